From an optimization exercise on the open Yosys and OpenROAD flow, aimed at small area, a short achievable clock period and few clock cycles per item; shortcuts taken in it are not production practice.
RTL that was checked went through simulation tests only; none was proved equivalent to the original.
The runs stand in the order in which they began. Some may have run side by side, so a run need not build on the results above it, and the first need not be the original design.
Not every run is shown, and edits may drop behaviour that the tests do not exercise.
Only the layout flow was run in runs 14, 23 and 25; the RTL was not checked for function there.
No activity file was given, so power comes from the tool's default toggle rates.

===== flow/constraint.sdc =====
create_clock -name core_clock -period 8.0 [get_ports {clk}]
set_input_delay 1.6000 -clock core_clock [delete_from_list [all_inputs] [get_ports {clk}]]
set_output_delay 1.6000 -clock core_clock [all_outputs]
set_load 0.01 [all_outputs]

===== flow/config.mk =====
export PLATFORM = sky130hd
export DESIGN_NAME = lms_core
export DESIGN_NICKNAME = lms_core
export VERILOG_FILES = /design/flow/design.v
export SDC_FILE = /design/flow/constraint.sdc
export NUM_CORES = 4
export LEC_CHECK = 0
export CAP_MARGIN = 20
export CORE_MARGIN = 2
export CORE_UTILIZATION = 40
export SLEW_MARGIN = 20

===== flow/run.sh =====
#!/bin/bash
# synth_recipe.tcl (not shown) runs the flow's synth.tcl, then flattens the netlist and writes it again
# the make line also repeats each setting of config.mk as NAME=value (left out here)
make -C /OpenROAD-flow-scripts/flow DESIGN_CONFIG=/design/flow/config.mk WORK_HOME=/design/flow/orfs CLKGATE_MAP_FILE= SYNTH_SCRIPT=/design/flow/synth_recipe.tcl finish

===== flow/design.v =====
`timescale 1ns / 1ps
module lms_core #(
    parameter WIDTH = 16,
    parameter FRAC  = 8
)(
    input wire clk,
    input wire rst,
    input wire start,
    input wire signed [WIDTH-1:0] x_in,
    input wire signed [WIDTH-1:0] d_in,
    output reg signed [WIDTH-1:0] y_out,
    output reg signed [WIDTH-1:0] e_out,
    output reg done
);
    localparam signed [WIDTH-1:0] MU_FIXED = 16'd2; 
    reg signed [WIDTH-1:0] w0, w1, w2, w3, w4, w5, w6, w7;
    reg signed [WIDTH-1:0] x0, x1, x2, x3, x4, x5, x6, x7;
    reg [4:0] bit_idx;       
    reg signed [31:0] acc;       
    reg signed [WIDTH-1:0] w_sum;  
    reg signed [WIDTH-1:0] slice_reg; 
    reg signed [31:0] slice_shifted;
    reg signed [WIDTH-1:0] term0, term1, term2, term3, term4, term5, term6, term7;
    reg [2:0] state;
    localparam IDLE = 0, CALC_OFFSET = 1, CALC_SLICE = 2, CALC_ACC = 3, CALC_E = 4, UPDATE_W = 5;
    function signed [WIDTH-1:0] fixed_mul;
        input signed [WIDTH-1:0] a, b;
        reg signed [2*WIDTH-1:0] res;
        begin
            res = a * b;
            fixed_mul = res >>> FRAC;
        end
    endfunction
    always @(posedge clk) begin
        if (rst) begin
            w0<=0; w1<=0; w2<=0; w3<=0; w4<=0; w5<=0; w6<=0; w7<=0;
            x0<=0; x1<=0; x2<=0; x3<=0; x4<=0; x5<=0; x6<=0; x7<=0;
            y_out <= 0; e_out <= 0; done <= 0;
            state <= IDLE;
        end else begin
            case (state)
                IDLE: begin
                    done <= 0;
                    if (start) begin
                        x7<=x6; x6<=x5; x5<=x4; x4<=x3; x3<=x2; x2<=x1; x1<=x0;
                        x0 <= x_in;
                        state <= CALC_OFFSET;
                    end
                end
                CALC_OFFSET: begin
                    w_sum = w0 + w1 + w2 + w3 + w4 + w5 + w6 + w7;
                    acc <= -w_sum; 
                    bit_idx <= 0; 
                    state <= CALC_SLICE;
                end
                CALC_SLICE: begin
                    if (bit_idx == WIDTH-1) begin
                         slice_reg <= (x0[bit_idx] ? -w0 : w0) + 
                                      (x1[bit_idx] ? -w1 : w1) + 
                                      (x2[bit_idx] ? -w2 : w2) + 
                                      (x3[bit_idx] ? -w3 : w3) + 
                                      (x4[bit_idx] ? -w4 : w4) + 
                                      (x5[bit_idx] ? -w5 : w5) + 
                                      (x6[bit_idx] ? -w6 : w6) + 
                                      (x7[bit_idx] ? -w7 : w7);
                    end else begin
                         slice_reg <= (x0[bit_idx] ? w0 : -w0) + 
                                      (x1[bit_idx] ? w1 : -w1) + 
                                      (x2[bit_idx] ? w2 : -w2) + 
                                      (x3[bit_idx] ? w3 : -w3) + 
                                      (x4[bit_idx] ? w4 : -w4) + 
                                      (x5[bit_idx] ? w5 : -w5) + 
                                      (x6[bit_idx] ? w6 : -w6) + 
                                      (x7[bit_idx] ? w7 : -w7);
                    end
                    state <= CALC_ACC;
                end
                CALC_ACC: begin
                    slice_shifted = {{16{slice_reg[15]}}, slice_reg};
                    acc <= acc + (slice_shifted <<< bit_idx);
                    if (bit_idx == WIDTH-1)
                        state <= CALC_E;
                    else begin
                        bit_idx <= bit_idx + 1;
                        state <= CALC_SLICE;
                    end
                end
                CALC_E: begin
                    y_out <= acc >>> 9;
                    e_out <= d_in - (acc >>> 9);
                    state <= UPDATE_W;
                end
                UPDATE_W: begin
                    term0 = fixed_mul(MU_FIXED, x0);
                    term1 = fixed_mul(MU_FIXED, x1);
                    term2 = fixed_mul(MU_FIXED, x2);
                    term3 = fixed_mul(MU_FIXED, x3);
                    term4 = fixed_mul(MU_FIXED, x4);
                    term5 = fixed_mul(MU_FIXED, x5);
                    term6 = fixed_mul(MU_FIXED, x6);
                    term7 = fixed_mul(MU_FIXED, x7);
                    if (e_out > 0) begin
                        w0 <= w0 + term0; w1 <= w1 + term1; w2 <= w2 + term2; w3 <= w3 + term3;
                        w4 <= w4 + term4; w5 <= w5 + term5; w6 <= w6 + term6; w7 <= w7 + term7;
                    end else if (e_out < 0) begin
                        w0 <= w0 - term0; w1 <= w1 - term1; w2 <= w2 - term2; w3 <= w3 - term3;
                        w4 <= w4 - term4; w5 <= w5 - term5; w6 <= w6 - term6; w7 <= w7 - term7;
                    end
                    done <= 1;
                    state <= IDLE;
                end
            endcase
        end
    end
endmodule

==> results of run 1 <==
==> per-stage QoR <==
step	total power, mW	hold WS, ps
5_1_grt	4.42	471
3_5_place_dp	2.34	446
2_1_floorplan	2.20	433
4_1_cts	4.30	454
3_3_place_gp	2.33	441
6_report	4.26	452
==> area by class of cell <==
| class | instances | area (um^2) |
|---|---|---|
| tap | 1155 | 1450 |
| sequential | 338 | 7230 |
| fill | 8808 | 48500 |
| inverter | 477 | 1790 |
| clock buffer | 63 | 1200 |
| timing repair buffer | 118 | 1070 |
| multi-input combinational | 3352 | 25300 |
| antenna | 1 | 2.50 |
| clock inverter | 11 | 186 |
==> cells in the final DEF (no fill, tap or decap), drive strengths merged, types with 23 or more instances in the layout <==
cell type      synthesis  layout
xor2                 105     105
edfxtp                46      46
nor2                 321     321
mux2i                 55      55
nor4                  25      25
o21ai                113     113
a211oi                27      27
a21oi                476     476
buf                   24      52
inv                  476     478
nor3                 103     103
nand2                701     701
nor2b                 57      57
a31oi                 23      23
dfxtp                292     292
mux4                  42      42
a21o                  50      50
nand2b                32      32
nand3                 54      54
clkbuf               174      63
or3                   41      41
fa                   267     267
ha                   220     220
clkdlybuf4s50          0      66
xnor2                361     361
o31ai                 32      32
==> layer usage <==
layer / GRT usage / share of wire / up-vias
met3: 0.0220 / 0.047 / 153
met2: 0.385 / 0.46 / 726
met1: 0.318 / 0.45 / 14400
li1: - / - / 14400
met4: 0.0836 / 0.038 / 0
met5: 0 / 0 / -
==> power by group through the flow <==
stage          registers, mW  clock network [mW]  logic [mW]
4_1_cts                 1.77                2.00       0.528
3_5_place_dp            1.81                   0       0.525
2_1_floorplan           1.79                   0       0.403
6_report                1.77                1.96       0.527
5_1_grt                 1.78                2.06       0.583
3_3_place_gp            1.81                   0       0.523
==> worst reg2reg max path, delay by kind of cell, from the launching register on <==
kind	cells	cell delay [ps]
DFF	1	390
buffers and inverters	4	440
xor gates and xnor gates	2	360
adders and majority gates	6	2540
AOI/OAI and AO/OA	7	1440
and+or+nand+nor	2	330
muxes	3	1480
==> synthesized netlist by cell type, types with 14 or more instances <==
| master | n | area [um^2] |
|---|---|---|
| o31ai_1 | 32 | 240 |
| nand2_1 | 701 | 2630 |
| edfxtp_1 | 46 | 1380 |
| a21o_1 | 50 | 375 |
| ha_1 | 220 | 2750 |
| mux2i_1 | 55 | 551 |
| xnor2_1 | 361 | 3160 |
| mux4_2 | 39 | 878 |
| dfxtp_1 | 292 | 5850 |
| nor4_1 | 22 | 138 |
| a211oi_1 | 27 | 203 |
| fa_1 | 267 | 5350 |
| a21oi_1 | 475 | 2380 |
| o21a_1 | 21 | 158 |
| nand4_1 | 14 | 87.6 |
| or3_1 | 41 | 257 |
| nor2b_1 | 57 | 357 |
| nor3_1 | 103 | 515 |
| o21ai_0 | 111 | 556 |
| nand3_1 | 54 | 270 |
| clkbuf_1 | 174 | 653 |
| xor2_1 | 104 | 911 |
| or2_2 | 14 | 87.6 |
| nor2_1 | 321 | 1200 |
| buf_1 | 16 | 60.1 |
| and3_1 | 17 | 106 |
| nand2b_1 | 32 | 200 |
| a31oi_1 | 23 | 144 |
| o22ai_1 | 16 | 100 |
| inv_1 | 475 | 1780 |
==> logic make-up (layout without fill, tap and decap cells) <==
group / after synthesis / after routing
AO/OA/AOI/OAI: 861 / 861
XOR/XNOR: 467 / 467
adder cells (fa/ha/maj): 487 / 487
buffers and inverters: 675 / 669
flip-flops: 338 / 338
multiplexers: 109 / 109
other: 0 / 1
AND/OR/NAND/NOR: 1428 / 1428
==> final timing paths <==
check,from,to,cells after the start
worst max register to register,bit_idx[0],slice_reg[14],24
worst max-delay path,bit_idx[0],slice_reg[14],24
worst min register to register,x7[6],x7[6],2
worst min-delay path,x7[6],x7[6],2
==> impl_metrics.env, run 1 <==
export IMPL_clockRootBuffer="clkbuf_16"
export IMPL_layout_setup_ws_ps=746
export IMPL_cts_resized=0
export IMPL_cap_violations=0
export IMPL_place_gp_congestion=0.982
export IMPL_synth_top_family_by_area="adder cells"
export IMPL_ys_types=76
export IMPL_die_area_um2=90000
export IMPL_synth_edf_count=46
export IMPL_antenna_found_initial=0
export IMPL_ys_ff_latch=338
export IMPL_post_route_period_util=0.907
export IMPL_dr_pass1_iters=5
export IMPL_synth_cells=4365
export IMPL_hold_path_class="register to register"
export IMPL_cp_required_ps=8310
export IMPL_grt_pass1_wl_mm=165
export IMPL_skew_ps=24.0
export IMPL_rsz0062_at_grt="no"
export IMPL_synthXorXnorAreaFrac=0.117
export IMPL_cts_buffers=42
export IMPL_clk_latency_ps=590
export IMPL_pre_cts_slack_ps=747
export IMPL_p_sw_frac=0.276
export IMPL_utilization=0.441
export IMPL_via_per_inst=5.39
export IMPL_ir_drop_uv=140
export IMPL_largest_register_ffs=25
export IMPL_area_delta_synth_final_pct=9.16
export IMPL_synth_compound_area_frac=0.146
export IMPL_setup_viol=0
export IMPL_start_kind="register"
export IMPL_place_area_um2=36800
export IMPL_r2r_slack_ps=750
export IMPL_critPathBufInv=4
export IMPL_vias=29700
export IMPL_synth_area_um2=35000
export IMPL_htree_levels=2
export IMPL_wl_per_cell_um=19.3
export IMPL_grt_pass1_vias=28700
export IMPL_endpoint_kind="register"
export IMPL_pin_count=68
export IMPL_synth_mux_area_frac=0.0469
export IMPL_status="finished clean"
export IMPL_cts_hold_buf=0
export IMPL_drc=0
export IMPL_dp_hpwl_mm=84.9
export IMPL_portBuffers=67
export IMPL_cts_tree="built"
export IMPL_core_um2=86800
export IMPL_synth_fa_ha_area_frac=0.231
export IMPL_slew_headroom=0.251
export IMPL_slew_violations=0
export IMPL_fmax_mhz=138
export IMPL_max_stage_delay_ps=800
export IMPL_drtAntennaViolNets=0
export IMPL_top_register="acc"
export IMPL_nets=4851
export IMPL_num_rows=108
export IMPL_p_comb_frac=0.124
export IMPL_crit_family="adder cells"
export IMPL_placedCellCount=5440
export IMPL_cp_common_cell="fa_1"
export IMPL_ys_flop_type="dfxtp_1"
export IMPL_fin_tns_setup_ps=0
export IMPL_die_h_um=300
export IMPL_intPower_mw=3.09
export IMPL_yosysWarnings=1
export IMPL_p_clk_frac=0.460
export IMPL_clock_sinks=338
export IMPL_clk_path_buf_depth=3
export IMPL_start_util=0.404
export IMPL_grt_overflow_total=0
export IMPL_drive_gt1_frac=0.0463
export IMPL_die_width_um=300
export IMPL_grt_max_degree=105
export IMPL_path_cells="buf_12 > mux4_2 > mux4_2 > nor2b_1 > xnor2_1 > fa_1 > fa_1 > fa_1 > inv_1 > fa_1 > inv_1 > ha_1 > inv_1 > fa_1 > nor2b_1 > o21ai_0 > a21oi_1 > o21ai_0 > a21oi_1 > o21ai_0 > a21oi_1 > o41ai_1 > xor2_1 > mux2i_1"
export IMPL_fin_cells=5515
export IMPL_yosys_area_share_simple=0.179
export IMPL_powerDensity_nw_per_um2=112
export IMPL_cts_clk_slew_worst_paths_ps=60
export IMPL_postCtsSetupRepairBufs=0
export IMPL_crit_type="register to register"
export IMPL_syn_avg_cell_area_um2=8.02
export IMPL_fin_crit_ps=7250
export IMPL_ys_async_sr_fraction=0
export IMPL_critPathArrivalTime_ps=7570
export IMPL_grt_usage=0.233
export IMPL_critPathSlowestCell="mux4_2"
export IMPL_finalInstanceArea_um2=38200
export IMPL_pwr_share_seq=0.416
export IMPL_worst_slew_pin_slew_ps=1110
export IMPL_hold_viol=0
export IMPL_ys_seq_area_frac=0.206
export IMPL_p_sw_mw=1.18
export IMPL_routed_wl_mm=106
export IMPL_path_max_fanout=33
export IMPL_leakage_nw=15.5
export IMPL_drt_iter0_drc=2332
Testbench counts, summed over its fixed seeds: cycles 73,728, items 2,048.
==> run 2: too many edits to list; what changed since run 1 <==
flow/design.v: 115 -> 2359 lines; modules unchanged: 0
  lms_core: edited, 114 -> 2358 lines, shown in part
==> module lms_core, changes in run 2, first 45 of 2450 lines <==
@@ -7,108 +7,2352 @@
     input wire start,
     input wire signed [WIDTH-1:0] x_in,
     input wire signed [WIDTH-1:0] d_in,
-    output reg signed [WIDTH-1:0] y_out,
-    output reg signed [WIDTH-1:0] e_out,
+    output wire signed [WIDTH-1:0] y_out,
+    output wire signed [WIDTH-1:0] e_out,
     output reg done
 );
-    localparam signed [WIDTH-1:0] MU_FIXED = 16'd2; 
-    reg signed [WIDTH-1:0] w0, w1, w2, w3, w4, w5, w6, w7;
-    reg signed [WIDTH-1:0] x0, x1, x2, x3, x4, x5, x6, x7;
-    reg [4:0] bit_idx;       
-    reg signed [31:0] acc;       
-    reg signed [WIDTH-1:0] w_sum;  
-    reg signed [WIDTH-1:0] slice_reg; 
-    reg signed [31:0] slice_shifted;
-    reg signed [WIDTH-1:0] term0, term1, term2, term3, term4, term5, term6, term7;
-    reg [2:0] state;
-    localparam IDLE = 0, CALC_OFFSET = 1, CALC_SLICE = 2, CALC_ACC = 3, CALC_E = 4, UPDATE_W = 5;
-    function signed [WIDTH-1:0] fixed_mul;
-        input signed [WIDTH-1:0] a, b;
-        reg signed [2*WIDTH-1:0] res;
-        begin
-            res = a * b;
-            fixed_mul = res >>> FRAC;
-        end
-    endfunction
+    reg [15:0] x0, x1, x2, x3, x4, x5, x6, x7;    
+    reg [15:0] u0, u1, u2, u3, v0, v1, v2, v3;    
+    reg [15:0] d_r;
+    reg ph1, ph2;                                 
+    reg [24:0] acc_a, acc_b;                      
+    wire xb1_0 = ph2 ? x0[8] : x0[0];
+    wire xb1_1 = ph2 ? x1[8] : x1[0];
+    wire xb1_2 = ph2 ? x2[8] : x2[0];
+    wire xb1_3 = ph2 ? x3[8] : x3[0];
+    wire xb1_4 = ph2 ? x4[8] : x4[0];
+    wire xb1_5 = ph2 ? x5[8] : x5[0];
+    wire xb1_6 = ph2 ? x6[8] : x6[0];
+    wire xb1_7 = ph2 ? x7[8] : x7[0];
+    wire xb2_0 = ph2 ? x0[9] : x0[1];
+    wire xb2_1 = ph2 ? x1[9] : x1[1];
+    wire xb2_2 = ph2 ? x2[9] : x2[1];
==> run 2 against run 1 <==
- worst hold slack gained 11 ps
- final cell count grew 42%
- worst setup slack lost 500 ps
- critical path depth grew 1
- clock skew grew 16 ps
- global-route usage grew 7.6 points
- clock-buffer cell count shrank 7
- sequential share of layout area shrank 7.6 points
- synthesized area grew 52%
- critical path type unchanged
- non-clock buffer count grew 162
- first-iteration DRC count grew 80%
==> impl_metrics.env, run 2 <==
export IMPL_critPathArrivalTime_ps=8290
export IMPL_via_per_inst=5.54
export IMPL_grt_max_degree=101
export IMPL_grt_usage=0.309
export IMPL_fmax_mhz=129
export IMPL_setup_viol=0
export IMPL_drtAntennaViolNets=0
export IMPL_final_common_cell="inv_1"
export IMPL_core_um2=132000
export IMPL_synth_area_leaders="fa_1, mux2i_1, dfxtp_1"
export IMPL_wl_per_cell_um=27.2
export IMPL_slew_violations=0
export IMPL_cap_violations=0
export IMPL_vias=43300
export IMPL_nets=7135
export IMPL_skew_ps=40.1
export IMPL_ys_ff_latch=325
export IMPL_htree_levels=2
export IMPL_drt_iter0_drc=4191
export IMPL_top_regs="acc_a x25, acc_b x25"
export IMPL_drive_gt1_frac=0.0710
export IMPL_utilization=0.446
export IMPL_grt_pass1_vias=43300
export IMPL_grt_overflow_total=0
export IMPL_die_area_um2=136000
export IMPL_dp_hpwl_mm=175
export IMPL_fin_cells=7812
export IMPL_grt_pass1_wl_mm=303
export IMPL_clk_latency_ps=670
export IMPL_cts_hold_buf=0
export IMPL_place_gp_congestion=1.05
export IMPL_synth_area_um2=53300
export IMPL_routed_wl_mm=212
export IMPL_ys_async_sr_fraction=0
export IMPL_rsz0062_at_grt="no"
export IMPL_antenna_found_initial=7
export IMPL_placedCellCount=7723
export IMPL_die_h_um=369
export IMPL_synth_cells=6004
export IMPL_syn_avg_cell_area_um2=8.88
export IMPL_cts_clk_slew_worst_paths_ps=60
export IMPL_start_util=0.404
export IMPL_slew_headroom=0.109
export IMPL_synth_edf_count=16
export IMPL_ys_seq_area_frac=0.125
export IMPL_crit_type="register to register"
export IMPL_portBuffers=67
export IMPL_synth_top_area_share=0.222
export IMPL_post_route_period_util=0.969
export IMPL_hold_path_class="register to register"
export IMPL_cp_required_ps=8540
export IMPL_endpoint_kind="register"
export IMPL_status="finished clean"
export IMPL_hold_viol=0
export IMPL_clk_path_buf_depth=3
export IMPL_num_rows=133
export IMPL_cts_buffers=46
export IMPL_ys_flop_type="dfxtp_1"
export IMPL_synth_top_cell_by_area="fa_1"
export IMPL_fin_tns_setup_ps=0
export IMPL_ys_types=84
export IMPL_synthTopCellsByCount="inv_1, mux2i_1, xnor2_1, fa_1, ha_1"
export IMPL_path_max_fanout=16
export IMPL_clock_sinks=325
export IMPL_worst_slew_pin_slew_ps=1340
export IMPL_pin_count=68
export IMPL_yosysMostFrequentCell="inv_1"
export IMPL_cts_tree="built"
export IMPL_yosysWarnings=1
export IMPL_die_width_um=369
export IMPL_clockRootBuffer="clkbuf_16"
export IMPL_drc=0
export IMPL_start_kind="register"
export IMPL_postCtsSetupRepairBufs=0
export IMPL_fin_crit_ps=7750
export IMPL_mostFrequentLayoutCells="inv_1, mux2i_1, xnor2_1, fa_1, ha_1"
export IMPL_area_delta_synth_final_pct=10.3
export IMPL_dr_pass1_iters=6
==> run 2: changes by cell type in the layout (fill, tap and decap cells not counted), moves of 30 or more <==
| cell | previous run | this run |
|---|---|---|
| nor2_1 | 321 | 460 |
| mux4_2 | 39 | 0 |
| ha_1 | 220 | 494 |
| edfxtp_1 | 46 | 16 |
| mux2i_1 | 55 | 627 |
| a21oi_1 | 475 | 191 |
| or3_1 | 41 | 4 |
| buf_4 | 50 | 210 |
| nand2_1 | 700 | 179 |
| fa_1 | 267 | 590 |
| inv_1 | 475 | 1026 |
| o21a_1 | 21 | 72 |
| a21o_1 | 50 | 126 |
| xnor2_1 | 361 | 613 |
==> run 2: what timing repair did <==
action / in CTS / in global routing
resized for setup: 0 / 1
setup endpoints to repair: 0 / 8
endpoints found under the hold margin: 0 / 0
==> run 2: path summary, 6_finish.rpt <==
| path | endpoint | depth (start not counted) | from | slack, ps |
|---|---|---|---|---|
| max | acc_b[20] | 25 | ph2 | 250 |
| min | ph2 | 1 | ph1 | 460 |
| max reg2reg | acc_b[20] | 25 | ph2 | 250 |
| min reg2reg | ph2 | 1 | ph1 | 460 |
==> run 2: worst max-delay path: stages (launching register included) <==
cell	delay, ps
dfxtp_4	620
mux2i_1	630
xnor2_2	200
mux2i_1	240
xor2_1	120
fa_1	470
fa_1	540
inv_1	50
fa_1	560
ha_1	230
a21o_1	160
a21o_1	190
a21o_1	180
a21o_1	180
a21o_1	190
a211oi_1	340
o21ai_0	260
o211ai_1	190
a31oi_1	130
o31ai_1	340
fa_1	250
inv_1	60
fa_1	500
inv_1	50
fa_1	460
fa_1	470
==> run 2: cell families after synthesis <==
logic type	after synthesis	share of synthesized area
compound gates	781	0.0975
flops	325	0.125
fa+ha+maj	1084	0.338
mux	693	0.131
simple gates	1013	0.0887
xor+xnor	753	0.124
buf+inv	1355	0.0963
==> run 2: cell type report <==
class	instances	area, um^2
multi-input combinational	4324	42100
fill	12900	73000
tap	1755	2200
sequential	325	6670
clock buffer	56	1250
antenna	3	7.51
timing repair buffer	280	2320
inverter	1039	3900
clock inverter	30	372
==> run 2: stage by stage <==
step / hold slack, ps / instance area (um^2) / worst slack, ps
2_1_floorplan: 414 / 53300 / 359
4_1_cts: 458 / 58800 / 340
5_1_grt: 475 / 58800 / 29.8
3_5_place_dp: 448 / 57100 / 330
3_3_place_gp: 449 / 57100 / 401
6_report: 463 / 58800 / 249
==> run 2: layer usage <==
metal | share of wire | track usage | routed length [um] | vias up
li1 | - | - | - | 19400
met1 | 0.41 | 0.405 | 88100 | 21400
met2 | 0.43 | 0.478 | 91300 | 1959
met3 | 0.095 | 0.0669 | 20200 | 470
met4 | 0.060 | 0.155 | 12700 | 10
met5 | 0.00032 | 0 | 68 | -
Testbench counts for the RTL of run 2, summed over its fixed seeds: cycles 6,144, items 2,048.
Power of run 2 is left out: the tool's default activity adds up to more than one toggle a clock period on the data nets, which glitch-free logic cannot reach.
--- run 3: outline of the changes from run 2 ---
flow/design.v: 2359 -> 4439 lines; modules unchanged: 0
  lms_core: edited, 2358 -> 4409 lines, shown in part
  lms_gp: new, 11 lines
  lms_g: new, 8 lines
  lms_fa: new, 10 lines
==> module lms_core as of run 3, first 91 of 4409 lines <==
module lms_core #(
    parameter WIDTH = 16,
    parameter FRAC  = 8
)(
    input wire clk,
    input wire rst,
    input wire start,
    input wire signed [WIDTH-1:0] x_in,
    input wire signed [WIDTH-1:0] d_in,
    output wire signed [WIDTH-1:0] y_out,
    output wire signed [WIDTH-1:0] e_out,
    output reg done
);
    reg [15:0] x0, x1, x2, x3, x4, x5, x6, x7;    
    reg [15:0] u0, u1, u2, u3, v0, v1, v2, v3;    
    reg [15:0] d_r;
    reg ph1, ph2;                                 
    reg [24:0] acc_a, acc_b;                      
    reg eq1_0;
    reg ng1_0;
    reg eq1_1;
    reg ng1_1;
    reg eq1_2;
    reg ng1_2;
    reg eq1_3;
    reg ng1_3;
    reg eq2_0;
    reg ng2_0;
    reg eq2_1;
    reg ng2_1;
    reg eq2_2;
    reg ng2_2;
    reg eq2_3;
    reg ng2_3;
    reg eq3_0;
    reg ng3_0;
    reg eq3_1;
    reg ng3_1;
    reg eq3_2;
    reg ng3_2;
    reg eq3_3;
    reg ng3_3;
    reg eq4_0;
    reg ng4_0;
    reg eq4_1;
    reg ng4_1;
    reg eq4_2;
    reg ng4_2;
    reg eq4_3;
    reg ng4_3;
    reg eq5_0;
    reg ng5_0;
    reg eq5_1;
    reg ng5_1;
    reg eq5_2;
    reg ng5_2;
    reg eq5_3;
    reg ng5_3;
    reg eq6_0;
    reg ng6_0;
    reg eq6_1;
    reg ng6_1;
    reg eq6_2;
    reg ng6_2;
    reg eq6_3;
    reg ng6_3;
    reg eq7_0;
    reg ng7_0;
    reg eq7_1;
    reg ng7_1;
    reg eq7_2;
    reg ng7_2;
    reg eq7_3;
    reg ng7_3;
    reg eq8_0;
    reg ng8_0;
    reg eq8_1;
    reg ng8_1;
    reg eq8_2;
    reg ng8_2;
    reg eq8_3;
    reg ng8_3;
    wire eqA1_0 = ~(x_in[0] ^ x0[0]);
    wire ngA1_0 = ~x_in[0];
    wire eqB1_0 = ~(x0[8] ^ x1[8]);
    wire ngB1_0 = ~x0[8];
    wire eqA1_1 = ~(x1[0] ^ x2[0]);
    wire ngA1_1 = ~x1[0];
    wire eqB1_1 = ~(x2[8] ^ x3[8]);
    wire ngB1_1 = ~x2[8];
    wire eqA1_2 = ~(x3[0] ^ x4[0]);
==> module lms_gp as of run 3 <==
module lms_gp (
    input wire g1,
    input wire p1,
    input wire g0,
    input wire p0,
    output wire g,
    output wire p
);
    assign g = g1 | (p1 & g0);
    assign p = p1 & p0;
endmodule
==> module lms_g as of run 3 <==
module lms_g (
    input wire g1,
    input wire p1,
    input wire g0,
    output wire g
);
    assign g = g1 | (p1 & g0);
endmodule
==> module lms_fa as of run 3 <==
module lms_fa (
    input wire a,
    input wire b,
    input wire c,
    output wire s,
    output wire co
);
    assign s = a ^ b ^ c;
    assign co = (a & b) | (a & c) | (b & c);
endmodule
--- a/flow/config.mk
+++ b/flow/config.mk
@@ -8,4 +8,7 @@
 export CAP_MARGIN = 20
 export CORE_MARGIN = 2
 export CORE_UTILIZATION = 40
+export SETUP_SLACK_MARGIN = 3.0
 export SLEW_MARGIN = 20
+export SYNTH_HIERARCHICAL = 1
+export SYNTH_MINIMUM_KEEP_SIZE = 0
==> run 3 against run 2 <==
- clock skew is 6.3 ps lower
- cell area is 1.5% higher
- critical path depth is 2 lower
==> impl_metrics.env, run 3 <==
export IMPL_start_kind="register"
export IMPL_grt_overflow_total=0
export IMPL_path_cells="inv_1 > ha_4 > fa_1 > ha_4 > and2_4 > a21o_4 > a21o_4 > a21o_1 > xor2_1 > or4_1 > or4_4 > o211ai_4 > buf_12 > buf_16 > mux2i_2 > ha_1 > and2_1 > a21o_1 > a21o_1 > a21o_1 > xor2_1 > nor4b_1 > or4_1"
export IMPL_synth_area_um2=50800
export IMPL_ys_async_sr_fraction=0
export IMPL_status="finished clean"
export IMPL_grt_max_degree=119
export IMPL_routed_wl_mm=180
export IMPL_endpoint_kind="register"
export IMPL_mostFrequentLayoutCells="mux2i_1, xnor2_1, fa_1, a21o_1, and2_1"
export IMPL_pin_count=68
export IMPL_cts_tree="built"
export IMPL_slew_headroom=0.292
export IMPL_fin_tns_setup_ps=0
export IMPL_drtAntennaViolNets=0
export IMPL_die_area_um2=130000
export IMPL_clk_latency_ps=640
export IMPL_area_delta_synth_final_pct=17.4
export IMPL_synth_top_cell_by_area="fa_1"
export IMPL_critPathSlowestCell="or4_4"
export IMPL_start_util=0.404
export IMPL_ys_types=50
export IMPL_via_per_inst=5.59
export IMPL_num_rows=130
export IMPL_busiest_layer="met2"
export IMPL_htree_levels=2
export IMPL_synth_area_leaders="fa_1, dfxtp_1, mux2i_1"
export IMPL_ys_seq_area_frac=0.154
export IMPL_wl_per_cell_um=26.2
export IMPL_cp_required_ps=8510
export IMPL_drt_iter0_drc=3006
export IMPL_drive_gt1_frac=0.208
export IMPL_cts_clk_slew_worst_paths_ps=60
export IMPL_dr_pass1_iters=6
export IMPL_vias=38400
export IMPL_clock_sinks=382
export IMPL_clk_path_buf_depth=3
export IMPL_fin_crit_ps=6200
export IMPL_drc=0
export IMPL_antenna_found_initial=3
export IMPL_cts_hold_buf=0
export IMPL_hold_viol=0
export IMPL_diodes=0
export IMPL_cts_buffers=48
export IMPL_skew_ps=33.8
export IMPL_worst_slew_pin_slew_ps=1040
export IMPL_nets=6202
export IMPL_place_gp_congestion=0.948
export IMPL_dp_hpwl_mm=136
export IMPL_globalRouteMet1Util=0.361
export IMPL_cap_violations=0
export IMPL_cp_common_cell="a21o_1"
export IMPL_use_met2=0.420
export IMPL_synth_edf_count=16
export IMPL_yosysMostFrequentCell="xnor2_1"
export IMPL_crit_type="register to register"
export IMPL_clockRootBuffer="clkbuf_16"
export IMPL_max_stage_delay_ps=540
export IMPL_syn_avg_cell_area_um2=10.0
export IMPL_grt_usage=0.270
export IMPL_core_um2=126000
export IMPL_hold_path_class="register to register"
export IMPL_fmax_mhz=161
export IMPL_die_h_um=361
export IMPL_die_width_um=361
export IMPL_setup_viol=0
export IMPL_synthTopCellsByCount="xnor2_1, mux2i_1, fa_1, a21o_1, and2_1"
export IMPL_grt_use_met3=0.0608
export IMPL_grt_pass1_vias=39400
export IMPL_yosysWarnings=7
export IMPL_ys_ff_latch=382
export IMPL_grt_pass1_wl_mm=262
export IMPL_path_max_fanout=7
export IMPL_portBuffers=67
export IMPL_post_route_period_util=0.775
export IMPL_critPathArrivalTime_ps=6710
export IMPL_synth_top_area_share=0.238
export IMPL_synth_cells=5082
export IMPL_ys_flop_type="dfxtp_1"
export IMPL_rsz0062_at_grt="yes"
export IMPL_final_common_cell="mux2i_1"
export IMPL_top_regs="acc_a x25, acc_b x25"
export IMPL_slew_violations=0
==> run 3: worst paths after layout <==
kind                                to  depth (start not counted)  slack, ps      from
worst max register to register  u0[15]                         23       1800  acc_b[2]
worst min register to register   ng5_3                          1        490     x5[4]
worst min-delay path             ng5_3                          1        490     x5[4]
worst max-delay path            u0[15]                         23       1800  acc_b[2]
==> run 3: logic make-up after synthesis <==
group / share of synthesized area
DFF: 0.154
muxes: 0.137
buffers and inverters: 0.0397
and+or+nand+nor: 0.115
adders and majority gates: 0.330
xor gates and xnor gates: 0.138
AOI/OAI and AO/OA: 0.0873
==> run 3: final cells by class <==
type / instances / area, um^2
Clock buffer: 68 / 1380
Clock inverter: 15 / 214
Fill cell: 11700 / 66200
Inverter: 108 / 407
Multi-Input combinational cell: 4198 / 43000
Sequential cell: 382 / 8090
Tap cell: 1650 / 2060
Timing Repair Buffer: 450 / 4530
==> run 3: critical path: cells and delay by family, from the launching register on <==
kind	cells	cell delay [ps]
simple gates	6	1990
compound gates	7	1440
fa+ha+maj	4	1370
buf+inv	3	450
xor+xnor	2	340
flops	1	320
mux	1	150
==> run 3: per-layer routing <==
layer,part of all wire,up-vias,wire length (um)
li1,-,17000,-
met1,0.43,19400,76700
met2,0.43,1584,77900
met3,0.088,483,15900
met4,0.052,2,9430
met5,0.000072,-,13
==> run 3: what timing repair did <==
| item | CTS | global route |
|---|---|---|
| setup endpoints to repair | 171 | 165 |
| pin swaps | 150 | 121 |
| resized for setup | 498 | 223 |
| buffers inserted | 192 | 99 |
| cloned | 5 | 1 |
| hold endpoints to repair | 0 | 0 |
==> run 3: per-module statistics from Yosys, one instance, submodules excluded <==
module	cells inside	flip-flops and latches
lms_gp	2	0
lms_g	1	0
lms_core	3781	382
lms_fa	1	0
==> run 3: through the flow <==
stage	hold WS (ps)	instance area, um^2	setup slack (ps)	cells	util
3_3_place_gp	481	52900	1120	6491	0.420
6_report	495	59700	1800	6871	0.474
3_5_place_dp	483	52900	1080	6491	0.420
2_1_floorplan	459	51400	2020	5082	-
4_1_cts	499	58000	1720	6771	0.461
5_1_grt	538	59700	1610	6871	0.474
Testbench counts for the RTL of run 3, summed over its fixed seeds: cycles 6,144, items 2,048.
Power of run 3 is left out for the same reason.
==> run 4: too many edits to list; what changed since run 3 <==
flow/design.v: 4439 -> 4688 lines; modules unchanged: 3
  lms_core: edited, 4409 -> 4658 lines, shown in part
==> module lms_core, changes in run 4, first 42 of 8386 lines <==
@@ -16,6 +16,11 @@
     reg [15:0] d_r;
     reg ph1, ph2;                                 
     reg [24:0] acc_a, acc_b;                      
+    reg [15:0] w_r;                               
+    reg [16:0] h_r;                               
+    reg [16:0] q_r;                               
+    wire [15:0] w_sum;
+    wire [16:0] h_sum, q_sum;
     reg eq1_0;
     reg ng1_0;
     reg eq1_1;
@@ -208,3164 +213,3405 @@
     wire ngA8_3 = ~x5[7];
     wire eqB8_3 = ~(x6[15] ^ x7[15]);
     wire ngB8_3 = x6[15];
-    wire s0_s1 = u0[0] ^ u1[0];
-    wire s0_c1 = u0[0] & u1[0];
-    wire s0_s2, s0_c2;
-    lms_fa fa2 (.a(u0[1]), .b(u1[1]), .c(u2[1]), .s(s0_s2), .co(s0_c2));
-    wire s0_s3, s0_c3;
-    lms_fa fa3 (.a(u0[2]), .b(u1[2]), .c(u2[2]), .s(s0_s3), .co(s0_c3));
-    wire s0_s4, s0_c4;
-    lms_fa fa4 (.a(u0[3]), .b(u1[3]), .c(u2[3]), .s(s0_s4), .co(s0_c4));
-    wire s0_s5, s0_c5;
-    lms_fa fa5 (.a(u0[4]), .b(u1[4]), .c(u2[4]), .s(s0_s5), .co(s0_c5));
-    wire s0_s6, s0_c6;
-    lms_fa fa6 (.a(u0[5]), .b(u1[5]), .c(u2[5]), .s(s0_s6), .co(s0_c6));
-    wire s0_s7, s0_c7;
-    lms_fa fa7 (.a(u0[6]), .b(u1[6]), .c(u2[6]), .s(s0_s7), .co(s0_c7));
-    wire s0_s8, s0_c8;
-    lms_fa fa8 (.a(u0[7]), .b(u1[7]), .c(u2[7]), .s(s0_s8), .co(s0_c8));
-    wire s0_s9, s0_c9;
-    lms_fa fa9 (.a(u0[8]), .b(u1[8]), .c(u2[8]), .s(s0_s9), .co(s0_c9));
-    wire s0_s10, s0_c10;
-    lms_fa fa10 (.a(u0[9]), .b(u1[9]), .c(u2[9]), .s(s0_s10), .co(s0_c10));
-    wire s0_s11, s0_c11;
-    lms_fa fa11 (.a(u0[10]), .b(u1[10]), .c(u2[10]), .s(s0_s11), .co(s0_c11));
-    wire s0_s12, s0_c12;
-    lms_fa fa12 (.a(u0[11]), .b(u1[11]), .c(u2[11]), .s(s0_s12), .co(s0_c12));
-    wire s0_s13, s0_c13;
-    lms_fa fa13 (.a(u0[12]), .b(u1[12]), .c(u2[12]), .s(s0_s13), .co(s0_c13));
==> run 4 against run 3 <==
- still clean
- die area increased by 4.9%
- register-to-register slack better by 820 ps
- flip-flop and latch count is 49 higher
- critical path type unchanged
- critical endpoint is now acc_b[18]
==> impl_metrics.env, run 4 <==
export IMPL_status="finished clean"
export IMPL_pin_count=68
export IMPL_synth_top_area_share=0.213
export IMPL_place_area_um2=55300
export IMPL_dp_hpwl_mm=138
export IMPL_worst_slew_pin_slew_ps=1050
export IMPL_synth_mux_area_frac=0.127
export IMPL_drtAntennaViolNets=0
export IMPL_synth_area_um2=53400
export IMPL_crit_type="register to register"
export IMPL_diodes=0
export IMPL_yosys_area_share_simple=0.103
export IMPL_yosysWarnings=7
export IMPL_die_h_um=369
export IMPL_synth_fa_ha_area_frac=0.322
export IMPL_wl_per_cell_um=25.3
export IMPL_skew_ps=33.5
export IMPL_synthTopCellsByCount="xnor2_1, mux2i_1, fa_1, a21o_1, ha_1"
export IMPL_clockRootBuffer="clkbuf_16"
export IMPL_cts_buffers=51
export IMPL_ys_types=59
export IMPL_portBuffers=67
export IMPL_clk_path_buf_depth=3
export IMPL_post_route_period_util=0.673
export IMPL_ys_flop_type="dfxtp_1"
export IMPL_grt_pass1_wl_mm=262
export IMPL_worstHoldPathCells=1
export IMPL_fin_tns_setup_ps=0
export IMPL_fill_cells=12400
export IMPL_synth_edf_count=16
export IMPL_die_area_um2=136000
export IMPL_slew_headroom=0.301
export IMPL_place_gp_congestion=0.930
export IMPL_yosysMostFrequentCell="xnor2_1"
export IMPL_synth_cells=5332
export IMPL_core_um2=133000
export IMPL_fin_crit_ps=5380
export IMPL_start_util=0.401
export IMPL_r2r_end="acc_b[18]"
export IMPL_syn_avg_cell_area_um2=10.0
export IMPL_r2r_slack_ps=2620
export IMPL_grt_max_degree=142
export IMPL_cap_violations=0
export IMPL_final_common_cell="xnor2_1"
export IMPL_synth_top_family_by_area="adder cells"
export IMPL_clk_latency_ps=680
export IMPL_synthXorXnorAreaFrac=0.149
export IMPL_num_rows=134
export IMPL_hold_path_end="done"
export IMPL_start_kind="register"
export IMPL_ys_async_sr_fraction=0
export IMPL_largest_register_ffs=25
export IMPL_routed_wl_mm=181
export IMPL_antenna_found_initial=6
export IMPL_r2r_cells=14
export IMPL_mostFrequentLayoutCells="xnor2_1, mux2i_1, a21o_1, fa_1, and2_1"
export IMPL_slew_violations=0
export IMPL_top_regs="acc_a x25, acc_b x24"
export IMPL_top_register="acc_a"
export IMPL_hold_path_class="register to register"
export IMPL_grt_usage=0.260
export IMPL_r2r_start="ng2_0"
export IMPL_cts_clk_slew_worst_paths_ps=60
export IMPL_critPathArrivalTime_ps=5930
export IMPL_hold_viol=0
export IMPL_nets=6425
export IMPL_grt_overflow_total=0
export IMPL_endpoint_kind="register"
export IMPL_path_max_fanout=3
export IMPL_cts_hold_buf=0
export IMPL_fmax_mhz=186
export IMPL_ys_ff_latch=431
export IMPL_via_per_inst=5.44
export IMPL_synth_compound_area_frac=0.0923
export IMPL_ys_seq_area_frac=0.165
export IMPL_synth_area_leaders="fa_1, dfxtp_1, xnor2_1"
export IMPL_vias=39000
export IMPL_finalInstanceArea_um2=61600
export IMPL_synth_top_cell_by_area="fa_1"
export IMPL_drc=0
export IMPL_setup_viol=0
export IMPL_die_width_um=369
export IMPL_cts_tree="built"
export IMPL_clock_sinks=431
export IMPL_drt_iter0_drc=3161
export IMPL_rsz0062_at_grt="yes"
export IMPL_holdCritStartpoint="ph2"
export IMPL_htree_levels=2
export IMPL_drive_gt1_frac=0.171
export IMPL_area_delta_synth_final_pct=15.5
export IMPL_dr_pass1_iters=5
export IMPL_cp_required_ps=8540
export IMPL_grt_pass1_vias=39400
==> run 4: cell types whose count changed after synthesis, moves of 18 or more <==
cell | before | now
xor2_1 | 95 | 134
clkbuf_1 | 204 | 185
inv_1 | 107 | 172
xnor2_1 | 707 | 770
a21o_1 | 448 | 546
mux2i_1 | 694 | 668
dfxtp_1 | 366 | 415
or2_2 | 129 | 109
o21ai_0 | 72 | 51
ha_1 | 375 | 464
fa_1 | 604 | 568
nor2_1 | 339 | 311
nand2_1 | 102 | 120
==> run 4: worst max-delay path by stage <==
| stage | startpoint | end | slack, ps | depth (start not counted) |
|---|---|---|---|---|
| 3_5_place_dp | acc_a[3] | u3[15] | 1680 | 22 |
| 5_1_grt | ng1_2 | acc_b[17] | 2510 | 17 |
| 6_report | ng2_0 | acc_b[18] | 2620 | 14 |
| 4_1_cts | ng2_2 | acc_b[18] | 2600 | 15 |
| 2_1_floorplan | eq2_0 | acc_b[18] | 2980 | 17 |
| 3_3_place_gp | acc_a[3] | u3[15] | 1760 | 22 |
==> run 4: cell families after synthesis <==
| logic type | Yosys count |
|---|---|
| adders and majority gates | 1032 |
| AOI/OAI and AO/OA | 681 |
| and+or+nand+nor | 1050 |
| xor gates and xnor gates | 906 |
| buffers and inverters | 555 |
| DFF | 431 |
| other | 2 |
| muxes | 675 |
==> run 4: layout make-up <==
type,instances,area (um^2),area share
Tap cell,1768,2210,0.0359
Sequential cell,431,9070,0.147
Timing Repair Buffer,350,3600,0.0584
Clock buffer,72,1520,0.0246
Multi-Input combinational cell,4349,44100,0.716
Timing Repair inverter,1,11.3,0.000183
Clock inverter,24,408,0.00662
Inverter,174,696,0.0113
==> run 4: worst max-delay path: stages, from the launching register on <==
cell and delay (ps):
dfxtp_4 410, fa_1 530, fa_2 370, fa_1 480
fa_2 530, or2_4 240, a21o_1 170, a21o_1 200
a21o_4 250, a21o_1 170, nand2_2 90, fa_1 470
fa_2 360, fa_2 540, fa_1 420
==> run 4: layer usage <==
layer | vias up | global-route usage | part of all wire
li1 | 17600 | - | -
met1 | 19300 | 0.351 | 0.43
met2 | 1641 | 0.401 | 0.43
met3 | 412 | 0.0555 | 0.090
met4 | 8 | 0.107 | 0.050
met5 | - | 0 | 0.00023
==> run 4: repair_timing <==
action,4_1_cts,5_1_grt
endpoints found under the setup margin,165,85
pin swaps,69,105
gates resized for setup,365,206
cloned,5,7
setup buffers,114,99
==> run 4: Yosys stat by module, one instance, submodules excluded <==
module	cells	flops+latches
lms_gp	2	0
lms_g	1	0
lms_core	3924	431
lms_fa	1	0
==> run 4: metrics by stage <==
| step | util | hold WS [ps] | cells | worst slack (ps) |
|---|---|---|---|---|
| 2_1_floorplan | - | 414 | 5334 | 2980 |
| 3_3_place_gp | 0.416 | 419 | 6848 | 1760 |
| 3_5_place_dp | 0.416 | 429 | 6848 | 1680 |
| 4_1_cts | 0.449 | 441 | 7063 | 2600 |
| 5_1_grt | 0.464 | 460 | 7169 | 2510 |
| 6_report | 0.464 | 439 | 7169 | 2620 |
Testbench counts for the RTL of run 4, summed over its fixed seeds: cycles 6,144, items 2,048.
Power of run 4 is left out for the same reason.
==> run 5: too many edits to list; what changed since run 4 <==
flow/design.v: 4688 -> 4343 lines; modules unchanged: 3
  lms_core: edited, 4658 -> 4313 lines, shown in part
==> module lms_core as of run 5, first 89 of 4313 lines <==
module lms_core #(
    parameter WIDTH = 16,
    parameter FRAC  = 8
)(
    input wire clk,
    input wire rst,
    input wire start,
    input wire signed [WIDTH-1:0] x_in,
    input wire signed [WIDTH-1:0] d_in,
    output wire signed [WIDTH-1:0] y_out,
    output wire signed [WIDTH-1:0] e_out,
    output reg done
);
    reg [15:0] x0, x1, x2, x3, x4, x5, x6, x7;    
    reg [15:0] u0, u1, u2, u3, v0, v1, v2, v3;    
    reg ph1, ph2;                                 
    reg [24:0] acc_a, acc_b;                      
    reg [15:0] w_r;                               
    reg [16:0] h_r;                               
    reg [16:0] q_r;                               
    wire [15:0] w_sum;
    wire [16:0] h_sum, q_sum;
    reg eq1_0;
    reg ng1_0;
    reg eq1_1;
    reg ng1_1;
    reg eq1_2;
    reg ng1_2;
    reg eq1_3;
    reg ng1_3;
    reg eq2_0;
    reg ng2_0;
    reg eq2_1;
    reg ng2_1;
    reg eq2_2;
    reg ng2_2;
    reg eq2_3;
    reg ng2_3;
    reg eq3_0;
    reg ng3_0;
    reg eq3_1;
    reg ng3_1;
    reg eq3_2;
    reg ng3_2;
    reg eq3_3;
    reg ng3_3;
    reg eq4_0;
    reg ng4_0;
    reg eq4_1;
    reg ng4_1;
    reg eq4_2;
    reg ng4_2;
    reg eq4_3;
    reg ng4_3;
    reg eq5_0;
    reg ng5_0;
    reg eq5_1;
    reg ng5_1;
    reg eq5_2;
    reg ng5_2;
    reg eq5_3;
    reg ng5_3;
    reg eq6_0;
    reg ng6_0;
    reg eq6_1;
    reg ng6_1;
    reg eq6_2;
    reg ng6_2;
    reg eq6_3;
    reg ng6_3;
    reg eq7_0;
    reg ng7_0;
    reg eq7_1;
    reg ng7_1;
    reg eq7_2;
    reg ng7_2;
    reg eq7_3;
    reg ng7_3;
    reg eq8_0;
    reg ng8_0;
    reg eq8_1;
    reg ng8_1;
    reg eq8_2;
    reg ng8_2;
    reg eq8_3;
    reg ng8_3;
    wire eqA1_0 = ~(x_in[0] ^ x0[0]);
    wire ngA1_0 = ~x_in[0];
    wire eqB1_0 = ~(x0[8] ^ x1[8]);
==> run 5 against run 4 <==
- still clean on timing, DRC and antenna
- clock skew rose by 20 ps
- fmax fell by 1.1%
- worst hold slack improved by 4.3 ps
==> impl_metrics.env, run 5 <==
export IMPL_status="finished clean"
export IMPL_clk_latency_ps=690
export IMPL_slew_violations=0
export IMPL_mostFrequentLayoutCells="xnor2_1, mux2i_1, a21o_1, fa_1, ha_1"
export IMPL_ys_async_sr_fraction=0
export IMPL_path_max_fanout=2
export IMPL_start_util=0.404
export IMPL_ys_flop_type="dfxtp_1"
export IMPL_fin_tns_setup_ps=0
export IMPL_grt_usage=0.270
export IMPL_htree_levels=2
export IMPL_slew_headroom=0.262
export IMPL_syn_avg_cell_area_um2=9.90
export IMPL_die_width_um=369
export IMPL_via_per_inst=5.55
export IMPL_num_rows=133
export IMPL_place_gp_congestion=0.964
export IMPL_rsz0062_at_grt="yes"
export IMPL_cts_clk_slew_worst_paths_ps=60
export IMPL_fill_cells=12400
export IMPL_worst_slew_pin_slew_ps=1080
export IMPL_synth_cells=5382
export IMPL_fin_cells=7207
export IMPL_yosysMostFrequentCell="xnor2_1"
export IMPL_grt_pass1_vias=40700
export IMPL_top_regs="acc_a x25, acc_b x24"
export IMPL_crit_family="adder cells"
export IMPL_cp_common_cell="fa_2"
export IMPL_start_kind="register"
export IMPL_routed_wl_mm=188
export IMPL_die_h_um=369
export IMPL_wl_per_cell_um=26.0
export IMPL_path_cells="fa_1 > fa_2 > fa_1 > fa_2 > buf_6 > and2_4 > a21o_1 > a21o_1 > a21o_1 > a21o_1 > nand2_2 > fa_1 > fa_2 > fa_2 > fa_2"
export IMPL_dp_hpwl_mm=141
export IMPL_worstHoldPathCells=1
export IMPL_fin_crit_ps=5440
export IMPL_pin_count=68
export IMPL_r2r_start="ng2_2"
export IMPL_diodes=0
export IMPL_hold_viol=0
export IMPL_crit_type="register to register"
export IMPL_ys_ff_latch=415
export IMPL_r2r_slack_ps=2560
export IMPL_met2_length_mm=81.4
export IMPL_synth_area_um2=53300
export IMPL_skew_ps=53.7
export IMPL_largest_register_ffs=25
export IMPL_dr_pass1_iters=5
export IMPL_critPathArrivalTime_ps=5960
export IMPL_critPathSlowestCell="fa_1"
export IMPL_top_register="acc_a"
export IMPL_clockRootBuffer="clkbuf_16"
export IMPL_fmax_mhz=184
export IMPL_area_delta_synth_final_pct=15.3
export IMPL_critPathBufInv=1
export IMPL_yosysWarnings=7
export IMPL_vias=40000
export IMPL_ys_seq_area_frac=0.156
export IMPL_grt_pass1_wl_mm=272
export IMPL_synth_edf_count=0
export IMPL_clk_path_buf_depth=3
export IMPL_synth_top_area_share=0.214
export IMPL_cap_violations=0
export IMPL_drive_gt1_frac=0.164
export IMPL_grt_max_degree=142
export IMPL_synth_area_leaders="fa_1, dfxtp_1, mux2i_1"
export IMPL_placedCellCount=6889
export IMPL_layout_setup_ws_ps=2560
export IMPL_die_area_um2=136000
export IMPL_nets=6480
export IMPL_synth_top_cell_by_area="fa_1"
export IMPL_post_route_period_util=0.680
export IMPL_synthTopCellsByCount="xnor2_1, mux2i_1, fa_1, a21o_1, ha_1"
export IMPL_hold_path_class="register to register"
export IMPL_drt_iter0_drc=3306
export IMPL_drtAntennaViolNets=0
export IMPL_endpoint_kind="register"
export IMPL_pre_cts_slack_ps=1520
export IMPL_cts_tree="built"
export IMPL_r2r_end="acc_b[18]"
export IMPL_hold_path_end="done"
export IMPL_clock_sinks=415
export IMPL_antenna_found_initial=2
export IMPL_cts_buffers=51
export IMPL_r2r_cells=15
export IMPL_max_stage_delay_ps=580
export IMPL_setup_viol=0
export IMPL_cp_required_ps=8520
export IMPL_wl_met1_mm=80.1
export IMPL_final_common_cell="xnor2_1"
export IMPL_utilization=0.466
export IMPL_highest_layer="met4"
export IMPL_met3WireLength_mm=15.8
export IMPL_core_um2=132000
export IMPL_drc=0
export IMPL_holdCritStartpoint="ph2"
export IMPL_ys_types=51
export IMPL_portBuffers=67
export IMPL_grt_overflow_total=0
-- run 5: cell types whose count changed in the layout (fill, tap and decap cells not counted), sizes merged, moves of 16 or more --
| cell | change |
|---|---|
| a21o | -25 |
| xnor2 | -25 |
| edfxtp | -16 |
| nand2 | -55 |
| nor3 | +36 |
| nand3 | +30 |
-- run 5: worst max-delay path by stage --
stage               cells past startpoint  startpoint  slack [ps]   endpoint
floorplan                              21    acc_a[1]        2960     v0[15]
global placement                       21    acc_a[1]        1600     u1[15]
detailed placement                     21    acc_a[1]        1520     u0[15]
CTS                                    16       ng2_1        2580  acc_b[18]
global route                           14       eq3_0        2490  acc_b[16]
finish                                 15       ng2_2        2560  acc_b[18]
-- run 5: final cells by class --
class	count	area (um^2)	area share
multi-input combinational	4402	44500	0.724
clock inverter	23	210	0.00342
timing repair buffer	359	3840	0.0624
tap	1755	2200	0.0357
inverter	181	699	0.0114
clock buffer	70	1420	0.0231
timing repair inverter	2	25.0	0.000407
sequential	415	8560	0.139
-- run 5: kinds of logic (layout without fill, tap and decap cells) --
kind of cell	Yosys count	count (layout)	synth area share
AO/OA/AOI/OAI	749	750	0.102
multiplexers	674	674	0.127
other	2	4	0.000141
flip-flops	415	415	0.156
buffers and inverters	569	635	0.0428
XOR/XNOR	887	887	0.146
AND/OR/NAND/NOR	1053	1054	0.104
adder cells (fa/ha/maj)	1033	1033	0.323
-- run 5: layer usage --
metal  global-route usage  up-vias
met4                0.127        0
met5                    0        -
met3               0.0566      474
met2                0.415     1685
li1                     -    17900
met1                0.360    19900
-- run 5: stage by stage --
step,cell area [um^2],hold WS (ps)
3_3_place_gp,55200,418
4_1_cts,59800,448
3_5_place_dp,55200,427
6_report,61500,444
2_1_floorplan,53500,414
5_1_grt,61500,470
-- run 5: Yosys stat by module (local to each module, per instance) --
module	flip-flops and latches	copies in the design	cell area, um^2	cells inside
lms_fa	0	560	20.0	1
lms_gp	0	295	13.8	2
lms_core	415	1	36400	4016
lms_g	0	216	7.51	1
-- run 5: worst reg2reg max path: stages, from the launching register on --
cell	delay, ps
dfxtp_1	480
fa_1	510
fa_2	360
fa_1	580
fa_2	450
buf_6	130
and2_4	140
a21o_1	150
a21o_1	170
a21o_1	240
a21o_1	200
nand2_2	100
fa_1	440
fa_2	360
fa_2	540
fa_2	430
-- run 5: timing repair --
action,in CTS,in global routing
hold buffers,0,0
pin swaps,97,102
gates cloned,7,6
buffers inserted,142,70
endpoints found under the hold margin,0,0
gates resized for setup,415,162
setup endpoints to repair,184,93
Testbench counts for the RTL of run 5, summed over its fixed seeds: cycles 6,144, items 2,048.
Power of run 5 is left out for the same reason.
==> run 6, diff against run 5 <==
--- a/flow/config.mk
+++ b/flow/config.mk
@@ -8,7 +8,7 @@
 export CAP_MARGIN = 20
 export CORE_MARGIN = 2
 export CORE_UTILIZATION = 40
-export SETUP_SLACK_MARGIN = 3.0
+export SETUP_SLACK_MARGIN = 4.0
 export SLEW_MARGIN = 20
 export SYNTH_HIERARCHICAL = 1
 export SYNTH_MINIMUM_KEEP_SIZE = 0
==> run 6 against run 5 <==
- synthesized cell count is the same
- clock-buffer cell count shrank 4
- worst hold slack lost 6.7 ps
- wire length grew 2.0%
- critical path depth shrank 1
- non-clock buffer count grew 72
- cell area grew 3.8%
- clock skew shrank 1.8 ps
- fmax grew 1.7%
- largest cell class unchanged
==> impl_metrics.env, run 6 <==
export IMPL_ys_flop_type="dfxtp_1"
export IMPL_place_gp_congestion=0.965
export IMPL_endpoint_kind="register"
export IMPL_hold_path_class="register to register"
export IMPL_critPathArrivalTime_ps=5890
export IMPL_die_width_um=369
export IMPL_yosysMostFrequentCell="xnor2_1"
export IMPL_grt_overflow_total=0
export IMPL_grt_max_degree=121
export IMPL_die_h_um=369
export IMPL_slew_violations=0
export IMPL_synth_top_area_share=0.214
export IMPL_max_stage_delay_ps=860
export IMPL_holdCritStartpoint="ph2"
export IMPL_top_regs="acc_a x25, acc_b x24"
export IMPL_fmax_mhz=187
export IMPL_r2r_start="v0[1]"
export IMPL_status="finished clean"
export IMPL_cts_clk_slew_worst_paths_ps=60
export IMPL_setup_viol=0
export IMPL_skew_ps=51.9
export IMPL_ys_async_sr_fraction=0
export IMPL_grt_pass1_wl_mm=276
export IMPL_cts_buffers=50
export IMPL_post_route_period_util=0.669
export IMPL_cap_violations=0
export IMPL_portBuffers=67
export IMPL_nets=6558
export IMPL_drtAntennaViolNets=0
export IMPL_mostFrequentLayoutCells="xnor2_1, mux2i_1, a21o_1, fa_1, and2_1"
export IMPL_fin_tns_setup_ps=0
export IMPL_synth_edf_count=0
export IMPL_cp_required_ps=8540
export IMPL_r2r_cells=14
export IMPL_critPathSlowestCell="dfxtp_1"
export IMPL_synth_top_cell_by_area="fa_1"
export IMPL_routed_wl_mm=191
export IMPL_vias=40800
export IMPL_crit_family="adder cells"
export IMPL_crit_type="register to register"
export IMPL_dr_pass1_iters=6
export IMPL_clk_latency_ps=680
export IMPL_clockRootBuffer="clkbuf_16"
export IMPL_slew_headroom=0.344
export IMPL_worst_slew_pin_slew_ps=978
export IMPL_pin_count=68
export IMPL_fin_crit_ps=5350
export IMPL_path_cells="mux2i_1 > xnor2_1 > fa_1 > fa_2 > or2_4 > a21o_1 > a21o_1 > a21o_1 > a21o_1 > nand2_1 > fa_1 > fa_2 > fa_2 > fa_2"
export IMPL_drc=0
export IMPL_ys_types=51
export IMPL_wl_per_cell_um=26.3
export IMPL_cts_tree="built"
export IMPL_die_area_um2=136000
export IMPL_synthTopCellsByCount="xnor2_1, mux2i_1, fa_1, a21o_1, ha_1"
export IMPL_antenna_found_initial=0
export IMPL_via_per_inst=5.60
export IMPL_rsz0062_at_grt="yes"
export IMPL_start_util=0.404
export IMPL_final_common_cell="xnor2_1"
export IMPL_start_kind="register"
export IMPL_grt_pass1_vias=40900
export IMPL_top_register="acc_a"
export IMPL_yosysWarnings=7
export IMPL_ys_ff_latch=415
export IMPL_drive_gt1_frac=0.215
export IMPL_largest_register_ffs=25
export IMPL_critPathBufInv=0
export IMPL_syn_avg_cell_area_um2=9.90
export IMPL_clock_sinks=415
export IMPL_path_max_fanout=9
export IMPL_cp_startpoint="v0[1]"
export IMPL_htree_levels=2
export IMPL_synth_area_um2=53300
export IMPL_num_rows=133
export IMPL_worstHoldPathCells=1
export IMPL_clk_path_buf_depth=3
export IMPL_synth_cells=5382
export IMPL_area_delta_synth_final_pct=19.7
export IMPL_cp_depth=14
export IMPL_dp_hpwl_mm=141
export IMPL_ys_seq_area_frac=0.156
export IMPL_core_um2=132000
export IMPL_grt_usage=0.275
export IMPL_drt_iter0_drc=4073
export IMPL_hold_viol=0
export IMPL_synth_area_leaders="fa_1, dfxtp_1, mux2i_1"
==> run 6: cell counts after synthesis <==
Identical to the previous run, type by type.
==> run 6: through the flow <==
step / cell area [um^2] / utilization / hold slack, ps / cells / worst slack [ps]
after floorplan: 54300 / - / 414 / 5384 / 3120
after global placement: 55400 / 0.421 / 417 / 6866 / 1730
after detailed placement: 55500 / 0.421 / 426 / 6868 / 1650
after CTS: 61600 / 0.468 / 440 / 7174 / 2630
after global routing: 63800 / 0.484 / 450 / 7282 / 2540
final: 63800 / 0.484 / 437 / 7285 / 2650
==> run 6: per-module statistics from Yosys, one instance, submodules excluded <==
module | cells | times used
lms_g | 1 | 216
lms_gp | 2 | 295
lms_core | 4016 | 1
lms_fa | 1 | 560
==> run 6: per-layer routing <==
layer  wire length (um)  vias to the layer above  GRT usage  part of all wire
met4              11200                        2      0.122             0.058
met2              80700                     2004      0.416              0.42
met3              19200                      530     0.0646              0.10
met5                 46                        -          0           0.00024
li1                   -                    18100          -                 -
met1              80200                    20200      0.370              0.42
==> run 6: area by class of cell <==
type / count / area, um^2
timing repair buffer: 431 / 4620
inverter: 181 / 699
multi-input combinational: 4408 / 45900
timing repair inverter: 3 / 31.3
tap: 1755 / 2200
fill: 12000 / 68000
sequential: 415 / 8600
clock buffer: 66 / 1390
clock inverter: 23 / 374
antenna: 3 / 7.51
==> run 6: logic make-up after synthesis <==
group                    synth area share
multiplexers                        0.127
flip-flops                          0.156
other                            0.000141
buffers and inverters              0.0428
adder cells (fa/ha/maj)             0.323
XOR/XNOR                            0.146
AND/OR/NAND/NOR                     0.104
AO/OA/AOI/OAI                       0.102
==> run 6: worst paths after layout <==
path	to	slack, ps
worst max register to register	acc_b[19]	2650
worst min register to register	done	440
worst max-delay path	acc_b[19]	2650
worst min-delay path	done	440
==> run 6: worst register-to-register path: cells and delay by family (launching register included) <==
family / cells / cell delay (ps)
compound gates: 4 / 810
xor+xnor: 1 / 200
fa+ha+maj: 6 / 2810
flops: 1 / 860
mux: 1 / 230
simple gates: 2 / 320
==> run 6: what timing repair did <==
action	in CTS	in global routing
gates cloned	16	5
resized for setup	661	218
endpoints found under the setup margin	221	210
buffers inserted	201	103
hold buffers	0	0
pin swaps	162	160
Power of run 6 is left out for the same reason.
## Run 7: large edit since run 6, in outline
flow/design.v: 4343 -> 4401 lines; modules unchanged: 3
  lms_core: edited, 4313 -> 4371 lines, shown in part
==> module lms_core, changes in run 7, first 91 of 7223 lines <==
@@ -15,6 +15,8 @@
     reg [15:0] u0, u1, u2, u3, v0, v1, v2, v3;    
     reg ph1, ph2;                                 
     reg [24:0] acc_a, acc_b;                      
+    reg [7:1] sc_r;                               
+    wire [7:1] sc_w;
     reg [15:0] w_r;                               
     reg [16:0] h_r;                               
     reg [16:0] q_r;                               
@@ -28,6 +30,9 @@
     reg ng1_2;
     reg eq1_3;
     reg ng1_3;
+    reg k1_0;
+    reg k1_1;
+    reg k1_2;
     reg eq2_0;
     reg ng2_0;
     reg eq2_1;
@@ -36,6 +41,9 @@
     reg ng2_2;
     reg eq2_3;
     reg ng2_3;
+    reg k2_0;
+    reg k2_1;
+    reg k2_2;
     reg eq3_0;
     reg ng3_0;
     reg eq3_1;
@@ -44,6 +52,9 @@
     reg ng3_2;
     reg eq3_3;
     reg ng3_3;
+    reg k3_0;
+    reg k3_1;
+    reg k3_2;
     reg eq4_0;
     reg ng4_0;
     reg eq4_1;
@@ -52,6 +63,9 @@
     reg ng4_2;
     reg eq4_3;
     reg ng4_3;
+    reg k4_0;
+    reg k4_1;
+    reg k4_2;
     reg eq5_0;
     reg ng5_0;
     reg eq5_1;
@@ -60,6 +74,9 @@
     reg ng5_2;
     reg eq5_3;
     reg ng5_3;
+    reg k5_0;
+    reg k5_1;
+    reg k5_2;
     reg eq6_0;
     reg ng6_0;
     reg eq6_1;
@@ -68,6 +85,9 @@
     reg ng6_2;
     reg eq6_3;
     reg ng6_3;
+    reg k6_0;
+    reg k6_1;
+    reg k6_2;
     reg eq7_0;
     reg ng7_0;
     reg eq7_1;
@@ -76,6 +96,9 @@
     reg ng7_2;
     reg eq7_3;
     reg ng7_3;
+    reg k7_0;
+    reg k7_1;
+    reg k7_2;
     reg eq8_0;
     reg ng8_0;
     reg eq8_1;
@@ -84,6 +107,9 @@
     reg ng8_2;
     reg eq8_3;
     reg ng8_3;
+    reg k8_0;
+    reg k8_1;
+    reg k8_2;
     wire eqA1_0 = ~(x_in[0] ^ x0[0]);
     wire ngA1_0 = ~x_in[0];
     wire eqB1_0 = ~(x0[8] ^ x1[8]);
@@ -100,6 +126,8 @@
     wire ngA1_3 = ~x5[0];
--- a/flow/config.mk
+++ b/flow/config.mk
@@ -8,7 +8,7 @@
 export CAP_MARGIN = 20
 export CORE_MARGIN = 2
 export CORE_UTILIZATION = 40
-export SETUP_SLACK_MARGIN = 4.0
+export SETUP_SLACK_MARGIN = 3.0
 export SLEW_MARGIN = 20
 export SYNTH_HIERARCHICAL = 1
 export SYNTH_MINIMUM_KEEP_SIZE = 0
==> run 7 against run 6 <==
- global-route usage is 1.3 points lower
- flip-flop and latch count is 31 higher
- utilization is 2.4 points lower
- fmax is 1.1% lower
- synthesized cell count is 1.8% higher
- highest routed layer is now met4
==> impl_metrics.env, run 7 <==
export IMPL_status="finished clean"
export IMPL_fin_crit_ps=5410
export IMPL_largest_register_ffs=25
export IMPL_synthTopCellsByCount="xnor2_1, mux2i_1, fa_1, a21o_1, ha_1"
export IMPL_die_area_um2=139000
export IMPL_synth_top_area_share=0.212
export IMPL_setup_viol=0
export IMPL_rsz0062_at_grt="yes"
export IMPL_multi_input_area_um2=44900
export IMPL_path_cells="buf_12 > buf_12 > buf_12 > mux2i_2 > xnor2_1 > ha_2 > fa_1 > fa_2 > fa_2 > fa_2 > fa_1 > fa_2 > fa_2 > fa_2"
export IMPL_cp_common_cell="fa_2"
export IMPL_fin_tns_setup_ps=0
export IMPL_via_per_inst=5.45
export IMPL_drt_iter0_drc=3656
export IMPL_cts_tree="built"
export IMPL_area_delta_synth_final_pct=14.2
export IMPL_ys_types=59
export IMPL_critPathBufInv=3
export IMPL_drc=0
export IMPL_drtAntennaViolNets=0
export IMPL_slew_headroom=0.325
export IMPL_place_gp_congestion=0.948
export IMPL_dp_hpwl_mm=144
export IMPL_slew_violations=0
export IMPL_core_um2=135000
export IMPL_seq_area_um2=9120
export IMPL_grt_pass1_wl_mm=270
export IMPL_wl_per_cell_um=25.5
export IMPL_fin_hold_ws_ps=440
export IMPL_mostFrequentLayoutCells="xnor2_1, mux2i_1, a21o_1, fa_1, ha_1"
export IMPL_clockRootBuffer="clkbuf_16"
export IMPL_ys_ff_latch=446
export IMPL_synth_area_um2=54500
export IMPL_hold_path_class="register to register"
export IMPL_ys_async_sr_fraction=0
export IMPL_top_register="acc_a"
export IMPL_vias=39800
export IMPL_max_stage_delay_ps=670
export IMPL_hold_viol=0
export IMPL_portBuffers=67
export IMPL_grt_usage=0.261
export IMPL_crit_family="adder cells"
export IMPL_fill_cells=12600
export IMPL_diodes=0
export IMPL_num_rows=135
export IMPL_syn_avg_cell_area_um2=9.95
export IMPL_synth_cells=5480
export IMPL_cap_violations=0
export IMPL_r2r_slack_ps=2590
export IMPL_drive_gt1_frac=0.157
export IMPL_path_max_fanout=8
export IMPL_top_regs="acc_a x25, acc_b x24"
export IMPL_dr_pass1_iters=6
export IMPL_antenna_found_initial=9
export IMPL_start_util=0.403
export IMPL_die_h_um=373
export IMPL_utilization=0.460
export IMPL_cp_required_ps=8520
export IMPL_grt_overflow_total=0
export IMPL_yosysWarnings=7
export IMPL_worst_slew_pin_slew_ps=1010
export IMPL_routed_wl_mm=186
export IMPL_synth_area_leaders="fa_1, dfxtp_1, xnor2_1"
export IMPL_cts_hold_buf=0
export IMPL_clock_sinks=446
export IMPL_ys_flop_type="dfxtp_1"
export IMPL_endpoint_kind="register"
export IMPL_placedCellCount=7017
export IMPL_crit_type="register to register"
export IMPL_cts_clk_slew_worst_paths_ps=60
export IMPL_fin_cells=7306
export IMPL_synth_edf_count=0
export IMPL_fmax_mhz=185
export IMPL_critPathArrivalTime_ps=5930
export IMPL_final_common_cell="xnor2_1"
export IMPL_pin_count=68
export IMPL_clk_latency_ps=710
export IMPL_ys_seq_area_frac=0.164
export IMPL_synth_top_cell_by_area="fa_1"
export IMPL_htree_levels=2
export IMPL_grt_max_degree=152
export IMPL_skew_ps=74.2
export IMPL_post_route_period_util=0.676
export IMPL_cts_buffers=55
export IMPL_grt_pass1_vias=40200
export IMPL_nets=6591
export IMPL_yosysMostFrequentCell="xnor2_1"
export IMPL_critPathSlowestCell="fa_2"
export IMPL_start_kind="register"
export IMPL_die_width_um=373
export IMPL_clk_path_buf_depth=3
-- run 7: cell types whose count changed after synthesis, sizes merged, moves of 32 or more --
| cell | previous run | this run |
|---|---|---|
| nor2 | 313 | 365 |
| ha | 464 | 498 |
| inv | 181 | 230 |
| buf | 222 | 190 |
| nand3 | 40 | 1 |
| mux2 | 0 | 32 |
-- run 7: area by class of cell --
type / instances / share of cell area
inverter: 231 / 0.0144
timing repair buffer: 318 / 0.0501
tap: 1781 / 0.0358
multi-input combinational: 4429 / 0.722
clock inverter: 30 / 0.00716
sequential: 446 / 0.146
clock buffer: 71 / 0.0245
-- run 7: path summary, 6_finish.rpt --
check	from	to	cells past startpoint
setup / recovery	eq1_0	acc_b[15]	14
hold / removal	ph2	done	1
setup reg to reg	eq1_0	acc_b[15]	14
hold reg to reg	ph2	done	1
-- run 7: timing repair --
item	4_1_cts	5_1_grt
pin swaps	55	105
setup buffers	90	84
endpoints found under the setup margin	160	82
resized for setup	328	209
hold endpoints to repair	0	0
cloned	13	1
-- run 7: kinds of logic (layout without fill, tap and decap cells) --
| group | after synthesis | in the layout | synth area share |
|---|---|---|---|
| adders and majority gates | 1075 | 1075 | 0.326 |
| and+or+nand+nor | 1062 | 1068 | 0.101 |
| xor gates and xnor gates | 905 | 905 | 0.145 |
| muxes | 699 | 699 | 0.129 |
| AOI/OAI and AO/OA | 677 | 679 | 0.0892 |
| buffers and inverters | 614 | 650 | 0.0450 |
| DFF | 446 | 446 | 0.164 |
| other | 2 | 3 | 0.000138 |
-- run 7: stage by stage --
step                worst slack [ps]  area, um^2
floorplan                       3000       54700
global placement                1850       56400
detailed placement              1730       56400
CTS                             2660       60600
global route                    2530       62200
finish                          2590       62200
-- run 7: Yosys stat by module, one instance, submodules excluded --
module    times used  cell area, um^2  flip-flops and latches  cells
lms_core           1            37800                     446   4122
lms_fa           552             20.0                       0      1
lms_g            216             7.51                       0      1
lms_gp           295             13.8                       0      2
-- run 7: routing by layer --
layer | track usage | up-vias | wire (um)
li1 | - | 18000 | -
met1 | 0.359 | 19800 | 81100
met2 | 0.402 | 1697 | 80000
met3 | 0.0586 | 369 | 17700
met4 | 0.0897 | 0 | 7160
met5 | 0 | - | 0
Testbench counts for the RTL of run 7, summed over its fixed seeds: cycles 6,144, items 2,048.
Power of run 7 is left out for the same reason.
==> run 8, diff against run 7 <==
--- a/flow/config.mk
+++ b/flow/config.mk
@@ -7,7 +7,8 @@
 export LEC_CHECK = 0
 export CAP_MARGIN = 20
 export CORE_MARGIN = 2
-export CORE_UTILIZATION = 40
+export CORE_UTILIZATION = 55
+export CTS_BUF_LIST = sky130_fd_sc_hd__clkbuf_4 sky130_fd_sc_hd__clkbuf_8
 export SETUP_SLACK_MARGIN = 3.0
 export SLEW_MARGIN = 20
 export SYNTH_HIERARCHICAL = 1
==> run 8 against run 7 <==
- critical endpoint is now acc_b[9]
- global-route usage rose by 9.9 points
- utilization grew 17 points
- critical path depth fell by 1
- cell area is 0.35% lower
- first-iteration DRC count is 8.1% lower
- clock-buffer cell count up 55
- still clean
- highest routed layer unchanged
- final cell count decreased by 5.8%
- via count is 0.82% higher
- synthesized area stayed put
- worst hold slack got worse by 4.8 ps
==> impl_metrics.env, run 8 <==
export IMPL_core_um2=98300
export IMPL_pin_count=68
export IMPL_synth_cells=5480
export IMPL_grt_usage=0.360
export IMPL_ys_flop_type="dfxtp_1"
export IMPL_seq_area_um2=9200
export IMPL_via_per_inst=5.83
export IMPL_worstHoldPathCells=1
export IMPL_r2r_slack_ps=2690
export IMPL_slew_violations=0
export IMPL_clock_sinks=446
export IMPL_setup_viol=0
export IMPL_path_cells="buf_12 > buf_12 > mux2i_2 > xnor2_1 > ha_2 > fa_1 > fa_2 > fa_1 > fa_2 > fa_1 > fa_2 > fa_2 > fa_2"
export IMPL_ys_types=59
export IMPL_wl_met1_mm=79.6
export IMPL_synth_area_um2=54500
export IMPL_portBuffers=67
export IMPL_critPathSlowestCell="fa_2"
export IMPL_r2r_end="acc_b[9]"
export IMPL_yosysMostFrequentCell="xnor2_1"
export IMPL_hold_path_end="done"
export IMPL_grt_pass1_wl_mm=268
export IMPL_start_util=0.555
export IMPL_highest_layer="met4"
export IMPL_nets=6631
export IMPL_drt_iter0_drc=3360
export IMPL_die_area_um2=102000
export IMPL_cp_common_cell="fa_2"
export IMPL_grt_max_degree=157
export IMPL_synth_edf_count=0
export IMPL_skew_ps=75.6
export IMPL_yosys_area_share_simple=0.101
export IMPL_cp_required_ps=8630
export IMPL_final_common_cell="xnor2_1"
export IMPL_synth_compound_area_frac=0.0892
export IMPL_max_stage_delay_ps=620
export IMPL_cap_violations=0
export IMPL_r2r_start="eq1_0"
export IMPL_clk_latency_ps=780
export IMPL_largest_register_ffs=25
export IMPL_grt_pass1_vias=40200
export IMPL_routed_wl_mm=187
export IMPL_crit_family="adder cells"
export IMPL_synth_top_area_share=0.212
export IMPL_hold_path_class="register to register"
export IMPL_met2_length_mm=84.2
export IMPL_top_register="acc_a"
export IMPL_grt_overflow_total=0
export IMPL_start_kind="register"
export IMPL_die_h_um=319
export IMPL_cp_startpoint="eq1_0"
export IMPL_mostFrequentLayoutCells="xnor2_1, mux2i_1, a21o_1, fa_1, ha_1"
export IMPL_num_rows=115
export IMPL_fill_cells=8256
export IMPL_synth_area_leaders="fa_1, dfxtp_1, xnor2_1"
export IMPL_clockRootBuffer="clkbuf_8"
export IMPL_syn_avg_cell_area_um2=9.95
export IMPL_ys_seq_area_frac=0.164
export IMPL_drc=0
export IMPL_multi_input_area_um2=45000
export IMPL_die_width_um=319
export IMPL_wl_per_cell_um=27.2
export IMPL_rsz0062_at_grt="yes"
export IMPL_vias=40100
export IMPL_top_regs="acc_a x25, acc_b x24"
export IMPL_cts_buffers=84
export IMPL_endpoint_kind="register"
export IMPL_crit_type="register to register"
export IMPL_antenna_found_initial=4
export IMPL_drive_gt1_frac=0.180
export IMPL_synthTopCellsByCount="xnor2_1, mux2i_1, fa_1, a21o_1, ha_1"
export IMPL_cts_clk_slew_worst_paths_ps=60
export IMPL_synth_fa_ha_area_frac=0.326
export IMPL_area_delta_synth_final_pct=13.8
export IMPL_met3WireLength_mm=15.1
export IMPL_post_route_period_util=0.664
export IMPL_fmax_mhz=188
export IMPL_status="finished clean"
export IMPL_ys_ff_latch=446
export IMPL_path_max_fanout=8
export IMPL_cts_tree="built"
export IMPL_clk_path_buf_depth=3
export IMPL_hold_viol=0
export IMPL_critPathArrivalTime_ps=5940
export IMPL_r2r_cells=13
export IMPL_synth_mux_area_frac=0.129
export IMPL_ys_async_sr_fraction=0
export IMPL_slew_headroom=0.218
export IMPL_fin_tns_setup_ps=0
export IMPL_dp_hpwl_mm=145
export IMPL_synth_top_cell_by_area="fa_1"
export IMPL_holdCritStartpoint="ph2"
export IMPL_synthXorXnorAreaFrac=0.145
export IMPL_synth_top_family_by_area="adder cells"
export IMPL_drtAntennaViolNets=0
export IMPL_worst_slew_pin_slew_ps=1170
export IMPL_fin_crit_ps=5310
export IMPL_place_gp_congestion=0.953
export IMPL_dr_pass1_iters=5
export IMPL_yosysWarnings=7
export IMPL_htree_levels=3
export IMPL_critPathBufInv=2
-- run 8: changes by cell type in the layout (fill, tap and decap cells not counted), sizes merged --
cell	change
buf	+19
bufbuf	-1
bufinv	-5
clkbuf	+57
clkdlybuf4s50	-1
clkinv	+1
diode	+5
dlygate4sd2	-5
dlymetal6s2s	+2
inv	+2
nand2	-5
-- run 8: stage by stage --
step                utilization  hold slack, ps  setup slack (ps)  instances  cell area [um^2]
floorplan                     -             414              3000       5481             54700
global placement          0.566             423              1710       6500             55600
detailed placement        0.566             427              1790       6500             55700
CTS                       0.609             440              2750       6753             59900
global route              0.631             477              2620       6881             62000
finish                    0.631             435              2690       6881             62000
-- run 8: routing by layer --
metal  GRT usage  vias up
met3      0.0686      421
met4       0.134        0
met2       0.575     1607
met1       0.484    20000
met5           0        -
li1            -    18000
-- run 8: timing repair --
action | 4_1_cts | 5_1_grt
buffers inserted | 94 | 115
hold buffers | 0 | 0
pin swaps | 57 | 121
endpoints found under the setup margin | 161 | 90
cloned | 5 | 8
resized for setup | 404 | 223
hold endpoints to repair | 0 | 0
-- run 8: cells by family after synthesis --
kind of cell / count (synthesis)
buf+inv: 614
xor+xnor: 905
mux: 699
flops: 446
simple gates: 1062
other cells: 2
compound gates: 677
fa+ha+maj: 1075
-- run 8: worst reg2reg max path: stages (launching register included) --
cell	delay (ps)
dfxtp_4	390
buf_12	140
buf_12	150
mux2i_2	230
xnor2_1	150
ha_2	200
fa_1	420
fa_2	590
fa_1	470
fa_2	620
fa_1	470
fa_2	380
fa_2	540
fa_2	420
-- run 8: area by class of cell --
| type | count | share of cell area |
|---|---|---|
| clock inverter | 28 | 0.00452 |
| tap | 1287 | 0.0260 |
| multi-input combinational | 4424 | 0.726 |
| inverter | 231 | 0.0144 |
| timing repair buffer | 334 | 0.0547 |
| clock buffer | 126 | 0.0261 |
| antenna | 5 | 0.000202 |
| sequential | 446 | 0.148 |
-- run 8: how the worst max path moves through the flow --
stage	cells after the start	slack (ps)	endpoint
final	13	2690	acc_b[9]
after global routing	13	2620	acc_b[15]
after CTS	13	2750	acc_b[15]
after detailed placement	22	1790	u1[15]
after global placement	20	1710	u3[15]
after floorplan	23	3000	u2[15]
-- run 8: per-module statistics from Yosys, one instance, submodules excluded --
module | area (um^2) | cells inside | flops+latches | times used
lms_g | 7.51 | 1 | 0 | 216
lms_gp | 13.8 | 2 | 0 | 295
lms_core | 37800 | 4122 | 446 | 1
lms_fa | 20.0 | 1 | 0 | 552
Power of run 8 is left out for the same reason.
==> run 9, diff against run 8 <==
--- a/flow/design.v
+++ b/flow/design.v
@@ -25,89 +25,153 @@
     wire [16:0] h_sum, q_sum;
     reg eq1_0;
     reg ng1_0;
+    reg eqn1_0;
+    reg ngn1_0;
     reg eq1_1;
     reg ng1_1;
+    reg eqn1_1;
+    reg ngn1_1;
     reg eq1_2;
     reg ng1_2;
+    reg eqn1_2;
+    reg ngn1_2;
     reg eq1_3;
     reg ng1_3;
+    reg eqn1_3;
+    reg ngn1_3;
     reg k1_0;
     reg k1_1;
     reg k1_2;
     reg eq2_0;
     reg ng2_0;
+    reg eqn2_0;
+    reg ngn2_0;
     reg eq2_1;
     reg ng2_1;
+    reg eqn2_1;
+    reg ngn2_1;
     reg eq2_2;
     reg ng2_2;
+    reg eqn2_2;
+    reg ngn2_2;
     reg eq2_3;
     reg ng2_3;
+    reg eqn2_3;
+    reg ngn2_3;
     reg k2_0;
     reg k2_1;
     reg k2_2;
     reg eq3_0;
     reg ng3_0;
+    reg eqn3_0;
+    reg ngn3_0;
     reg eq3_1;
     reg ng3_1;
+    reg eqn3_1;
+    reg ngn3_1;
     reg eq3_2;
     reg ng3_2;
+    reg eqn3_2;
+    reg ngn3_2;
     reg eq3_3;
     reg ng3_3;
+    reg eqn3_3;
+    reg ngn3_3;
     reg k3_0;
     reg k3_1;
     reg k3_2;
     reg eq4_0;
     reg ng4_0;
+    reg eqn4_0;
+    reg ngn4_0;
     reg eq4_1;
     reg ng4_1;
+    reg eqn4_1;
+    reg ngn4_1;
     reg eq4_2;
     reg ng4_2;
+    reg eqn4_2;
+    reg ngn4_2;
     reg eq4_3;
     reg ng4_3;
+    reg eqn4_3;
+    reg ngn4_3;
     reg k4_0;
     reg k4_1;
     reg k4_2;
     reg eq5_0;
     reg ng5_0;
+    reg eqn5_0;
+    reg ngn5_0;
     reg eq5_1;
     reg ng5_1;
+    reg eqn5_1;
+    reg ngn5_1;
     reg eq5_2;
     reg ng5_2;
+    reg eqn5_2;
+    reg ngn5_2;
     reg eq5_3;
     reg ng5_3;
+    reg eqn5_3;
+    reg ngn5_3;
     reg k5_0;
     reg k5_1;
     reg k5_2;
     reg eq6_0;
     reg ng6_0;
+    reg eqn6_0;
+    reg ngn6_0;
     reg eq6_1;
     reg ng6_1;
+    reg eqn6_1;
+    reg ngn6_1;
     reg eq6_2;
     reg ng6_2;
+    reg eqn6_2;
+    reg ngn6_2;
     reg eq6_3;
     reg ng6_3;
+    reg eqn6_3;
+    reg ngn6_3;
     reg k6_0;
     reg k6_1;
     reg k6_2;
     reg eq7_0;
     reg ng7_0;
+    reg eqn7_0;
+    reg ngn7_0;
     reg eq7_1;
     reg ng7_1;
+    reg eqn7_1;
+    reg ngn7_1;
     reg eq7_2;
     reg ng7_2;
+    reg eqn7_2;
+    reg ngn7_2;
     reg eq7_3;
     reg ng7_3;
+    reg eqn7_3;
+    reg ngn7_3;
     reg k7_0;
     reg k7_1;
     reg k7_2;
     reg eq8_0;
     reg ng8_0;
+    reg eqn8_0;
+    reg ngn8_0;
     reg eq8_1;
     reg ng8_1;
+    reg eqn8_1;
+    reg ngn8_1;
     reg eq8_2;
     reg ng8_2;
+    reg eqn8_2;
+    reg ngn8_2;
     reg eq8_3;
     reg ng8_3;
+    reg eqn8_3;
+    reg ngn8_3;
     reg k8_0;
     reg k8_1;
     reg k8_2;
@@ -263,14 +327,14 @@
     wire t1_0_6 = (eq1_0 ? u0[5] : v0[5]) ^ ng1_0;
     wire t1_0_7 = (eq1_0 ? u0[6] : v0[6]) ^ ng1_0;
     wire t1_0_8 = (eq1_0 ? u0[7] : v0[7]) ^ ng1_0;
-    wire t1_0_9 = (eq1_0 ? u0[8] : v0[8]) ^ ng1_0;
-    wire t1_0_10 = (eq1_0 ? u0[9] : v0[9]) ^ ng1_0;
-    wire t1_0_11 = (eq1_0 ? u0[10] : v0[10]) ^ ng1_0;
-    wire t1_0_12 = (eq1_0 ? u0[11] : v0[11]) ^ ng1_0;
-    wire t1_0_13 = (eq1_0 ? u0[12] : v0[12]) ^ ng1_0;
-    wire t1_0_14 = (eq1_0 ? u0[13] : v0[13]) ^ ng1_0;
-    wire t1_0_15 = (eq1_0 ? u0[14] : v0[14]) ^ ng1_0;
-    wire t1_0_16 = (eq1_0 ? u0[15] : v0[15]) ^ ng1_0;
+    wire t1_0_9 = ~((eqn1_0 ? v0[8] : u0[8]) ^ ngn1_0);
+    wire t1_0_10 = ~((eqn1_0 ? v0[9] : u0[9]) ^ ngn1_0);
+    wire t1_0_11 = ~((eqn1_0 ? v0[10] : u0[10]) ^ ngn1_0);
+    wire t1_0_12 = ~((eqn1_0 ? v0[11] : u0[11]) ^ ngn1_0);
+    wire t1_0_13 = ~((eqn1_0 ? v0[12] : u0[12]) ^ ngn1_0);
+    wire t1_0_14 = ~((eqn1_0 ? v0[13] : u0[13]) ^ ngn1_0);
+    wire t1_0_15 = ~((eqn1_0 ? v0[14] : u0[14]) ^ ngn1_0);
+    wire t1_0_16 = ~((eqn1_0 ? v0[15] : u0[15]) ^ ngn1_0);
     wire t1_1_17 = (eq1_1 ? u1[0] : v1[0]) ^ ng1_1;
     wire t1_1_18 = (eq1_1 ? u1[1] : v1[1]) ^ ng1_1;
     wire t1_1_19 = (eq1_1 ? u1[2] : v1[2]) ^ ng1_1;
@@ -279,14 +343,14 @@
     wire t1_1_22 = (eq1_1 ? u1[5] : v1[5]) ^ ng1_1;
     wire t1_1_23 = (eq1_1 ? u1[6] : v1[6]) ^ ng1_1;
     wire t1_1_24 = (eq1_1 ? u1[7] : v1[7]) ^ ng1_1;
-    wire t1_1_25 = (eq1_1 ? u1[8] : v1[8]) ^ ng1_1;
-    wire t1_1_26 = (eq1_1 ? u1[9] : v1[9]) ^ ng1_1;
-    wire t1_1_27 = (eq1_1 ? u1[10] : v1[10]) ^ ng1_1;
-    wire t1_1_28 = (eq1_1 ? u1[11] : v1[11]) ^ ng1_1;
-    wire t1_1_29 = (eq1_1 ? u1[12] : v1[12]) ^ ng1_1;
-    wire t1_1_30 = (eq1_1 ? u1[13] : v1[13]) ^ ng1_1;
-    wire t1_1_31 = (eq1_1 ? u1[14] : v1[14]) ^ ng1_1;
-    wire t1_1_32 = (eq1_1 ? u1[15] : v1[15]) ^ ng1_1;
+    wire t1_1_25 = ~((eqn1_1 ? v1[8] : u1[8]) ^ ngn1_1);
+    wire t1_1_26 = ~((eqn1_1 ? v1[9] : u1[9]) ^ ngn1_1);
+    wire t1_1_27 = ~((eqn1_1 ? v1[10] : u1[10]) ^ ngn1_1);
+    wire t1_1_28 = ~((eqn1_1 ? v1[11] : u1[11]) ^ ngn1_1);
+    wire t1_1_29 = ~((eqn1_1 ? v1[12] : u1[12]) ^ ngn1_1);
+    wire t1_1_30 = ~((eqn1_1 ? v1[13] : u1[13]) ^ ngn1_1);
+    wire t1_1_31 = ~((eqn1_1 ? v1[14] : u1[14]) ^ ngn1_1);
+    wire t1_1_32 = ~((eqn1_1 ? v1[15] : u1[15]) ^ ngn1_1);
     wire t1_2_33 = (eq1_2 ? u2[0] : v2[0]) ^ ng1_2;
     wire t1_2_34 = (eq1_2 ? u2[1] : v2[1]) ^ ng1_2;
     wire t1_2_35 = (eq1_2 ? u2[2] : v2[2]) ^ ng1_2;
@@ -295,14 +359,14 @@
     wire t1_2_38 = (eq1_2 ? u2[5] : v2[5]) ^ ng1_2;
     wire t1_2_39 = (eq1_2 ? u2[6] : v2[6]) ^ ng1_2;
     wire t1_2_40 = (eq1_2 ? u2[7] : v2[7]) ^ ng1_2;
-    wire t1_2_41 = (eq1_2 ? u2[8] : v2[8]) ^ ng1_2;
-    wire t1_2_42 = (eq1_2 ? u2[9] : v2[9]) ^ ng1_2;
-    wire t1_2_43 = (eq1_2 ? u2[10] : v2[10]) ^ ng1_2;
-    wire t1_2_44 = (eq1_2 ? u2[11] : v2[11]) ^ ng1_2;
-    wire t1_2_45 = (eq1_2 ? u2[12] : v2[12]) ^ ng1_2;
-    wire t1_2_46 = (eq1_2 ? u2[13] : v2[13]) ^ ng1_2;
-    wire t1_2_47 = (eq1_2 ? u2[14] : v2[14]) ^ ng1_2;
-    wire t1_2_48 = (eq1_2 ? u2[15] : v2[15]) ^ ng1_2;
+    wire t1_2_41 = ~((eqn1_2 ? v2[8] : u2[8]) ^ ngn1_2);
+    wire t1_2_42 = ~((eqn1_2 ? v2[9] : u2[9]) ^ ngn1_2);
+    wire t1_2_43 = ~((eqn1_2 ? v2[10] : u2[10]) ^ ngn1_2);
+    wire t1_2_44 = ~((eqn1_2 ? v2[11] : u2[11]) ^ ngn1_2);
+    wire t1_2_45 = ~((eqn1_2 ? v2[12] : u2[12]) ^ ngn1_2);
+    wire t1_2_46 = ~((eqn1_2 ? v2[13] : u2[13]) ^ ngn1_2);
+    wire t1_2_47 = ~((eqn1_2 ? v2[14] : u2[14]) ^ ngn1_2);
+    wire t1_2_48 = ~((eqn1_2 ? v2[15] : u2[15]) ^ ngn1_2);
     wire t1_3_49 = (eq1_3 ? u3[0] : v3[0]) ^ ng1_3;
     wire t1_3_50 = (eq1_3 ? u3[1] : v3[1]) ^ ng1_3;
     wire t1_3_51 = (eq1_3 ? u3[2] : v3[2]) ^ ng1_3;
@@ -311,14 +375,14 @@
     wire t1_3_54 = (eq1_3 ? u3[5] : v3[5]) ^ ng1_3;
     wire t1_3_55 = (eq1_3 ? u3[6] : v3[6]) ^ ng1_3;
     wire t1_3_56 = (eq1_3 ? u3[7] : v3[7]) ^ ng1_3;
-    wire t1_3_57 = (eq1_3 ? u3[8] : v3[8]) ^ ng1_3;
-    wire t1_3_58 = (eq1_3 ? u3[9] : v3[9]) ^ ng1_3;
-    wire t1_3_59 = (eq1_3 ? u3[10] : v3[10]) ^ ng1_3;
-    wire t1_3_60 = (eq1_3 ? u3[11] : v3[11]) ^ ng1_3;
-    wire t1_3_61 = (eq1_3 ? u3[12] : v3[12]) ^ ng1_3;
-    wire t1_3_62 = (eq1_3 ? u3[13] : v3[13]) ^ ng1_3;
-    wire t1_3_63 = (eq1_3 ? u3[14] : v3[14]) ^ ng1_3;
-    wire t1_3_64 = (eq1_3 ? u3[15] : v3[15]) ^ ng1_3;
+    wire t1_3_57 = ~((eqn1_3 ? v3[8] : u3[8]) ^ ngn1_3);
+    wire t1_3_58 = ~((eqn1_3 ? v3[9] : u3[9]) ^ ngn1_3);
+    wire t1_3_59 = ~((eqn1_3 ? v3[10] : u3[10]) ^ ngn1_3);
+    wire t1_3_60 = ~((eqn1_3 ? v3[11] : u3[11]) ^ ngn1_3);
+    wire t1_3_61 = ~((eqn1_3 ? v3[12] : u3[12]) ^ ngn1_3);
+    wire t1_3_62 = ~((eqn1_3 ? v3[13] : u3[13]) ^ ngn1_3);
+    wire t1_3_63 = ~((eqn1_3 ? v3[14] : u3[14]) ^ ngn1_3);
+    wire t1_3_64 = ~((eqn1_3 ? v3[15] : u3[15]) ^ ngn1_3);
     wire s1_s65 = k1_0 ^ t1_0_1;
     wire s1_c65 = k1_0 & t1_0_1;
     wire s1_s66, s1_c66;
@@ -485,14 +549,14 @@
     wire t2_0_164 = (eq2_0 ? u0[5] : v0[5]) ^ ng2_0;
     wire t2_0_165 = (eq2_0 ? u0[6] : v0[6]) ^ ng2_0;
     wire t2_0_166 = (eq2_0 ? u0[7] : v0[7]) ^ ng2_0;
-    wire t2_0_167 = (eq2_0 ? u0[8] : v0[8]) ^ ng2_0;
-    wire t2_0_168 = (eq2_0 ? u0[9] : v0[9]) ^ ng2_0;
-    wire t2_0_169 = (eq2_0 ? u0[10] : v0[10]) ^ ng2_0;
-    wire t2_0_170 = (eq2_0 ? u0[11] : v0[11]) ^ ng2_0;
-    wire t2_0_171 = (eq2_0 ? u0[12] : v0[12]) ^ ng2_0;
-    wire t2_0_172 = (eq2_0 ? u0[13] : v0[13]) ^ ng2_0;
-    wire t2_0_173 = (eq2_0 ? u0[14] : v0[14]) ^ ng2_0;
-    wire t2_0_174 = (eq2_0 ? u0[15] : v0[15]) ^ ng2_0;
+    wire t2_0_167 = ~((eqn2_0 ? v0[8] : u0[8]) ^ ngn2_0);
+    wire t2_0_168 = ~((eqn2_0 ? v0[9] : u0[9]) ^ ngn2_0);
+    wire t2_0_169 = ~((eqn2_0 ? v0[10] : u0[10]) ^ ngn2_0);
+    wire t2_0_170 = ~((eqn2_0 ? v0[11] : u0[11]) ^ ngn2_0);
+    wire t2_0_171 = ~((eqn2_0 ? v0[12] : u0[12]) ^ ngn2_0);
+    wire t2_0_172 = ~((eqn2_0 ? v0[13] : u0[13]) ^ ngn2_0);
+    wire t2_0_173 = ~((eqn2_0 ? v0[14] : u0[14]) ^ ngn2_0);
+    wire t2_0_174 = ~((eqn2_0 ? v0[15] : u0[15]) ^ ngn2_0);
     wire t2_1_175 = (eq2_1 ? u1[0] : v1[0]) ^ ng2_1;
     wire t2_1_176 = (eq2_1 ? u1[1] : v1[1]) ^ ng2_1;
     wire t2_1_177 = (eq2_1 ? u1[2] : v1[2]) ^ ng2_1;
@@ -501,14 +565,14 @@
     wire t2_1_180 = (eq2_1 ? u1[5] : v1[5]) ^ ng2_1;
     wire t2_1_181 = (eq2_1 ? u1[6] : v1[6]) ^ ng2_1;
     wire t2_1_182 = (eq2_1 ? u1[7] : v1[7]) ^ ng2_1;
-    wire t2_1_183 = (eq2_1 ? u1[8] : v1[8]) ^ ng2_1;
-    wire t2_1_184 = (eq2_1 ? u1[9] : v1[9]) ^ ng2_1;
-    wire t2_1_185 = (eq2_1 ? u1[10] : v1[10]) ^ ng2_1;
-    wire t2_1_186 = (eq2_1 ? u1[11] : v1[11]) ^ ng2_1;
-    wire t2_1_187 = (eq2_1 ? u1[12] : v1[12]) ^ ng2_1;
-    wire t2_1_188 = (eq2_1 ? u1[13] : v1[13]) ^ ng2_1;
-    wire t2_1_189 = (eq2_1 ? u1[14] : v1[14]) ^ ng2_1;
-    wire t2_1_190 = (eq2_1 ? u1[15] : v1[15]) ^ ng2_1;
+    wire t2_1_183 = ~((eqn2_1 ? v1[8] : u1[8]) ^ ngn2_1);
+    wire t2_1_184 = ~((eqn2_1 ? v1[9] : u1[9]) ^ ngn2_1);
+    wire t2_1_185 = ~((eqn2_1 ? v1[10] : u1[10]) ^ ngn2_1);
+    wire t2_1_186 = ~((eqn2_1 ? v1[11] : u1[11]) ^ ngn2_1);
+    wire t2_1_187 = ~((eqn2_1 ? v1[12] : u1[12]) ^ ngn2_1);
+    wire t2_1_188 = ~((eqn2_1 ? v1[13] : u1[13]) ^ ngn2_1);
+    wire t2_1_189 = ~((eqn2_1 ? v1[14] : u1[14]) ^ ngn2_1);
+    wire t2_1_190 = ~((eqn2_1 ? v1[15] : u1[15]) ^ ngn2_1);
     wire t2_2_191 = (eq2_2 ? u2[0] : v2[0]) ^ ng2_2;
     wire t2_2_192 = (eq2_2 ? u2[1] : v2[1]) ^ ng2_2;
     wire t2_2_193 = (eq2_2 ? u2[2] : v2[2]) ^ ng2_2;
@@ -517,14 +581,14 @@
     wire t2_2_196 = (eq2_2 ? u2[5] : v2[5]) ^ ng2_2;
     wire t2_2_197 = (eq2_2 ? u2[6] : v2[6]) ^ ng2_2;
     wire t2_2_198 = (eq2_2 ? u2[7] : v2[7]) ^ ng2_2;
-    wire t2_2_199 = (eq2_2 ? u2[8] : v2[8]) ^ ng2_2;
-    wire t2_2_200 = (eq2_2 ? u2[9] : v2[9]) ^ ng2_2;
-    wire t2_2_201 = (eq2_2 ? u2[10] : v2[10]) ^ ng2_2;
-    wire t2_2_202 = (eq2_2 ? u2[11] : v2[11]) ^ ng2_2;
-    wire t2_2_203 = (eq2_2 ? u2[12] : v2[12]) ^ ng2_2;
-    wire t2_2_204 = (eq2_2 ? u2[13] : v2[13]) ^ ng2_2;
-    wire t2_2_205 = (eq2_2 ? u2[14] : v2[14]) ^ ng2_2;
-    wire t2_2_206 = (eq2_2 ? u2[15] : v2[15]) ^ ng2_2;
+    wire t2_2_199 = ~((eqn2_2 ? v2[8] : u2[8]) ^ ngn2_2);
+    wire t2_2_200 = ~((eqn2_2 ? v2[9] : u2[9]) ^ ngn2_2);
+    wire t2_2_201 = ~((eqn2_2 ? v2[10] : u2[10]) ^ ngn2_2);
+    wire t2_2_202 = ~((eqn2_2 ? v2[11] : u2[11]) ^ ngn2_2);
+    wire t2_2_203 = ~((eqn2_2 ? v2[12] : u2[12]) ^ ngn2_2);
+    wire t2_2_204 = ~((eqn2_2 ? v2[13] : u2[13]) ^ ngn2_2);
+    wire t2_2_205 = ~((eqn2_2 ? v2[14] : u2[14]) ^ ngn2_2);
+    wire t2_2_206 = ~((eqn2_2 ? v2[15] : u2[15]) ^ ngn2_2);
     wire t2_3_207 = (eq2_3 ? u3[0] : v3[0]) ^ ng2_3;
     wire t2_3_208 = (eq2_3 ? u3[1] : v3[1]) ^ ng2_3;
     wire t2_3_209 = (eq2_3 ? u3[2] : v3[2]) ^ ng2_3;
@@ -533,14 +597,14 @@
     wire t2_3_212 = (eq2_3 ? u3[5] : v3[5]) ^ ng2_3;
     wire t2_3_213 = (eq2_3 ? u3[6] : v3[6]) ^ ng2_3;
     wire t2_3_214 = (eq2_3 ? u3[7] : v3[7]) ^ ng2_3;
-    wire t2_3_215 = (eq2_3 ? u3[8] : v3[8]) ^ ng2_3;
-    wire t2_3_216 = (eq2_3 ? u3[9] : v3[9]) ^ ng2_3;
-    wire t2_3_217 = (eq2_3 ? u3[10] : v3[10]) ^ ng2_3;
-    wire t2_3_218 = (eq2_3 ? u3[11] : v3[11]) ^ ng2_3;
-    wire t2_3_219 = (eq2_3 ? u3[12] : v3[12]) ^ ng2_3;
-    wire t2_3_220 = (eq2_3 ? u3[13] : v3[13]) ^ ng2_3;
-    wire t2_3_221 = (eq2_3 ? u3[14] : v3[14]) ^ ng2_3;
-    wire t2_3_222 = (eq2_3 ? u3[15] : v3[15]) ^ ng2_3;
+    wire t2_3_215 = ~((eqn2_3 ? v3[8] : u3[8]) ^ ngn2_3);
+    wire t2_3_216 = ~((eqn2_3 ? v3[9] : u3[9]) ^ ngn2_3);
+    wire t2_3_217 = ~((eqn2_3 ? v3[10] : u3[10]) ^ ngn2_3);
+    wire t2_3_218 = ~((eqn2_3 ? v3[11] : u3[11]) ^ ngn2_3);
+    wire t2_3_219 = ~((eqn2_3 ? v3[12] : u3[12]) ^ ngn2_3);
+    wire t2_3_220 = ~((eqn2_3 ? v3[13] : u3[13]) ^ ngn2_3);
+    wire t2_3_221 = ~((eqn2_3 ? v3[14] : u3[14]) ^ ngn2_3);
+    wire t2_3_222 = ~((eqn2_3 ? v3[15] : u3[15]) ^ ngn2_3);
     wire s2_s223 = k2_0 ^ t2_0_159;
     wire s2_c223 = k2_0 & t2_0_159;
     wire s2_s224, s2_c224;
@@ -708,14 +772,14 @@
     wire t3_0_322 = (eq3_0 ? u0[5] : v0[5]) ^ ng3_0;
     wire t3_0_323 = (eq3_0 ? u0[6] : v0[6]) ^ ng3_0;
     wire t3_0_324 = (eq3_0 ? u0[7] : v0[7]) ^ ng3_0;
-    wire t3_0_325 = (eq3_0 ? u0[8] : v0[8]) ^ ng3_0;
-    wire t3_0_326 = (eq3_0 ? u0[9] : v0[9]) ^ ng3_0;
-    wire t3_0_327 = (eq3_0 ? u0[10] : v0[10]) ^ ng3_0;
-    wire t3_0_328 = (eq3_0 ? u0[11] : v0[11]) ^ ng3_0;
-    wire t3_0_329 = (eq3_0 ? u0[12] : v0[12]) ^ ng3_0;
-    wire t3_0_330 = (eq3_0 ? u0[13] : v0[13]) ^ ng3_0;
-    wire t3_0_331 = (eq3_0 ? u0[14] : v0[14]) ^ ng3_0;
-    wire t3_0_332 = (eq3_0 ? u0[15] : v0[15]) ^ ng3_0;
+    wire t3_0_325 = ~((eqn3_0 ? v0[8] : u0[8]) ^ ngn3_0);
+    wire t3_0_326 = ~((eqn3_0 ? v0[9] : u0[9]) ^ ngn3_0);
+    wire t3_0_327 = ~((eqn3_0 ? v0[10] : u0[10]) ^ ngn3_0);
+    wire t3_0_328 = ~((eqn3_0 ? v0[11] : u0[11]) ^ ngn3_0);
+    wire t3_0_329 = ~((eqn3_0 ? v0[12] : u0[12]) ^ ngn3_0);
+    wire t3_0_330 = ~((eqn3_0 ? v0[13] : u0[13]) ^ ngn3_0);
+    wire t3_0_331 = ~((eqn3_0 ? v0[14] : u0[14]) ^ ngn3_0);
+    wire t3_0_332 = ~((eqn3_0 ? v0[15] : u0[15]) ^ ngn3_0);
     wire t3_1_333 = (eq3_1 ? u1[0] : v1[0]) ^ ng3_1;
     wire t3_1_334 = (eq3_1 ? u1[1] : v1[1]) ^ ng3_1;
     wire t3_1_335 = (eq3_1 ? u1[2] : v1[2]) ^ ng3_1;
@@ -724,14 +788,14 @@
     wire t3_1_338 = (eq3_1 ? u1[5] : v1[5]) ^ ng3_1;
     wire t3_1_339 = (eq3_1 ? u1[6] : v1[6]) ^ ng3_1;
     wire t3_1_340 = (eq3_1 ? u1[7] : v1[7]) ^ ng3_1;
-    wire t3_1_341 = (eq3_1 ? u1[8] : v1[8]) ^ ng3_1;
-    wire t3_1_342 = (eq3_1 ? u1[9] : v1[9]) ^ ng3_1;
-    wire t3_1_343 = (eq3_1 ? u1[10] : v1[10]) ^ ng3_1;
-    wire t3_1_344 = (eq3_1 ? u1[11] : v1[11]) ^ ng3_1;
-    wire t3_1_345 = (eq3_1 ? u1[12] : v1[12]) ^ ng3_1;
-    wire t3_1_346 = (eq3_1 ? u1[13] : v1[13]) ^ ng3_1;
-    wire t3_1_347 = (eq3_1 ? u1[14] : v1[14]) ^ ng3_1;
-    wire t3_1_348 = (eq3_1 ? u1[15] : v1[15]) ^ ng3_1;
+    wire t3_1_341 = ~((eqn3_1 ? v1[8] : u1[8]) ^ ngn3_1);
+    wire t3_1_342 = ~((eqn3_1 ? v1[9] : u1[9]) ^ ngn3_1);
+    wire t3_1_343 = ~((eqn3_1 ? v1[10] : u1[10]) ^ ngn3_1);
+    wire t3_1_344 = ~((eqn3_1 ? v1[11] : u1[11]) ^ ngn3_1);
+    wire t3_1_345 = ~((eqn3_1 ? v1[12] : u1[12]) ^ ngn3_1);
+    wire t3_1_346 = ~((eqn3_1 ? v1[13] : u1[13]) ^ ngn3_1);
+    wire t3_1_347 = ~((eqn3_1 ? v1[14] : u1[14]) ^ ngn3_1);
+    wire t3_1_348 = ~((eqn3_1 ? v1[15] : u1[15]) ^ ngn3_1);
     wire t3_2_349 = (eq3_2 ? u2[0] : v2[0]) ^ ng3_2;
     wire t3_2_350 = (eq3_2 ? u2[1] : v2[1]) ^ ng3_2;
     wire t3_2_351 = (eq3_2 ? u2[2] : v2[2]) ^ ng3_2;
@@ -740,14 +804,14 @@
     wire t3_2_354 = (eq3_2 ? u2[5] : v2[5]) ^ ng3_2;
     wire t3_2_355 = (eq3_2 ? u2[6] : v2[6]) ^ ng3_2;
     wire t3_2_356 = (eq3_2 ? u2[7] : v2[7]) ^ ng3_2;
-    wire t3_2_357 = (eq3_2 ? u2[8] : v2[8]) ^ ng3_2;
-    wire t3_2_358 = (eq3_2 ? u2[9] : v2[9]) ^ ng3_2;
-    wire t3_2_359 = (eq3_2 ? u2[10] : v2[10]) ^ ng3_2;
-    wire t3_2_360 = (eq3_2 ? u2[11] : v2[11]) ^ ng3_2;
-    wire t3_2_361 = (eq3_2 ? u2[12] : v2[12]) ^ ng3_2;
-    wire t3_2_362 = (eq3_2 ? u2[13] : v2[13]) ^ ng3_2;
-    wire t3_2_363 = (eq3_2 ? u2[14] : v2[14]) ^ ng3_2;
-    wire t3_2_364 = (eq3_2 ? u2[15] : v2[15]) ^ ng3_2;
+    wire t3_2_357 = ~((eqn3_2 ? v2[8] : u2[8]) ^ ngn3_2);
+    wire t3_2_358 = ~((eqn3_2 ? v2[9] : u2[9]) ^ ngn3_2);
+    wire t3_2_359 = ~((eqn3_2 ? v2[10] : u2[10]) ^ ngn3_2);
+    wire t3_2_360 = ~((eqn3_2 ? v2[11] : u2[11]) ^ ngn3_2);
+    wire t3_2_361 = ~((eqn3_2 ? v2[12] : u2[12]) ^ ngn3_2);
+    wire t3_2_362 = ~((eqn3_2 ? v2[13] : u2[13]) ^ ngn3_2);
+    wire t3_2_363 = ~((eqn3_2 ? v2[14] : u2[14]) ^ ngn3_2);
+    wire t3_2_364 = ~((eqn3_2 ? v2[15] : u2[15]) ^ ngn3_2);
     wire t3_3_365 = (eq3_3 ? u3[0] : v3[0]) ^ ng3_3;
     wire t3_3_366 = (eq3_3 ? u3[1] : v3[1]) ^ ng3_3;
     wire t3_3_367 = (eq3_3 ? u3[2] : v3[2]) ^ ng3_3;
@@ -756,14 +820,14 @@
     wire t3_3_370 = (eq3_3 ? u3[5] : v3[5]) ^ ng3_3;
     wire t3_3_371 = (eq3_3 ? u3[6] : v3[6]) ^ ng3_3;
     wire t3_3_372 = (eq3_3 ? u3[7] : v3[7]) ^ ng3_3;
-    wire t3_3_373 = (eq3_3 ? u3[8] : v3[8]) ^ ng3_3;
-    wire t3_3_374 = (eq3_3 ? u3[9] : v3[9]) ^ ng3_3;
-    wire t3_3_375 = (eq3_3 ? u3[10] : v3[10]) ^ ng3_3;
-    wire t3_3_376 = (eq3_3 ? u3[11] : v3[11]) ^ ng3_3;
-    wire t3_3_377 = (eq3_3 ? u3[12] : v3[12]) ^ ng3_3;
-    wire t3_3_378 = (eq3_3 ? u3[13] : v3[13]) ^ ng3_3;
-    wire t3_3_379 = (eq3_3 ? u3[14] : v3[14]) ^ ng3_3;
-    wire t3_3_380 = (eq3_3 ? u3[15] : v3[15]) ^ ng3_3;
+    wire t3_3_373 = ~((eqn3_3 ? v3[8] : u3[8]) ^ ngn3_3);
+    wire t3_3_374 = ~((eqn3_3 ? v3[9] : u3[9]) ^ ngn3_3);
+    wire t3_3_375 = ~((eqn3_3 ? v3[10] : u3[10]) ^ ngn3_3);
+    wire t3_3_376 = ~((eqn3_3 ? v3[11] : u3[11]) ^ ngn3_3);
+    wire t3_3_377 = ~((eqn3_3 ? v3[12] : u3[12]) ^ ngn3_3);
+    wire t3_3_378 = ~((eqn3_3 ? v3[13] : u3[13]) ^ ngn3_3);
+    wire t3_3_379 = ~((eqn3_3 ? v3[14] : u3[14]) ^ ngn3_3);
+    wire t3_3_380 = ~((eqn3_3 ? v3[15] : u3[15]) ^ ngn3_3);
     wire s3_s381 = k3_0 ^ t3_0_317;
     wire s3_c381 = k3_0 & t3_0_317;
     wire s3_s382, s3_c382;
@@ -931,14 +995,14 @@
     wire t4_0_480 = (eq4_0 ? u0[5] : v0[5]) ^ ng4_0;
     wire t4_0_481 = (eq4_0 ? u0[6] : v0[6]) ^ ng4_0;
     wire t4_0_482 = (eq4_0 ? u0[7] : v0[7]) ^ ng4_0;
-    wire t4_0_483 = (eq4_0 ? u0[8] : v0[8]) ^ ng4_0;
-    wire t4_0_484 = (eq4_0 ? u0[9] : v0[9]) ^ ng4_0;
-    wire t4_0_485 = (eq4_0 ? u0[10] : v0[10]) ^ ng4_0;
-    wire t4_0_486 = (eq4_0 ? u0[11] : v0[11]) ^ ng4_0;
-    wire t4_0_487 = (eq4_0 ? u0[12] : v0[12]) ^ ng4_0;
-    wire t4_0_488 = (eq4_0 ? u0[13] : v0[13]) ^ ng4_0;
-    wire t4_0_489 = (eq4_0 ? u0[14] : v0[14]) ^ ng4_0;
-    wire t4_0_490 = (eq4_0 ? u0[15] : v0[15]) ^ ng4_0;
+    wire t4_0_483 = ~((eqn4_0 ? v0[8] : u0[8]) ^ ngn4_0);
+    wire t4_0_484 = ~((eqn4_0 ? v0[9] : u0[9]) ^ ngn4_0);
+    wire t4_0_485 = ~((eqn4_0 ? v0[10] : u0[10]) ^ ngn4_0);
+    wire t4_0_486 = ~((eqn4_0 ? v0[11] : u0[11]) ^ ngn4_0);
+    wire t4_0_487 = ~((eqn4_0 ? v0[12] : u0[12]) ^ ngn4_0);
+    wire t4_0_488 = ~((eqn4_0 ? v0[13] : u0[13]) ^ ngn4_0);
+    wire t4_0_489 = ~((eqn4_0 ? v0[14] : u0[14]) ^ ngn4_0);
+    wire t4_0_490 = ~((eqn4_0 ? v0[15] : u0[15]) ^ ngn4_0);
     wire t4_1_491 = (eq4_1 ? u1[0] : v1[0]) ^ ng4_1;
     wire t4_1_492 = (eq4_1 ? u1[1] : v1[1]) ^ ng4_1;
     wire t4_1_493 = (eq4_1 ? u1[2] : v1[2]) ^ ng4_1;
@@ -947,14 +1011,14 @@
     wire t4_1_496 = (eq4_1 ? u1[5] : v1[5]) ^ ng4_1;
     wire t4_1_497 = (eq4_1 ? u1[6] : v1[6]) ^ ng4_1;
     wire t4_1_498 = (eq4_1 ? u1[7] : v1[7]) ^ ng4_1;
-    wire t4_1_499 = (eq4_1 ? u1[8] : v1[8]) ^ ng4_1;
-    wire t4_1_500 = (eq4_1 ? u1[9] : v1[9]) ^ ng4_1;
-    wire t4_1_501 = (eq4_1 ? u1[10] : v1[10]) ^ ng4_1;
-    wire t4_1_502 = (eq4_1 ? u1[11] : v1[11]) ^ ng4_1;
-    wire t4_1_503 = (eq4_1 ? u1[12] : v1[12]) ^ ng4_1;
-    wire t4_1_504 = (eq4_1 ? u1[13] : v1[13]) ^ ng4_1;
-    wire t4_1_505 = (eq4_1 ? u1[14] : v1[14]) ^ ng4_1;
-    wire t4_1_506 = (eq4_1 ? u1[15] : v1[15]) ^ ng4_1;
+    wire t4_1_499 = ~((eqn4_1 ? v1[8] : u1[8]) ^ ngn4_1);
+    wire t4_1_500 = ~((eqn4_1 ? v1[9] : u1[9]) ^ ngn4_1);
+    wire t4_1_501 = ~((eqn4_1 ? v1[10] : u1[10]) ^ ngn4_1);
+    wire t4_1_502 = ~((eqn4_1 ? v1[11] : u1[11]) ^ ngn4_1);
+    wire t4_1_503 = ~((eqn4_1 ? v1[12] : u1[12]) ^ ngn4_1);
+    wire t4_1_504 = ~((eqn4_1 ? v1[13] : u1[13]) ^ ngn4_1);
+    wire t4_1_505 = ~((eqn4_1 ? v1[14] : u1[14]) ^ ngn4_1);
+    wire t4_1_506 = ~((eqn4_1 ? v1[15] : u1[15]) ^ ngn4_1);
     wire t4_2_507 = (eq4_2 ? u2[0] : v2[0]) ^ ng4_2;
     wire t4_2_508 = (eq4_2 ? u2[1] : v2[1]) ^ ng4_2;
     wire t4_2_509 = (eq4_2 ? u2[2] : v2[2]) ^ ng4_2;
@@ -963,14 +1027,14 @@
     wire t4_2_512 = (eq4_2 ? u2[5] : v2[5]) ^ ng4_2;
     wire t4_2_513 = (eq4_2 ? u2[6] : v2[6]) ^ ng4_2;
     wire t4_2_514 = (eq4_2 ? u2[7] : v2[7]) ^ ng4_2;
-    wire t4_2_515 = (eq4_2 ? u2[8] : v2[8]) ^ ng4_2;
-    wire t4_2_516 = (eq4_2 ? u2[9] : v2[9]) ^ ng4_2;
-    wire t4_2_517 = (eq4_2 ? u2[10] : v2[10]) ^ ng4_2;
-    wire t4_2_518 = (eq4_2 ? u2[11] : v2[11]) ^ ng4_2;
-    wire t4_2_519 = (eq4_2 ? u2[12] : v2[12]) ^ ng4_2;
-    wire t4_2_520 = (eq4_2 ? u2[13] : v2[13]) ^ ng4_2;
-    wire t4_2_521 = (eq4_2 ? u2[14] : v2[14]) ^ ng4_2;
-    wire t4_2_522 = (eq4_2 ? u2[15] : v2[15]) ^ ng4_2;
+    wire t4_2_515 = ~((eqn4_2 ? v2[8] : u2[8]) ^ ngn4_2);
+    wire t4_2_516 = ~((eqn4_2 ? v2[9] : u2[9]) ^ ngn4_2);
+    wire t4_2_517 = ~((eqn4_2 ? v2[10] : u2[10]) ^ ngn4_2);
+    wire t4_2_518 = ~((eqn4_2 ? v2[11] : u2[11]) ^ ngn4_2);
+    wire t4_2_519 = ~((eqn4_2 ? v2[12] : u2[12]) ^ ngn4_2);
+    wire t4_2_520 = ~((eqn4_2 ? v2[13] : u2[13]) ^ ngn4_2);
+    wire t4_2_521 = ~((eqn4_2 ? v2[14] : u2[14]) ^ ngn4_2);
+    wire t4_2_522 = ~((eqn4_2 ? v2[15] : u2[15]) ^ ngn4_2);
     wire t4_3_523 = (eq4_3 ? u3[0] : v3[0]) ^ ng4_3;
     wire t4_3_524 = (eq4_3 ? u3[1] : v3[1]) ^ ng4_3;
     wire t4_3_525 = (eq4_3 ? u3[2] : v3[2]) ^ ng4_3;
@@ -979,14 +1043,14 @@
     wire t4_3_528 = (eq4_3 ? u3[5] : v3[5]) ^ ng4_3;
     wire t4_3_529 = (eq4_3 ? u3[6] : v3[6]) ^ ng4_3;
     wire t4_3_530 = (eq4_3 ? u3[7] : v3[7]) ^ ng4_3;
-    wire t4_3_531 = (eq4_3 ? u3[8] : v3[8]) ^ ng4_3;
-    wire t4_3_532 = (eq4_3 ? u3[9] : v3[9]) ^ ng4_3;
-    wire t4_3_533 = (eq4_3 ? u3[10] : v3[10]) ^ ng4_3;
-    wire t4_3_534 = (eq4_3 ? u3[11] : v3[11]) ^ ng4_3;
-    wire t4_3_535 = (eq4_3 ? u3[12] : v3[12]) ^ ng4_3;
-    wire t4_3_536 = (eq4_3 ? u3[13] : v3[13]) ^ ng4_3;
-    wire t4_3_537 = (eq4_3 ? u3[14] : v3[14]) ^ ng4_3;
-    wire t4_3_538 = (eq4_3 ? u3[15] : v3[15]) ^ ng4_3;
+    wire t4_3_531 = ~((eqn4_3 ? v3[8] : u3[8]) ^ ngn4_3);
+    wire t4_3_532 = ~((eqn4_3 ? v3[9] : u3[9]) ^ ngn4_3);
+    wire t4_3_533 = ~((eqn4_3 ? v3[10] : u3[10]) ^ ngn4_3);
+    wire t4_3_534 = ~((eqn4_3 ? v3[11] : u3[11]) ^ ngn4_3);
+    wire t4_3_535 = ~((eqn4_3 ? v3[12] : u3[12]) ^ ngn4_3);
+    wire t4_3_536 = ~((eqn4_3 ? v3[13] : u3[13]) ^ ngn4_3);
+    wire t4_3_537 = ~((eqn4_3 ? v3[14] : u3[14]) ^ ngn4_3);
+    wire t4_3_538 = ~((eqn4_3 ? v3[15] : u3[15]) ^ ngn4_3);
     wire s4_s539 = k4_0 ^ t4_0_475;
     wire s4_c539 = k4_0 & t4_0_475;
     wire s4_s540, s4_c540;
@@ -1154,14 +1218,14 @@
     wire t5_0_638 = (eq5_0 ? u0[5] : v0[5]) ^ ng5_0;
     wire t5_0_639 = (eq5_0 ? u0[6] : v0[6]) ^ ng5_0;
     wire t5_0_640 = (eq5_0 ? u0[7] : v0[7]) ^ ng5_0;
-    wire t5_0_641 = (eq5_0 ? u0[8] : v0[8]) ^ ng5_0;
-    wire t5_0_642 = (eq5_0 ? u0[9] : v0[9]) ^ ng5_0;
-    wire t5_0_643 = (eq5_0 ? u0[10] : v0[10]) ^ ng5_0;
-    wire t5_0_644 = (eq5_0 ? u0[11] : v0[11]) ^ ng5_0;
-    wire t5_0_645 = (eq5_0 ? u0[12] : v0[12]) ^ ng5_0;
-    wire t5_0_646 = (eq5_0 ? u0[13] : v0[13]) ^ ng5_0;
-    wire t5_0_647 = (eq5_0 ? u0[14] : v0[14]) ^ ng5_0;
-    wire t5_0_648 = (eq5_0 ? u0[15] : v0[15]) ^ ng5_0;
+    wire t5_0_641 = ~((eqn5_0 ? v0[8] : u0[8]) ^ ngn5_0);
+    wire t5_0_642 = ~((eqn5_0 ? v0[9] : u0[9]) ^ ngn5_0);
+    wire t5_0_643 = ~((eqn5_0 ? v0[10] : u0[10]) ^ ngn5_0);
+    wire t5_0_644 = ~((eqn5_0 ? v0[11] : u0[11]) ^ ngn5_0);
+    wire t5_0_645 = ~((eqn5_0 ? v0[12] : u0[12]) ^ ngn5_0);
+    wire t5_0_646 = ~((eqn5_0 ? v0[13] : u0[13]) ^ ngn5_0);
+    wire t5_0_647 = ~((eqn5_0 ? v0[14] : u0[14]) ^ ngn5_0);
+    wire t5_0_648 = ~((eqn5_0 ? v0[15] : u0[15]) ^ ngn5_0);
     wire t5_1_649 = (eq5_1 ? u1[0] : v1[0]) ^ ng5_1;
     wire t5_1_650 = (eq5_1 ? u1[1] : v1[1]) ^ ng5_1;
     wire t5_1_651 = (eq5_1 ? u1[2] : v1[2]) ^ ng5_1;
@@ -1170,14 +1234,14 @@
     wire t5_1_654 = (eq5_1 ? u1[5] : v1[5]) ^ ng5_1;
     wire t5_1_655 = (eq5_1 ? u1[6] : v1[6]) ^ ng5_1;
     wire t5_1_656 = (eq5_1 ? u1[7] : v1[7]) ^ ng5_1;
-    wire t5_1_657 = (eq5_1 ? u1[8] : v1[8]) ^ ng5_1;
-    wire t5_1_658 = (eq5_1 ? u1[9] : v1[9]) ^ ng5_1;
-    wire t5_1_659 = (eq5_1 ? u1[10] : v1[10]) ^ ng5_1;
-    wire t5_1_660 = (eq5_1 ? u1[11] : v1[11]) ^ ng5_1;
-    wire t5_1_661 = (eq5_1 ? u1[12] : v1[12]) ^ ng5_1;
-    wire t5_1_662 = (eq5_1 ? u1[13] : v1[13]) ^ ng5_1;
-    wire t5_1_663 = (eq5_1 ? u1[14] : v1[14]) ^ ng5_1;
-    wire t5_1_664 = (eq5_1 ? u1[15] : v1[15]) ^ ng5_1;
+    wire t5_1_657 = ~((eqn5_1 ? v1[8] : u1[8]) ^ ngn5_1);
+    wire t5_1_658 = ~((eqn5_1 ? v1[9] : u1[9]) ^ ngn5_1);
+    wire t5_1_659 = ~((eqn5_1 ? v1[10] : u1[10]) ^ ngn5_1);
+    wire t5_1_660 = ~((eqn5_1 ? v1[11] : u1[11]) ^ ngn5_1);
+    wire t5_1_661 = ~((eqn5_1 ? v1[12] : u1[12]) ^ ngn5_1);
+    wire t5_1_662 = ~((eqn5_1 ? v1[13] : u1[13]) ^ ngn5_1);
+    wire t5_1_663 = ~((eqn5_1 ? v1[14] : u1[14]) ^ ngn5_1);
+    wire t5_1_664 = ~((eqn5_1 ? v1[15] : u1[15]) ^ ngn5_1);
     wire t5_2_665 = (eq5_2 ? u2[0] : v2[0]) ^ ng5_2;
     wire t5_2_666 = (eq5_2 ? u2[1] : v2[1]) ^ ng5_2;
     wire t5_2_667 = (eq5_2 ? u2[2] : v2[2]) ^ ng5_2;
@@ -1186,14 +1250,14 @@
     wire t5_2_670 = (eq5_2 ? u2[5] : v2[5]) ^ ng5_2;
     wire t5_2_671 = (eq5_2 ? u2[6] : v2[6]) ^ ng5_2;
     wire t5_2_672 = (eq5_2 ? u2[7] : v2[7]) ^ ng5_2;
-    wire t5_2_673 = (eq5_2 ? u2[8] : v2[8]) ^ ng5_2;
-    wire t5_2_674 = (eq5_2 ? u2[9] : v2[9]) ^ ng5_2;
-    wire t5_2_675 = (eq5_2 ? u2[10] : v2[10]) ^ ng5_2;
-    wire t5_2_676 = (eq5_2 ? u2[11] : v2[11]) ^ ng5_2;
-    wire t5_2_677 = (eq5_2 ? u2[12] : v2[12]) ^ ng5_2;
-    wire t5_2_678 = (eq5_2 ? u2[13] : v2[13]) ^ ng5_2;
-    wire t5_2_679 = (eq5_2 ? u2[14] : v2[14]) ^ ng5_2;
-    wire t5_2_680 = (eq5_2 ? u2[15] : v2[15]) ^ ng5_2;
+    wire t5_2_673 = ~((eqn5_2 ? v2[8] : u2[8]) ^ ngn5_2);
+    wire t5_2_674 = ~((eqn5_2 ? v2[9] : u2[9]) ^ ngn5_2);
+    wire t5_2_675 = ~((eqn5_2 ? v2[10] : u2[10]) ^ ngn5_2);
+    wire t5_2_676 = ~((eqn5_2 ? v2[11] : u2[11]) ^ ngn5_2);
+    wire t5_2_677 = ~((eqn5_2 ? v2[12] : u2[12]) ^ ngn5_2);
+    wire t5_2_678 = ~((eqn5_2 ? v2[13] : u2[13]) ^ ngn5_2);
+    wire t5_2_679 = ~((eqn5_2 ? v2[14] : u2[14]) ^ ngn5_2);
+    wire t5_2_680 = ~((eqn5_2 ? v2[15] : u2[15]) ^ ngn5_2);
     wire t5_3_681 = (eq5_3 ? u3[0] : v3[0]) ^ ng5_3;
     wire t5_3_682 = (eq5_3 ? u3[1] : v3[1]) ^ ng5_3;
     wire t5_3_683 = (eq5_3 ? u3[2] : v3[2]) ^ ng5_3;
@@ -1202,14 +1266,14 @@
     wire t5_3_686 = (eq5_3 ? u3[5] : v3[5]) ^ ng5_3;
     wire t5_3_687 = (eq5_3 ? u3[6] : v3[6]) ^ ng5_3;
     wire t5_3_688 = (eq5_3 ? u3[7] : v3[7]) ^ ng5_3;
-    wire t5_3_689 = (eq5_3 ? u3[8] : v3[8]) ^ ng5_3;
-    wire t5_3_690 = (eq5_3 ? u3[9] : v3[9]) ^ ng5_3;
-    wire t5_3_691 = (eq5_3 ? u3[10] : v3[10]) ^ ng5_3;
-    wire t5_3_692 = (eq5_3 ? u3[11] : v3[11]) ^ ng5_3;
-    wire t5_3_693 = (eq5_3 ? u3[12] : v3[12]) ^ ng5_3;
-    wire t5_3_694 = (eq5_3 ? u3[13] : v3[13]) ^ ng5_3;
-    wire t5_3_695 = (eq5_3 ? u3[14] : v3[14]) ^ ng5_3;
-    wire t5_3_696 = (eq5_3 ? u3[15] : v3[15]) ^ ng5_3;
+    wire t5_3_689 = ~((eqn5_3 ? v3[8] : u3[8]) ^ ngn5_3);
+    wire t5_3_690 = ~((eqn5_3 ? v3[9] : u3[9]) ^ ngn5_3);
+    wire t5_3_691 = ~((eqn5_3 ? v3[10] : u3[10]) ^ ngn5_3);
+    wire t5_3_692 = ~((eqn5_3 ? v3[11] : u3[11]) ^ ngn5_3);
+    wire t5_3_693 = ~((eqn5_3 ? v3[12] : u3[12]) ^ ngn5_3);
+    wire t5_3_694 = ~((eqn5_3 ? v3[13] : u3[13]) ^ ngn5_3);
+    wire t5_3_695 = ~((eqn5_3 ? v3[14] : u3[14]) ^ ngn5_3);
+    wire t5_3_696 = ~((eqn5_3 ? v3[15] : u3[15]) ^ ngn5_3);
     wire s5_s697 = k5_0 ^ t5_0_633;
     wire s5_c697 = k5_0 & t5_0_633;
     wire s5_s698, s5_c698;
@@ -1377,14 +1441,14 @@
     wire t6_0_796 = (eq6_0 ? u0[5] : v0[5]) ^ ng6_0;
     wire t6_0_797 = (eq6_0 ? u0[6] : v0[6]) ^ ng6_0;
     wire t6_0_798 = (eq6_0 ? u0[7] : v0[7]) ^ ng6_0;
-    wire t6_0_799 = (eq6_0 ? u0[8] : v0[8]) ^ ng6_0;
-    wire t6_0_800 = (eq6_0 ? u0[9] : v0[9]) ^ ng6_0;
-    wire t6_0_801 = (eq6_0 ? u0[10] : v0[10]) ^ ng6_0;
-    wire t6_0_802 = (eq6_0 ? u0[11] : v0[11]) ^ ng6_0;
-    wire t6_0_803 = (eq6_0 ? u0[12] : v0[12]) ^ ng6_0;
-    wire t6_0_804 = (eq6_0 ? u0[13] : v0[13]) ^ ng6_0;
-    wire t6_0_805 = (eq6_0 ? u0[14] : v0[14]) ^ ng6_0;
-    wire t6_0_806 = (eq6_0 ? u0[15] : v0[15]) ^ ng6_0;
+    wire t6_0_799 = ~((eqn6_0 ? v0[8] : u0[8]) ^ ngn6_0);
+    wire t6_0_800 = ~((eqn6_0 ? v0[9] : u0[9]) ^ ngn6_0);
+    wire t6_0_801 = ~((eqn6_0 ? v0[10] : u0[10]) ^ ngn6_0);
+    wire t6_0_802 = ~((eqn6_0 ? v0[11] : u0[11]) ^ ngn6_0);
+    wire t6_0_803 = ~((eqn6_0 ? v0[12] : u0[12]) ^ ngn6_0);
+    wire t6_0_804 = ~((eqn6_0 ? v0[13] : u0[13]) ^ ngn6_0);
+    wire t6_0_805 = ~((eqn6_0 ? v0[14] : u0[14]) ^ ngn6_0);
+    wire t6_0_806 = ~((eqn6_0 ? v0[15] : u0[15]) ^ ngn6_0);
     wire t6_1_807 = (eq6_1 ? u1[0] : v1[0]) ^ ng6_1;
     wire t6_1_808 = (eq6_1 ? u1[1] : v1[1]) ^ ng6_1;
     wire t6_1_809 = (eq6_1 ? u1[2] : v1[2]) ^ ng6_1;
@@ -1393,14 +1457,14 @@
     wire t6_1_812 = (eq6_1 ? u1[5] : v1[5]) ^ ng6_1;
     wire t6_1_813 = (eq6_1 ? u1[6] : v1[6]) ^ ng6_1;
     wire t6_1_814 = (eq6_1 ? u1[7] : v1[7]) ^ ng6_1;
-    wire t6_1_815 = (eq6_1 ? u1[8] : v1[8]) ^ ng6_1;
-    wire t6_1_816 = (eq6_1 ? u1[9] : v1[9]) ^ ng6_1;
-    wire t6_1_817 = (eq6_1 ? u1[10] : v1[10]) ^ ng6_1;
-    wire t6_1_818 = (eq6_1 ? u1[11] : v1[11]) ^ ng6_1;
-    wire t6_1_819 = (eq6_1 ? u1[12] : v1[12]) ^ ng6_1;
-    wire t6_1_820 = (eq6_1 ? u1[13] : v1[13]) ^ ng6_1;
-    wire t6_1_821 = (eq6_1 ? u1[14] : v1[14]) ^ ng6_1;
-    wire t6_1_822 = (eq6_1 ? u1[15] : v1[15]) ^ ng6_1;
+    wire t6_1_815 = ~((eqn6_1 ? v1[8] : u1[8]) ^ ngn6_1);
+    wire t6_1_816 = ~((eqn6_1 ? v1[9] : u1[9]) ^ ngn6_1);
+    wire t6_1_817 = ~((eqn6_1 ? v1[10] : u1[10]) ^ ngn6_1);
+    wire t6_1_818 = ~((eqn6_1 ? v1[11] : u1[11]) ^ ngn6_1);
+    wire t6_1_819 = ~((eqn6_1 ? v1[12] : u1[12]) ^ ngn6_1);
+    wire t6_1_820 = ~((eqn6_1 ? v1[13] : u1[13]) ^ ngn6_1);
+    wire t6_1_821 = ~((eqn6_1 ? v1[14] : u1[14]) ^ ngn6_1);
+    wire t6_1_822 = ~((eqn6_1 ? v1[15] : u1[15]) ^ ngn6_1);
     wire t6_2_823 = (eq6_2 ? u2[0] : v2[0]) ^ ng6_2;
     wire t6_2_824 = (eq6_2 ? u2[1] : v2[1]) ^ ng6_2;
     wire t6_2_825 = (eq6_2 ? u2[2] : v2[2]) ^ ng6_2;
@@ -1409,14 +1473,14 @@
     wire t6_2_828 = (eq6_2 ? u2[5] : v2[5]) ^ ng6_2;
     wire t6_2_829 = (eq6_2 ? u2[6] : v2[6]) ^ ng6_2;
     wire t6_2_830 = (eq6_2 ? u2[7] : v2[7]) ^ ng6_2;
-    wire t6_2_831 = (eq6_2 ? u2[8] : v2[8]) ^ ng6_2;
-    wire t6_2_832 = (eq6_2 ? u2[9] : v2[9]) ^ ng6_2;
-    wire t6_2_833 = (eq6_2 ? u2[10] : v2[10]) ^ ng6_2;
-    wire t6_2_834 = (eq6_2 ? u2[11] : v2[11]) ^ ng6_2;
-    wire t6_2_835 = (eq6_2 ? u2[12] : v2[12]) ^ ng6_2;
-    wire t6_2_836 = (eq6_2 ? u2[13] : v2[13]) ^ ng6_2;
-    wire t6_2_837 = (eq6_2 ? u2[14] : v2[14]) ^ ng6_2;
-    wire t6_2_838 = (eq6_2 ? u2[15] : v2[15]) ^ ng6_2;
+    wire t6_2_831 = ~((eqn6_2 ? v2[8] : u2[8]) ^ ngn6_2);
+    wire t6_2_832 = ~((eqn6_2 ? v2[9] : u2[9]) ^ ngn6_2);
+    wire t6_2_833 = ~((eqn6_2 ? v2[10] : u2[10]) ^ ngn6_2);
+    wire t6_2_834 = ~((eqn6_2 ? v2[11] : u2[11]) ^ ngn6_2);
+    wire t6_2_835 = ~((eqn6_2 ? v2[12] : u2[12]) ^ ngn6_2);
+    wire t6_2_836 = ~((eqn6_2 ? v2[13] : u2[13]) ^ ngn6_2);
+    wire t6_2_837 = ~((eqn6_2 ? v2[14] : u2[14]) ^ ngn6_2);
+    wire t6_2_838 = ~((eqn6_2 ? v2[15] : u2[15]) ^ ngn6_2);
     wire t6_3_839 = (eq6_3 ? u3[0] : v3[0]) ^ ng6_3;
     wire t6_3_840 = (eq6_3 ? u3[1] : v3[1]) ^ ng6_3;
     wire t6_3_841 = (eq6_3 ? u3[2] : v3[2]) ^ ng6_3;
@@ -1425,14 +1489,14 @@
     wire t6_3_844 = (eq6_3 ? u3[5] : v3[5]) ^ ng6_3;
     wire t6_3_845 = (eq6_3 ? u3[6] : v3[6]) ^ ng6_3;
     wire t6_3_846 = (eq6_3 ? u3[7] : v3[7]) ^ ng6_3;
-    wire t6_3_847 = (eq6_3 ? u3[8] : v3[8]) ^ ng6_3;
-    wire t6_3_848 = (eq6_3 ? u3[9] : v3[9]) ^ ng6_3;
-    wire t6_3_849 = (eq6_3 ? u3[10] : v3[10]) ^ ng6_3;
-    wire t6_3_850 = (eq6_3 ? u3[11] : v3[11]) ^ ng6_3;
-    wire t6_3_851 = (eq6_3 ? u3[12] : v3[12]) ^ ng6_3;
-    wire t6_3_852 = (eq6_3 ? u3[13] : v3[13]) ^ ng6_3;
-    wire t6_3_853 = (eq6_3 ? u3[14] : v3[14]) ^ ng6_3;
-    wire t6_3_854 = (eq6_3 ? u3[15] : v3[15]) ^ ng6_3;
+    wire t6_3_847 = ~((eqn6_3 ? v3[8] : u3[8]) ^ ngn6_3);
+    wire t6_3_848 = ~((eqn6_3 ? v3[9] : u3[9]) ^ ngn6_3);
+    wire t6_3_849 = ~((eqn6_3 ? v3[10] : u3[10]) ^ ngn6_3);
+    wire t6_3_850 = ~((eqn6_3 ? v3[11] : u3[11]) ^ ngn6_3);
+    wire t6_3_851 = ~((eqn6_3 ? v3[12] : u3[12]) ^ ngn6_3);
+    wire t6_3_852 = ~((eqn6_3 ? v3[13] : u3[13]) ^ ngn6_3);
+    wire t6_3_853 = ~((eqn6_3 ? v3[14] : u3[14]) ^ ngn6_3);
+    wire t6_3_854 = ~((eqn6_3 ? v3[15] : u3[15]) ^ ngn6_3);
     wire s6_s855 = k6_0 ^ t6_0_791;
     wire s6_c855 = k6_0 & t6_0_791;
     wire s6_s856, s6_c856;
@@ -1600,14 +1664,14 @@
     wire t7_0_954 = (eq7_0 ? u0[5] : v0[5]) ^ ng7_0;
     wire t7_0_955 = (eq7_0 ? u0[6] : v0[6]) ^ ng7_0;
     wire t7_0_956 = (eq7_0 ? u0[7] : v0[7]) ^ ng7_0;
-    wire t7_0_957 = (eq7_0 ? u0[8] : v0[8]) ^ ng7_0;
-    wire t7_0_958 = (eq7_0 ? u0[9] : v0[9]) ^ ng7_0;
-    wire t7_0_959 = (eq7_0 ? u0[10] : v0[10]) ^ ng7_0;
-    wire t7_0_960 = (eq7_0 ? u0[11] : v0[11]) ^ ng7_0;
-    wire t7_0_961 = (eq7_0 ? u0[12] : v0[12]) ^ ng7_0;
-    wire t7_0_962 = (eq7_0 ? u0[13] : v0[13]) ^ ng7_0;
-    wire t7_0_963 = (eq7_0 ? u0[14] : v0[14]) ^ ng7_0;
-    wire t7_0_964 = (eq7_0 ? u0[15] : v0[15]) ^ ng7_0;
+    wire t7_0_957 = ~((eqn7_0 ? v0[8] : u0[8]) ^ ngn7_0);
+    wire t7_0_958 = ~((eqn7_0 ? v0[9] : u0[9]) ^ ngn7_0);
+    wire t7_0_959 = ~((eqn7_0 ? v0[10] : u0[10]) ^ ngn7_0);
+    wire t7_0_960 = ~((eqn7_0 ? v0[11] : u0[11]) ^ ngn7_0);
+    wire t7_0_961 = ~((eqn7_0 ? v0[12] : u0[12]) ^ ngn7_0);
+    wire t7_0_962 = ~((eqn7_0 ? v0[13] : u0[13]) ^ ngn7_0);
+    wire t7_0_963 = ~((eqn7_0 ? v0[14] : u0[14]) ^ ngn7_0);
+    wire t7_0_964 = ~((eqn7_0 ? v0[15] : u0[15]) ^ ngn7_0);
     wire t7_1_965 = (eq7_1 ? u1[0] : v1[0]) ^ ng7_1;
     wire t7_1_966 = (eq7_1 ? u1[1] : v1[1]) ^ ng7_1;
     wire t7_1_967 = (eq7_1 ? u1[2] : v1[2]) ^ ng7_1;
@@ -1616,14 +1680,14 @@
     wire t7_1_970 = (eq7_1 ? u1[5] : v1[5]) ^ ng7_1;
     wire t7_1_971 = (eq7_1 ? u1[6] : v1[6]) ^ ng7_1;
     wire t7_1_972 = (eq7_1 ? u1[7] : v1[7]) ^ ng7_1;
-    wire t7_1_973 = (eq7_1 ? u1[8] : v1[8]) ^ ng7_1;
-    wire t7_1_974 = (eq7_1 ? u1[9] : v1[9]) ^ ng7_1;
-    wire t7_1_975 = (eq7_1 ? u1[10] : v1[10]) ^ ng7_1;
-    wire t7_1_976 = (eq7_1 ? u1[11] : v1[11]) ^ ng7_1;
-    wire t7_1_977 = (eq7_1 ? u1[12] : v1[12]) ^ ng7_1;
-    wire t7_1_978 = (eq7_1 ? u1[13] : v1[13]) ^ ng7_1;
-    wire t7_1_979 = (eq7_1 ? u1[14] : v1[14]) ^ ng7_1;
-    wire t7_1_980 = (eq7_1 ? u1[15] : v1[15]) ^ ng7_1;
+    wire t7_1_973 = ~((eqn7_1 ? v1[8] : u1[8]) ^ ngn7_1);
+    wire t7_1_974 = ~((eqn7_1 ? v1[9] : u1[9]) ^ ngn7_1);
+    wire t7_1_975 = ~((eqn7_1 ? v1[10] : u1[10]) ^ ngn7_1);
+    wire t7_1_976 = ~((eqn7_1 ? v1[11] : u1[11]) ^ ngn7_1);
+    wire t7_1_977 = ~((eqn7_1 ? v1[12] : u1[12]) ^ ngn7_1);
+    wire t7_1_978 = ~((eqn7_1 ? v1[13] : u1[13]) ^ ngn7_1);
+    wire t7_1_979 = ~((eqn7_1 ? v1[14] : u1[14]) ^ ngn7_1);
+    wire t7_1_980 = ~((eqn7_1 ? v1[15] : u1[15]) ^ ngn7_1);
     wire t7_2_981 = (eq7_2 ? u2[0] : v2[0]) ^ ng7_2;
     wire t7_2_982 = (eq7_2 ? u2[1] : v2[1]) ^ ng7_2;
     wire t7_2_983 = (eq7_2 ? u2[2] : v2[2]) ^ ng7_2;
@@ -1632,14 +1696,14 @@
     wire t7_2_986 = (eq7_2 ? u2[5] : v2[5]) ^ ng7_2;
     wire t7_2_987 = (eq7_2 ? u2[6] : v2[6]) ^ ng7_2;
     wire t7_2_988 = (eq7_2 ? u2[7] : v2[7]) ^ ng7_2;
-    wire t7_2_989 = (eq7_2 ? u2[8] : v2[8]) ^ ng7_2;
-    wire t7_2_990 = (eq7_2 ? u2[9] : v2[9]) ^ ng7_2;
-    wire t7_2_991 = (eq7_2 ? u2[10] : v2[10]) ^ ng7_2;
-    wire t7_2_992 = (eq7_2 ? u2[11] : v2[11]) ^ ng7_2;
-    wire t7_2_993 = (eq7_2 ? u2[12] : v2[12]) ^ ng7_2;
-    wire t7_2_994 = (eq7_2 ? u2[13] : v2[13]) ^ ng7_2;
-    wire t7_2_995 = (eq7_2 ? u2[14] : v2[14]) ^ ng7_2;
-    wire t7_2_996 = (eq7_2 ? u2[15] : v2[15]) ^ ng7_2;
+    wire t7_2_989 = ~((eqn7_2 ? v2[8] : u2[8]) ^ ngn7_2);
+    wire t7_2_990 = ~((eqn7_2 ? v2[9] : u2[9]) ^ ngn7_2);
+    wire t7_2_991 = ~((eqn7_2 ? v2[10] : u2[10]) ^ ngn7_2);
+    wire t7_2_992 = ~((eqn7_2 ? v2[11] : u2[11]) ^ ngn7_2);
+    wire t7_2_993 = ~((eqn7_2 ? v2[12] : u2[12]) ^ ngn7_2);
+    wire t7_2_994 = ~((eqn7_2 ? v2[13] : u2[13]) ^ ngn7_2);
+    wire t7_2_995 = ~((eqn7_2 ? v2[14] : u2[14]) ^ ngn7_2);
+    wire t7_2_996 = ~((eqn7_2 ? v2[15] : u2[15]) ^ ngn7_2);
     wire t7_3_997 = (eq7_3 ? u3[0] : v3[0]) ^ ng7_3;
     wire t7_3_998 = (eq7_3 ? u3[1] : v3[1]) ^ ng7_3;
     wire t7_3_999 = (eq7_3 ? u3[2] : v3[2]) ^ ng7_3;
@@ -1648,14 +1712,14 @@
     wire t7_3_1002 = (eq7_3 ? u3[5] : v3[5]) ^ ng7_3;
     wire t7_3_1003 = (eq7_3 ? u3[6] : v3[6]) ^ ng7_3;
     wire t7_3_1004 = (eq7_3 ? u3[7] : v3[7]) ^ ng7_3;
-    wire t7_3_1005 = (eq7_3 ? u3[8] : v3[8]) ^ ng7_3;
-    wire t7_3_1006 = (eq7_3 ? u3[9] : v3[9]) ^ ng7_3;
-    wire t7_3_1007 = (eq7_3 ? u3[10] : v3[10]) ^ ng7_3;
-    wire t7_3_1008 = (eq7_3 ? u3[11] : v3[11]) ^ ng7_3;
-    wire t7_3_1009 = (eq7_3 ? u3[12] : v3[12]) ^ ng7_3;
-    wire t7_3_1010 = (eq7_3 ? u3[13] : v3[13]) ^ ng7_3;
-    wire t7_3_1011 = (eq7_3 ? u3[14] : v3[14]) ^ ng7_3;
-    wire t7_3_1012 = (eq7_3 ? u3[15] : v3[15]) ^ ng7_3;
+    wire t7_3_1005 = ~((eqn7_3 ? v3[8] : u3[8]) ^ ngn7_3);
+    wire t7_3_1006 = ~((eqn7_3 ? v3[9] : u3[9]) ^ ngn7_3);
+    wire t7_3_1007 = ~((eqn7_3 ? v3[10] : u3[10]) ^ ngn7_3);
+    wire t7_3_1008 = ~((eqn7_3 ? v3[11] : u3[11]) ^ ngn7_3);
+    wire t7_3_1009 = ~((eqn7_3 ? v3[12] : u3[12]) ^ ngn7_3);
+    wire t7_3_1010 = ~((eqn7_3 ? v3[13] : u3[13]) ^ ngn7_3);
+    wire t7_3_1011 = ~((eqn7_3 ? v3[14] : u3[14]) ^ ngn7_3);
+    wire t7_3_1012 = ~((eqn7_3 ? v3[15] : u3[15]) ^ ngn7_3);
     wire s7_s1013 = k7_0 ^ t7_0_949;
     wire s7_c1013 = k7_0 & t7_0_949;
     wire s7_s1014, s7_c1014;
@@ -1823,14 +1887,14 @@
     wire t8_0_1112 = (eq8_0 ? u0[5] : v0[5]) ^ ng8_0;
     wire t8_0_1113 = (eq8_0 ? u0[6] : v0[6]) ^ ng8_0;
     wire t8_0_1114 = (eq8_0 ? u0[7] : v0[7]) ^ ng8_0;
-    wire t8_0_1115 = (eq8_0 ? u0[8] : v0[8]) ^ ng8_0;
-    wire t8_0_1116 = (eq8_0 ? u0[9] : v0[9]) ^ ng8_0;
-    wire t8_0_1117 = (eq8_0 ? u0[10] : v0[10]) ^ ng8_0;
-    wire t8_0_1118 = (eq8_0 ? u0[11] : v0[11]) ^ ng8_0;
-    wire t8_0_1119 = (eq8_0 ? u0[12] : v0[12]) ^ ng8_0;
-    wire t8_0_1120 = (eq8_0 ? u0[13] : v0[13]) ^ ng8_0;
-    wire t8_0_1121 = (eq8_0 ? u0[14] : v0[14]) ^ ng8_0;
-    wire t8_0_1122 = (eq8_0 ? u0[15] : v0[15]) ^ ng8_0;
+    wire t8_0_1115 = ~((eqn8_0 ? v0[8] : u0[8]) ^ ngn8_0);
+    wire t8_0_1116 = ~((eqn8_0 ? v0[9] : u0[9]) ^ ngn8_0);
+    wire t8_0_1117 = ~((eqn8_0 ? v0[10] : u0[10]) ^ ngn8_0);
+    wire t8_0_1118 = ~((eqn8_0 ? v0[11] : u0[11]) ^ ngn8_0);
+    wire t8_0_1119 = ~((eqn8_0 ? v0[12] : u0[12]) ^ ngn8_0);
+    wire t8_0_1120 = ~((eqn8_0 ? v0[13] : u0[13]) ^ ngn8_0);
+    wire t8_0_1121 = ~((eqn8_0 ? v0[14] : u0[14]) ^ ngn8_0);
+    wire t8_0_1122 = ~((eqn8_0 ? v0[15] : u0[15]) ^ ngn8_0);
     wire t8_1_1123 = (eq8_1 ? u1[0] : v1[0]) ^ ng8_1;
     wire t8_1_1124 = (eq8_1 ? u1[1] : v1[1]) ^ ng8_1;
     wire t8_1_1125 = (eq8_1 ? u1[2] : v1[2]) ^ ng8_1;
@@ -1839,14 +1903,14 @@
     wire t8_1_1128 = (eq8_1 ? u1[5] : v1[5]) ^ ng8_1;
     wire t8_1_1129 = (eq8_1 ? u1[6] : v1[6]) ^ ng8_1;
     wire t8_1_1130 = (eq8_1 ? u1[7] : v1[7]) ^ ng8_1;
-    wire t8_1_1131 = (eq8_1 ? u1[8] : v1[8]) ^ ng8_1;
-    wire t8_1_1132 = (eq8_1 ? u1[9] : v1[9]) ^ ng8_1;
-    wire t8_1_1133 = (eq8_1 ? u1[10] : v1[10]) ^ ng8_1;
-    wire t8_1_1134 = (eq8_1 ? u1[11] : v1[11]) ^ ng8_1;
-    wire t8_1_1135 = (eq8_1 ? u1[12] : v1[12]) ^ ng8_1;
-    wire t8_1_1136 = (eq8_1 ? u1[13] : v1[13]) ^ ng8_1;
-    wire t8_1_1137 = (eq8_1 ? u1[14] : v1[14]) ^ ng8_1;
-    wire t8_1_1138 = (eq8_1 ? u1[15] : v1[15]) ^ ng8_1;
+    wire t8_1_1131 = ~((eqn8_1 ? v1[8] : u1[8]) ^ ngn8_1);
+    wire t8_1_1132 = ~((eqn8_1 ? v1[9] : u1[9]) ^ ngn8_1);
+    wire t8_1_1133 = ~((eqn8_1 ? v1[10] : u1[10]) ^ ngn8_1);
+    wire t8_1_1134 = ~((eqn8_1 ? v1[11] : u1[11]) ^ ngn8_1);
+    wire t8_1_1135 = ~((eqn8_1 ? v1[12] : u1[12]) ^ ngn8_1);
+    wire t8_1_1136 = ~((eqn8_1 ? v1[13] : u1[13]) ^ ngn8_1);
+    wire t8_1_1137 = ~((eqn8_1 ? v1[14] : u1[14]) ^ ngn8_1);
+    wire t8_1_1138 = ~((eqn8_1 ? v1[15] : u1[15]) ^ ngn8_1);
     wire t8_2_1139 = (eq8_2 ? u2[0] : v2[0]) ^ ng8_2;
     wire t8_2_1140 = (eq8_2 ? u2[1] : v2[1]) ^ ng8_2;
     wire t8_2_1141 = (eq8_2 ? u2[2] : v2[2]) ^ ng8_2;
@@ -1855,14 +1919,14 @@
     wire t8_2_1144 = (eq8_2 ? u2[5] : v2[5]) ^ ng8_2;
     wire t8_2_1145 = (eq8_2 ? u2[6] : v2[6]) ^ ng8_2;
     wire t8_2_1146 = (eq8_2 ? u2[7] : v2[7]) ^ ng8_2;
-    wire t8_2_1147 = (eq8_2 ? u2[8] : v2[8]) ^ ng8_2;
-    wire t8_2_1148 = (eq8_2 ? u2[9] : v2[9]) ^ ng8_2;
-    wire t8_2_1149 = (eq8_2 ? u2[10] : v2[10]) ^ ng8_2;
-    wire t8_2_1150 = (eq8_2 ? u2[11] : v2[11]) ^ ng8_2;
-    wire t8_2_1151 = (eq8_2 ? u2[12] : v2[12]) ^ ng8_2;
-    wire t8_2_1152 = (eq8_2 ? u2[13] : v2[13]) ^ ng8_2;
-    wire t8_2_1153 = (eq8_2 ? u2[14] : v2[14]) ^ ng8_2;
-    wire t8_2_1154 = (eq8_2 ? u2[15] : v2[15]) ^ ng8_2;
+    wire t8_2_1147 = ~((eqn8_2 ? v2[8] : u2[8]) ^ ngn8_2);
+    wire t8_2_1148 = ~((eqn8_2 ? v2[9] : u2[9]) ^ ngn8_2);
+    wire t8_2_1149 = ~((eqn8_2 ? v2[10] : u2[10]) ^ ngn8_2);
+    wire t8_2_1150 = ~((eqn8_2 ? v2[11] : u2[11]) ^ ngn8_2);
+    wire t8_2_1151 = ~((eqn8_2 ? v2[12] : u2[12]) ^ ngn8_2);
+    wire t8_2_1152 = ~((eqn8_2 ? v2[13] : u2[13]) ^ ngn8_2);
+    wire t8_2_1153 = ~((eqn8_2 ? v2[14] : u2[14]) ^ ngn8_2);
+    wire t8_2_1154 = ~((eqn8_2 ? v2[15] : u2[15]) ^ ngn8_2);
     wire t8_3_1155 = (eq8_3 ? u3[0] : v3[0]) ^ ng8_3;
     wire t8_3_1156 = (eq8_3 ? u3[1] : v3[1]) ^ ng8_3;
     wire t8_3_1157 = (eq8_3 ? u3[2] : v3[2]) ^ ng8_3;
@@ -1871,14 +1935,14 @@
     wire t8_3_1160 = (eq8_3 ? u3[5] : v3[5]) ^ ng8_3;
     wire t8_3_1161 = (eq8_3 ? u3[6] : v3[6]) ^ ng8_3;
     wire t8_3_1162 = (eq8_3 ? u3[7] : v3[7]) ^ ng8_3;
-    wire t8_3_1163 = (eq8_3 ? u3[8] : v3[8]) ^ ng8_3;
-    wire t8_3_1164 = (eq8_3 ? u3[9] : v3[9]) ^ ng8_3;
-    wire t8_3_1165 = (eq8_3 ? u3[10] : v3[10]) ^ ng8_3;
-    wire t8_3_1166 = (eq8_3 ? u3[11] : v3[11]) ^ ng8_3;
-    wire t8_3_1167 = (eq8_3 ? u3[12] : v3[12]) ^ ng8_3;
-    wire t8_3_1168 = (eq8_3 ? u3[13] : v3[13]) ^ ng8_3;
-    wire t8_3_1169 = (eq8_3 ? u3[14] : v3[14]) ^ ng8_3;
-    wire t8_3_1170 = (eq8_3 ? u3[15] : v3[15]) ^ ng8_3;
+    wire t8_3_1163 = ~((eqn8_3 ? v3[8] : u3[8]) ^ ngn8_3);
+    wire t8_3_1164 = ~((eqn8_3 ? v3[9] : u3[9]) ^ ngn8_3);
+    wire t8_3_1165 = ~((eqn8_3 ? v3[10] : u3[10]) ^ ngn8_3);
+    wire t8_3_1166 = ~((eqn8_3 ? v3[11] : u3[11]) ^ ngn8_3);
+    wire t8_3_1167 = ~((eqn8_3 ? v3[12] : u3[12]) ^ ngn8_3);
+    wire t8_3_1168 = ~((eqn8_3 ? v3[13] : u3[13]) ^ ngn8_3);
+    wire t8_3_1169 = ~((eqn8_3 ? v3[14] : u3[14]) ^ ngn8_3);
+    wire t8_3_1170 = ~((eqn8_3 ? v3[15] : u3[15]) ^ ngn8_3);
     wire s8_s1171 = k8_0 ^ t8_0_1107;
     wire s8_c1171 = k8_0 & t8_0_1107;
     wire s8_s1172, s8_c1172;
@@ -4282,89 +4346,153 @@
         q_r <= q_sum;
         eq1_0 <= ph1 ? eqB1_0 : eqA1_0;
         ng1_0 <= ph1 ? ngB1_0 : ngA1_0;
+        eqn1_0 <= ph1 ? ~eqB1_0 : ~eqA1_0;
+        ngn1_0 <= ph1 ? ~ngB1_0 : ~ngA1_0;
         eq1_1 <= ph1 ? eqB1_1 : eqA1_1;
         ng1_1 <= ph1 ? ngB1_1 : ngA1_1;
+        eqn1_1 <= ph1 ? ~eqB1_1 : ~eqA1_1;
+        ngn1_1 <= ph1 ? ~ngB1_1 : ~ngA1_1;
         eq1_2 <= ph1 ? eqB1_2 : eqA1_2;
         ng1_2 <= ph1 ? ngB1_2 : ngA1_2;
+        eqn1_2 <= ph1 ? ~eqB1_2 : ~eqA1_2;
+        ngn1_2 <= ph1 ? ~ngB1_2 : ~ngA1_2;
         eq1_3 <= ph1 ? eqB1_3 : eqA1_3;
         ng1_3 <= ph1 ? ngB1_3 : ngA1_3;
+        eqn1_3 <= ph1 ? ~eqB1_3 : ~eqA1_3;
+        ngn1_3 <= ph1 ? ~ngB1_3 : ~ngA1_3;
         k1_0 <= ph1 ? kB1[0] : kA1[0];
         k1_1 <= ph1 ? kB1[1] : kA1[1];
         k1_2 <= ph1 ? kB1[2] : kA1[2];
         eq2_0 <= ph1 ? eqB2_0 : eqA2_0;
         ng2_0 <= ph1 ? ngB2_0 : ngA2_0;
+        eqn2_0 <= ph1 ? ~eqB2_0 : ~eqA2_0;
+        ngn2_0 <= ph1 ? ~ngB2_0 : ~ngA2_0;
         eq2_1 <= ph1 ? eqB2_1 : eqA2_1;
         ng2_1 <= ph1 ? ngB2_1 : ngA2_1;
+        eqn2_1 <= ph1 ? ~eqB2_1 : ~eqA2_1;
+        ngn2_1 <= ph1 ? ~ngB2_1 : ~ngA2_1;
         eq2_2 <= ph1 ? eqB2_2 : eqA2_2;
         ng2_2 <= ph1 ? ngB2_2 : ngA2_2;
+        eqn2_2 <= ph1 ? ~eqB2_2 : ~eqA2_2;
+        ngn2_2 <= ph1 ? ~ngB2_2 : ~ngA2_2;
         eq2_3 <= ph1 ? eqB2_3 : eqA2_3;
         ng2_3 <= ph1 ? ngB2_3 : ngA2_3;
+        eqn2_3 <= ph1 ? ~eqB2_3 : ~eqA2_3;
+        ngn2_3 <= ph1 ? ~ngB2_3 : ~ngA2_3;
         k2_0 <= ph1 ? kB2[0] : kA2[0];
         k2_1 <= ph1 ? kB2[1] : kA2[1];
         k2_2 <= ph1 ? kB2[2] : kA2[2];
         eq3_0 <= ph1 ? eqB3_0 : eqA3_0;
         ng3_0 <= ph1 ? ngB3_0 : ngA3_0;
+        eqn3_0 <= ph1 ? ~eqB3_0 : ~eqA3_0;
+        ngn3_0 <= ph1 ? ~ngB3_0 : ~ngA3_0;
         eq3_1 <= ph1 ? eqB3_1 : eqA3_1;
         ng3_1 <= ph1 ? ngB3_1 : ngA3_1;
+        eqn3_1 <= ph1 ? ~eqB3_1 : ~eqA3_1;
+        ngn3_1 <= ph1 ? ~ngB3_1 : ~ngA3_1;
         eq3_2 <= ph1 ? eqB3_2 : eqA3_2;
         ng3_2 <= ph1 ? ngB3_2 : ngA3_2;
+        eqn3_2 <= ph1 ? ~eqB3_2 : ~eqA3_2;
+        ngn3_2 <= ph1 ? ~ngB3_2 : ~ngA3_2;
         eq3_3 <= ph1 ? eqB3_3 : eqA3_3;
         ng3_3 <= ph1 ? ngB3_3 : ngA3_3;
+        eqn3_3 <= ph1 ? ~eqB3_3 : ~eqA3_3;
+        ngn3_3 <= ph1 ? ~ngB3_3 : ~ngA3_3;
         k3_0 <= ph1 ? kB3[0] : kA3[0];
         k3_1 <= ph1 ? kB3[1] : kA3[1];
         k3_2 <= ph1 ? kB3[2] : kA3[2];
         eq4_0 <= ph1 ? eqB4_0 : eqA4_0;
         ng4_0 <= ph1 ? ngB4_0 : ngA4_0;
+        eqn4_0 <= ph1 ? ~eqB4_0 : ~eqA4_0;
+        ngn4_0 <= ph1 ? ~ngB4_0 : ~ngA4_0;
         eq4_1 <= ph1 ? eqB4_1 : eqA4_1;
         ng4_1 <= ph1 ? ngB4_1 : ngA4_1;
+        eqn4_1 <= ph1 ? ~eqB4_1 : ~eqA4_1;
+        ngn4_1 <= ph1 ? ~ngB4_1 : ~ngA4_1;
         eq4_2 <= ph1 ? eqB4_2 : eqA4_2;
         ng4_2 <= ph1 ? ngB4_2 : ngA4_2;
+        eqn4_2 <= ph1 ? ~eqB4_2 : ~eqA4_2;
+        ngn4_2 <= ph1 ? ~ngB4_2 : ~ngA4_2;
         eq4_3 <= ph1 ? eqB4_3 : eqA4_3;
         ng4_3 <= ph1 ? ngB4_3 : ngA4_3;
+        eqn4_3 <= ph1 ? ~eqB4_3 : ~eqA4_3;
+        ngn4_3 <= ph1 ? ~ngB4_3 : ~ngA4_3;
         k4_0 <= ph1 ? kB4[0] : kA4[0];
         k4_1 <= ph1 ? kB4[1] : kA4[1];
         k4_2 <= ph1 ? kB4[2] : kA4[2];
         eq5_0 <= ph1 ? eqB5_0 : eqA5_0;
         ng5_0 <= ph1 ? ngB5_0 : ngA5_0;
+        eqn5_0 <= ph1 ? ~eqB5_0 : ~eqA5_0;
+        ngn5_0 <= ph1 ? ~ngB5_0 : ~ngA5_0;
         eq5_1 <= ph1 ? eqB5_1 : eqA5_1;
         ng5_1 <= ph1 ? ngB5_1 : ngA5_1;
+        eqn5_1 <= ph1 ? ~eqB5_1 : ~eqA5_1;
+        ngn5_1 <= ph1 ? ~ngB5_1 : ~ngA5_1;
         eq5_2 <= ph1 ? eqB5_2 : eqA5_2;
         ng5_2 <= ph1 ? ngB5_2 : ngA5_2;
+        eqn5_2 <= ph1 ? ~eqB5_2 : ~eqA5_2;
+        ngn5_2 <= ph1 ? ~ngB5_2 : ~ngA5_2;
         eq5_3 <= ph1 ? eqB5_3 : eqA5_3;
         ng5_3 <= ph1 ? ngB5_3 : ngA5_3;
+        eqn5_3 <= ph1 ? ~eqB5_3 : ~eqA5_3;
+        ngn5_3 <= ph1 ? ~ngB5_3 : ~ngA5_3;
         k5_0 <= ph1 ? kB5[0] : kA5[0];
         k5_1 <= ph1 ? kB5[1] : kA5[1];
         k5_2 <= ph1 ? kB5[2] : kA5[2];
         eq6_0 <= ph1 ? eqB6_0 : eqA6_0;
         ng6_0 <= ph1 ? ngB6_0 : ngA6_0;
+        eqn6_0 <= ph1 ? ~eqB6_0 : ~eqA6_0;
+        ngn6_0 <= ph1 ? ~ngB6_0 : ~ngA6_0;
         eq6_1 <= ph1 ? eqB6_1 : eqA6_1;
         ng6_1 <= ph1 ? ngB6_1 : ngA6_1;
+        eqn6_1 <= ph1 ? ~eqB6_1 : ~eqA6_1;
+        ngn6_1 <= ph1 ? ~ngB6_1 : ~ngA6_1;
         eq6_2 <= ph1 ? eqB6_2 : eqA6_2;
         ng6_2 <= ph1 ? ngB6_2 : ngA6_2;
+        eqn6_2 <= ph1 ? ~eqB6_2 : ~eqA6_2;
+        ngn6_2 <= ph1 ? ~ngB6_2 : ~ngA6_2;
         eq6_3 <= ph1 ? eqB6_3 : eqA6_3;
         ng6_3 <= ph1 ? ngB6_3 : ngA6_3;
+        eqn6_3 <= ph1 ? ~eqB6_3 : ~eqA6_3;
+        ngn6_3 <= ph1 ? ~ngB6_3 : ~ngA6_3;
         k6_0 <= ph1 ? kB6[0] : kA6[0];
         k6_1 <= ph1 ? kB6[1] : kA6[1];
         k6_2 <= ph1 ? kB6[2] : kA6[2];
         eq7_0 <= ph1 ? eqB7_0 : eqA7_0;
         ng7_0 <= ph1 ? ngB7_0 : ngA7_0;
+        eqn7_0 <= ph1 ? ~eqB7_0 : ~eqA7_0;
+        ngn7_0 <= ph1 ? ~ngB7_0 : ~ngA7_0;
         eq7_1 <= ph1 ? eqB7_1 : eqA7_1;
         ng7_1 <= ph1 ? ngB7_1 : ngA7_1;
+        eqn7_1 <= ph1 ? ~eqB7_1 : ~eqA7_1;
+        ngn7_1 <= ph1 ? ~ngB7_1 : ~ngA7_1;
         eq7_2 <= ph1 ? eqB7_2 : eqA7_2;
         ng7_2 <= ph1 ? ngB7_2 : ngA7_2;
+        eqn7_2 <= ph1 ? ~eqB7_2 : ~eqA7_2;
+        ngn7_2 <= ph1 ? ~ngB7_2 : ~ngA7_2;
         eq7_3 <= ph1 ? eqB7_3 : eqA7_3;
         ng7_3 <= ph1 ? ngB7_3 : ngA7_3;
+        eqn7_3 <= ph1 ? ~eqB7_3 : ~eqA7_3;
+        ngn7_3 <= ph1 ? ~ngB7_3 : ~ngA7_3;
         k7_0 <= ph1 ? kB7[0] : kA7[0];
         k7_1 <= ph1 ? kB7[1] : kA7[1];
         k7_2 <= ph1 ? kB7[2] : kA7[2];
         eq8_0 <= ph1 ? eqB8_0 : eqA8_0;
         ng8_0 <= ph1 ? ngB8_0 : ngA8_0;
+        eqn8_0 <= ph1 ? ~eqB8_0 : ~eqA8_0;
+        ngn8_0 <= ph1 ? ~ngB8_0 : ~ngA8_0;
         eq8_1 <= ph1 ? eqB8_1 : eqA8_1;
         ng8_1 <= ph1 ? ngB8_1 : ngA8_1;
+        eqn8_1 <= ph1 ? ~eqB8_1 : ~eqA8_1;
+        ngn8_1 <= ph1 ? ~ngB8_1 : ~ngA8_1;
         eq8_2 <= ph1 ? eqB8_2 : eqA8_2;
         ng8_2 <= ph1 ? ngB8_2 : ngA8_2;
+        eqn8_2 <= ph1 ? ~eqB8_2 : ~eqA8_2;
+        ngn8_2 <= ph1 ? ~ngB8_2 : ~ngA8_2;
         eq8_3 <= ph1 ? eqB8_3 : eqA8_3;
         ng8_3 <= ph1 ? ngB8_3 : ngA8_3;
+        eqn8_3 <= ph1 ? ~eqB8_3 : ~eqA8_3;
+        ngn8_3 <= ph1 ? ~ngB8_3 : ~ngA8_3;
         k8_0 <= ph1 ? kB8[0] : kA8[0];
         k8_1 <= ph1 ? kB8[1] : kA8[1];
         k8_2 <= ph1 ? kB8[2] : kA8[2];
==> run 9 against run 8 <==
- worst setup slack better by 52 ps
- highest routed layer is now met5
- still clean
- critical path type unchanged
- fmax is 0.98% higher
- wire length is 5.2% higher
- non-clock buffer count is 48 lower
- first-iteration DRC count is 13% higher
- worst hold slack better by 4.8 ps
- critical path depth is 3 higher
==> impl_metrics.env, run 9 <==
export IMPL_status="finished clean"
export IMPL_r2r_start="eq1_1"
export IMPL_cp_common_cell="fa_2"
export IMPL_path_cells="buf_6 > mux2i_1 > xnor2_1 > fa_2 > fa_1 > fa_2 > or2_4 > and2_4 > a21o_1 > a21o_4 > a21o_1 > nand2_2 > fa_2 > fa_2 > fa_2 > fa_2"
export IMPL_vias=40600
export IMPL_via_per_inst=5.76
export IMPL_cap_violations=0
export IMPL_max_stage_delay_ps=540
export IMPL_clockRootBuffer="clkbuf_8"
export IMPL_holdCritStartpoint="ph2"
export IMPL_mostFrequentLayoutCells="mux2i_1, xnor2_1, fa_1, a21o_1, ha_1"
export IMPL_critPathSlowestCell="fa_1"
export IMPL_synth_top_cell_by_area="fa_1"
export IMPL_hold_path_end="done"
export IMPL_clock_sinks=510
export IMPL_grt_usage=0.374
export IMPL_slew_headroom=0.128
export IMPL_r2r_cells=16
export IMPL_fmax_mhz=190
export IMPL_critPathBufInv=1
export IMPL_rsz0062_at_grt="yes"
export IMPL_clk_path_buf_depth=3
export IMPL_drtAntennaViolNets=0
export IMPL_die_width_um=323
export IMPL_synth_cells=5606
export IMPL_ys_async_sr_fraction=0
export IMPL_top_regs="acc_a x25, acc_b x24"
export IMPL_endpoint_kind="register"
export IMPL_fin_crit_ps=5260
export IMPL_ys_seq_area_frac=0.182
export IMPL_r2r_end="acc_b[17]"
export IMPL_worst_slew_pin_slew_ps=1310
export IMPL_setup_viol=0
export IMPL_area_delta_synth_final_pct=12.4
export IMPL_worstHoldPathCells=1
export IMPL_grt_max_degree=203
export IMPL_syn_avg_cell_area_um2=10.0
export IMPL_place_gp_congestion=0.990
export IMPL_antenna_found_initial=8
export IMPL_die_area_um2=105000
export IMPL_start_kind="register"
export IMPL_drc=0
export IMPL_yosysMostFrequentCell="mux2i_1"
export IMPL_grt_overflow_total=0
export IMPL_synth_area_um2=56100
export IMPL_dr_pass1_iters=5
export IMPL_synth_area_leaders="fa_1, dfxtp_1, mux2i_1"
export IMPL_routed_wl_mm=197
export IMPL_largest_register_ffs=25
export IMPL_r2r_slack_ps=2740
export IMPL_ys_ff_latch=510
export IMPL_die_h_um=323
export IMPL_skew_ps=74.4
export IMPL_portBuffers=67
export IMPL_yosysWarnings=7
export IMPL_top_register="acc_a"
export IMPL_fin_tns_setup_ps=0
export IMPL_ys_types=60
export IMPL_cts_clk_slew_worst_paths_ps=60
export IMPL_cp_required_ps=8620
export IMPL_hold_viol=0
export IMPL_pre_cts_slack_ps=1460
export IMPL_num_rows=117
export IMPL_utilization=0.622
export IMPL_drt_iter0_drc=3807
export IMPL_htree_levels=3
export IMPL_layout_setup_ws_ps=2740
export IMPL_grt_pass1_wl_mm=279
export IMPL_slew_violations=0
export IMPL_synth_edf_count=0
export IMPL_drive_gt1_frac=0.178
export IMPL_cts_buffers=91
export IMPL_nets=6720
export IMPL_synth_top_area_share=0.206
export IMPL_hold_path_class="register to register"
export IMPL_final_common_cell="mux2i_1"
export IMPL_synthTopCellsByCount="mux2i_1, fa_1, xnor2_1, a21o_1, dfxtp_1"
export IMPL_pin_count=68
export IMPL_crit_type="register to register"
export IMPL_ys_flop_type="dfxtp_1"
export IMPL_grt_pass1_vias=40500
export IMPL_critPathArrivalTime_ps=5880
export IMPL_post_route_period_util=0.658
export IMPL_start_util=0.553
export IMPL_clk_latency_ps=810
export IMPL_path_max_fanout=4
export IMPL_cts_tree="built"
export IMPL_crit_family="adder cells"
export IMPL_dp_hpwl_mm=153
export IMPL_wl_per_cell_um=27.9
export IMPL_core_um2=101000
==> run 9: metal layers <==
metal,part of all wire,GRT usage,vias to the layer above,wire length (um)
met4,0.066,0.193,8,12900
met1,0.42,0.500,20100,83400
met2,0.43,0.566,1689,84200
li1,-,-,18300,-
met5,0.00028,0,-,55
met3,0.083,0.0853,505,16400
==> run 9: Yosys stat by module, one instance, submodules excluded <==
module    flip-flops and latches  cells inside  times used
lms_core                     510          4248           1
lms_fa                         0             1         552
lms_g                          0             1         216
lms_gp                         0             2         295
==> run 9: stage by stage <==
stage               cells  hold WS [ps]  instance area [um^2]
global placement     6699           430                 57200
global route         7047           471                 63000
finish               7050           440                 63100
floorplan            5607           414                 56100
CTS                  6938           451                 61100
detailed placement   6699           434                 57200
==> run 9: how the worst max path moves through the flow <==
stage	to	startpoint	slack, ps	cells past startpoint
after global routing	acc_b[17]	eq1_1	2620	17
after floorplan	v3[15]	acc_a[1]	2940	22
after global placement	v3[15]	acc_a[1]	1550	21
after CTS	acc_b[9]	eq1_0	2730	12
after detailed placement	v3[15]	acc_a[1]	1460	21
final	acc_b[17]	eq1_1	2740	16
==> run 9: area by class of cell <==
class	instances	area, um^2
flip-flops and latches	510	10600
repair buffers	286	2670
inverters	305	1180
multi-input cells	4415	44900
diodes	8	20.0
repair inverters	1	8.76
clock buffers	136	1700
well taps	1368	1710
fillers	8698	38400
clock inverters	21	251
==> run 9: logic make-up after synthesis <==
family                   count (synthesis)  share of synthesized area
buffers and inverters                  685                     0.0489
XOR/XNOR                               904                      0.142
flip-flops                             510                      0.182
AO/OA/AOI/OAI                          686                     0.0882
adder cells (fa/ha/maj)               1075                      0.317
AND/OR/NAND/NOR                       1052                     0.0974
other                                    2                   0.000134
multiplexers                           692                      0.125
==> run 9: timing repair <==
item                       in CTS  in global routing
gates cloned                    5                  2
pin swaps                      55                 90
setup buffers                  77                102
hold buffers                    0                  0
setup endpoints to repair     149                 52
gates resized for setup       436                225
Testbench counts for the RTL of run 9, summed over its fixed seeds: cycles 6,144, items 2,048.
Power of run 9 is left out for the same reason.
==> run 10, diff against run 9 <==
--- a/flow/design.v
+++ b/flow/design.v
@@ -3366,7 +3366,7 @@
     wire ez2007 = (era[16] ^ erb[16]) ~^ (era[15] | erb[15]);
     wire e_zero = ez1992 & ez1993 & ez1994 & ez1995 & ez1996 & ez1997 & ez1998 & ez1999 & ez2000 & ez2001 & ez2002 & ez2003 & ez2004 & ez2005 & ez2006 & ez2007;
     assign e_out = {eas1991, eas1990, eas1989, eas1988, eas1987, eas1986, eas1985, eas1984, eas1983, eas1982, eas1981, eas1980, eas1979, eas1978, eas1977, eas1976};
-    wire upd_n = done & e_out[15];
+    wire e_neg = e_out[15];
     wire upd = done & ~e_zero;
     wire [15:0] t0 = {{7{x0[15]}}, x0[15:7]};
     wire [15:0] t1 = {{7{x1[15]}}, x1[15:7]};
@@ -3388,9 +3388,8 @@
     wire [9:0] du3s = {t6[8], t6[8:0]} + {t7[8], t7[8:0]};
     wire [9:0] dv3s = {t6[8], t6[8:0]} - {t7[8], t7[8:0]};
     wire [15:0] du3 = {{6{du3s[9]}}, du3s}, dv3 = {{6{dv3s[9]}}, dv3s};
-    wire [15:0] m16 = {16{upd_n}};
-    wire [15:0] g16 = {16{upd}};
-    wire [15:0] du0g = (du0 & g16) ^ m16;
+    wire [15:0] m16 = {16{e_neg}};
+    wire [15:0] du0g = du0 ^ m16;
     wire u0ax2009 = u0[0] ^ du0g[0];
     wire u0ax2010 = u0[1] ^ du0g[1];
     wire u0ax2011 = u0[2] ^ du0g[2];
@@ -3424,7 +3423,7 @@
     wire u0ag2039 = u0[14] & du0g[14];
     wire u0ag2040 = u0[15] & du0g[15];
     wire u0ag2041;
-    lms_g gq2041 (.g1(u0ag2025), .p1(u0ax2009), .g0(upd_n), .g(u0ag2041));
+    lms_g gq2041 (.g1(u0ag2025), .p1(u0ax2009), .g0(e_neg), .g(u0ag2041));
     wire u0ag2042, u0ap2042;
     lms_gp gp2042 (.g1(u0ag2027), .p1(u0ax2011), .g0(u0ag2026), .p0(u0ax2010), .g(u0ag2042), .p(u0ap2042));
     wire u0ag2043, u0ap2043;
@@ -3489,7 +3488,7 @@
     lms_g gq2072 (.g1(u0ag2064), .p1(u0ap2064), .g0(u0ag2060), .g(u0ag2072));
     wire u0ag2073;
     lms_g gq2073 (.g1(u0ag2040), .p1(u0ax2024), .g0(u0ag2072), .g(u0ag2073));
-    wire u0as2074 = u0ax2009 ^ upd_n;
+    wire u0as2074 = u0ax2009 ^ e_neg;
     wire u0as2075 = u0ax2010 ^ u0ag2041;
     wire u0as2076 = u0ax2011 ^ u0ag2049;
     wire u0as2077 = u0ax2012 ^ u0ag2050;
@@ -3505,8 +3504,9 @@
     wire u0as2087 = u0ax2022 ^ u0ag2070;
     wire u0as2088 = u0ax2023 ^ u0ag2071;
     wire u0as2089 = u0ax2024 ^ u0ag2072;
-    wire [15:0] u0n = {u0as2089, u0as2088, u0as2087, u0as2086, u0as2085, u0as2084, u0as2083, u0as2082, u0as2081, u0as2080, u0as2079, u0as2078, u0as2077, u0as2076, u0as2075, u0as2074};
-    wire [15:0] du1g = (du1 & g16) ^ m16;
+    wire [15:0] u0s = {u0as2089, u0as2088, u0as2087, u0as2086, u0as2085, u0as2084, u0as2083, u0as2082, u0as2081, u0as2080, u0as2079, u0as2078, u0as2077, u0as2076, u0as2075, u0as2074};
+    wire [15:0] u0n = upd ? u0s : u0;
+    wire [15:0] du1g = du1 ^ m16;
     wire u1ax2090 = u1[0] ^ du1g[0];
     wire u1ax2091 = u1[1] ^ du1g[1];
     wire u1ax2092 = u1[2] ^ du1g[2];
@@ -3540,7 +3540,7 @@
     wire u1ag2120 = u1[14] & du1g[14];
     wire u1ag2121 = u1[15] & du1g[15];
     wire u1ag2122;
-    lms_g gq2122 (.g1(u1ag2106), .p1(u1ax2090), .g0(upd_n), .g(u1ag2122));
+    lms_g gq2122 (.g1(u1ag2106), .p1(u1ax2090), .g0(e_neg), .g(u1ag2122));
     wire u1ag2123, u1ap2123;
     lms_gp gp2123 (.g1(u1ag2108), .p1(u1ax2092), .g0(u1ag2107), .p0(u1ax2091), .g(u1ag2123), .p(u1ap2123));
     wire u1ag2124, u1ap2124;
@@ -3605,7 +3605,7 @@
     lms_g gq2153 (.g1(u1ag2145), .p1(u1ap2145), .g0(u1ag2141), .g(u1ag2153));
     wire u1ag2154;
     lms_g gq2154 (.g1(u1ag2121), .p1(u1ax2105), .g0(u1ag2153), .g(u1ag2154));
-    wire u1as2155 = u1ax2090 ^ upd_n;
+    wire u1as2155 = u1ax2090 ^ e_neg;
     wire u1as2156 = u1ax2091 ^ u1ag2122;
     wire u1as2157 = u1ax2092 ^ u1ag2130;
     wire u1as2158 = u1ax2093 ^ u1ag2131;
@@ -3621,8 +3621,9 @@
     wire u1as2168 = u1ax2103 ^ u1ag2151;
     wire u1as2169 = u1ax2104 ^ u1ag2152;
     wire u1as2170 = u1ax2105 ^ u1ag2153;
-    wire [15:0] u1n = {u1as2170, u1as2169, u1as2168, u1as2167, u1as2166, u1as2165, u1as2164, u1as2163, u1as2162, u1as2161, u1as2160, u1as2159, u1as2158, u1as2157, u1as2156, u1as2155};
-    wire [15:0] du2g = (du2 & g16) ^ m16;
+    wire [15:0] u1s = {u1as2170, u1as2169, u1as2168, u1as2167, u1as2166, u1as2165, u1as2164, u1as2163, u1as2162, u1as2161, u1as2160, u1as2159, u1as2158, u1as2157, u1as2156, u1as2155};
+    wire [15:0] u1n = upd ? u1s : u1;
+    wire [15:0] du2g = du2 ^ m16;
     wire u2ax2171 = u2[0] ^ du2g[0];
     wire u2ax2172 = u2[1] ^ du2g[1];
     wire u2ax2173 = u2[2] ^ du2g[2];
@@ -3656,7 +3657,7 @@
     wire u2ag2201 = u2[14] & du2g[14];
     wire u2ag2202 = u2[15] & du2g[15];
     wire u2ag2203;
-    lms_g gq2203 (.g1(u2ag2187), .p1(u2ax2171), .g0(upd_n), .g(u2ag2203));
+    lms_g gq2203 (.g1(u2ag2187), .p1(u2ax2171), .g0(e_neg), .g(u2ag2203));
     wire u2ag2204, u2ap2204;
     lms_gp gp2204 (.g1(u2ag2189), .p1(u2ax2173), .g0(u2ag2188), .p0(u2ax2172), .g(u2ag2204), .p(u2ap2204));
     wire u2ag2205, u2ap2205;
@@ -3721,7 +3722,7 @@
     lms_g gq2234 (.g1(u2ag2226), .p1(u2ap2226), .g0(u2ag2222), .g(u2ag2234));
     wire u2ag2235;
     lms_g gq2235 (.g1(u2ag2202), .p1(u2ax2186), .g0(u2ag2234), .g(u2ag2235));
-    wire u2as2236 = u2ax2171 ^ upd_n;
+    wire u2as2236 = u2ax2171 ^ e_neg;
     wire u2as2237 = u2ax2172 ^ u2ag2203;
     wire u2as2238 = u2ax2173 ^ u2ag2211;
     wire u2as2239 = u2ax2174 ^ u2ag2212;
@@ -3737,8 +3738,9 @@
     wire u2as2249 = u2ax2184 ^ u2ag2232;
     wire u2as2250 = u2ax2185 ^ u2ag2233;
     wire u2as2251 = u2ax2186 ^ u2ag2234;
-    wire [15:0] u2n = {u2as2251, u2as2250, u2as2249, u2as2248, u2as2247, u2as2246, u2as2245, u2as2244, u2as2243, u2as2242, u2as2241, u2as2240, u2as2239, u2as2238, u2as2237, u2as2236};
-    wire [15:0] du3g = (du3 & g16) ^ m16;
+    wire [15:0] u2s = {u2as2251, u2as2250, u2as2249, u2as2248, u2as2247, u2as2246, u2as2245, u2as2244, u2as2243, u2as2242, u2as2241, u2as2240, u2as2239, u2as2238, u2as2237, u2as2236};
+    wire [15:0] u2n = upd ? u2s : u2;
+    wire [15:0] du3g = du3 ^ m16;
     wire u3ax2252 = u3[0] ^ du3g[0];
     wire u3ax2253 = u3[1] ^ du3g[1];
     wire u3ax2254 = u3[2] ^ du3g[2];
@@ -3772,7 +3774,7 @@
     wire u3ag2282 = u3[14] & du3g[14];
     wire u3ag2283 = u3[15] & du3g[15];
     wire u3ag2284;
-    lms_g gq2284 (.g1(u3ag2268), .p1(u3ax2252), .g0(upd_n), .g(u3ag2284));
+    lms_g gq2284 (.g1(u3ag2268), .p1(u3ax2252), .g0(e_neg), .g(u3ag2284));
     wire u3ag2285, u3ap2285;
     lms_gp gp2285 (.g1(u3ag2270), .p1(u3ax2254), .g0(u3ag2269), .p0(u3ax2253), .g(u3ag2285), .p(u3ap2285));
     wire u3ag2286, u3ap2286;
@@ -3837,7 +3839,7 @@
     lms_g gq2315 (.g1(u3ag2307), .p1(u3ap2307), .g0(u3ag2303), .g(u3ag2315));
     wire u3ag2316;
     lms_g gq2316 (.g1(u3ag2283), .p1(u3ax2267), .g0(u3ag2315), .g(u3ag2316));
-    wire u3as2317 = u3ax2252 ^ upd_n;
+    wire u3as2317 = u3ax2252 ^ e_neg;
     wire u3as2318 = u3ax2253 ^ u3ag2284;
     wire u3as2319 = u3ax2254 ^ u3ag2292;
     wire u3as2320 = u3ax2255 ^ u3ag2293;
@@ -3853,8 +3855,9 @@
     wire u3as2330 = u3ax2265 ^ u3ag2313;
     wire u3as2331 = u3ax2266 ^ u3ag2314;
     wire u3as2332 = u3ax2267 ^ u3ag2315;
-    wire [15:0] u3n = {u3as2332, u3as2331, u3as2330, u3as2329, u3as2328, u3as2327, u3as2326, u3as2325, u3as2324, u3as2323, u3as2322, u3as2321, u3as2320, u3as2319, u3as2318, u3as2317};
-    wire [15:0] dv0g = (dv0 & g16) ^ m16;
+    wire [15:0] u3s = {u3as2332, u3as2331, u3as2330, u3as2329, u3as2328, u3as2327, u3as2326, u3as2325, u3as2324, u3as2323, u3as2322, u3as2321, u3as2320, u3as2319, u3as2318, u3as2317};
+    wire [15:0] u3n = upd ? u3s : u3;
+    wire [15:0] dv0g = dv0 ^ m16;
     wire v0ax2333 = v0[0] ^ dv0g[0];
     wire v0ax2334 = v0[1] ^ dv0g[1];
     wire v0ax2335 = v0[2] ^ dv0g[2];
@@ -3888,7 +3891,7 @@
     wire v0ag2363 = v0[14] & dv0g[14];
     wire v0ag2364 = v0[15] & dv0g[15];
     wire v0ag2365;
-    lms_g gq2365 (.g1(v0ag2349), .p1(v0ax2333), .g0(upd_n), .g(v0ag2365));
+    lms_g gq2365 (.g1(v0ag2349), .p1(v0ax2333), .g0(e_neg), .g(v0ag2365));
     wire v0ag2366, v0ap2366;
     lms_gp gp2366 (.g1(v0ag2351), .p1(v0ax2335), .g0(v0ag2350), .p0(v0ax2334), .g(v0ag2366), .p(v0ap2366));
     wire v0ag2367, v0ap2367;
@@ -3953,7 +3956,7 @@
     lms_g gq2396 (.g1(v0ag2388), .p1(v0ap2388), .g0(v0ag2384), .g(v0ag2396));
     wire v0ag2397;
     lms_g gq2397 (.g1(v0ag2364), .p1(v0ax2348), .g0(v0ag2396), .g(v0ag2397));
-    wire v0as2398 = v0ax2333 ^ upd_n;
+    wire v0as2398 = v0ax2333 ^ e_neg;
     wire v0as2399 = v0ax2334 ^ v0ag2365;
     wire v0as2400 = v0ax2335 ^ v0ag2373;
     wire v0as2401 = v0ax2336 ^ v0ag2374;
@@ -3969,8 +3972,9 @@
     wire v0as2411 = v0ax2346 ^ v0ag2394;
     wire v0as2412 = v0ax2347 ^ v0ag2395;
     wire v0as2413 = v0ax2348 ^ v0ag2396;
-    wire [15:0] v0n = {v0as2413, v0as2412, v0as2411, v0as2410, v0as2409, v0as2408, v0as2407, v0as2406, v0as2405, v0as2404, v0as2403, v0as2402, v0as2401, v0as2400, v0as2399, v0as2398};
-    wire [15:0] dv1g = (dv1 & g16) ^ m16;
+    wire [15:0] v0s = {v0as2413, v0as2412, v0as2411, v0as2410, v0as2409, v0as2408, v0as2407, v0as2406, v0as2405, v0as2404, v0as2403, v0as2402, v0as2401, v0as2400, v0as2399, v0as2398};
+    wire [15:0] v0n = upd ? v0s : v0;
+    wire [15:0] dv1g = dv1 ^ m16;
     wire v1ax2414 = v1[0] ^ dv1g[0];
     wire v1ax2415 = v1[1] ^ dv1g[1];
     wire v1ax2416 = v1[2] ^ dv1g[2];
@@ -4004,7 +4008,7 @@
     wire v1ag2444 = v1[14] & dv1g[14];
     wire v1ag2445 = v1[15] & dv1g[15];
     wire v1ag2446;
-    lms_g gq2446 (.g1(v1ag2430), .p1(v1ax2414), .g0(upd_n), .g(v1ag2446));
+    lms_g gq2446 (.g1(v1ag2430), .p1(v1ax2414), .g0(e_neg), .g(v1ag2446));
     wire v1ag2447, v1ap2447;
     lms_gp gp2447 (.g1(v1ag2432), .p1(v1ax2416), .g0(v1ag2431), .p0(v1ax2415), .g(v1ag2447), .p(v1ap2447));
     wire v1ag2448, v1ap2448;
@@ -4069,7 +4073,7 @@
     lms_g gq2477 (.g1(v1ag2469), .p1(v1ap2469), .g0(v1ag2465), .g(v1ag2477));
     wire v1ag2478;
     lms_g gq2478 (.g1(v1ag2445), .p1(v1ax2429), .g0(v1ag2477), .g(v1ag2478));
-    wire v1as2479 = v1ax2414 ^ upd_n;
+    wire v1as2479 = v1ax2414 ^ e_neg;
     wire v1as2480 = v1ax2415 ^ v1ag2446;
     wire v1as2481 = v1ax2416 ^ v1ag2454;
     wire v1as2482 = v1ax2417 ^ v1ag2455;
@@ -4085,8 +4089,9 @@
     wire v1as2492 = v1ax2427 ^ v1ag2475;
     wire v1as2493 = v1ax2428 ^ v1ag2476;
     wire v1as2494 = v1ax2429 ^ v1ag2477;
-    wire [15:0] v1n = {v1as2494, v1as2493, v1as2492, v1as2491, v1as2490, v1as2489, v1as2488, v1as2487, v1as2486, v1as2485, v1as2484, v1as2483, v1as2482, v1as2481, v1as2480, v1as2479};
-    wire [15:0] dv2g = (dv2 & g16) ^ m16;
+    wire [15:0] v1s = {v1as2494, v1as2493, v1as2492, v1as2491, v1as2490, v1as2489, v1as2488, v1as2487, v1as2486, v1as2485, v1as2484, v1as2483, v1as2482, v1as2481, v1as2480, v1as2479};
+    wire [15:0] v1n = upd ? v1s : v1;
+    wire [15:0] dv2g = dv2 ^ m16;
     wire v2ax2495 = v2[0] ^ dv2g[0];
     wire v2ax2496 = v2[1] ^ dv2g[1];
     wire v2ax2497 = v2[2] ^ dv2g[2];
@@ -4120,7 +4125,7 @@
     wire v2ag2525 = v2[14] & dv2g[14];
     wire v2ag2526 = v2[15] & dv2g[15];
     wire v2ag2527;
-    lms_g gq2527 (.g1(v2ag2511), .p1(v2ax2495), .g0(upd_n), .g(v2ag2527));
+    lms_g gq2527 (.g1(v2ag2511), .p1(v2ax2495), .g0(e_neg), .g(v2ag2527));
     wire v2ag2528, v2ap2528;
     lms_gp gp2528 (.g1(v2ag2513), .p1(v2ax2497), .g0(v2ag2512), .p0(v2ax2496), .g(v2ag2528), .p(v2ap2528));
     wire v2ag2529, v2ap2529;
@@ -4185,7 +4190,7 @@
     lms_g gq2558 (.g1(v2ag2550), .p1(v2ap2550), .g0(v2ag2546), .g(v2ag2558));
     wire v2ag2559;
     lms_g gq2559 (.g1(v2ag2526), .p1(v2ax2510), .g0(v2ag2558), .g(v2ag2559));
-    wire v2as2560 = v2ax2495 ^ upd_n;
+    wire v2as2560 = v2ax2495 ^ e_neg;
     wire v2as2561 = v2ax2496 ^ v2ag2527;
     wire v2as2562 = v2ax2497 ^ v2ag2535;
     wire v2as2563 = v2ax2498 ^ v2ag2536;
@@ -4201,8 +4206,9 @@
     wire v2as2573 = v2ax2508 ^ v2ag2556;
     wire v2as2574 = v2ax2509 ^ v2ag2557;
     wire v2as2575 = v2ax2510 ^ v2ag2558;
-    wire [15:0] v2n = {v2as2575, v2as2574, v2as2573, v2as2572, v2as2571, v2as2570, v2as2569, v2as2568, v2as2567, v2as2566, v2as2565, v2as2564, v2as2563, v2as2562, v2as2561, v2as2560};
-    wire [15:0] dv3g = (dv3 & g16) ^ m16;
+    wire [15:0] v2s = {v2as2575, v2as2574, v2as2573, v2as2572, v2as2571, v2as2570, v2as2569, v2as2568, v2as2567, v2as2566, v2as2565, v2as2564, v2as2563, v2as2562, v2as2561, v2as2560};
+    wire [15:0] v2n = upd ? v2s : v2;
+    wire [15:0] dv3g = dv3 ^ m16;
     wire v3ax2576 = v3[0] ^ dv3g[0];
     wire v3ax2577 = v3[1] ^ dv3g[1];
     wire v3ax2578 = v3[2] ^ dv3g[2];
@@ -4236,7 +4242,7 @@
     wire v3ag2606 = v3[14] & dv3g[14];
     wire v3ag2607 = v3[15] & dv3g[15];
     wire v3ag2608;
-    lms_g gq2608 (.g1(v3ag2592), .p1(v3ax2576), .g0(upd_n), .g(v3ag2608));
+    lms_g gq2608 (.g1(v3ag2592), .p1(v3ax2576), .g0(e_neg), .g(v3ag2608));
     wire v3ag2609, v3ap2609;
     lms_gp gp2609 (.g1(v3ag2594), .p1(v3ax2578), .g0(v3ag2593), .p0(v3ax2577), .g(v3ag2609), .p(v3ap2609));
     wire v3ag2610, v3ap2610;
@@ -4301,7 +4307,7 @@
     lms_g gq2639 (.g1(v3ag2631), .p1(v3ap2631), .g0(v3ag2627), .g(v3ag2639));
     wire v3ag2640;
     lms_g gq2640 (.g1(v3ag2607), .p1(v3ax2591), .g0(v3ag2639), .g(v3ag2640));
-    wire v3as2641 = v3ax2576 ^ upd_n;
+    wire v3as2641 = v3ax2576 ^ e_neg;
     wire v3as2642 = v3ax2577 ^ v3ag2608;
     wire v3as2643 = v3ax2578 ^ v3ag2616;
     wire v3as2644 = v3ax2579 ^ v3ag2617;
@@ -4317,7 +4323,8 @@
     wire v3as2654 = v3ax2589 ^ v3ag2637;
     wire v3as2655 = v3ax2590 ^ v3ag2638;
     wire v3as2656 = v3ax2591 ^ v3ag2639;
-    wire [15:0] v3n = {v3as2656, v3as2655, v3as2654, v3as2653, v3as2652, v3as2651, v3as2650, v3as2649, v3as2648, v3as2647, v3as2646, v3as2645, v3as2644, v3as2643, v3as2642, v3as2641};
+    wire [15:0] v3s = {v3as2656, v3as2655, v3as2654, v3as2653, v3as2652, v3as2651, v3as2650, v3as2649, v3as2648, v3as2647, v3as2646, v3as2645, v3as2644, v3as2643, v3as2642, v3as2641};
+    wire [15:0] v3n = upd ? v3s : v3;
     always @(posedge clk) begin
         if (rst) begin
             x0 <= 16'd0; x1 <= 16'd0; x2 <= 16'd0; x3 <= 16'd0;
==> run 10 against run 9 <==
- largest cell class unchanged
- non-clock buffer count grew 33
- clock-buffer cell count grew 9
- via count grew 1.3%
- first-iteration DRC count shrank 0.97%
- worst hold slack gained 70 ps
- cell area grew 1.6%
- still clean
- critical endpoint unchanged
==> impl_metrics.env, run 10 <==
export IMPL_grt_max_degree=185
export IMPL_dp_hpwl_mm=153
export IMPL_ys_types=52
export IMPL_core_um2=102000
export IMPL_grt_pass1_wl_mm=284
export IMPL_yosysWarnings=7
export IMPL_post_route_period_util=0.649
export IMPL_synth_area_leaders="fa_1, dfxtp_1, mux2i_1"
export IMPL_clock_sinks=510
export IMPL_die_h_um=325
export IMPL_start_kind="register"
export IMPL_yosysMostFrequentCell="mux2i_1"
export IMPL_rsz0062_at_grt="yes"
export IMPL_cp_common_cell="fa_2"
export IMPL_synth_edf_count=0
export IMPL_portBuffers=67
export IMPL_critPathSlowestCell="fa_1"
export IMPL_hold_path_class="register to register"
export IMPL_status="finished clean"
export IMPL_ys_async_sr_fraction=0
export IMPL_die_area_um2=105000
export IMPL_routed_wl_mm=199
export IMPL_drt_iter0_drc=3770
export IMPL_clockRootBuffer="clkbuf_8"
export IMPL_place_gp_congestion=0.984
export IMPL_synth_top_cell_by_area="fa_1"
export IMPL_largest_register_ffs=25
export IMPL_ys_ff_latch=510
export IMPL_nets=6750
export IMPL_cp_required_ps=8580
export IMPL_setup_viol=0
export IMPL_synthTopCellsByCount="mux2i_1, fa_1, a21o_1, xnor2_1, dfxtp_1"
export IMPL_synth_area_um2=56600
export IMPL_top_register="acc_a"
export IMPL_clk_latency_ps=750
export IMPL_ys_flop_type="dfxtp_1"
export IMPL_max_stage_delay_ps=590
export IMPL_finalInstanceArea_um2=64000
export IMPL_slew_violations=0
export IMPL_ys_seq_area_frac=0.180
export IMPL_fin_crit_ps=5200
export IMPL_fin_hold_ws_ps=510
export IMPL_synth_top_area_share=0.204
export IMPL_clk_path_buf_depth=3
export IMPL_worst_slew_pin_slew_ps=1230
export IMPL_cap_violations=0
export IMPL_path_cells="mux2i_2 > xnor2_1 > fa_1 > fa_1 > inv_1 > ha_2 > inv_1 > a21o_1 > a21o_1 > a21o_4 > a21o_1 > nand2_2 > fa_2 > fa_2 > fa_2 > fa_2"
export IMPL_critPathArrivalTime_ps=5770
export IMPL_cts_tree="built"
export IMPL_fill_cells=8542
export IMPL_cts_clk_slew_worst_paths_ps=50
export IMPL_fin_tns_setup_ps=0
export IMPL_synth_cells=5621
export IMPL_endpoint_kind="register"
export IMPL_area_delta_synth_final_pct=13.2
export IMPL_die_width_um=325
export IMPL_skew_ps=50.2
export IMPL_antenna_found_initial=16
export IMPL_grt_pass1_vias=41600
export IMPL_syn_avg_cell_area_um2=10.1
export IMPL_dr_pass1_iters=6
export IMPL_crit_type="register to register"
export IMPL_drc=0
export IMPL_path_max_fanout=8
export IMPL_grt_usage=0.372
export IMPL_top_regs="acc_a x25, acc_b x24"
export IMPL_mostFrequentLayoutCells="mux2i_1, a21o_1, fa_1, xnor2_1, ha_1"
export IMPL_wl_per_cell_um=28.1
export IMPL_num_rows=117
export IMPL_slew_headroom=0.179
export IMPL_drtAntennaViolNets=0
export IMPL_htree_levels=3
export IMPL_start_util=0.555
export IMPL_cts_buffers=94
export IMPL_pin_count=68
export IMPL_final_common_cell="mux2i_1"
export IMPL_grt_overflow_total=0
export IMPL_drive_gt1_frac=0.196
export IMPL_fmax_mhz=192
export IMPL_vias=41100
export IMPL_place_area_um2=58000
export IMPL_hold_viol=0
export IMPL_via_per_inst=5.80
## run 10: final cells by class
cell class	instances	area, um^2	area share
repair buffers	319	2990	0.0467
well taps	1368	1710	0.0267
clock inverters	22	250	0.00391
inverters	311	1200	0.0187
clock buffers	145	1790	0.0279
diodes	6	15.0	0.000234
flip-flops and latches	510	10700	0.167
multi-input cells	4404	45400	0.709
## run 10: cells by family after synthesis
family / after synthesis / synth area share
adder cells (fa/ha/maj): 1075 / 0.314
AND/OR/NAND/NOR: 922 / 0.0867
XOR/XNOR: 896 / 0.140
AO/OA/AOI/OAI: 824 / 0.105
buffers and inverters: 708 / 0.0519
multiplexers: 684 / 0.122
flip-flops: 510 / 0.180
other: 2 / 0.000133
## run 10: final timing paths
check,start,end,slack [ps],depth (start not counted)
max,eq1_2,acc_b[17],2800,16
min,u1[4],u1[4],510,2
max reg2reg,eq1_2,acc_b[17],2800,16
min reg2reg,u1[4],u1[4],510,2
## run 10: critical path: cells and delay by family (launching register included)
| kind | cells | cell delay, ps |
|---|---|---|
| flops | 1 | 500 |
| fa+ha+maj | 7 | 2980 |
| compound gates | 4 | 770 |
| simple gates | 1 | 80 |
| buf+inv | 2 | 120 |
| xor+xnor | 1 | 180 |
| mux | 1 | 400 |
## run 10: metrics by stage
step,instances,setup slack [ps],utilization
after floorplan,5622,2980,-
after global placement,6718,2200,0.569
after detailed placement,6718,2100,0.569
after CTS,6984,2760,0.609
after global routing,7082,2730,0.628
final,7085,2800,0.628
## run 10: routing by layer
metal  up-vias  part of all wire  track usage
met2      1728              0.43        0.566
met3       410             0.094       0.0925
met1     20300              0.42        0.495
met5         -           0.00052            0
li1      18600                 -            -
met4        14             0.055        0.182
## run 10: repair_timing
item,4_1_cts,5_1_grt
setup endpoints to repair,147,108
buffers inserted,96,93
cloned,3,1
hold buffers,0,0
resized for setup,459,295
pin swaps,76,172
## run 10: Yosys stat by module (local to each module, per instance)
module	cell area (um^2)	flops+latches
lms_core	39900	510
lms_fa	20.0	0
lms_g	7.51	0
lms_gp	13.8	0
Testbench counts for the RTL of run 10, summed over its fixed seeds: cycles 6,144, items 2,048.
Power of run 10 is left out for the same reason.
==> run 11, diff against run 10 <==
==> flow/design.v: back to that of run 4 <==
==> flow/config.mk (replaced) <==
export PLATFORM = sky130hd
export DESIGN_NAME = lms_core
export DESIGN_NICKNAME = lms_core
export VERILOG_FILES = /design/flow/design.v
export SDC_FILE = /design/flow/constraint.sdc
export NUM_CORES = 4
export LEC_CHECK = 0
export CAP_MARGIN = 20
export CORE_MARGIN = 2
export CORE_UTILIZATION = 40
export SETUP_SLACK_MARGIN = 2.0
export SLEW_MARGIN = 20
export SYNTH_HIERARCHICAL = 1
export SYNTH_MINIMUM_KEEP_SIZE = 0
==> run 11 against run 10 <==
- global-route usage decreased by 12 points
- non-clock buffer count down 192
- clock-buffer cell count down 67
- critical path type unchanged
- first-iteration DRC count fell by 17%
==> impl_metrics.env, run 11 <==
export IMPL_portBuffers=67
export IMPL_seq_area_um2=8850
export IMPL_die_area_um2=136000
export IMPL_antenna_found_initial=4
export IMPL_dr_pass1_iters=5
export IMPL_critPathBufInv=2
export IMPL_crit_type="register to register"
export IMPL_top_register="acc_a"
export IMPL_syn_avg_cell_area_um2=10.0
export IMPL_drtAntennaViolNets=0
export IMPL_top_regs="acc_a x25, acc_b x24"
export IMPL_grt_overflow_total=0
export IMPL_pin_count=68
export IMPL_largest_register_ffs=25
export IMPL_cts_hold_buf=0
export IMPL_crit_family="adder cells"
export IMPL_start_util=0.401
export IMPL_r2r_slack_ps=2060
export IMPL_wl_met1_mm=77.9
export IMPL_setup_viol=0
export IMPL_nets=6203
export IMPL_hold_viol=0
export IMPL_synth_area_um2=53400
export IMPL_slew_headroom=0.254
export IMPL_num_rows=134
export IMPL_hold_path_end="done"
export IMPL_synth_area_leaders="fa_1, dfxtp_1, xnor2_1"
export IMPL_drc=0
export IMPL_skew_ps=24.1
export IMPL_synth_mux_area_frac=0.127
export IMPL_r2r_cells=16
export IMPL_hold_path_class="register to register"
export IMPL_slew_violations=0
export IMPL_endpoint_kind="register"
export IMPL_max_stage_delay_ps=720
export IMPL_grt_usage=0.257
export IMPL_area_delta_synth_final_pct=7.28
export IMPL_critPathArrivalTime_ps=6470
export IMPL_die_width_um=369
export IMPL_vias=37600
export IMPL_holdCritStartpoint="ph2"
export IMPL_cts_clk_slew_worst_paths_ps=60
export IMPL_yosysMostFrequentCell="xnor2_1"
export IMPL_clk_latency_ps=670
export IMPL_ys_ff_latch=431
export IMPL_fill_cells=12800
export IMPL_core_um2=133000
export IMPL_worstHoldPathCells=1
export IMPL_clk_path_buf_depth=3
export IMPL_synth_compound_area_frac=0.0923
export IMPL_fmax_mhz=168
export IMPL_status="finished clean"
export IMPL_path_max_fanout=17
export IMPL_synth_top_cell_by_area="fa_1"
export IMPL_met2_length_mm=75.4
export IMPL_cp_required_ps=8540
export IMPL_r2r_end="acc_b[17]"
export IMPL_wl_per_cell_um=25.3
export IMPL_ys_seq_area_frac=0.165
export IMPL_post_route_period_util=0.742
export IMPL_ys_flop_type="dfxtp_1"
export IMPL_path_cells="fa_1 > fa_1 > fa_1 > fa_1 > inv_1 > ha_1 > inv_1 > a21o_1 > a21o_1 > a21o_1 > a21o_1 > nand2_1 > fa_1 > fa_1 > fa_1 > fa_1"
export IMPL_synthTopCellsByCount="xnor2_1, mux2i_1, fa_1, a21o_1, ha_1"
export IMPL_cp_common_cell="fa_1"
export IMPL_worst_slew_pin_slew_ps=1120
export IMPL_final_common_cell="xnor2_1"
export IMPL_routed_wl_mm=175
export IMPL_grt_pass1_wl_mm=259
export IMPL_multi_input_area_um2=42500
export IMPL_yosys_area_share_simple=0.103
export IMPL_grt_max_degree=111
export IMPL_synth_cells=5332
export IMPL_cts_buffers=53
export IMPL_die_h_um=369
export IMPL_place_gp_congestion=0.961
export IMPL_clock_sinks=431
export IMPL_dp_hpwl_mm=138
export IMPL_highest_layer="met5"
export IMPL_cts_tree="built"
export IMPL_htree_levels=2
export IMPL_synth_edf_count=16
export IMPL_drt_iter0_drc=3133
export IMPL_met3WireLength_mm=14.6
export IMPL_synth_top_family_by_area="adder cells"
export IMPL_drive_gt1_frac=0.0629
export IMPL_grt_pass1_vias=38600
export IMPL_fin_crit_ps=5940
export IMPL_yosysWarnings=7
export IMPL_ys_types=59
export IMPL_mostFrequentLayoutCells="xnor2_1, mux2i_1, fa_1, a21o_1, ha_1"
export IMPL_start_kind="register"
export IMPL_critPathSlowestCell="dfxtp_4"
export IMPL_synth_fa_ha_area_frac=0.322
export IMPL_rsz0062_at_grt="yes"
export IMPL_clockRootBuffer="clkbuf_16"
export IMPL_r2r_start="ng1_1"
export IMPL_via_per_inst=5.42
export IMPL_fin_tns_setup_ps=0
export IMPL_synth_top_area_share=0.213
export IMPL_cap_violations=0
export IMPL_ys_async_sr_fraction=0
export IMPL_synthXorXnorAreaFrac=0.149
run 11: cell type report:
| type | count | area share |
|---|---|---|
| Multi-Input combinational cell | 4348 | 0.742 |
| Sequential cell | 431 | 0.155 |
| Tap cell | 1768 | 0.0386 |
| Clock buffer | 78 | 0.0271 |
| Timing Repair Buffer | 127 | 0.0207 |
| Inverter | 174 | 0.0115 |
| Clock inverter | 20 | 0.00544 |
| Timing Repair inverter | 1 | 0.0000874 |
| Antenna cell | 1 | 0.0000437 |
run 11: timing repair:
| action | in CTS | in global routing |
|---|---|---|
| setup buffers | 0 | 1 |
| setup endpoints to repair | 64 | 22 |
| gates resized for setup | 14 | 19 |
| cloned | 0 | 2 |
| pin swaps | 1 | 2 |
run 11: modules after synthesis (local to each module, per instance):
module / cells inside / cell area, um^2 / flip-flops and latches / times used
lms_core: 3924 / 36200 / 431 / 1
lms_fa: 1 / 20.0 / 0 / 560
lms_gp: 2 / 13.8 / 0 / 309
lms_g: 1 / 7.51 / 0 / 230
run 11: how the worst max path moves through the flow:
stage,start,cells past startpoint,to
after global routing,acc_a[2],12,e_out[15]
after detailed placement,acc_a[1],23,v2[15]
final,ng1_1,16,acc_b[17]
after CTS,acc_a[1],20,v2[15]
after global placement,acc_a[1],22,v3[15]
after floorplan,eq2_0,17,acc_b[18]
run 11: cell families after synthesis:
| logic type | Yosys count |
|---|---|
| compound gates | 681 |
| flops | 431 |
| other cells | 2 |
| buf+inv | 555 |
| simple gates | 1050 |
| mux | 675 |
| fa+ha+maj | 1032 |
| xor+xnor | 906 |
run 11: layer usage:
metal | track usage | up-vias
met5 | 0 | -
met4 | 0.0944 | 4
met3 | 0.0478 | 362
met2 | 0.397 | 1457
met1 | 0.355 | 18700
li1 | - | 17100
run 11: metrics by stage:
step	hold slack, ps	std cells	instance area, um^2	setup slack, ps	utilization
2_1_floorplan	414	5334	53400	2510	-
5_1_grt	462	6947	57300	1940	0.431
4_1_cts	436	6944	57100	1960	0.430
3_3_place_gp	419	6845	55200	1510	0.415
6_report	431	6948	57300	2060	0.431
3_5_place_dp	430	6846	55200	1430	0.415
Testbench counts for the RTL of run 11, summed over its fixed seeds: cycles 6,144, items 2,048.
Power of run 11 is left out for the same reason.
==> run 12, diff against run 11 <==
--- a/flow/config.mk
+++ b/flow/config.mk
@@ -8,7 +8,7 @@
 export CAP_MARGIN = 20
 export CORE_MARGIN = 2
 export CORE_UTILIZATION = 40
-export SETUP_SLACK_MARGIN = 2.0
+export SETUP_SLACK_MARGIN = 2.5
 export SLEW_MARGIN = 20
 export SYNTH_HIERARCHICAL = 1
 export SYNTH_MINIMUM_KEEP_SIZE = 0
==> run 12 against run 11 <==
- clock skew fell by 1.5 ps
- critical endpoint unchanged
- synthesized area is the same
- first-iteration DRC count up 9.7%
- final cell count grew 1.4%
- wire length up 1.8%
- worst hold slack barely moved
- non-clock buffer count rose by 95
- synthesized cell count stayed put
- die area unchanged
- register-to-register slack better by 440 ps
==> impl_metrics.env, run 12 <==
export IMPL_status="finished clean"
export IMPL_cts_tree="built"
export IMPL_cap_violations=0
export IMPL_clock_sinks=431
export IMPL_num_rows=134
export IMPL_top_register="acc_a"
export IMPL_synth_area_leaders="fa_1, dfxtp_1, xnor2_1"
export IMPL_start_util=0.401
export IMPL_fill_cells=12700
export IMPL_area_delta_synth_final_pct=9.76
export IMPL_worstHoldPathCells=1
export IMPL_ys_ff_latch=431
export IMPL_top_regs="acc_a x25, acc_b x24"
export IMPL_pre_cts_slack_ps=1430
export IMPL_grt_usage=0.259
export IMPL_cts_buffers=53
export IMPL_cts_hold_buf=0
export IMPL_grt_max_degree=111
export IMPL_core_um2=133000
export IMPL_fin_crit_ps=5490
export IMPL_htree_levels=2
export IMPL_r2r_cells=14
export IMPL_die_width_um=369
export IMPL_endpoint_kind="register"
export IMPL_ys_seq_area_frac=0.165
export IMPL_post_route_period_util=0.686
export IMPL_synthTopCellsByCount="xnor2_1, mux2i_1, fa_1, a21o_1, ha_1"
export IMPL_syn_avg_cell_area_um2=10.0
export IMPL_cp_required_ps=8540
export IMPL_vias=38300
export IMPL_cts_clk_slew_worst_paths_ps=60
export IMPL_drtAntennaViolNets=0
export IMPL_fmax_mhz=182
export IMPL_antenna_found_initial=5
export IMPL_path_max_fanout=9
export IMPL_mostFrequentLayoutCells="xnor2_1, mux2i_1, fa_1, a21o_1, ha_1"
export IMPL_die_h_um=369
export IMPL_synth_top_cell_by_area="fa_1"
export IMPL_place_gp_congestion=0.961
export IMPL_r2r_start="v0[1]"
export IMPL_via_per_inst=5.43
export IMPL_place_area_um2=55200
export IMPL_drt_iter0_drc=3436
export IMPL_r2r_end="acc_b[17]"
export IMPL_dp_hpwl_mm=138
export IMPL_ys_types=59
export IMPL_skew_ps=22.6
export IMPL_setup_viol=0
export IMPL_grt_pass1_vias=38900
export IMPL_grt_pass1_wl_mm=262
export IMPL_r2r_slack_ps=2510
export IMPL_hold_viol=0
export IMPL_grt_overflow_total=0
export IMPL_drc=0
export IMPL_ys_async_sr_fraction=0
export IMPL_synth_area_um2=53400
export IMPL_ys_flop_type="dfxtp_1"
export IMPL_slew_violations=0
export IMPL_holdCritStartpoint="ph2"
export IMPL_finalInstanceArea_um2=58600
export IMPL_clk_latency_ps=670
export IMPL_crit_type="register to register"
export IMPL_slew_headroom=0.278
export IMPL_synth_cells=5332
export IMPL_clockRootBuffer="clkbuf_16"
export IMPL_hold_path_class="register to register"
export IMPL_routed_wl_mm=179
export IMPL_worst_slew_pin_slew_ps=1080
export IMPL_start_kind="register"
export IMPL_final_common_cell="xnor2_1"
export IMPL_portBuffers=67
export IMPL_synth_top_area_share=0.213
export IMPL_rsz0062_at_grt="yes"
export IMPL_nets=6299
export IMPL_dr_pass1_iters=5
export IMPL_wl_per_cell_um=25.4
export IMPL_yosysMostFrequentCell="xnor2_1"
export IMPL_critPathArrivalTime_ps=6030
export IMPL_pin_count=68
export IMPL_yosysWarnings=7
export IMPL_die_area_um2=136000
export IMPL_fin_tns_setup_ps=0
export IMPL_layout_setup_ws_ps=2510
export IMPL_synth_edf_count=16
export IMPL_largest_register_ffs=25
export IMPL_clk_path_buf_depth=3
export IMPL_hold_path_end="done"
export IMPL_drive_gt1_frac=0.0955
run 12: modules after synthesis, one instance, submodules excluded:
module	flip-flops and latches	times used
lms_gp	0	309
lms_g	0	230
lms_fa	0	560
lms_core	431	1
run 12: kinds of logic (layout without fill, tap and decap cells):
kind of cell	after synthesis	in the layout	synth area share
AND/OR/NAND/NOR	1050	1051	0.103
other	2	6	0.000141
buffers and inverters	555	495	0.0417
multiplexers	675	675	0.127
AO/OA/AOI/OAI	681	681	0.0923
XOR/XNOR	906	906	0.149
flip-flops	431	431	0.165
adder cells (fa/ha/maj)	1032	1032	0.322
run 12: timing repair:
action,4_1_cts,5_1_grt
setup endpoints to repair,135,39
resized for setup,97,94
buffers inserted,32,62
gates cloned,3,2
pin swaps,14,20
run 12: per-layer routing:
metal / up-vias / share of wire / global-route usage
met3: 367 / 0.090 / 0.0495
li1: 17300 / - / -
met4: 2 / 0.043 / 0.0977
met2: 1583 / 0.43 / 0.401
met5: - / 0.000045 / 0
met1: 19000 / 0.44 / 0.358
run 12: metrics by stage:
step	instances	util	hold WS, ps
finish	7045	0.441	432
global route	7044	0.441	462
CTS	6979	0.435	436
detailed placement	6846	0.415	430
global placement	6845	0.415	419
floorplan	5334	-	414
run 12: critical path, cell delays in order, from the launching register on:
cell and delay (ps):
dfxtp_1 830, mux2i_1 230, xnor2_1 250, fa_1 490, fa_1 510, ha_1 260, a21o_1 160, a21o_1 190
a21o_1 240, a21o_1 260, nand2_1 130, fa_2 460, fa_2 380, fa_1 530, fa_1 420
run 12: cell type report:
cell class	count	area, um^2	share of cell area
Clock inverter	20	312	0.00532
Antenna cell	2	5.00	0.0000854
Clock buffer	78	1550	0.0265
Inverter	174	684	0.0117
Tap cell	1768	2210	0.0378
Timing Repair inverter	1	5.00	0.0000854
Sequential cell	431	8970	0.153
Timing Repair Buffer	222	2210	0.0378
Multi-Input combinational cell	4349	42600	0.728
run 12: how the worst max path moves through the flow:
| stage | start | to | slack (ps) | depth (start not counted) |
|---|---|---|---|---|
| 6_report | v0[1] | acc_b[17] | 2510 | 14 |
| 3_3_place_gp | acc_a[1] | v3[15] | 1510 | 22 |
| 5_1_grt | ng4_1 | acc_b[20] | 2450 | 15 |
| 3_5_place_dp | acc_a[1] | v2[15] | 1430 | 23 |
| 2_1_floorplan | eq2_0 | acc_b[18] | 2510 | 17 |
| 4_1_cts | ng3_1 | acc_b[19] | 2460 | 15 |
Power of run 12 is left out for the same reason.
==> run 13, diff against run 12 <==
--- a/flow/config.mk
+++ b/flow/config.mk
@@ -8,7 +8,7 @@
 export CAP_MARGIN = 20
 export CORE_MARGIN = 2
 export CORE_UTILIZATION = 40
-export SETUP_SLACK_MARGIN = 2.5
+export SETUP_SLACK_MARGIN = 2.75
 export SLEW_MARGIN = 20
 export SYNTH_HIERARCHICAL = 1
 export SYNTH_MINIMUM_KEEP_SIZE = 0
==> run 13 against run 12 <==
- still clean
- critical path type unchanged
- fmax rose by 2.3%
- first-iteration DRC count fell by 11%
- non-clock buffer count rose by 20
- highest routed layer unchanged
==> impl_metrics.env, run 13 <==
export IMPL_r2r_end="acc_b[17]"
export IMPL_antenna_found_initial=5
export IMPL_synth_cells=5332
export IMPL_pre_cts_slack_ps=1720
export IMPL_hold_path_class="register to register"
export IMPL_fin_crit_ps=5370
export IMPL_fin_cells=7059
export IMPL_path_max_fanout=9
export IMPL_skew_ps=42.9
export IMPL_grt_pass1_wl_mm=259
export IMPL_pin_count=68
export IMPL_wl_per_cell_um=25.0
export IMPL_hold_path_end="done"
export IMPL_drtAntennaViolNets=0
export IMPL_cts_clk_slew_worst_paths_ps=60
export IMPL_synth_area_um2=53400
export IMPL_slew_headroom=0.272
export IMPL_rsz0062_at_grt="yes"
export IMPL_synth_top_cell_by_area="fa_1"
export IMPL_core_um2=133000
export IMPL_clock_sinks=431
export IMPL_cts_tree="built"
export IMPL_grt_usage=0.256
export IMPL_clockRootBuffer="clkbuf_16"
export IMPL_ys_ff_latch=431
export IMPL_hold_viol=0
export IMPL_setup_viol=0
export IMPL_post_route_period_util=0.671
export IMPL_dr_pass1_iters=5
export IMPL_drc=0
export IMPL_htree_levels=2
export IMPL_placedCellCount=6844
export IMPL_grt_pass1_vias=39200
export IMPL_routed_wl_mm=177
export IMPL_clk_latency_ps=690
export IMPL_ys_flop_type="dfxtp_1"
export IMPL_top_register="acc_a"
export IMPL_largest_register_ffs=25
export IMPL_synth_area_leaders="fa_1, dfxtp_1, xnor2_1"
export IMPL_cp_required_ps=8540
export IMPL_start_util=0.401
export IMPL_layout_setup_ws_ps=2630
export IMPL_drive_gt1_frac=0.120
export IMPL_via_per_inst=5.41
export IMPL_synth_edf_count=16
export IMPL_mostFrequentLayoutCells="xnor2_1, mux2i_1, a21o_1, fa_1, ha_1"
export IMPL_clk_path_buf_depth=3
export IMPL_yosysWarnings=7
export IMPL_area_delta_synth_final_pct=11.0
export IMPL_ys_async_sr_fraction=0
export IMPL_cap_violations=0
export IMPL_nets=6316
export IMPL_grt_overflow_total=0
export IMPL_place_gp_congestion=0.971
export IMPL_num_rows=134
export IMPL_endpoint_kind="register"
export IMPL_status="finished clean"
export IMPL_top_regs="acc_a x25, acc_b x24"
export IMPL_fmax_mhz=186
export IMPL_r2r_start="eq1_0"
export IMPL_vias=38200
export IMPL_syn_avg_cell_area_um2=10.0
export IMPL_grt_max_degree=144
export IMPL_drt_iter0_drc=3074
export IMPL_dp_hpwl_mm=137
export IMPL_r2r_slack_ps=2630
export IMPL_synthTopCellsByCount="xnor2_1, mux2i_1, fa_1, a21o_1, ha_1"
export IMPL_synth_top_area_share=0.213
export IMPL_worst_slew_pin_slew_ps=1090
export IMPL_holdCritStartpoint="ph2"
export IMPL_ys_types=59
export IMPL_die_area_um2=136000
export IMPL_fin_tns_setup_ps=0
export IMPL_portBuffers=67
export IMPL_r2r_cells=16
export IMPL_cts_buffers=51
export IMPL_critPathArrivalTime_ps=5910
export IMPL_crit_type="register to register"
export IMPL_yosysMostFrequentCell="xnor2_1"
export IMPL_die_width_um=369
export IMPL_final_common_cell="xnor2_1"
export IMPL_start_kind="register"
export IMPL_worstHoldPathCells=1
export IMPL_slew_violations=0
export IMPL_die_h_um=369
export IMPL_ys_seq_area_frac=0.165
export IMPL_fill_cells=12600
-- run 13: cell count changes in the layout (fill, tap and decap cells not counted), sizes merged, moves of 3 or more --
cell	change
buf	+19
inv	-3
clkinvlp	+6
dlygate4sd2	+3
clkbuf	-12
clkinv	+7
clkdlybuf4s50	-4
-- run 13: modules after synthesis (local to each module, per instance) --
module,cells inside,times used,flops+latches,area [um^2]
lms_core,3924,1,431,36200
lms_fa,1,560,0,20.0
lms_gp,2,309,0,13.8
lms_g,1,230,0,7.51
-- run 13: final cells by class --
| class | instances | area (um^2) | share of cell area |
|---|---|---|---|
| clock buffer | 64 | 1410 | 0.0237 |
| timing repair inverter | 1 | 5.00 | 0.0000845 |
| sequential | 431 | 9050 | 0.153 |
| clock inverter | 29 | 342 | 0.00576 |
| antenna | 2 | 5.00 | 0.0000845 |
| multi-input combinational | 4348 | 43100 | 0.727 |
| tap | 1768 | 2210 | 0.0373 |
| timing repair buffer | 242 | 2450 | 0.0414 |
| inverter | 174 | 674 | 0.0114 |
-- run 13: cells by family (layout without fill, tap and decap cells) --
kind of cell | count (synthesis) | after routing | synth area share
AND/OR/NAND/NOR | 1050 | 1050 | 0.103
adder cells (fa/ha/maj) | 1032 | 1032 | 0.322
XOR/XNOR | 906 | 906 | 0.149
AO/OA/AOI/OAI | 681 | 681 | 0.0923
multiplexers | 675 | 675 | 0.127
buffers and inverters | 555 | 510 | 0.0417
flip-flops | 431 | 431 | 0.165
other | 2 | 6 | 0.000141
-- run 13: repair_timing --
action                     in CTS  in global routing
gates cloned                    4                  2
hold buffers                    0                  0
pin swaps                      25                 25
gates resized for setup       185                131
buffers inserted               57                 57
setup endpoints to repair     144                 46
-- run 13: metal layers --
metal	wire, um	global-route usage
met1	77000	0.348
met2	77100	0.400
met3	14700	0.0514
met4	7820	0.100
met5	32	0
-- run 13: how the worst max path moves through the flow --
| stage | start | to |
|---|---|---|
| final | eq1_0 | acc_b[17] |
| after global routing | eq1_0 | acc_b[17] |
| after CTS | ng2_0 | acc_b[18] |
| after detailed placement | acc_a[1] | v3[15] |
| after global placement | acc_a[1] | u3[15] |
| after floorplan | ng2_1 | acc_b[18] |
-- run 13: metrics by stage --
step | hold WS (ps) | area, um^2 | util
2_1_floorplan | 414 | 53400 | -
3_3_place_gp | 418 | 55200 | 0.415
3_5_place_dp | 425 | 55200 | 0.415
4_1_cts | 438 | 58200 | 0.437
5_1_grt | 469 | 59200 | 0.446
6_report | 433 | 59300 | 0.446
-- run 13: worst max-delay path, stage by stage, from the launching register on --
cell	delay (ps)
dfxtp_4	350
buf_12	160
mux2i_1	270
xnor2_1	140
ha_1	260
fa_2	580
fa_1	480
or2_2	310
and2_1	130
a21o_1	210
a21o_1	260
a21o_1	240
nand2_2	90
fa_1	430
fa_2	350
fa_1	510
fa_2	420
Power of run 13 is left out for the same reason.
--- run 14: outline of the changes from run 13 ---
flow/design.v: 4688 -> 4408 lines; modules unchanged: 3
  lms_core: edited, 4658 -> 4378 lines, shown in part
==> module lms_core, changes in run 14, first 91 of 8290 lines <==
@@ -13,9 +13,10 @@
 );
     reg [15:0] x0, x1, x2, x3, x4, x5, x6, x7;    
     reg [15:0] u0, u1, u2, u3, v0, v1, v2, v3;    
-    reg [15:0] d_r;
     reg ph1, ph2;                                 
     reg [24:0] acc_a, acc_b;                      
+    reg [7:1] sc_r;                               
+    wire [7:1] sc_w;
     reg [15:0] w_r;                               
     reg [16:0] h_r;                               
     reg [16:0] q_r;                               
@@ -29,6 +30,9 @@
     reg ng1_2;
     reg eq1_3;
     reg ng1_3;
+    reg k1_0;
+    reg k1_1;
+    reg k1_2;
     reg eq2_0;
     reg ng2_0;
     reg eq2_1;
@@ -37,6 +41,9 @@
     reg ng2_2;
     reg eq2_3;
     reg ng2_3;
+    reg k2_0;
+    reg k2_1;
+    reg k2_2;
     reg eq3_0;
     reg ng3_0;
     reg eq3_1;
@@ -45,6 +52,9 @@
     reg ng3_2;
     reg eq3_3;
     reg ng3_3;
+    reg k3_0;
+    reg k3_1;
+    reg k3_2;
     reg eq4_0;
     reg ng4_0;
     reg eq4_1;
@@ -53,6 +63,9 @@
     reg ng4_2;
     reg eq4_3;
     reg ng4_3;
+    reg k4_0;
+    reg k4_1;
+    reg k4_2;
     reg eq5_0;
     reg ng5_0;
     reg eq5_1;
@@ -61,6 +74,9 @@
     reg ng5_2;
     reg eq5_3;
     reg ng5_3;
+    reg k5_0;
+    reg k5_1;
+    reg k5_2;
     reg eq6_0;
     reg ng6_0;
     reg eq6_1;
@@ -69,6 +85,9 @@
     reg ng6_2;
     reg eq6_3;
     reg ng6_3;
+    reg k6_0;
+    reg k6_1;
+    reg k6_2;
     reg eq7_0;
     reg ng7_0;
     reg eq7_1;
@@ -77,6 +96,9 @@
     reg ng7_2;
     reg eq7_3;
     reg ng7_3;
+    reg k7_0;
+    reg k7_1;
+    reg k7_2;
     reg eq8_0;
     reg ng8_0;
     reg eq8_1;
@@ -85,6 +107,9 @@
     reg ng8_2;
     reg eq8_3;
     reg ng8_3;
+    reg k8_0;
+    reg k8_1;
+    reg k8_2;
     wire eqA1_0 = ~(x_in[0] ^ x0[0]);
     wire ngA1_0 = ~x_in[0];
==> run 14 against run 13 <==
- non-clock buffer count grew 21
- highest routed layer is now met4
- first-iteration DRC count grew 9.6%
- worst hold slack gained 69 ps
- sequential share of layout area shrank 0.31 points
- flip-flop and latch count grew 15
- clock-buffer cell count shrank 2
- critical path depth shrank 2
- synthesized area grew 2.7%
- critical path type unchanged
==> impl_metrics.env, run 14 <==
export IMPL_synth_top_area_share=0.211
export IMPL_r2r_start="v2[4]"
export IMPL_synth_area_leaders="fa_1, dfxtp_1, mux2i_1"
export IMPL_start_util=0.404
export IMPL_path_max_fanout=10
export IMPL_placedCellCount=7019
export IMPL_synth_cells=5463
export IMPL_yosysWarnings=7
export IMPL_cts_buffers=54
export IMPL_endpoint="acc_b[17]"
export IMPL_via_per_inst=5.57
export IMPL_antenna_found_initial=3
export IMPL_synth_edf_count=0
export IMPL_ys_flop_type="dfxtp_1"
export IMPL_drtAntennaViolNets=0
export IMPL_synthTopCellsByCount="xnor2_1, mux2i_1, fa_1, a21o_1, ha_1"
export IMPL_synth_compound_area_frac=0.109
export IMPL_cts_tree="built"
export IMPL_portBuffers=67
export IMPL_synth_top_cell_by_area="fa_1"
export IMPL_grt_usage=0.264
export IMPL_die_area_um2=140000
export IMPL_clk_path_buf_depth=3
export IMPL_top_register="acc_a"
export IMPL_final_common_cell="xnor2_1"
export IMPL_rsz0062_at_grt="yes"
export IMPL_synth_area_um2=54800
export IMPL_top_regs="acc_a x25, acc_b x24"
export IMPL_status="finished clean"
export IMPL_mostFrequentLayoutCells="xnor2_1, mux2i_1, fa_1, a21o_1, ha_1"
export IMPL_slew_headroom=0.287
export IMPL_vias=40200
export IMPL_synth_fa_ha_area_frac=0.324
export IMPL_endpoint_kind="register"
export IMPL_critPathArrivalTime_ps=5910
export IMPL_fmax_mhz=186
export IMPL_wl_per_cell_um=26.1
export IMPL_htree_levels=2
export IMPL_ys_ff_latch=446
export IMPL_num_rows=135
export IMPL_slew_violations=0
export IMPL_area_delta_synth_final_pct=11.5
export IMPL_ys_seq_area_frac=0.163
export IMPL_drt_iter0_drc=3368
export IMPL_clockRootBuffer="clkbuf_16"
export IMPL_r2r_slack_ps=2620
export IMPL_grt_pass1_wl_mm=274
export IMPL_synthXorXnorAreaFrac=0.144
export IMPL_setup_viol=0
export IMPL_largest_register_ffs=25
export IMPL_hold_path_class="register to register"
export IMPL_post_route_period_util=0.672
export IMPL_clk_latency_ps=700
export IMPL_synth_mux_area_frac=0.126
export IMPL_synth_top_family_by_area="adder cells"
export IMPL_fin_cells=7229
export IMPL_fin_tns_setup_ps=0
export IMPL_cts_hold_buf=0
export IMPL_grt_overflow_total=0
export IMPL_cp_startpoint="v2[4]"
export IMPL_die_h_um=374
export IMPL_r2r_end="acc_b[17]"
export IMPL_r2r_cells=14
export IMPL_fin_crit_ps=5380
export IMPL_syn_avg_cell_area_um2=10.0
export IMPL_routed_wl_mm=188
export IMPL_dr_pass1_iters=6
export IMPL_cap_violations=0
export IMPL_worst_slew_pin_slew_ps=1070
export IMPL_ys_types=57
export IMPL_pre_cts_slack_ps=2280
export IMPL_yosysMostFrequentCell="xnor2_1"
export IMPL_cp_required_ps=8530
export IMPL_grt_max_degree=220
export IMPL_clock_sinks=446
export IMPL_drc=0
export IMPL_pin_count=68
export IMPL_dp_hpwl_mm=145
export IMPL_core_um2=136000
export IMPL_cts_clk_slew_worst_paths_ps=60
export IMPL_start_kind="register"
export IMPL_grt_pass1_vias=40700
export IMPL_layout_setup_ws_ps=2620
export IMPL_die_width_um=374
export IMPL_ys_async_sr_fraction=0
export IMPL_nets=6512
export IMPL_yosys_area_share_simple=0.0877
export IMPL_skew_ps=49.8
export IMPL_crit_type="register to register"
export IMPL_place_gp_congestion=0.942
export IMPL_drive_gt1_frac=0.128
export IMPL_hold_viol=0
run 14: changes by cell type after synthesis, moves of 43 or more:
cell,delta
inv_1,+80
a211oi_1,+121
xnor2_1,-43
nor2_1,-54
clkbuf_1,+96
nand2_1,-66
buf_1,-97
run 14: how the worst min path moves through the flow:
stage	from	cells after the start	to
global route	u0[8]	2	u0[8]
detailed placement	v0[9]	2	v0[9]
finish	v0[9]	2	v0[9]
global placement	u0[8]	2	u0[8]
floorplan	ph2	1	done
CTS	v0[9]	2	v0[9]
run 14: critical path, stage by stage (launching register included):
cell	delay, ps
dfxtp_1	810
mux2i_1	220
xnor2_1	200
fa_1	490
fa_1	580
or2_2	340
a21o_1	160
a21o_1	170
a21o_1	220
a21o_1	230
nand2_2	90
fa_1	440
fa_2	360
fa_2	530
fa_1	400
run 14: per-module statistics from Yosys, one instance, submodules excluded:
module | cells inside | cell area, um^2
lms_core | 4105 | 38100
lms_fa | 1 | 20.0
lms_g | 1 | 7.51
lms_gp | 2 | 13.8
run 14: cell families after synthesis:
family                     Yosys count
buffers and inverters              636
xor gates and xnor gates           897
other                                2
AOI/OAI and AO/OA                  829
adders and majority gates         1075
and+or+nand+nor                    893
muxes                              685
DFF                                446
run 14: routing by layer:
| metal | vias to the layer above | wire [um] | track usage |
|---|---|---|---|
| met1 | 20100 | 82100 | 0.363 |
| li1 | 18000 | - | - |
| met4 | 0 | 8220 | 0.0937 |
| met5 | - | 0 | 0 |
| met3 | 425 | 16500 | 0.0522 |
| met2 | 1659 | 81500 | 0.412 |
run 14: cell type report:
class                   count  area, um^2
diodes                      4        10.0
clock buffers              62        1430
clock inverters            36         455
fillers                 12800       74700
inverters                 255         968
multi-input cells        4382       44300
flip-flops and latches    446        9150
well taps                1781        2230
repair buffers            263        2590
run 14: through the flow:
stage	utilization	hold WS [ps]	instance area, um^2
floorplan	-	414	54900
global placement	0.419	489	56900
detailed placement	0.419	495	56900
CTS	0.441	503	59900
global route	0.450	516	61100
finish	0.450	502	61100
run 14: repair_timing:
item,4_1_cts,5_1_grt
cloned,6,1
endpoints found under the hold margin,0,0
setup endpoints to repair,93,40
resized for setup,167,162
pin swaps,18,54
buffers inserted,44,57
Power of run 14 is left out for the same reason.
==> run 15, diff against run 14 <==
==> flow/design.v: back to that of run 4 <==
--- a/flow/config.mk
+++ b/flow/config.mk
@@ -7,7 +7,8 @@
 export LEC_CHECK = 0
 export CAP_MARGIN = 20
 export CORE_MARGIN = 2
-export CORE_UTILIZATION = 40
+export CORE_UTILIZATION = 55
+export CTS_BUF_LIST = sky130_fd_sc_hd__clkbuf_4 sky130_fd_sc_hd__clkbuf_8
 export SETUP_SLACK_MARGIN = 2.75
 export SLEW_MARGIN = 20
 export SYNTH_HIERARCHICAL = 1
==> run 15 against run 14 <==
- first-iteration DRC count is essentially flat
- synthesized area shrank 2.7%
- register-to-register slack gained 40 ps
- worst hold slack lost 53 ps
==> impl_metrics.env, run 15 <==
export IMPL_vias=38400
export IMPL_status="finished clean"
export IMPL_cts_tree="built"
export IMPL_core_um2=96400
export IMPL_skew_ps=63.6
export IMPL_wl_per_cell_um=26.6
export IMPL_hold_viol=0
export IMPL_dr_pass1_iters=5
export IMPL_critPathArrivalTime_ps=5980
export IMPL_cts_buffers=84
export IMPL_top_register="acc_a"
export IMPL_synth_edf_count=16
export IMPL_synth_top_cell_by_area="fa_1"
export IMPL_top_regs="acc_a x25, acc_b x24"
export IMPL_clk_latency_ps=790
export IMPL_routed_wl_mm=177
export IMPL_place_gp_congestion=0.956
export IMPL_fin_hold_ws_ps=449
export IMPL_fin_cells=6642
export IMPL_largest_register_ffs=25
export IMPL_drt_iter0_drc=3367
export IMPL_syn_avg_cell_area_um2=10.0
export IMPL_fin_tns_setup_ps=0
export IMPL_cts_clk_slew_worst_paths_ps=60
export IMPL_synth_top_area_share=0.213
export IMPL_htree_levels=3
export IMPL_rsz0062_at_grt="yes"
export IMPL_die_area_um2=99600
export IMPL_num_rows=114
export IMPL_endpoint_kind="register"
export IMPL_final_common_cell="xnor2_1"
export IMPL_wl_met1_mm=74.9
export IMPL_synthTopCellsByCount="xnor2_1, mux2i_1, fa_1, a21o_1, ha_1"
export IMPL_antenna_found_initial=3
export IMPL_grt_pass1_vias=39200
export IMPL_drc=0
export IMPL_cp_required_ps=8640
export IMPL_mostFrequentLayoutCells="xnor2_1, mux2i_1, a21o_1, fa_1, ha_1"
export IMPL_dp_hpwl_mm=139
export IMPL_drtAntennaViolNets=0
export IMPL_drive_gt1_frac=0.132
export IMPL_cts_hold_buf=0
export IMPL_placedCellCount=6351
export IMPL_clock_sinks=431
export IMPL_clockRootBuffer="clkbuf_8"
export IMPL_r2r_slack_ps=2670
export IMPL_grt_overflow_total=0
export IMPL_clk_path_buf_depth=3
export IMPL_ys_async_sr_fraction=0
export IMPL_ys_ff_latch=431
export IMPL_synth_area_um2=53400
export IMPL_die_h_um=316
export IMPL_cap_violations=0
export IMPL_post_route_period_util=0.667
export IMPL_synth_cells=5332
export IMPL_met3WireLength_mm=15.0
export IMPL_fin_crit_ps=5330
export IMPL_ys_seq_area_frac=0.165
export IMPL_slew_headroom=0.343
export IMPL_start_util=0.554
export IMPL_worst_slew_pin_slew_ps=986
export IMPL_grt_max_degree=132
export IMPL_ys_types=59
export IMPL_slew_violations=0
export IMPL_hold_path_class="register to register"
export IMPL_pin_count=68
export IMPL_finalInstanceArea_um2=59000
export IMPL_grt_usage=0.355
export IMPL_portBuffers=67
export IMPL_path_max_fanout=13
export IMPL_area_delta_synth_final_pct=10.5
export IMPL_yosysMostFrequentCell="xnor2_1"
export IMPL_die_width_um=316
export IMPL_synth_area_leaders="fa_1, dfxtp_1, xnor2_1"
export IMPL_fmax_mhz=187
export IMPL_start_kind="register"
export IMPL_via_per_inst=5.79
export IMPL_highest_layer="met4"
export IMPL_ys_flop_type="dfxtp_1"
export IMPL_place_area_um2=54600
export IMPL_met2_length_mm=78.0
export IMPL_crit_type="register to register"
export IMPL_nets=6360
export IMPL_yosysWarnings=7
export IMPL_setup_viol=0
export IMPL_grt_pass1_wl_mm=257
run 15: modules after synthesis (local to each module, per instance):
module | cells inside | copies in the design
lms_core | 3924 | 1
lms_g | 1 | 230
lms_fa | 1 | 560
lms_gp | 2 | 309
run 15: cell type report:
class | count | area (um^2)
Timing Repair inverter | 1 | 8.76
Fill cell | 8377 | 37500
Sequential cell | 431 | 9000
Antenna cell | 2 | 5.00
Clock inverter | 37 | 428
Clock buffer | 120 | 1500
Multi-Input combinational cell | 4349 | 43200
Tap cell | 1276 | 1600
Timing Repair Buffer | 252 | 2580
Inverter | 174 | 677
run 15: path summary, 6_finish.rpt:
path / depth (start not counted) / from / endpoint
setup / recovery: 13 / eq1_0 / acc_b[15]
hold / removal: 1 / ph2 / done
setup reg to reg: 13 / eq1_0 / acc_b[15]
hold reg to reg: 1 / ph2 / done
run 15: cell families (layout without fill, tap and decap cells):
family          after synthesis  count (layout)  share of synthesized area
buf+inv                     555             584                     0.0417
xor+xnor                    906             906                      0.149
compound gates              681             681                     0.0923
mux                         675             675                      0.127
other cells                   2               6                   0.000141
fa+ha+maj                  1032            1032                      0.322
flops                       431             431                      0.165
simple gates               1050            1051                      0.103
run 15: what timing repair did:
item | CTS | global route
pin swaps | 35 | 34
resized for setup | 187 | 137
setup buffers | 75 | 51
setup endpoints to repair | 150 | 45
gates cloned | 4 | 2
run 15: worst max-delay path: stages, from the launching register on:
cell	delay [ps]
dfxtp_4	350
buf_12	180
buf_4	150
mux2i_2	230
xnor2_1	150
ha_1	190
fa_1	430
fa_2	690
fa_1	500
fa_2	560
fa_1	420
fa_1	390
fa_1	500
fa_1	410
run 15: metrics by stage:
stage               utilization  setup WS, ps
global placement          0.566          1830
CTS                       0.601          2570
finish                    0.612          2670
global route              0.612          2570
floorplan                     -          2710
detailed placement        0.566          1690
run 15: layer usage:
metal | GRT usage | vias up
li1 | - | 17500
met1 | 0.469 | 19000
met2 | 0.560 | 1518
met3 | 0.0831 | 454
met4 | 0.149 | 0
met5 | 0 | -
Testbench counts for the RTL of run 15, summed over its fixed seeds: cycles 6,144, items 2,048.
Power of run 15 is left out for the same reason.
==> run 16, diff against run 15 <==
==> flow/design.v: back to that of run 5 <==
==> run 16 against run 15 <==
- still clean on timing, DRC and antenna
- clock skew decreased by 17 ps
- non-clock buffer count increased by 34
- synthesized cell count increased by 0.94%
- wire length rose by 3.1%
- fmax fell by 2.8%
- first-iteration DRC count shrank 3.1%
- sequential share of layout area decreased by 0.89 points
==> impl_metrics.env, run 16 <==
export IMPL_status="finished clean"
export IMPL_synth_area_leaders="fa_1, dfxtp_1, mux2i_1"
export IMPL_ys_async_sr_fraction=0
export IMPL_critPathArrivalTime_ps=6100
export IMPL_endpoint="acc_b[20]"
export IMPL_use_met2=0.581
export IMPL_crit_type="register to register"
export IMPL_syn_avg_cell_area_um2=9.90
export IMPL_routed_wl_mm=182
export IMPL_dp_hpwl_mm=139
export IMPL_slew_headroom=0.289
export IMPL_r2r_end="acc_b[20]"
export IMPL_drtAntennaViolNets=0
export IMPL_hold_path_class="register to register"
export IMPL_synth_area_um2=53300
export IMPL_yosysMostFrequentCell="xnor2_1"
export IMPL_post_route_period_util=0.686
export IMPL_path_cells="buf_6 > fa_1 > fa_2 > fa_1 > fa_1 > and2_1 > a21o_1 > a21o_1 > a21o_1 > a21o_1 > nand2_1 > fa_2 > fa_1 > fa_2 > fa_2"
export IMPL_ys_flop_type="dfxtp_1"
export IMPL_start_util=0.553
export IMPL_core_um2=96400
export IMPL_clock_sinks=415
export IMPL_place_gp_congestion=0.936
export IMPL_drc=0
export IMPL_yosysWarnings=7
export IMPL_cap_violations=0
export IMPL_die_width_um=315
export IMPL_wl_per_cell_um=27.2
export IMPL_seq_area_um2=8540
export IMPL_ys_ff_latch=415
export IMPL_utilization=0.616
export IMPL_r2r_cells=15
export IMPL_busiest_layer="met2"
export IMPL_slew_violations=0
export IMPL_start_kind="register"
export IMPL_multi_input_area_um2=43800
export IMPL_grt_pass1_wl_mm=264
export IMPL_synth_top_cell_by_area="fa_1"
export IMPL_rsz0062_at_grt="yes"
export IMPL_die_h_um=315
export IMPL_htree_levels=3
export IMPL_final_common_cell="xnor2_1"
export IMPL_grt_overflow_total=0
export IMPL_grt_usage=0.364
export IMPL_fin_crit_ps=5490
export IMPL_synth_top_area_share=0.214
export IMPL_nets=6436
export IMPL_r2r_slack_ps=2510
export IMPL_endpoint_kind="register"
export IMPL_globalRouteMet1Util=0.472
export IMPL_vias=39600
export IMPL_fin_hold_ws_ps=433
export IMPL_critPathSlowestCell="fa_2"
export IMPL_pin_count=68
export IMPL_fmax_mhz=182
export IMPL_top_register="acc_a"
export IMPL_drive_gt1_frac=0.145
export IMPL_largest_register_ffs=25
export IMPL_cts_hold_buf=0
export IMPL_cp_required_ps=8610
export IMPL_dr_pass1_iters=5
export IMPL_fin_tns_setup_ps=0
export IMPL_cp_startpoint="ng4_0"
export IMPL_grt_use_met3=0.0839
export IMPL_antenna_found_initial=2
export IMPL_mostFrequentLayoutCells="xnor2_1, mux2i_1, a21o_1, fa_1, ha_1"
export IMPL_worst_slew_pin_slew_ps=1070
export IMPL_synth_cells=5382
export IMPL_r2r_start="ng4_0"
export IMPL_via_per_inst=5.90
export IMPL_clockRootBuffer="clkbuf_8"
export IMPL_ys_seq_area_frac=0.156
export IMPL_setup_viol=0
export IMPL_synth_edf_count=0
export IMPL_cts_tree="built"
export IMPL_die_area_um2=99400
export IMPL_cts_buffers=80
export IMPL_drt_iter0_drc=3262
export IMPL_cts_clk_slew_worst_paths_ps=70
export IMPL_path_max_fanout=3
export IMPL_portBuffers=67
export IMPL_area_delta_synth_final_pct=11.5
export IMPL_num_rows=114
export IMPL_hold_viol=0
export IMPL_ys_types=51
export IMPL_max_stage_delay_ps=550
export IMPL_clk_latency_ps=760
export IMPL_fill_cells=8267
export IMPL_skew_ps=46.6
export IMPL_grt_max_degree=166
export IMPL_grt_pass1_vias=39700
export IMPL_synthTopCellsByCount="xnor2_1, mux2i_1, fa_1, a21o_1, ha_1"
export IMPL_top_regs="acc_a x25, acc_b x24"
export IMPL_clk_path_buf_depth=3
[run 16: changes by cell type in the layout (fill, tap and decap cells not counted), moves of 18 or more]
cell	change
nand3_1	+30
nor3_1	+37
buf_4	+31
dfxtp_2	+25
dfxtp_1	-23
xnor2_1	-32
a21o_1	-26
nand2_1	-57
fa_2	+18
[run 16: cells by family (layout without fill, tap and decap cells)]
kind of cell | after synthesis | after routing | share of synthesized area
adder cells (fa/ha/maj) | 1033 | 1033 | 0.323
other | 2 | 5 | 0.000141
flip-flops | 415 | 415 | 0.156
multiplexers | 674 | 674 | 0.127
AND/OR/NAND/NOR | 1053 | 1055 | 0.104
AO/OA/AOI/OAI | 749 | 749 | 0.102
buffers and inverters | 569 | 614 | 0.0428
XOR/XNOR | 887 | 887 | 0.146
[run 16: per-stage QoR]
| stage | cells | setup WS (ps) | cell area, um^2 |
|---|---|---|---|
| 2_1_floorplan | 5384 | 2720 | 53400 |
| 3_3_place_gp | 6390 | 1710 | 54500 |
| 3_5_place_dp | 6390 | 1590 | 54500 |
| 4_1_cts | 6611 | 2550 | 57900 |
| 5_1_grt | 6708 | 2490 | 59400 |
| 6_report | 6708 | 2510 | 59400 |
[run 16: final cells by class]
cell class,count,area share
diodes,1,0.0000421
clock buffers,130,0.0268
clock inverters,15,0.00368
inverters,181,0.0118
multi-input cells,4402,0.738
flip-flops and latches,415,0.144
well taps,1276,0.0269
repair buffers,286,0.0487
repair inverters,2,0.000653
[run 16: worst min path at each step]
stage	from	endpoint	slack, ps	cells past startpoint
3_5_place_dp	ph2	done	420	1
6_report	ph2	done	430	1
4_1_cts	ph2	done	440	1
3_3_place_gp	ph2	done	420	1
2_1_floorplan	ph2	done	410	1
5_1_grt	ph2	done	460	1
[run 16: per-module statistics from Yosys (local to each module, per instance)]
module	flip-flops and latches	cell area (um^2)
lms_core	415	36400
lms_g	0	7.51
lms_fa	0	20.0
lms_gp	0	13.8
[run 16: worst max-delay path, delay by kind of cell, from the launching register on]
family,cells,cell delay [ps]
buffers and inverters,1,150
AND/OR/NAND/NOR,2,240
adder cells (fa/ha/maj),8,3690
flip-flops,1,400
AO/OA/AOI/OAI,4,820
[run 16: layer usage]
metal | share of wire | wire, um
met5 | 0 | 0
met4 | 0.054 | 9870
met3 | 0.085 | 15400
met2 | 0.45 | 81900
met1 | 0.41 | 75000
[run 16: repair_timing]
action / 4_1_cts / 5_1_grt
buffers inserted: 68 / 94
resized for setup: 268 / 161
endpoints found under the setup margin: 165 / 45
cloned: 8 / 2
pin swaps: 28 / 70
Testbench counts for the RTL of run 16, summed over its fixed seeds: cycles 6,144, items 2,048.
Power of run 16 is left out for the same reason.
==> run 17, diff against run 16 <==
==> flow/design.v: back to that of run 4 <==
--- a/flow/config.mk
+++ b/flow/config.mk
@@ -9,7 +9,7 @@
 export CORE_MARGIN = 2
 export CORE_UTILIZATION = 55
 export CTS_BUF_LIST = sky130_fd_sc_hd__clkbuf_4 sky130_fd_sc_hd__clkbuf_8
-export SETUP_SLACK_MARGIN = 2.75
+export SETUP_SLACK_MARGIN = 2.9
 export SLEW_MARGIN = 20
 export SYNTH_HIERARCHICAL = 1
 export SYNTH_MINIMUM_KEEP_SIZE = 0
==> run 17 against run 16 <==
- critical path depth is 3 higher
- synthesized area is 0.15% higher
- sequential share of layout area is 0.63 points higher
- first-iteration DRC count is 0.43% higher
- cell area is 1.2% higher
- register-to-register slack better by 30 ps
- fmax is 0.55% higher
- worst hold slack better by 26 ps
- critical path type unchanged
- critical endpoint is now acc_b[18]
==> impl_metrics.env, run 17 <==
export IMPL_critPathSlowestCell="fa_1"
export IMPL_synth_edf_count=16
export IMPL_num_rows=114
export IMPL_area_delta_synth_final_pct=12.7
export IMPL_clk_path_buf_depth=3
export IMPL_synthTopCellsByCount="xnor2_1, mux2i_1, fa_1, a21o_1, ha_1"
export IMPL_largest_register_ffs=25
export IMPL_routed_wl_mm=181
export IMPL_worst_slew_pin_slew_ps=944
export IMPL_place_gp_congestion=0.948
export IMPL_r2r_start="eq2_1"
export IMPL_core_um2=96400
export IMPL_r2r_cells=18
export IMPL_grt_usage=0.361
export IMPL_clock_sinks=431
export IMPL_hold_path_class="register to register"
export IMPL_critPathBufInv=4
export IMPL_ys_types=59
export IMPL_dr_pass1_iters=6
export IMPL_layout_setup_ws_ps=2540
export IMPL_finalInstanceArea_um2=60100
export IMPL_clockRootBuffer="clkbuf_8"
export IMPL_die_area_um2=99600
export IMPL_drc=0
export IMPL_slew_headroom=0.371
export IMPL_cts_hold_buf=0
export IMPL_crit_family="adder cells"
export IMPL_grt_max_degree=133
export IMPL_fin_tns_setup_ps=0
export IMPL_htree_levels=3
export IMPL_via_per_inst=5.81
export IMPL_synth_top_cell_by_area="fa_1"
export IMPL_synth_top_area_share=0.213
export IMPL_drtAntennaViolNets=0
export IMPL_start_kind="register"
export IMPL_rsz0062_at_grt="yes"
export IMPL_wl_per_cell_um=27.1
export IMPL_start_util=0.554
export IMPL_drive_gt1_frac=0.164
export IMPL_final_common_cell="xnor2_1"
export IMPL_drt_iter0_drc=3276
export IMPL_ys_async_sr_fraction=0
export IMPL_worstHoldPathCells=1
export IMPL_synth_cells=5332
export IMPL_top_regs="acc_a x25, acc_b x24"
export IMPL_critPathArrivalTime_ps=6090
export IMPL_ys_seq_area_frac=0.165
export IMPL_pin_count=68
export IMPL_fin_hold_ws_ps=459
export IMPL_fin_crit_ps=5460
export IMPL_grt_pass1_wl_mm=260
export IMPL_path_max_fanout=4
export IMPL_pre_cts_slack_ps=1590
export IMPL_slew_violations=0
export IMPL_grt_pass1_vias=38900
export IMPL_top_register="acc_a"
export IMPL_place_area_um2=54600
export IMPL_synth_area_um2=53400
export IMPL_portBuffers=67
export IMPL_die_h_um=316
export IMPL_wl_met1_mm=76.0
export IMPL_cap_violations=0
export IMPL_cp_required_ps=8630
export IMPL_cts_tree="built"
export IMPL_mostFrequentLayoutCells="xnor2_1, mux2i_1, a21o_1, fa_1"
export IMPL_r2r_end="acc_b[18]"
export IMPL_r2r_slack_ps=2540
export IMPL_hold_viol=0
export IMPL_path_cells="buf_12 > buf_16 > buf_12 > buf_6 > mux2i_2 > xnor2_1 > fa_1 > fa_2 > or2_4 > a21o_1 > a21o_1 > a21o_1 > a21o_1 > nand2_2 > fa_1 > fa_2 > fa_2 > fa_2"
export IMPL_holdCritStartpoint="ph2"
export IMPL_yosysWarnings=7
export IMPL_skew_ps=38.7
export IMPL_fmax_mhz=183
export IMPL_clk_latency_ps=790
export IMPL_die_width_um=316
export IMPL_vias=38800
export IMPL_syn_avg_cell_area_um2=10.0
export IMPL_hold_path_end="done"
export IMPL_ys_flop_type="dfxtp_1"
export IMPL_synth_area_leaders="fa_1, dfxtp_1, xnor2_1"
export IMPL_yosysMostFrequentCell="xnor2_1"
export IMPL_ys_ff_latch=431
export IMPL_post_route_period_util=0.682
export IMPL_highest_layer="met4"
export IMPL_met2_length_mm=81.0
export IMPL_grt_overflow_total=0
export IMPL_endpoint_kind="register"
export IMPL_status="finished clean"
export IMPL_setup_viol=0
export IMPL_antenna_found_initial=5
export IMPL_dp_hpwl_mm=140
export IMPL_cts_clk_slew_worst_paths_ps=60
export IMPL_nets=6416
export IMPL_max_stage_delay_ps=600
export IMPL_cts_buffers=82
export IMPL_met3WireLength_mm=15.1
export IMPL_crit_type="register to register"
==> run 17: changes by cell type after synthesis, moves of 16 or more <==
cell and delta:
nand2_1 +56, buf_1 -23, o21ai_0 -18, nand3_1 -30
a21o_1 +25, clkbuf_1 +20, nor3_1 -36, xnor2_1 +24
edfxtp_1 +16
==> run 17: per-module statistics from Yosys, one instance, submodules excluded <==
module	cells inside	times used	area (um^2)	flops+latches
lms_gp	2	309	13.8	0
lms_fa	1	560	20.0	0
lms_g	1	230	7.51	0
lms_core	3924	1	36200	431
==> run 17: cell families after synthesis <==
kind of cell / share of synthesized area
other cells: 0.000141
compound gates: 0.0923
buf+inv: 0.0417
simple gates: 0.103
flops: 0.165
mux: 0.127
xor+xnor: 0.149
fa+ha+maj: 0.322
==> run 17: repair_timing <==
item                                    CTS  global route
gates resized for setup                 326           179
cloned                                   10             4
buffers inserted                        115            66
pin swaps                                86            89
endpoints found under the setup margin  155            55
==> run 17: cell type report <==
class	count	area (um^2)
timing repair inverter	1	16.3
timing repair buffer	308	3150
multi-input combinational	4351	43900
antenna	4	10.0
tap	1276	1600
clock buffer	126	1580
sequential	431	9030
inverter	174	682
fill	8306	36300
clock inverter	16	186
==> run 17: stage by stage <==
step	instances	util
3_3_place_gp	6346	0.566
2_1_floorplan	5334	-
6_report	6687	0.624
4_1_cts	6613	0.609
5_1_grt	6685	0.624
3_5_place_dp	6346	0.566
==> run 17: per-layer routing <==
layer,up-vias,global-route usage
met2,1627,0.576
li1,17600,-
met1,19200,0.471
met3,436,0.0847
met4,0,0.148
met5,-,0
==> run 17: how the worst max path moves through the flow <==
stage                end  startpoint  cells past startpoint  slack [ps]
6_report       acc_b[18]       eq2_1                     18        2540
5_1_grt        acc_b[14]       eq2_1                     15        2460
4_1_cts        acc_b[18]       eq2_1                     18        2620
3_5_place_dp      v3[15]    acc_a[1]                     23        1590
3_3_place_gp      v3[15]    acc_a[3]                     23        1720
2_1_floorplan  acc_b[18]       ng2_0                     16        2890
Testbench counts for the RTL of run 17, summed over its fixed seeds: cycles 6,144, items 2,048.
Power of run 17 is left out for the same reason.
==> run 18, diff against run 17 <==
--- a/flow/config.mk
+++ b/flow/config.mk
@@ -9,7 +9,8 @@
 export CORE_MARGIN = 2
 export CORE_UTILIZATION = 55
 export CTS_BUF_LIST = sky130_fd_sc_hd__clkbuf_4 sky130_fd_sc_hd__clkbuf_8
-export SETUP_SLACK_MARGIN = 2.9
+export SETUP_SLACK_MARGIN = 2.75
 export SLEW_MARGIN = 20
 export SYNTH_HIERARCHICAL = 1
 export SYNTH_MINIMUM_KEEP_SIZE = 0
+export TNS_END_PERCENT = 3
==> run 18 against run 17 <==
- synthesized area unchanged
- flip-flop and latch count unchanged
- worst hold slack lost 5.6 ps
- register-to-register slack better by 20 ps
- clock skew grew 21 ps
- worst setup slack improved by 24 ps
- via count shrank 2.2%
- critical endpoint is now acc_b[14]
- highest routed layer is now met5
==> impl_metrics.env, run 18 <==
export IMPL_ys_flop_type="dfxtp_1"
export IMPL_yosys_area_share_simple=0.103
export IMPL_cts_buffers=83
export IMPL_post_route_period_util=0.679
export IMPL_drtAntennaViolNets=0
export IMPL_critPathArrivalTime_ps=6070
export IMPL_setup_viol=0
export IMPL_yosysWarnings=7
export IMPL_pin_count=68
export IMPL_portBuffers=67
export IMPL_die_width_um=316
export IMPL_skew_ps=59.4
export IMPL_yosysMostFrequentCell="xnor2_1"
export IMPL_ys_types=59
export IMPL_wl_per_cell_um=26.6
export IMPL_die_h_um=316
export IMPL_ys_ff_latch=431
export IMPL_clock_sinks=431
export IMPL_synth_mux_area_frac=0.127
export IMPL_synth_edf_count=16
export IMPL_antenna_found_initial=6
export IMPL_ys_async_sr_fraction=0
export IMPL_clockRootBuffer="clkbuf_8"
export IMPL_clk_latency_ps=780
export IMPL_cts_hold_buf=0
export IMPL_start_kind="register"
export IMPL_rsz0062_at_grt="yes"
export IMPL_clk_path_buf_depth=3
export IMPL_synth_cells=5332
export IMPL_grt_overflow_total=0
export IMPL_drive_gt1_frac=0.0931
export IMPL_fill_cells=8480
export IMPL_synthXorXnorAreaFrac=0.149
export IMPL_fmax_mhz=184
export IMPL_routed_wl_mm=175
export IMPL_final_common_cell="xnor2_1"
export IMPL_cap_violations=0
export IMPL_grt_pass1_wl_mm=256
export IMPL_die_area_um2=99600
export IMPL_cts_tree="built"
export IMPL_status="finished clean"
export IMPL_place_gp_congestion=0.955
export IMPL_dr_pass1_iters=6
export IMPL_crit_type="register to register"
export IMPL_synth_top_cell_by_area="fa_1"
export IMPL_grt_pass1_vias=38900
export IMPL_core_um2=96400
export IMPL_endpoint_kind="register"
export IMPL_area_delta_synth_final_pct=7.66
export IMPL_htree_levels=3
export IMPL_synth_area_leaders="fa_1, dfxtp_1, xnor2_1"
export IMPL_mostFrequentLayoutCells="xnor2_1, mux2i_1, fa_1, a21o_1, ha_1"
export IMPL_drc=0
export IMPL_worst_slew_pin_slew_ps=1020
export IMPL_path_max_fanout=9
export IMPL_drt_iter0_drc=2970
export IMPL_slew_violations=0
export IMPL_via_per_inst=5.79
export IMPL_fin_tns_setup_ps=0
export IMPL_dp_hpwl_mm=138
export IMPL_num_rows=114
export IMPL_start_util=0.554
export IMPL_synthTopCellsByCount="xnor2_1, mux2i_1, fa_1, a21o_1, ha_1"
export IMPL_fin_hold_ws_ps=453
export IMPL_synth_fa_ha_area_frac=0.322
export IMPL_synth_area_um2=53400
export IMPL_largest_register_ffs=25
export IMPL_top_regs="acc_a x25, acc_b x24"
export IMPL_grt_max_degree=119
export IMPL_fin_crit_ps=5430
export IMPL_synth_top_family_by_area="adder cells"
export IMPL_hold_path_class="register to register"
export IMPL_synth_top_area_share=0.213
export IMPL_grt_usage=0.354
export IMPL_nets=6291
export IMPL_vias=38000
export IMPL_syn_avg_cell_area_um2=10.0
export IMPL_hold_viol=0
export IMPL_slew_headroom=0.320
export IMPL_cts_clk_slew_worst_paths_ps=60
export IMPL_utilization=0.596
export IMPL_cp_required_ps=8640
export IMPL_top_register="acc_a"
export IMPL_synth_compound_area_frac=0.0923
export IMPL_ys_seq_area_frac=0.165
run 18: cell counts after synthesis:
Identical to the previous run, type by type.
run 18: per-stage QoR:
stage	cell area, um^2	instances	setup WS, ps
final	57500	6562	2570
after global routing	57500	6561	2480
after CTS	57200	6542	2530
after detailed placement	54600	6350	1550
after global placement	54600	6350	1640
after floorplan	53400	5334	2680
run 18: area by class of cell:
type	count	area (um^2)	share of cell area
Antenna cell	4	10.0	0.000174
Clock inverter	20	256	0.00446
Tap cell	1276	1600	0.0278
Sequential cell	431	8940	0.156
Clock buffer	123	1540	0.0268
Timing Repair Buffer	185	1760	0.0307
Timing Repair inverter	1	16.3	0.000283
Inverter	174	682	0.0119
Multi-Input combinational cell	4348	42700	0.742
run 18: cell families (layout without fill, tap and decap cells):
logic type                 count (synthesis)  in the layout
AOI/OAI and AO/OA                        681            681
xor gates and xnor gates                 906            906
adders and majority gates               1032           1032
buffers and inverters                    555            503
DFF                                      431            431
muxes                                    675            675
other                                      2              8
and+or+nand+nor                         1050           1050
run 18: critical path, cell delays in order (launching register included):
cell and delay [ps]:
dfxtp_1 830, mux2i_1 200, xnor2_1 180, ha_1 220, fa_1 390, fa_1 610, fa_1 610, fa_1 440
fa_1 470, fa_1 400, fa_1 440, fa_1 500
run 18: final timing paths:
| path | start | endpoint | slack [ps] | cells past startpoint |
|---|---|---|---|---|
| max | v0[9] | acc_b[14] | 2570 | 11 |
| min reg2reg | ph2 | done | 450 | 1 |
| min | ph2 | done | 450 | 1 |
| max reg2reg | v0[9] | acc_b[14] | 2570 | 11 |
run 18: Yosys stat by module, one instance, submodules excluded:
| module | area [um^2] | cells inside | flip-flops and latches |
|---|---|---|---|
| lms_core | 36200 | 3924 | 431 |
| lms_fa | 20.0 | 1 | 0 |
| lms_gp | 13.8 | 2 | 0 |
| lms_g | 7.51 | 1 | 0 |
run 18: repair_timing:
| action | in CTS | in global routing |
|---|---|---|
| cloned | 1 | 0 |
| pin swaps | 7 | 10 |
| buffers inserted | 48 | 16 |
| gates resized for setup | 97 | 42 |
| hold endpoints to repair | 0 | 0 |
| setup endpoints to repair | 153 | 76 |
run 18: routing by layer:
layer / track usage / routed length (um)
met3: 0.0853 / 15000
met5: 0 / 13
met2: 0.557 / 76800
met4: 0.149 / 8570
met1: 0.466 / 74300
Power of run 18 is left out for the same reason.
==> run 19, diff against run 18 <==
--- a/flow/config.mk
+++ b/flow/config.mk
@@ -7,10 +7,10 @@
 export LEC_CHECK = 0
 export CAP_MARGIN = 20
 export CORE_MARGIN = 2
-export CORE_UTILIZATION = 55
+export CORE_UTILIZATION = 65
 export CTS_BUF_LIST = sky130_fd_sc_hd__clkbuf_4 sky130_fd_sc_hd__clkbuf_8
 export SETUP_SLACK_MARGIN = 2.75
 export SLEW_MARGIN = 20
 export SYNTH_HIERARCHICAL = 1
 export SYNTH_MINIMUM_KEEP_SIZE = 0
-export TNS_END_PERCENT = 3
+export TNS_END_PERCENT = 10
==> run 19 against run 18 <==
- still clean
- via count is 3.0% higher
- clock skew up 7.7 ps
- synthesized cell count unchanged
- clock-buffer cell count decreased by 1
- worst setup slack got worse by 17 ps
- synthesized area unchanged
- fmax shrank 0.30%
- largest cell class unchanged
==> impl_metrics.env, run 19 <==
export IMPL_synth_compound_area_frac=0.0923
export IMPL_area_delta_synth_final_pct=8.92
export IMPL_vias=39100
export IMPL_synthTopCellsByCount="xnor2_1, mux2i_1, fa_1, a21o_1, ha_1"
export IMPL_critPathSlowestCell="dfxtp_1"
export IMPL_synth_cells=5332
export IMPL_dp_hpwl_mm=132
export IMPL_clk_latency_ps=780
export IMPL_yosysMostFrequentCell="xnor2_1"
export IMPL_status="finished clean"
export IMPL_grt_usage=0.400
export IMPL_synthXorXnorAreaFrac=0.149
export IMPL_hold_viol=0
export IMPL_setup_viol=0
export IMPL_clock_sinks=431
export IMPL_fmax_mhz=184
export IMPL_dr_pass1_iters=6
export IMPL_synth_edf_count=16
export IMPL_fill_cells=6314
export IMPL_finalInstanceArea_um2=58100
export IMPL_clk_path_buf_depth=3
export IMPL_ys_types=59
export IMPL_ys_flop_type="dfxtp_1"
export IMPL_mostFrequentLayoutCells="xnor2_1, mux2i_1, fa_1, a21o_1, ha_1"
export IMPL_synth_top_family_by_area="adder cells"
export IMPL_ys_async_sr_fraction=0
export IMPL_portBuffers=67
export IMPL_synth_area_leaders="fa_1, dfxtp_1, xnor2_1"
export IMPL_drtAntennaViolNets=0
export IMPL_endpoint_kind="register"
export IMPL_hold_path_class="register to register"
export IMPL_max_stage_delay_ps=770
export IMPL_htree_levels=3
export IMPL_clockRootBuffer="clkbuf_8"
export IMPL_via_per_inst=6.08
export IMPL_worst_slew_pin_slew_ps=1040
export IMPL_grt_pass1_wl_mm=251
export IMPL_critPathBufInv=0
export IMPL_largest_register_ffs=25
export IMPL_grt_max_degree=128
export IMPL_synth_area_um2=53400
export IMPL_synth_mux_area_frac=0.127
export IMPL_fin_crit_ps=5450
export IMPL_yosys_area_share_simple=0.103
export IMPL_path_cells="mux2i_1 > xnor2_1 > fa_1 > fa_1 > or2_2 > and2_1 > and2_1 > a21o_1 > a21o_1 > nand2_1 > fa_1 > fa_2 > fa_1 > fa_1"
export IMPL_cts_hold_buf=0
export IMPL_rsz0062_at_grt="yes"
export IMPL_synth_fa_ha_area_frac=0.322
export IMPL_cts_buffers=83
export IMPL_cp_common_cell="fa_1"
export IMPL_top_register="acc_a"
export IMPL_synth_top_cell_by_area="fa_1"
export IMPL_drt_iter0_drc=3155
export IMPL_wl_per_cell_um=26.4
export IMPL_synth_top_area_share=0.213
export IMPL_cts_tree="built"
export IMPL_core_um2=81700
export IMPL_cap_violations=0
export IMPL_place_gp_congestion=0.974
export IMPL_drive_gt1_frac=0.114
export IMPL_fin_tns_setup_ps=0
export IMPL_nets=6364
export IMPL_num_rows=105
export IMPL_cts_clk_slew_worst_paths_ps=70
export IMPL_antenna_found_initial=5
export IMPL_pin_count=68
export IMPL_ys_seq_area_frac=0.165
export IMPL_cp_required_ps=8600
export IMPL_grt_pass1_vias=40200
export IMPL_skew_ps=67.1
export IMPL_slew_headroom=0.304
export IMPL_top_regs="acc_a x25, acc_b x24"
export IMPL_start_kind="register"
export IMPL_yosysWarnings=7
export IMPL_place_area_um2=54400
export IMPL_crit_type="register to register"
export IMPL_post_route_period_util=0.681
export IMPL_critPathArrivalTime_ps=6050
export IMPL_routed_wl_mm=170
export IMPL_die_area_um2=84400
export IMPL_ys_ff_latch=431
export IMPL_drc=0
export IMPL_start_util=0.653
export IMPL_crit_family="adder cells"
export IMPL_slew_violations=0
export IMPL_syn_avg_cell_area_um2=10.0
export IMPL_final_common_cell="xnor2_1"
export IMPL_grt_overflow_total=0
export IMPL_die_h_um=291
export IMPL_path_max_fanout=10
export IMPL_die_width_um=291
## run 19: final cells by class
class                   instances  area [um^2]  share of cell area
multi-input cells            4351        42800               0.736
flip-flops and latches        431         8950               0.154
repair buffers                256         2560              0.0441
clock buffers                 122         1530              0.0263
well taps                    1070         1340              0.0230
inverters                     174          671              0.0115
clock inverters                26          304             0.00523
diodes                          4         10.0            0.000172
## run 19: repair_timing
item                                    CTS  global route
endpoints found under the setup margin  151            63
cloned                                    5             2
gates resized for setup                 110            97
pin swaps                                24            24
setup buffers                            48            75
hold endpoints to repair                  0             0
## run 19: worst register-to-register path, cell delays in order, from the launching register on
cell,delay [ps]
dfxtp_1,770
mux2i_1,220
xnor2_1,200
fa_1,500
fa_1,610
or2_2,360
and2_1,170
and2_1,150
a21o_1,260
a21o_1,220
nand2_1,90
fa_1,440
fa_2,350
fa_1,540
fa_1,400
## run 19: worst paths after layout
kind	slack (ps)	cells past startpoint	startpoint	end
worst max-delay path	2550	14	u3[6]	acc_b[18]
worst min-delay path	460	1	ph2	done
worst min register to register	460	1	ph2	done
worst max register to register	2550	14	u3[6]	acc_b[18]
## run 19: logic make-up (layout without fill, tap and decap cells)
kind of cell,count (synthesis),in the layout
buf+inv,555,578
flops,431,431
fa+ha+maj,1032,1032
xor+xnor,906,906
simple gates,1050,1052
compound gates,681,682
other cells,2,8
mux,675,675
## run 19: through the flow
step	utilization	setup WS, ps	hold WS, ps	instances
2_1_floorplan	-	2700	414	5334
3_3_place_gp	0.665	1790	447	6152
3_5_place_dp	0.665	1640	446	6152
4_1_cts	0.700	2550	461	6353
5_1_grt	0.711	2510	461	6432
6_report	0.711	2550	455	6434
## run 19: modules after synthesis (local to each module, per instance)
module | cells inside | times used
lms_gp | 2 | 309
lms_fa | 1 | 560
lms_core | 3924 | 1
lms_g | 1 | 230
## run 19: layer usage
layer | global-route usage | vias up | part of all wire
met5 | 0 | - | 0.00014
met4 | 0.207 | 4 | 0.064
met3 | 0.122 | 587 | 0.11
met2 | 0.620 | 1964 | 0.43
met1 | 0.505 | 19100 | 0.40
li1 | - | 17500 | -
Power of run 19 is left out for the same reason.
==> run 20, diff against run 19 <==
==> flow/design.v: back to that of run 9 <==
--- a/flow/config.mk
+++ b/flow/config.mk
@@ -7,7 +7,7 @@
 export LEC_CHECK = 0
 export CAP_MARGIN = 20
 export CORE_MARGIN = 2
-export CORE_UTILIZATION = 65
+export CORE_UTILIZATION = 55
 export CTS_BUF_LIST = sky130_fd_sc_hd__clkbuf_4 sky130_fd_sc_hd__clkbuf_8
 export SETUP_SLACK_MARGIN = 2.75
 export SLEW_MARGIN = 20
==> run 20 against run 19 <==
- via count grew 1.8%
- critical path depth shrank 5
- cell area grew 4.2%
- die area grew 24%
- non-clock buffer count shrank 93
- register-to-register slack gained 140 ps
- synthesized area grew 5.1%
- clock-buffer cell count grew 18
- clock skew shrank 9.6 ps
- worst setup slack gained 110 ps
==> impl_metrics.env, run 20 <==
export IMPL_status="finished clean"
export IMPL_top_regs="acc_a x25, acc_b x24"
export IMPL_clk_path_buf_depth=3
export IMPL_placedCellCount=6708
export IMPL_synthTopCellsByCount="mux2i_1, fa_1, xnor2_1, a21o_1, dfxtp_1"
export IMPL_routed_wl_mm=192
export IMPL_setup_viol=0
export IMPL_highest_layer="met5"
export IMPL_met3WireLength_mm=16.5
export IMPL_clock_sinks=510
export IMPL_core_um2=101000
export IMPL_portBuffers=67
export IMPL_fmax_mhz=187
export IMPL_antenna_found_initial=4
export IMPL_slew_violations=0
export IMPL_synth_edf_count=0
export IMPL_drt_iter0_drc=3410
export IMPL_slew_headroom=0.129
export IMPL_yosysMostFrequentCell="mux2i_1"
export IMPL_grt_max_degree=136
export IMPL_wl_per_cell_um=27.7
export IMPL_dr_pass1_iters=6
export IMPL_dp_hpwl_mm=154
export IMPL_grt_pass1_wl_mm=274
export IMPL_ys_types=60
export IMPL_ys_flop_type="dfxtp_1"
export IMPL_crit_type="register to output port"
export IMPL_die_area_um2=105000
export IMPL_place_gp_congestion=0.989
export IMPL_drc=0
export IMPL_drtAntennaViolNets=0
export IMPL_num_rows=117
export IMPL_synth_area_leaders="fa_1, dfxtp_1, mux2i_1"
export IMPL_ys_ff_latch=510
export IMPL_pre_cts_slack_ps=1420
export IMPL_rsz0062_at_grt="yes"
export IMPL_path_max_fanout=9
export IMPL_largest_register_ffs=25
export IMPL_mostFrequentLayoutCells="mux2i_1, fa_1, xnor2_1, a21o_1, ha_1"
export IMPL_syn_avg_cell_area_um2=10.0
export IMPL_synth_top_area_share=0.206
export IMPL_start_kind="register"
export IMPL_clk_latency_ps=780
export IMPL_area_delta_synth_final_pct=8.02
export IMPL_clockRootBuffer="clkbuf_8"
export IMPL_grt_pass1_vias=40000
export IMPL_via_per_inst=5.75
export IMPL_grt_overflow_total=0
export IMPL_drive_gt1_frac=0.115
export IMPL_post_route_period_util=0.667
export IMPL_endpoint_kind="output port"
export IMPL_fin_crit_ps=5330
export IMPL_hold_viol=0
export IMPL_worst_slew_pin_slew_ps=1290
export IMPL_wl_met1_mm=81.5
export IMPL_cap_violations=0
export IMPL_cts_hold_buf=0
export IMPL_grt_usage=0.368
export IMPL_ys_seq_area_frac=0.182
export IMPL_synth_top_cell_by_area="fa_1"
export IMPL_cts_tree="built"
export IMPL_ys_async_sr_fraction=0
export IMPL_synth_area_um2=56100
export IMPL_skew_ps=57.4
export IMPL_yosysWarnings=7
export IMPL_cts_buffers=94
export IMPL_hold_path_class="register to register"
export IMPL_vias=39800
export IMPL_start_util=0.553
export IMPL_synth_cells=5606
export IMPL_htree_levels=3
export IMPL_die_h_um=323
export IMPL_die_width_um=323
export IMPL_critPathArrivalTime_ps=3730
export IMPL_cp_required_ps=6400
export IMPL_fin_cells=6928
export IMPL_pin_count=68
export IMPL_fin_tns_setup_ps=0
export IMPL_final_common_cell="mux2i_1"
export IMPL_layout_setup_ws_ps=2670
export IMPL_nets=6599
export IMPL_cts_clk_slew_worst_paths_ps=60
export IMPL_top_register="acc_a"
export IMPL_met2_length_mm=82.7
-- run 20: cell count changes after synthesis, sizes merged, moves of 94 or more --
cell    previous run  this run
buf              196       101
xor2             134       368
clkbuf           185       279
dfxtp            415       510
inv              174       305
xnor2            771       536
-- run 20: per-stage QoR --
step	util	hold WS, ps	instance area [um^2]
floorplan	-	414	56100
global placement	0.564	436	57200
detailed placement	0.564	432	57200
CTS	0.591	446	60000
global route	0.597	476	60600
finish	0.597	440	60600
-- run 20: Yosys stat by module (local to each module, per instance) --
module | flops+latches | cells | area, um^2 | copies in the design
lms_gp | 0 | 2 | 13.8 | 295
lms_core | 510 | 4248 | 39400 | 1
lms_fa | 0 | 1 | 20.0 | 552
lms_g | 0 | 1 | 7.51 | 216
-- run 20: timing repair --
action	CTS	global route
endpoints found under the setup margin	137	56
cloned	5	0
pin swaps	12	10
buffers inserted	29	19
gates resized for setup	88	213
-- run 20: final timing paths --
kind	startpoint	to	slack, ps	cells past startpoint
worst min register to register	ph2	done	440	1
worst min-delay path	ph2	done	440	1
worst max register to register	x6[8]	u3[15]	2690	16
worst max-delay path	acc_a[1]	y_out[15]	2670	9
-- run 20: cell type report --
class | count | area, um^2
Clock inverter | 26 | 312
Sequential cell | 510 | 10500
Antenna cell | 1 | 2.50
Multi-Input combinational cell | 4414 | 43500
Clock buffer | 140 | 1800
Timing Repair inverter | 1 | 8.76
Inverter | 305 | 1170
Timing Repair Buffer | 163 | 1560
Tap cell | 1368 | 1710
Fill cell | 8967 | 40800
-- run 20: layer usage --
metal / vias to the layer above / track usage
met5: - / 0
met2: 1680 / 0.561
met3: 402 / 0.0801
li1: 18100 / -
met4: 2 / 0.195
met1: 19700 / 0.490
-- run 20: logic make-up after synthesis --
group                      count (synthesis)  share of synthesized area
other                                      2                   0.000134
muxes                                    692                      0.125
adders and majority gates               1075                      0.317
AOI/OAI and AO/OA                        686                     0.0882
buffers and inverters                    685                     0.0489
DFF                                      510                      0.182
and+or+nand+nor                         1052                     0.0974
xor gates and xnor gates                 904                      0.142
-- run 20: critical path, stage by stage, from the launching register on --
cell	delay, ps
dfxtp_2	340
fa_1	460
ha_1	330
a21o_1	220
a21o_1	250
a21o_4	290
a21o_1	200
xnor2_2	150
xnor2_1	140
clkdlybuf4s50_1	580
Testbench counts for the RTL of run 20, summed over its fixed seeds: cycles 6,144, items 2,048.
Power of run 20 is left out for the same reason.
==> run 21, diff against run 20 <==
==> flow/design.v: back to that of run 4 <==
--- a/flow/config.mk
+++ b/flow/config.mk
@@ -9,7 +9,7 @@
 export CORE_MARGIN = 2
 export CORE_UTILIZATION = 55
 export CTS_BUF_LIST = sky130_fd_sc_hd__clkbuf_4 sky130_fd_sc_hd__clkbuf_8
-export SETUP_SLACK_MARGIN = 2.75
+export SETUP_SLACK_MARGIN = 2.6
 export SLEW_MARGIN = 20
 export SYNTH_HIERARCHICAL = 1
 export SYNTH_MINIMUM_KEEP_SIZE = 0
==> run 21 against run 20 <==
- still clean on timing, DRC and antenna
- sequential share of layout area down 1.9 points
- global-route usage down 1.3 points
- synthesized cell count down 4.9%
- fmax down 3.7%
- die area down 4.8%
- first-iteration DRC count down 3.6%
- cell area down 4.0%
- via count down 3.6%
- synthesized area down 4.9%
- critical path depth up 6
- largest cell class unchanged
==> impl_metrics.env, run 21 <==
export IMPL_status="finished clean"
export IMPL_start_util=0.554
export IMPL_fin_tns_setup_ps=0
export IMPL_drt_iter0_drc=3288
export IMPL_pin_count=68
export IMPL_clk_path_buf_depth=3
export IMPL_cp_startpoint="ng3_1"
export IMPL_post_route_period_util=0.692
export IMPL_mostFrequentLayoutCells="xnor2_1, mux2i_1, a21o_1, fa_1, ha_1"
export IMPL_yosysMostFrequentCell="xnor2_1"
export IMPL_r2r_start="ng3_1"
export IMPL_slew_violations=0
export IMPL_fin_cells=6618
export IMPL_dr_pass1_iters=5
export IMPL_cts_hold_buf=0
export IMPL_hold_viol=0
export IMPL_drtAntennaViolNets=0
export IMPL_grt_pass1_wl_mm=258
export IMPL_largest_register_ffs=25
export IMPL_core_um2=96400
export IMPL_final_common_cell="xnor2_1"
export IMPL_r2r_cells=15
export IMPL_num_rows=114
export IMPL_htree_levels=3
export IMPL_ys_types=59
export IMPL_cp_required_ps=8650
export IMPL_start_kind="register"
export IMPL_clock_sinks=431
export IMPL_cts_buffers=83
export IMPL_fmax_mhz=181
export IMPL_die_width_um=316
export IMPL_synth_area_leaders="fa_1, dfxtp_1, xnor2_1"
export IMPL_ys_seq_area_frac=0.165
export IMPL_clk_latency_ps=820
export IMPL_clockRootBuffer="clkbuf_8"
export IMPL_top_register="acc_a"
export IMPL_portBuffers=67
export IMPL_antenna_found_initial=3
export IMPL_ys_flop_type="dfxtp_1"
export IMPL_fin_crit_ps=5540
export IMPL_synth_area_um2=53400
export IMPL_ys_async_sr_fraction=0
export IMPL_area_delta_synth_final_pct=8.98
export IMPL_crit_type="register to register"
export IMPL_r2r_end="acc_b[19]"
export IMPL_dp_hpwl_mm=139
export IMPL_critPathArrivalTime_ps=6190
export IMPL_vias=38400
export IMPL_worst_slew_pin_slew_ps=1050
export IMPL_skew_ps=58.7
export IMPL_place_gp_congestion=0.983
export IMPL_die_area_um2=99600
export IMPL_yosysWarnings=7
export IMPL_synth_cells=5332
export IMPL_cts_clk_slew_worst_paths_ps=60
export IMPL_cts_tree="built"
export IMPL_drive_gt1_frac=0.113
export IMPL_grt_overflow_total=0
export IMPL_grt_pass1_vias=38900
export IMPL_grt_usage=0.356
export IMPL_met3WireLength_mm=14.0
export IMPL_synthTopCellsByCount="xnor2_1, mux2i_1, fa_1, a21o_1, ha_1"
export IMPL_syn_avg_cell_area_um2=10.0
export IMPL_setup_viol=0
export IMPL_path_max_fanout=3
export IMPL_wl_met1_mm=75.3
export IMPL_cap_violations=0
export IMPL_ys_ff_latch=431
export IMPL_endpoint_kind="register"
export IMPL_synth_edf_count=16
export IMPL_placedCellCount=6358
export IMPL_via_per_inst=5.80
export IMPL_synth_top_area_share=0.213
export IMPL_rsz0062_at_grt="yes"
export IMPL_synth_top_cell_by_area="fa_1"
export IMPL_endpoint="acc_b[19]"
export IMPL_highest_layer="met4"
export IMPL_slew_headroom=0.303
export IMPL_drc=0
export IMPL_top_regs="acc_a x25, acc_b x24"
export IMPL_r2r_slack_ps=2460
export IMPL_die_h_um=316
export IMPL_met2_length_mm=78.1
export IMPL_grt_max_degree=147
export IMPL_wl_per_cell_um=26.7
export IMPL_routed_wl_mm=177
export IMPL_hold_path_class="register to register"
export IMPL_nets=6347
==> run 21: repair_timing <==
action,in CTS,in global routing
gates cloned,2,0
hold endpoints to repair,0,0
gates resized for setup,98,112
setup endpoints to repair,152,52
pin swaps,21,10
setup buffers,24,87
==> run 21: worst min path at each step <==
stage	startpoint	to	slack, ps	cells after the start
after floorplan	ph2	done	410	1
after global placement	ph2	done	420	1
after detailed placement	ph2	done	430	1
after CTS	ph2	done	440	1
after global routing	ph2	done	460	1
final	ph2	done	440	1
==> run 21: cells by family (layout without fill, tap and decap cells) <==
logic type	after synthesis	count (layout)	synth area share
fa+ha+maj	1032	1032	0.322
flops	431	431	0.165
buf+inv	555	561	0.0417
xor+xnor	906	906	0.149
mux	675	675	0.127
simple gates	1050	1050	0.103
other cells	2	6	0.000141
compound gates	681	681	0.0923
==> run 21: stage by stage <==
step / setup slack (ps) / hold WS [ps] / instance area (um^2) / utilization
floorplan: 2590 / 414 / 53400 / -
global placement: 1690 / 419 / 54600 / 0.567
detailed placement: 1550 / 427 / 54600 / 0.567
CTS: 2480 / 441 / 57200 / 0.593
global route: 2400 / 463 / 58200 / 0.603
finish: 2460 / 438 / 58200 / 0.603
==> run 21: area by class of cell <==
type / instances / area (um^2)
antenna: 2 / 5.00
clock buffer: 130 / 1610
clock inverter: 15 / 282
fill: 8479 / 38200
inverter: 174 / 668
multi-input combinational: 4348 / 42700
sequential: 431 / 8980
tap: 1276 / 1600
timing repair buffer: 241 / 2360
timing repair inverter: 1 / 5.00
==> run 21: per-module statistics from Yosys (local to each module, per instance) <==
module	flip-flops and latches	area, um^2
lms_gp	0	13.8
lms_core	431	36200
lms_g	0	7.51
lms_fa	0	20.0
==> run 21: worst max-delay path, stage by stage (launching register included) <==
cell and delay (ps):
dfxtp_1 330, buf_12 140, fa_1 470, fa_2 380
fa_1 460, fa_1 530, or2_2 290, a21o_1 190
a21o_1 260, a21o_1 270, a21o_1 250, nand2_2 90
fa_1 420, fa_2 360, fa_1 520, fa_1 420
==> run 21: routing by layer <==
layer | GRT usage | vias up
met3 | 0.0777 | 462
met5 | 0 | -
met2 | 0.561 | 1528
met1 | 0.469 | 19000
li1 | - | 17400
met4 | 0.161 | 0
Testbench counts for the RTL of run 21, summed over its fixed seeds: cycles 6,144, items 2,048.
Power of run 21 is left out for the same reason.
==> run 22, diff against run 21 <==
--- a/flow/config.mk
+++ b/flow/config.mk
@@ -9,7 +9,7 @@
 export CORE_MARGIN = 2
 export CORE_UTILIZATION = 55
 export CTS_BUF_LIST = sky130_fd_sc_hd__clkbuf_4 sky130_fd_sc_hd__clkbuf_8
-export SETUP_SLACK_MARGIN = 2.6
+export SETUP_SLACK_MARGIN = 2.75
 export SLEW_MARGIN = 20
 export SYNTH_HIERARCHICAL = 1
 export SYNTH_MINIMUM_KEEP_SIZE = 0
==> run 22 against run 21 <==
- synthesized area stayed put
- largest cell class unchanged
- fmax up 2.5%
- global-route usage up 0.082 points
- critical path type unchanged
- non-clock buffer count fell by 47
- via count shrank 0.96%
- worst setup slack better by 140 ps
- clock-buffer cell count fell by 3
- flip-flop and latch count did not move
==> impl_metrics.env, run 22 <==
export IMPL_status="finished clean"
export IMPL_ys_types=59
export IMPL_syn_avg_cell_area_um2=10.0
export IMPL_r2r_end="acc_b[19]"
export IMPL_path_max_fanout=3
export IMPL_worst_slew_pin_slew_ps=1080
export IMPL_num_rows=114
export IMPL_grt_pass1_vias=38900
export IMPL_yosysMostFrequentCell="xnor2_1"
export IMPL_grt_usage=0.357
export IMPL_synth_cells=5332
export IMPL_fmax_mhz=185
export IMPL_r2r_start="ng3_0"
export IMPL_die_width_um=316
export IMPL_fin_crit_ps=5400
export IMPL_seq_area_um2=8960
export IMPL_routed_wl_mm=176
export IMPL_grt_pass1_wl_mm=258
export IMPL_portBuffers=67
export IMPL_top_regs="acc_a x25, acc_b x24"
export IMPL_critPathArrivalTime_ps=6050
export IMPL_critPathSlowestCell="fa_1"
export IMPL_clockRootBuffer="clkbuf_8"
export IMPL_slew_headroom=0.279
export IMPL_pin_count=68
export IMPL_clk_path_buf_depth=3
export IMPL_final_common_cell="xnor2_1"
export IMPL_core_um2=96400
export IMPL_dr_pass1_iters=5
export IMPL_rsz0062_at_grt="yes"
export IMPL_holdCritStartpoint="ph2"
export IMPL_clk_latency_ps=790
export IMPL_hold_viol=0
export IMPL_wl_per_cell_um=26.7
export IMPL_drc=0
export IMPL_yosysWarnings=7
export IMPL_clock_sinks=431
export IMPL_worstHoldPathCells=1
export IMPL_area_delta_synth_final_pct=8.28
export IMPL_max_stage_delay_ps=520
export IMPL_endpoint_kind="register"
export IMPL_ys_ff_latch=431
export IMPL_synth_area_um2=53400
export IMPL_synth_top_area_share=0.213
export IMPL_cts_buffers=83
export IMPL_cts_tree="built"
export IMPL_place_gp_congestion=0.944
export IMPL_fin_tns_setup_ps=0
export IMPL_fill_cells=8535
export IMPL_slew_violations=0
export IMPL_top_register="acc_a"
export IMPL_synth_top_cell_by_area="fa_1"
export IMPL_grt_overflow_total=0
export IMPL_die_area_um2=99600
export IMPL_cts_clk_slew_worst_paths_ps=60
export IMPL_cp_required_ps=8640
export IMPL_nets=6301
export IMPL_vias=38000
export IMPL_start_kind="register"
export IMPL_via_per_inst=5.77
export IMPL_crit_family="adder cells"
export IMPL_synth_edf_count=16
export IMPL_htree_levels=3
export IMPL_multi_input_area_um2=42700
export IMPL_dp_hpwl_mm=140
export IMPL_synth_area_leaders="fa_1, dfxtp_1, xnor2_1"
export IMPL_post_route_period_util=0.675
export IMPL_r2r_slack_ps=2600
export IMPL_skew_ps=50.7
export IMPL_crit_type="register to register"
export IMPL_ys_seq_area_frac=0.165
export IMPL_setup_viol=0
export IMPL_drtAntennaViolNets=0
export IMPL_utilization=0.599
export IMPL_drt_iter0_drc=3188
export IMPL_antenna_found_initial=4
export IMPL_hold_path_class="register to register"
export IMPL_synthTopCellsByCount="xnor2_1, mux2i_1, fa_1, a21o_1, ha_1"
export IMPL_drive_gt1_frac=0.102
export IMPL_path_cells="fa_1 > fa_2 > fa_1 > fa_1 > buf_6 > and2_4 > a21o_1 > a21o_1 > a21o_1 > a21o_1 > nand2_1 > fa_1 > fa_2 > fa_1 > fa_1"
export IMPL_ys_flop_type="dfxtp_1"
export IMPL_die_h_um=316
export IMPL_start_util=0.554
export IMPL_ys_async_sr_fraction=0
export IMPL_grt_max_degree=94
export IMPL_mostFrequentLayoutCells="xnor2_1, mux2i_1, fa_1, a21o_1, ha_1"
export IMPL_cp_common_cell="fa_1"
export IMPL_cap_violations=0
export IMPL_r2r_cells=15
export IMPL_largest_register_ffs=25
export IMPL_hold_path_end="done"
export IMPL_critPathBufInv=1
## run 22: timing repair
action | 4_1_cts | 5_1_grt
hold buffers | 0 | 0
setup endpoints to repair | 151 | 59
gates resized for setup | 111 | 65
pin swaps | 15 | 15
buffers inserted | 37 | 34
gates cloned | 2 | 0
## run 22: final cells by class
| type | instances | area share |
|---|---|---|
| multi-input cells | 4348 | 0.739 |
| flip-flops and latches | 431 | 0.155 |
| repair buffers | 194 | 0.0330 |
| well taps | 1276 | 0.0276 |
| clock buffers | 127 | 0.0274 |
| inverters | 174 | 0.0116 |
| clock inverters | 24 | 0.00563 |
| diodes | 9 | 0.000390 |
| repair inverters | 2 | 0.000303 |
## run 22: per-stage QoR
| stage | std cells | setup WS, ps | area [um^2] | hold WS, ps |
|---|---|---|---|---|
| 4_1_cts | 6542 | 2520 | 57300 | 444 |
| 6_report | 6585 | 2600 | 57800 | 446 |
| 2_1_floorplan | 5334 | 2700 | 53400 | 414 |
| 3_5_place_dp | 6352 | 1560 | 54600 | 431 |
| 5_1_grt | 6584 | 2510 | 57800 | 480 |
| 3_3_place_gp | 6352 | 1650 | 54600 | 433 |
## run 22: Yosys stat by module (local to each module, per instance)
module | cell area [um^2] | cells inside
lms_fa | 20.0 | 1
lms_gp | 13.8 | 2
lms_core | 36200 | 3924
lms_g | 7.51 | 1
## run 22: worst max-delay path by stage
stage | cells after the start | to | slack [ps] | from
floorplan | 12 | acc_b[10] | 2700 | eq2_2
global placement | 23 | v3[15] | 1650 | acc_a[3]
detailed placement | 22 | u3[15] | 1560 | acc_a[1]
CTS | 15 | acc_b[20] | 2520 | ng4_2
global route | 10 | acc_b[11] | 2510 | eq5_3
finish | 15 | acc_b[19] | 2600 | ng3_0
## run 22: logic make-up (layout without fill, tap and decap cells)
family / count (synthesis) / count (layout) / synth area share
compound gates: 681 / 681 / 0.0923
buf+inv: 555 / 521 / 0.0417
xor+xnor: 906 / 906 / 0.149
simple gates: 1050 / 1050 / 0.103
flops: 431 / 431 / 0.165
mux: 675 / 675 / 0.127
fa+ha+maj: 1032 / 1032 / 0.322
other cells: 2 / 13 / 0.000141
## run 22: worst register-to-register path, stage by stage (launching register included)
cell and delay [ps]:
dfxtp_4 480, fa_1 520, fa_2 380, fa_1 460
fa_1 520, buf_6 140, and2_4 140, a21o_1 150
a21o_1 240, a21o_1 260, a21o_1 200, nand2_1 80
fa_1 430, fa_2 350, fa_1 500, fa_1 400
## run 22: layer usage
metal  GRT usage  vias up  routed length (um)
met3      0.0867      395               15400
met5           0        -                  11
met2       0.564     1511               77800
met1       0.471    18800               75000
met4       0.141        2                7830
li1            -    17300                   -
Power of run 22 is left out for the same reason.
--- run 23: outline of the changes from run 22 ---
flow/design.v: 4688 -> 4403 lines; modules unchanged: 3
  lms_core: edited, 4658 -> 4373 lines, shown in part
==> module lms_core, changes in run 23, first 92 of 8265 lines <==
@@ -13,9 +13,11 @@
 );
     reg [15:0] x0, x1, x2, x3, x4, x5, x6, x7;    
     reg [15:0] u0, u1, u2, u3, v0, v1, v2, v3;    
-    reg [15:0] d_r;
     reg ph1, ph2;                                 
     reg [24:0] acc_a, acc_b;                      
+    reg [7:1] sc_r;                               
+    wire [7:1] sc_w;
+    reg [15:0] d_r;
     reg [15:0] w_r;                               
     reg [16:0] h_r;                               
     reg [16:0] q_r;                               
@@ -29,6 +31,9 @@
     reg ng1_2;
     reg eq1_3;
     reg ng1_3;
+    reg k1_0;
+    reg k1_1;
+    reg k1_2;
     reg eq2_0;
     reg ng2_0;
     reg eq2_1;
@@ -37,6 +42,9 @@
     reg ng2_2;
     reg eq2_3;
     reg ng2_3;
+    reg k2_0;
+    reg k2_1;
+    reg k2_2;
     reg eq3_0;
     reg ng3_0;
     reg eq3_1;
@@ -45,6 +53,9 @@
     reg ng3_2;
     reg eq3_3;
     reg ng3_3;
+    reg k3_0;
+    reg k3_1;
+    reg k3_2;
     reg eq4_0;
     reg ng4_0;
     reg eq4_1;
@@ -53,6 +64,9 @@
     reg ng4_2;
     reg eq4_3;
     reg ng4_3;
+    reg k4_0;
+    reg k4_1;
+    reg k4_2;
     reg eq5_0;
     reg ng5_0;
     reg eq5_1;
@@ -61,6 +75,9 @@
     reg ng5_2;
     reg eq5_3;
     reg ng5_3;
+    reg k5_0;
+    reg k5_1;
+    reg k5_2;
     reg eq6_0;
     reg ng6_0;
     reg eq6_1;
@@ -69,6 +86,9 @@
     reg ng6_2;
     reg eq6_3;
     reg ng6_3;
+    reg k6_0;
+    reg k6_1;
+    reg k6_2;
     reg eq7_0;
     reg ng7_0;
     reg eq7_1;
@@ -77,6 +97,9 @@
     reg ng7_2;
     reg eq7_3;
     reg ng7_3;
+    reg k7_0;
+    reg k7_1;
+    reg k7_2;
     reg eq8_0;
     reg ng8_0;
     reg eq8_1;
@@ -85,6 +108,9 @@
     reg ng8_2;
     reg eq8_3;
     reg ng8_3;
+    reg k8_0;
+    reg k8_1;
+    reg k8_2;
     wire eqA1_0 = ~(x_in[0] ^ x0[0]);
     wire ngA1_0 = ~x_in[0];
==> run 23 against run 22 <==
- die area is 3.1% higher
- sequential share of layout area is 0.47 points higher
- clock skew is 13 ps lower
- clock-buffer cell count is 9 higher
- via count is 2.4% higher
- utilization is 0.26 points higher
- non-clock buffer count is 7 lower
- register-to-register slack hardly changed
- first-iteration DRC count is 4.5% lower
- worst setup slack worse by 8.4 ps
- cell area is 3.9% higher
- fmax is 0.16% lower
- critical endpoint is now acc_b[12]
==> impl_metrics.env, run 23 <==
export IMPL_nets=6501
export IMPL_vias=38900
export IMPL_status="finished clean"
export IMPL_path_max_fanout=16
export IMPL_yosysWarnings=7
export IMPL_synth_top_area_share=0.210
export IMPL_ys_ff_latch=462
export IMPL_synth_area_um2=55000
export IMPL_hold_path_class="register to register"
export IMPL_fin_hold_ws_ps=439
export IMPL_clock_sinks=462
export IMPL_grt_pass1_vias=39700
export IMPL_die_width_um=320
export IMPL_cts_clk_slew_worst_paths_ps=60
export IMPL_rsz0062_at_grt="yes"
export IMPL_grt_usage=0.351
export IMPL_start_kind="register"
export IMPL_syn_avg_cell_area_um2=10.0
export IMPL_cap_violations=0
export IMPL_dr_pass1_iters=6
export IMPL_ys_async_sr_fraction=0
export IMPL_drtAntennaViolNets=0
export IMPL_crit_type="register to register"
export IMPL_grt_pass1_wl_mm=263
export IMPL_top_regs="acc_a x25, acc_b x24"
export IMPL_synth_area_leaders="fa_1, dfxtp_1, mux2i_1"
export IMPL_clockRootBuffer="clkbuf_8"
export IMPL_synth_top_cell_by_area="fa_1"
export IMPL_fin_tns_setup_ps=0
export IMPL_drive_gt1_frac=0.113
export IMPL_antenna_found_initial=7
export IMPL_dp_hpwl_mm=144
export IMPL_ys_seq_area_frac=0.171
export IMPL_wl_per_cell_um=26.7
export IMPL_synth_cells=5492
export IMPL_slew_violations=0
export IMPL_via_per_inst=5.75
export IMPL_start_util=0.552
export IMPL_pin_count=68
export IMPL_layout_setup_ws_ps=2590
export IMPL_synth_edf_count=16
export IMPL_endpoint_kind="register"
export IMPL_grt_max_degree=107
export IMPL_final_common_cell="xnor2_1"
export IMPL_post_route_period_util=0.676
export IMPL_largest_register_ffs=25
export IMPL_top_register="acc_a"
export IMPL_cp_required_ps=8620
export IMPL_fmax_mhz=185
export IMPL_synthTopCellsByCount="xnor2_1, mux2i_1, fa_1, a21o_1, ha_1"
export IMPL_yosysMostFrequentCell="xnor2_1"
export IMPL_hold_viol=0
export IMPL_area_delta_synth_final_pct=9.08
export IMPL_mostFrequentLayoutCells="xnor2_1, mux2i_1, fa_1, a21o_1, ha_1"
export IMPL_grt_overflow_total=0
export IMPL_critPathArrivalTime_ps=6030
export IMPL_fin_crit_ps=5410
export IMPL_ys_flop_type="dfxtp_1"
export IMPL_die_h_um=320
export IMPL_pre_cts_slack_ps=1740
export IMPL_setup_viol=0
export IMPL_portBuffers=67
export IMPL_routed_wl_mm=180
export IMPL_worst_slew_pin_slew_ps=960
export IMPL_slew_headroom=0.360
export IMPL_core_um2=99700
export IMPL_skew_ps=38.1
export IMPL_cts_tree="built"
export IMPL_clk_path_buf_depth=3
export IMPL_drt_iter0_drc=3046
export IMPL_ys_types=66
export IMPL_clk_latency_ps=770
export IMPL_place_gp_congestion=0.945
export IMPL_num_rows=116
export IMPL_drc=0
export IMPL_cts_buffers=90
export IMPL_htree_levels=3
export IMPL_die_area_um2=103000
run 23: changes by cell type after synthesis, sizes merged, moves of 31 or more:
cell,change
inv,+58
nor2,+48
ha,+34
dfxtp,+31
nand2,-34
run 23: kinds of logic (layout without fill, tap and decap cells):
family,count (synthesis),in the layout,share of synthesized area
xor+xnor,902,902,0.144
compound gates,680,681,0.0891
flops,462,462,0.171
mux,700,700,0.128
other cells,2,7,0.000136
fa+ha+maj,1075,1075,0.323
buf+inv,615,586,0.0449
simple gates,1056,1056,0.100
run 23: final timing paths:
check / from / end / cells after the start / slack (ps)
min reg2reg: ph2 / done / 1 / 440
max reg2reg: ng4_2 / acc_b[12] / 9 / 2590
max: ng4_2 / acc_b[12] / 9 / 2590
min: ph2 / done / 1 / 440
run 23: routing by layer:
layer,GRT usage,vias to the layer above,wire length [um]
li1,-,17800,-
met4,0.121,2,7300
met3,0.0748,386,13800
met1,0.476,19300,78900
met5,0,-,20
met2,0.554,1364,80400
run 23: per-module statistics from Yosys, one instance, submodules excluded:
module    cell area, um^2  copies in the design  flops+latches
lms_core            38300                     1            462
lms_fa               20.0                   552              0
lms_gp               13.8                   295              0
lms_g                7.51                   216              0
run 23: worst max-delay path: stages (launching register included):
cell,delay (ps)
dfxtp_2,900
xnor2_1,250
fa_1,550
fa_1,600
fa_1,520
fa_1,590
fa_1,450
fa_1,410
fa_1,510
fa_1,410
run 23: cell type report:
class / instances / area, um^2
repair inverters: 1 / 8.76
inverters: 232 / 913
diodes: 4 / 10.0
repair buffers: 187 / 1920
flip-flops and latches: 462 / 9590
well taps: 1298 / 1620
multi-input cells: 4417 / 43800
clock buffers: 136 / 1770
fillers: 8636 / 39700
clock inverters: 30 / 424
run 23: repair_timing:
item	in CTS	in global routing
pin swaps	5	30
hold buffers	0	0
endpoints found under the setup margin	138	56
buffers inserted	12	56
gates cloned	4	2
resized for setup	98	147
run 23: stage by stage:
| stage | instance area, um^2 | std cells | utilization |
|---|---|---|---|
| finish | 60000 | 6767 | 0.602 |
| global route | 60000 | 6765 | 0.602 |
| CTS | 58900 | 6705 | 0.591 |
| detailed placement | 56200 | 6523 | 0.563 |
| global placement | 56200 | 6523 | 0.563 |
| floorplan | 55100 | 5493 | - |
Power of run 23 is left out for the same reason.
==> run 24, diff against run 23 <==
==> flow/design.v: back to that of run 4 <==
--- a/flow/config.mk
+++ b/flow/config.mk
@@ -5,6 +5,7 @@
 export SDC_FILE = /design/flow/constraint.sdc
 export NUM_CORES = 4
 export LEC_CHECK = 0
+export ABC_AREA = 1
 export CAP_MARGIN = 20
 export CORE_MARGIN = 2
 export CORE_UTILIZATION = 55
==> run 24 against run 23 <==
- final cell count increased by 34%
- non-clock buffer count decreased by 13
- worst hold slack got worse by 32 ps
- critical path type unchanged
- synthesized area increased by 1.5%
- critical path depth increased by 4
- cell area increased by 0.33%
- still clean on timing, DRC and antenna
- via count increased by 23%
- largest cell class unchanged
- wire length increased by 6.8%
- global-route usage increased by 2.1 points
- sequential share of layout area decreased by 1.0 points
- clock skew increased by 25 ps
- first-iteration DRC count increased by 46%
==> impl_metrics.env, run 24 <==
export IMPL_status="finished clean"
export IMPL_critPathBufInv=2
export IMPL_fin_cells=9069
export IMPL_drt_iter0_drc=4444
export IMPL_dr_pass1_iters=6
export IMPL_area_delta_synth_final_pct=7.83
export IMPL_cp_common_cell="fa_1"
export IMPL_cts_clk_slew_worst_paths_ps=70
export IMPL_clockRootBuffer="clkbuf_8"
export IMPL_yosysWarnings=7
export IMPL_synth_area_um2=55900
export IMPL_endpoint="acc_b[17]"
export IMPL_placedCellCount=8848
export IMPL_largest_register_ffs=25
export IMPL_crit_family="adder cells"
export IMPL_nets=8706
export IMPL_top_register="acc_a"
export IMPL_via_per_inst=5.26
export IMPL_ys_async_sr_fraction=0
export IMPL_place_gp_congestion=0.975
export IMPL_drtAntennaViolNets=0
export IMPL_path_max_fanout=5
export IMPL_worst_slew_pin_slew_ps=1050
export IMPL_drc=0
export IMPL_hold_path_class="register to register"
export IMPL_syn_avg_cell_area_um2=7.22
export IMPL_r2r_cells=13
export IMPL_routed_wl_mm=193
export IMPL_grt_max_degree=104
export IMPL_hold_viol=0
export IMPL_die_area_um2=104000
export IMPL_htree_levels=3
export IMPL_top_regs="acc_a x25, acc_b x24"
export IMPL_fin_tns_setup_ps=0
export IMPL_post_route_period_util=0.665
export IMPL_grt_pass1_wl_mm=286
export IMPL_core_um2=100000
export IMPL_critPathArrivalTime_ps=5960
export IMPL_die_h_um=323
export IMPL_antenna_found_initial=3
export IMPL_fmax_mhz=188
export IMPL_skew_ps=63.2
export IMPL_r2r_slack_ps=2680
export IMPL_slew_violations=0
export IMPL_final_common_cell="nand2_1"
export IMPL_mostFrequentLayoutCells="nand2_1, inv_1, xor2_1, o21ai_0, fa_1"
export IMPL_cap_violations=0
export IMPL_yosysMostFrequentCell="nand2_1"
export IMPL_ys_types=35
export IMPL_synth_top_area_share=0.204
export IMPL_path_cells="clkinvlp_4 > buf_4 > o21ai_0 > xor2_1 > ha_1 > fa_1 > fa_2 > fa_1 > fa_1 > fa_1 > fa_2 > fa_1 > fa_1"
export IMPL_num_rows=116
export IMPL_fin_crit_ps=5320
export IMPL_ys_ff_latch=431
export IMPL_wl_per_cell_um=21.2
export IMPL_r2r_end="acc_b[17]"
export IMPL_cts_tree="built"
export IMPL_utilization=0.600
export IMPL_grt_usage=0.371
export IMPL_endpoint_kind="register"
export IMPL_portBuffers=67
export IMPL_crit_type="register to register"
export IMPL_grt_pass1_vias=45600
export IMPL_clock_sinks=431
export IMPL_start_util=0.556
export IMPL_globalRouteMet1Util=0.498
export IMPL_grt_use_met3=0.0785
export IMPL_synth_cells=7741
export IMPL_setup_viol=0
export IMPL_clk_path_buf_depth=3
export IMPL_rsz0062_at_grt="yes"
export IMPL_vias=47700
export IMPL_grt_overflow_total=0
export IMPL_use_met2=0.574
export IMPL_r2r_start="v1[10]"
export IMPL_critPathSlowestCell="fa_1"
export IMPL_drive_gt1_frac=0.0763
export IMPL_cp_depth=13
export IMPL_synth_edf_count=16
export IMPL_ys_flop_type="dfxtp_1"
export IMPL_worstHoldPathCells=2
export IMPL_ys_seq_area_frac=0.157
export IMPL_pin_count=68
export IMPL_max_stage_delay_ps=580
export IMPL_cp_startpoint="v1[10]"
export IMPL_synth_top_cell_by_area="fa_1"
export IMPL_clk_latency_ps=800
export IMPL_start_kind="register"
export IMPL_cp_required_ps=8640
export IMPL_busiest_layer="met2"
export IMPL_dp_hpwl_mm=151
export IMPL_cts_buffers=85
export IMPL_synth_area_leaders="fa_1, nand2_1, dfxtp_1"
export IMPL_die_width_um=323
export IMPL_slew_headroom=0.302
export IMPL_synthTopCellsByCount="nand2_1, inv_1, o21ai_0, xor2_1, fa_1"
[run 24: timing repair]
action | 4_1_cts | 5_1_grt
gates resized for setup | 137 | 136
hold buffers | 0 | 0
setup buffers | 29 | 31
cloned | 1 | 0
endpoints found under the hold margin | 0 | 0
pin swaps | 6 | 10
setup endpoints to repair | 121 | 108
[run 24: layout make-up]
cell class	count	area (um^2)
diodes	3	7.51
well taps	1357	1700
flip-flops and latches	431	9010
fillers	9549	40200
clock buffers	135	1690
repair buffers	174	1770
clock inverters	22	329
inverters	1283	4870
multi-input cells	5664	40800
[run 24: cell families after synthesis]
group,after synthesis,share of synthesized area
AO/OA/AOI/OAI,828,0.0750
buffers and inverters,1649,0.117
other,2,0.000134
adder cells (fa/ha/maj),1032,0.308
XOR/XNOR,838,0.131
flip-flops,431,0.157
AND/OR/NAND/NOR,2933,0.207
multiplexers,28,0.00502
[run 24: tightest hold or removal path, stage by stage, from the launching register on]
cell and delay (ps):
dfxtp_1 300, inv_1 40, nor2_1 30
[run 24: stage by stage]
| stage | area [um^2] | setup slack [ps] | hold WS, ps |
|---|---|---|---|
| after floorplan | 55900 | 2960 | 388 |
| after global placement | 56900 | 2220 | 393 |
| after detailed placement | 56900 | 2150 | 407 |
| after CTS | 59600 | 2570 | 402 |
| after global routing | 60200 | 2600 | 471 |
| final | 60200 | 2680 | 406 |
[run 24: per-layer routing]
| layer | wire, um | up-vias |
|---|---|---|
| met5 | 0 | - |
| met4 | 10900 | 0 |
| met3 | 18400 | 537 |
| met2 | 82100 | 2090 |
| met1 | 81200 | 22200 |
| li1 | - | 23000 |
[run 24: per-module statistics from Yosys (local to each module, per instance)]
module / times used / flip-flops and latches / area (um^2) / cells inside
lms_fa: 560 / 0 / 20.0 / 1
lms_g: 230 / 0 / 11.3 / 3
lms_core: 1 / 431 / 36300 / 4946
lms_gp: 309 / 0 / 18.8 / 5
[run 24: how the worst min path moves through the flow]
stage	startpoint	endpoint
global placement	ph2	done
detailed placement	ph2	done
finish	ph2	done
global route	ph2	done
CTS	ph2	done
floorplan	ph2	done
Testbench counts for the RTL of run 24, summed over its fixed seeds: cycles 6,144, items 2,048.
Power of run 24 is left out for the same reason.
==> run 25, diff against run 24 <==
--- a/flow/design.v
+++ b/flow/design.v
@@ -17,6 +17,8 @@
     reg [15:0] d_r;
     reg ph1, ph2;                                 
     reg [24:0] acc_a, acc_b;                      
+    reg [7:1] sc_r;                               
+    wire [7:1] sc_w;
     reg [15:0] w_r;                               
     reg [16:0] h_r;                               
     reg [16:0] q_r;                               
@@ -720,6 +722,7 @@
     lms_g gq346 (.g1(cy2_g339), .p1(cy2_p339), .g0(cy2_g336), .g(cy2_g346));
     wire sp347 = ~p2_288;
     wire sc348 = ~(~p2_288 & cy2_g346);
+    assign sc_w[1] = sc348;
     wire t3_0_349 = (eq3_0 ? u0[0] : v0[0]) ^ ng3_0;
     wire t3_0_350 = (eq3_0 ? u0[1] : v0[1]) ^ ng3_0;
     wire t3_0_351 = (eq3_0 ? u0[2] : v0[2]) ^ ng3_0;
@@ -973,6 +976,7 @@
     lms_g gq520 (.g1(cy3_g513), .p1(cy3_p513), .g0(cy3_g510), .g(cy3_g520));
     wire sp521 = ~p3_462;
     wire sc522 = ~(~p3_462 & cy3_g520);
+    assign sc_w[2] = sc522;
     wire t4_0_523 = (eq4_0 ? u0[0] : v0[0]) ^ ng4_0;
     wire t4_0_524 = (eq4_0 ? u0[1] : v0[1]) ^ ng4_0;
     wire t4_0_525 = (eq4_0 ? u0[2] : v0[2]) ^ ng4_0;
@@ -1226,6 +1230,7 @@
     lms_g gq694 (.g1(cy4_g687), .p1(cy4_p687), .g0(cy4_g684), .g(cy4_g694));
     wire sp695 = ~p4_636;
     wire sc696 = ~(~p4_636 & cy4_g694);
+    assign sc_w[3] = sc696;
     wire t5_0_697 = (eq5_0 ? u0[0] : v0[0]) ^ ng5_0;
     wire t5_0_698 = (eq5_0 ? u0[1] : v0[1]) ^ ng5_0;
     wire t5_0_699 = (eq5_0 ? u0[2] : v0[2]) ^ ng5_0;
@@ -1479,6 +1484,7 @@
     lms_g gq868 (.g1(cy5_g861), .p1(cy5_p861), .g0(cy5_g858), .g(cy5_g868));
     wire sp869 = ~p5_810;
     wire sc870 = ~(~p5_810 & cy5_g868);
+    assign sc_w[4] = sc870;
     wire t6_0_871 = (eq6_0 ? u0[0] : v0[0]) ^ ng6_0;
     wire t6_0_872 = (eq6_0 ? u0[1] : v0[1]) ^ ng6_0;
     wire t6_0_873 = (eq6_0 ? u0[2] : v0[2]) ^ ng6_0;
@@ -1732,6 +1738,7 @@
     lms_g gq1042 (.g1(cy6_g1035), .p1(cy6_p1035), .g0(cy6_g1032), .g(cy6_g1042));
     wire sp1043 = ~p6_984;
     wire sc1044 = ~(~p6_984 & cy6_g1042);
+    assign sc_w[5] = sc1044;
     wire t7_0_1045 = (eq7_0 ? u0[0] : v0[0]) ^ ng7_0;
     wire t7_0_1046 = (eq7_0 ? u0[1] : v0[1]) ^ ng7_0;
     wire t7_0_1047 = (eq7_0 ? u0[2] : v0[2]) ^ ng7_0;
@@ -1985,6 +1992,7 @@
     lms_g gq1216 (.g1(cy7_g1209), .p1(cy7_p1209), .g0(cy7_g1206), .g(cy7_g1216));
     wire sp1217 = ~p7_1158;
     wire sc1218 = ~(~p7_1158 & cy7_g1216);
+    assign sc_w[6] = sc1218;
     wire t8_0_1219 = (eq8_0 ? u0[0] : v0[0]) ^ ng8_0;
     wire t8_0_1220 = (eq8_0 ? u0[1] : v0[1]) ^ ng8_0;
     wire t8_0_1221 = (eq8_0 ? u0[2] : v0[2]) ^ ng8_0;
@@ -2238,6 +2246,7 @@
     lms_g gq1390 (.g1(cy8_g1383), .p1(cy8_p1383), .g0(cy8_g1380), .g(cy8_g1390));
     wire sp1391 = ~p8_1332;
     wire sc1392 = ~(~p8_1332 & cy8_g1390);
+    assign sc_w[7] = sc1392;
     wire f_s1393 = sl1a[6] ^ sl1b[6];
     wire f_c1393 = sl1a[6] & sl1b[6];
     wire f_s1394, f_c1394;
@@ -2298,8 +2307,8 @@
     lms_fa fa1421 (.a(sl4a[13]), .b(sl4b[13]), .c(sl5a[12]), .s(f_s1421), .co(f_c1421));
     wire f_s1422 = sl5b[12] ^ sl6a[11];
     wire f_c1422 = sl5b[12] & sl6a[11];
-    wire f_s1423, f_c1423;
-    lms_fa fa1423 (.a(sl4a[14]), .b(sl4b[14]), .c(sl5a[13]), .s(f_s1423), .co(f_c1423));
+    wire f_s1423 = sl4a[14] ^ sl4b[14];
+    wire f_c1423 = sl4a[14] & sl4b[14];
     wire f_s1424 = sl1a[4] ^ sl1b[4];
     wire f_c1424 = sl1a[4] & sl1b[4];
     wire f_s1425, f_c1425;
@@ -2393,21 +2402,21 @@
     wire f_s1469, f_c1469;
     lms_fa fa1469 (.a(f_c1419), .b(f_s1420), .c(f_s1421), .s(f_s1469), .co(f_c1469));
     wire f_s1470, f_c1470;
-    lms_fa fa1470 (.a(sl5b[13]), .b(sl6a[12]), .c(sl6b[12]), .s(f_s1470), .co(f_c1470));
+    lms_fa fa1470 (.a(sl5a[13]), .b(sl5b[13]), .c(sl6a[12]), .s(f_s1470), .co(f_c1470));
     wire f_s1471, f_c1471;
-    lms_fa fa1471 (.a(sl7a[11]), .b(sl7b[11]), .c(sl8a[10]), .s(f_s1471), .co(f_c1471));
+    lms_fa fa1471 (.a(sl6b[12]), .b(sl7a[11]), .c(sl7b[11]), .s(f_s1471), .co(f_c1471));
     wire f_s1472, f_c1472;
-    lms_fa fa1472 (.a(sl8b[10]), .b(f_c1422), .c(sp521), .s(f_s1472), .co(f_c1472));
+    lms_fa fa1472 (.a(sl8a[10]), .b(sl8b[10]), .c(f_c1422), .s(f_s1472), .co(f_c1472));
     wire f_s1473, f_c1473;
-    lms_fa fa1473 (.a(f_c1420), .b(f_c1421), .c(f_s1423), .s(f_s1473), .co(f_c1473));
+    lms_fa fa1473 (.a(f_s1423), .b(sp521), .c(f_c1420), .s(f_s1473), .co(f_c1473));
     wire f_s1474, f_c1474;
     lms_fa fa1474 (.a(sl5a[14]), .b(sl5b[14]), .c(sl6a[13]), .s(f_s1474), .co(f_c1474));
     wire f_s1475, f_c1475;
     lms_fa fa1475 (.a(sl6b[13]), .b(sl7a[12]), .c(sl7b[12]), .s(f_s1475), .co(f_c1475));
-    wire f_s1476, f_c1476;
-    lms_fa fa1476 (.a(sl8a[11]), .b(sl8b[11]), .c(sp695), .s(f_s1476), .co(f_c1476));
-    wire f_s1477, f_c1477;
-    lms_fa fa1477 (.a(sl6a[14]), .b(sl6b[14]), .c(sl7a[13]), .s(f_s1477), .co(f_c1477));
+    wire f_s1476 = sl8a[11] ^ sl8b[11];
+    wire f_c1476 = sl8a[11] & sl8b[11];
+    wire f_s1477 = sl6a[14] ^ sl6b[14];
+    wire f_c1477 = sl6a[14] & sl6b[14];
     wire f_s1478, f_c1478;
     lms_fa fa1478 (.a(sl1a[3]), .b(sl1b[3]), .c(sl2a[2]), .s(f_s1478), .co(f_c1478));
     wire f_s1479, f_c1479;
@@ -2485,29 +2494,29 @@
     wire f_s1515, f_c1515;
     lms_fa fa1515 (.a(f_s1467), .b(f_c1464), .c(f_c1465), .s(f_s1515), .co(f_c1515));
     wire f_s1516, f_c1516;
-    lms_fa fa1516 (.a(f_s1468), .b(sc174), .c(f_s1469), .s(f_s1516), .co(f_c1516));
+    lms_fa fa1516 (.a(f_s1468), .b(f_s1469), .c(sc174), .s(f_s1516), .co(f_c1516));
     wire f_s1517, f_c1517;
-    lms_fa fa1517 (.a(f_c1466), .b(f_s1470), .c(f_s1471), .s(f_s1517), .co(f_c1517));
+    lms_fa fa1517 (.a(f_c1466), .b(f_c1421), .c(f_s1470), .s(f_s1517), .co(f_c1517));
     wire f_s1518, f_c1518;
-    lms_fa fa1518 (.a(f_c1467), .b(f_s1472), .c(f_c1468), .s(f_s1518), .co(f_c1518));
+    lms_fa fa1518 (.a(f_s1471), .b(f_c1467), .c(f_s1472), .s(f_s1518), .co(f_c1518));
     wire f_s1519, f_c1519;
-    lms_fa fa1519 (.a(f_c1469), .b(sc348), .c(f_s1473), .s(f_s1519), .co(f_c1519));
+    lms_fa fa1519 (.a(f_c1468), .b(f_c1469), .c(f_s1473), .s(f_s1519), .co(f_c1519));
     wire f_s1520, f_c1520;
-    lms_fa fa1520 (.a(f_c1470), .b(f_c1471), .c(f_c1423), .s(f_s1520), .co(f_c1520));
+    lms_fa fa1520 (.a(f_c1423), .b(f_s1476), .c(sp695), .s(f_s1520), .co(f_c1520));
     wire f_s1521, f_c1521;
-    lms_fa fa1521 (.a(f_s1474), .b(f_s1475), .c(f_c1472), .s(f_s1521), .co(f_c1521));
+    lms_fa fa1521 (.a(f_c1470), .b(f_c1471), .c(f_s1474), .s(f_s1521), .co(f_c1521));
     wire f_s1522, f_c1522;
-    lms_fa fa1522 (.a(f_s1476), .b(f_c1473), .c(sc522), .s(f_s1522), .co(f_c1522));
+    lms_fa fa1522 (.a(f_s1475), .b(f_c1472), .c(f_c1473), .s(f_s1522), .co(f_c1522));
     wire f_s1523, f_c1523;
-    lms_fa fa1523 (.a(sl7b[13]), .b(sl8a[12]), .c(sl8b[12]), .s(f_s1523), .co(f_c1523));
+    lms_fa fa1523 (.a(sl7a[13]), .b(sl7b[13]), .c(sl8a[12]), .s(f_s1523), .co(f_c1523));
     wire f_s1524, f_c1524;
-    lms_fa fa1524 (.a(sp869), .b(f_c1474), .c(f_c1475), .s(f_s1524), .co(f_c1524));
+    lms_fa fa1524 (.a(sl8b[12]), .b(f_c1476), .c(f_s1477), .s(f_s1524), .co(f_c1524));
     wire f_s1525, f_c1525;
-    lms_fa fa1525 (.a(f_s1477), .b(f_c1476), .c(sc696), .s(f_s1525), .co(f_c1525));
+    lms_fa fa1525 (.a(sp869), .b(f_c1474), .c(f_c1475), .s(f_s1525), .co(f_c1525));
     wire f_s1526, f_c1526;
     lms_fa fa1526 (.a(sl7a[14]), .b(sl7b[14]), .c(sl8a[13]), .s(f_s1526), .co(f_c1526));
-    wire f_s1527, f_c1527;
-    lms_fa fa1527 (.a(sl8b[13]), .b(sp1043), .c(f_c1477), .s(f_s1527), .co(f_c1527));
+    wire f_s1527 = sl8b[13] ^ f_c1477;
+    wire f_c1527 = sl8b[13] & f_c1477;
     wire f_s1528, f_c1528;
     lms_fa fa1528 (.a(sl1a[2]), .b(sl1b[2]), .c(sl2a[1]), .s(f_s1528), .co(f_c1528));
     wire f_s1529, f_c1529;
@@ -2567,25 +2576,25 @@
     wire f_s1556, f_c1556;
     lms_fa fa1556 (.a(f_c1513), .b(f_s1515), .c(f_s1516), .s(f_s1556), .co(f_c1556));
     wire f_s1557, f_c1557;
-    lms_fa fa1557 (.a(f_c1514), .b(f_s1517), .c(f_c1515), .s(f_s1557), .co(f_c1557));
+    lms_fa fa1557 (.a(f_c1514), .b(f_s1517), .c(f_s1518), .s(f_s1557), .co(f_c1557));
     wire f_s1558, f_c1558;
-    lms_fa fa1558 (.a(f_s1518), .b(f_c1516), .c(f_s1519), .s(f_s1558), .co(f_c1558));
+    lms_fa fa1558 (.a(f_c1515), .b(f_s1519), .c(f_c1516), .s(f_s1558), .co(f_c1558));
     wire f_s1559, f_c1559;
-    lms_fa fa1559 (.a(f_c1517), .b(f_s1520), .c(f_s1521), .s(f_s1559), .co(f_c1559));
+    lms_fa fa1559 (.a(f_s1520), .b(f_c1517), .c(f_s1521), .s(f_s1559), .co(f_c1559));
     wire f_s1560, f_c1560;
     lms_fa fa1560 (.a(f_c1518), .b(f_c1519), .c(f_s1522), .s(f_s1560), .co(f_c1560));
     wire f_s1561, f_c1561;
     lms_fa fa1561 (.a(f_s1523), .b(f_c1520), .c(f_s1524), .s(f_s1561), .co(f_c1561));
     wire f_s1562, f_c1562;
-    lms_fa fa1562 (.a(f_c1521), .b(f_c1522), .c(f_s1525), .s(f_s1562), .co(f_c1562));
+    lms_fa fa1562 (.a(f_c1521), .b(f_s1525), .c(f_c1522), .s(f_s1562), .co(f_c1562));
     wire f_s1563, f_c1563;
-    lms_fa fa1563 (.a(f_c1523), .b(f_s1526), .c(f_c1524), .s(f_s1563), .co(f_c1563));
+    lms_fa fa1563 (.a(sp1043), .b(f_c1523), .c(f_s1526), .s(f_s1563), .co(f_c1563));
     wire f_s1564, f_c1564;
-    lms_fa fa1564 (.a(f_s1527), .b(sc870), .c(f_c1525), .s(f_s1564), .co(f_c1564));
+    lms_fa fa1564 (.a(f_s1527), .b(f_c1524), .c(f_c1525), .s(f_s1564), .co(f_c1564));
     wire f_s1565, f_c1565;
     lms_fa fa1565 (.a(sl8a[14]), .b(sl8b[14]), .c(sp1217), .s(f_s1565), .co(f_c1565));
-    wire f_s1566, f_c1566;
-    lms_fa fa1566 (.a(f_c1526), .b(f_c1527), .c(sc1044), .s(f_s1566), .co(f_c1566));
+    wire f_s1566 = f_c1526 ^ f_c1527;
+    wire f_c1566 = f_c1526 & f_c1527;
     wire f_s1567 = sl1a[1] ^ sl1b[1];
     wire f_c1567 = sl1a[1] & sl1b[1];
     wire f_s1568, f_c1568;
@@ -2621,15 +2630,15 @@
     wire f_s1583, f_c1583;
     lms_fa fa1583 (.a(f_c1555), .b(f_s1557), .c(f_c1556), .s(f_s1583), .co(f_c1583));
     wire f_s1584, f_c1584;
-    lms_fa fa1584 (.a(f_s1559), .b(f_c1557), .c(f_c1558), .s(f_s1584), .co(f_c1584));
+    lms_fa fa1584 (.a(f_s1559), .b(f_c1557), .c(f_s1560), .s(f_s1584), .co(f_c1584));
     wire f_s1585, f_c1585;
     lms_fa fa1585 (.a(f_s1561), .b(f_c1559), .c(f_c1560), .s(f_s1585), .co(f_c1585));
     wire f_s1586, f_c1586;
-    lms_fa fa1586 (.a(f_c1561), .b(f_s1563), .c(f_s1564), .s(f_s1586), .co(f_c1586));
+    lms_fa fa1586 (.a(f_s1563), .b(f_c1561), .c(f_s1564), .s(f_s1586), .co(f_c1586));
     wire f_s1587, f_c1587;
-    lms_fa fa1587 (.a(f_s1565), .b(f_c1563), .c(f_s1566), .s(f_s1587), .co(f_c1587));
-    wire f_s1588, f_c1588;
-    lms_fa fa1588 (.a(sp1391), .b(f_c1565), .c(sc1218), .s(f_s1588), .co(f_c1588));
+    lms_fa fa1587 (.a(f_s1566), .b(f_s1565), .c(f_c1563), .s(f_s1587), .co(f_c1587));
+    wire f_s1588 = sp1391 ^ f_c1566;
+    wire f_c1588 = sp1391 & f_c1566;
     wire f_s1589 = sl2a[0] ^ sl2b[0];
     wire f_c1589 = sl2a[0] & sl2b[0];
     wire f_s1590, f_c1590;
@@ -2661,21 +2670,21 @@
     wire f_s1603, f_c1603;
     lms_fa fa1603 (.a(f_s1554), .b(f_c1580), .c(f_s1581), .s(f_s1603), .co(f_c1603));
     wire f_s1604, f_c1604;
-    lms_fa fa1604 (.a(f_s1556), .b(f_c1581), .c(f_s1582), .s(f_s1604), .co(f_c1604));
+    lms_fa fa1604 (.a(f_c1581), .b(f_s1582), .c(f_s1556), .s(f_s1604), .co(f_c1604));
     wire f_s1605, f_c1605;
-    lms_fa fa1605 (.a(f_s1558), .b(f_c1582), .c(f_s1583), .s(f_s1605), .co(f_c1605));
+    lms_fa fa1605 (.a(f_c1582), .b(f_s1558), .c(f_s1583), .s(f_s1605), .co(f_c1605));
     wire f_s1606, f_c1606;
-    lms_fa fa1606 (.a(f_s1560), .b(f_c1583), .c(f_s1584), .s(f_s1606), .co(f_c1606));
+    lms_fa fa1606 (.a(f_s1584), .b(f_c1558), .c(f_c1583), .s(f_s1606), .co(f_c1606));
     wire f_s1607, f_c1607;
     lms_fa fa1607 (.a(f_s1562), .b(f_c1584), .c(f_s1585), .s(f_s1607), .co(f_c1607));
     wire f_s1608, f_c1608;
-    lms_fa fa1608 (.a(f_c1562), .b(f_c1585), .c(f_s1586), .s(f_s1608), .co(f_c1608));
+    lms_fa fa1608 (.a(f_c1562), .b(f_s1586), .c(f_c1585), .s(f_s1608), .co(f_c1608));
     wire f_s1609, f_c1609;
     lms_fa fa1609 (.a(f_c1564), .b(f_s1587), .c(f_c1586), .s(f_s1609), .co(f_c1609));
     wire f_s1610, f_c1610;
-    lms_fa fa1610 (.a(f_c1566), .b(f_s1588), .c(f_c1587), .s(f_s1610), .co(f_c1610));
-    wire f_s1611, f_c1611;
-    lms_fa fa1611 (.a(1'b1), .b(sc1392), .c(f_c1588), .s(f_s1611), .co(f_c1611));
+    lms_fa fa1610 (.a(f_c1565), .b(f_s1588), .c(f_c1587), .s(f_s1610), .co(f_c1610));
+    wire f_s1611 = 1'b1 ^ f_c1588;
+    wire f_c1611 = 1'b1 & f_c1588;
     wire [24:0] treea = {f_c1611, f_c1610, f_c1609, f_c1608, f_c1607, f_c1606, f_c1605, f_c1604, f_c1603, f_c1602, f_c1601, f_c1600, f_c1599, f_c1598, f_c1597, f_c1596, f_c1595, f_c1594, f_c1593, f_c1592, f_c1591, f_c1590, f_c1589, f_s1589, sl1a[0]};
     wire [24:0] treeb = {1'b0, f_s1611, f_s1610, f_s1609, f_s1608, f_s1607, f_s1606, f_s1605, f_s1604, f_s1603, f_s1602, f_s1601, f_s1600, f_s1599, f_s1598, f_s1597, f_s1596, f_s1595, f_s1594, f_s1593, f_s1592, f_s1591, f_s1590, f_s1567, sl1b[0]};
     wire w_s1612 = u0[0] ^ u1[0];
@@ -2890,20 +2899,20 @@
     wire x_c1738 = acc_a[15] & acc_b[15];
     wire x_s1739 = acc_a[16] ^ acc_b[16];
     wire x_c1739 = acc_a[16] & acc_b[16];
-    wire x_s1740 = acc_a[17] ^ acc_b[17];
-    wire x_c1740 = acc_a[17] & acc_b[17];
-    wire x_s1741 = acc_a[18] ^ acc_b[18];
-    wire x_c1741 = acc_a[18] & acc_b[18];
-    wire x_s1742 = acc_a[19] ^ acc_b[19];
-    wire x_c1742 = acc_a[19] & acc_b[19];
-    wire x_s1743 = acc_a[20] ^ acc_b[20];
-    wire x_c1743 = acc_a[20] & acc_b[20];
-    wire x_s1744 = acc_a[21] ^ acc_b[21];
-    wire x_c1744 = acc_a[21] & acc_b[21];
-    wire x_s1745 = acc_a[22] ^ acc_b[22];
-    wire x_c1745 = acc_a[22] & acc_b[22];
-    wire x_s1746 = acc_a[23] ^ acc_b[23];
-    wire x_c1746 = acc_a[23] & acc_b[23];
+    wire x_s1740, x_c1740;
+    lms_fa fa1740 (.a(acc_a[17]), .b(acc_b[17]), .c(~w_r[15]), .s(x_s1740), .co(x_c1740));
+    wire x_s1741, x_c1741;
+    lms_fa fa1741 (.a(acc_a[18]), .b(acc_b[18]), .c(~w_r[15]), .s(x_s1741), .co(x_c1741));
+    wire x_s1742, x_c1742;
+    lms_fa fa1742 (.a(acc_a[19]), .b(acc_b[19]), .c(~w_r[15]), .s(x_s1742), .co(x_c1742));
+    wire x_s1743, x_c1743;
+    lms_fa fa1743 (.a(acc_a[20]), .b(acc_b[20]), .c(~w_r[15]), .s(x_s1743), .co(x_c1743));
+    wire x_s1744, x_c1744;
+    lms_fa fa1744 (.a(acc_a[21]), .b(acc_b[21]), .c(~w_r[15]), .s(x_s1744), .co(x_c1744));
+    wire x_s1745, x_c1745;
+    lms_fa fa1745 (.a(acc_a[22]), .b(acc_b[22]), .c(~w_r[15]), .s(x_s1745), .co(x_c1745));
+    wire x_s1746, x_c1746;
+    lms_fa fa1746 (.a(acc_a[23]), .b(acc_b[23]), .c(~w_r[15]), .s(x_s1746), .co(x_c1746));
     wire x_s1747 = acc_a[24] ^ acc_b[24];
     wire x_c1747 = acc_a[24] & acc_b[24];
     wire x_s1748 = acc_b[0] ^ ~w_r[0];
@@ -2941,21 +2950,21 @@
     wire x_s1764, x_c1764;
     lms_fa fa1764 (.a(~w_r[15]), .b(x_c1738), .c(x_s1739), .s(x_s1764), .co(x_c1764));
     wire x_s1765, x_c1765;
-    lms_fa fa1765 (.a(~w_r[15]), .b(x_c1739), .c(x_s1740), .s(x_s1765), .co(x_c1765));
+    lms_fa fa1765 (.a(sc_r[1]), .b(x_c1739), .c(x_s1740), .s(x_s1765), .co(x_c1765));
     wire x_s1766, x_c1766;
-    lms_fa fa1766 (.a(~w_r[15]), .b(x_c1740), .c(x_s1741), .s(x_s1766), .co(x_c1766));
+    lms_fa fa1766 (.a(sc_r[2]), .b(x_c1740), .c(x_s1741), .s(x_s1766), .co(x_c1766));
     wire x_s1767, x_c1767;
-    lms_fa fa1767 (.a(~w_r[15]), .b(x_c1741), .c(x_s1742), .s(x_s1767), .co(x_c1767));
+    lms_fa fa1767 (.a(sc_r[3]), .b(x_c1741), .c(x_s1742), .s(x_s1767), .co(x_c1767));
     wire x_s1768, x_c1768;
-    lms_fa fa1768 (.a(~w_r[15]), .b(x_c1742), .c(x_s1743), .s(x_s1768), .co(x_c1768));
+    lms_fa fa1768 (.a(sc_r[4]), .b(x_c1742), .c(x_s1743), .s(x_s1768), .co(x_c1768));
     wire x_s1769, x_c1769;
-    lms_fa fa1769 (.a(~w_r[15]), .b(x_c1743), .c(x_s1744), .s(x_s1769), .co(x_c1769));
+    lms_fa fa1769 (.a(sc_r[5]), .b(x_c1743), .c(x_s1744), .s(x_s1769), .co(x_c1769));
     wire x_s1770, x_c1770;
-    lms_fa fa1770 (.a(~w_r[15]), .b(x_c1744), .c(x_s1745), .s(x_s1770), .co(x_c1770));
+    lms_fa fa1770 (.a(sc_r[6]), .b(x_c1744), .c(x_s1745), .s(x_s1770), .co(x_c1770));
     wire x_s1771, x_c1771;
-    lms_fa fa1771 (.a(~w_r[15]), .b(x_c1745), .c(x_s1746), .s(x_s1771), .co(x_c1771));
+    lms_fa fa1771 (.a(sc_r[7]), .b(x_c1745), .c(x_s1746), .s(x_s1771), .co(x_c1771));
     wire x_s1772, x_c1772;
-    lms_fa fa1772 (.a(~w_r[15]), .b(x_c1746), .c(x_s1747), .s(x_s1772), .co(x_c1772));
+    lms_fa fa1772 (.a(~w_r[15]), .b(x_s1747), .c(x_c1746), .s(x_s1772), .co(x_c1772));
     wire [24:0] xra = {x_c1771, x_c1770, x_c1769, x_c1768, x_c1767, x_c1766, x_c1765, x_c1764, x_c1763, x_c1762, x_c1761, x_c1760, x_c1759, x_c1758, x_c1757, x_c1756, x_c1755, x_c1754, x_c1753, x_c1752, x_c1751, x_c1750, x_c1749, x_c1748, x_s1748};
     wire [24:0] xrb = {x_s1772, x_s1771, x_s1770, x_s1769, x_s1768, x_s1767, x_s1766, x_s1765, x_s1764, x_s1763, x_s1762, x_s1761, x_s1760, x_s1759, x_s1758, x_s1757, x_s1756, x_s1755, x_s1754, x_s1753, x_s1752, x_s1751, x_s1750, x_s1749, x_s1723};
     wire xax1773 = xra[0] ^ xrb[0];
@@ -4589,6 +4598,7 @@
         acc_a <= treea;
         acc_b <= treeb;
         w_r <= w_sum;
+        sc_r <= sc_w;
         h_r <= h_sum;
         q_r <= q_sum;
         eq1_0 <= ph1 ? eqB1_0 : eqA1_0;
--- a/flow/config.mk
+++ b/flow/config.mk
@@ -5,7 +5,6 @@
 export SDC_FILE = /design/flow/constraint.sdc
 export NUM_CORES = 4
 export LEC_CHECK = 0
-export ABC_AREA = 1
 export CAP_MARGIN = 20
 export CORE_MARGIN = 2
 export CORE_UTILIZATION = 55
==> run 25 against run 24 <==
- fmax decreased by 1.5%
- global-route usage is 0.97 points lower
- synthesized cell count decreased by 31%
- register-to-register slack worse by 80 ps
- flip-flop and latch count up 7
- utilization is 0.89 points higher
- first-iteration DRC count decreased by 29%
- largest cell class unchanged
==> impl_metrics.env, run 25 <==
export IMPL_die_h_um=316
export IMPL_start_util=0.554
export IMPL_grt_max_degree=133
export IMPL_slew_headroom=0.280
export IMPL_r2r_cells=14
export IMPL_area_delta_synth_final_pct=9.77
export IMPL_ys_async_sr_fraction=0
export IMPL_critPathSlowestCell="dfxtp_1"
export IMPL_core_um2=96700
export IMPL_busiest_layer="met2"
export IMPL_place_gp_congestion=0.942
export IMPL_multi_input_area_um2=43000
export IMPL_portBuffers=67
export IMPL_synthTopCellsByCount="xnor2_1, mux2i_1, fa_1, a21o_1, ha_1"
export IMPL_fill_cells=8477
export IMPL_ys_ff_latch=438
export IMPL_die_width_um=316
export IMPL_grt_overflow_total=0
export IMPL_die_area_um2=100000
export IMPL_grt_pass1_vias=39700
export IMPL_top_register="acc_a"
export IMPL_synth_compound_area_frac=0.0997
export IMPL_crit_type="register to register"
export IMPL_top_regs="acc_a x25, acc_b x24"
export IMPL_use_met2=0.561
export IMPL_clockRootBuffer="clkbuf_8"
export IMPL_cp_required_ps=8590
export IMPL_synth_top_family_by_area="adder cells"
export IMPL_vias=39100
export IMPL_synth_edf_count=16
export IMPL_critPathArrivalTime_ps=5990
export IMPL_setup_viol=0
export IMPL_dr_pass1_iters=5
export IMPL_dp_hpwl_mm=140
export IMPL_syn_avg_cell_area_um2=9.97
export IMPL_ys_flop_type="dfxtp_1"
export IMPL_yosysWarnings=7
export IMPL_cap_violations=0
export IMPL_globalRouteMet1Util=0.485
export IMPL_nets=6389
export IMPL_max_stage_delay_ps=820
export IMPL_fin_tns_setup_ps=0
export IMPL_path_cells="mux2i_1 > xnor2_1 > fa_1 > fa_1 > or2_2 > and2_1 > and2_1 > a21o_4 > a21o_1 > nand2_2 > fa_1 > fa_2 > fa_1 > fa_1"
export IMPL_final_common_cell="xnor2_1"
export IMPL_fmax_mhz=185
export IMPL_largest_register_ffs=25
export IMPL_worstHoldPathCells=1
export IMPL_synth_top_cell_by_area="fa_1"
export IMPL_via_per_inst=5.86
export IMPL_synthXorXnorAreaFrac=0.141
export IMPL_num_rows=114
export IMPL_grt_usage=0.362
export IMPL_wl_per_cell_um=27.1
export IMPL_synth_area_um2=53600
export IMPL_ys_types=53
export IMPL_pin_count=68
export IMPL_ys_seq_area_frac=0.167
export IMPL_synth_mux_area_frac=0.125
export IMPL_fin_crit_ps=5400
export IMPL_clk_latency_ps=800
export IMPL_clk_path_buf_depth=3
export IMPL_cts_tree="built"
export IMPL_drt_iter0_drc=3136
export IMPL_start_kind="register"
export IMPL_slew_violations=0
export IMPL_rsz0062_at_grt="yes"
export IMPL_status="finished clean"
export IMPL_synth_cells=5379
export IMPL_worst_slew_pin_slew_ps=1070
export IMPL_drtAntennaViolNets=0
export IMPL_antenna_found_initial=2
export IMPL_routed_wl_mm=181
export IMPL_post_route_period_util=0.675
export IMPL_clock_sinks=438
export IMPL_cts_hold_buf=0
export IMPL_drive_gt1_frac=0.115
export IMPL_htree_levels=3
export IMPL_mostFrequentLayoutCells="xnor2_1, mux2i_1, fa_1, a21o_1, ha_1"
export IMPL_endpoint_kind="register"
export IMPL_synth_top_area_share=0.212
export IMPL_path_max_fanout=9
export IMPL_drc=0
export IMPL_cts_buffers=85
export IMPL_seq_area_um2=9130
export IMPL_yosys_area_share_simple=0.104
export IMPL_yosysMostFrequentCell="xnor2_1"
export IMPL_hold_path_class="register to register"
export IMPL_grt_pass1_wl_mm=263
export IMPL_cts_clk_slew_worst_paths_ps=60
export IMPL_hold_viol=0
export IMPL_grt_use_met3=0.0880
export IMPL_cp_common_cell="fa_1"
export IMPL_skew_ps=84.7
export IMPL_synth_area_leaders="fa_1, dfxtp_1, mux2i_1"
export IMPL_synth_fa_ha_area_frac=0.321
==> run 25: cell types whose count changed in the layout (fill, tap and decap cells not counted), moves of 49 or more <==
| cell | delta |
|---|---|
| a21o_1 | +538 |
| a21oi_1 | -66 |
| and2_1 | +419 |
| buf_4 | +49 |
| inv_1 | -1080 |
| mux2i_1 | +631 |
| nand2_1 | -2246 |
| nand3_1 | -82 |
| o21ai_0 | -597 |
| xnor2_1 | +567 |
| xor2_1 | -544 |
==> run 25: cells by family (layout without fill, tap and decap cells) <==
logic type      after synthesis  after routing
simple gates               1054           1054
fa+ha+maj                  1034           1034
xor+xnor                    866            866
compound gates              749            750
mux                         670            670
buf+inv                     566            572
flops                       438            438
other cells                   2              7
==> run 25: per-module statistics from Yosys, one instance, submodules excluded <==
module	copies in the design	area, um^2	flops+latches
lms_gp	309	13.8	0
lms_g	230	7.51	0
lms_fa	560	20.0	0
lms_core	1	36400	438
==> run 25: area by class of cell <==
cell class	instances	share of cell area
clock inverters	21	0.00580
repair buffers	232	0.0402
flip-flops and latches	438	0.155
multi-input cells	4377	0.731
inverters	186	0.0124
well taps	1276	0.0271
clock buffers	133	0.0283
diodes	4	0.000170
==> run 25: final timing paths <==
path / startpoint / end / slack [ps]
setup / recovery: v3[6] / acc_b[17] / 2600
hold / removal: ph2 / done / 450
setup reg to reg: v3[6] / acc_b[17] / 2600
hold reg to reg: ph2 / done / 450
==> run 25: layer usage <==
metal,part of all wire,wire [um]
met4,0.046,8260
met2,0.44,78700
met1,0.43,77500
met3,0.090,16300
met5,0,0
==> run 25: worst max-delay path: cells and delay by family (launching register included) <==
kind | cells | cell delay [ps]
DFF | 1 | 820
xor gates and xnor gates | 1 | 190
and+or+nand+nor | 4 | 760
adders and majority gates | 6 | 2800
muxes | 1 | 180
AOI/OAI and AO/OA | 2 | 440
==> run 25: repair_timing <==
action                                  4_1_cts  5_1_grt
pin swaps                                    18       17
gates resized for setup                     133       85
endpoints found under the hold margin         0        0
cloned                                        4        2
endpoints found under the setup margin      148       68
buffers inserted                             35       65
==> run 25: metrics by stage <==
stage           util  hold slack [ps]  area, um^2  setup WS, ps  cells
6_report       0.609              445       58800          2600   6667
5_1_grt        0.608              469       58800          2480   6665
4_1_cts        0.599              449       57900          2540   6595
3_5_place_dp   0.567              435       54800          1580   6402
3_3_place_gp   0.567              419       54800          1680   6402
2_1_floorplan      -              414       53600          2730   5380
Power of run 25 is left out for the same reason.
==> run 26, diff against run 25 <==
==> flow/design.v: back to that of run 4 <==
--- a/flow/config.mk
+++ b/flow/config.mk
@@ -9,6 +9,7 @@
 export CORE_MARGIN = 2
 export CORE_UTILIZATION = 55
 export CTS_BUF_LIST = sky130_fd_sc_hd__clkbuf_4 sky130_fd_sc_hd__clkbuf_8
+export GPL_ROUTABILITY_DRIVEN = 0
 export SETUP_SLACK_MARGIN = 2.75
 export SLEW_MARGIN = 20
 export SYNTH_HIERARCHICAL = 1
==> run 26 against run 25 <==
- flip-flop and latch count shrank 7
- highest routed layer is now met5
- register-to-register slack worse by 40 ps
- critical path type unchanged
- fmax decreased by 0.66%
- largest cell class unchanged
==> impl_metrics.env, run 26 <==
export IMPL_htree_levels=3
export IMPL_clk_latency_ps=780
export IMPL_wl_per_cell_um=26.5
export IMPL_fmax_mhz=184
export IMPL_critPathArrivalTime_ps=6060
export IMPL_synth_cells=5332
export IMPL_r2r_slack_ps=2560
export IMPL_finalInstanceArea_um2=58100
export IMPL_post_route_period_util=0.679
export IMPL_ys_flop_type="dfxtp_1"
export IMPL_dp_hpwl_mm=138
export IMPL_fill_cells=8374
export IMPL_antenna_found_initial=4
export IMPL_core_um2=96400
export IMPL_drive_gt1_frac=0.106
export IMPL_synth_top_area_share=0.213
export IMPL_clockRootBuffer="clkbuf_8"
export IMPL_cts_tree="built"
export IMPL_rsz0062_at_grt="yes"
export IMPL_area_delta_synth_final_pct=8.89
export IMPL_vias=38400
export IMPL_ys_types=59
export IMPL_nets=6330
export IMPL_skew_ps=72.2
export IMPL_via_per_inst=5.81
export IMPL_grt_pass1_vias=38900
export IMPL_mostFrequentLayoutCells="xnor2_1, mux2i_1, fa_1, a21o_1, ha_1"
export IMPL_num_rows=114
export IMPL_cap_violations=0
export IMPL_grt_overflow_total=0
export IMPL_ys_ff_latch=431
export IMPL_fin_crit_ps=5440
export IMPL_cts_hold_buf=0
export IMPL_start_util=0.554
export IMPL_place_area_um2=54500
export IMPL_slew_headroom=0.327
export IMPL_grt_max_degree=147
export IMPL_final_common_cell="xnor2_1"
export IMPL_top_register="acc_a"
export IMPL_drc=0
export IMPL_start_kind="register"
export IMPL_layout_setup_ws_ps=2560
export IMPL_grt_pass1_wl_mm=257
export IMPL_yosysWarnings=7
export IMPL_synth_edf_count=16
export IMPL_cts_buffers=85
export IMPL_status="finished clean"
export IMPL_grt_usage=0.353
export IMPL_synthTopCellsByCount="xnor2_1, mux2i_1, fa_1, a21o_1, ha_1"
export IMPL_top_regs="acc_a x25, acc_b x24"
export IMPL_cts_clk_slew_worst_paths_ps=50
export IMPL_hold_viol=0
export IMPL_path_max_fanout=9
export IMPL_ys_async_sr_fraction=0
export IMPL_cp_required_ps=8630
export IMPL_clk_path_buf_depth=3
export IMPL_largest_register_ffs=25
export IMPL_yosysMostFrequentCell="xnor2_1"
export IMPL_syn_avg_cell_area_um2=10.0
export IMPL_routed_wl_mm=175
export IMPL_slew_violations=0
export IMPL_setup_viol=0
export IMPL_synth_area_um2=53400
export IMPL_hold_path_class="register to register"
export IMPL_pre_cts_slack_ps=1740
export IMPL_worst_slew_pin_slew_ps=1010
export IMPL_dr_pass1_iters=5
export IMPL_pin_count=68
export IMPL_die_area_um2=99600
export IMPL_die_width_um=316
export IMPL_endpoint_kind="register"
export IMPL_crit_type="register to register"
export IMPL_drtAntennaViolNets=0
export IMPL_drt_iter0_drc=2947
export IMPL_portBuffers=67
export IMPL_synth_top_cell_by_area="fa_1"
export IMPL_die_h_um=316
export IMPL_fin_tns_setup_ps=0
export IMPL_synth_area_leaders="fa_1, dfxtp_1, xnor2_1"
export IMPL_ys_seq_area_frac=0.165
export IMPL_clock_sinks=431
-- run 26: changes by cell type after synthesis, moves of 9 or more --
cell,previous run,this run
o21bai_1,20,7
or3_1,14,2
xnor2_1,732,770
inv_1,184,172
a21oi_1,54,26
buf_1,164,151
nor2_1,327,311
nand3_1,28,10
o21ai_0,68,51
clkbuf_1,171,185
nand2_1,75,120
and3_1,9,0
-- run 26: final cells by class --
| cell class | count | area, um^2 | area share |
|---|---|---|---|
| inverter | 174 | 682 | 0.0117 |
| sequential | 431 | 8960 | 0.154 |
| timing repair buffer | 222 | 2170 | 0.0373 |
| multi-input combinational | 4349 | 42800 | 0.736 |
| tap | 1276 | 1600 | 0.0275 |
| clock buffer | 133 | 1690 | 0.0291 |
| antenna | 7 | 17.5 | 0.000301 |
| clock inverter | 16 | 229 | 0.00394 |
-- run 26: worst max-delay path, stage by stage, from the launching register on --
cell and delay [ps]:
dfxtp_1 790, mux2i_1 190, xnor2_1 180, ha_1 230, fa_1 510, fa_1 510, fa_1 620, fa_1 450
fa_1 490, fa_1 400, fa_1 520, fa_1 400
-- run 26: metrics by stage --
step,instances,hold WS (ps),util
2_1_floorplan,5334,414,-
3_3_place_gp,6344,417,0.566
3_5_place_dp,6344,424,0.566
4_1_cts,6551,437,0.597
5_1_grt,6603,464,0.603
6_report,6608,432,0.603
-- run 26: cell families after synthesis --
logic type,Yosys count,synth area share
AOI/OAI and AO/OA,681,0.0923
xor gates and xnor gates,906,0.149
adders and majority gates,1032,0.322
buffers and inverters,555,0.0417
DFF,431,0.165
muxes,675,0.127
other,2,0.000141
and+or+nand+nor,1050,0.103
-- run 26: Yosys stat by module, one instance, submodules excluded --
module,cell area [um^2],cells inside,flip-flops and latches
lms_core,36200,3924,431
lms_fa,20.0,1,0
lms_gp,13.8,2,0
lms_g,7.51,1,0
-- run 26: worst paths after layout --
kind,from,to,cells after the start
setup / recovery,v0[9],acc_b[12],11
setup reg to reg,v0[9],acc_b[12],11
hold reg to reg,ph2,done,1
hold / removal,ph2,done,1
-- run 26: metal layers --
metal | part of all wire | track usage
met4 | 0.051 | 0.161
met5 | 0.00026 | 0
met2 | 0.44 | 0.553
met1 | 0.42 | 0.463
met3 | 0.085 | 0.0857
-- run 26: what timing repair did --
| action | 4_1_cts | 5_1_grt |
|---|---|---|
| buffers inserted | 54 | 50 |
| gates cloned | 4 | 0 |
| pin swaps | 25 | 13 |
| setup endpoints to repair | 148 | 65 |
| gates resized for setup | 128 | 46 |
Testbench counts for the RTL of run 26, summed over its fixed seeds: cycles 6,144, items 2,048.
Power of run 26 is left out for the same reason.
==> run 27, diff against run 26 <==
--- a/flow/config.mk
+++ b/flow/config.mk
@@ -7,9 +7,8 @@
 export LEC_CHECK = 0
 export CAP_MARGIN = 20
 export CORE_MARGIN = 2
-export CORE_UTILIZATION = 55
+export CORE_UTILIZATION = 50
 export CTS_BUF_LIST = sky130_fd_sc_hd__clkbuf_4 sky130_fd_sc_hd__clkbuf_8
-export GPL_ROUTABILITY_DRIVEN = 0
 export SETUP_SLACK_MARGIN = 2.75
 export SLEW_MARGIN = 20
 export SYNTH_HIERARCHICAL = 1
==> run 27 against run 26 <==
- register-to-register slack gained 70 ps
- cell area up 0.36%
- fmax is 1.4% higher
- via count is 0.61% lower
- largest cell class unchanged
- worst hold slack better by 4.3 ps
- global-route usage down 3.3 points
- critical path type unchanged
- wire length down 0.68%
- flip-flop and latch count stayed put
==> impl_metrics.env, run 27 <==
export IMPL_status="finished clean"
export IMPL_vias=38100
export IMPL_endpoint="acc_b[20]"
export IMPL_drtAntennaViolNets=0
export IMPL_r2r_end="acc_b[20]"
export IMPL_crit_family="adder cells"
export IMPL_grt_max_degree=109
export IMPL_cts_tree="built"
export IMPL_grt_usage=0.320
export IMPL_synth_area_leaders="fa_1, dfxtp_1, xnor2_1"
export IMPL_grt_pass1_wl_mm=256
export IMPL_cp_startpoint="ng4_0"
export IMPL_critPathSlowestCell="fa_1"
export IMPL_clk_path_buf_depth=3
export IMPL_fin_hold_ws_ps=436
export IMPL_dr_pass1_iters=5
export IMPL_clock_sinks=431
export IMPL_drc=0
export IMPL_synth_top_area_share=0.213
export IMPL_ys_seq_area_frac=0.165
export IMPL_via_per_inst=5.67
export IMPL_critPathBufInv=1
export IMPL_highest_layer="met4"
export IMPL_yosysMostFrequentCell="xnor2_1"
export IMPL_r2r_cells=15
export IMPL_largest_register_ffs=25
export IMPL_routed_wl_mm=174
export IMPL_post_route_period_util=0.670
export IMPL_top_register="acc_a"
export IMPL_slew_violations=0
export IMPL_r2r_start="ng4_0"
export IMPL_ys_ff_latch=431
export IMPL_final_common_cell="xnor2_1"
export IMPL_synth_cells=5332
export IMPL_place_gp_congestion=0.946
export IMPL_clockRootBuffer="clkbuf_8"
export IMPL_syn_avg_cell_area_um2=10.0
export IMPL_synth_top_cell_by_area="fa_1"
export IMPL_num_rows=119
export IMPL_utilization=0.553
export IMPL_ys_flop_type="dfxtp_1"
export IMPL_cap_violations=0
export IMPL_synth_edf_count=16
export IMPL_cts_buffers=83
export IMPL_slew_headroom=0.374
export IMPL_top_regs="acc_a x25, acc_b x24"
export IMPL_met2_length_mm=76.4
export IMPL_fmax_mhz=186
export IMPL_cp_depth=15
export IMPL_fin_crit_ps=5360
export IMPL_rsz0062_at_grt="yes"
export IMPL_skew_ps=60.5
export IMPL_cts_clk_slew_worst_paths_ps=70
export IMPL_yosysWarnings=7
export IMPL_die_area_um2=109000
export IMPL_ys_async_sr_fraction=0
export IMPL_core_um2=106000
export IMPL_synthTopCellsByCount="xnor2_1, mux2i_1, fa_1, a21o_1, ha_1"
export IMPL_nets=6325
export IMPL_critPathArrivalTime_ps=6030
export IMPL_crit_type="register to register"
export IMPL_pin_count=68
export IMPL_fin_tns_setup_ps=0
export IMPL_worst_slew_pin_slew_ps=938
export IMPL_wl_per_cell_um=25.9
export IMPL_htree_levels=3
export IMPL_area_delta_synth_final_pct=9.28
export IMPL_cp_required_ps=8660
export IMPL_dp_hpwl_mm=136
export IMPL_r2r_slack_ps=2640
export IMPL_mostFrequentLayoutCells="xnor2_1, mux2i_1, a21o_1, fa_1, ha_1"
export IMPL_drt_iter0_drc=3126
export IMPL_drive_gt1_frac=0.112
export IMPL_met3WireLength_mm=13.9
export IMPL_portBuffers=67
export IMPL_endpoint_kind="register"
export IMPL_max_stage_delay_ps=520
export IMPL_hold_path_class="register to register"
export IMPL_wl_met1_mm=74.8
export IMPL_hold_viol=0
export IMPL_setup_viol=0
export IMPL_path_cells="buf_4 > fa_1 > fa_1 > fa_1 > fa_1 > or2_2 > a21o_1 > a21o_1 > a21o_4 > a21o_1 > nand2_1 > fa_1 > fa_1 > fa_1 > fa_1"
export IMPL_die_width_um=331
export IMPL_antenna_found_initial=2
export IMPL_cp_common_cell="fa_1"
export IMPL_grt_overflow_total=0
export IMPL_synth_area_um2=53400
export IMPL_clk_latency_ps=800
export IMPL_ys_types=59
export IMPL_grt_pass1_vias=39100
export IMPL_die_h_um=331
export IMPL_start_kind="register"
export IMPL_path_max_fanout=3
export IMPL_start_util=0.506
## run 27: worst min path at each step
stage | start | cells past startpoint | end
after CTS | ph2 | 1 | done
after floorplan | ph2 | 1 | done
after global routing | ph2 | 1 | done
after detailed placement | ph2 | 1 | done
final | ph2 | 1 | done
after global placement | ph2 | 1 | done
## run 27: kinds of logic (layout without fill, tap and decap cells)
logic type / Yosys count / count (layout) / synth area share
AND/OR/NAND/NOR: 1050 / 1050 / 0.103
adder cells (fa/ha/maj): 1032 / 1032 / 0.322
XOR/XNOR: 906 / 906 / 0.149
AO/OA/AOI/OAI: 681 / 681 / 0.0923
multiplexers: 675 / 675 / 0.127
buffers and inverters: 555 / 547 / 0.0417
flip-flops: 431 / 431 / 0.165
other: 2 / 7 / 0.000141
## run 27: modules after synthesis (local to each module, per instance)
module	copies in the design	flip-flops and latches	cells
lms_core	1	431	3924
lms_fa	560	0	1
lms_g	230	0	1
lms_gp	309	0	2
## run 27: worst register-to-register path, delay by kind of cell, from the launching register on
| family | cells | cell delay (ps) |
|---|---|---|
| AND/OR/NAND/NOR | 2 | 370 |
| buffers and inverters | 1 | 180 |
| AO/OA/AOI/OAI | 4 | 840 |
| flip-flops | 1 | 370 |
| adder cells (fa/ha/maj) | 8 | 3470 |
## run 27: cell type report
cell class	count	area [um^2]
Sequential cell	431	8990
Clock buffer	132	1640
Multi-Input combinational cell	4348	42800
Timing Repair Buffer	219	2220
Fill cell	9389	47200
Timing Repair inverter	1	5.00
Inverter	174	673
Antenna cell	3	7.51
Tap cell	1391	1740
Clock inverter	21	289
## run 27: per-layer routing
layer | global-route usage | vias up
li1 | - | 17400
met1 | 0.424 | 18900
met2 | 0.505 | 1450
met3 | 0.0694 | 409
met4 | 0.137 | 0
met5 | 0 | -
## run 27: what timing repair did
item / 4_1_cts / 5_1_grt
hold buffers: 0 / 0
resized for setup: 123 / 89
endpoints found under the setup margin: 148 / 60
pin swaps: 27 / 25
buffers inserted: 52 / 42
cloned: 4 / 2
## run 27: per-stage QoR
| step | worst slack (ps) | cell area (um^2) | instances |
|---|---|---|---|
| 2_1_floorplan | 2700 | 53400 | 5334 |
| 6_report | 2640 | 58300 | 6720 |
| 5_1_grt | 2530 | 58300 | 6719 |
| 4_1_cts | 2590 | 57700 | 6673 |
| 3_5_place_dp | 1850 | 54700 | 6464 |
| 3_3_place_gp | 1960 | 54700 | 6464 |
Power of run 27 is left out for the same reason.
==> run 28, diff against run 27 <==
--- a/flow/config.mk
+++ b/flow/config.mk
@@ -7,8 +7,9 @@
 export LEC_CHECK = 0
 export CAP_MARGIN = 20
 export CORE_MARGIN = 2
-export CORE_UTILIZATION = 50
+export CORE_UTILIZATION = 55
 export CTS_BUF_LIST = sky130_fd_sc_hd__clkbuf_4 sky130_fd_sc_hd__clkbuf_8
+export PLACE_DENSITY = 0.7
 export SETUP_SLACK_MARGIN = 2.75
 export SLEW_MARGIN = 20
 export SYNTH_HIERARCHICAL = 1
==> run 28 against run 27 <==
- utilization up 4.9 points
- register-to-register slack lost 230 ps
- fmax down 4.1%
- global-route usage is 1.6 points higher
- die area shrank 9.0%
==> impl_metrics.env, run 28 <==
export IMPL_cp_startpoint="ng2_0"
export IMPL_final_common_cell="xnor2_1"
export IMPL_wl_per_cell_um=25.2
export IMPL_setup_viol=0
export IMPL_syn_avg_cell_area_um2=10.0
export IMPL_synthTopCellsByCount="xnor2_1, mux2i_1, fa_1, a21o_1, ha_1"
export IMPL_ys_ff_latch=431
export IMPL_skew_ps=72.8
export IMPL_cp_required_ps=8600
export IMPL_drtAntennaViolNets=0
export IMPL_grt_usage=0.337
export IMPL_met2_length_mm=72.5
export IMPL_multi_input_area_um2=42600
export IMPL_drc=0
export IMPL_ys_flop_type="dfxtp_1"
export IMPL_grt_max_degree=106
export IMPL_cts_buffers=81
export IMPL_placedCellCount=6358
export IMPL_ys_seq_area_frac=0.165
export IMPL_synth_area_leaders="fa_1, dfxtp_1, xnor2_1"
export IMPL_routed_wl_mm=167
export IMPL_seq_area_um2=8950
export IMPL_slew_headroom=0.336
export IMPL_core_um2=96400
export IMPL_nets=6359
export IMPL_highest_layer="met5"
export IMPL_synth_edf_count=16
export IMPL_dr_pass1_iters=5
export IMPL_rsz0062_at_grt="yes"
export IMPL_r2r_start="ng2_0"
export IMPL_met3WireLength_mm=15.9
export IMPL_grt_pass1_vias=39500
export IMPL_largest_register_ffs=25
export IMPL_mostFrequentLayoutCells="xnor2_1, mux2i_1, fa_1, a21o_1, ha_1"
export IMPL_fmax_mhz=179
export IMPL_drive_gt1_frac=0.107
export IMPL_slew_violations=0
export IMPL_post_route_period_util=0.699
export IMPL_place_gp_congestion=0.974
export IMPL_clockRootBuffer="clkbuf_8"
export IMPL_holdCritStartpoint="ph2"
export IMPL_clock_sinks=431
export IMPL_portBuffers=67
export IMPL_synth_area_um2=53400
export IMPL_endpoint_kind="register"
export IMPL_clk_latency_ps=770
export IMPL_area_delta_synth_final_pct=8.74
export IMPL_synth_cells=5332
export IMPL_drt_iter0_drc=3354
export IMPL_r2r_slack_ps=2410
export IMPL_start_util=0.554
export IMPL_path_max_fanout=8
export IMPL_clk_path_buf_depth=3
export IMPL_num_rows=114
export IMPL_yosysMostFrequentCell="xnor2_1"
export IMPL_critPathArrivalTime_ps=6190
export IMPL_crit_type="register to register"
export IMPL_fin_crit_ps=5590
export IMPL_top_regs="acc_a x25, acc_b x24"
export IMPL_grt_overflow_total=0
export IMPL_pin_count=68
export IMPL_wl_met1_mm=68.0
export IMPL_worst_slew_pin_slew_ps=996
export IMPL_cts_tree="built"
export IMPL_status="finished clean"
export IMPL_hold_viol=0
export IMPL_fill_cells=8213
export IMPL_via_per_inst=5.83
export IMPL_ys_types=59
export IMPL_yosysWarnings=7
export IMPL_cap_violations=0
export IMPL_cts_clk_slew_worst_paths_ps=60
export IMPL_fin_hold_ws_ps=443
export IMPL_top_register="acc_a"
export IMPL_grt_pass1_wl_mm=248
export IMPL_vias=38700
export IMPL_htree_levels=3
export IMPL_fin_tns_setup_ps=0
export IMPL_antenna_found_initial=5
export IMPL_hold_path_class="register to register"
export IMPL_die_h_um=316
export IMPL_die_width_um=316
export IMPL_synth_top_area_share=0.213
export IMPL_ys_async_sr_fraction=0
export IMPL_fin_cells=6630
export IMPL_die_area_um2=99600
export IMPL_start_kind="register"
export IMPL_utilization=0.602
export IMPL_dp_hpwl_mm=131
export IMPL_synth_top_cell_by_area="fa_1"
==> run 28: cell counts after synthesis <==
Identical to the previous run, type by type.
==> run 28: layout make-up <==
type | instances | share of cell area
multi-input cells | 4348 | 0.734
flip-flops and latches | 431 | 0.154
repair buffers | 255 | 0.0415
well taps | 1276 | 0.0275
clock buffers | 120 | 0.0265
inverters | 174 | 0.0116
clock inverters | 22 | 0.00431
repair inverters | 1 | 0.000151
diodes | 3 | 0.000129
==> run 28: logic make-up (layout without fill, tap and decap cells) <==
kind of cell | after synthesis | in the layout | synth area share
and+or+nand+nor | 1050 | 1050 | 0.103
DFF | 431 | 431 | 0.165
other | 2 | 7 | 0.000141
xor gates and xnor gates | 906 | 906 | 0.149
muxes | 675 | 675 | 0.127
AOI/OAI and AO/OA | 681 | 681 | 0.0923
buffers and inverters | 555 | 572 | 0.0417
adders and majority gates | 1032 | 1032 | 0.322
==> run 28: worst paths after layout <==
path / end / depth (start not counted)
max: acc_b[18] / 15
min: done / 1
max reg2reg: acc_b[18] / 15
min reg2reg: done / 1
==> run 28: metal layers <==
layer / vias up / track usage
met5: - / 0
met4: 2 / 0.176
met3: 565 / 0.0804
met2: 1815 / 0.526
met1: 18800 / 0.434
li1: 17500 / -
==> run 28: what timing repair did <==
action	4_1_cts	5_1_grt
hold buffers	0	0
pin swaps	11	5
cloned	2	0
endpoints found under the setup margin	151	65
buffers inserted	39	86
resized for setup	85	68
==> run 28: worst max-delay path: stages, from the launching register on <==
cell and delay (ps):
dfxtp_4 540, fa_1 510, fa_2 400, fa_2 600, fa_2 450, buf_6 130, and2_4 140, a21o_1 140
a21o_1 180, a21o_4 250, a21o_1 190, nand2_2 110, fa_1 450, fa_2 370, fa_2 560, fa_1 400
==> run 28: stage by stage <==
step	instance area (um^2)	setup WS [ps]
final	58000	2410
after global routing	58000	2340
after CTS	57100	2390
after detailed placement	54600	1590
after global placement	54600	1720
after floorplan	53400	2700
==> run 28: modules after synthesis (local to each module, per instance) <==
module | flops+latches | times used | cells
lms_gp | 0 | 309 | 2
lms_core | 431 | 1 | 3924
lms_g | 0 | 230 | 1
lms_fa | 0 | 560 | 1
Power of run 28 is left out for the same reason.

-- what the ideal ports hide --
The results above use ideal ports. As a check the final layouts listed here were re-extracted and re-timed, cells and wires unchanged.
Step 1, drivers: a clkbuf_16 drives clk and a buf_2 each remaining input, both assumed.
Step 2 moves the port delays by t, midway between the first and last clock arrival at a register: inputs arrive t later, outputs are due t later. That takes back most of the time a late clock gives input paths.
Three values: ideal, step 1, step 2; two values: the first two.
run | t, ns | setup WS [ns] | latest minus earliest clock arrival (ns)
run 1 | 0.653 | 0.746 / 0.746 / 0.746 | 0.024 / 0.024
run 2 | 0.728 | 0.249 / 0.249 / 0.249 | 0.040 / 0.040
run 3 | 0.703 | 1.801 / 1.801 / 1.801 | 0.033 / 0.034
run 4 | 0.738 | 2.617 / 2.617 / 2.617 | 0.034 / 0.035
run 5 | 0.742 | 2.557 / 2.557 / 2.557 | 0.055 / 0.055
run 6 | 0.731 | 2.646 / 2.646 / 2.646 | 0.054 / 0.054
run 7 | 0.746 | 2.589 / 2.589 / 2.589 | 0.074 / 0.074
run 8 | 0.809 | 2.688 / 2.688 / 2.688 | 0.076 / 0.076
run 9 | 0.844 | 2.739 / 2.739 / 2.739 | 0.076 / 0.076
run 10 | 0.796 | 2.805 / 2.761 / 2.805 | 0.054 / 0.054
run 11 | 0.735 | 2.064 / 2.011 / 2.064 | 0.024 / 0.024
run 12 | 0.736 | 2.509 / 2.509 / 2.509 | 0.023 / 0.023
run 13 | 0.745 | 2.632 / 2.632 / 2.632 | 0.046 / 0.046
run 14 | 0.749 | 2.622 / 2.622 / 2.622 | 0.050 / 0.050
run 15 | 0.821 | 2.666 / 2.666 / 2.666 | 0.063 / 0.064
run 16 | 0.803 | 2.514 / 2.514 / 2.514 | 0.050 / 0.049
run 17 | 0.833 | 2.544 / 2.544 / 2.544 | 0.038 / 0.039
run 18 | 0.817 | 2.568 / 2.568 / 2.568 | 0.059 / 0.060
run 19 | 0.804 | 2.551 / 2.551 / 2.551 | 0.071 / 0.070
run 20 | 0.815 | 2.666 / 2.604 / 2.695 | 0.059 / 0.059
run 21 | 0.857 | 2.460 / 2.448 / 2.460 | 0.059 / 0.059
run 22 | 0.827 | 2.597 / 2.574 / 2.597 | 0.051 / 0.051
run 23 | 0.824 | 2.589 / 2.589 / 2.589 | 0.039 / 0.039
run 24 | 0.832 | 2.682 / 2.682 / 2.682 | 0.063 / 0.063
run 25 | 0.826 | 2.600 / 2.600 / 2.600 | 0.085 / 0.085
run 26 | 0.810 | 2.564 / 2.564 / 2.564 | 0.072 / 0.072
run 27 | 0.833 | 2.637 / 2.637 / 2.637 | 0.061 / 0.061
run 28 | 0.798 | 2.407 / 2.407 / 2.407 | 0.073 / 0.072
After both steps every run listed still meets setup and hold.
